Context: an optimization exercise on an open-source flow, tuned for small area and a short achievable clock period. The choices shown serve that exercise and are no tape-out recipe. At most, simulation tests tie the RTL to the original design; equivalence was not proved. Runs are listed by start time; runs that overlapped did not see each other's results, and the first one shown may already differ from the original design. Some runs may be left out. An edit can pass the tests and still lose a function that they never use. For runs 2, 3, 5, 8 to 10, 12 and 13, only the layout was checked, not whether the RTL still works. Power figures rest on the tool's default switching activity, not on a simulated workload.

==> flow/design.v <==
module ALU (
    input [15:0] data1,
    input [15:0] data2,
    input [3:0] alu_op,  
    output reg [15:0] result
);
    always @(*) begin
        case (alu_op)
            4'b0000: result = data1 + data2;  
            4'b0001: result = data1 - data2;  
            4'b0010: result = data1 & data2;  
            4'b0011: result = data1 | data2;  
            4'b0100: result = data1 ^ data2;  
            4'b0101: result = ~data1;         
            4'b0110: result = data1 << data2[3:0];  
            4'b0111: result = data1 >> data2[3:0];  
            4'b1000: result = (data1 < data2) ? 16'b1 : 16'b0;  
            default: result = 16'b0;
        endcase
    end
endmodule
module Control_Unit (
    input [15:0] instr,
    output reg [3:0] alu_op,
    output reg mem_read,
    output reg mem_write,
    output reg reg_write,
    output reg [3:0] write_reg
);
    always @(*) begin
        case(instr[15:12])
            4'b0000: begin  
                alu_op = 4'b0000;
                mem_read = 1'b0;
                mem_write = 1'b0;
                reg_write = 1'b0;
                write_reg = 4'b0000;
            end
            4'b0001: begin  
                alu_op = 4'b0000;
                mem_read = 1'b0;
                mem_write = 1'b0;
                reg_write = 1'b1;
                write_reg = instr[11:8];
            end
            4'b0010: begin  
                alu_op = 4'b0001;
                mem_read = 1'b0;
                mem_write = 1'b0;
                reg_write = 1'b1;
                write_reg = instr[11:8];
            end
            4'b0011: begin  
                alu_op = 4'b0010;
                mem_read = 1'b0;
                mem_write = 1'b0;
                reg_write = 1'b1;
                write_reg = instr[11:8];
            end
            4'b0100: begin  
                alu_op = 4'b0011;
                mem_read = 1'b0;
                mem_write = 1'b0;
                reg_write = 1'b1;
                write_reg = instr[11:8];
            end
            4'b0101: begin  
                alu_op = 4'b0000;  
                mem_read = 1'b1;
                mem_write = 1'b0;
                reg_write = 1'b1;
                write_reg = instr[11:8];
            end
            4'b0110: begin  
                alu_op = 4'b0000;  
                mem_read = 1'b0;
                mem_write = 1'b1;
                reg_write = 1'b0;
                write_reg = 4'b0000;
            end
            default: begin
                alu_op = 4'b0000;
                mem_read = 1'b0;
                mem_write = 1'b0;
                reg_write = 1'b0;
                write_reg = 4'b0000;
            end
        endcase
    end
endmodule
module Register_File (
    input clk,
    input reset,
    input [3:0] read_reg1,
    input [3:0] read_reg2,
    input [3:0] write_reg,
    input [15:0] write_data,
    input reg_write,
    output [15:0] reg_data1,
    output [15:0] reg_data2
);
    reg [15:0] registers [0:15];
    integer i;
    always @(posedge clk or posedge reset) begin
        if(reset) begin
            for(i=0;i<16;i=i+1)
                registers[i]<=16'b0;
                end
        else if (reg_write) begin
            registers[write_reg] <= write_data;
        end
    end
    assign reg_data1 = registers[read_reg1];
    assign reg_data2 = registers[read_reg2];
endmodule
module Hazard_Detection_Unit (
    input [15:0] if_id_instr,
    input id_ex_mem_read,
    input [3:0] id_ex_write_reg,
    output reg hazard_detected
);
    always @(*) begin
        hazard_detected = (id_ex_mem_read &&
                           (id_ex_write_reg == if_id_instr[11:8] ||
                            id_ex_write_reg == if_id_instr[7:4]));
    end
endmodule
module CPU (
    input clk, 
    input reset, 
    output [15:0] pc, 
    input [15:0] instr, 
    output [15:0] alu_out, 
    output mem_read, 
    output mem_write, 
    input [15:0] mem_data
);
    reg [15:0] pc_reg;
    reg [15:0] if_id_instr;
    reg [15:0] id_ex_reg_data1, id_ex_reg_data2;
    reg [3:0] id_ex_alu_op;
    reg [15:0] id_ex_instr;
    reg id_ex_mem_read, id_ex_mem_write, id_ex_reg_write;
    reg [3:0] id_ex_write_reg;
    wire [15:0] alu_result;
    wire hazard_detected;
    wire [15:0] rf_reg_data1, rf_reg_data2;
    wire [3:0] alu_op;
    wire reg_write;
    wire [3:0] write_reg;
    wire [15:0] write_data;
    reg [15:0] ex_mem_alu_result;
    reg ex_mem_mem_read, ex_mem_mem_write, ex_mem_reg_write;
    reg [3:0] ex_mem_write_reg;
    always @(posedge clk or posedge reset) begin
        if (reset) begin
            pc_reg <= 0;
            if_id_instr <= 16'b0;
        end else if (!hazard_detected) begin
            pc_reg <= pc_reg + 1;
            if_id_instr <= instr;
        end
    end
    Control_Unit cu (
        .instr(if_id_instr), 
        .alu_op(alu_op), 
        .mem_read(mem_read), 
        .mem_write(mem_write), 
        .reg_write(reg_write), 
        .write_reg(write_reg)
    );
    Register_File rf (
        .clk(clk), 
        .reset(reset),
        .read_reg1(if_id_instr[11:8]), 
        .read_reg2(if_id_instr[7:4]), 
        .write_reg(ex_mem_write_reg), 
        .write_data(write_data), 
        .reg_write(ex_mem_reg_write), 
        .reg_data1(rf_reg_data1), 
        .reg_data2(rf_reg_data2)
    );
    ALU alu (
        .data1(id_ex_reg_data1), 
        .data2(id_ex_reg_data2), 
        .alu_op(id_ex_alu_op), 
        .result(alu_result)
    );
    Hazard_Detection_Unit hdu (
        .if_id_instr(if_id_instr),
        .id_ex_mem_read(id_ex_mem_read),
        .id_ex_write_reg(id_ex_write_reg),
        .hazard_detected(hazard_detected)
    );
    assign pc = pc_reg;
    assign alu_out = ex_mem_alu_result;
    always @(posedge clk or posedge reset) begin
        if (reset) begin
            id_ex_reg_data1 <= 16'b0;
            id_ex_reg_data2 <= 16'b0;
            id_ex_alu_op <= 4'b0;
            id_ex_instr <= 16'b0;
            id_ex_mem_read <= 1'b0;
            id_ex_mem_write <= 1'b0;
            id_ex_reg_write <= 1'b0;
            id_ex_write_reg <= 4'b0;
        end else if (!hazard_detected) begin
            id_ex_reg_data1 <= rf_reg_data1;
            id_ex_reg_data2 <= rf_reg_data2;
            id_ex_alu_op <= alu_op;
            id_ex_instr <= if_id_instr;
            id_ex_mem_read <= mem_read;
            id_ex_mem_write <= mem_write;
            id_ex_reg_write <= reg_write;
            id_ex_write_reg <= write_reg;
        end
    end
    always @(posedge clk or posedge reset) begin
        if (reset) begin
            ex_mem_alu_result <= 16'b0;
            ex_mem_mem_read <= 1'b0;
            ex_mem_mem_write <= 1'b0;
            ex_mem_reg_write <= 1'b0;
            ex_mem_write_reg <= 4'b0;
        end else begin
            ex_mem_alu_result <= alu_result;
            ex_mem_mem_read <= id_ex_mem_read;
            ex_mem_mem_write <= id_ex_mem_write;
            ex_mem_reg_write <= id_ex_reg_write;
            ex_mem_write_reg <= id_ex_write_reg;
        end
    end
    assign write_data = ex_mem_mem_read ? mem_data : ex_mem_alu_result;
endmodule
==> flow/run.sh <==
#!/bin/bash
# synth_recipe.tcl (not shown) runs the flow's synth.tcl, then flattens the netlist and writes it again
# the make line also repeats each setting of config.mk as NAME=value (left out here)
make -C /OpenROAD-flow-scripts/flow DESIGN_CONFIG=/design/flow/config.mk WORK_HOME=/design/flow/orfs CLKGATE_MAP_FILE= SYNTH_SCRIPT=/design/flow/synth_recipe.tcl finish
==> flow/config.mk <==
export PLATFORM = sky130hd
export DESIGN_NAME = CPU
export DESIGN_NICKNAME = CPU
export VERILOG_FILES = /design/flow/design.v
export SDC_FILE = /design/flow/constraint.sdc
export NUM_CORES = 4
export LEC_CHECK = 0
export CAP_MARGIN = 20
export CORE_MARGIN = 2
export CORE_UTILIZATION = 40
export SETUP_SLACK_MARGIN = 1.5
export SLEW_MARGIN = 20
==> flow/constraint.sdc <==
create_clock -name core_clock -period 3.5 [get_ports {clk}]
set_input_delay 0.7000 -clock core_clock [delete_from_list [all_inputs] [get_ports {clk}]]
set_output_delay 0.7000 -clock core_clock [all_outputs]
set_load 0.01 [all_outputs]
==> results of run 1 <==
cell usage after synthesis, drive strengths merged, types with 12 or more instances:
master	instances
a222oi	17
a21oi	228
mux2i	36
nand3	26
dfrtp	346
nand4	17
mux2	26
nor3	12
a32oi	15
inv	28
a22oi	77
clkbuf	142
a221oi	29
a22o	38
nand2b	23
o22ai	21
o21ai	165
nor2b	23
nor2	278
o221ai	12
xor2	30
nand2	183
ha	19
xnor2	20
worst paths after layout:
kind	depth (start not counted)	startpoint	end
max	12	id_ex_reg_data2[2]	ex_mem_alu_result[15]
min	0	id_ex_reg_write	ex_mem_reg_write
max reg2reg	12	id_ex_reg_data2[2]	ex_mem_alu_result[15]
min reg2reg	0	id_ex_reg_write	ex_mem_reg_write
max in group asynchronous	3	reset	id_ex_reg_data2[0]
min in group asynchronous	2	reset	rf.registers[13][13]
logic make-up (layout without fill, tap and decap cells):
family                   after synthesis  count (layout)  synth area share (%)
multiplexers                          63              63                  3.82
buffers and inverters                179             469                  3.80
adder cells (fa/ha/maj)               31              31                  2.08
other                                  0               1                     0
XOR/XNOR                              50              50                  2.48
AO/OA/AOI/OAI                        669             669                  24.1
flip-flops                           346             346                  49.0
AND/OR/NAND/NOR                      602             602                  14.7
metal layers:
layer / global-route usage, % / up-vias / routed length (um)
met5: 0 / - / 0
met4: 19.8 / 0 / 5430
met3: 8.23 / 351 / 8780
met2: 49.9 / 1227 / 33700
met1: 45.6 / 8628 / 31000
li1: - / 7552 / -
stage by stage:
stage / instances / TNS [ns] / util, % / area [um^2]
after global routing: 2822 / 0 / 55.5 / 24400
after CTS: 2797 / 0 / 54.0 / 23700
final: 2823 / 0 / 55.5 / 24400
after detailed placement: 2583 / 0 / 45.0 / 19800
after global placement: 2583 / 0 / 45.0 / 19800
after floorplan: 1940 / -633.34 / - / 17800
layout make-up:
type / count / share of cell area (%)
antenna: 1 / 0.0103
clock buffer: 51 / 4.40
clock inverter: 17 / 0.867
inverter: 28 / 0.472
multi-input combinational: 1415 / 39.7
sequential: 346 / 35.6
tap: 592 / 3.04
timing repair buffer: 373 / 15.9
power breakdown:
group	internal, W	switching (W)	total, W
Combinational	0.00218	0.00281	0.00499
Sequential	0.00505	0.00112	0.00616
Clock	0.00246	0.00175	0.00421
worst max-delay path, stage by stage, from the launching register on:
cell and delay, ns:
dfrtp_2 0.43, nor4_4 0.38, buf_4 0.18, nand2_2 0.10
o21ai_0 0.29, xor2_1 0.12, ha_1 0.35, nand2_1 0.15
o21ai_4 0.31, a2111oi_4 0.08, a211oi_2 0.23, or4b_4 0.47
nand4b_1 0.09
repair_timing:
| action | CTS | global route |
|---|---|---|
| setup buffers | 136 | 25 |
| endpoints found under the hold margin | 0 | 0 |
| pin swaps | 103 | 47 |
| endpoints found under the setup margin | 115 | 121 |
| gates resized for setup | 352 | 108 |
| cloned | 10 | 0 |
==> results_dict.tcl, run 1 <==
set metrics [dict create \
    overflow 0 \
    synth-edff-count 0 \
    clock-root-buffer "clkbuf_16" \
    grt_first_pass_wirelength_mm 116 \
    hold_path.class "flip-flop to flip-flop" \
    arrival_ns 3.77 \
    drc_errors 0 \
    status "finished clean" \
    setup_viol 0 \
    firstDrtPassIters 7 \
    grt_max_degree 91 \
    clk_pin_slew_ns 0.06 \
    drive_gt1_share_pct 28.6 \
    layout_commonest_cell "dfrtp_1" \
    syn_area_mm2 0.0177 \
    cp-start-kind "flip-flop" \
    ys.flop_type "dfrtp_1" \
    end_kind "flip-flop" \
    fin_crit_sh_pct 93.4 \
    grt_pass1_vias 17300 \
    htree_levels 2 \
    synth_seq_cells 346 \
    worst-r2r-setup-slack_ns 0.23 \
    syn_to_final_growth_pct 38.0 \
    power_w 0.0154 \
    path_class "flip-flop to flip-flop" \
    clock-sinks 346 \
    cap_violations 0 \
    grt_use_total_pct 33.9 \
    synth.area.top_cells "dfrtp_1 (49%), a21oi_1 (6.5%), nor2_1 (5.9%), o21ai_0 (4.6%), nand2_1 (3.9%)" \
    ys_warn_count 6 \
    fin_crit_ns 3.27 \
    syn_area_per_cell_um2 9.11 \
    ctsHoldBuffers 0 \
    place_hpwl_mm 48.7 \
    wl_per_cell_um 28.0 \
    drt_iter0_drc 2607 \
    die_h_um 214 \
    top_register "rf.registers" \
    drtAntennaViolNets 0 \
    antenna_found_initial 3 \
    finClkSkew_ns 0.0159 \
    seq_area_frac_synth_pct 49.0 \
    layout.area.seq_mm2 0.00868 \
    coreArea_mm2 0.0439 \
    multi_input_area_mm2 0.00967 \
    preCtsSetupSlack_ns 0.126 \
    viasPerCell 6.29 \
    clockBufferDepth 3 \
    yosysUniqueCellTypes 72 \
    power_density_mw_per_mm2 630 \
    start_util_pct 40.2 \
    holdWs_ns 0.384 \
    slew_headroom_pct 36.0 \
    clkLatencyLatePin_ns 0.57 \
    max_freq_ghz 0.306 \
    synth-async-reset-ratio_pct 100 \
    io_pins 68 \
    final_hold_viol_count 0 \
    routed_wl_mm 78.9 \
    crit_fanout 4 \
    die_w_um 214 \
    synth_top_area_share_pct 49.0 \
    drv_slew 0 \
    setup_ws_ns 0.230 \
    fillerInstances 3852 \
    num_vias 17800 \
    gp_congestion 0.997 \
    fin_nets 2257 \
    rsz0062_at_grt "yes" \
    tightest_slew_ns 0.959 \
    layout_common_cells "dfrtp_1 (335), nor2_1 (227), a21oi_1 (205), buf_4 (195), nand2_1 (169)" \
    io_buffers 63 \
    required_ns 4.00 \
    p_leak_nw 10.1 \
    largest_register_ffs 256 \
    cts_buffers 39 \
    yosys.area.top_type "dfrtp_1" \
    cts_tree "done" \
    synth_cells 1940 \
    row_count 77 \
    peakVddDrop_mv 0.423 \
    synth_nets 1994 \
    die_area_mm2 0.0459 \
]
==> run 2: changes to the inputs <==
==> flow/design.v (replaced) <==
module ALU (
    input  [15:0] data1,
    input  [15:0] data2,
    input  [1:0]  op,
    output [15:0] result
);
    wire [15:0] sum = data1 + (op[0] ? ~data2 : data2) + {15'b0, op[0]};
    assign result = op[1] ? (op[0] ? (data1 | data2) : (data1 & data2)) : sum;
endmodule
module Control_Unit (
    input  [3:0] opcode,
    output       mem_read,
    output       mem_write,
    output       reg_write,
    output [1:0] alu_op
);
    assign mem_read  = (opcode == 4'd5);
    assign mem_write = (opcode == 4'd6);
    assign reg_write = (opcode >= 4'd1) && (opcode <= 4'd5);
    assign alu_op    = (opcode == 4'd2) ? 2'd1 :
                       (opcode == 4'd3) ? 2'd2 :
                       (opcode == 4'd4) ? 2'd3 : 2'd0;
endmodule
module Register_File (
    input         clk,
    input         reset,
    input  [3:0]  read_reg1,
    input  [3:0]  read_reg2,
    input  [3:0]  write_reg,
    input  [15:0] write_data,
    input         reg_write,
    output reg [15:0] reg_data1,
    output reg [15:0] reg_data2
);
    reg [15:0] registers [0:15];
    reg [15:0] valid;
    integer i;
    always @(posedge clk) begin
        for (i = 0; i < 16; i = i + 1)
            if (reg_write && write_reg == i)
                registers[i] <= write_data;
    end
    always @(posedge clk or posedge reset) begin
        if (reset)
            valid <= 16'b0;
        else
            for (i = 0; i < 16; i = i + 1)
                if (reg_write && write_reg == i)
                    valid[i] <= 1'b1;
    end
    always @(*) begin
        reg_data1 = 16'b0;
        reg_data2 = 16'b0;
        for (i = 0; i < 16; i = i + 1) begin
            reg_data1 = reg_data1 | (registers[i] & {16{valid[i] && read_reg1 == i}});
            reg_data2 = reg_data2 | (registers[i] & {16{valid[i] && read_reg2 == i}});
        end
    end
endmodule
module Hazard_Detection_Unit (
    input        clk,
    input        reset,
    input        id_mem_read,
    input  [3:0] id_rd,
    input  [15:0] instr,
    output reg   stall
);
    always @(posedge clk or posedge reset) begin
        if (reset)
            stall <= 1'b0;
        else if (id_mem_read && (id_rd == instr[11:8] || id_rd == instr[7:4]))
            stall <= 1'b1;
    end
endmodule
module CPU (
    input clk,
    input reset,
    output [15:0] pc,
    input [15:0] instr,
    output [15:0] alu_out,
    output mem_read,
    output mem_write,
    input [15:0] mem_data
);
    wire stall;
    reg  stall_d;    
    reg [15:0] pc_reg;
    reg        id_mem_read, id_mem_write, id_reg_write;
    reg [1:0]  id_alu_op;
    reg [3:0]  id_ra, id_rb;
    reg [15:0] ex_data1, ex_data2;
    reg [1:0]  ex_alu_op;
    reg        ex_mem_read, ex_reg_write;
    reg [3:0]  ex_rd;
    reg [15:0] wb_result;
    reg        wb_mem_read, wb_reg_write;
    reg [3:0]  wb_rd;
    wire       dec_mem_read, dec_mem_write, dec_reg_write;
    wire [1:0] dec_alu_op;
    wire [15:0] rf_data1, rf_data2, alu_result;
    Control_Unit cu (
        .opcode(instr[15:12]),
        .mem_read(dec_mem_read),
        .mem_write(dec_mem_write),
        .reg_write(dec_reg_write),
        .alu_op(dec_alu_op)
    );
    Hazard_Detection_Unit hdu (
        .clk(clk),
        .reset(reset),
        .id_mem_read(id_mem_read),
        .id_rd(id_ra),
        .instr(instr),
        .stall(stall)
    );
    always @(posedge clk or posedge reset) begin
        if (reset) begin
            pc_reg       <= 16'b0;
            id_mem_read  <= 1'b0;
            id_mem_write <= 1'b0;
        end else begin
            pc_reg <= pc_reg + {15'b0, ~stall};
            if (!stall) begin
                id_mem_read  <= dec_mem_read;
                id_mem_write <= dec_mem_write;
            end
        end
    end
    always @(posedge clk or posedge reset) begin
        if (reset) begin
            id_reg_write <= 1'b0;
            id_alu_op    <= 2'b0;
            id_ra        <= 4'b0;
            id_rb        <= 4'b0;
        end else begin
            id_reg_write <= dec_reg_write;
            id_alu_op    <= dec_alu_op;
            id_ra        <= instr[11:8];
            id_rb        <= instr[7:4];
        end
    end
    Register_File rf (
        .clk(clk),
        .reset(reset),
        .read_reg1(id_ra),
        .read_reg2(id_rb),
        .write_reg(wb_rd),
        .write_data(wb_mem_read ? mem_data : wb_result),
        .reg_write(wb_reg_write),
        .reg_data1(rf_data1),
        .reg_data2(rf_data2)
    );
    always @(posedge clk or posedge reset) begin
        if (reset) begin
            ex_data1     <= 16'b0;
            ex_data2     <= 16'b0;
            ex_alu_op    <= 2'b0;
            ex_mem_read  <= 1'b0;
            ex_reg_write <= 1'b0;
            ex_rd        <= 4'b0;
        end else begin
            ex_data1     <= rf_data1;
            ex_data2     <= rf_data2;
            ex_alu_op    <= id_alu_op;
            ex_mem_read  <= id_mem_read;
            ex_reg_write <= id_reg_write;
            ex_rd        <= id_ra;
        end
    end
    ALU alu (
        .data1(ex_data1),
        .data2(ex_data2),
        .op(ex_alu_op),
        .result(alu_result)
    );
    always @(posedge clk or posedge reset) begin
        if (reset) begin
            stall_d      <= 1'b0;
            wb_result    <= 16'b0;
            wb_mem_read  <= 1'b0;
            wb_reg_write <= 1'b0;
            wb_rd        <= 4'b0;
        end else begin
            stall_d      <= stall;
            if (!stall_d)
                wb_result <= alu_result;
            wb_mem_read  <= ex_mem_read;
            wb_reg_write <= ex_reg_write;
            wb_rd        <= ex_rd;
        end
    end
    assign pc       = pc_reg;
    assign alu_out  = wb_result;
    assign mem_read = id_mem_read;
    assign mem_write = id_mem_write;
endmodule
==> run 2 against run 1 <==
Cell area decreased by 22%; highest routed layer unchanged; core utilization decreased by 6.1 points; clock skew increased by 0.0066 ns; hold slack got worse by 0.038 ns.
==> results_dict.tcl, run 2 <==
set metrics [dict create \
    max_freq_ghz 0.389 \
    busiest_layer "met2" \
    layout_commonest_cell "edfxtp_1" \
    yosysMostFrequentCell "edfxtp_1" \
    io_buffers 63 \
    largest_register_ffs 256 \
    clock-sinks 365 \
    syn_to_final_growth_pct 22.4 \
    synth_cells 1072 \
    synth_seq_cells 365 \
    drc_errors 0 \
    synth_nets 1125 \
    arrival_ns 2.99 \
    synth.area.top_cells "edfxtp_1 (49%), dfrtp_1 (18%), a221oi_1 (7.3%), a22o_1 (7.3%), xor2_1 (2.0%)" \
    die_area_mm2 0.0405 \
    cap_violations 0 \
    ys.flop_type "edfxtp_1" \
    end_kind "flip-flop" \
    yosys.area.top_type "edfxtp_1" \
    htree_levels 2 \
    rsz0062_at_grt "yes" \
    cp-start-kind "flip-flop" \
    syn_area_mm2 0.0156 \
    viasPerCell 6.47 \
    path_delay_family "compound AO/OA/AOI/OAI gates" \
    peakVddDrop_mv 0.302 \
    start_util_pct 40.4 \
    path_class "flip-flop to flip-flop" \
    overflow 0 \
    io_pins 68 \
    finClkSkew_ns 0.0225 \
    fin_crit_sh_pct 73.5 \
    top_register "rf.registers" \
    clk_pin_slew_ns 0.06 \
    tightest_slew_ns 0.824 \
    wl_per_cell_um 29.5 \
    synth-edff-count 256 \
    cts_buffers 38 \
    status "finished clean" \
    yosysUniqueCellTypes 55 \
    synth_top_area_share_pct 49.4 \
    hold_path.class "flip-flop to flip-flop" \
    drv_slew 0 \
    die_w_um 201 \
    setup_ws_ns 0.928 \
    finish.utilization_pct 49.4 \
    fin_crit_ns 2.57 \
    ys_warn_count 4 \
    row_count 72 \
    cp_slowest_cell "dfrtp_4" \
    syn_area_per_cell_um2 14.5 \
    met1_usage_pct 33.0 \
    grt_first_pass_wirelength_mm 73.9 \
    required_ns 3.92 \
    drive_gt1_share_pct 23.2 \
    coreArea_mm2 0.0386 \
    grt_max_degree 53 \
    firstDrtPassIters 6 \
    fillerInstances 3298 \
    crit_fanout 8 \
    place_hpwl_mm 30.6 \
    layout_common_cells "edfxtp_1 (256), a22o_1 (129), a221oi_1 (117), dfrtp_1 (101), buf_4 (86)" \
    path_buf_inv 2 \
    grt_pass1_vias 11000 \
    clkLatencyLatePin_ns 0.54 \
    setup_viol 0 \
    fin_nets 1255 \
    synth-async-reset-ratio_pct 29.9 \
    num_vias 11300 \
    crit_chain "buf_6 -> xor2_1 -> ha_1 -> a211o_1 -> o22a_1 -> o41ai_4 -> buf_4 -> nor3_2 -> o2111a_1 -> a211o_1" \
    drtAntennaViolNets 0 \
    grt_use_total_pct 25.0 \
    ctsHoldBuffers 0 \
    antenna_found_initial 1 \
    gp_congestion 0.934 \
    slowest_delay_ns 0.54 \
    cts_tree "done" \
    slew_headroom_pct 44.9 \
    grt_use_met2_pct 38.4 \
    die_h_um 201 \
    n_antenna_cell 0 \
    clockBufferDepth 3 \
    preCtsSetupSlack_ns 0.617 \
    seq_area_frac_synth_pct 66.9 \
    drt_iter0_drc 1802 \
    use_met3_pct 6.19 \
    fin_tns_setup_ns 0 \
    p_leak_nw 6.68 \
    netlist_top_cells_count "edfxtp_1 (256), a221oi_1 (129), a22o_1 (129)" \
    routed_wl_mm 51.5 \
    worst_path_most_repeated_cell "a211o_1" \
    final_hold_viol_count 0 \
    power_density_mw_per_mm2 560 \
    clock-root-buffer "clkbuf_16" \
]
[run 2: area by class of cell]
class,count,area (um^2),share of cell area (%)
inverters,9,37.5,0.197
clock inverters,18,138,0.722
clock buffers,51,1100,5.75
multi-input cells,622,5240,27.5
well taps,518,648,3.40
repair buffers,166,1470,7.71
flip-flops and latches,365,10400,54.7
[run 2: cell families (layout without fill, tap and decap cells)]
| family | Yosys count | in the layout | synth area share [%] |
|---|---|---|---|
| AOI/OAI and AO/OA | 329 | 329 | 17.6 |
| xor gates and xnor gates | 50 | 50 | 2.81 |
| adders and majority gates | 30 | 30 | 2.28 |
| buffers and inverters | 86 | 244 | 2.12 |
| DFF | 365 | 365 | 66.9 |
| muxes | 19 | 19 | 1.38 |
| and+or+nand+nor | 193 | 194 | 6.86 |
[run 2: path summary, 6_finish.rpt]
kind / start / endpoint / slack (ns) / depth (start not counted)
max: ex_alu_op[0] / wb_result[15] / 0.93 / 10
min: ex_rd[2] / wb_rd[2] / 0.35 / 0
max reg2reg: ex_alu_op[0] / wb_result[15] / 0.93 / 10
min reg2reg: ex_rd[2] / wb_rd[2] / 0.35 / 0
max in group asynchronous: reset / ex_alu_op[0] / 1.99 / 3
min in group asynchronous: reset / wb_result[5] / 0.63 / 2
[run 2: per-stage QoR]
stage / instances / hold slack, ns / cell area [um^2] / total power [W]
after floorplan: 1072 / 0.331 / 15700 / 0.00604
after global placement: 1630 / 0.333 / 17100 / 0.00645
after detailed placement: 1630 / 0.335 / 17100 / 0.00646
after CTS: 1730 / 0.347 / 18700 / 0.0106
after global routing: 1749 / 0.353 / 19100 / 0.0110
final: 1749 / 0.346 / 19100 / 0.0107
[run 2: power breakdown]
group          total, W  internal, W  leakage, nW  switching (W)
sequential      0.00499      0.00480         3.16       0.000187
combinational   0.00169     0.000779         2.91       0.000915
clock           0.00398      0.00229        0.608        0.00169
[run 2: routing by layer]
metal | vias to the layer above | routed length [um] | part of all wire [%]
met4 | 0 | 2840 | 5.5
met1 | 5575 | 19300 | 37
met2 | 881 | 22900 | 44
met5 | - | 0 | 0
met3 | 208 | 6480 | 13
li1 | 4658 | - | -
[run 2: timing repair]
item | CTS | global route
endpoints found under the setup margin | 131 | 44
cloned | 0 | 1
pin swaps | 19 | 22
resized for setup | 98 | 46
buffers inserted | 31 | 18
==> run 3: changes to the inputs <==
--- a/flow/config.mk
+++ b/flow/config.mk
@@ -9,4 +9,5 @@
 export CORE_MARGIN = 2
-export CORE_UTILIZATION = 40
-export SETUP_SLACK_MARGIN = 1.5
+export CORE_UTILIZATION = 60
+export PLACE_DENSITY = 0.7
+export SETUP_SLACK_MARGIN = 1.7
 export SLEW_MARGIN = 20
==> run 3 against run 2 <==
Still clean; combinational power rose by 21%; count of clock-buffer cells in the layout decreased by 3; global-route usage rose by 15 points; synthesized cell count did not move; final cell count is 2.9% lower; largest power group unchanged; die area fell by 33%; hold slack worse by 0.0056 ns; setup slack got worse by 0.0080 ns; critical path depth up 1; critical path type unchanged; register-to-register slack about the same.
==> results_dict.tcl, run 3 <==
set metrics [dict create \
    required_ns 3.91 \
    synth_seq_cells 365 \
    rsz0062_at_grt "yes" \
    end_kind "flip-flop" \
    fin_crit_sh_pct 73.7 \
    cts_tree "done" \
    num_vias 13000 \
    drtAntennaViolNets 0 \
    start_util_pct 61.5 \
    viasPerCell 7.66 \
    hold_depth 0 \
    multi_input_area_mm2 0.00608 \
    grt_pass1_vias 11900 \
    cts_buffers 37 \
    status "finished clean" \
    syn_area_mm2 0.0156 \
    coreArea_mm2 0.0253 \
    fin_tns_setup_ns 0 \
    clkLatencyLatePin_ns 0.54 \
    r2r_end "wb_result[15]" \
    synth_xor_area_share_pct 2.81 \
    place_hpwl_mm 29.7 \
    slew_headroom_pct 50.3 \
    layout_common_cells "edfxtp_1 (256), buf_4 (172), a22o_1 (129), a221oi_2 (107), dfrtp_1 (95)" \
    drt_iter0_drc 2533 \
    preCtsSetupSlack_ns 0.587 \
    synth-async-reset-ratio_pct 29.9 \
    hold_end "wb_rd[0]" \
    tightest_slew_ns 0.742 \
    yosysMostFrequentCell "edfxtp_1" \
    clk_pin_slew_ns 0.07 \
    seq_area_frac_synth_pct 66.9 \
    drv_slew 0 \
    io_buffers 63 \
    row_count 58 \
    fin_nets 1391 \
    setup_ws_ns 0.920 \
    synth-edff-count 256 \
    layout.area.seq_mm2 0.0104 \
    clockBufferDepth 3 \
    crit_fanout 14 \
    hold_path.class "flip-flop to flip-flop" \
    synth_simple_gate_area_share_pct 6.86 \
    max_freq_ghz 0.388 \
    fillerInstances 1202 \
    cap_violations 0 \
    synth_cells 1072 \
    power_density_mw_per_mm2 529 \
    gp_congestion 0.902 \
    peakVddDrop_mv 0.436 \
    arrival_ns 2.99 \
    clock-root-buffer "clkbuf_16" \
    die_h_um 165 \
    cp-start-kind "flip-flop" \
    synth_top_family_by_area "compound AO/OA/AOI/OAI gates" \
    clock-sinks 365 \
    path_class "flip-flop to flip-flop" \
    synth.area.mux_share_pct 1.38 \
    grt_max_degree 57 \
    fin_crit_ns 2.58 \
    rr_worst_depth 11 \
    synth_top_area_share_pct 49.4 \
    ys_warn_count 4 \
    drive_gt1_share_pct 42.8 \
    ys.flop_type "edfxtp_1" \
    layout_commonest_cell "edfxtp_1" \
    firstDrtPassIters 8 \
    synth_nets 1125 \
    io_pins 68 \
    final_hold_viol_count 0 \
    grt_use_total_pct 39.9 \
    setup_viol 0 \
    p_leak_nw 7.67 \
    largest_register_ffs 256 \
    regToRegStartpoint "ex_alu_op[0]" \
    yosysUniqueCellTypes 55 \
    syn_area_per_cell_um2 14.5 \
    wl_per_cell_um 35.1 \
    die_area_mm2 0.0273 \
    top_register "rf.registers" \
    drc_errors 0 \
    finClkSkew_ns 0.0284 \
    syn_to_final_growth_pct 35.1 \
    synth_fa_ha_area_share_pct 2.28 \
    synth_compound_area_share_pct 17.6 \
    grt_first_pass_wirelength_mm 76.2 \
    die_w_um 165 \
    worst-r2r-setup-slack_ns 0.92 \
    overflow 0 \
    routed_wl_mm 59.6 \
    netlist_top_cells_count "edfxtp_1 (256), a221oi_1 (129), a22o_1 (129)" \
    worstHoldStart "ex_rd[0]" \
    yosys.area.top_type "edfxtp_1" \
    synth.area.top_cells "edfxtp_1 (49%), dfrtp_1 (18%), a221oi_1 (7.3%), a22o_1 (7.3%), xor2_1 (2.0%)" \
    antenna_found_initial 2 \
    htree_levels 2 \
]
-- run 3: changes by cell type in the layout (fill, tap and decap cells not counted), moves of 7 or more --
cell           previous run  this run
dlygate4sd2_1            34         0
buf_6                    12        27
dfrtp_2                   7        14
buf_2                     0        31
nor2_1                   18        10
buf_4                    86       172
and3_4                   23        34
a221oi_2                 11       107
buf_12                    5        26
and3_1                   15         5
a221oi_1                117        20
buf_8                     0        10
-- run 3: logic make-up (layout without fill, tap and decap cells) --
| logic type | Yosys count | in the layout |
|---|---|---|
| buf+inv | 86 | 377 |
| simple gates | 193 | 197 |
| fa+ha+maj | 30 | 30 |
| mux | 19 | 19 |
| other cells | 0 | 1 |
| compound gates | 329 | 329 |
| xor+xnor | 50 | 50 |
| flops | 365 | 365 |
-- run 3: worst max-delay path: stages, from the launching register on --
cell and delay, ns:
dfrtp_2 0.42, buf_12 0.15, buf_6 0.15, xor2_1 0.18
ha_2 0.22, a211o_1 0.35, o22a_1 0.22, o41ai_4 0.06
buf_4 0.19, nor3_4 0.05, o2111a_1 0.24, a211o_1 0.23
-- run 3: stage by stage --
stage | area (um^2) | power (W) | utilization, % | hold WS, ns | cells
6_report | 21000 | 0.0111 | 83.0 | 0.340 | 1698
3_5_place_dp | 16800 | 0.00646 | 66.3 | 0.335 | 1436
2_1_floorplan | 15700 | 0.00604 | - | 0.331 | 1072
5_1_grt | 21000 | 0.0114 | 83.0 | 0.353 | 1697
3_3_place_gp | 16800 | 0.00643 | 66.3 | 0.333 | 1436
4_1_cts | 19900 | 0.0107 | 78.7 | 0.343 | 1636
-- run 3: where the power goes --
part	switching, W	total [W]	internal, W	leakage, nW
Combinational	0.00108	0.00205	0.000972	3.91
Clock	0.00171	0.00405	0.00233	0.612
Sequential	0.000215	0.00502	0.00480	3.16
Total	0.00301	0.0111	0.00811	7.67
-- run 3: how the worst max path moves through the flow --
| stage | from | end | slack, ns | depth (start not counted) |
|---|---|---|---|---|
| global route | ex_alu_op[0] | wb_result[14] | 0.84 | 10 |
| global placement | ex_alu_op[0] | wb_result[15] | 0.62 | 8 |
| CTS | ex_alu_op[0] | wb_result[14] | 0.92 | 9 |
| floorplan | ex_alu_op[0] | wb_result[15] | 0.87 | 11 |
| finish | ex_alu_op[0] | wb_result[15] | 0.92 | 11 |
| detailed placement | ex_alu_op[0] | wb_result[15] | 0.59 | 8 |
-- run 3: repair_timing --
| action | 4_1_cts | 5_1_grt |
|---|---|---|
| gates resized for setup | 352 | 117 |
| hold buffers | 0 | 0 |
| setup endpoints to repair | 190 | 125 |
| buffers inserted | 128 | 56 |
| pin swaps | 79 | 89 |
| gates cloned | 4 | 5 |
-- run 3: metal layers --
layer	vias to the layer above	global-route usage (%)	part of all wire [%]
met1	6189	50.6	32
met5	-	0	0.045
met4	4	23.6	8.5
met3	432	13.7	16
li1	4952	-	-
met2	1425	59.8	43
-- run 3: cell type report --
cell class / instances / area share (%)
Antenna cell: 1 / 0.0119
Clock buffer: 48 / 4.95
Clock inverter: 20 / 0.857
Inverter: 9 / 0.178
Multi-Input combinational cell: 625 / 28.9
Sequential cell: 365 / 49.6
Tap cell: 330 / 1.96
Timing Repair Buffer: 300 / 13.5
==> run 4: changes to the inputs <==
--- a/flow/design.v
+++ b/flow/design.v
@@ -1,4 +1,15 @@
-module ALU (
+module ALU_PG (
     input  [15:0] data1,
     input  [15:0] data2,
+    input         sub,
+    output [15:0] p,
+    output [15:0] g
+);
+    wire [15:0] b = data2 ^ {16{sub}};
+    assign p = data1 ^ b;
+    assign g = {data1[15:1] & b[15:1], (data1[0] & b[0]) | ((data1[0] ^ b[0]) & sub)};
+endmodule
+module ALU (
+    input  [15:0] p,
+    input  [15:0] g,
     input  [1:0]  op,
@@ -6,4 +17,41 @@
 );
-    wire [15:0] sum = data1 + (op[0] ? ~data2 : data2) + {15'b0, op[0]};
-    assign result = op[1] ? (op[0] ? (data1 | data2) : (data1 & data2)) : sum;
+    wire [15:0] g1, p1, g2, p2, g3, p3, c;
+    genvar i;
+    generate
+        for (i = 0; i < 16; i = i + 1) begin : l1
+            if (i >= 1) begin
+                assign g1[i] = g[i] | (p[i] & g[i-1]);
+                assign p1[i] = p[i] & p[i-1];
+            end else begin
+                assign g1[i] = g[i];
+                assign p1[i] = p[i];
+            end
+        end
+        for (i = 0; i < 16; i = i + 1) begin : l2
+            if (i >= 2) begin
+                assign g2[i] = g1[i] | (p1[i] & g1[i-2]);
+                assign p2[i] = p1[i] & p1[i-2];
+            end else begin
+                assign g2[i] = g1[i];
+                assign p2[i] = p1[i];
+            end
+        end
+        for (i = 0; i < 16; i = i + 1) begin : l3
+            if (i >= 4) begin
+                assign g3[i] = g2[i] | (p2[i] & g2[i-4]);
+                assign p3[i] = p2[i] & p2[i-4];
+            end else begin
+                assign g3[i] = g2[i];
+                assign p3[i] = p2[i];
+            end
+        end
+        for (i = 0; i < 16; i = i + 1) begin : l4
+            if (i >= 8)
+                assign c[i] = g3[i] | (p3[i] & g3[i-8]);
+            else
+                assign c[i] = g3[i];
+        end
+    endgenerate
+    wire [15:0] sum = p ^ {c[14:0], op[0]};
+    assign result = op[1] ? (op[0] ? (p | g) : g) : sum;
 endmodule
@@ -90,3 +138,3 @@
     reg [3:0]  id_ra, id_rb;
-    reg [15:0] ex_data1, ex_data2;
+    reg [15:0] ex_p, ex_g;
     reg [1:0]  ex_alu_op;
@@ -99,3 +147,3 @@
     wire [1:0] dec_alu_op;
-    wire [15:0] rf_data1, rf_data2, alu_result;
+    wire [15:0] rf_data1, rf_data2, alu_result, id_p, id_g;
     Control_Unit cu (
@@ -152,6 +200,13 @@
     );
-    always @(posedge clk or posedge reset) begin
-        if (reset) begin
-            ex_data1     <= 16'b0;
-            ex_data2     <= 16'b0;
+    ALU_PG alu_pg (
+        .data1(rf_data1),
+        .data2(rf_data2),
+        .sub(id_alu_op == 2'd1),
+        .p(id_p),
+        .g(id_g)
+    );
+    always @(posedge clk or posedge reset) begin
+        if (reset) begin
+            ex_p         <= 16'b0;
+            ex_g         <= 16'b0;
             ex_alu_op    <= 2'b0;
@@ -161,4 +216,4 @@
         end else begin
-            ex_data1     <= rf_data1;
-            ex_data2     <= rf_data2;
+            ex_p         <= id_p;
+            ex_g         <= id_g;
             ex_alu_op    <= id_alu_op;
@@ -170,4 +225,4 @@
     ALU alu (
-        .data1(ex_data1),
-        .data2(ex_data2),
+        .p(ex_p),
+        .g(ex_g),
         .op(ex_alu_op),
--- a/flow/config.mk
+++ b/flow/config.mk
@@ -9,5 +9,5 @@
 export CORE_MARGIN = 2
-export CORE_UTILIZATION = 60
-export PLACE_DENSITY = 0.7
-export SETUP_SLACK_MARGIN = 1.7
+export CORE_UTILIZATION = 55
+export CTS_BUF_LIST = sky130_fd_sc_hd__clkbuf_8
+export SETUP_SLACK_MARGIN = 1.2
 export SLEW_MARGIN = 20
==> run 4 against run 3 <==
Highest routed layer unchanged; hold slack gained 0.0016 ns; maximum frequency rose by 9.4%; sequential share of layout area rose by 4.7 points; die area grew 10%; first-iteration DRC count down 21%; combinational power down 49%; setup slack improved by 0.22 ns; via count decreased by 4.9%; global-route usage down 4.8 points; core utilization shrank 15 points; cell area decreased by 8.8%.
==> results_dict.tcl, run 4 <==
set metrics [dict create \
    routed_wl_mm 56.3 \
    max_freq_ghz 0.424 \
    cp_slowest_cell "or4_4" \
    crit_start "id_ra[1]" \
    slowest_delay_ns 0.57 \
    overflow 0 \
    synth_seq_cells 365 \
    synth_top_area_share_pct 48.7 \
    yosys.area.top_type "edfxtp_1" \
    fin_crit_sh_pct 67.3 \
    finClkSkew_ns 0.0379 \
    yosysMostFrequentCell "a22oi_1" \
    power_density_mw_per_mm2 498 \
    peakVddDrop_mv 0.395 \
    tightest_slew_ns 0.931 \
    fin_tns_setup_ns 0 \
    seq_area_frac_synth_pct 66.0 \
    synth-edff-count 256 \
    cts_tree "done" \
    required_ns 3.97 \
    wl_per_cell_um 31.3 \
    p_leak_nw 7.42 \
    viasPerCell 6.89 \
    seq_power_share_pct 52.6 \
    cp-endpoint "ex_p[1]" \
    htree_levels 2 \
    syn_area_per_cell_um2 13.0 \
    internal_power_w 0.00705 \
    holdWs_ns 0.342 \
    ctsHoldBuffers 0 \
    path_class "flip-flop to flip-flop" \
    cp.depth 7 \
    drc_errors 0 \
    switching_share_pct 26.3 \
    start_util_pct 56.3 \
    p_clk_share_pct 36.5 \
    slew_headroom_pct 37.8 \
    gp_congestion 0.906 \
    rsz0062_at_grt "yes" \
    layout_commonest_cell "edfxtp_1" \
    firstDrtPassIters 9 \
    ys.flop_type "edfxtp_1" \
    end_kind "flip-flop" \
    drtAntennaViolNets 0 \
    hold_path.class "flip-flop to flip-flop" \
    arrival_ns 2.82 \
    num_vias 12400 \
    grt_first_pass_wirelength_mm 76.5 \
    clock-root-buffer "clkbuf_8" \
    fillerInstances 2057 \
    coreArea_mm2 0.0280 \
    top_register "rf.registers" \
    layout_common_cells "edfxtp_1 (256), a22oi_1 (245), nand2_1 (155), dfrtp_1 (101), buf_4 (86)" \
    pwr-share-comb_pct 10.9 \
    regToRegStartpoint "id_ra[1]" \
    netlist_top_cells_count "a22oi_1 (260), edfxtp_1 (256), nand2_1 (156)" \
    die_h_um 173 \
    syn_area_mm2 0.0158 \
    drt_iter0_drc 2004 \
    yosysUniqueCellTypes 59 \
    setup_viol 0 \
    crit_chain "nor2b_4 -> and3_4 -> buf_4 -> a22oi_2 -> nand2_1 -> or4_4 -> ha_1" \
    place_hpwl_mm 30.9 \
    rr_worst_depth 7 \
    row_count 61 \
    grt_max_degree 67 \
    synth-async-reset-ratio_pct 29.9 \
    grt_pass1_vias 11700 \
    grt_use_total_pct 35.1 \
    fin_nets 1421 \
    cap_violations 0 \
    antenna_found_initial 2 \
    cts_buffers 58 \
    clkLatencyLatePin_ns 0.62 \
    drive_gt1_share_pct 24.1 \
    drv_slew 0 \
    r2r_end "ex_p[1]" \
    synth_cells 1216 \
    final_hold_viol_count 0 \
    largest_register_ffs 256 \
    worst-r2r-setup-slack_ns 1.14 \
    cp-start-kind "flip-flop" \
    clk_pin_slew_ns 0.06 \
    path_buf_inv 1 \
    ys_warn_count 4 \
    synth.area.top_cells "edfxtp_1 (49%), dfrtp_1 (17%), a22oi_1 (12%), nand2_1 (3.7%), xnor2_1 (1.7%)" \
    switchingPower_w 0.00251 \
    clock-sinks 365 \
    io_pins 68 \
    fin_crit_ns 2.36 \
    status "finished clean" \
    crit_fanout 6 \
    synth_nets 1268 \
    hold_depth 0 \
    io_buffers 63 \
    path_delay_family "simple AND/OR/NAND/NOR gates" \
    clockBufferDepth 3 \
    die_area_mm2 0.0301 \
    die_w_um 173 \
    worstHoldStart "ex_rd[1]" \
    syn_to_final_growth_pct 21.6 \
]
==> run 4: changes by cell type after synthesis, sizes merged, moves of 14 or more <==
cell / before / now
nand2: 23 / 156
nor4: 3 / 19
or4: 1 / 15
a22oi: 1 / 260
xnor2: 14 / 30
xor2: 36 / 14
a221oi: 129 / 3
nand4: 34 / 5
a22o: 129 / 4
==> run 4: layout make-up <==
type / instances / area, um^2 / share of cell area [%]
diodes: 5 / 12.5 / 0.0652
flip-flops and latches: 365 / 10400 / 54.3
multi-input cells: 763 / 5530 / 28.8
repair buffers: 168 / 1590 / 8.30
inverters: 13 / 52.6 / 0.274
well taps: 378 / 473 / 2.47
clock inverters: 37 / 179 / 0.933
clock buffers: 67 / 922 / 4.81
==> run 4: logic make-up after synthesis <==
logic type,synth area share [%]
DFF,66.0
muxes,1.05
and+or+nand+nor,10.4
adders and majority gates,1.43
xor gates and xnor gates,2.44
AOI/OAI and AO/OA,15.9
buffers and inverters,2.77
==> run 4: worst min-delay path by stage <==
stage / to / slack (ns)
after floorplan: ex_reg_write / 0.33
after global placement: wb_mem_read / 0.33
after detailed placement: wb_mem_read / 0.34
after CTS: wb_rd[1] / 0.34
after global routing: wb_rd[1] / 0.36
final: wb_rd[1] / 0.34
==> run 4: timing repair <==
action	in CTS	in global routing
pin swaps	13	33
cloned	0	6
endpoints found under the setup margin	34	34
buffers inserted	18	29
gates resized for setup	96	62
==> run 4: worst reg2reg max path: stages (launching register included) <==
cell,delay [ns]
dfrtp_2,0.45
nor2b_4,0.18
and3_4,0.28
buf_4,0.22
a22oi_2,0.14
nand2_1,0.08
or4_4,0.57
ha_1,0.30
==> run 4: routing by layer <==
metal	track usage (%)	routed length (um)
met1	46.4	19900
met5	0	84
met4	19.9	3750
met2	52.8	24400
met3	9.17	8050
==> run 4: through the flow <==
| stage | util, % | instance area, um^2 | instances | worst slack (ns) | power [W] |
|---|---|---|---|---|---|
| 3_5_place_dp | 60.7 | 17000 | 1634 | 0.675 | 0.00593 |
| 6_report | 68.5 | 19200 | 1796 | 1.14 | 0.00956 |
| 2_1_floorplan | - | 15800 | 1216 | 1.28 | 0.00559 |
| 3_3_place_gp | 60.7 | 17000 | 1634 | 0.688 | 0.00592 |
| 4_1_cts | 66.5 | 18600 | 1756 | 1.19 | 0.00944 |
| 5_1_grt | 68.4 | 19200 | 1791 | 1.13 | 0.00986 |
==> run 4: power groups by stage <==
stage	clock network [W]	logic [W]	registers, W
6_report	0.00349	0.00104	0.00503
2_1_floorplan	0	0.000610	0.00498
5_1_grt	0.00370	0.00112	0.00504
4_1_cts	0.00350	0.000955	0.00499
3_5_place_dp	0	0.000869	0.00506
3_3_place_gp	0	0.000856	0.00506
==> run 5: changes to the inputs <==
--- a/flow/design.v
+++ b/flow/design.v
@@ -74,7 +74,10 @@
     input         reset,
-    input  [3:0]  read_reg1,
-    input  [3:0]  read_reg2,
-    input  [3:0]  write_reg,
+    input  [3:0]  next_reg1,     
+    input  [3:0]  next_reg2,
+    input  [15:0] read_sel1,     
+    input  [15:0] read_sel2,
+    input  [15:0] write_en,      
     input  [15:0] write_data,
-    input         reg_write,
+    output reg [15:0] next_sel1,
+    output reg [15:0] next_sel2,
     output reg [15:0] reg_data1,
@@ -84,2 +87,3 @@
     reg [15:0] valid;
+    wire [15:0] we = write_en;
     integer i;
@@ -87,3 +91,3 @@
         for (i = 0; i < 16; i = i + 1)
-            if (reg_write && write_reg == i)
+            if (we[i])
                 registers[i] <= write_data;
@@ -94,5 +98,9 @@
         else
-            for (i = 0; i < 16; i = i + 1)
-                if (reg_write && write_reg == i)
-                    valid[i] <= 1'b1;
+            valid <= valid | we;
+    end
+    always @(*) begin
+        for (i = 0; i < 16; i = i + 1) begin
+            next_sel1[i] = (valid[i] || we[i]) && next_reg1 == i;
+            next_sel2[i] = (valid[i] || we[i]) && next_reg2 == i;
+        end
     end
@@ -102,4 +110,4 @@
         for (i = 0; i < 16; i = i + 1) begin
-            reg_data1 = reg_data1 | (registers[i] & {16{valid[i] && read_reg1 == i}});
-            reg_data2 = reg_data2 | (registers[i] & {16{valid[i] && read_reg2 == i}});
+            reg_data1 = reg_data1 | (registers[i] & {16{read_sel1[i]}});
+            reg_data2 = reg_data2 | (registers[i] & {16{read_sel2[i]}});
         end
@@ -137,3 +145,4 @@
     reg [1:0]  id_alu_op;
-    reg [3:0]  id_ra, id_rb;
+    reg [3:0]  id_ra;
+    reg [15:0] id_sel1, id_sel2;   
     reg [15:0] ex_p, ex_g;
@@ -143,6 +152,7 @@
     reg [15:0] wb_result;
-    reg        wb_mem_read, wb_reg_write;
-    reg [3:0]  wb_rd;
+    reg        wb_mem_read;
+    reg [15:0] wb_we;        
     wire       dec_mem_read, dec_mem_write, dec_reg_write;
     wire [1:0] dec_alu_op;
+    wire [15:0] next_sel1, next_sel2;
     wire [15:0] rf_data1, rf_data2, alu_result, id_p, id_g;
@@ -181,3 +191,4 @@
             id_ra        <= 4'b0;
-            id_rb        <= 4'b0;
+            id_sel1      <= 16'b0;
+            id_sel2      <= 16'b0;
         end else begin
@@ -186,3 +197,4 @@
             id_ra        <= instr[11:8];
-            id_rb        <= instr[7:4];
+            id_sel1      <= next_sel1;
+            id_sel2      <= next_sel2;
         end
@@ -192,7 +204,10 @@
         .reset(reset),
-        .read_reg1(id_ra),
-        .read_reg2(id_rb),
-        .write_reg(wb_rd),
+        .next_reg1(instr[11:8]),
+        .next_reg2(instr[7:4]),
+        .read_sel1(id_sel1),
+        .read_sel2(id_sel2),
+        .write_en(wb_we),
         .write_data(wb_mem_read ? mem_data : wb_result),
-        .reg_write(wb_reg_write),
+        .next_sel1(next_sel1),
+        .next_sel2(next_sel2),
         .reg_data1(rf_data1),
@@ -235,4 +250,3 @@
             wb_mem_read  <= 1'b0;
-            wb_reg_write <= 1'b0;
-            wb_rd        <= 4'b0;
+            wb_we        <= 16'b0;
         end else begin
@@ -242,4 +256,3 @@
             wb_mem_read  <= ex_mem_read;
-            wb_reg_write <= ex_reg_write;
-            wb_rd        <= ex_rd;
+            wb_we        <= {15'b0, ex_reg_write} << ex_rd;
         end
==> flow/flow/run.sh (new file) <==
#!/bin/bash
# Layout flow: the standard ORFS flow (standard.sh), with the standard
# synthesis unchanged. Only two layout settings differ from the standard
# flow: the resizer may swap a cell for one of another footprint, and the
# port buffers start as buf_2 instead of a delay cell. Each step's full
# output goes to a log file of its own here.
set -euo pipefail
bash standard.sh synth > synth.log 2>&1
bash standard.sh MATCH_CELL_FOOTPRINT=0 \
  "BUFFER_PORTS_ARGS=-buffer_cell sky130_fd_sc_hd__buf_2" finish > layout.log 2>&1
==> flow/standard.sh (new file) <==
#!/bin/bash
# synth_recipe.tcl (not shown) runs the flow's synth.tcl, then flattens the netlist and writes it again
# the make line also repeats each setting of config.mk as NAME=value (left out here)
make -C /OpenROAD-flow-scripts/flow DESIGN_CONFIG=/design/flow/config.mk WORK_HOME=/design/flow/orfs CLKGATE_MAP_FILE= SYNTH_SCRIPT=/design/flow/synth_recipe.tcl "${@:-finish}"
--- a/flow/config.mk
+++ b/flow/config.mk
@@ -10,4 +10,6 @@
 export CORE_UTILIZATION = 55
-export CTS_BUF_LIST = sky130_fd_sc_hd__clkbuf_8
-export SETUP_SLACK_MARGIN = 1.2
+export CTS_BUF_LIST = sky130_fd_sc_hd__clkbuf_16
+export CTS_CLUSTER_DIAMETER = 100
+export CTS_CLUSTER_SIZE = 30
+export SETUP_SLACK_MARGIN = 1.5
 export SLEW_MARGIN = 20
removed: flow/run.sh
==> run 5 against run 4 <==
First-iteration DRC count is 14% lower; hold slack worse by 0.0088 ns; sequential power is 9.7% higher; sequential cell count is 39 higher; count of clock-buffer cells in the layout is 50 lower; clock power is 32% lower; via count is 5.2% lower; final cell count is 8.5% lower; routed wire length is 6.6% lower.
==> results_dict.tcl, run 5 <==
set metrics [dict create \
    synth.area.top_cells "edfxtp_1 (46%), dfrtp_1 (22%), a22o_1 (6.7%), a221oi_1 (6.6%), xnor2_1 (1.8%)" \
    cts_buffers 17 \
    synth-async-reset-ratio_pct 36.6 \
    top_register "rf.registers" \
    htree_levels 1 \
    cap_violations 0 \
    r2r_end "ex_p[4]" \
    finClkSkew_ns 0.0222 \
    gp_congestion 0.893 \
    drt_iter0_drc 1714 \
    synth_top_area_share_pct 46.3 \
    yosysMostFrequentCell "edfxtp_1" \
    hold_depth 1 \
    grt_pass1_vias 11300 \
    synth-edff-count 256 \
    syn_to_final_growth_pct 13.6 \
    drive_gt1_share_pct 22.8 \
    cp-start-kind "flip-flop" \
    end_kind "flip-flop" \
    switching_share_pct 25.6 \
    pwr-share-comb_pct 11.0 \
    yosysUniqueCellTypes 60 \
    crit_start "id_sel2[1]" \
    fin_tns_setup_ns 0 \
    power_density_mw_per_mm2 471 \
    layout_commonest_cell "edfxtp_1" \
    max_freq_ghz 0.485 \
    coreArea_mm2 0.0297 \
    fillerInstances 2226 \
    place_hpwl_mm 29.3 \
    hold_path.class "input pin to flip-flop" \
    die_area_mm2 0.0316 \
    clockBufferDepth 3 \
    start_util_pct 55.9 \
    path_class "flip-flop to flip-flop" \
    row_count 63 \
    synth_seq_cells 404 \
    largest_register_ffs 256 \
    clkLatencyLatePin_ns 0.55 \
    finish.utilization_pct 63.5 \
    slew_headroom_pct 17.0 \
    final_hold_viol_count 0 \
    rsz0062_at_grt "yes" \
    ys_warn_count 4 \
    status "finished clean" \
    seq_area_frac_synth_pct 68.6 \
    multi_input_area_mm2 0.00509 \
    setup_viol 0 \
    wl_per_cell_um 32.0 \
    drv_slew 0 \
    layout.area.seq_mm2 0.0115 \
    synth_nets 1200 \
    firstDrtPassIters 9 \
    die_w_um 178 \
    p_clk_share_pct 26.8 \
    ctsHoldBuffers 0 \
    rr_worst_depth 6 \
    peakVddDrop_mv 0.323 \
    p_leak_nw 6.93 \
    crit_fanout 6 \
    cts_tree "done" \
    viasPerCell 7.14 \
    fin_crit_sh_pct 58.9 \
    tightest_slew_ns 1.25 \
    grt_max_degree 149 \
    grt_first_pass_wirelength_mm 73.9 \
    fin_nets 1294 \
    grt_use_total_pct 33.0 \
    clock-sinks 404 \
    clock-root-buffer "clkbuf_16" \
    drc_errors 0 \
    io_buffers 63 \
    io_pins 68 \
    overflow 0 \
    netlist_top_cells_count "edfxtp_1 (256), dfrtp_1 (148), a22o_1 (127)" \
    required_ns 3.95 \
    syn_area_per_cell_um2 14.5 \
    layout_common_cells "edfxtp_1 (256), a22o_1 (127), dfrtp_1 (114), a221oi_1 (85), buf_4 (67)" \
    arrival_ns 2.51 \
    cp-endpoint "ex_p[4]" \
    worst-r2r-setup-slack_ns 1.44 \
    num_vias 11700 \
    n_antenna_cell 0 \
    fin_crit_ns 2.06 \
    ys.flop_type "edfxtp_1" \
    switchingPower_w 0.00228 \
    internal_power_w 0.00661 \
    clk_pin_slew_ns 0.12 \
    die_h_um 178 \
    routed_wl_mm 52.6 \
    regToRegStartpoint "id_sel2[1]" \
    seq_power_share_pct 62.1 \
    syn_area_mm2 0.0166 \
    synth_cells 1148 \
    yosys.area.top_type "edfxtp_1" \
    holdWs_ns 0.333 \
    drtAntennaViolNets 0 \
    antenna_found_initial 0 \
]
-- run 5: cell type report --
type / count / share of cell area (%)
clock inverter: 13 / 0.371
sequential: 404 / 60.9
clock buffer: 17 / 2.25
timing repair buffer: 154 / 6.35
inverter: 28 / 0.577
tap: 390 / 2.59
multi-input combinational: 637 / 27.0
-- run 5: worst min path at each step --
| stage | endpoint | from |
|---|---|---|
| 2_1_floorplan | ex_reg_write | id_reg_write |
| 3_3_place_gp | wb_mem_read | ex_mem_read |
| 3_5_place_dp | wb_mem_read | ex_mem_read |
| 4_1_cts | id_ra[2] | instr[10] |
| 5_1_grt | id_ra[2] | instr[10] |
| 6_report | id_ra[2] | instr[10] |
-- run 5: power by group through the flow --
stage | clock (W) | sequential (W) | combinational [W]
floorplan | 0 | 0.00549 | 0.000662
global placement | 0 | 0.00563 | 0.000824
detailed placement | 0 | 0.00564 | 0.000839
CTS | 0.00242 | 0.00551 | 0.000928
global route | 0.00255 | 0.00555 | 0.00107
finish | 0.00239 | 0.00552 | 0.000980
-- run 5: critical path, stage by stage, from the launching register on --
cell and delay (ns):
dfrtp_4 0.58, buf_8 0.19, a22o_1 0.22, a221oi_2 0.18, nand4_1 0.30, xnor2_1 0.23, ha_1 0.28
-- run 5: metal layers --
| layer | global-route usage [%] | wire [um] | up-vias |
|---|---|---|---|
| met4 | 15.6 | 2610 | 0 |
| met3 | 6.88 | 5540 | 163 |
| li1 | - | - | 4805 |
| met5 | 0 | 0 | - |
| met2 | 48.9 | 23500 | 770 |
| met1 | 46.8 | 20900 | 5988 |
-- run 5: kinds of logic after synthesis --
logic type      share of synthesized area, %
compound gates                          17.3
xor+xnor                                2.48
fa+ha+maj                               1.36
flops                                   68.6
mux                                     1.07
buf+inv                                 2.45
simple gates                            6.70
-- run 5: timing repair --
item | 4_1_cts | 5_1_grt
setup endpoints to repair | 37 | 24
pin swaps | 16 | 43
endpoints found under the hold margin | 0 | 0
setup buffers | 52 | 13
gates resized for setup | 56 | 57
-- run 5: through the flow --
stage | worst slack [ns] | instances | power (W) | area (um^2)
final | 1.44 | 1643 | 0.00889 | 18900
after global routing | 1.44 | 1643 | 0.00917 | 18900
after detailed placement | 1.14 | 1548 | 0.00648 | 17300
after global placement | 1.11 | 1548 | 0.00646 | 17300
after floorplan | 0.939 | 1148 | 0.00615 | 16600
after CTS | 1.46 | 1630 | 0.00886 | 18400
==> run 6: changes to the inputs <==
--- a/flow/design.v
+++ b/flow/design.v
@@ -142,2 +142,3 @@
     reg  stall_d;    
+    reg  [1:0] started;
     reg [15:0] pc_reg;
@@ -158,2 +159,3 @@
     wire [15:0] rf_data1, rf_data2, alu_result, id_p, id_g;
+    reg  [15:0] ex_we;
     Control_Unit cu (
@@ -178,2 +180,3 @@
             id_mem_write <= 1'b0;
+            id_reg_write <= 1'b0;
         end else begin
@@ -184,18 +187,10 @@
             end
-        end
-    end
-    always @(posedge clk or posedge reset) begin
-        if (reset) begin
-            id_reg_write <= 1'b0;
-            id_alu_op    <= 2'b0;
-            id_ra        <= 4'b0;
-            id_sel1      <= 16'b0;
-            id_sel2      <= 16'b0;
-        end else begin
             id_reg_write <= dec_reg_write;
-            id_alu_op    <= dec_alu_op;
-            id_ra        <= instr[11:8];
-            id_sel1      <= next_sel1;
-            id_sel2      <= next_sel2;
-        end
+        end
+    end
+    always @(posedge clk) begin
+        id_alu_op <= dec_alu_op;
+        id_ra     <= instr[11:8];
+        id_sel1   <= next_sel1;
+        id_sel2   <= next_sel2;
     end
@@ -223,17 +218,13 @@
     always @(posedge clk or posedge reset) begin
-        if (reset) begin
-            ex_p         <= 16'b0;
-            ex_g         <= 16'b0;
-            ex_alu_op    <= 2'b0;
-            ex_mem_read  <= 1'b0;
+        if (reset)
             ex_reg_write <= 1'b0;
-            ex_rd        <= 4'b0;
-        end else begin
-            ex_p         <= id_p;
-            ex_g         <= id_g;
-            ex_alu_op    <= id_alu_op;
-            ex_mem_read  <= id_mem_read;
+        else
             ex_reg_write <= id_reg_write;
-            ex_rd        <= id_ra;
-        end
+    end
+    always @(posedge clk) begin
+        ex_p        <= id_p;
+        ex_g        <= id_g;
+        ex_alu_op   <= id_alu_op;
+        ex_mem_read <= id_mem_read;
+        ex_rd       <= id_ra;
     end
@@ -245,16 +236,24 @@
     );
+    integer i;
+    always @(*)
+        for (i = 0; i < 16; i = i + 1)
+            ex_we[i] = ex_reg_write && ex_rd == i;
     always @(posedge clk or posedge reset) begin
         if (reset) begin
+            started      <= 2'b0;
             stall_d      <= 1'b0;
             wb_result    <= 16'b0;
-            wb_mem_read  <= 1'b0;
             wb_we        <= 16'b0;
         end else begin
+            started      <= {started[0], 1'b1};
             stall_d      <= stall;
-            if (!stall_d)
+            if (!started[1])
+                wb_result <= 16'b0;
+            else if (!stall_d)
                 wb_result <= alu_result;
-            wb_mem_read  <= ex_mem_read;
-            wb_we        <= {15'b0, ex_reg_write} << ex_rd;
-        end
-    end
+            wb_we        <= ex_we;
+        end
+    end
+    always @(posedge clk)
+        wb_mem_read <= ex_mem_read;
     assign pc       = pc_reg;
--- a/flow/config.mk
+++ b/flow/config.mk
@@ -11,5 +11,5 @@
 export CTS_BUF_LIST = sky130_fd_sc_hd__clkbuf_16
-export CTS_CLUSTER_DIAMETER = 100
-export CTS_CLUSTER_SIZE = 30
-export SETUP_SLACK_MARGIN = 1.5
+export CTS_CLUSTER_DIAMETER = 80
+export CTS_CLUSTER_SIZE = 24
+export SETUP_SLACK_MARGIN = 1.6
 export SLEW_MARGIN = 20
==> run 6 against run 5 <==
Hold slack improved by 0.013 ns; sequential cell count rose by 2; synthesized cell count fell by 0.26%; non-clock buffer count fell by 28; via count fell by 4.1%; sequential share of layout area rose by 1.0 points; final cell count fell by 1.9%; cell area fell by 4.6%; register-to-register slack improved by 0.17 ns; critical path type unchanged; largest power group unchanged.
==> results_dict.tcl, run 6 <==
set metrics [dict create \
    wl_per_cell_um 31.7 \
    die_h_um 176 \
    io_pins 68 \
    fin_nets 1264 \
    grt_use_total_pct 33.2 \
    clock-root-buffer "clkbuf_16" \
    netlist_top_cells_count "edfxtp_1 (256), a221oi_1 (129), a22o_1 (127)" \
    drc_errors 0 \
    gp_congestion 0.912 \
    cp_slowest_cell "dfxtp_4" \
    antenna_found_initial 0 \
    max_freq_ghz 0.530 \
    finish.utilization_pct 62.4 \
    clkLatencyLatePin_ns 0.55 \
    final_hold_viol_count 0 \
    arrival_ns 2.32 \
    syn_to_final_growth_pct 11.2 \
    layout_common_cells "edfxtp_1 (256), a22o_1 (127), a221oi_1 (122), dfrtp_1 (69), buf_2 (63)" \
    coreArea_mm2 0.0289 \
    path_class "flip-flop to flip-flop" \
    drtAntennaViolNets 0 \
    synth_seq_cells 406 \
    syn_area_per_cell_um2 14.1 \
    cp-start-kind "flip-flop" \
    seq_area_frac_synth_pct 68.3 \
    drive_gt1_share_pct 18.7 \
    drv_slew 0 \
    crit_chain "a22o_1 -> a221oi_1 -> nand4_1 -> xnor2_1 -> ha_1" \
    fin_tns_setup_ns 0 \
    firstDrtPassIters 7 \
    required_ns 3.93 \
    io_buffers 63 \
    grt_first_pass_wirelength_mm 73.5 \
    die_area_mm2 0.0308 \
    slowest_delay_ns 0.47 \
    p_leak_nw 6.18 \
    synth_top_area_share_pct 47.5 \
    layout_commonest_cell "edfxtp_1" \
    row_count 62 \
    synth-async-reset-ratio_pct 17.7 \
    routed_wl_mm 51.0 \
    n_antenna_cell 0 \
    drt_iter0_drc 1717 \
    cts_tree "done" \
    path_buf_inv 0 \
    grt_pass1_vias 10900 \
    num_vias 11200 \
    overflow 0 \
    ys_warn_count 4 \
    clock-sinks 406 \
    crit_fanout 16 \
    largest_register_ffs 256 \
    cts_buffers 21 \
    peakVddDrop_mv 0.380 \
    status "finished clean" \
    synth_cells 1145 \
    clk_pin_slew_ns 0.10 \
    tightest_slew_ns 1.11 \
    ctsHoldBuffers 0 \
    cap_violations 0 \
    syn_area_mm2 0.0162 \
    setup_viol 0 \
    die_w_um 176 \
    place_hpwl_mm 30.3 \
    clockBufferDepth 3 \
    yosysMostFrequentCell "edfxtp_1" \
    htree_levels 1 \
    finClkSkew_ns 0.0248 \
    ys.flop_type "edfxtp_1" \
    fillerInstances 2275 \
    path_delay_family "flip-flops" \
    fin_crit_ns 1.89 \
    slew_headroom_pct 26.0 \
    synth-edff-count 256 \
    fin_crit_sh_pct 53.9 \
    yosys.area.top_type "edfxtp_1" \
    synth_nets 1197 \
    hold_path.class "flip-flop to flip-flop" \
    end_kind "flip-flop" \
    rsz0062_at_grt "yes" \
    top_register "rf.registers" \
    synth.area.top_cells "edfxtp_1 (47%), dfrtp_1 (11%), dfxtp_1 (9.6%), a221oi_1 (7.0%), a22o_1 (6.9%)" \
    yosysUniqueCellTypes 59 \
    power_density_mw_per_mm2 529 \
    grt_max_degree 73 \
    viasPerCell 6.98 \
    start_util_pct 56.1 \
]
## run 6: changes by cell type after synthesis, moves of 5 or more
cell,delta
inv_1,-5
dfxtp_1,+78
nor2_1,+6
o21ai_0,+9
dfrtp_1,-76
## run 6: layer usage
layer	up-vias	part of all wire (%)	wire [um]	track usage, %
met5	-	0	0	0
met4	0	4.6	2330	13.6
met3	145	12	5890	6.93
met2	775	45	23100	51.1
met1	5596	39	19700	46.6
li1	4726	-	-	-
## run 6: power breakdown
group / leakage (nW) / internal (W) / switching (W)
Clock: 0.346 / 0.00112 / 0.00151
Combinational: 2.42 / 0.000560 / 0.000687
Sequential: 3.41 / 0.00531 / 0.000341
## run 6: cell type report
class,instances,area [um^2],area share (%)
flip-flops and latches,406,11100,61.9
multi-input cells,634,4800,26.7
repair buffers,126,867,4.82
clock buffers,21,526,2.92
well taps,384,480,2.67
inverters,23,93.8,0.521
clock inverters,17,85.1,0.473
## run 6: kinds of logic after synthesis
family	Yosys count	share of synthesized area (%)
compound gates	347	17.7
other cells	1	0.0232
mux	17	1.17
xor+xnor	47	2.54
fa+ha+maj	18	1.39
simple gates	204	6.38
flops	406	68.3
buf+inv	105	2.50
## run 6: worst paths after layout
kind | start | end | slack, ns | depth (start not counted)
min in group asynchronous | reset | wb_result[3] | 0.46 | 3
setup reg to reg | id_sel2[13] | ex_p[13] | 1.61 | 5
hold / removal | ex_mem_read | wb_mem_read | 0.35 | 0
setup / recovery | id_sel2[13] | ex_p[13] | 1.61 | 5
hold reg to reg | ex_mem_read | wb_mem_read | 0.35 | 0
max in group asynchronous | reset | wb_we[14] | 2.37 | 3
## run 6: what timing repair did
item | CTS | global route
cloned | 0 | 0
endpoints found under the setup margin | 35 | 18
pin swaps | 9 | 19
gates resized for setup | 51 | 21
setup buffers | 7 | 30
## run 6: through the flow
stage / hold WS, ns / setup slack, ns / instances / total power, W / area (um^2)
floorplan: 0.310 / 1.76 / 1145 / 0.00649 / 16200
detailed placement: 0.324 / 1.19 / 1536 / 0.00692 / 16900
global route: 0.346 / 1.57 / 1611 / 0.00989 / 18000
global placement: 0.315 / 1.22 / 1536 / 0.00691 / 16900
finish: 0.345 / 1.61 / 1611 / 0.00952 / 18000
CTS: 0.339 / 1.56 / 1581 / 0.00949 / 17700
## run 6: worst reg2reg max path: cells and delay by family (launching register included)
kind	cells	cell delay (ns)
fa+ha+maj	1	0.30
simple gates	1	0.31
flops	1	0.47
compound gates	2	0.47
xor+xnor	1	0.23
==> run 7: changes to the inputs <==
==> flow/flow/run.sh (replaced) <==
#!/bin/bash
set -euo pipefail
bash standard.sh synth > synth.log 2>&1
bash standard.sh MATCH_CELL_FOOTPRINT=0 \
  "BUFFER_PORTS_ARGS=-buffer_cell sky130_fd_sc_hd__buf_2" \
  "CTS_ARGS=-sink_clustering_enable -repair_clock_nets -buf_list sky130_fd_sc_hd__clkbuf_16 -sink_clustering_size 24 -sink_clustering_max_diameter 80 -dont_use_dummy_load" \
  finish > layout.log 2>&1
--- a/flow/config.mk
+++ b/flow/config.mk
@@ -9,3 +9,3 @@
 export CORE_MARGIN = 2
-export CORE_UTILIZATION = 55
+export CORE_UTILIZATION = 65
 export CTS_BUF_LIST = sky130_fd_sc_hd__clkbuf_16
==> run 7 against run 6 <==
Critical path type unchanged; maximum frequency down 2.2%; via count grew 1.7%; highest routed layer unchanged; first-iteration DRC count is 24% higher; combinational power about the same; clock power down 6%; critical endpoint unchanged; count of clock-buffer cells in the layout unchanged; register-to-register slack worse by 0.04 ns; critical path depth stayed put; synthesized area is the same; die area decreased by 15%; non-clock buffer count shrank 20; synthesized cell count unchanged.
==> results_dict.tcl, run 7 <==
set metrics [dict create \
    cts_buffers 21 \
    num_vias 11400 \
    seq_area_frac_synth_pct 68.3 \
    syn_area_mm2 0.0162 \
    p_leak_nw 5.98 \
    drc_errors 0 \
    largest_register_ffs 256 \
    hold_path.class "input pin to flip-flop" \
    setup_viol 0 \
    die_area_mm2 0.0262 \
    io_buffers 63 \
    yosysUniqueCellTypes 59 \
    peakVddDrop_mv 0.467 \
    drv_slew 0 \
    clock-root-buffer "clkbuf_16" \
    syn_area_per_cell_um2 14.1 \
    synth_seq_cells 406 \
    path_class "flip-flop to flip-flop" \
    synth_nets 1197 \
    drive_gt1_share_pct 18.3 \
    n_antenna_cell 0 \
    top_register "rf.registers" \
    power_density_mw_per_mm2 528 \
    dp_cells 1462 \
    overflow 0 \
    start_util_pct 66.4 \
    htree_levels 1 \
    crit_fanout 7 \
    ys.flop_type "edfxtp_1" \
    instances_no_fill 1514 \
    holdWs_ns 0.323 \
    routed_wl_mm 48.5 \
    end_kind "flip-flop" \
    firstDrtPassIters 6 \
    fin_crit_ns 1.93 \
    synth_top_area_share_pct 47.5 \
    multi_input_area_mm2 0.00483 \
    synth-edff-count 256 \
    place_hpwl_mm 27.7 \
    gp_congestion 0.901 \
    tightest_slew_ns 1.20 \
    synth_cells 1145 \
    io_pins 68 \
    max_freq_ghz 0.518 \
    clock-sinks 406 \
    row_count 57 \
    yosys.area.top_type "edfxtp_1" \
    grt_use_total_pct 36.8 \
    cts_tree "done" \
    grt_max_degree 73 \
    clockBufferDepth 3 \
    ys_warn_count 4 \
    fin_crit_sh_pct 55.2 \
    synth-async-reset-ratio_pct 17.7 \
    coreArea_mm2 0.0244 \
    cap_violations 0 \
    drtAntennaViolNets 0 \
    layout.area.seq_mm2 0.0112 \
    fillerInstances 1613 \
    antenna_found_initial 0 \
    arrival_ns 2.32 \
    rsz0062_at_grt "yes" \
    die_w_um 162 \
    slew_headroom_pct 19.7 \
    fin_tns_setup_ns 0 \
    die_h_um 162 \
    final_hold_viol_count 0 \
    viasPerCell 7.55 \
    drt_iter0_drc 2134 \
    cp_slowest_cell "dfxtp_4" \
    crit_chain "buf_4 -> a221oi_1 -> nand4_1 -> xnor2_1 -> ha_1" \
    clk_pin_slew_ns 0.09 \
    fin_nets 1244 \
    hold_depth 1 \
    netlist_top_cells_count "edfxtp_1 (256), a221oi_1 (129), a22o_1 (127)" \
    status "finished clean" \
    finClkSkew_ns 0.0544 \
    cp-start-kind "flip-flop" \
    layout_commonest_cell "edfxtp_1" \
    grt_first_pass_wirelength_mm 69.5 \
    yosysMostFrequentCell "edfxtp_1" \
    syn_to_final_growth_pct 9.62 \
    wl_per_cell_um 32.1 \
    required_ns 3.89 \
    rr_worst_depth 5 \
    layout_common_cells "edfxtp_1 (256), a22o_1 (127), a221oi_1 (120), dfrtp_1 (65), buf_2 (63)" \
    slowest_delay_ns 0.42 \
    grt_pass1_vias 11000 \
    synth.area.top_cells "edfxtp_1 (47%), dfrtp_1 (11%), dfxtp_1 (9.6%), a221oi_1 (7.0%), a22o_1 (6.9%)" \
    clkLatencyLatePin_ns 0.55 \
]
==> run 7: stage by stage <==
step | area (um^2) | power, W | setup WS (ns) | util, %
final | 17700 | 0.00936 | 1.57 | 72.8
after global routing | 17700 | 0.00971 | 1.48 | 72.8
after floorplan | 16200 | 0.00649 | 1.76 | -
after detailed placement | 16700 | 0.00689 | 1.27 | 68.4
after CTS | 17400 | 0.00929 | 1.54 | 71.4
after global placement | 16700 | 0.00686 | 1.28 | 68.4
==> run 7: final cells by class <==
cell class | instances | area share, %
timing repair buffer | 106 | 4.18
multi-input combinational | 634 | 27.2
inverter | 23 | 0.529
tap | 324 | 2.28
sequential | 406 | 62.8
clock buffer | 21 | 2.96
==> run 7: cells by family (layout without fill, tap and decap cells) <==
logic type      count (synthesis)  after routing  share of synthesized area, %
compound gates                347            347                          17.7
xor+xnor                       47             47                          2.54
fa+ha+maj                      18             18                          1.39
buf+inv                       105            150                          2.50
flops                         406            406                          68.3
mux                            17             17                          1.17
other cells                     1              1                        0.0232
simple gates                  204            204                          6.38
==> run 7: what timing repair did <==
item                                    in CTS  in global routing
pin swaps                                   12                 17
gates cloned                                 0                  0
endpoints found under the setup margin      46                 22
hold buffers                                 0                  0
gates resized for setup                     55                 22
setup buffers                                8                 23
==> run 7: where the power goes <==
group,total [W],switching (W),internal (W)
combinational,0.00123,0.000662,0.000567
sequential,0.00567,0.000364,0.00531
clock,0.00246,0.00139,0.00107
==> run 7: worst paths after layout <==
kind	startpoint	slack (ns)	end
min in group asynchronous	reset	0.45	pc_reg[6]
worst max register to register	id_sel2[14]	1.57	ex_p[13]
max in group asynchronous	reset	2.39	wb_we[6]
worst min register to register	id_alu_op[0]	0.34	ex_alu_op[0]
worst max-delay path	id_sel2[14]	1.57	ex_p[13]
worst min-delay path	instr[11]	0.32	id_ra[3]
==> run 7: metal layers <==
metal	vias up	wire [um]	share of wire (%)	GRT usage, %
met5	-	0	0	0
met4	0	3000	6.2	19.8
met3	217	7010	14	9.55
met2	1005	21200	44	54.6
met1	5542	17300	36	50.4
li1	4664	-	-	-
==> run 7: worst max-delay path: cells and delay by family (launching register included) <==
| kind | cells | cell delay, ns |
|---|---|---|
| buffers and inverters | 1 | 0.21 |
| flip-flops | 1 | 0.42 |
| adder cells (fa/ha/maj) | 1 | 0.30 |
| AO/OA/AOI/OAI | 1 | 0.33 |
| AND/OR/NAND/NOR | 1 | 0.30 |
| XOR/XNOR | 1 | 0.21 |
==> run 8: changes to the inputs <==
--- a/flow/design.v
+++ b/flow/design.v
@@ -8,4 +8,4 @@
     wire [15:0] b = data2 ^ {16{sub}};
-    assign p = data1 ^ b;
-    assign g = {data1[15:1] & b[15:1], (data1[0] & b[0]) | ((data1[0] ^ b[0]) & sub)};
+    assign p = (data1 ^ data2) ^ {16{sub}};
+    assign g = {data1[15:1] & b[15:1], (data1[0] & b[0]) | (p[0] & sub)};
 endmodule
--- a/flow/config.mk
+++ b/flow/config.mk
@@ -9,3 +9,3 @@
 export CORE_MARGIN = 2
-export CORE_UTILIZATION = 65
+export CORE_UTILIZATION = 60
 export CTS_BUF_LIST = sky130_fd_sc_hd__clkbuf_16
==> run 8 against run 7 <==
First-iteration DRC count down 11%; register-to-register slack better by 0.02 ns; combinational power about the same; synthesized cell count grew 5.6%; count of clock-buffer cells in the layout stayed put; via count up 0.89%; routed wire length up 2.8%; critical endpoint is now ex_p[12].
==> results_dict.tcl, run 8 <==
set metrics [dict create \
    viasPerCell 7.26 \
    slowest_delay_ns 0.37 \
    required_ns 3.92 \
    rsz0062_at_grt "yes" \
    design_area_mm2 0.0178 \
    status "finished clean" \
    fin_nets 1286 \
    clkLatencyLatePin_ns 0.55 \
    cts_buffers 21 \
    drtAntennaViolNets 0 \
    die_h_um 170 \
    arrival_ns 2.34 \
    synth_cells 1209 \
    internal_power_w 0.00691 \
    top_register "rf.registers" \
    power_w 0.00937 \
    crit_chain "buf_4 -> a22o_1 -> a221oi_1 -> nand4_1 -> xnor2_2 -> xor2_1" \
    ctsHoldBuffers 0 \
    gp_congestion 0.906 \
    io_buffers 63 \
    regToRegStartpoint "id_sel2[4]" \
    drv_slew 0 \
    yosys.area.top_type "edfxtp_1" \
    cp-endpoint "ex_p[12]" \
    grt_max_degree 43 \
    switchingPower_w 0.00246 \
    power_density_mw_per_mm2 525 \
    grt_first_pass_wirelength_mm 70.9 \
    slew_headroom_pct 19.2 \
    syn_to_final_growth_pct 7.80 \
    row_count 60 \
    r2r_end "ex_p[12]" \
    cp-start-kind "flip-flop" \
    layout_commonest_cell "edfxtp_1" \
    seq_area_frac_synth_pct 66.8 \
    clock-root-buffer "clkbuf_16" \
    peakVddDrop_mv 0.451 \
    synth_seq_cells 406 \
    die_area_mm2 0.0289 \
    largest_register_ffs 256 \
    switching_share_pct 26.2 \
    synth_nets 1246 \
    num_vias 11500 \
    seq_power_share_pct 60.3 \
    drc_errors 0 \
    firstDrtPassIters 6 \
    io_pins 68 \
    max_freq_ghz 0.522 \
    antenna_found_initial 0 \
    path_class "flip-flop to flip-flop" \
    crit_fanout 16 \
    p_leak_nw 5.98 \
    path_buf_inv 1 \
    cap_violations 0 \
    crit_start "id_sel2[4]" \
    final_hold_viol_count 0 \
    fin_tns_setup_ns 0 \
    cts_tree "done" \
    layout_common_cells "edfxtp_1 (256), a22o_1 (94), a221oi_1 (78), nor2_1 (77), a22oi_1 (70)" \
    dpl_cell_area_mm2 0.0170 \
    path_delay_family "compound AO/OA/AOI/OAI gates" \
    ys_warn_count 4 \
    finish.utilization_pct 66.0 \
    grt_use_total_pct 34.5 \
    setup_viol 0 \
    worst-r2r-setup-slack_ns 1.58 \
    hold_path.class "input pin to async pin" \
    overflow 0 \
    syn_area_per_cell_um2 13.7 \
    yosysMostFrequentCell "edfxtp_1" \
    fin_crit_ns 1.92 \
    yosysUniqueCellTypes 54 \
    die_w_um 170 \
    wl_per_cell_um 31.4 \
    n_antenna_cell 0 \
    clock-sinks 406 \
    drt_iter0_drc 1906 \
    place_hpwl_mm 29.1 \
    htree_levels 1 \
    syn_area_mm2 0.0165 \
    pwr-share-comb_pct 13.0 \
    fin_crit_sh_pct 54.7 \
    coreArea_mm2 0.0270 \
    routed_wl_mm 49.9 \
    netlist_top_cells_count "edfxtp_1 (256), a22o_1 (94), a221oi_1 (82)" \
    rr_worst_depth 6 \
    synth.area.top_cells "edfxtp_1 (46%), dfrtp_1 (11%), dfxtp_1 (9.4%), a22o_1 (5.0%), a221oi_1 (4.3%)" \
    cp_slowest_cell "nand4_1" \
    synth-edff-count 256 \
    end_kind "flip-flop" \
    tightest_slew_ns 1.21 \
    synth_top_area_share_pct 46.5 \
    clockBufferDepth 3 \
    start_util_pct 61.2 \
    finClkSkew_ns 0.0471 \
    clk_pin_slew_ns 0.09 \
    cp.depth 6 \
    grt_pass1_vias 10900 \
    synth-async-reset-ratio_pct 17.7 \
    ys.flop_type "edfxtp_1" \
    p_clk_share_pct 26.7 \
    drive_gt1_share_pct 18.0 \
]
run 8: cell count changes after synthesis, moves of 18 or more:
cell,previous run,this run
a22oi_1,11,70
clkbuf_1,77,52
buf_6,1,19
a22o_1,127,94
nor2_1,47,80
nand3_1,15,44
a221oi_1,129,82
run 8: worst register-to-register path: stages (launching register included):
cell	delay (ns)
dfxtp_1	0.29
buf_4	0.24
a22o_1	0.26
a221oi_1	0.24
nand4_1	0.37
xnor2_2	0.26
xor2_1	0.17
run 8: power groups by stage:
| stage | logic, W | registers [W] | clock network (W) |
|---|---|---|---|
| after floorplan | 0.000942 | 0.00557 | 0 |
| after global placement | 0.00112 | 0.00574 | 0 |
| after detailed placement | 0.00114 | 0.00575 | 0 |
| after CTS | 0.00117 | 0.00563 | 0.00251 |
| after global routing | 0.00135 | 0.00568 | 0.00267 |
| final | 0.00122 | 0.00565 | 0.00250 |
run 8: how the worst min path moves through the flow:
| stage | start | end | slack (ns) | cells after the start |
|---|---|---|---|---|
| global route | instr[11] | id_ra[3] | 0.33 | 1 |
| CTS | instr[11] | id_ra[3] | 0.31 | 1 |
| global placement | ex_mem_read | wb_mem_read | 0.31 | 0 |
| finish | reset | pc_reg[11] | 0.30 | 2 |
| floorplan | ex_mem_read | wb_mem_read | 0.31 | 0 |
| detailed placement | ex_mem_read | wb_mem_read | 0.31 | 0 |
run 8: cells by family after synthesis:
logic type	Yosys count	share of synthesized area, %
AO/OA/AOI/OAI	350	17.4
flip-flops	406	66.8
XOR/XNOR	61	3.23
adder cells (fa/ha/maj)	3	0.227
buffers and inverters	110	3.58
other	1	0.0227
AND/OR/NAND/NOR	260	7.55
multiplexers	18	1.21
run 8: what timing repair did:
item | CTS | global route
buffers inserted | 2 | 7
hold endpoints to repair | 0 | 0
pin swaps | 5 | 11
resized for setup | 44 | 23
setup endpoints to repair | 34 | 23
run 8: layout make-up:
type | count | area, um^2
well taps | 341 | 427
repair buffers | 103 | 627
multi-input cells | 693 | 5030
flip-flops and latches | 406 | 11100
inverters | 24 | 97.6
clock buffers | 21 | 526
fillers | 1978 | 9200
run 8: stage by stage:
stage,cells,setup slack [ns],hold slack (ns)
after detailed placement,1558,1.31,0.312
after global routing,1588,1.52,0.327
after global placement,1558,1.31,0.312
after CTS,1581,1.58,0.310
after floorplan,1209,1.87,0.310
final,1588,1.58,0.303
run 8: metal layers:
metal	part of all wire (%)	up-vias	wire length, um	GRT usage, %
li1	-	4808	-	-
met1	37	5614	18700	48.4
met2	44	929	22100	52.7
met3	13	179	6560	8.07
met4	5.1	0	2570	14.0
met5	0	-	0	0
==> run 9: changes to the inputs <==
--- a/flow/design.v
+++ b/flow/design.v
@@ -141,4 +141,4 @@
     wire stall;
-    reg  stall_d;    
-    reg  [1:0] started;
+    reg        started;
+    reg        wb_load, wb_hold;
     reg [15:0] pc_reg;
@@ -146,2 +146,3 @@
     reg [1:0]  id_alu_op;
+    reg        id_sub;
     reg [3:0]  id_ra;
@@ -192,2 +193,3 @@
         id_alu_op <= dec_alu_op;
+        id_sub    <= dec_alu_op == 2'd1;
         id_ra     <= instr[11:8];
@@ -213,3 +215,3 @@
         .data2(rf_data2),
-        .sub(id_alu_op == 2'd1),
+        .sub(id_sub),
         .p(id_p),
@@ -242,4 +244,5 @@
         if (reset) begin
-            started      <= 2'b0;
-            stall_d      <= 1'b0;
+            started      <= 1'b0;
+            wb_load      <= 1'b0;
+            wb_hold      <= 1'b0;
             wb_result    <= 16'b0;
@@ -247,8 +250,6 @@
         end else begin
-            started      <= {started[0], 1'b1};
-            stall_d      <= stall;
-            if (!started[1])
-                wb_result <= 16'b0;
-            else if (!stall_d)
-                wb_result <= alu_result;
+            started      <= 1'b1;
+            wb_load      <= started & ~stall;
+            wb_hold      <= started & stall;
+            wb_result    <= (alu_result & {16{wb_load}}) | (wb_result & {16{wb_hold}});
             wb_we        <= ex_we;
==> run 9 against run 8 <==
Register-to-register slack worse by 0.08 ns; still clean; sequential share of layout area grew 0.96 points; setup slack got worse by 0.076 ns; count of clock-buffer cells in the layout stayed put; synthesized cell count fell by 3.1%; combinational power fell by about 30%; critical endpoint is now wb_result[6]; global-route usage decreased by 0.28 points.
==> results_dict.tcl, run 9 <==
set metrics [dict create \
    required_ns 3.92 \
    crit_fanout 3 \
    die_h_um 168 \
    die_area_mm2 0.0283 \
    power_density_mw_per_mm2 508 \
    yosys.area.top_type "edfxtp_1" \
    viasPerCell 7.24 \
    max_freq_ghz 0.502 \
    syn_area_per_cell_um2 13.8 \
    drt_iter0_drc 1744 \
    r2r_end "wb_result[6]" \
    row_count 60 \
    synth-edff-count 256 \
    fin_crit_sh_pct 56.9 \
    io_pins 68 \
    start_util_pct 60.6 \
    ys_warn_count 4 \
    syn_area_mm2 0.0162 \
    grt_pass1_vias 10700 \
    slowest_delay_ns 0.38 \
    clock-root-buffer "clkbuf_16" \
    cap_violations 0 \
    holdWs_ns 0.330 \
    n_antenna_cell 0 \
    clock-sinks 407 \
    p_leak_nw 6.28 \
    wl_per_cell_um 31.3 \
    cp.depth 8 \
    crit_start "ex_g[0]" \
    synth.area.top_cells "edfxtp_1 (47%), dfrtp_1 (11%), dfxtp_1 (9.8%), a22o_1 (5.5%), a221oi_1 (5.1%)" \
    path_class "flip-flop to flip-flop" \
    clk_pin_slew_ns 0.09 \
    finClkSkew_ns 0.0202 \
    clkLatencyLatePin_ns 0.54 \
    synth_seq_cells 407 \
    io_buffers 63 \
    path_buf_inv 1 \
    die_w_um 168 \
    cts_tree "done" \
    synth_cells 1172 \
    netlist_top_cells_count "edfxtp_1 (256), a22o_1 (101), a221oi_1 (94)" \
    fillerInstances 1977 \
    gp_congestion 0.912 \
    ys.flop_type "edfxtp_1" \
    final_hold_viol_count 0 \
    layout_common_cells "edfxtp_1 (256), a22o_1 (101), a221oi_1 (91), a22oi_1 (68), dfrtp_1 (68)" \
    grt_use_total_pct 34.3 \
    synth_nets 1209 \
    syn_to_final_growth_pct 8.78 \
    place_hpwl_mm 28.0 \
    finish.utilization_pct 65.9 \
    num_vias 11200 \
    internal_power_w 0.00677 \
    cp_slowest_cell "dfxtp_4" \
    switching_share_pct 24.4 \
    drive_gt1_share_pct 16.0 \
    coreArea_mm2 0.0267 \
    clockBufferDepth 3 \
    htree_levels 1 \
    fin_crit_ns 1.99 \
    cp-endpoint "wb_result[6]" \
    firstDrtPassIters 5 \
    dpl_cell_area_mm2 0.0168 \
    antenna_found_initial 0 \
    cp-start-kind "flip-flop" \
    path_delay_family "compound AO/OA/AOI/OAI gates" \
    synth_top_area_share_pct 47.5 \
    end_kind "flip-flop" \
    top_register "rf.registers" \
    hold_path.class "input pin to async pin" \
    status "finished clean" \
    drv_slew 0 \
    fin_tns_setup_ns 0 \
    crit_chain "ha_4 -> o211ai_1 -> a21oi_2 -> buf_4 -> or2_1 -> nor3b_1 -> a221o_1 -> a22o_1" \
    tightest_slew_ns 1.17 \
    p_clk_share_pct 27.8 \
    slew_headroom_pct 21.8 \
    seq_power_share_pct 62.7 \
    largest_register_ffs 256 \
    setup_viol 0 \
    peakVddDrop_mv 0.377 \
    switchingPower_w 0.00219 \
    ctsHoldBuffers 0 \
    rr_worst_depth 8 \
    pwr-share-comb_pct 9.6 \
    seq_area_frac_synth_pct 68.4 \
    fin_nets 1248 \
    cts_buffers 21 \
    yosysUniqueCellTypes 54 \
    regToRegStartpoint "ex_g[0]" \
    drc_errors 0 \
    grt_max_degree 44 \
    rsz0062_at_grt "yes" \
    grt_first_pass_wirelength_mm 69.5 \
    yosysMostFrequentCell "edfxtp_1" \
    layout_commonest_cell "edfxtp_1" \
    drtAntennaViolNets 0 \
    overflow 0 \
    arrival_ns 2.41 \
    synth-async-reset-ratio_pct 17.7 \
    worst-r2r-setup-slack_ns 1.51 \
    routed_wl_mm 48.5 \
    design_area_mm2 0.0176 \
]
run 9: cell types whose count changed in the layout (fill, tap and decap cells not counted), sizes merged, moves of 5 or more:
| cell | delta |
|---|---|
| nor2 | -21 |
| xnor2 | +15 |
| nor2b | +13 |
| xor2 | -12 |
| nand2 | -11 |
| o21ai | -10 |
| a221o | +7 |
| o221ai | +7 |
| a31oi | -6 |
| buf | -6 |
| a22o | +5 |
run 9: metrics by stage:
stage               total power, W  cells  setup slack (ns)
finish                     0.00895   1550              1.51
global route               0.00922   1550              1.44
CTS                        0.00891   1544              1.50
detailed placement         0.00650   1514              1.34
global placement           0.00648   1514              1.37
floorplan                  0.00618   1172              1.66
run 9: how the worst min path moves through the flow:
stage / from / endpoint / slack, ns / cells past startpoint
final: reset / id_reg_write / 0.33 / 2
after global routing: id_alu_op[0] / ex_alu_op[0] / 0.34 / 0
after CTS: instr[11] / id_ra[3] / 0.33 / 1
after detailed placement: id_alu_op[0] / ex_alu_op[0] / 0.31 / 0
after global placement: id_alu_op[1] / ex_alu_op[1] / 0.31 / 0
after floorplan: id_alu_op[0] / ex_alu_op[0] / 0.31 / 0
run 9: final cells by class:
class | count | area, um^2 | area share (%)
Clock buffer | 21 | 526 | 2.98
Inverter | 21 | 82.6 | 0.469
Multi-Input combinational cell | 663 | 4840 | 27.5
Sequential cell | 407 | 11100 | 63.3
Tap cell | 341 | 427 | 2.42
Timing Repair Buffer | 97 | 578 | 3.28
run 9: kinds of logic (layout without fill, tap and decap cells):
family          Yosys count  in the layout  synth area share (%)
mux                      17             17                  1.18
fa+ha+maj                 3              3                 0.232
other cells               1              1                0.0232
buf+inv                 102            139                  2.37
flops                   407            407                  68.4
xor+xnor                 64             64                  3.46
simple gates            243            243                  7.55
compound gates          335            335                  16.8
run 9: timing repair:
item,CTS,global route
buffers inserted,9,6
hold endpoints to repair,0,0
pin swaps,11,16
setup endpoints to repair,40,34
resized for setup,31,35
run 9: layer usage:
metal	vias up	global-route usage [%]	part of all wire, %
li1	4690	-	-
met1	5519	48.7	38
met2	860	52.8	45
met3	153	6.89	13
met4	0	13.3	4.3
met5	-	0	0
run 9: power by group through the flow:
stage / sequential, W / combinational (W) / clock (W)
3_5_place_dp: 0.00570 / 0.000802 / 0
5_1_grt: 0.00563 / 0.000938 / 0.00265
4_1_cts: 0.00560 / 0.000817 / 0.00249
6_report: 0.00561 / 0.000856 / 0.00248
2_1_floorplan: 0.00554 / 0.000644 / 0
3_3_place_gp: 0.00569 / 0.000787 / 0
==> run 10: changes to the inputs <==
--- a/flow/config.mk
+++ b/flow/config.mk
@@ -13,3 +13,3 @@
 export CTS_CLUSTER_SIZE = 24
-export SETUP_SLACK_MARGIN = 1.6
+export SETUP_SLACK_MARGIN = 1.8
 export SLEW_MARGIN = 20
==> run 10 against run 9 <==
First-iteration DRC count rose by 18%; register-to-register slack improved by 0.06 ns; global-route usage increased by 2.1 points; maximum frequency is 3.1% higher; count of clock-buffer cells in the layout unchanged; die area did not move; largest cell class unchanged; non-clock buffer count up 87; clock skew rose by 0.024 ns; setup slack better by 0.059 ns; power rose by 1.7%; sequential cell count did not move; critical path depth fell by 1.
==> results_dict.tcl, run 10 <==
set metrics [dict create \
    synth.area.mux_share_pct 1.18 \
    synth_simple_gate_area_share_pct 7.55 \
    synth_cells 1172 \
    ctsHoldBuffers 0 \
    power_density_mw_per_mm2 480 \
    io_pins 68 \
    gp_congestion 0.951 \
    required_ns 3.94 \
    grt_first_pass_wirelength_mm 73.7 \
    max_freq_ghz 0.517 \
    finish.utilization_pct 71.0 \
    io_buffers 63 \
    antenna_found_initial 0 \
    synth-async-reset-ratio_pct 17.7 \
    crit_fanout 6 \
    slew_headroom_pct 46.8 \
    clockBufferDepth 3 \
    synth_xor_area_share_pct 3.46 \
    p_clk_share_pct 27.7 \
    switching_share_pct 25.0 \
    peakVddDrop_mv 0.351 \
    num_vias 11800 \
    top_register "rf.registers" \
    cts_buffers 21 \
    start_util_pct 60.6 \
    yosysUniqueCellTypes 54 \
    die_w_um 168 \
    drc_errors 0 \
    largest_register_ffs 256 \
    final_hold_viol_count 0 \
    synth_seq_cells 407 \
    syn_area_mm2 0.0162 \
    fin_crit_ns 1.93 \
    synth.area.top_cells "edfxtp_1 (47%), dfrtp_1 (11%), dfxtp_1 (9.8%), a22o_1 (5.5%), a221oi_1 (5.1%)" \
    routed_wl_mm 52.2 \
    syn_to_final_growth_pct 17.2 \
    drt_iter0_drc 2062 \
    rr_worst_depth 7 \
    die_h_um 168 \
    path_class "flip-flop to flip-flop" \
    seq_area_frac_synth_pct 68.4 \
    row_count 60 \
    wl_per_cell_um 31.9 \
    syn_area_per_cell_um2 13.8 \
    switchingPower_w 0.00228 \
    fin_tns_setup_ns 0 \
    status "finished clean" \
    cp-start-kind "flip-flop" \
    yosys.area.top_type "edfxtp_1" \
    yosysMostFrequentCell "edfxtp_1" \
    rsz0062_at_grt "yes" \
    fillerInstances 1802 \
    seq_power_share_pct 61.5 \
    clk_pin_slew_ns 0.09 \
    synth_fa_ha_area_share_pct 0.232 \
    clock-sinks 407 \
    ys_warn_count 4 \
    firstDrtPassIters 6 \
    preCtsSetupSlack_ns 1.31 \
    fin_crit_sh_pct 55.2 \
    power_w 0.00910 \
    synth-edff-count 256 \
    fin_nets 1335 \
    cts_tree "done" \
    setup_viol 0 \
    ys.flop_type "edfxtp_1" \
    synth_compound_area_share_pct 16.8 \
    clkLatencyLatePin_ns 0.56 \
    cap_violations 0 \
    coreArea_mm2 0.0267 \
    end_kind "flip-flop" \
    overflow 0 \
    synth_top_area_share_pct 47.5 \
    grt_pass1_vias 11400 \
    setup_ws_ns 1.57 \
    grt_max_degree 73 \
    n_antenna_cell 0 \
    finClkSkew_ns 0.0443 \
    clock-root-buffer "clkbuf_16" \
    arrival_ns 2.37 \
    tightest_slew_ns 0.799 \
    grt_use_total_pct 36.4 \
    internal_power_w 0.00683 \
    viasPerCell 7.24 \
    htree_levels 1 \
    hold_path.class "input pin to async pin" \
    drtAntennaViolNets 0 \
    drive_gt1_share_pct 27.5 \
    layout_common_cells "edfxtp_1 (256), a22o_1 (101), buf_4 (89), a22oi_1 (68), dfrtp_1 (67)" \
    die_area_mm2 0.0283 \
    p_leak_nw 6.99 \
    synth_nets 1209 \
    place_hpwl_mm 28.1 \
    drv_slew 0 \
    layout_commonest_cell "edfxtp_1" \
    synth_top_family_by_area "compound AO/OA/AOI/OAI gates" \
    netlist_top_cells_count "edfxtp_1 (256), a22o_1 (101), a221oi_1 (94)" \
    pwr-share-comb_pct 10.9 \
]
run 10: stage by stage:
stage / hold WS (ns) / instance area (um^2) / instances
6_report: 0.246 / 19000 / 1637
4_1_cts: 0.261 / 18500 / 1614
5_1_grt: 0.279 / 19000 / 1637
3_5_place_dp: 0.313 / 16800 / 1509
2_1_floorplan: 0.310 / 16200 / 1172
3_3_place_gp: 0.311 / 16800 / 1509
run 10: final cells by class:
type / count / area, um^2 / share of cell area, %
clock buffer: 21 / 526 / 2.77
multi-input combinational: 663 / 5250 / 27.7
tap: 341 / 427 / 2.25
inverter: 21 / 82.6 / 0.435
timing repair buffer: 184 / 1500 / 7.89
sequential: 407 / 11200 / 59.0
run 10: logic make-up after synthesis:
kind of cell             count (synthesis)
AO/OA/AOI/OAI                          335
XOR/XNOR                                64
adder cells (fa/ha/maj)                  3
buffers and inverters                  102
flip-flops                             407
multiplexers                            17
other                                    1
AND/OR/NAND/NOR                        243
run 10: what timing repair did:
action                                  in CTS  in global routing
buffers inserted                            84                 23
gates resized for setup                    124                 52
pin swaps                                   41                 42
endpoints found under the setup margin     156                 83
run 10: power groups by stage:
| stage | clock network [W] | registers (W) | logic (W) |
|---|---|---|---|
| floorplan | 0 | 0.00554 | 0.000645 |
| global placement | 0 | 0.00571 | 0.000772 |
| detailed placement | 0 | 0.00571 | 0.000789 |
| CTS | 0.00254 | 0.00558 | 0.000909 |
| global route | 0.00268 | 0.00562 | 0.00106 |
| finish | 0.00252 | 0.00559 | 0.000988 |
run 10: worst max-delay path, cell delays in order, from the launching register on:
cell     delay, ns
dfxtp_1       0.51
nand2_1       0.07
o21ai_0       0.34
nor3_1        0.10
a21oi_2       0.17
nand2_1       0.08
or4_1         0.41
a31oi_1       0.17
run 10: per-layer routing:
| metal | global-route usage [%] | wire length, um | vias to the layer above | part of all wire, % |
|---|---|---|---|---|
| met4 | 16.3 | 2380 | 0 | 4.6 |
| met5 | 0 | 0 | - | 0 |
| met1 | 50.2 | 19400 | 5836 | 37 |
| met2 | 54.8 | 23300 | 973 | 45 |
| met3 | 9.76 | 7170 | 168 | 14 |
| li1 | - | - | 4869 | - |
run 10: path summary, 6_finish.rpt:
path                            slack (ns)            end          from
worst min-delay path                  0.25       wb_we[7]         reset
max in group asynchronous             2.91  wb_result[12]         reset
worst max register to register        1.57  wb_result[14]       ex_p[9]
worst min register to register        0.33   ex_alu_op[1]  id_alu_op[1]
worst max-delay path                  1.57  wb_result[14]       ex_p[9]
min in group core_clock               0.31       id_ra[3]     instr[11]
==> run 11: changes to the inputs <==
--- a/flow/design.v
+++ b/flow/design.v
@@ -14,4 +14,6 @@
     input  [15:0] g,
-    input  [1:0]  op,
-    output [15:0] result
+    input         sub,
+    output [15:0] sum,
+    output [15:0] and_result,
+    output [15:0] or_result
 );
@@ -54,4 +56,5 @@
     endgenerate
-    wire [15:0] sum = p ^ {c[14:0], op[0]};
-    assign result = op[1] ? (op[0] ? (p | g) : g) : sum;
+    assign sum = p ^ {c[14:0], sub};
+    assign and_result = g;
+    assign or_result  = p | g;
 endmodule
@@ -142,3 +145,3 @@
     reg        started;
-    reg        wb_load, wb_hold;
+    reg        ex_sel_sum, ex_sel_and, ex_sel_or, wb_hold;
     reg [15:0] pc_reg;
@@ -150,3 +153,3 @@
     reg [15:0] ex_p, ex_g;
-    reg [1:0]  ex_alu_op;
+    reg        ex_sub;
     reg        ex_mem_read, ex_reg_write;
@@ -159,3 +162,3 @@
     wire [15:0] next_sel1, next_sel2;
-    wire [15:0] rf_data1, rf_data2, alu_result, id_p, id_g;
+    wire [15:0] rf_data1, rf_data2, id_p, id_g, alu_sum, alu_and, alu_or;
     reg  [15:0] ex_we;
@@ -228,3 +231,3 @@
         ex_g        <= id_g;
-        ex_alu_op   <= id_alu_op;
+        ex_sub      <= id_sub;
         ex_mem_read <= id_mem_read;
@@ -235,4 +238,6 @@
         .g(ex_g),
-        .op(ex_alu_op),
-        .result(alu_result)
+        .sub(ex_sub),
+        .sum(alu_sum),
+        .and_result(alu_and),
+        .or_result(alu_or)
     );
@@ -245,3 +250,5 @@
             started      <= 1'b0;
-            wb_load      <= 1'b0;
+            ex_sel_sum   <= 1'b0;
+            ex_sel_and   <= 1'b0;
+            ex_sel_or    <= 1'b0;
             wb_hold      <= 1'b0;
@@ -251,5 +258,8 @@
             started      <= 1'b1;
-            wb_load      <= started & ~stall;
+            ex_sel_sum   <= started & ~stall & ~id_alu_op[1];
+            ex_sel_and   <= started & ~stall & (id_alu_op == 2'd2);
+            ex_sel_or    <= started & ~stall & (id_alu_op == 2'd3);
             wb_hold      <= started & stall;
-            wb_result    <= (alu_result & {16{wb_load}}) | (wb_result & {16{wb_hold}});
+            wb_result    <= (alu_sum & {16{ex_sel_sum}}) | (alu_and & {16{ex_sel_and}})
+                          | (alu_or & {16{ex_sel_or}}) | (wb_result & {16{wb_hold}});
             wb_we        <= ex_we;
--- a/flow/config.mk
+++ b/flow/config.mk
@@ -13,3 +13,3 @@
 export CTS_CLUSTER_SIZE = 24
-export SETUP_SLACK_MARGIN = 1.8
+export SETUP_SLACK_MARGIN = 1.6
 export SLEW_MARGIN = 20
==> run 11 against run 10 <==
Count of clock-buffer cells in the layout did not move; sequential cell count increased by 1; critical path type unchanged; first-iteration DRC count grew 1.8%; synthesized cell count up 1.9%; power shrank 1.9%; sequential power about the same; via count decreased by 4.4%; maximum frequency increased by 1.6%; sequential share of layout area up 4.3 points; final cell count shrank 4.9%; critical endpoint is now ex_g[5]; core utilization is 5.2 points lower; register-to-register slack improved by 0.03 ns.
==> results_dict.tcl, run 11 <==
set metrics [dict create \
    status "finished clean" \
    switchingPower_w 0.00219 \
    path_class "flip-flop to flip-flop" \
    yosysUniqueCellTypes 65 \
    htree_levels 1 \
    grt_first_pass_wirelength_mm 70.8 \
    pwr-share-comb_pct 9.0 \
    ctsHoldBuffers 0 \
    clockBufferDepth 3 \
    top_register "rf.registers" \
    syn_area_per_cell_um2 13.7 \
    hold_path.class "input pin to async pin" \
    synth_seq_cells 408 \
    cts_buffers 21 \
    r2r_end "ex_g[5]" \
    end_kind "flip-flop" \
    max_freq_ghz 0.526 \
    synth_nets 1231 \
    die_area_mm2 0.0286 \
    worst-r2r-setup-slack_ns 1.60 \
    switching_share_pct 24.6 \
    die_w_um 169 \
    cts_tree "done" \
    rsz0062_at_grt "yes" \
    setup_viol 0 \
    drv_slew 0 \
    slew_headroom_pct 19.3 \
    grt_max_degree 43 \
    dp_cells 1534 \
    ys.flop_type "edfxtp_1" \
    place_hpwl_mm 28.4 \
    yosysMostFrequentCell "edfxtp_1" \
    holdWs_ns 0.294 \
    overflow 0 \
    rr_worst_depth 5 \
    drtAntennaViolNets 0 \
    io_buffers 63 \
    layout_common_cells "edfxtp_1 (256), a221oi_1 (99), a22o_1 (98), dfrtp_1 (71)" \
    setup_ws_ns 1.60 \
    seq_area_frac_synth_pct 67.8 \
    coreArea_mm2 0.0269 \
    grt_use_total_pct 34.4 \
    syn_area_mm2 0.0164 \
    clock-sinks 408 \
    peakVddDrop_mv 0.353 \
    drt_iter0_drc 2099 \
    synth_cells 1194 \
    clkLatencyLatePin_ns 0.55 \
    internal_power_w 0.00673 \
    viasPerCell 7.27 \
    instances_no_fill 1557 \
    synth_top_area_share_pct 46.9 \
    row_count 60 \
    layout_commonest_cell "edfxtp_1" \
    clock-root-buffer "clkbuf_16" \
    preCtsSetupSlack_ns 1.34 \
    fin_nets 1255 \
    cp-start-kind "flip-flop" \
    power_density_mw_per_mm2 505 \
    n_antenna_cell 0 \
    drc_errors 0 \
    cap_violations 0 \
    largest_register_ffs 256 \
    wl_per_cell_um 31.8 \
    finClkSkew_ns 0.0462 \
    required_ns 3.91 \
    fin_tns_setup_ns 0 \
    final_hold_viol_count 0 \
    dpl_cell_area_mm2 0.0169 \
    crit_fanout 16 \
    gp_congestion 0.932 \
    die_h_um 169 \
    synth.area.top_cells "edfxtp_1 (47%), dfrtp_1 (11%), dfxtp_1 (9.5%), a221oi_1 (5.3%), a22o_1 (5.2%)" \
    start_util_pct 61.0 \
    synth-async-reset-ratio_pct 18.1 \
    ys_warn_count 4 \
    fin_crit_sh_pct 54.3 \
    routed_wl_mm 49.5 \
    io_pins 68 \
    arrival_ns 2.31 \
    grt_pass1_vias 11100 \
    regToRegStartpoint "id_sel2[0]" \
    syn_to_final_growth_pct 7.89 \
    fin_crit_ns 1.90 \
    tightest_slew_ns 1.21 \
    drive_gt1_share_pct 15.0 \
    p_leak_nw 6.28 \
    seq_power_share_pct 63.0 \
    synth-edff-count 256 \
    design_area_mm2 0.0177 \
    clk_pin_slew_ns 0.09 \
    yosys.area.top_type "edfxtp_1" \
    netlist_top_cells_count "edfxtp_1 (256), a221oi_1 (99), a22o_1 (98)" \
    fillerInstances 1980 \
    antenna_found_initial 0 \
    num_vias 11300 \
    p_clk_share_pct 28.0 \
    firstDrtPassIters 6 \
]
## run 11: logic make-up (layout without fill, tap and decap cells)
| logic type | count (synthesis) | count (layout) | synth area share [%] |
|---|---|---|---|
| compound gates | 347 | 347 | 17.2 |
| xor+xnor | 60 | 60 | 3.21 |
| fa+ha+maj | 3 | 3 | 0.229 |
| buf+inv | 106 | 128 | 2.63 |
| flops | 408 | 408 | 67.8 |
| mux | 19 | 19 | 1.29 |
| other cells | 1 | 1 | 0.0229 |
| simple gates | 250 | 250 | 7.71 |
## run 11: final cells by class
| class | instances | area (um^2) | share of cell area [%] |
|---|---|---|---|
| inverter | 21 | 82.6 | 0.467 |
| sequential | 408 | 11200 | 63.2 |
| timing repair buffer | 86 | 504 | 2.85 |
| multi-input combinational | 680 | 4960 | 28.1 |
| tap | 341 | 427 | 2.41 |
| clock buffer | 21 | 526 | 2.97 |
## run 11: worst max path at each step
stage                      startpoint            end  slack [ns]  depth (start not counted)
after global routing         ex_p[11]  wb_result[15]        1.57                          5
after floorplan               ex_g[0]  wb_result[10]        1.69                          6
final                      id_sel2[0]        ex_g[5]        1.60                          5
after global placement      ex_sel_or  wb_result[14]        1.35                          5
after CTS                    ex_p[11]  wb_result[15]        1.60                          5
after detailed placement  id_sel2[14]       ex_g[12]        1.34                          5
## run 11: stage by stage
| step | total power [W] | util, % |
|---|---|---|
| after global routing | 0.00920 | 65.8 |
| after floorplan | 0.00617 | - |
| final | 0.00893 | 65.8 |
| after detailed placement | 0.00648 | 63.1 |
| after CTS | 0.00890 | 65.4 |
| after global placement | 0.00646 | 63.1 |
## run 11: critical path: stages, from the launching register on
cell      delay, ns
dfxtp_4        0.47
a22o_1         0.26
a221oi_1       0.25
nand4_1        0.37
xnor2_2        0.25
nor2b_1        0.15
## run 11: repair_timing
item | in CTS | in global routing
setup buffers | 2 | 0
pin swaps | 2 | 9
setup endpoints to repair | 42 | 31
hold endpoints to repair | 0 | 0
resized for setup | 39 | 28
## run 11: power by group through the flow
stage	sequential [W]	clock (W)	combinational, W
after floorplan	0.00554	0	0.000634
after global placement	0.00571	0	0.000751
after detailed placement	0.00571	0	0.000765
after CTS	0.00561	0.00252	0.000778
after global routing	0.00565	0.00268	0.000874
final	0.00562	0.00250	0.000803
## run 11: metal layers
layer	global-route usage, %	share of wire (%)	vias up
met3	8.12	14	161
met1	48.0	37	5547
li1	-	-	4749
met4	15.4	4.8	0
met5	0	0	-
met2	52.2	44	864
==> run 12: changes to the inputs <==
--- a/flow/design.v
+++ b/flow/design.v
@@ -89,15 +89,14 @@
     reg [15:0] registers [0:15];
-    reg [15:0] valid;
-    wire [15:0] we = write_en;
+    reg        clear;
     integer i;
+    always @(posedge clk or posedge reset) begin
+        if (reset)
+            clear <= 1'b1;
+        else
+            clear <= 1'b0;
+    end
     always @(posedge clk) begin
         for (i = 0; i < 16; i = i + 1)
-            if (we[i])
-                registers[i] <= write_data;
-    end
-    always @(posedge clk or posedge reset) begin
-        if (reset)
-            valid <= 16'b0;
-        else
-            valid <= valid | we;
+            if (write_en[i] || clear)
+                registers[i] <= write_data & {16{~clear}};
     end
@@ -105,4 +104,4 @@
         for (i = 0; i < 16; i = i + 1) begin
-            next_sel1[i] = (valid[i] || we[i]) && next_reg1 == i;
-            next_sel2[i] = (valid[i] || we[i]) && next_reg2 == i;
+            next_sel1[i] = next_reg1 == i;
+            next_sel2[i] = next_reg2 == i;
         end
==> run 12 against run 11 <==
Register-to-register slack lost 0.23 ns; core utilization grew 1.0 points; cell area shrank 1.3%; die area shrank 2.3%; maximum frequency shrank 11%; count of clock-buffer cells in the layout shrank 1; still clean; largest power group unchanged; sequential share of layout area shrank 1.3 points; synthesized cell count is the same; clock skew shrank 0.00074 ns; highest routed layer unchanged; via count grew 0.40%; hold slack gained 0.028 ns; largest cell class unchanged; sequential cell count shrank 15.
==> results_dict.tcl, run 12 <==
set metrics [dict create \
    viasPerCell 7.35 \
    dp_cells 1513 \
    synth_seq_cells 393 \
    final_hold_viol_count 0 \
    switching_share_pct 26.4 \
    syn_area_mm2 0.0160 \
    fin_tns_setup_ns 0 \
    switchingPower_w 0.00247 \
    largest_register_ffs 256 \
    instances_no_fill 1546 \
    cap_violations 0 \
    drc_errors 0 \
    grt_first_pass_wirelength_mm 71.6 \
    rr_worst_depth 7 \
    cts_buffers 20 \
    coreArea_mm2 0.0261 \
    synth.area.top_cells "edfxtp_1 (48%), dfxtp_1 (9.8%), dfrtp_1 (9.1%), a221oi_1 (5.2%), a22o_1 (5.1%)" \
    fin_crit_ns 2.13 \
    syn_to_final_growth_pct 9.10 \
    num_vias 11400 \
    end_kind "flip-flop" \
    firstDrtPassIters 17 \
    drv_slew 0 \
    routed_wl_mm 49.5 \
    grt_use_total_pct 35.2 \
    io_pins 68 \
    synth_nets 1231 \
    drive_gt1_share_pct 17.6 \
    status "finished clean" \
    fin_crit_sh_pct 60.9 \
    synth-async-reset-ratio_pct 15.0 \
    setup_viol 0 \
    layout_commonest_cell "edfxtp_1" \
    yosysUniqueCellTypes 58 \
    max_freq_ghz 0.469 \
    die_area_mm2 0.0280 \
    clk_pin_slew_ns 0.09 \
    peakVddDrop_mv 0.370 \
    cts_tree "done" \
    grt_pass1_vias 11000 \
    multi_input_area_mm2 0.00515 \
    htree_levels 1 \
    required_ns 3.88 \
    synth_top_area_share_pct 48.1 \
    ys_warn_count 4 \
    p_clk_share_pct 25.6 \
    die_w_um 167 \
    crit_fanout 3 \
    io_buffers 63 \
    power_w 0.00935 \
    clkLatencyLatePin_ns 0.54 \
    grt_max_degree 45 \
    fin_nets 1250 \
    cp-start-kind "flip-flop" \
    arrival_ns 2.51 \
    tightest_slew_ns 0.888 \
    synth-edff-count 256 \
    slew_headroom_pct 40.7 \
    clock-root-buffer "clkbuf_16" \
    die_h_um 167 \
    ys.flop_type "edfxtp_1" \
    netlist_top_cells_count "edfxtp_1 (256), a221oi_1 (95), a22o_1 (94)" \
    start_util_pct 61.2 \
    finClkSkew_ns 0.0455 \
    path_class "flip-flop to flip-flop" \
    synth_cells 1194 \
    seq_area_frac_synth_pct 67.1 \
    p_leak_nw 6.43 \
    yosys.area.top_type "edfxtp_1" \
    seq_power_share_pct 62.0 \
    gp_congestion 0.901 \
    layout_common_cells "edfxtp_1 (256), a22o_1 (94), a221oi_1 (92), a22oi_1 (69), nor2_1 (68)" \
    row_count 59 \
    clock-sinks 393 \
    power_density_mw_per_mm2 536 \
    hold_path.class "input pin to async pin" \
    layout.area.seq_mm2 0.0108 \
    clockBufferDepth 3 \
    internal_power_w 0.00688 \
    antenna_found_initial 0 \
    syn_area_per_cell_um2 13.4 \
    yosysMostFrequentCell "edfxtp_1" \
    finish.utilization_pct 66.8 \
    drtAntennaViolNets 0 \
    wl_per_cell_um 32.0 \
    drt_iter0_drc 2002 \
    pwr-share-comb_pct 12.5 \
    top_register "rf.registers" \
    rsz0062_at_grt "yes" \
    place_hpwl_mm 28.1 \
    fillerInstances 1931 \
    overflow 0 \
    n_antenna_cell 0 \
    ctsHoldBuffers 0 \
]
## run 12: metal layers
| layer | wire length, um | track usage [%] |
|---|---|---|
| met5 | 0 | 0 |
| met2 | 21800 | 54.4 |
| met1 | 18100 | 48.2 |
| met4 | 2900 | 16.8 |
| met3 | 6650 | 7.75 |
## run 12: cells by family (layout without fill, tap and decap cells)
| kind of cell | after synthesis | in the layout | share of synthesized area (%) |
|---|---|---|---|
| DFF | 393 | 393 | 67.1 |
| AOI/OAI and AO/OA | 343 | 343 | 17.3 |
| and+or+nand+nor | 266 | 266 | 8.16 |
| buffers and inverters | 104 | 121 | 2.51 |
| xor gates and xnor gates | 65 | 65 | 3.56 |
| muxes | 18 | 18 | 1.13 |
| adders and majority gates | 3 | 3 | 0.235 |
| other | 2 | 2 | 0.0470 |
## run 12: cell type report
class                           count  area share [%]
Tap cell                          335            2.40
Clock buffer                       20            2.87
Multi-Input combinational cell    697            29.5
Sequential cell                   393            61.9
Timing Repair Buffer               90            3.05
Inverter                           11           0.258
## run 12: worst max-delay path, cell delays in order, from the launching register on
cell and delay [ns]:
dfxtp_2 0.34, ha_2 0.17, or2_1 0.22, a221o_2 0.41
a31oi_1 0.24, a21oi_1 0.12, xor2_1 0.17, a221o_1 0.30
## run 12: power by group through the flow
stage	clock network (W)	logic, W	registers (W)
after floorplan	0	0.000811	0.00564
after global placement	0	0.000982	0.00585
after detailed placement	0	0.000998	0.00585
after CTS	0.00240	0.00108	0.00576
after global routing	0.00256	0.00126	0.00583
final	0.00239	0.00117	0.00579
## run 12: final timing paths
| check | from | to | slack (ns) |
|---|---|---|---|
| min in group core_clock | ex_mem_read | wb_mem_read | 0.34 |
| worst max-delay path | ex_g[0] | wb_result[14] | 1.37 |
| worst min-delay path | reset | wb_hold | 0.32 |
| worst min register to register | ex_mem_read | wb_mem_read | 0.34 |
| max in group asynchronous | reset | wb_result[13] | 2.41 |
| worst max register to register | ex_g[0] | wb_result[14] | 1.37 |
## run 12: stage by stage
stage	hold WS, ns	area (um^2)	setup WS [ns]
after detailed placement	0.325	16500	1.22
after CTS	0.341	17300	1.37
after global routing	0.345	17500	1.33
after floorplan	0.310	16000	1.60
after global placement	0.315	16500	1.28
final	0.321	17500	1.37
## run 12: timing repair
| item | CTS | global route |
|---|---|---|
| hold endpoints to repair | 0 | 0 |
| setup buffers | 3 | 10 |
| pin swaps | 16 | 19 |
| setup endpoints to repair | 554 | 117 |
| gates cloned | 0 | 0 |
| gates resized for setup | 85 | 33 |
==> run 13: changes to the inputs <==
--- a/flow/config.mk
+++ b/flow/config.mk
@@ -15 +15,2 @@
 export SLEW_MARGIN = 20
+export SYNTH_HIERARCHICAL = 1
==> run 13 against run 12 <==
Maximum frequency grew 9.8%; clock skew is 0.013 ns lower; register-to-register slack better by 0.19 ns; first-iteration DRC count down 48%.
==> results_dict.tcl, run 13 <==
set metrics [dict create \
    hold_path.class "input pin to async pin" \
    synth.area.top_cells "edfxtp_1 (46%), dfxtp_1 (9.4%), dfrtp_1 (8.8%), a221oi_1 (6.7%), a22o_1 (6.3%)" \
    cp_slowest_cell "a221oi_1" \
    finClkSkew_ns 0.0321 \
    clockBufferDepth 3 \
    start_util_pct 61.2 \
    drc_errors 0 \
    yosys.area.top_type "edfxtp_1" \
    dp_cells 1482 \
    syn_area_mm2 0.0165 \
    crit_chain "a221oi_1 -> nand4_1 -> and2_2" \
    final_hold_viol_count 0 \
    routed_wl_mm 40.9 \
    fin_crit_sh_pct 55.5 \
    coreArea_mm2 0.0270 \
    drt_iter0_drc 1033 \
    netlist_top_cells_count "edfxtp_1 (256), a221oi_1 (126), a22o_1 (119)" \
    synth_seq_cells 393 \
    synth_cells 1161 \
    p_leak_nw 6.60 \
    rsz0062_at_grt "yes" \
    synth_top_area_share_pct 46.5 \
    setup_viol 0 \
    largest_register_ffs 256 \
    max_freq_ghz 0.515 \
    peakVddDrop_mv 0.501 \
    synth-async-reset-ratio_pct 15.0 \
    place_hpwl_mm 27.0 \
    htree_levels 1 \
    end_kind "flip-flop" \
    grt_use_total_pct 28.6 \
    gp_congestion 0.862 \
    grt_pass1_vias 9995 \
    num_vias 10300 \
    slowest_delay_ns 0.64 \
    synth-edff-count 256 \
    overflow 0 \
    grt_first_pass_wirelength_mm 60.9 \
    path_class "flip-flop to flip-flop" \
    drive_gt1_share_pct 23.7 \
    yosysUniqueCellTypes 62 \
    top_register "rf.registers" \
    n_antenna_cell 0 \
    io_pins 68 \
    clock-sinks 393 \
    layout_commonest_cell "edfxtp_1" \
    fillerInstances 2011 \
    status "finished clean" \
    antenna_found_initial 0 \
    rr_worst_depth 3 \
    finish.utilization_pct 64.9 \
    drv_slew 0 \
    clock-root-buffer "clkbuf_16" \
    cp-start-kind "flip-flop" \
    path_delay_family "compound AO/OA/AOI/OAI gates" \
    syn_to_final_growth_pct 6.09 \
    layout.area.seq_mm2 0.0108 \
    fin_tns_setup_ns 0 \
    holdWs_ns 0.0291 \
    ctsHoldBuffers 0 \
    die_h_um 170 \
    r2r_end "ex_g[11]" \
    crit_fanout 16 \
    cts_buffers 20 \
    instances_no_fill 1502 \
    grt_max_degree 42 \
    path_buf_inv 0 \
    ys_warn_count 10 \
    tightest_slew_ns 0.984 \
    dpl_cell_area_mm2 0.0167 \
    row_count 60 \
    syn_area_per_cell_um2 14.2 \
    fin_nets 1200 \
    drtAntennaViolNets 0 \
    slew_headroom_pct 34.3 \
    cap_violations 0 \
    io_buffers 63 \
    regToRegStartpoint "id_sel1[6]" \
    fin_crit_ns 1.94 \
    design_area_mm2 0.0175 \
    seq_area_frac_synth_pct 64.9 \
    layout_common_cells "edfxtp_1 (256), a22o_1 (119), a221oi_1 (96), buf_2 (63), dfrtp_1 (51)" \
    arrival_ns 2.34 \
    viasPerCell 6.87 \
    die_area_mm2 0.0289 \
    required_ns 3.90 \
    clk_pin_slew_ns 0.08 \
    synth_nets 1198 \
    power_density_mw_per_mm2 609 \
    multi_input_area_mm2 0.00535 \
    wl_per_cell_um 27.2 \
    ys.flop_type "edfxtp_1" \
    yosysMostFrequentCell "edfxtp_1" \
    worst-r2r-setup-slack_ns 1.56 \
    firstDrtPassIters 5 \
    clkLatencyLatePin_ns 0.53 \
    cts_tree "done" \
    die_w_um 170 \
]
==> run 13: cell count changes after synthesis, moves of 23 or more <==
cell	change
clkbuf_1	-61
nor2_1	-52
nand3_1	-39
a22oi_1	-37
a221oi_1	+31
xnor2_1	-30
xor2_1	+26
a22o_1	+25
buf_2	+25
buf_6	+23
==> run 13: how the worst max path moves through the flow <==
stage,slack [ns],to,cells past startpoint,from
2_1_floorplan,1.87,wb_result[6],8,ex_p[1]
3_3_place_gp,1.29,ex_g[9],5,id_sel2[4]
3_5_place_dp,1.27,ex_g[5],5,id_sel2[4]
4_1_cts,1.57,rf.registers[0][12],1,rf.clear
5_1_grt,1.49,pc_reg[14],6,hdu.stall
6_report,1.56,ex_g[11],3,id_sel1[6]
==> run 13: cells by family after synthesis <==
family	count (synthesis)	synth area share [%]
mux	19	1.29
flops	393	64.9
buf+inv	107	4.34
fa+ha+maj	3	0.227
xor+xnor	69	4.02
simple gates	238	8.20
other cells	2	0.0454
compound gates	330	17.0
==> run 13: area by class of cell <==
class,instances,area share [%]
Multi-Input combinational cell,661,30.5
Clock buffer,20,2.85
Timing Repair Buffer,78,2.44
Sequential cell,393,61.6
Inverter,9,0.214
Tap cell,341,2.43
==> run 13: what timing repair did <==
item,in CTS,in global routing
hold endpoints to repair,0,0
pin swaps,3,16
buffers inserted,0,0
endpoints found under the setup margin,213,288
gates resized for setup,55,41
==> run 13: where the power goes <==
group	internal, W	switching, W	leakage [nW]	total [W]
combinational	0.000763	0.000976	2.28	0.00174
sequential	0.00585	0.000710	4.07	0.00656
clock	0.00103	0.00135	0.246	0.00238
total	0.00764	0.00304	6.60	0.0107
==> run 13: layer usage <==
metal	global-route usage, %	share of wire (%)
met5	0	0
met4	10.6	3.9
met3	2.37	5.9
met2	48.9	50
met1	38.8	40
==> run 13: Yosys stat by module (local to each module, per instance) <==
module	cells inside	cell area [um^2]	flops+latches	copies in the design
ALU	115	776	0	1
ALU_PG	50	485	0	1
CPU	283	4030	135	1
Control_Unit	10	68.8	0	1
Hazard_Detection_Unit	13	121	1	1
Register_File	690	11100	257	1
==> run 13: stage by stage <==
step | power, W | worst slack, ns
CTS | 0.0106 | 1.57
detailed placement | 0.00830 | 1.27
finish | 0.0107 | 1.56
global route | 0.0111 | 1.49
floorplan | 0.00764 | 1.87
global placement | 0.00823 | 1.29
==> run 14: changes to the inputs <==
--- a/flow/design.v
+++ b/flow/design.v
@@ -76,3 +76,3 @@
     input         clk,
-    input         reset,
+    input         clear,
     input  [3:0]  next_reg1,     
@@ -89,10 +89,3 @@
     reg [15:0] registers [0:15];
-    reg        clear;
     integer i;
-    always @(posedge clk or posedge reset) begin
-        if (reset)
-            clear <= 1'b1;
-        else
-            clear <= 1'b0;
-    end
     always @(posedge clk) begin
@@ -143,3 +136,5 @@
     wire stall;
-    reg        started;
+    reg  [1:0] after_reset;
+    wire       rf_clear = after_reset != 2'd3;
+    wire       started  = after_reset != 2'd0;
     reg        ex_sel_sum, ex_sel_and, ex_sel_or, wb_hold;
@@ -180,2 +175,3 @@
         if (reset) begin
+            after_reset  <= 2'd0;
             pc_reg       <= 16'b0;
@@ -183,4 +179,5 @@
             id_mem_write <= 1'b0;
-            id_reg_write <= 1'b0;
         end else begin
+            if (rf_clear)
+                after_reset <= after_reset + 2'd1;
             pc_reg <= pc_reg + {15'b0, ~stall};
@@ -190,11 +187,11 @@
             end
-            id_reg_write <= dec_reg_write;
-        end
-    end
-    always @(posedge clk) begin
-        id_alu_op <= dec_alu_op;
-        id_sub    <= dec_alu_op == 2'd1;
-        id_ra     <= instr[11:8];
-        id_sel1   <= next_sel1;
-        id_sel2   <= next_sel2;
+        end
+    end
+    always @(posedge clk) begin
+        id_reg_write <= dec_reg_write;
+        id_alu_op    <= dec_alu_op;
+        id_sub       <= dec_alu_op == 2'd1;
+        id_ra        <= instr[11:8];
+        id_sel1      <= next_sel1;
+        id_sel2      <= next_sel2;
     end
@@ -202,3 +199,3 @@
         .clk(clk),
-        .reset(reset),
+        .clear(rf_clear),
         .next_reg1(instr[11:8]),
@@ -221,14 +218,9 @@
     );
-    always @(posedge clk or posedge reset) begin
-        if (reset)
-            ex_reg_write <= 1'b0;
-        else
-            ex_reg_write <= id_reg_write;
-    end
-    always @(posedge clk) begin
-        ex_p        <= id_p;
-        ex_g        <= id_g;
-        ex_sub      <= id_sub;
-        ex_mem_read <= id_mem_read;
-        ex_rd       <= id_ra;
+    always @(posedge clk) begin
+        ex_p         <= id_p;
+        ex_g         <= id_g;
+        ex_sub       <= id_sub;
+        ex_mem_read  <= id_mem_read;
+        ex_reg_write <= id_reg_write;
+        ex_rd        <= id_ra;
     end
@@ -248,3 +240,2 @@
         if (reset) begin
-            started      <= 1'b0;
             ex_sel_sum   <= 1'b0;
@@ -254,5 +245,3 @@
             wb_result    <= 16'b0;
-            wb_we        <= 16'b0;
         end else begin
-            started      <= 1'b1;
             ex_sel_sum   <= started & ~stall & ~id_alu_op[1];
@@ -263,7 +252,8 @@
                           | (alu_or & {16{ex_sel_or}}) | (wb_result & {16{wb_hold}});
-            wb_we        <= ex_we;
-        end
-    end
-    always @(posedge clk)
+        end
+    end
+    always @(posedge clk) begin
         wb_mem_read <= ex_mem_read;
+        wb_we       <= ex_we;
+    end
     assign pc       = pc_reg;
--- a/flow/config.mk
+++ b/flow/config.mk
@@ -15,2 +15 @@
 export SLEW_MARGIN = 20
-export SYNTH_HIERARCHICAL = 1
==> run 14 against run 13 <==
Still clean on timing, DRC and antenna; non-clock buffer count increased by 16; combinational power fell by 55%; sequential cell count unchanged; cell area down 0.98%; synthesized area fell by 3.5%; register-to-register slack improved by 0.04 ns; first-iteration DRC count increased by 52%; sequential share of layout area up 0.11 points; critical endpoint is now ex_p[6]; highest routed layer unchanged.
==> results_dict.tcl, run 14 <==
set metrics [dict create \
    synth-edff-count 256 \
    cap_violations 0 \
    grt_pass1_vias 10600 \
    syn_area_mm2 0.0160 \
    status "finished clean" \
    place_hpwl_mm 26.6 \
    fin_nets 1252 \
    fin_crit_ns 1.91 \
    synth-async-reset-ratio_pct 10.4 \
    clkLatencyLatePin_ns 0.53 \
    cts_tree "done" \
    clockBufferDepth 3 \
    overflow 0 \
    viasPerCell 7.15 \
    die_area_mm2 0.0279 \
    hold_path.class "input pin to async pin" \
    slew_headroom_pct 35.8 \
    antenna_found_initial 0 \
    peakVddDrop_mv 0.431 \
    end_kind "flip-flop" \
    synth.area.top_cells "edfxtp_1 (48%), dfxtp_1 (12%), dfrtp_1 (6.4%), a221oi_1 (5.3%), a22o_1 (5.2%)" \
    max_freq_ghz 0.525 \
    htree_levels 1 \
    yosys.area.top_type "edfxtp_1" \
    clk_pin_slew_ns 0.09 \
    syn_to_final_growth_pct 8.89 \
    top_register "rf.registers" \
    required_ns 3.88 \
    die_h_um 167 \
    io_buffers 63 \
    grt_max_degree 42 \
    crit_fanout 16 \
    holdWs_ns 0.277 \
    drv_slew 0 \
    seq_area_frac_synth_pct 66.7 \
    power_density_mw_per_mm2 489 \
    num_vias 11100 \
    drive_gt1_share_pct 16.8 \
    io_pins 68 \
    fin_tns_setup_ns 0 \
    instances_no_fill 1546 \
    synth_seq_cells 393 \
    largest_register_ffs 256 \
    clock-sinks 393 \
    syn_area_per_cell_um2 13.4 \
    row_count 59 \
    dpl_cell_area_mm2 0.0165 \
    design_area_mm2 0.0174 \
    ctsHoldBuffers 0 \
    firstDrtPassIters 5 \
    start_util_pct 61.2 \
    final_hold_viol_count 0 \
    yosysMostFrequentCell "edfxtp_1" \
    cts_buffers 20 \
    drt_iter0_drc 1565 \
    synth_cells 1187 \
    yosysUniqueCellTypes 56 \
    drc_errors 0 \
    finClkSkew_ns 0.0455 \
    gp_congestion 0.877 \
    netlist_top_cells_count "edfxtp_1 (256), a221oi_1 (97), dfxtp_1 (96)" \
    rsz0062_at_grt "yes" \
    drtAntennaViolNets 0 \
    arrival_ns 2.28 \
    multi_input_area_mm2 0.00514 \
    setup_viol 0 \
    layout_common_cells "edfxtp_1 (256), a22o_1 (94), a221oi_1 (93), nor2_1 (73), a22oi_1 (68)" \
    dp_cells 1516 \
    n_antenna_cell 0 \
    coreArea_mm2 0.0261 \
    die_w_um 167 \
    path_class "flip-flop to flip-flop" \
    fin_crit_sh_pct 54.4 \
    cp-start-kind "flip-flop" \
    ys_warn_count 4 \
    layout_commonest_cell "edfxtp_1" \
    clock-root-buffer "clkbuf_16" \
    synth_top_area_share_pct 48.2 \
    grt_first_pass_wirelength_mm 67.7 \
    tightest_slew_ns 0.954 \
    grt_use_total_pct 33.1 \
    routed_wl_mm 46.8 \
    layout.area.seq_mm2 0.0107 \
    wl_per_cell_um 30.3 \
    ys.flop_type "edfxtp_1" \
    fillerInstances 1924 \
    synth_nets 1226 \
    p_leak_nw 6.28 \
]
==> run 14: routing by layer <==
layer	global-route usage, %	vias up	share of wire [%]
li1	-	4690	-
met1	45.3	5326	37
met2	50.6	858	45
met3	8.37	184	13
met4	14.4	0	4.9
met5	0	-	0
==> run 14: area by class of cell <==
type,count,area share [%]
inverters,9,0.194
well taps,335,2.41
repair buffers,94,3.23
flip-flops and latches,393,61.7
clock buffers,20,2.88
multi-input cells,695,29.6
==> run 14: worst paths after layout <==
check	end	depth (start not counted)	slack (ns)	start
hold / removal	pc_reg[10]	3	0.28	reset
setup / recovery	ex_p[6]	5	1.59	id_sel2[1]
hold reg to reg	wb_mem_read	0	0.34	ex_mem_read
max in group asynchronous	wb_result[11]	3	2.82	reset
setup reg to reg	ex_p[6]	5	1.59	id_sel2[1]
min in group core_clock	wb_mem_read	0	0.34	ex_mem_read
==> run 14: what timing repair did <==
item,in CTS,in global routing
setup endpoints to repair,299,272
gates resized for setup,55,47
setup buffers,1,9
pin swaps,1,10
==> run 14: cell families after synthesis <==
family,Yosys count,synth area share [%]
AO/OA/AOI/OAI,329,16.7
AND/OR/NAND/NOR,274,8.86
adder cells (fa/ha/maj),5,0.392
buffers and inverters,99,2.42
multiplexers,22,1.40
flip-flops,393,66.7
XOR/XNOR,65,3.57
==> run 14: worst max-delay path, stage by stage, from the launching register on <==
cell and delay [ns]:
dfxtp_4 0.46, a22o_1 0.24, a221oi_1 0.32, nand4_1 0.22
xnor2_1 0.19, xnor2_1 0.30
==> run 14: per-stage QoR <==
step / total power [W] / utilization (%) / worst slack [ns]
floorplan: 0.00587 / - / 1.75
global placement: 0.00609 / 63.3 / 1.17
detailed placement: 0.00611 / 63.3 / 1.07
CTS: 0.00843 / 65.6 / 1.59
global route: 0.00877 / 66.7 / 1.51
finish: 0.00849 / 66.7 / 1.59
==> run 14: where the power goes <==
part	switching, W	total (W)	internal, W
Sequential	0.000245	0.00533	0.00509
Clock	0.00136	0.00238	0.00102
Combinational	0.000425	0.000778	0.000352
==> run 15: changes to the inputs <==
--- a/flow/config.mk
+++ b/flow/config.mk
@@ -9,3 +9,3 @@
 export CORE_MARGIN = 2
-export CORE_UTILIZATION = 60
+export CORE_UTILIZATION = 55
 export CTS_BUF_LIST = sky130_fd_sc_hd__clkbuf_16
==> run 15 against run 14 <==
Synthesized area did not move; critical path type unchanged; routed wire length rose by 5.5%; non-clock buffer count rose by 17; first-iteration DRC count rose by 6.6%; highest routed layer unchanged; maximum frequency fell by 2.4%; combinational power rose by 4.1%; critical endpoint is now ex_g[2]; power rose by 0.51%; sequential cell count did not move; global-route usage fell by 1.1 points.
==> results_dict.tcl, run 15 <==
set metrics [dict create \
    status "finished clean" \
    end_kind "flip-flop" \
    synth_seq_cells 393 \
    hold_path.class "input pin to async pin" \
    clockBufferDepth 3 \
    start_util_pct 55.7 \
    htree_levels 1 \
    yosys.area.top_type "edfxtp_1" \
    ys_warn_count 4 \
    synth.area.top_cells "edfxtp_1 (48%), dfxtp_1 (12%), dfrtp_1 (6.4%), a221oi_1 (5.3%), a22o_1 (5.2%)" \
    cts_buffers 20 \
    clkLatencyLatePin_ns 0.53 \
    gp_congestion 0.884 \
    clock-root-buffer "clkbuf_16" \
    fin_tns_setup_ns 0 \
    setup_viol 0 \
    path_class "flip-flop to flip-flop" \
    layout_commonest_cell "edfxtp_1" \
    place_hpwl_mm 29.1 \
    cap_violations 0 \
    clk_pin_slew_ns 0.10 \
    synth_top_family_by_area "compound AO/OA/AOI/OAI gates" \
    synth_nets 1226 \
    arrival_ns 2.40 \
    synth_fa_ha_area_share_pct 0.392 \
    required_ns 3.95 \
    dpl_cell_area_mm2 0.0167 \
    max_freq_ghz 0.512 \
    peakVddDrop_mv 0.451 \
    syn_to_final_growth_pct 9.84 \
    final_hold_viol_count 0 \
    p_leak_nw 6.33 \
    wl_per_cell_um 30.6 \
    crit_start "id_sel2[1]" \
    synth.area.mux_share_pct 1.40 \
    grt_first_pass_wirelength_mm 70.3 \
    die_h_um 174 \
    rsz0062_at_grt "yes" \
    grt_use_total_pct 32.0 \
    regToRegStartpoint "id_sel2[1]" \
    drtAntennaViolNets 0 \
    fillerInstances 2250 \
    synth_compound_area_share_pct 16.7 \
    die_w_um 174 \
    top_register "rf.registers" \
    syn_area_mm2 0.0160 \
    syn_area_per_cell_um2 13.4 \
    yosysUniqueCellTypes 56 \
    grt_pass1_vias 10500 \
    drc_errors 0 \
    fin_crit_ns 1.95 \
    fin_crit_sh_pct 55.8 \
    die_area_mm2 0.0304 \
    drt_iter0_drc 1668 \
    io_buffers 63 \
    power_density_mw_per_mm2 487 \
    netlist_top_cells_count "edfxtp_1 (256), a221oi_1 (97), dfxtp_1 (96)" \
    synth_xor_area_share_pct 3.57 \
    finClkSkew_ns 0.0304 \
    io_pins 68 \
    slew_headroom_pct 42.7 \
    fin_nets 1269 \
    seq_area_frac_synth_pct 66.7 \
    slowest_delay_ns 0.44 \
    largest_register_ffs 256 \
    ys.flop_type "edfxtp_1" \
    clock-sinks 393 \
    tightest_slew_ns 0.859 \
    num_vias 11100 \
    worst-r2r-setup-slack_ns 1.55 \
    drive_gt1_share_pct 17.3 \
    synth_simple_gate_area_share_pct 8.86 \
    synth-async-reset-ratio_pct 10.4 \
    antenna_found_initial 0 \
    row_count 62 \
    cp-start-kind "flip-flop" \
    viasPerCell 6.90 \
    crit_chain "buf_4 -> a22o_1 -> a221oi_1 -> nand4_1 -> xnor2_1 -> nor2b_1" \
    cts_tree "done" \
    cp_slowest_cell "dfxtp_2" \
    yosysMostFrequentCell "edfxtp_1" \
    drv_slew 0 \
    synth_cells 1187 \
    synth_top_area_share_pct 48.2 \
    design_area_mm2 0.0175 \
    synth-edff-count 256 \
    grt_max_degree 42 \
    overflow 0 \
    routed_wl_mm 49.4 \
    coreArea_mm2 0.0286 \
    layout_common_cells "edfxtp_1 (256), a221oi_1 (95), a22o_1 (94), nor2_1 (75), a22oi_1 (68)" \
    firstDrtPassIters 5 \
    crit_fanout 9 \
    ctsHoldBuffers 0 \
]
## run 15: cell types whose count changed in the layout (fill, tap and decap cells not counted), sizes merged
cell / previous run / this run
inv: 8 / 9
buf: 94 / 111
clkinv: 1 / 0
diode: 0 / 1
## run 15: layer usage
layer | vias to the layer above | global-route usage [%] | share of wire, %
met5 | - | 0 | 0
met3 | 174 | 5.71 | 10
met4 | 0 | 13.4 | 4.6
met1 | 5467 | 43.3 | 39
met2 | 762 | 51.4 | 46
li1 | 4723 | - | -
## run 15: critical path: cells and delay by family, from the launching register on
family                    cells  cell delay (ns)
and+or+nand+nor               2             0.43
buffers and inverters         1             0.25
DFF                           1             0.44
AOI/OAI and AO/OA             2             0.46
xor gates and xnor gates      1             0.28
## run 15: power by group
group          internal [W]  switching (W)
Clock               0.00103        0.00139
Combinational      0.000351       0.000459
Sequential          0.00509       0.000217
## run 15: repair_timing
item                                    in CTS  in global routing
pin swaps                                    6                 10
gates resized for setup                     51                 40
endpoints found under the setup margin     306                 53
setup buffers                                2                  4
## run 15: path summary, 6_finish.rpt
check / end / depth (start not counted)
setup / recovery: ex_g[2] / 6
min in group core_clock: ex_reg_write / 0
hold reg to reg: ex_reg_write / 0
max in group asynchronous: id_mem_read / 2
setup reg to reg: ex_g[2] / 6
hold / removal: pc_reg[8] / 2
## run 15: area by class of cell
cell class	count	area, um^2	share of cell area (%)
repair buffers	111	694	3.96
clock buffers	20	500	2.86
flip-flops and latches	393	10700	61.1
diodes	1	2.50	0.0143
well taps	384	480	2.74
inverters	9	33.8	0.193
multi-input cells	695	5110	29.2
## run 15: metrics by stage
| stage | total power [W] | setup WS, ns | std cells | utilization (%) | hold slack (ns) |
|---|---|---|---|---|---|
| floorplan | 0.00587 | 1.75 | 1187 | - | 0.310 |
| global placement | 0.00612 | 1.14 | 1586 | 58.4 | 0.313 |
| detailed placement | 0.00613 | 1.08 | 1586 | 58.4 | 0.317 |
| CTS | 0.00851 | 1.60 | 1608 | 60.6 | 0.340 |
| global route | 0.00881 | 1.54 | 1612 | 61.2 | 0.343 |
| finish | 0.00854 | 1.55 | 1613 | 61.2 | 0.337 |
## run 15: logic make-up after synthesis
family | count (synthesis)
compound gates | 329
xor+xnor | 65
fa+ha+maj | 5
buf+inv | 99
flops | 393
mux | 22
simple gates | 274
==> run 16: changes to the inputs <==
--- a/flow/config.mk
+++ b/flow/config.mk
@@ -9,3 +9,3 @@
 export CORE_MARGIN = 2
-export CORE_UTILIZATION = 55
+export CORE_UTILIZATION = 65
 export CTS_BUF_LIST = sky130_fd_sc_hd__clkbuf_16
==> run 16 against run 15 <==
Still clean on timing, DRC and antenna; non-clock buffer count is 17 lower; clock power down 2%; sequential power hardly changed; combinational power is 2% lower; maximum frequency is 2.1% higher; die area down 15%; routed wire length shrank 4.7%; first-iteration DRC count up 18%; sequential cell count stayed put; global-route usage increased by 3.8 points; count of clock-buffer cells in the layout unchanged; critical path depth did not move; critical endpoint is now ex_g[4]; largest cell class unchanged; largest power group unchanged.
==> results_dict.tcl, run 16 <==
set metrics [dict create \
    status "finished clean" \
    drv_slew 0 \
    synth_top_family_by_area "compound AO/OA/AOI/OAI gates" \
    p_leak_nw 6.29 \
    cap_violations 0 \
    yosysMostFrequentCell "edfxtp_1" \
    clkLatencyLatePin_ns 0.53 \
    syn_to_final_growth_pct 9.12 \
    synth_seq_cells 393 \
    fillerInstances 1635 \
    synth_nets 1226 \
    viasPerCell 7.32 \
    synth_top_area_share_pct 48.2 \
    layout_common_cells "edfxtp_1 (256), a22o_1 (94), a221oi_1 (94), nor2_1 (74), a22oi_1 (68)" \
    power_density_mw_per_mm2 487 \
    synth_simple_gate_area_share_pct 8.86 \
    start_util_pct 66.0 \
    finClkSkew_ns 0.0368 \
    required_ns 3.97 \
    die_h_um 161 \
    grt_use_total_pct 35.8 \
    fin_crit_sh_pct 54.6 \
    synth.area.top_cells "edfxtp_1 (48%), dfxtp_1 (12%), dfrtp_1 (6.4%), a221oi_1 (5.3%), a22o_1 (5.2%)" \
    io_pins 68 \
    fin_tns_setup_ns 0 \
    io_buffers 63 \
    synth-edff-count 256 \
    hold_path.class "input pin to async pin" \
    grt_pass1_vias 10500 \
    top_register "rf.registers" \
    clockBufferDepth 3 \
    syn_area_mm2 0.0160 \
    die_area_mm2 0.0258 \
    synth_xor_area_share_pct 3.57 \
    final_hold_viol_count 0 \
    htree_levels 1 \
    synth_fa_ha_area_share_pct 0.392 \
    crit_fanout 14 \
    ys.flop_type "edfxtp_1" \
    ctsHoldBuffers 0 \
    layout_commonest_cell "edfxtp_1" \
    gp_congestion 0.906 \
    routed_wl_mm 47.1 \
    yosysUniqueCellTypes 56 \
    yosys.area.top_type "edfxtp_1" \
    end_kind "flip-flop" \
    synth.area.mux_share_pct 1.40 \
    cts_buffers 20 \
    max_freq_ghz 0.523 \
    slew_headroom_pct 39.5 \
    setup_viol 0 \
    grt_max_degree 30 \
    synth-async-reset-ratio_pct 10.4 \
    drc_errors 0 \
    synth_cells 1187 \
    num_vias 11200 \
    fin_crit_ns 1.91 \
    antenna_found_initial 2 \
    syn_area_per_cell_um2 13.4 \
    grt_first_pass_wirelength_mm 67.1 \
    coreArea_mm2 0.0242 \
    clk_pin_slew_ns 0.09 \
    die_w_um 161 \
    seq_area_frac_synth_pct 66.7 \
    tightest_slew_ns 0.900 \
    synth_compound_area_share_pct 16.7 \
    netlist_top_cells_count "edfxtp_1 (256), a221oi_1 (97), dfxtp_1 (96)" \
    path_class "flip-flop to flip-flop" \
    firstDrtPassIters 6 \
    arrival_ns 2.38 \
    row_count 57 \
    largest_register_ffs 256 \
    cts_tree "done" \
    drive_gt1_share_pct 17.4 \
    place_hpwl_mm 26.7 \
    drt_iter0_drc 1972 \
    fin_nets 1252 \
    ys_warn_count 4 \
    wl_per_cell_um 30.6 \
    clock-root-buffer "clkbuf_16" \
    rsz0062_at_grt "yes" \
    overflow 0 \
    cp-start-kind "flip-flop" \
    finish.utilization_pct 72.0 \
    clock-sinks 393 \
    peakVddDrop_mv 0.427 \
    drtAntennaViolNets 0 \
]
## run 16: changes by cell type in the layout (fill, tap and decap cells not counted), moves of 2 or more
cell | previous run | this run
dfxtp_4 | 10 | 12
nor2b_2 | 14 | 17
dfxtp_1 | 65 | 62
buf_4 | 43 | 30
xnor2_1 | 44 | 36
nor2b_1 | 16 | 13
ha_1 | 4 | 2
xnor2_2 | 6 | 14
buf_6 | 5 | 1
## run 16: cell type report
type / instances / area [um^2] / share of cell area [%]
antenna: 2 / 5.00 / 0.0288
inverter: 9 / 33.8 / 0.194
tap: 324 / 405 / 2.33
multi-input combinational: 695 / 5200 / 29.9
sequential: 393 / 10700 / 61.5
timing repair buffer: 94 / 552 / 3.17
clock buffer: 20 / 500 / 2.88
## run 16: stage by stage
step	total power (W)	cell area (um^2)	hold slack (ns)	cells	worst slack, ns
after floorplan	0.00587	16000	0.310	1187	1.75
after global placement	0.00610	16500	0.314	1512	1.14
after detailed placement	0.00611	16500	0.317	1512	1.10
after CTS	0.00842	17200	0.107	1532	1.53
after global routing	0.00873	17400	0.128	1535	1.57
final	0.00848	17400	0.110	1537	1.59
## run 16: metal layers
layer	GRT usage (%)	routed length (um)	part of all wire (%)	vias to the layer above
met4	15.7	2550	5.4	2
met3	9.58	6910	15	242
met5	0	13	0.028	-
li1	-	-	-	4686
met1	48.1	16700	35	5349
met2	55.8	21000	45	967
## run 16: path summary, 6_finish.rpt
path	cells after the start	to	slack (ns)	startpoint
max in group asynchronous	3	wb_result[10]	2.69	reset
worst max-delay path	6	ex_g[4]	1.59	id_sel2[0]
worst min register to register	0	wb_mem_read	0.34	ex_mem_read
worst max register to register	6	ex_g[4]	1.59	id_sel2[0]
min in group core_clock	0	wb_mem_read	0.34	ex_mem_read
worst min-delay path	2	pc_reg[2]	0.11	reset
## run 16: timing repair
action / CTS / global route
gates resized for setup: 57 / 51
endpoints found under the setup margin: 558 / 111
gates cloned: 0 / 0
pin swaps: 0 / 11
buffers inserted: 0 / 3
## run 16: worst max-delay path, cell delays in order, from the launching register on
cell and delay, ns:
dfxtp_2 0.38, buf_6 0.20, a22o_1 0.22, a221oi_1 0.30, nand4_1 0.22, xnor2_2 0.33, nor2b_1 0.19
## run 16: kinds of logic after synthesis
group / count (synthesis)
AO/OA/AOI/OAI: 329
XOR/XNOR: 65
adder cells (fa/ha/maj): 5
buffers and inverters: 99
flip-flops: 393
multiplexers: 22
AND/OR/NAND/NOR: 274
## run 16: power by group
group	leakage, nW	internal [W]	total (W)	switching, W
clock network	0.246	0.00102	0.00237	0.00134
registers	3.66	0.00509	0.00532	0.000231
logic	2.39	0.000348	0.000795	0.000447
total	6.29	0.00646	0.00848	0.00202
==> run 17: changes to the inputs <==
==> flow/flow/run.sh (replaced) <==
#!/bin/bash
set -euo pipefail
bash standard.sh synth > synth.log 2>&1
bash standard.sh MATCH_CELL_FOOTPRINT=0 \
  "BUFFER_PORTS_ARGS=-buffer_cell sky130_fd_sc_hd__buf_1" \
  "CTS_ARGS=-sink_clustering_enable -repair_clock_nets -buf_list sky130_fd_sc_hd__clkbuf_16 -sink_clustering_size 24 -sink_clustering_max_diameter 80 -dont_use_dummy_load" \
  finish > layout.log 2>&1
--- a/flow/config.mk
+++ b/flow/config.mk
@@ -9,3 +9,3 @@
 export CORE_MARGIN = 2
-export CORE_UTILIZATION = 65
+export CORE_UTILIZATION = 60
 export CTS_BUF_LIST = sky130_fd_sc_hd__clkbuf_16
==> run 17 against run 16 <==
Count of clock-buffer cells in the layout is the same; synthesized cell count stayed put; cell area did not move; sequential power about the same; critical path depth down 1; non-clock buffer count up 15; sequential share of layout area barely moved; clock skew increased by 0.017 ns; combinational power is 2% higher; routed wire length up 1.5%; highest routed layer is now met4.
==> results_dict.tcl, run 17 <==
set metrics [dict create \
    largest_register_ffs 256 \
    clockBufferDepth 3 \
    wl_per_cell_um 30.6 \
    tightest_slew_ns 0.730 \
    arrival_ns 2.30 \
    path_buf_inv 0 \
    clock-sinks 393 \
    n_antenna_cell 0 \
    grt_max_degree 42 \
    finish.utilization_pct 66.8 \
    finClkSkew_ns 0.0536 \
    die_h_um 167 \
    cp-start-kind "flip-flop" \
    slew_headroom_pct 51.3 \
    synth_seq_cells 393 \
    drv_slew 0 \
    end_kind "flip-flop" \
    die_area_mm2 0.0279 \
    routed_wl_mm 47.8 \
    gp_congestion 0.895 \
    synth_nets 1226 \
    drc_errors 0 \
    holdWs_ns 0.268 \
    dp_cells 1528 \
    crit_chain "a22o_1 -> a221oi_1 -> nand4_1 -> xnor2_2 -> nor2b_1" \
    fin_crit_ns 1.93 \
    yosysUniqueCellTypes 56 \
    drt_iter0_drc 1785 \
    cp_slowest_cell "dfxtp_4" \
    start_util_pct 61.2 \
    syn_area_mm2 0.0160 \
    hold_path.class "input pin to async pin" \
    p_clk_share_pct 28.1 \
    io_pins 68 \
    ys.flop_type "edfxtp_1" \
    synth-async-reset-ratio_pct 10.4 \
    pwr-share-comb_pct 9.6 \
    synth_cells 1187 \
    layout_common_cells "edfxtp_1 (256), a22o_1 (94), a221oi_1 (93), nor2_1 (72), a22oi_1 (68)" \
    syn_area_per_cell_um2 13.4 \
    setup_viol 0 \
    peakVddDrop_mv 0.520 \
    drtAntennaViolNets 0 \
    viasPerCell 7.20 \
    syn_to_final_growth_pct 9.12 \
    p_leak_nw 6.11 \
    synth_top_area_share_pct 48.2 \
    switching_share_pct 24.1 \
    path_class "flip-flop to flip-flop" \
    internal_power_w 0.00647 \
    synth-edff-count 256 \
    cts_tree "done" \
    firstDrtPassIters 6 \
    switchingPower_w 0.00205 \
    coreArea_mm2 0.0261 \
    power_w 0.00852 \
    antenna_found_initial 0 \
    max_freq_ghz 0.519 \
    instances_no_fill 1561 \
    fin_tns_setup_ns 0 \
    overflow 0 \
    fin_crit_sh_pct 55.1 \
    netlist_top_cells_count "edfxtp_1 (256), a221oi_1 (97), dfxtp_1 (96)" \
    cap_violations 0 \
    yosysMostFrequentCell "edfxtp_1" \
    clkLatencyLatePin_ns 0.54 \
    die_w_um 167 \
    num_vias 11200 \
    htree_levels 1 \
    synth.area.top_cells "edfxtp_1 (48%), dfxtp_1 (12%), dfrtp_1 (6.4%), a221oi_1 (5.3%), a22o_1 (5.2%)" \
    clk_pin_slew_ns 0.09 \
    required_ns 3.87 \
    crit_fanout 16 \
    path_delay_family "compound AO/OA/AOI/OAI gates" \
    yosys.area.top_type "edfxtp_1" \
    ctsHoldBuffers 0 \
    fin_nets 1267 \
    seq_area_frac_synth_pct 66.7 \
    final_hold_viol_count 0 \
    grt_pass1_vias 10400 \
    top_register "rf.registers" \
    ys_warn_count 4 \
    rsz0062_at_grt "yes" \
    status "finished clean" \
    place_hpwl_mm 27.6 \
    seq_power_share_pct 62.3 \
    grt_first_pass_wirelength_mm 68.8 \
    row_count 59 \
    slowest_delay_ns 0.47 \
    cts_buffers 20 \
    power_density_mw_per_mm2 489 \
    clock-root-buffer "clkbuf_16" \
    layout_commonest_cell "edfxtp_1" \
    grt_use_total_pct 33.7 \
    io_buffers 63 \
    drive_gt1_share_pct 13.0 \
]
==> run 17: cell counts after synthesis <==
No cell type changed its count.
==> run 17: layout make-up <==
cell class | count | area [um^2]
clock buffers | 20 | 500
fillers | 1936 | 8650
inverters | 9 | 33.8
multi-input cells | 695 | 5140
flip-flops and latches | 393 | 10700
well taps | 335 | 419
repair buffers | 109 | 594
==> run 17: path summary, 6_finish.rpt <==
| check | end | slack, ns | start | cells after the start |
|---|---|---|---|---|
| worst min-delay path | wb_result[1] | 0.27 | reset | 3 |
| worst max register to register | ex_g[14] | 1.57 | id_sel2[1] | 5 |
| min in group core_clock | wb_mem_read | 0.33 | ex_mem_read | 0 |
| worst min register to register | wb_mem_read | 0.33 | ex_mem_read | 0 |
| max in group asynchronous | wb_result[8] | 2.85 | reset | 3 |
| worst max-delay path | ex_g[14] | 1.57 | id_sel2[1] | 5 |
==> run 17: kinds of logic after synthesis <==
kind of cell / synth area share (%)
xor gates and xnor gates: 3.57
and+or+nand+nor: 8.86
adders and majority gates: 0.392
muxes: 1.40
AOI/OAI and AO/OA: 16.7
DFF: 66.7
buffers and inverters: 2.42
==> run 17: metrics by stage <==
step                setup WS (ns)  area (um^2)
CTS                          1.56        17100
floorplan                    1.75        16000
detailed placement           1.07        16500
global route                 1.52        17400
global placement             1.16        16500
finish                       1.57        17400
==> run 17: metal layers <==
metal  vias up  GRT usage, %  wire [um]
li1       4716             -          -
met2       918          51.1      21100
met3       185          7.56       6330
met1      5427          47.5      18000
met4         0          14.2       2300
met5         -             0          0
==> run 17: power groups by stage <==
| stage | clock network, W | logic (W) | registers [W] |
|---|---|---|---|
| after global routing | 0.00256 | 0.000888 | 0.00532 |
| after global placement | 0 | 0.000704 | 0.00540 |
| final | 0.00240 | 0.000814 | 0.00531 |
| after CTS | 0.00241 | 0.000732 | 0.00529 |
| after floorplan | 0 | 0.000586 | 0.00528 |
| after detailed placement | 0 | 0.000716 | 0.00540 |
==> run 17: worst register-to-register path, cell delays in order, from the launching register on <==
cell and delay [ns]:
dfxtp_4 0.47, a22o_1 0.29, a221oi_1 0.28, nand4_1 0.32
xnor2_2 0.25, nor2b_1 0.15
==> run 17: repair_timing <==
item,CTS,global route
pin swaps,2,15
endpoints found under the hold margin,0,0
resized for setup,50,53
setup endpoints to repair,299,276
buffers inserted,1,12
==> run 18: changes to the inputs <==
==> flow/flow/run.sh (replaced) <==
#!/bin/bash
set -euo pipefail
bash standard.sh synth > synth.log 2>&1
bash standard.sh MATCH_CELL_FOOTPRINT=0 \
  "BUFFER_PORTS_ARGS=-buffer_cell sky130_fd_sc_hd__buf_2" \
  "CTS_ARGS=-sink_clustering_enable -repair_clock_nets -buf_list sky130_fd_sc_hd__clkbuf_16 -sink_clustering_size 24 -sink_clustering_max_diameter 80 -dont_use_dummy_load" \
  finish > layout.log 2>&1
--- a/flow/config.mk
+++ b/flow/config.mk
@@ -13,3 +13,3 @@
 export CTS_CLUSTER_SIZE = 24
-export SETUP_SLACK_MARGIN = 1.6
+export SETUP_SLACK_MARGIN = 1.5
 export SLEW_MARGIN = 20
==> run 18 against run 17 <==
Still clean; sequential power about the same; via count decreased by 1.8%; synthesized cell count unchanged; final cell count decreased by 1.5%; core utilization decreased by 0.88 points; non-clock buffer count decreased by 24; critical path type unchanged; largest cell class unchanged; highest routed layer unchanged.
==> results_dict.tcl, run 18 <==
set metrics [dict create \
    crit_fanout 16 \
    end_kind "flip-flop" \
    power_density_mw_per_mm2 491 \
    largest_register_ffs 256 \
    use_met3_pct 8.53 \
    path_buf_inv 0 \
    yosysUniqueCellTypes 56 \
    die_area_mm2 0.0279 \
    path_class "flip-flop to flip-flop" \
    start_util_pct 61.2 \
    clock-sinks 393 \
    coreArea_mm2 0.0261 \
    holdWs_ns 0.283 \
    fin_tns_setup_ns 0 \
    place_hpwl_mm 26.6 \
    synth_top_family_by_area "compound AO/OA/AOI/OAI gates" \
    synth_cells 1187 \
    hold_path.class "input pin to async pin" \
    synth_simple_gate_area_share_pct 8.86 \
    synth_top_area_share_pct 48.2 \
    ys_warn_count 4 \
    cap_violations 0 \
    synth_fa_ha_area_share_pct 0.392 \
    die_h_um 167 \
    ys.flop_type "edfxtp_1" \
    row_count 59 \
    internal_power_w 0.00643 \
    htree_levels 1 \
    clk_pin_slew_ns 0.09 \
    drc_errors 0 \
    layout_commonest_cell "edfxtp_1" \
    grt_use_met2_pct 50.8 \
    seq_area_frac_synth_pct 66.7 \
    seq_power_share_pct 63.2 \
    synth_compound_area_share_pct 16.7 \
    arrival_ns 2.41 \
    top_register "rf.registers" \
    cp-start-kind "flip-flop" \
    p_leak_nw 6.19 \
    syn_area_mm2 0.0160 \
    fin_crit_sh_pct 58.1 \
    cp_slowest_cell "dfxtp_1" \
    rsz0062_at_grt "no" \
    clock-root-buffer "clkbuf_16" \
    dpl_cell_area_mm2 0.0165 \
    grt_first_pass_wirelength_mm 67.6 \
    grt_pass1_vias 10500 \
    drtAntennaViolNets 0 \
    syn_area_per_cell_um2 13.4 \
    busiest_layer "met2" \
    design_area_mm2 0.0172 \
    fin_crit_ns 2.03 \
    clkLatencyLatePin_ns 0.53 \
    io_buffers 63 \
    drive_gt1_share_pct 14.4 \
    yosysMostFrequentCell "edfxtp_1" \
    firstDrtPassIters 8 \
    multi_input_area_mm2 0.00505 \
    synth-async-reset-ratio_pct 10.4 \
    synth.area.top_cells "edfxtp_1 (48%), dfxtp_1 (12%), dfrtp_1 (6.4%), a221oi_1 (5.3%), a22o_1 (5.2%)" \
    grt_use_total_pct 33.1 \
    n_antenna_cell 0 \
    fin_nets 1243 \
    slew_headroom_pct 20.8 \
    grt_max_degree 42 \
    tightest_slew_ns 1.19 \
    met1_usage_pct 45.0 \
    switching_share_pct 23.7 \
    synth_seq_cells 393 \
    layout_common_cells "edfxtp_1 (256), a221oi_1 (96), a22o_1 (94), nor2_1 (76), a22oi_1 (68)" \
    required_ns 3.88 \
    cts_buffers 20 \
    gp_congestion 0.877 \
    viasPerCell 7.19 \
    drt_iter0_drc 1765 \
    routed_wl_mm 46.7 \
    syn_to_final_growth_pct 7.68 \
    finClkSkew_ns 0.0411 \
    layout.area.seq_mm2 0.0107 \
    num_vias 11000 \
    synth_xor_area_share_pct 3.57 \
    die_w_um 167 \
    pwr-share-comb_pct 8.6 \
    fillerInstances 1961 \
    setup_viol 0 \
    antenna_found_initial 0 \
    peakVddDrop_mv 0.433 \
    status "finished clean" \
    wl_per_cell_um 30.4 \
    yosys.area.top_type "edfxtp_1" \
    final_hold_viol_count 0 \
    synth_nets 1226 \
    drv_slew 0 \
    slowest_delay_ns 0.67 \
    cp.depth 5 \
    rr_worst_depth 5 \
    overflow 0 \
    clockBufferDepth 3 \
    netlist_top_cells_count "edfxtp_1 (256), a221oi_1 (97), dfxtp_1 (96)" \
    switchingPower_w 0.00200 \
    crit_chain "a22o_1 -> a221oi_1 -> nand3_1 -> nor2_1 -> xnor2_1" \
    max_freq_ghz 0.492 \
    cts_tree "done" \
    path_delay_family "flip-flops" \
    p_clk_share_pct 28.3 \
    synth.area.mux_share_pct 1.40 \
    synth-edff-count 256 \
    io_pins 68 \
]
-- run 18: per-layer routing --
layer	vias to the layer above	share of wire, %
li1	4677	-
met1	5328	37
met2	864	45
met3	179	13
met4	0	4.8
met5	-	0
-- run 18: tightest hold or removal path, delay by kind of cell --
kind | cells | cell delay [ns]
buffers and inverters | 3 | 0.57
-- run 18: worst paths after layout --
path | slack, ns | endpoint | start
max | 1.47 | ex_p[6] | id_sel1[3]
min reg2reg | 0.34 | wb_mem_read | ex_mem_read
max in group asynchronous | 2.82 | wb_result[12] | reset
min | 0.28 | pc_reg[10] | reset
max reg2reg | 1.47 | ex_p[6] | id_sel1[3]
min in group core_clock | 0.34 | wb_mem_read | ex_mem_read
-- run 18: logic make-up (layout without fill, tap and decap cells) --
logic type | count (synthesis) | in the layout
fa+ha+maj | 5 | 5
simple gates | 274 | 274
compound gates | 329 | 329
buf+inv | 99 | 114
xor+xnor | 65 | 65
mux | 22 | 22
flops | 393 | 393
-- run 18: power by group through the flow --
stage               Clock [W]  Sequential, W  Combinational [W]
finish                0.00238        0.00532           0.000722
global route          0.00258        0.00534           0.000797
CTS                   0.00241        0.00531           0.000698
detailed placement          0        0.00542           0.000688
global placement            0        0.00541           0.000679
floorplan                   0        0.00528           0.000586
-- run 18: metrics by stage --
stage          utilization (%)  std cells  total power [W]  setup WS [ns]
2_1_floorplan                -       1187          0.00587           1.75
3_3_place_gp              63.3       1516          0.00609           1.17
3_5_place_dp              63.3       1516          0.00611           1.07
4_1_cts                   65.5       1536          0.00842           1.50
5_1_grt                   65.9       1537          0.00871           1.50
6_report                  65.9       1537          0.00843           1.47
-- run 18: area by class of cell --
| cell class | instances | area share (%) |
|---|---|---|
| Sequential cell | 393 | 62.2 |
| Tap cell | 335 | 2.44 |
| Clock buffer | 20 | 2.91 |
| Timing Repair Buffer | 85 | 2.80 |
| Multi-Input combinational cell | 695 | 29.4 |
| Inverter | 9 | 0.197 |
-- run 18: repair_timing --
| action | 4_1_cts | 5_1_grt |
|---|---|---|
| resized for setup | 38 | 32 |
| pin swaps | 0 | 3 |
| buffers inserted | 0 | 1 |
| hold buffers | 0 | 0 |
| endpoints found under the setup margin | 264 | 62 |
==> run 19: changes to the inputs <==
--- a/flow/config.mk
+++ b/flow/config.mk
@@ -13,3 +13,3 @@
 export CTS_CLUSTER_SIZE = 24
-export SETUP_SLACK_MARGIN = 1.5
+export SETUP_SLACK_MARGIN = 1.7
 export SLEW_MARGIN = 20
==> run 19 against run 18 <==
Final cell count rose by 3.9%; critical path depth is 3 lower; clock power barely moved; sequential cell count is the same; still clean on timing, DRC and antenna; critical endpoint is now rf.registers[12][11]; cell area increased by 5.7%; routed wire length grew 2.0%; via count increased by 2.3%; sequential share of layout area down 3.1 points; highest routed layer unchanged; power up 1.6%; hold slack got worse by 0.0067 ns; core utilization up 3.8 points.
==> results_dict.tcl, run 19 <==
set metrics [dict create \
    status "finished clean" \
    grt_first_pass_wirelength_mm 68.6 \
    seq_area_frac_synth_pct 66.7 \
    drt_iter0_drc 1713 \
    crit_start "wb_mem_read" \
    synth_top_area_share_pct 48.2 \
    routed_wl_mm 47.7 \
    p_clk_share_pct 27.8 \
    synth_compound_area_share_pct 16.7 \
    yosysMostFrequentCell "edfxtp_1" \
    ys_warn_count 4 \
    top_register "rf.registers" \
    drive_gt1_share_pct 22.9 \
    power_density_mw_per_mm2 471 \
    fin_tns_setup_ns 0 \
    clock-sinks 393 \
    firstDrtPassIters 5 \
    synth-edff-count 256 \
    syn_area_per_cell_um2 13.4 \
    syn_to_final_growth_pct 13.9 \
    layout.area.seq_mm2 0.0107 \
    seq_power_share_pct 62.2 \
    max_freq_ghz 0.539 \
    gp_congestion 0.877 \
    path_class "flip-flop to flip-flop" \
    synth_xor_area_share_pct 3.57 \
    synth_top_family_by_area "compound AO/OA/AOI/OAI gates" \
    clk_pin_slew_ns 0.09 \
    io_buffers 63 \
    syn_area_mm2 0.0160 \
    r2r_end "rf.registers[12][11]" \
    cap_violations 0 \
    htree_levels 1 \
    grt_max_degree 42 \
    cts_buffers 20 \
    drv_slew 0 \
    ys.flop_type "edfxtp_1" \
    grt_pass1_vias 10700 \
    cp-start-kind "flip-flop" \
    row_count 59 \
    die_area_mm2 0.0279 \
    num_vias 11300 \
    yosysUniqueCellTypes 56 \
    p_leak_nw 6.74 \
    place_hpwl_mm 26.6 \
    netlist_top_cells_count "edfxtp_1 (256), a221oi_1 (97), dfxtp_1 (96)" \
    viasPerCell 7.08 \
    rr_worst_depth 2 \
    finish.utilization_pct 69.7 \
    overflow 0 \
    io_pins 68 \
    drtAntennaViolNets 0 \
    pwr-share-comb_pct 9.9 \
    switchingPower_w 0.00206 \
    wl_per_cell_um 29.9 \
    worst-r2r-setup-slack_ns 1.65 \
    largest_register_ffs 256 \
    multi_input_area_mm2 0.00538 \
    synth.area.top_cells "edfxtp_1 (48%), dfxtp_1 (12%), dfrtp_1 (6.4%), a221oi_1 (5.3%), a22o_1 (5.2%)" \
    ctsHoldBuffers 0 \
    end_kind "flip-flop" \
    yosys.area.top_type "edfxtp_1" \
    coreArea_mm2 0.0261 \
    internal_power_w 0.00650 \
    switching_share_pct 24.0 \
    final_hold_viol_count 0 \
    hold_path.class "input pin to async pin" \
    regToRegStartpoint "wb_mem_read" \
    clockBufferDepth 3 \
    cts_tree "done" \
    antenna_found_initial 0 \
    fin_crit_ns 1.85 \
    clkLatencyLatePin_ns 0.53 \
    grt_use_total_pct 33.5 \
    crit_fanout 16 \
    fin_nets 1303 \
    fillerInstances 1845 \
    slew_headroom_pct 33.7 \
    synth-async-reset-ratio_pct 10.4 \
    drc_errors 0 \
    n_antenna_cell 0 \
    synth_fa_ha_area_share_pct 0.392 \
    required_ns 3.72 \
    setup_viol 0 \
    layout_common_cells "edfxtp_1 (256), a22o_1 (94), a221oi_1 (81), nor2_1 (68), a22oi_1 (68)" \
    start_util_pct 61.2 \
    synth_seq_cells 393 \
    die_w_um 167 \
    synth.area.mux_share_pct 1.40 \
    die_h_um 167 \
    rsz0062_at_grt "yes" \
    synth_simple_gate_area_share_pct 8.86 \
    arrival_ns 2.07 \
    finClkSkew_ns 0.0387 \
    tightest_slew_ns 0.986 \
    layout_commonest_cell "edfxtp_1" \
    synth_nets 1226 \
    fin_crit_sh_pct 53.0 \
    peakVddDrop_mv 0.436 \
    synth_cells 1187 \
    clock-root-buffer "clkbuf_16" \
]
-- run 19: how the worst max path moves through the flow --
stage	depth (start not counted)	to
floorplan	4	rf.registers[0][10]
global placement	2	rf.registers[11][14]
detailed placement	2	rf.registers[11][14]
CTS	7	wb_result[10]
global route	6	ex_p[14]
finish	2	rf.registers[12][11]
-- run 19: power groups by stage --
stage	Combinational [W]	Clock, W	Sequential (W)
finish	0.000851	0.00238	0.00533
global route	0.000928	0.00258	0.00534
CTS	0.000762	0.00241	0.00531
detailed placement	0.000688	0	0.00542
global placement	0.000679	0	0.00541
floorplan	0.000586	0	0.00528
-- run 19: per-layer routing --
metal / up-vias / track usage (%) / share of wire [%]
met5: - / 0 / 0
met2: 901 / 51.6 / 45
met4: 0 / 14.1 / 4.7
li1: 4790 / - / -
met1: 5439 / 45.8 / 36
met3: 175 / 8.20 / 14
-- run 19: worst max-delay path, stage by stage (launching register included) --
cell and delay, ns:
dfxtp_2 0.62, mux2i_1 0.71, nor2b_4 0.20
-- run 19: cell families (layout without fill, tap and decap cells) --
family,Yosys count,in the layout
buffers and inverters,99,174
xor gates and xnor gates,65,65
and+or+nand+nor,274,274
adders and majority gates,5,5
AOI/OAI and AO/OA,329,329
DFF,393,393
muxes,22,22
-- run 19: metrics by stage --
step,total power (W),hold slack [ns],instance area [um^2],instances,setup slack [ns]
after detailed placement,0.00611,0.329,16500,1516,1.07
after global placement,0.00609,0.313,16500,1516,1.17
after CTS,0.00848,0.286,17500,1563,1.68
after global routing,0.00885,0.311,18200,1597,1.60
after floorplan,0.00587,0.310,16000,1187,1.75
final,0.00856,0.276,18200,1597,1.65
-- run 19: final cells by class --
type / instances / share of cell area [%]
inverters: 9 / 0.186
repair buffers: 145 / 5.97
multi-input cells: 695 / 29.6
flip-flops and latches: 393 / 59.2
clock buffers: 20 / 2.76
well taps: 335 / 2.31
-- run 19: timing repair --
action | 4_1_cts | 5_1_grt
pin swaps | 11 | 28
resized for setup | 101 | 82
endpoints found under the setup margin | 323 | 331
setup buffers | 27 | 34
==> run 20: changes to the inputs <==
--- a/flow/config.mk
+++ b/flow/config.mk
@@ -13,3 +13,4 @@
 export CTS_CLUSTER_SIZE = 24
-export SETUP_SLACK_MARGIN = 1.7
+export PLACE_DENSITY = 0.68
+export SETUP_SLACK_MARGIN = 1.6
 export SLEW_MARGIN = 20
==> run 20 against run 19 <==
Still clean; non-clock buffer count is 35 lower; count of clock-buffer cells in the layout stayed put; register-to-register slack worse by 0.05 ns; core utilization is 2.5 points lower; final cell count is 2.2% lower; first-iteration DRC count is 5.0% higher.
==> results_dict.tcl, run 20 <==
set metrics [dict create \
    synth-async-reset-ratio_pct 10.4 \
    die_w_um 167 \
    p_clk_share_pct 28.1 \
    synth-edff-count 256 \
    fin_crit_sh_pct 54.4 \
    fin_crit_ns 1.90 \
    die_area_mm2 0.0279 \
    wl_met3_mm 6.25 \
    cp_slowest_cell "dfxtp_2" \
    grt_max_degree 25 \
    htree_levels 1 \
    start_util_pct 61.2 \
    yosysUniqueCellTypes 56 \
    routed_wl_mm 47.8 \
    gp_congestion 0.918 \
    wl_met2_mm 21.9 \
    num_vias 11200 \
    clock-sinks 393 \
    clock-root-buffer "clkbuf_16" \
    max_freq_ghz 0.525 \
    cp-start-kind "flip-flop" \
    ys_warn_count 4 \
    syn_area_mm2 0.0160 \
    synth_cells 1187 \
    fin_nets 1268 \
    yosys.area.top_type "edfxtp_1" \
    coreArea_mm2 0.0261 \
    fin_tns_setup_ns 0 \
    finClkSkew_ns 0.0266 \
    top_layer "met4" \
    largest_register_ffs 256 \
    crit_fanout 16 \
    final_hold_viol_count 0 \
    ys.flop_type "edfxtp_1" \
    power_density_mw_per_mm2 488 \
    io_pins 68 \
    overflow 0 \
    seq_power_share_pct 62.1 \
    layout_commonest_cell "edfxtp_1" \
    place_hpwl_mm 27.6 \
    viasPerCell 7.17 \
    syn_to_final_growth_pct 9.70 \
    preCtsSetupSlack_ns 1.07 \
    switchingPower_w 0.00205 \
    cap_violations 0 \
    seq_area_frac_synth_pct 66.7 \
    crit_chain "a22o_1 -> a221oi_1 -> nand3_1 -> nor2_1 -> xnor2_1" \
    n_antenna_cell 0 \
    clk_pin_slew_ns 0.10 \
    die_h_um 167 \
    crit_start "id_sel1[0]" \
    status "finished clean" \
    drt_iter0_drc 1799 \
    peakVddDrop_mv 0.434 \
    cts_tree "done" \
    synth_top_area_share_pct 48.2 \
    p_leak_nw 6.35 \
    ctsHoldBuffers 0 \
    cts_buffers 20 \
    drv_slew 0 \
    synth_seq_cells 393 \
    slowest_delay_ns 0.55 \
    rsz0062_at_grt "yes" \
    setup_ws_ns 1.60 \
    synth_nets 1226 \
    clockBufferDepth 3 \
    grt_pass1_vias 10500 \
    antenna_found_initial 2 \
    synth.area.top_cells "edfxtp_1 (48%), dfxtp_1 (12%), dfrtp_1 (6.4%), a221oi_1 (5.3%), a22o_1 (5.2%)" \
    slew_headroom_pct 40.7 \
    top_register "rf.registers" \
    drtAntennaViolNets 0 \
    grt_use_total_pct 33.6 \
    io_buffers 63 \
    switching_share_pct 24.1 \
    path_buf_inv 0 \
    path_class "flip-flop to flip-flop" \
    wl_per_cell_um 30.6 \
    regToRegStartpoint "id_sel1[0]" \
    drive_gt1_share_pct 17.6 \
    firstDrtPassIters 6 \
    pwr-share-comb_pct 9.8 \
    setup_viol 0 \
    grt_first_pass_wirelength_mm 68.4 \
    drc_errors 0 \
    fillerInstances 1903 \
    clkLatencyLatePin_ns 0.53 \
    end_kind "flip-flop" \
    tightest_slew_ns 0.882 \
    arrival_ns 2.30 \
    path_delay_family "compound AO/OA/AOI/OAI gates" \
    row_count 59 \
    syn_area_per_cell_um2 13.4 \
    internal_power_w 0.00648 \
    yosysMostFrequentCell "edfxtp_1" \
    required_ns 3.89 \
    drt-met1-wl_mm 17.3 \
    layout_common_cells "edfxtp_1 (256), a221oi_1 (95), a22o_1 (94), nor2_1 (75), a22oi_1 (68)" \
    netlist_top_cells_count "edfxtp_1 (256), a221oi_1 (97), dfxtp_1 (96)" \
    hold_path.class "input pin to async pin" \
]
==> run 20: cell types whose count changed in the layout (fill, tap and decap cells not counted), sizes merged <==
cell  delta
buf     -35
==> run 20: what timing repair did <==
action,CTS,global route
endpoints found under the setup margin,556,207
pin swaps,1,11
gates resized for setup,52,47
hold endpoints to repair,0,0
cloned,0,0
buffers inserted,1,7
==> run 20: power groups by stage <==
| stage | clock, W | sequential (W) | combinational [W] |
|---|---|---|---|
| 2_1_floorplan | 0 | 0.00528 | 0.000586 |
| 3_3_place_gp | 0 | 0.00539 | 0.000720 |
| 3_5_place_dp | 0 | 0.00540 | 0.000731 |
| 4_1_cts | 0.00240 | 0.00529 | 0.000758 |
| 5_1_grt | 0.00257 | 0.00532 | 0.000900 |
| 6_report | 0.00240 | 0.00530 | 0.000836 |
==> run 20: cell families after synthesis <==
family	Yosys count	synth area share (%)
XOR/XNOR	65	3.57
AND/OR/NAND/NOR	274	8.86
AO/OA/AOI/OAI	329	16.7
adder cells (fa/ha/maj)	5	0.392
flip-flops	393	66.7
buffers and inverters	99	2.42
multiplexers	22	1.40
==> run 20: area by class of cell <==
class                      instances  area [um^2]  area share, %
clock buffer                      20          500           2.86
inverter                           9         33.8          0.193
multi-input combinational        695         5170           29.5
sequential                       393        10700           61.2
tap                              335          419           2.40
timing repair buffer             110          672           3.84
==> run 20: path summary, 6_finish.rpt <==
path	endpoint	cells after the start	slack (ns)
worst max-delay path	ex_p[11]	5	1.60
worst min-delay path	id_mem_read	2	0.16
worst max register to register	ex_p[11]	5	1.60
worst min register to register	wb_mem_read	0	0.35
max in group asynchronous	wb_result[13]	3	2.67
min in group core_clock	wb_mem_read	0	0.35
==> run 20: stage by stage <==
stage               area, um^2  util (%)  hold WS, ns  std cells  power [W]
floorplan                16000         -        0.310       1187    0.00587
global placement         16600      63.8        0.315       1534    0.00611
detailed placement       16600      63.8        0.318       1534    0.00613
CTS                      17300      66.2        0.170       1555    0.00845
global route             17500      67.2        0.204       1562    0.00879
finish                   17500      67.2        0.159       1562    0.00853
==> run 20: layer usage <==
layer	track usage (%)	vias up
met4	14.2	0
met2	53.5	944
met5	0	-
li1	-	4714
met3	7.41	196
met1	44.9	5347
==> run 21: changes to the inputs <==
--- a/flow/config.mk
+++ b/flow/config.mk
@@ -13,3 +13,3 @@
 export CTS_CLUSTER_SIZE = 24
-export PLACE_DENSITY = 0.68
+export PLACE_DENSITY = 0.78
 export SETUP_SLACK_MARGIN = 1.6
==> run 21 against run 20 <==
Cell area decreased by 0.88%; final cell count down 1.0%; maximum frequency shrank 0.77%; clock skew increased by 0.015 ns; first-iteration DRC count increased by 26%; critical path type unchanged; largest power group unchanged.
==> results_dict.tcl, run 21 <==
set metrics [dict create \
    layout_common_cells "edfxtp_1 (256), a221oi_1 (96), a22o_1 (94), nor2_1 (74), a22oi_1 (68)" \
    fillerInstances 1833 \
    instances_no_fill 1546 \
    layout_commonest_cell "edfxtp_1" \
    routed_wl_mm 46.3 \
    ys.flop_type "edfxtp_1" \
    place_hpwl_mm 26.5 \
    clk_pin_slew_ns 0.10 \
    grt_max_degree 31 \
    clock-sinks 393 \
    dp_cells 1521 \
    top_register "rf.registers" \
    coreArea_mm2 0.0261 \
    ctsHoldBuffers 0 \
    seq_area_frac_synth_pct 66.7 \
    die_w_um 167 \
    drt_iter0_drc 2263 \
    wl_per_cell_um 29.9 \
    setup_viol 0 \
    crit_fanout 16 \
    synth_cells 1187 \
    grt_pass1_vias 10800 \
    synth_seq_cells 393 \
    clkLatencyLatePin_ns 0.54 \
    fin_tns_setup_ns 0 \
    synth-async-reset-ratio_pct 10.4 \
    cts_buffers 20 \
    rsz0062_at_grt "yes" \
    num_vias 11300 \
    drv_slew 0 \
    hold_path.class "input pin to async pin" \
    overflow 0 \
    die_area_mm2 0.0279 \
    yosysUniqueCellTypes 56 \
    antenna_found_initial 3 \
    firstDrtPassIters 10 \
    io_pins 68 \
    clock-root-buffer "clkbuf_16" \
    arrival_ns 2.35 \
    row_count 59 \
    path_class "flip-flop to flip-flop" \
    viasPerCell 7.31 \
    max_freq_ghz 0.521 \
    status "finished clean" \
    largest_register_ffs 256 \
    syn_to_final_growth_pct 8.74 \
    io_buffers 63 \
    syn_area_per_cell_um2 13.4 \
    syn_area_mm2 0.0160 \
    cap_violations 0 \
    fin_crit_sh_pct 54.8 \
    power_density_mw_per_mm2 490 \
    htree_levels 1 \
    holdWs_ns 0.0866 \
    synth.area.top_cells "edfxtp_1 (48%), dfxtp_1 (12%), dfrtp_1 (6.4%), a221oi_1 (5.3%), a22o_1 (5.2%)" \
    fin_crit_ns 1.92 \
    netlist_top_cells_count "edfxtp_1 (256), a221oi_1 (97), dfxtp_1 (96)" \
    final_hold_viol_count 0 \
    gp_congestion 0.912 \
    grt_first_pass_wirelength_mm 66.6 \
    finClkSkew_ns 0.0414 \
    p_leak_nw 6.26 \
    cts_tree "done" \
    yosysMostFrequentCell "edfxtp_1" \
    rr_worst_depth 5 \
    required_ns 3.93 \
    peakVddDrop_mv 0.387 \
    fin_nets 1251 \
    die_h_um 167 \
    drc_errors 0 \
    cp-start-kind "flip-flop" \
    drtAntennaViolNets 0 \
    drive_gt1_share_pct 17.2 \
    ys_warn_count 4 \
    slew_headroom_pct 45.5 \
    synth_nets 1226 \
    synth_top_area_share_pct 48.2 \
    clockBufferDepth 3 \
    end_kind "flip-flop" \
    yosys.area.top_type "edfxtp_1" \
    start_util_pct 61.2 \
    tightest_slew_ns 0.810 \
    grt_use_total_pct 32.4 \
    synth-edff-count 256 \
]
run 21: cell type report:
type                       count  area, um^2  share of cell area [%]
tap                          335         419                    2.42
sequential                   393       10700                    61.7
clock buffer                  20         500                    2.89
timing repair buffer          93         541                    3.12
multi-input combinational    695        5150                    29.7
inverter                       9        33.8                   0.195
antenna                        1        2.50                  0.0144
run 21: timing repair:
action	in CTS	in global routing
setup buffers	0	4
setup endpoints to repair	550	221
pin swaps	1	5
resized for setup	51	46
run 21: worst paths after layout:
path                                   from       endpoint  slack (ns)
worst max register to register  id_sel2[13]       ex_p[14]        1.58
min in group core_clock         ex_mem_read    wb_mem_read        0.35
worst min-delay path                  reset  wb_result[14]        0.09
worst min register to register  ex_mem_read    wb_mem_read        0.35
worst max-delay path            id_sel2[13]       ex_p[14]        1.58
max in group asynchronous             reset      hdu.stall        2.67
run 21: logic make-up (layout without fill, tap and decap cells):
| group | after synthesis | count (layout) | share of synthesized area, % |
|---|---|---|---|
| mux | 22 | 22 | 1.40 |
| other cells | 0 | 1 | 0 |
| simple gates | 274 | 274 | 8.86 |
| buf+inv | 99 | 122 | 2.42 |
| fa+ha+maj | 5 | 5 | 0.392 |
| flops | 393 | 393 | 66.7 |
| compound gates | 329 | 329 | 16.7 |
| xor+xnor | 65 | 65 | 3.57 |
run 21: through the flow:
stage	worst slack, ns	instance area, um^2	power [W]	util (%)
2_1_floorplan	1.75	16000	0.00587	-
3_3_place_gp	1.20	16500	0.00608	63.4
3_5_place_dp	1.09	16500	0.00611	63.4
4_1_cts	1.54	17100	0.00841	65.7
5_1_grt	1.52	17300	0.00873	66.6
6_report	1.58	17300	0.00850	66.6
run 21: power by group:
| part | switching [W] | internal, W | total, W |
|---|---|---|---|
| Sequential | 0.000238 | 0.00509 | 0.00533 |
| Clock | 0.00136 | 0.00102 | 0.00239 |
| Combinational | 0.000441 | 0.000343 | 0.000784 |
run 21: routing by layer:
layer	share of wire (%)	GRT usage [%]	routed length, um	up-vias
li1	-	-	-	4701
met1	34	41.7	15900	5279
met2	44	50.1	20400	1057
met3	15	9.55	7110	256
met4	6.1	16.8	2850	2
met5	0.11	0	49	-
run 21: worst max-delay path, cell delays in order, from the launching register on:
cell and delay [ns]:
dfxtp_2 0.53, a22o_1 0.27, a221oi_1 0.27, nand4_1 0.23, xnor2_2 0.23, xnor2_2 0.29
==> run 22: changes to the inputs <==
--- a/flow/config.mk
+++ b/flow/config.mk
@@ -13,4 +13,4 @@
 export CTS_CLUSTER_SIZE = 24
-export PLACE_DENSITY = 0.78
 export SETUP_SLACK_MARGIN = 1.6
 export SLEW_MARGIN = 20
+export TNS_END_PERCENT = 30
==> run 22 against run 21 <==
Via count shrank 2.9%; synthesized cell count is the same; largest power group unchanged; synthesized area is the same.
==> results_dict.tcl, run 22 <==
set metrics [dict create \
    syn_area_mm2 0.0160 \
    die_h_um 167 \
    crit_chain "a21o_1 -> a21o_1 -> a31o_1 -> a221oi_2 -> xnor2_1 -> a221o_1" \
    cp-start-kind "flip-flop" \
    clkLatencyLatePin_ns 0.53 \
    power_density_mw_per_mm2 488 \
    preCtsSetupSlack_ns 1.07 \
    firstDrtPassIters 5 \
    io_buffers 63 \
    grt_max_degree 42 \
    yosys.area.top_type "edfxtp_1" \
    cp_slowest_cell "dfxtp_1" \
    required_ns 3.92 \
    end_kind "flip-flop" \
    regToRegStartpoint "ex_p[11]" \
    die_w_um 167 \
    netlist_top_cells_count "edfxtp_1 (256), a221oi_1 (97), dfxtp_1 (96)" \
    start_util_pct 61.2 \
    hold_path.class "input pin to async pin" \
    fin_tns_setup_ns 0 \
    cts_tree "done" \
    clk_pin_slew_ns 0.10 \
    multi_input_area_mm2 0.00511 \
    seq_area_frac_synth_pct 66.7 \
    coreArea_mm2 0.0261 \
    setup_ws_ns 1.56 \
    wl_per_cell_um 30.2 \
    synth_seq_cells 393 \
    cap_violations 0 \
    routed_wl_mm 46.6 \
    slowest_delay_ns 0.42 \
    num_vias 11000 \
    tightest_slew_ns 0.882 \
    setup_viol 0 \
    clock-root-buffer "clkbuf_16" \
    path_delay_family "compound AO/OA/AOI/OAI gates" \
    grt_use_total_pct 33.1 \
    path_class "flip-flop to flip-flop" \
    yosysUniqueCellTypes 56 \
    drc_errors 0 \
    clock-sinks 393 \
    synth-async-reset-ratio_pct 10.4 \
    syn_to_final_growth_pct 8.52 \
    place_hpwl_mm 26.6 \
    ys.flop_type "edfxtp_1" \
    cts_buffers 20 \
    htree_levels 1 \
    final_hold_viol_count 0 \
    fin_crit_sh_pct 55.5 \
    layout_common_cells "edfxtp_1 (256), a22o_1 (94), a221oi_1 (93), nor2_1 (73), a22oi_1 (68)" \
    layout.area.seq_mm2 0.0107 \
    path_buf_inv 0 \
    synth.area.top_cells "edfxtp_1 (48%), dfxtp_1 (12%), dfrtp_1 (6.4%), a221oi_1 (5.3%), a22o_1 (5.2%)" \
    crit_fanout 10 \
    antenna_found_initial 0 \
    viasPerCell 7.11 \
    grt_pass1_vias 10500 \
    max_freq_ghz 0.514 \
    top_register "rf.registers" \
    overflow 0 \
    io_pins 68 \
    peakVddDrop_mv 0.434 \
    crit_start "ex_p[11]" \
    status "finished clean" \
    synth-edff-count 256 \
    power_w 0.00845 \
    largest_register_ffs 256 \
    yosysMostFrequentCell "edfxtp_1" \
    row_count 59 \
    arrival_ns 2.36 \
    syn_area_per_cell_um2 13.4 \
    n_antenna_cell 0 \
    layout_commonest_cell "edfxtp_1" \
    synth_top_area_share_pct 48.2 \
    slew_headroom_pct 40.7 \
    synth_cells 1187 \
    holdWs_ns 0.276 \
    finClkSkew_ns 0.0429 \
    synth_nets 1226 \
    fin_nets 1249 \
    instances_no_fill 1543 \
    grt_first_pass_wirelength_mm 67.6 \
    ctsHoldBuffers 0 \
    drt_iter0_drc 1691 \
    gp_congestion 0.877 \
    drv_slew 0 \
    ys_warn_count 4 \
    rsz0062_at_grt "yes" \
    drive_gt1_share_pct 16.1 \
    fillerInstances 1941 \
    clockBufferDepth 3 \
    dp_cells 1516 \
    die_area_mm2 0.0279 \
    fin_crit_ns 1.94 \
    worst_path_most_repeated_cell "a21o_1" \
    p_leak_nw 6.25 \
    drtAntennaViolNets 0 \
]
[run 22: stage by stage]
stage               instance area [um^2]  utilization [%]
floorplan                          16000                -
global placement                   16500             63.3
detailed placement                 16500             63.3
CTS                                17000             65.4
global route                       17300             66.4
finish                             17300             66.4
[run 22: worst reg2reg max path, stage by stage (launching register included)]
cell,delay (ns)
dfxtp_1,0.42
a21o_1,0.22
a21o_1,0.20
a31o_1,0.21
a221oi_2,0.40
xnor2_1,0.11
a221o_1,0.29
[run 22: final timing paths]
check	to	slack [ns]	depth (start not counted)
setup / recovery	wb_result[15]	1.56	6
hold / removal	pc_reg[11]	0.28	3
setup reg to reg	wb_result[15]	1.56	6
hold reg to reg	wb_mem_read	0.34	0
max in group asynchronous	wb_result[12]	2.83	3
min in group core_clock	wb_mem_read	0.34	0
[run 22: kinds of logic after synthesis]
kind of cell	count (synthesis)	share of synthesized area (%)
DFF	393	66.7
AOI/OAI and AO/OA	329	16.7
and+or+nand+nor	274	8.86
buffers and inverters	99	2.42
xor gates and xnor gates	65	3.57
muxes	22	1.40
adders and majority gates	5	0.392
[run 22: final cells by class]
cell class | instances | area share, %
multi-input combinational | 695 | 29.5
tap | 335 | 2.42
timing repair buffer | 91 | 3.11
inverter | 9 | 0.195
sequential | 393 | 61.9
clock buffer | 20 | 2.89
[run 22: timing repair]
item / 4_1_cts / 5_1_grt
setup buffers: 0 / 7
gates resized for setup: 16 / 76
pin swaps: 0 / 10
cloned: 0 / 0
setup endpoints to repair: 299 / 291
[run 22: layer usage]
layer  GRT usage [%]  part of all wire (%)  up-vias
met5               0                     0        -
met4            14.4                   4.5        0
met3            8.37                    13      173
met2            50.6                    45      857
met1            45.2                    37     5254
li1                -                     -     4688
[run 22: power by group]
part	switching (W)	internal, W
combinational	0.000413	0.000334
sequential	0.000239	0.00509
clock	0.00136	0.00102
==> run 23: changes to the inputs <==
--- a/flow/config.mk
+++ b/flow/config.mk
@@ -15,2 +15,2 @@
 export SLEW_MARGIN = 20
-export TNS_END_PERCENT = 30
+export TNS_END_PERCENT = 60
==> run 23 against run 22 <==
Still clean on timing, DRC and antenna; count of clock-buffer cells in the layout did not move; setup slack gained 0.033 ns; sequential power about the same; core utilization up 0.12 points; die area unchanged; sequential share of layout area decreased by 0.10 points; maximum frequency up 1.7%; global-route usage is the same; routed wire length grew 0.67%; critical endpoint is now ex_p[6].
==> results_dict.tcl, run 23 <==
set metrics [dict create \
    status "finished clean" \
    final_hold_viol_count 0 \
    top_register "rf.registers" \
    syn_to_final_growth_pct 8.72 \
    die_h_um 167 \
    n_antenna_cell 0 \
    synth-edff-count 256 \
    fin_crit_sh_pct 54.6 \
    coreArea_mm2 0.0261 \
    start_util_pct 61.2 \
    r2r_end "ex_p[6]" \
    ys_warn_count 4 \
    gp_congestion 0.877 \
    drc_errors 0 \
    firstDrtPassIters 5 \
    cts_buffers 20 \
    seq_area_frac_synth_pct 66.7 \
    largest_register_ffs 256 \
    drive_gt1_share_pct 16.6 \
    fin_tns_setup_ns 0 \
    drt-met1-wl_mm 17.6 \
    viasPerCell 7.23 \
    synth_seq_cells 393 \
    slew_headroom_pct 35.6 \
    num_vias 11200 \
    worst-r2r-setup-slack_ns 1.59 \
    clkLatencyLatePin_ns 0.53 \
    instances_no_fill 1543 \
    cts_tree "done" \
    tightest_slew_ns 0.958 \
    grt_pass1_vias 10500 \
    ctsHoldBuffers 0 \
    fin_nets 1249 \
    io_buffers 63 \
    routed_wl_mm 46.9 \
    setup_viol 0 \
    regToRegStartpoint "id_sel2[1]" \
    netlist_top_cells_count "edfxtp_1 (256), a221oi_1 (97), dfxtp_1 (96)" \
    overflow 0 \
    peakVddDrop_mv 0.433 \
    synth-async-reset-ratio_pct 10.4 \
    wl_per_cell_um 30.4 \
    hold_path.class "input pin to async pin" \
    grt_first_pass_wirelength_mm 67.6 \
    syn_area_per_cell_um2 13.4 \
    finish.utilization_pct 66.6 \
    grt_max_degree 42 \
    syn_area_mm2 0.0160 \
    preCtsSetupSlack_ns 1.07 \
    dp_cells 1516 \
    die_area_mm2 0.0279 \
    power_density_mw_per_mm2 488 \
    synth_top_area_share_pct 48.2 \
    design_area_mm2 0.0173 \
    crit_fanout 16 \
    cp-start-kind "flip-flop" \
    yosys.area.top_type "edfxtp_1" \
    grt_use_total_pct 33.1 \
    rsz0062_at_grt "yes" \
    place_hpwl_mm 26.6 \
    drt_iter0_drc 1743 \
    die_w_um 167 \
    yosysMostFrequentCell "edfxtp_1" \
    row_count 59 \
    finClkSkew_ns 0.0452 \
    clock-sinks 393 \
    max_freq_ghz 0.523 \
    ys.flop_type "edfxtp_1" \
    p_leak_nw 6.26 \
    synth.area.top_cells "edfxtp_1 (48%), dfxtp_1 (12%), dfrtp_1 (6.4%), a221oi_1 (5.3%), a22o_1 (5.2%)" \
    arrival_ns 2.29 \
    drv_slew 0 \
    layout_common_cells "edfxtp_1 (256), a22o_1 (94), a221oi_1 (93), nor2_1 (72), a22oi_1 (68)" \
    top_layer "met4" \
    clockBufferDepth 3 \
    synth_cells 1187 \
    dpl_cell_area_mm2 0.0165 \
    antenna_found_initial 0 \
    clk_pin_slew_ns 0.09 \
    wl_met2_mm 20.9 \
    clock-root-buffer "clkbuf_16" \
    path_class "flip-flop to flip-flop" \
    drtAntennaViolNets 0 \
    htree_levels 1 \
    end_kind "flip-flop" \
    layout_commonest_cell "edfxtp_1" \
    io_pins 68 \
    yosysUniqueCellTypes 56 \
    fin_crit_ns 1.91 \
    required_ns 3.88 \
    cap_violations 0 \
    rr_worst_depth 5 \
    wl_met3_mm 6.01 \
    synth_nets 1226 \
    setup_ws_ns 1.59 \
]
## run 23: cell counts after synthesis
No cell type changed its count.
## run 23: cells by family (layout without fill, tap and decap cells)
family / Yosys count / count (layout) / synth area share, %
compound gates: 329 / 329 / 16.7
xor+xnor: 65 / 65 / 3.57
fa+ha+maj: 5 / 5 / 0.392
buf+inv: 99 / 120 / 2.42
flops: 393 / 393 / 66.7
mux: 22 / 22 / 1.40
simple gates: 274 / 274 / 8.86
## run 23: layout make-up
type / instances / area, um^2
multi-input combinational: 695 / 5140
inverter: 9 / 33.8
timing repair buffer: 91 / 538
clock buffer: 20 / 500
fill: 1929 / 8720
sequential: 393 / 10700
tap: 335 / 419
## run 23: critical path, stage by stage, from the launching register on
cell      delay [ns]
dfxtp_4         0.47
a22o_1          0.25
a221oi_1        0.32
nand4_1         0.23
xnor2_1         0.19
xnor2_1         0.30
## run 23: metal layers
metal,track usage [%],up-vias
met5,0,-
met3,8.37,198
li1,-,4684
met2,50.6,885
met1,45.2,5387
met4,14.4,0
## run 23: worst max path at each step
| stage | startpoint | end | slack, ns | depth (start not counted) |
|---|---|---|---|---|
| global placement | wb_mem_read | rf.registers[11][14] | 1.17 | 2 |
| floorplan | wb_mem_read | rf.registers[0][10] | 1.75 | 4 |
| global route | after_reset[0] | rf.registers[10][3] | 1.51 | 3 |
| CTS | id_sel2[1] | ex_g[2] | 1.35 | 5 |
| finish | id_sel2[1] | ex_p[6] | 1.59 | 5 |
| detailed placement | wb_mem_read | rf.registers[11][14] | 1.07 | 2 |
## run 23: power breakdown
part / switching (W) / internal, W / leakage, nW / total (W)
clock network: 0.00135 / 0.00102 / 0.246 / 0.00238
registers: 0.000245 / 0.00509 / 3.66 / 0.00533
logic: 0.000421 / 0.000340 / 2.35 / 0.000761
## run 23: stage by stage
step	hold slack [ns]	total power [W]
after floorplan	0.310	0.00587
after global placement	0.313	0.00609
after detailed placement	0.329	0.00611
after CTS	0.286	0.00841
after global routing	0.314	0.00876
final	0.277	0.00847
## run 23: repair_timing
item,4_1_cts,5_1_grt
pin swaps,0,10
gates cloned,0,0
setup buffers,0,7
gates resized for setup,16,84
endpoints found under the setup margin,299,291
==> run 24: changes to the inputs <==
--- a/flow/config.mk
+++ b/flow/config.mk
@@ -13,4 +13,4 @@
 export CTS_CLUSTER_SIZE = 24
-export SETUP_SLACK_MARGIN = 1.6
+export SETUP_SLACK_MARGIN = 1.7
 export SLEW_MARGIN = 20
-export TNS_END_PERCENT = 60
+export TNS_END_PERCENT = 30
==> run 24 against run 23 <==
Power grew 0.89%; clock skew is essentially flat; non-clock buffer count up 31; sequential share of layout area fell by 1.7 points; sequential cell count unchanged; die area stayed put; cell area increased by 3.1%; critical endpoint is now rf.registers[9][15]; largest power group unchanged.
==> results_dict.tcl, run 24 <==
set metrics [dict create \
    synth_seq_cells 393 \
    synth-async-reset-ratio_pct 10.4 \
    netlist_top_cells_count "edfxtp_1 (256), a221oi_1 (97), dfxtp_1 (96)" \
    synth_nets 1226 \
    grt_use_total_pct 33.1 \
    crit_chain "ha_1 -> buf_4 -> nor2b_2" \
    synth_top_area_share_pct 48.2 \
    power_density_mw_per_mm2 478 \
    drc_errors 0 \
    seq_area_frac_synth_pct 66.7 \
    required_ns 3.75 \
    io_buffers 63 \
    yosys.area.top_type "edfxtp_1" \
    rsz0062_at_grt "yes" \
    slew_headroom_pct 40.0 \
    start_util_pct 61.2 \
    peakVddDrop_mv 0.436 \
    clockBufferDepth 3 \
    n_antenna_cell 0 \
    grt_first_pass_wirelength_mm 67.6 \
    viasPerCell 7.13 \
    p_leak_nw 6.54 \
    regToRegStartpoint "after_reset[0]" \
    syn_area_mm2 0.0160 \
    crit_fanout 34 \
    pwr-share-comb_pct 9.9 \
    fin_nets 1280 \
    top_register "rf.registers" \
    coreArea_mm2 0.0261 \
    dp_cells 1516 \
    layout_common_cells "edfxtp_1 (256), a22o_1 (94), a221oi_1 (80), nor2_1 (68), a22oi_1 (68)" \
    synth_cells 1187 \
    instances_no_fill 1574 \
    ys.flop_type "edfxtp_1" \
    synth.area.top_cells "edfxtp_1 (48%), dfxtp_1 (12%), dfrtp_1 (6.4%), a221oi_1 (5.3%), a22o_1 (5.2%)" \
    htree_levels 1 \
    drt_iter0_drc 1672 \
    path_class "flip-flop to flip-flop" \
    clk_pin_slew_ns 0.10 \
    hold_path.class "input pin to async pin" \
    seq_power_share_pct 62.2 \
    cp_slowest_cell "nor2b_2" \
    syn_to_final_growth_pct 12.1 \
    place_hpwl_mm 26.6 \
    ctsHoldBuffers 0 \
    grt_pass1_vias 10500 \
    overflow 0 \
    largest_register_ffs 256 \
    clkLatencyLatePin_ns 0.53 \
    fin_crit_sh_pct 53.6 \
    tightest_slew_ns 0.892 \
    p_clk_share_pct 27.9 \
    drtAntennaViolNets 0 \
    drive_gt1_share_pct 21.0 \
    crit_start "after_reset[0]" \
    num_vias 11200 \
    cap_violations 0 \
    die_h_um 167 \
    clock-sinks 393 \
    antenna_found_initial 0 \
    syn_area_per_cell_um2 13.4 \
    power_w 0.00855 \
    firstDrtPassIters 5 \
    ys_warn_count 4 \
    dpl_cell_area_mm2 0.0165 \
    internal_power_w 0.00650 \
    die_w_um 167 \
    fin_tns_setup_ns 0 \
    status "finished clean" \
    finClkSkew_ns 0.0452 \
    routed_wl_mm 47.2 \
    end_kind "flip-flop" \
    switchingPower_w 0.00205 \
    max_freq_ghz 0.533 \
    setup_viol 0 \
    design_area_mm2 0.0179 \
    gp_congestion 0.877 \
    row_count 59 \
    fin_crit_ns 1.88 \
    layout_commonest_cell "edfxtp_1" \
    die_area_mm2 0.0279 \
    cts_buffers 20 \
    grt_max_degree 42 \
    synth-edff-count 256 \
    switching_share_pct 23.9 \
    slowest_delay_ns 0.60 \
    clock-root-buffer "clkbuf_16" \
    io_pins 68 \
    holdWs_ns 0.277 \
    arrival_ns 2.13 \
    fillerInstances 1867 \
    cp-start-kind "flip-flop" \
    yosysUniqueCellTypes 56 \
    final_hold_viol_count 0 \
    cts_tree "done" \
    yosysMostFrequentCell "edfxtp_1" \
    drv_slew 0 \
    wl_per_cell_um 30.0 \
]
[run 24: cell count changes in the layout (fill, tap and decap cells not counted), sizes merged]
cell | previous run | this run
buf | 91 | 122
[run 24: power by group through the flow]
stage / clock network [W] / logic, W / registers (W)
detailed placement: 0 / 0.000688 / 0.00542
floorplan: 0 / 0.000586 / 0.00528
CTS: 0.00241 / 0.000701 / 0.00531
global route: 0.00258 / 0.000919 / 0.00534
global placement: 0 / 0.000679 / 0.00541
finish: 0.00238 / 0.000844 / 0.00532
[run 24: cell type report]
class / count / area (um^2) / share of cell area (%)
multi-input combinational: 695 / 5320 / 29.7
tap: 335 / 419 / 2.34
sequential: 393 / 10700 / 60.0
timing repair buffer: 122 / 878 / 4.91
clock buffer: 20 / 500 / 2.80
inverter: 9 / 33.8 / 0.189
[run 24: metrics by stage]
stage / utilization [%] / setup slack [ns]
global placement: 63.3 / 1.17
floorplan: - / 1.75
detailed placement: 63.3 / 1.07
finish: 68.6 / 1.62
global route: 68.6 / 1.50
CTS: 65.7 / 1.56
[run 24: routing by layer]
layer | track usage (%) | part of all wire [%] | vias up | routed length (um)
li1 | - | - | 4749 | -
met1 | 45.2 | 37 | 5418 | 17500
met2 | 50.8 | 45 | 882 | 21300
met5 | 0 | 0 | - | 0
met4 | 14.2 | 4.7 | 0 | 2210
met3 | 8.34 | 13 | 169 | 6180
[run 24: worst max-delay path: cells and delay by family (launching register included)]
kind	cells	cell delay, ns
adders and majority gates	1	0.17
buffers and inverters	1	0.42
and+or+nand+nor	1	0.60
DFF	1	0.40
[run 24: cells by family (layout without fill, tap and decap cells)]
| logic type | Yosys count | in the layout | synth area share (%) |
|---|---|---|---|
| simple gates | 274 | 274 | 8.86 |
| compound gates | 329 | 329 | 16.7 |
| xor+xnor | 65 | 65 | 3.57 |
| flops | 393 | 393 | 66.7 |
| buf+inv | 99 | 151 | 2.42 |
| mux | 22 | 22 | 1.40 |
| fa+ha+maj | 5 | 5 | 0.392 |
[run 24: worst paths after layout]
path,endpoint,slack [ns],cells past startpoint
worst min register to register,wb_mem_read,0.34,0
worst min-delay path,pc_reg[12],0.28,3
min in group core_clock,wb_mem_read,0.34,0
max in group asynchronous,wb_result[12],2.83,3
worst max-delay path,rf.registers[9][15],1.62,3
worst max register to register,rf.registers[9][15],1.62,3
[run 24: repair_timing]
item,CTS,global route
endpoints found under the hold margin,0,0
resized for setup,54,93
endpoints found under the setup margin,323,447
setup buffers,0,38
pin swaps,0,27
==> run 25: changes to the inputs <==
--- a/flow/config.mk
+++ b/flow/config.mk
@@ -13,4 +13,4 @@
 export CTS_CLUSTER_SIZE = 24
-export SETUP_SLACK_MARGIN = 1.7
+export SETUP_SLACK_MARGIN = 1.6
 export SLEW_MARGIN = 20
-export TNS_END_PERCENT = 30
+export TNS_END_PERCENT = 0
==> run 25 against run 24 <==
Clock skew rose by 0.0022 ns; highest routed layer unchanged; die area did not move; register-to-register slack got worse by 0.15 ns; maximum frequency fell by 7.2%.
==> results_dict.tcl, run 25 <==
set metrics [dict create \
    status "finished clean" \
    row_count 59 \
    power_density_mw_per_mm2 491 \
    fin_crit_ns 2.02 \
    ctsHoldBuffers 0 \
    yosysUniqueCellTypes 56 \
    path_buf_inv 0 \
    fin_nets 1243 \
    dp_cells 1516 \
    peakVddDrop_mv 0.432 \
    holdWs_ns 0.276 \
    hold_path.class "input pin to async pin" \
    final_hold_viol_count 0 \
    power_w 0.00842 \
    required_ns 3.88 \
    synth_top_area_share_pct 48.2 \
    ys.flop_type "edfxtp_1" \
    num_vias 11000 \
    path_class "flip-flop to flip-flop" \
    clkLatencyLatePin_ns 0.53 \
    finClkSkew_ns 0.0474 \
    rsz0062_at_grt "yes" \
    grt_pass1_vias 10500 \
    synth-async-reset-ratio_pct 10.4 \
    start_util_pct 61.2 \
    viasPerCell 7.15 \
    antenna_found_initial 0 \
    synth-edff-count 256 \
    cp_slowest_cell "dfxtp_1" \
    crit_chain "a221oi_1 -> nand3_1 -> nor2_1 -> xnor2_1" \
    drive_gt1_share_pct 14.1 \
    n_antenna_cell 0 \
    setup_viol 0 \
    clockBufferDepth 3 \
    grt_first_pass_wirelength_mm 67.6 \
    netlist_top_cells_count "edfxtp_1 (256), a221oi_1 (97), dfxtp_1 (96)" \
    overflow 0 \
    die_w_um 167 \
    largest_register_ffs 256 \
    top_register "rf.registers" \
    coreArea_mm2 0.0261 \
    p_leak_nw 6.16 \
    firstDrtPassIters 6 \
    cts_tree "done" \
    tightest_slew_ns 1.21 \
    cts_buffers 20 \
    fillerInstances 1969 \
    drtAntennaViolNets 0 \
    preCtsSetupSlack_ns 1.07 \
    syn_to_final_growth_pct 7.38 \
    drv_slew 0 \
    io_pins 68 \
    layout_commonest_cell "edfxtp_1" \
    place_hpwl_mm 26.6 \
    clock-sinks 393 \
    layout.area.seq_mm2 0.0107 \
    yosysMostFrequentCell "edfxtp_1" \
    fin_tns_setup_ns 0 \
    slowest_delay_ns 1.12 \
    gp_congestion 0.877 \
    cap_violations 0 \
    slew_headroom_pct 19.5 \
    max_freq_ghz 0.494 \
    fin_crit_sh_pct 57.8 \
    die_area_mm2 0.0279 \
    setup_ws_ns 1.48 \
    arrival_ns 2.41 \
    layout_common_cells "edfxtp_1 (256), a221oi_1 (97), a22o_1 (94), nor2_1 (76), a22oi_1 (68)" \
    syn_area_mm2 0.0160 \
    wl_per_cell_um 30.2 \
    routed_wl_mm 46.4 \
    grt_use_total_pct 33.1 \
    instances_no_fill 1537 \
    seq_area_frac_synth_pct 66.7 \
    clock-root-buffer "clkbuf_16" \
    synth.area.top_cells "edfxtp_1 (48%), dfxtp_1 (12%), dfrtp_1 (6.4%), a221oi_1 (5.3%), a22o_1 (5.2%)" \
    drt_iter0_drc 1647 \
    die_h_um 167 \
    synth_seq_cells 393 \
    multi_input_area_mm2 0.00501 \
    io_buffers 63 \
    drc_errors 0 \
    crit_fanout 16 \
    yosys.area.top_type "edfxtp_1" \
    syn_area_per_cell_um2 13.4 \
    grt_max_degree 42 \
    htree_levels 1 \
    clk_pin_slew_ns 0.09 \
    synth_cells 1187 \
    end_kind "flip-flop" \
    synth_nets 1226 \
    ys_warn_count 4 \
    cp-start-kind "flip-flop" \
    path_delay_family "flip-flops" \
]
-- run 25: what timing repair did --
item                       4_1_cts  5_1_grt
gates resized for setup         16       43
buffers inserted                 0        1
pin swaps                        0        2
setup endpoints to repair      299      291
-- run 25: through the flow --
stage / utilization, % / cell area [um^2]
floorplan: - / 16000
detailed placement: 63.3 / 16500
finish: 65.7 / 17100
CTS: 65.4 / 17000
global placement: 63.3 / 16500
global route: 65.7 / 17100
-- run 25: kinds of logic (layout without fill, tap and decap cells) --
group,count (synthesis),count (layout),synth area share [%]
xor+xnor,65,65,3.57
simple gates,274,274,8.86
mux,22,22,1.40
compound gates,329,329,16.7
flops,393,393,66.7
buf+inv,99,114,2.42
fa+ha+maj,5,5,0.392
-- run 25: tightest hold or removal path: cells and delay by family --
kind | cells | cell delay (ns)
buffers and inverters | 3 | 0.56
-- run 25: where the power goes --
group          switching [W]  total, W  internal [W]
clock                0.00136   0.00238       0.00102
combinational       0.000394  0.000709      0.000315
sequential          0.000239   0.00533       0.00509
-- run 25: final timing paths --
check / from / end / slack, ns / depth (start not counted)
max: id_sel1[2] / ex_p[6] / 1.48 / 4
min: reset / pc_reg[11] / 0.28 / 3
max reg2reg: id_sel1[2] / ex_p[6] / 1.48 / 4
min reg2reg: ex_mem_read / wb_mem_read / 0.34 / 0
max in group asynchronous: reset / wb_result[12] / 2.83 / 3
min in group core_clock: ex_mem_read / wb_mem_read / 0.34 / 0
-- run 25: final cells by class --
cell class | instances | area share (%)
Sequential cell | 393 | 62.4
Multi-Input combinational cell | 695 | 29.3
Clock buffer | 20 | 2.92
Timing Repair Buffer | 85 | 2.80
Tap cell | 335 | 2.45
Inverter | 9 | 0.197
-- run 25: per-layer routing --
metal	part of all wire, %	vias to the layer above	track usage, %
li1	-	4676	-
met1	37	5273	45.2
met2	45	847	50.6
met3	13	196	8.37
met4	5.1	0	14.4
met5	0	-	0
==> run 26: changes to the inputs <==
--- a/flow/config.mk
+++ b/flow/config.mk
@@ -15,2 +15,2 @@
 export SLEW_MARGIN = 20
-export TNS_END_PERCENT = 0
+export TNS_END_PERCENT = 5
==> run 26 against run 25 <==
Non-clock buffer count increased by 2; clock skew decreased by 0.0018 ns; hold slack improved by 0.0012 ns; synthesized cell count unchanged; largest cell class unchanged; still clean on timing, DRC and antenna; routed wire length increased by 0.13%; core utilization increased by 0.31 points.
==> results_dict.tcl, run 26 <==
set metrics [dict create \
    cts_tree "done" \
    cap_violations 0 \
    required_ns 3.92 \
    synth_nets 1226 \
    synth.area.top_cells "edfxtp_1 (48%), dfxtp_1 (12%), dfrtp_1 (6.4%), a221oi_1 (5.3%), a22o_1 (5.2%)" \
    firstDrtPassIters 5 \
    pwr-share-comb_pct 8.5 \
    rsz0062_at_grt "yes" \
    worst-r2r-setup-slack_ns 1.55 \
    drv_slew 0 \
    antenna_found_initial 0 \
    finClkSkew_ns 0.0457 \
    yosysUniqueCellTypes 56 \
    die_w_um 167 \
    switching_share_pct 23.6 \
    routed_wl_mm 46.5 \
    syn_area_per_cell_um2 13.4 \
    drtAntennaViolNets 0 \
    hold_path.class "input pin to async pin" \
    clkLatencyLatePin_ns 0.54 \
    syn_to_final_growth_pct 7.89 \
    clockBufferDepth 3 \
    grt_pass1_vias 10500 \
    htree_levels 1 \
    slew_headroom_pct 40.7 \
    switchingPower_w 0.00199 \
    end_kind "flip-flop" \
    synth_cells 1187 \
    coreArea_mm2 0.0261 \
    fin_nets 1245 \
    clk_pin_slew_ns 0.10 \
    num_vias 11100 \
    grt_use_total_pct 33.1 \
    status "finished clean" \
    top_register "rf.registers" \
    crit_fanout 10 \
    start_util_pct 61.2 \
    layout_commonest_cell "edfxtp_1" \
    ys_warn_count 4 \
    finish.utilization_pct 66.0 \
    seq_power_share_pct 63.2 \
    io_pins 68 \
    r2r_end "wb_result[15]" \
    clock-root-buffer "clkbuf_16" \
    place_hpwl_mm 26.6 \
    viasPerCell 7.18 \
    p_clk_share_pct 28.2 \
    holdWs_ns 0.277 \
    overflow 0 \
    tightest_slew_ns 0.881 \
    setup_viol 0 \
    ys.flop_type "edfxtp_1" \
    p_leak_nw 6.19 \
    grt_max_degree 42 \
    worst_path_most_repeated_cell "a21o_1" \
    arrival_ns 2.37 \
    seq_area_frac_synth_pct 66.7 \
    die_h_um 167 \
    grt_first_pass_wirelength_mm 67.6 \
    max_freq_ghz 0.513 \
    power_density_mw_per_mm2 489 \
    final_hold_viol_count 0 \
    io_buffers 63 \
    clock-sinks 393 \
    netlist_top_cells_count "edfxtp_1 (256), a221oi_1 (97), dfxtp_1 (96)" \
    path_class "flip-flop to flip-flop" \
    yosysMostFrequentCell "edfxtp_1" \
    n_antenna_cell 0 \
    cts_buffers 20 \
    crit_chain "a21o_1 -> a21o_1 -> a31o_1 -> a221oi_2 -> xnor2_1 -> a221o_1" \
    internal_power_w 0.00643 \
    instances_no_fill 1539 \
    row_count 59 \
    path_buf_inv 0 \
    path_delay_family "compound AO/OA/AOI/OAI gates" \
    peakVddDrop_mv 0.433 \
    layout_common_cells "edfxtp_1 (256), a221oi_1 (95), a22o_1 (94), nor2_1 (74), a22oi_1 (68)" \
    die_area_mm2 0.0279 \
    wl_per_cell_um 30.2 \
    fin_crit_ns 1.95 \
    drc_errors 0 \
    syn_area_mm2 0.0160 \
    drive_gt1_share_pct 15.1 \
    regToRegStartpoint "ex_p[11]" \
    synth-edff-count 256 \
    largest_register_ffs 256 \
    synth_top_area_share_pct 48.2 \
    fin_tns_setup_ns 0 \
    gp_congestion 0.877 \
    synth_seq_cells 393 \
    rr_worst_depth 6 \
    slowest_delay_ns 0.42 \
    dp_cells 1516 \
    fin_crit_sh_pct 55.7 \
    drt_iter0_drc 1534 \
    yosys.area.top_type "edfxtp_1" \
    cp_slowest_cell "dfxtp_1" \
    synth-async-reset-ratio_pct 10.4 \
    cp-start-kind "flip-flop" \
]
## run 26: cell type report
class,count,area (um^2)
multi-input combinational,695,5050
clock buffer,20,500
fill,1958,8850
sequential,393,10700
inverter,9,33.8
tap,335,419
timing repair buffer,87,508
## run 26: timing repair
action | 4_1_cts | 5_1_grt
endpoints found under the setup margin | 299 | 291
pin swaps | 0 | 4
hold buffers | 0 | 0
gates resized for setup | 16 | 60
buffers inserted | 0 | 3
cloned | 0 | 0
## run 26: logic make-up (layout without fill, tap and decap cells)
kind of cell    after synthesis  in the layout  synth area share, %
compound gates              329            329                 16.7
xor+xnor                     65             65                 3.57
fa+ha+maj                     5              5                0.392
buf+inv                      99            116                 2.42
flops                       393            393                 66.7
mux                          22             22                 1.40
simple gates                274            274                 8.86
## run 26: how the worst max path moves through the flow
| stage | from | to | cells past startpoint |
|---|---|---|---|
| CTS | id_sel2[1] | ex_g[2] | 5 |
| global route | after_reset[0] | rf.registers[2][14] | 3 |
| global placement | wb_mem_read | rf.registers[11][14] | 2 |
| detailed placement | wb_mem_read | rf.registers[11][14] | 2 |
| floorplan | wb_mem_read | rf.registers[0][10] | 4 |
| finish | ex_p[11] | wb_result[15] | 6 |
## run 26: worst register-to-register path: stages (launching register included)
cell      delay [ns]
dfxtp_1         0.42
a21o_1          0.22
a21o_1          0.20
a31o_1          0.21
a221oi_2        0.40
xnor2_1         0.11
a221o_1         0.29
## run 26: power groups by stage
| stage | combinational (W) | sequential (W) | clock (W) |
|---|---|---|---|
| after CTS | 0.000694 | 0.00531 | 0.00241 |
| after floorplan | 0.000586 | 0.00528 | 0 |
| after detailed placement | 0.000688 | 0.00542 | 0 |
| after global routing | 0.000793 | 0.00534 | 0.00258 |
| after global placement | 0.000679 | 0.00541 | 0 |
| final | 0.000719 | 0.00532 | 0.00238 |
## run 26: per-layer routing
metal	vias up	track usage [%]	part of all wire, %
met3	204	8.37	13
met5	-	0	0
met4	0	14.4	5.0
met2	867	50.6	45
li1	4681	-	-
met1	5298	45.2	37
## run 26: through the flow
| stage | power, W | cell area (um^2) | setup slack [ns] |
|---|---|---|---|
| detailed placement | 0.00611 | 16500 | 1.07 |
| floorplan | 0.00587 | 16000 | 1.75 |
| global placement | 0.00609 | 16500 | 1.17 |
| global route | 0.00871 | 17200 | 1.47 |
| CTS | 0.00841 | 17000 | 1.35 |
| finish | 0.00842 | 17200 | 1.55 |
==> run 27: changes to the inputs <==
--- a/flow/config.mk
+++ b/flow/config.mk
@@ -15,2 +15,2 @@
 export SLEW_MARGIN = 20
-export TNS_END_PERCENT = 5
+export TNS_END_PERCENT = 10
==> run 27 against run 26 <==
Cell area grew 0.39%; sequential power hardly changed; critical endpoint unchanged; non-clock buffer count is 2 higher; still clean on timing, DRC and antenna; routed wire length grew 0.34%; critical path type unchanged; largest cell class unchanged; highest routed layer unchanged; count of clock-buffer cells in the layout did not move; register-to-register slack is essentially flat; synthesized area is the same; critical path depth unchanged; global-route usage unchanged; core utilization up 0.25 points.
==> results_dict.tcl, run 27 <==
set metrics [dict create \
    status "finished clean" \
    setup_ws_ns 1.55 \
    hold_path.class "input pin to async pin" \
    finClkSkew_ns 0.0483 \
    cts_tree "done" \
    synth_seq_cells 393 \
    rr_worst_depth 6 \
    fin_crit_sh_pct 55.6 \
    use_met3_pct 8.37 \
    design_area_mm2 0.0173 \
    io_buffers 63 \
    synth-async-reset-ratio_pct 10.4 \
    grt_pass1_vias 10500 \
    synth_cells 1187 \
    required_ns 3.92 \
    finish.utilization_pct 66.3 \
    max_freq_ghz 0.514 \
    fin_crit_ns 1.95 \
    die_w_um 167 \
    drv_slew 0 \
    wl_per_cell_um 30.3 \
    firstDrtPassIters 5 \
    yosysUniqueCellTypes 56 \
    largest_register_ffs 256 \
    ys.flop_type "edfxtp_1" \
    synth.area.top_cells "edfxtp_1 (48%), dfxtp_1 (12%), dfrtp_1 (6.4%), a221oi_1 (5.3%), a22o_1 (5.2%)" \
    preCtsSetupSlack_ns 1.07 \
    end_kind "flip-flop" \
    num_vias 11100 \
    seq_area_frac_synth_pct 66.7 \
    antenna_found_initial 0 \
    yosys.area.top_type "edfxtp_1" \
    grt_use_met2_pct 50.6 \
    row_count 59 \
    syn_area_mm2 0.0160 \
    ys_warn_count 4 \
    synth-edff-count 256 \
    gp_congestion 0.877 \
    layout_common_cells "edfxtp_1 (256), a22o_1 (94), a221oi_1 (93), nor2_1 (73), a22oi_1 (68)" \
    slew_headroom_pct 35.6 \
    clock-root-buffer "clkbuf_16" \
    clockBufferDepth 3 \
    cp-start-kind "flip-flop" \
    die_area_mm2 0.0279 \
    path_class "flip-flop to flip-flop" \
    overflow 0 \
    start_util_pct 61.2 \
    peakVddDrop_mv 0.431 \
    layout_commonest_cell "edfxtp_1" \
    grt_first_pass_wirelength_mm 67.6 \
    r2r_end "wb_result[15]" \
    viasPerCell 7.18 \
    drc_errors 0 \
    tightest_slew_ns 0.957 \
    drive_gt1_share_pct 15.8 \
    synth_nets 1226 \
    rsz0062_at_grt "yes" \
    cts_buffers 20 \
    power_density_mw_per_mm2 488 \
    yosysMostFrequentCell "edfxtp_1" \
    dpl_cell_area_mm2 0.0165 \
    io_pins 68 \
    fin_tns_setup_ns 0 \
    coreArea_mm2 0.0261 \
    drt_iter0_drc 1663 \
    clock-sinks 393 \
    routed_wl_mm 46.7 \
    p_leak_nw 6.21 \
    crit_fanout 10 \
    regToRegStartpoint "ex_p[11]" \
    die_h_um 167 \
    grt_max_degree 42 \
    worst-r2r-setup-slack_ns 1.55 \
    top_register "rf.registers" \
    cap_violations 0 \
    clkLatencyLatePin_ns 0.54 \
    syn_to_final_growth_pct 8.31 \
    htree_levels 1 \
    synth_top_area_share_pct 48.2 \
    busiest_layer "met2" \
    syn_area_per_cell_um2 13.4 \
    n_antenna_cell 0 \
    clk_pin_slew_ns 0.10 \
    setup_viol 0 \
    final_hold_viol_count 0 \
    grt_use_total_pct 33.1 \
    netlist_top_cells_count "edfxtp_1 (256), a221oi_1 (97), dfxtp_1 (96)" \
    arrival_ns 2.37 \
    drtAntennaViolNets 0 \
    met1_usage_pct 45.2 \
    fin_nets 1247 \
    place_hpwl_mm 26.6 \
]
-- run 27: cell count changes in the layout (fill, tap and decap cells not counted), moves of 2 or more --
cell	before	now
a221oi_1	95	93
ha_1	5	3
a221oi_2	3	5
ha_2	0	2
buf_4	23	25
-- run 27: critical path: stages, from the launching register on --
cell,delay (ns)
dfxtp_1,0.42
a21o_1,0.22
a21o_1,0.20
a31o_1,0.21
a221oi_2,0.40
xnor2_1,0.12
a221o_1,0.29
-- run 27: worst max-delay path by stage --
stage | startpoint | endpoint | slack (ns) | depth (start not counted)
global route | after_reset[0] | rf.registers[2][14] | 1.47 | 3
CTS | id_sel2[1] | ex_g[2] | 1.35 | 5
detailed placement | wb_mem_read | rf.registers[11][14] | 1.07 | 2
global placement | wb_mem_read | rf.registers[11][14] | 1.17 | 2
floorplan | wb_mem_read | rf.registers[0][10] | 1.75 | 4
finish | ex_p[11] | wb_result[15] | 1.55 | 6
-- run 27: where the power goes --
group	internal [W]	switching, W	total [W]
Sequential	0.00508	0.000240	0.00532
Combinational	0.000325	0.000410	0.000736
Clock	0.00102	0.00136	0.00238
Total	0.00643	0.00201	0.00844
-- run 27: repair_timing --
action,in CTS,in global routing
pin swaps,0,8
endpoints found under the setup margin,299,291
hold buffers,0,0
setup buffers,0,5
gates resized for setup,16,70
-- run 27: cells by family (layout without fill, tap and decap cells) --
logic type,after synthesis,after routing,synth area share (%)
AO/OA/AOI/OAI,329,329,16.7
XOR/XNOR,65,65,3.57
adder cells (fa/ha/maj),5,5,0.392
buffers and inverters,99,118,2.42
flip-flops,393,393,66.7
multiplexers,22,22,1.40
AND/OR/NAND/NOR,274,274,8.86
-- run 27: metal layers --
| metal | vias up | wire (um) | share of wire [%] |
|---|---|---|---|
| li1 | 4679 | - | - |
| met1 | 5349 | 17400 | 37 |
| met2 | 837 | 20800 | 44 |
| met3 | 193 | 6070 | 13 |
| met4 | 0 | 2410 | 5.2 |
| met5 | - | 0 | 0 |
-- run 27: per-stage QoR --
step | hold WS [ns] | total power, W | std cells
after floorplan | 0.310 | 0.00587 | 1187
after global placement | 0.313 | 0.00609 | 1516
after detailed placement | 0.329 | 0.00611 | 1516
after CTS | 0.286 | 0.00841 | 1536
after global routing | 0.314 | 0.00872 | 1541
final | 0.272 | 0.00844 | 1541
-- run 27: final cells by class --
cell class | instances | area (um^2)
timing repair buffer | 89 | 523
multi-input combinational | 695 | 5090
sequential | 393 | 10700
clock buffer | 20 | 500
inverter | 9 | 33.8
tap | 335 | 419
fill | 1950 | 8780
==> run 28: changes to the inputs <==
--- a/flow/design.v
+++ b/flow/design.v
@@ -4,13 +4,16 @@
     input         sub,
-    output [15:0] p,
-    output [15:0] g
+    output [15:0] t,
+    output [15:0] g,
+    output        sum0
 );
     wire [15:0] b = data2 ^ {16{sub}};
-    assign p = (data1 ^ data2) ^ {16{sub}};
-    assign g = {data1[15:1] & b[15:1], (data1[0] & b[0]) | (p[0] & sub)};
+    wire [15:0] gen = data1 & b;
+    assign t    = data1 | b;
+    assign g    = {gen[15:1], sub ? t[0] : gen[0]};
+    assign sum0 = data1[0] ^ data2[0];
 endmodule
 module ALU (
-    input  [15:0] p,
+    input  [15:0] t,
     input  [15:0] g,
-    input         sub,
+    input         sum0,
     output [15:0] sum,
@@ -24,7 +27,7 @@
             if (i >= 1) begin
-                assign g1[i] = g[i] | (p[i] & g[i-1]);
-                assign p1[i] = p[i] & p[i-1];
+                assign g1[i] = g[i] | (t[i] & g[i-1]);
+                assign p1[i] = t[i] & t[i-1];
             end else begin
                 assign g1[i] = g[i];
-                assign p1[i] = p[i];
+                assign p1[i] = t[i];
             end
@@ -56,5 +59,6 @@
     endgenerate
-    assign sum = p ^ {c[14:0], sub};
+    wire [15:0] p = t & ~g;
+    assign sum = {p[15:1] ^ c[14:0], sum0};
     assign and_result = g;
-    assign or_result  = p | g;
+    assign or_result  = t;
 endmodule
@@ -146,4 +150,4 @@
     reg [15:0] id_sel1, id_sel2;   
-    reg [15:0] ex_p, ex_g;
-    reg        ex_sub;
+    reg [15:0] ex_t, ex_g;
+    reg        ex_sum0;
     reg        ex_mem_read, ex_reg_write;
@@ -156,3 +160,4 @@
     wire [15:0] next_sel1, next_sel2;
-    wire [15:0] rf_data1, rf_data2, id_p, id_g, alu_sum, alu_and, alu_or;
+    wire [15:0] rf_data1, rf_data2, id_t, id_g, alu_sum, alu_and, alu_or;
+    wire        id_sum0;
     reg  [15:0] ex_we;
@@ -215,9 +220,10 @@
         .sub(id_sub),
-        .p(id_p),
-        .g(id_g)
-    );
-    always @(posedge clk) begin
-        ex_p         <= id_p;
+        .t(id_t),
+        .g(id_g),
+        .sum0(id_sum0)
+    );
+    always @(posedge clk) begin
+        ex_t         <= id_t;
         ex_g         <= id_g;
-        ex_sub       <= id_sub;
+        ex_sum0      <= id_sum0;
         ex_mem_read  <= id_mem_read;
@@ -227,5 +233,5 @@
     ALU alu (
-        .p(ex_p),
+        .t(ex_t),
         .g(ex_g),
-        .sub(ex_sub),
+        .sum0(ex_sum0),
         .sum(alu_sum),
==> run 28 against run 27 <==
Global-route usage rose by 2.1 points; core utilization fell by 0.40 points; critical endpoint is now ex_sum0; first-iteration DRC count rose by 11%; still clean; critical path type unchanged; highest routed layer unchanged; final cell count rose by 0.78%; sequential share of layout area rose by 0.36 points; via count rose by 2.5%.
==> results_dict.tcl, run 28 <==
set metrics [dict create \
    status "finished clean" \
    seq_area_frac_synth_pct 67.1 \
    largest_register_ffs 256 \
    synth-edff-count 256 \
    r2r_end "ex_sum0" \
    drive_gt1_share_pct 14.2 \
    grt_first_pass_wirelength_mm 71.0 \
    instances_no_fill 1553 \
    switchingPower_w 0.00194 \
    die_area_mm2 0.0277 \
    max_freq_ghz 0.512 \
    tightest_slew_ns 1.20 \
    syn_area_per_cell_um2 13.4 \
    num_vias 11300 \
    worst-r2r-setup-slack_ns 1.55 \
    syn_to_final_growth_pct 8.07 \
    layout_commonest_cell "edfxtp_1" \
    wl_per_cell_um 31.8 \
    synth_top_area_share_pct 48.5 \
    crit_fanout 16 \
    yosysMostFrequentCell "edfxtp_1" \
    top_register "rf.registers" \
    pwr-share-comb_pct 7.3 \
    rr_worst_depth 4 \
    place_hpwl_mm 28.6 \
    drv_slew 0 \
    fillerInstances 1948 \
    clkLatencyLatePin_ns 0.55 \
    power_density_mw_per_mm2 483 \
    overflow 0 \
    grt_pass1_vias 10900 \
    drc_errors 0 \
    crit_chain "a221oi_1 -> nand3_1 -> nor2_1 -> xor2_1" \
    layout_common_cells "edfxtp_1 (256), a22o_1 (95), a221oi_1 (94), a22oi_1 (78)" \
    netlist_top_cells_count "edfxtp_1 (256), dfxtp_1 (96), a221oi_1 (95), a22o_1 (95), clkbuf_1 (84)" \
    antenna_found_initial 0 \
    syn_area_mm2 0.0158 \
    gp_congestion 0.919 \
    clock-root-buffer "clkbuf_16" \
    firstDrtPassIters 8 \
    cts_tree "done" \
    setup_viol 0 \
    hold_path.class "input pin to async pin" \
    cp_slowest_cell "dfxtp_1" \
    slew_headroom_pct 19.9 \
    regToRegStartpoint "id_sel1[2]" \
    synth_cells 1186 \
    end_kind "flip-flop" \
    cap_violations 0 \
    finClkSkew_ns 0.0410 \
    drt_iter0_drc 1838 \
    switching_share_pct 23.5 \
    fin_crit_sh_pct 55.8 \
    cts_buffers 20 \
    die_h_um 167 \
    synth.area.top_cells "edfxtp_1 (49%), dfxtp_1 (12%), dfrtp_1 (6.5%), a221oi_1 (5.3%), a22o_1 (5.3%)" \
    htree_levels 1 \
    path_class "flip-flop to flip-flop" \
    final_hold_viol_count 0 \
    dp_cells 1531 \
    ys.flop_type "edfxtp_1" \
    die_w_um 167 \
    viasPerCell 7.30 \
    p_clk_share_pct 28.9 \
    start_util_pct 61.0 \
    cp-start-kind "flip-flop" \
    clock-sinks 393 \
    io_pins 68 \
    io_buffers 63 \
    grt_max_degree 25 \
    drtAntennaViolNets 0 \
    synth_nets 1224 \
    routed_wl_mm 49.5 \
    clockBufferDepth 3 \
    seq_power_share_pct 63.7 \
    rsz0062_at_grt "yes" \
    ys_warn_count 4 \
    fin_nets 1258 \
    required_ns 3.90 \
    slowest_delay_ns 1.12 \
    yosysUniqueCellTypes 58 \
    coreArea_mm2 0.0260 \
    arrival_ns 2.35 \
    internal_power_w 0.00632 \
    clk_pin_slew_ns 0.09 \
    synth_seq_cells 393 \
    holdWs_ns 0.175 \
    fin_tns_setup_ns 0 \
    p_leak_nw 6.25 \
    row_count 59 \
    synth-async-reset-ratio_pct 10.4 \
    grt_use_total_pct 35.2 \
    peakVddDrop_mv 0.588 \
    fin_crit_ns 1.95 \
    n_antenna_cell 0 \
    yosys.area.top_type "edfxtp_1" \
]
[run 28: layout make-up]
cell class / count / area, um^2 / share of cell area [%]
Sequential cell: 393 / 10700 / 62.3
Multi-Input combinational cell: 685 / 4860 / 28.4
Timing Repair Buffer: 101 / 604 / 3.53
Clock buffer: 20 / 500 / 2.92
Tap cell: 335 / 419 / 2.45
Inverter: 19 / 71.3 / 0.416
[run 28: how the worst max path moves through the flow]
| stage | start | to |
|---|---|---|
| floorplan | wb_mem_read | rf.registers[0][10] |
| global placement | after_reset[0] | rf.registers[0][11] |
| detailed placement | after_reset[0] | rf.registers[11][11] |
| CTS | id_sel2[10] | ex_t[4] |
| global route | ex_g[2] | wb_result[10] |
| finish | id_sel1[2] | ex_sum0 |
[run 28: cells by family (layout without fill, tap and decap cells)]
logic type	Yosys count	count (layout)	share of synthesized area, %
AOI/OAI and AO/OA	333	333	17.3
xor gates and xnor gates	42	42	2.32
adders and majority gates	4	4	0.316
buffers and inverters	108	140	2.60
DFF	393	393	67.1
muxes	20	20	1.27
and+or+nand+nor	286	286	9.10
[run 28: worst max-delay path, delay by kind of cell (launching register included)]
kind	cells	cell delay, ns
DFF	1	1.12
and+or+nand+nor	2	0.24
xor gates and xnor gates	1	0.16
AOI/OAI and AO/OA	1	0.28
[run 28: routing by layer]
layer | wire, um | GRT usage, % | vias up
li1 | - | - | 4729
met1 | 18000 | 47.7 | 5487
met2 | 22100 | 53.5 | 907
met3 | 6470 | 8.72 | 210
met4 | 2910 | 17.6 | 0
met5 | 0 | 0 | -
[run 28: metrics by stage]
step | setup WS (ns) | total power, W | cell area, um^2 | util (%)
after floorplan | 1.75 | 0.00569 | 15800 | -
after global placement | 1.25 | 0.00594 | 16500 | 63.5
after detailed placement | 1.09 | 0.00595 | 16500 | 63.5
after CTS | 1.47 | 0.00826 | 17000 | 65.6
after global routing | 1.53 | 0.00850 | 17100 | 65.9
final | 1.55 | 0.00827 | 17100 | 65.9
[run 28: timing repair]
item,4_1_cts,5_1_grt
pin swaps,0,2
buffers inserted,0,2
endpoints found under the setup margin,500,192
hold buffers,0,0
resized for setup,15,27
endpoints found under the hold margin,0,0
[run 28: power by group through the flow]
stage	Sequential (W)	Combinational [W]	Clock, W
CTS	0.00526	0.000597	0.00241
floorplan	0.00524	0.000454	0
global route	0.00528	0.000666	0.00256
detailed placement	0.00536	0.000592	0
global placement	0.00536	0.000584	0
finish	0.00527	0.000607	0.00239
==> run 29: changes to the inputs <==
--- a/flow/config.mk
+++ b/flow/config.mk
@@ -15,2 +15,2 @@
 export SLEW_MARGIN = 20
-export TNS_END_PERCENT = 10
+export TNS_END_PERCENT = 100
==> run 29 against run 28 <==
Core utilization up 0.15 points; global-route usage about the same; highest routed layer unchanged; die area unchanged; final cell count up 0.19%; first-iteration DRC count up 8.6%; largest power group unchanged.
==> results_dict.tcl, run 29 <==
set metrics [dict create \
    status "finished clean" \
    fin_crit_ns 1.93 \
    synth-edff-count 256 \
    synth_nets 1224 \
    synth.area.top_cells "edfxtp_1 (49%), dfxtp_1 (12%), dfrtp_1 (6.5%), a221oi_1 (5.3%), a22o_1 (5.3%)" \
    num_vias 11400 \
    p_leak_nw 6.27 \
    die_area_mm2 0.0277 \
    grt_first_pass_wirelength_mm 71.0 \
    io_pins 68 \
    synth-async-reset-ratio_pct 10.4 \
    setup_viol 0 \
    routed_wl_mm 49.6 \
    end_kind "flip-flop" \
    cts_tree "done" \
    clk_pin_slew_ns 0.09 \
    row_count 59 \
    cap_violations 0 \
    place_hpwl_mm 28.6 \
    power_w 0.00828 \
    tightest_slew_ns 1.13 \
    ys_warn_count 4 \
    drtAntennaViolNets 0 \
    start_util_pct 61.0 \
    fin_crit_sh_pct 55.1 \
    fillerInstances 1940 \
    arrival_ns 2.36 \
    multi_input_area_mm2 0.00487 \
    die_w_um 167 \
    finClkSkew_ns 0.0420 \
    grt_use_total_pct 35.2 \
    cp_slowest_cell "dfxtp_1" \
    peakVddDrop_mv 0.590 \
    synth_cells 1186 \
    rsz0062_at_grt "no" \
    antenna_found_initial 0 \
    clock-root-buffer "clkbuf_16" \
    wl_per_cell_um 31.9 \
    cts_buffers 20 \
    dpl_cell_area_mm2 0.0165 \
    final_hold_viol_count 0 \
    fin_tns_setup_ns 0 \
    drc_errors 0 \
    syn_area_per_cell_um2 13.4 \
    die_h_um 167 \
    regToRegStartpoint "id_sel2[11]" \
    clockBufferDepth 3 \
    coreArea_mm2 0.0260 \
    instances_no_fill 1556 \
    preCtsSetupSlack_ns 1.09 \
    grt_max_degree 25 \
    layout_commonest_cell "edfxtp_1" \
    max_freq_ghz 0.518 \
    setup_ws_ns 1.57 \
    viasPerCell 7.35 \
    drt_iter0_drc 1996 \
    largest_register_ffs 256 \
    slowest_delay_ns 0.43 \
    ys.flop_type "edfxtp_1" \
    yosysUniqueCellTypes 58 \
    dp_cells 1531 \
    layout.area.seq_mm2 0.0107 \
    layout_common_cells "edfxtp_1 (256), a22o_1 (95), a221oi_1 (94), a22oi_1 (78), nor2_1 (72)" \
    crit_fanout 12 \
    synth_top_area_share_pct 48.5 \
    design_area_mm2 0.0172 \
    slew_headroom_pct 24.4 \
    gp_congestion 0.919 \
    fin_nets 1261 \
    crit_start "id_sel2[11]" \
    drv_slew 0 \
    yosysMostFrequentCell "edfxtp_1" \
    htree_levels 1 \
    hold_path.class "input pin to async pin" \
    firstDrtPassIters 7 \
    top_register "rf.registers" \
    syn_to_final_growth_pct 8.32 \
    required_ns 3.93 \
    n_antenna_cell 0 \
    grt_pass1_vias 10900 \
    overflow 0 \
    power_density_mw_per_mm2 483 \
    yosys.area.top_type "edfxtp_1" \
    netlist_top_cells_count "edfxtp_1 (256), dfxtp_1 (96), a221oi_1 (95), a22o_1 (95), clkbuf_1 (84)" \
    syn_area_mm2 0.0158 \
    crit_chain "buf_6 -> a22o_1 -> a221oi_1 -> nand4_1 -> xnor2_1 -> nor2_1" \
    cp-start-kind "flip-flop" \
    path_class "flip-flop to flip-flop" \
    clkLatencyLatePin_ns 0.55 \
    drive_gt1_share_pct 14.7 \
    synth_seq_cells 393 \
    clock-sinks 393 \
    seq_area_frac_synth_pct 67.1 \
    io_buffers 63 \
]
## run 29: cell counts after synthesis
Identical to the previous run, type by type.
## run 29: where the power goes
part	switching [W]	internal (W)	total, W	leakage, nW
clock	0.00137	0.00102	0.00240	0.246
combinational	0.000377	0.000239	0.000616	2.37
sequential	0.000203	0.00507	0.00527	3.65
## run 29: final timing paths
| check | endpoint | slack [ns] | depth (start not counted) |
|---|---|---|---|
| max | ex_g[1] | 1.57 | 6 |
| min | pc_reg[7] | 0.17 | 2 |
| max reg2reg | ex_g[1] | 1.57 | 6 |
| min reg2reg | ex_reg_write | 0.34 | 0 |
| max in group asynchronous | wb_result[3] | 2.64 | 3 |
| min in group core_clock | ex_reg_write | 0.34 | 0 |
## run 29: routing by layer
metal	routed length (um)	up-vias	part of all wire, %	global-route usage, %
met2	22300	863	45	53.6
met4	2810	0	5.7	17.4
met3	6020	207	12	8.67
met1	18500	5628	37	47.8
li1	-	4733	-	-
met5	0	-	0	0
## run 29: kinds of logic after synthesis
family	synth area share, %
simple gates	9.10
flops	67.1
fa+ha+maj	0.316
xor+xnor	2.32
mux	1.27
buf+inv	2.60
compound gates	17.3
## run 29: cell type report
cell class / count / area share (%)
clock buffers: 20 / 2.92
repair buffers: 104 / 3.65
inverters: 19 / 0.416
multi-input cells: 685 / 28.4
well taps: 335 / 2.44
flip-flops and latches: 393 / 62.2
## run 29: stage by stage
stage | utilization, % | hold WS (ns)
after global placement | 63.5 | 0.310
after CTS | 65.7 | 0.188
after floorplan | - | 0.310
after global routing | 66.1 | 0.218
after detailed placement | 63.5 | 0.312
final | 66.1 | 0.169
## run 29: what timing repair did
action | CTS | global route
buffers inserted | 1 | 4
gates resized for setup | 33 | 18
pin swaps | 0 | 2
setup endpoints to repair | 500 | 26
hold buffers | 0 | 0
## run 29: worst max-delay path, delay by kind of cell, from the launching register on
family                 cells  cell delay [ns]
AO/OA/AOI/OAI              2             0.47
flip-flops                 1             0.43
XOR/XNOR                   1             0.38
AND/OR/NAND/NOR            2             0.29
buffers and inverters      1             0.24
==> run 30: changes to the inputs <==
--- a/flow/config.mk
+++ b/flow/config.mk
@@ -13,3 +13,3 @@
 export CTS_CLUSTER_SIZE = 24
-export SETUP_SLACK_MARGIN = 1.6
+export SETUP_SLACK_MARGIN = 1.8
 export SLEW_MARGIN = 20
==> run 30 against run 29 <==
Core utilization increased by 4.3 points; routed wire length shrank 0.85%; hold slack improved by 0.039 ns; final cell count grew 4.6%; combinational power is 14% higher; synthesized area did not move; register-to-register slack improved by 0.13 ns; largest power group unchanged.
==> results_dict.tcl, run 30 <==
set metrics [dict create \
    fillerInstances 1817 \
    pwr-share-comb_pct 8.4 \
    die_w_um 167 \
    layout_commonest_cell "edfxtp_1" \
    p_clk_share_pct 28.8 \
    cp-start-kind "flip-flop" \
    syn_area_mm2 0.0158 \
    start_util_pct 61.0 \
    path_class "flip-flop to flip-flop" \
    netlist_top_cells_count "edfxtp_1 (256), dfxtp_1 (96), a221oi_1 (95), a22o_1 (95), clkbuf_1 (84)" \
    tightest_slew_ns 1.00 \
    top_register "rf.registers" \
    fin_crit_sh_pct 51.4 \
    power_density_mw_per_mm2 457 \
    ys.flop_type "edfxtp_1" \
    io_pins 68 \
    r2r_end "ex_g[5]" \
    synth_nets 1224 \
    clkLatencyLatePin_ns 0.55 \
    htree_levels 1 \
    fin_tns_setup_ns 0 \
    cts_buffers 20 \
    io_buffers 63 \
    overflow 0 \
    slew_headroom_pct 33.0 \
    gp_congestion 0.861 \
    ctsHoldBuffers 0 \
    clock-sinks 393 \
    worst-r2r-setup-slack_ns 1.70 \
    grt_max_degree 25 \
    holdWs_ns 0.208 \
    fin_crit_ns 1.80 \
    seq_area_frac_synth_pct 67.1 \
    crit_chain "a221oi_1 -> nand4_1 -> xnor2_1 -> nor2_1" \
    path_buf_inv 0 \
    drc_errors 0 \
    ys_warn_count 4 \
    routed_wl_mm 49.2 \
    regToRegStartpoint "id_sel2[8]" \
    yosysMostFrequentCell "edfxtp_1" \
    cts_tree "done" \
    largest_register_ffs 256 \
    synth-edff-count 256 \
    row_count 59 \
    p_leak_nw 6.85 \
    antenna_found_initial 1 \
    synth-async-reset-ratio_pct 10.4 \
    crit_fanout 16 \
    arrival_ns 2.18 \
    clock-root-buffer "clkbuf_16" \
    wl_per_cell_um 30.2 \
    die_h_um 167 \
    clk_pin_slew_ns 0.09 \
    syn_area_per_cell_um2 13.4 \
    rr_worst_depth 4 \
    switchingPower_w 0.00199 \
    crit_start "id_sel2[8]" \
    finClkSkew_ns 0.0832 \
    synth_top_area_share_pct 48.5 \
    multi_input_area_mm2 0.00515 \
    layout.area.seq_mm2 0.0107 \
    cp_slowest_cell "dfxtp_2" \
    max_freq_ghz 0.556 \
    place_hpwl_mm 27.2 \
    drt_iter0_drc 1829 \
    drv_slew 0 \
    drtAntennaViolNets 0 \
    rsz0062_at_grt "yes" \
    status "finished clean" \
    die_area_mm2 0.0277 \
    grt_pass1_vias 10900 \
    grt_use_total_pct 34.4 \
    viasPerCell 7.10 \
    grt_first_pass_wirelength_mm 70.2 \
    layout_common_cells "edfxtp_1 (256), a22o_1 (95), buf_4 (80), a22oi_1 (78), a221oi_1 (74)" \
    synth.area.top_cells "edfxtp_1 (49%), dfxtp_1 (12%), dfrtp_1 (6.5%), a221oi_1 (5.3%), a22o_1 (5.3%)" \
    yosysUniqueCellTypes 58 \
    path_delay_family "flip-flops" \
    syn_to_final_growth_pct 15.4 \
    switching_share_pct 23.8 \
    setup_viol 0 \
    firstDrtPassIters 6 \
    hold_path.class "input pin to async pin" \
    peakVddDrop_mv 0.438 \
    cap_violations 0 \
    clockBufferDepth 3 \
    num_vias 11600 \
    end_kind "flip-flop" \
    internal_power_w 0.00638 \
    n_antenna_cell 0 \
    slowest_delay_ns 0.56 \
    synth_seq_cells 393 \
    synth_cells 1186 \
    coreArea_mm2 0.0260 \
    final_hold_viol_count 0 \
    yosys.area.top_type "edfxtp_1" \
    seq_power_share_pct 62.7 \
    fin_nets 1332 \
    drive_gt1_share_pct 24.0 \
    required_ns 3.88 \
]
[run 30: cell families (layout without fill, tap and decap cells)]
group | count (synthesis) | after routing | synth area share [%]
xor gates and xnor gates | 42 | 42 | 2.32
buffers and inverters | 108 | 214 | 2.60
AOI/OAI and AO/OA | 333 | 333 | 17.3
adders and majority gates | 4 | 4 | 0.316
DFF | 393 | 393 | 67.1
and+or+nand+nor | 286 | 286 | 9.10
muxes | 20 | 20 | 1.27
[run 30: worst reg2reg max path, delay by kind of cell (launching register included)]
kind            cells  cell delay, ns
flops               1            0.56
simple gates        2            0.41
compound gates      1            0.39
xor+xnor            1            0.28
[run 30: worst max path at each step]
stage	end	slack [ns]	cells after the start
floorplan	rf.registers[10][0]	1.84	3
global placement	rf.registers[11][3]	1.39	2
detailed placement	rf.registers[4][3]	1.33	2
CTS	wb_result[9]	1.75	7
global route	ex_t[5]	1.61	6
finish	ex_g[5]	1.70	4
[run 30: routing by layer]
| metal | vias to the layer above | part of all wire (%) | GRT usage (%) |
|---|---|---|---|
| met4 | 2 | 5.5 | 16.4 |
| met5 | - | 0.087 | 0 |
| met1 | 5552 | 36 | 45.0 |
| met3 | 200 | 13 | 9.46 |
| li1 | 4884 | - | - |
| met2 | 916 | 45 | 53.8 |
[run 30: power groups by stage]
| stage | Sequential [W] | Combinational [W] | Clock, W |
|---|---|---|---|
| after floorplan | 0.00524 | 0.000456 | 0 |
| after global placement | 0.00535 | 0.000571 | 0 |
| after detailed placement | 0.00535 | 0.000580 | 0 |
| after CTS | 0.00524 | 0.000659 | 0.00242 |
| after global routing | 0.00526 | 0.000761 | 0.00256 |
| final | 0.00525 | 0.000704 | 0.00241 |
[run 30: cell type report]
type / count / share of cell area, %
sequential: 393 / 58.8
inverter: 19 / 0.404
multi-input combinational: 685 / 28.2
tap: 335 / 2.29
timing repair buffer: 175 / 7.63
clock buffer: 20 / 2.74
[run 30: what timing repair did]
item / in CTS / in global routing
setup buffers: 73 / 12
pin swaps: 34 / 28
gates cloned: 1 / 0
gates resized for setup: 121 / 40
endpoints found under the setup margin: 590 / 490
[run 30: per-stage QoR]
| step | instances | total power [W] | setup slack (ns) | cell area [um^2] | util [%] |
|---|---|---|---|---|---|
| finish | 1627 | 0.00837 | 1.70 | 18300 | 70.4 |
| global route | 1627 | 0.00858 | 1.61 | 18300 | 70.4 |
| CTS | 1615 | 0.00832 | 1.75 | 18000 | 69.3 |
| floorplan | 1186 | 0.00569 | 1.84 | 15900 | - |
| detailed placement | 1521 | 0.00593 | 1.33 | 16500 | 63.3 |
| global placement | 1521 | 0.00592 | 1.39 | 16500 | 63.3 |
==> run 31: changes to the inputs <==
--- a/flow/config.mk
+++ b/flow/config.mk
@@ -13,3 +13,3 @@
 export CTS_CLUSTER_SIZE = 24
-export SETUP_SLACK_MARGIN = 1.8
+export SETUP_SLACK_MARGIN = 1.9
 export SLEW_MARGIN = 20
==> run 31 against run 30 <==
Still clean; maximum frequency grew 0.43%; sequential share of layout area is 2.8 points lower; count of clock-buffer cells in the layout is the same; final cell count increased by 2.8%; die area did not move; setup slack improved by 0.0076 ns; highest routed layer is now met4.
==> results_dict.tcl, run 31 <==
set metrics [dict create \
    max_freq_ghz 0.558 \
    top_register "rf.registers" \
    syn_to_final_growth_pct 21.1 \
    crit_chain "buf_12 -> a22o_1 -> a221oi_2 -> nand4_1 -> xnor2_2 -> nor2_1" \
    clock-sinks 393 \
    num_vias 12000 \
    slew_headroom_pct 27.8 \
    required_ns 3.95 \
    arrival_ns 2.24 \
    seq_area_frac_synth_pct 67.1 \
    cts_tree "done" \
    clkLatencyLatePin_ns 0.54 \
    rr_worst_depth 6 \
    dpl_cell_area_mm2 0.0165 \
    final_hold_viol_count 0 \
    yosysMostFrequentCell "edfxtp_1" \
    drtAntennaViolNets 0 \
    yosys.area.top_type "edfxtp_1" \
    routed_wl_mm 50.5 \
    viasPerCell 7.15 \
    cp-start-kind "flip-flop" \
    clockBufferDepth 3 \
    finClkSkew_ns 0.0655 \
    grt_max_degree 42 \
    row_count 59 \
    clk_pin_slew_ns 0.10 \
    synth_nets 1224 \
    power_density_mw_per_mm2 441 \
    antenna_found_initial 0 \
    die_w_um 167 \
    seq_power_share_pct 61.8 \
    setup_viol 0 \
    path_class "flip-flop to flip-flop" \
    design_area_mm2 0.0192 \
    io_pins 68 \
    drt_iter0_drc 2034 \
    ys_warn_count 4 \
    synth_top_area_share_pct 48.5 \
    synth_seq_cells 393 \
    hold_path.class "flip-flop to flip-flop" \
    grt_pass1_vias 11600 \
    place_hpwl_mm 27.2 \
    yosysUniqueCellTypes 58 \
    wl_per_cell_um 30.2 \
    die_area_mm2 0.0277 \
    cp_slowest_cell "nand4_1" \
    layout_common_cells "edfxtp_1 (256), buf_4 (108), a22o_1 (95), a22oi_1 (78), nor2_1 (66)" \
    firstDrtPassIters 6 \
    crit_fanout 3 \
    internal_power_w 0.00645 \
    p_leak_nw 7.34 \
    grt_first_pass_wirelength_mm 73.2 \
    hold_depth 0 \
    start_util_pct 61.0 \
    coreArea_mm2 0.0260 \
    synth-async-reset-ratio_pct 10.4 \
    layout_commonest_cell "edfxtp_1" \
    p_clk_share_pct 28.3 \
    tightest_slew_ns 1.08 \
    netlist_top_cells_count "edfxtp_1 (256), dfxtp_1 (96), a221oi_1 (95), a22o_1 (95), clkbuf_1 (84)" \
    ys.flop_type "edfxtp_1" \
    overflow 0 \
    switching_share_pct 23.9 \
    syn_area_mm2 0.0158 \
    htree_levels 1 \
    fin_crit_ns 1.79 \
    fin_crit_sh_pct 51.2 \
    fin_tns_setup_ns 0 \
    grt_use_total_pct 35.7 \
    drc_errors 0 \
    ctsHoldBuffers 0 \
    cap_violations 0 \
    synth_cells 1186 \
    synth-edff-count 256 \
    peakVddDrop_mv 0.636 \
    pwr-share-comb_pct 9.8 \
    gp_congestion 0.889 \
    drv_slew 0 \
    largest_register_ffs 256 \
    clock-root-buffer "clkbuf_16" \
    rsz0062_at_grt "yes" \
    syn_area_per_cell_um2 13.4 \
    fin_nets 1376 \
    slowest_delay_ns 0.39 \
    end_kind "flip-flop" \
    drive_gt1_share_pct 29.3 \
    io_buffers 63 \
    die_h_um 167 \
    synth.area.top_cells "edfxtp_1 (49%), dfxtp_1 (12%), dfrtp_1 (6.5%), a221oi_1 (5.3%), a22o_1 (5.3%)" \
    cts_buffers 20 \
    switchingPower_w 0.00202 \
    status "finished clean" \
]
-- run 31: cell counts after synthesis --
Identical to the previous run, type by type.
-- run 31: logic make-up (layout without fill, tap and decap cells) --
family | count (synthesis) | after routing | synth area share (%)
AO/OA/AOI/OAI | 333 | 333 | 17.3
XOR/XNOR | 42 | 42 | 2.32
adder cells (fa/ha/maj) | 4 | 4 | 0.316
buffers and inverters | 108 | 258 | 2.60
flip-flops | 393 | 393 | 67.1
multiplexers | 20 | 20 | 1.27
other | 0 | 1 | 0
AND/OR/NAND/NOR | 286 | 286 | 9.10
-- run 31: final timing paths --
check,start,to,slack (ns)
max,id_sel2[14],ex_g[15],1.71
min,ex_mem_read,wb_mem_read,0.35
max reg2reg,id_sel2[14],ex_g[15],1.71
min reg2reg,ex_mem_read,wb_mem_read,0.35
max in group asynchronous,reset,hdu.stall,2.57
min in group asynchronous,reset,wb_result[2],0.38
-- run 31: timing repair --
action	4_1_cts	5_1_grt
endpoints found under the setup margin	593	316
resized for setup	162	41
hold endpoints to repair	0	0
pin swaps	68	45
buffers inserted	111	20
-- run 31: per-stage QoR --
step	hold slack [ns]	total power (W)	worst slack (ns)	utilization (%)	instances
floorplan	0.310	0.00570	1.84	-	1186
global placement	0.313	0.00593	1.24	63.5	1520
detailed placement	0.320	0.00594	1.22	63.5	1520
CTS	0.356	0.00842	1.73	72.5	1651
global route	0.354	0.00872	1.66	73.9	1671
finish	0.349	0.00847	1.71	73.9	1672
-- run 31: cell type report --
class                   count  area (um^2)
well taps                 335          419
diodes                      1         2.50
multi-input cells         685         5490
inverters                  19         81.3
fillers                  1664         6790
flip-flops and latches    393        10700
clock buffers              20          500
repair buffers            219         1960
-- run 31: critical path: cells and delay by family, from the launching register on --
kind                      cells  cell delay (ns)
AOI/OAI and AO/OA             2             0.41
xor gates and xnor gates      1             0.25
and+or+nand+nor               2             0.53
DFF                           1             0.38
buffers and inverters         1             0.14
-- run 31: layer usage --
| layer | vias up | share of wire, % | track usage (%) |
|---|---|---|---|
| li1 | 4972 | - | - |
| met1 | 5794 | 37 | 47.9 |
| met2 | 995 | 45 | 55.9 |
| met3 | 198 | 13 | 9.67 |
| met4 | 0 | 4.9 | 14.2 |
| met5 | - | 0 | 0 |
-- run 31: power groups by stage --
| stage | combinational [W] | sequential, W | clock, W |
|---|---|---|---|
| 5_1_grt | 0.000887 | 0.00525 | 0.00258 |
| 3_3_place_gp | 0.000584 | 0.00534 | 0 |
| 4_1_cts | 0.000776 | 0.00522 | 0.00242 |
| 3_5_place_dp | 0.000595 | 0.00535 | 0 |
| 6_report | 0.000834 | 0.00524 | 0.00240 |
| 2_1_floorplan | 0.000458 | 0.00524 | 0 |
==> run 32: changes to the inputs <==
--- a/flow/config.mk
+++ b/flow/config.mk
@@ -13,3 +13,3 @@
 export CTS_CLUSTER_SIZE = 24
-export SETUP_SLACK_MARGIN = 1.9
+export SETUP_SLACK_MARGIN = 1.7
 export SLEW_MARGIN = 20
==> run 32 against run 31 <==
Still clean; power down 2.0%; routed wire length down 1.2%; register-to-register slack about the same; synthesized area unchanged; die area unchanged; clock skew down 0.021 ns.
==> results_dict.tcl, run 32 <==
set metrics [dict create \
    status "finished clean" \
    grt_max_degree 25 \
    die_w_um 167 \
    fin_nets 1292 \
    fin_tns_setup_ns 0 \
    drive_gt1_share_pct 18.6 \
    clockBufferDepth 3 \
    io_buffers 63 \
    path_buf_inv 1 \
    die_area_mm2 0.0277 \
    drt_iter0_drc 1811 \
    grt_use_total_pct 35.4 \
    place_hpwl_mm 28.6 \
    arrival_ns 1.11 \
    fin_crit_sh_pct 51.8 \
    grt_first_pass_wirelength_mm 71.5 \
    wl_per_cell_um 31.5 \
    netlist_top_cells_count "edfxtp_1 (256), dfxtp_1 (96), a221oi_1 (95), a22o_1 (95), clkbuf_1 (84)" \
    htree_levels 1 \
    holdWs_ns 0.172 \
    peakVddDrop_mv 0.594 \
    viasPerCell 7.26 \
    p_leak_nw 6.50 \
    num_vias 11500 \
    max_freq_ghz 0.552 \
    cts_tree "done" \
    routed_wl_mm 49.9 \
    setup_ws_ns 1.69 \
    cap_violations 0 \
    syn_area_per_cell_um2 13.4 \
    crit_fanout 2 \
    die_h_um 167 \
    largest_register_ffs 256 \
    synth_nets 1224 \
    syn_to_final_growth_pct 10.9 \
    ys_warn_count 4 \
    synth.area.top_cells "edfxtp_1 (49%), dfxtp_1 (12%), dfrtp_1 (6.5%), a221oi_1 (5.3%), a22o_1 (5.3%)" \
    drc_errors 0 \
    layout_common_cells "edfxtp_1 (256), a22o_1 (95), a221oi_1 (91), a22oi_1 (78), nor2_1 (72)" \
    cts_buffers 20 \
    drtAntennaViolNets 0 \
    hold_path.class "input pin to async pin" \
    layout_commonest_cell "edfxtp_1" \
    io_pins 68 \
    yosysMostFrequentCell "edfxtp_1" \
    ctsHoldBuffers 0 \
    tightest_slew_ns 0.745 \
    required_ns 2.80 \
    fin_crit_ns 1.81 \
    cp_slowest_cell "dfrtp_1" \
    synth-edff-count 256 \
    synth-async-reset-ratio_pct 10.4 \
    n_antenna_cell 0 \
    synth_cells 1186 \
    slowest_delay_ns 0.41 \
    clock-root-buffer "clkbuf_16" \
    path_class "flip-flop to output port" \
    slew_headroom_pct 50.3 \
    grt_pass1_vias 11000 \
    seq_area_frac_synth_pct 67.1 \
    antenna_found_initial 0 \
    yosysUniqueCellTypes 58 \
    path_delay_family "flip-flops" \
    clkLatencyLatePin_ns 0.55 \
    crit_chain "buf_2" \
    gp_congestion 0.919 \
    syn_area_mm2 0.0158 \
    overflow 0 \
    power_density_mw_per_mm2 472 \
    drv_slew 0 \
    top_register "rf.registers" \
    cp-start-kind "flip-flop" \
    synth_seq_cells 393 \
    yosys.area.top_type "edfxtp_1" \
    rsz0062_at_grt "yes" \
    ys.flop_type "edfxtp_1" \
    coreArea_mm2 0.0260 \
    finClkSkew_ns 0.0445 \
    clock-sinks 393 \
    firstDrtPassIters 8 \
    setup_viol 0 \
    final_hold_viol_count 0 \
    synth_top_area_share_pct 48.5 \
    preCtsSetupSlack_ns 1.09 \
    end_kind "output port" \
    row_count 59 \
    clk_pin_slew_ns 0.10 \
    worst-r2r-setup-slack_ns 1.72 \
    start_util_pct 61.0 \
]
[run 32: cell counts after synthesis]
Identical to the previous run, type by type.
[run 32: logic make-up (layout without fill, tap and decap cells)]
| logic type | Yosys count | after routing | share of synthesized area (%) |
|---|---|---|---|
| AO/OA/AOI/OAI | 333 | 333 | 17.3 |
| XOR/XNOR | 42 | 42 | 2.32 |
| adder cells (fa/ha/maj) | 4 | 4 | 0.316 |
| buffers and inverters | 108 | 174 | 2.60 |
| flip-flops | 393 | 393 | 67.1 |
| multiplexers | 20 | 20 | 1.27 |
| AND/OR/NAND/NOR | 286 | 286 | 9.10 |
[run 32: routing by layer]
metal	global-route usage, %	part of all wire [%]	up-vias
met5	0	0	-
met4	18.0	5.9	0
met3	8.67	13	231
met2	54.0	44	914
met1	48.0	37	5590
li1	-	-	4792
[run 32: worst reg2reg max path: cells and delay by family (launching register included)]
kind | cells | cell delay [ns]
DFF | 1 | 0.47
AOI/OAI and AO/OA | 2 | 0.60
xor gates and xnor gates | 1 | 0.17
and+or+nand+nor | 2 | 0.43
[run 32: what timing repair did]
action,4_1_cts,5_1_grt
cloned,0,0
resized for setup,49,49
endpoints found under the setup margin,551,193
setup buffers,18,18
pin swaps,3,12
[run 32: metrics by stage]
| stage | utilization [%] | std cells | cell area [um^2] | power, W |
|---|---|---|---|---|
| final | 67.6 | 1587 | 17600 | 0.00830 |
| after global routing | 67.6 | 1587 | 17600 | 0.00853 |
| after CTS | 66.4 | 1569 | 17200 | 0.00827 |
| after detailed placement | 63.5 | 1531 | 16500 | 0.00595 |
| after global placement | 63.5 | 1531 | 16500 | 0.00594 |
| after floorplan | - | 1186 | 15800 | 0.00569 |
[run 32: power by group]
part | switching (W) | internal (W) | total (W)
Clock | 0.00137 | 0.00103 | 0.00240
Sequential | 0.000204 | 0.00506 | 0.00527
Combinational | 0.000384 | 0.000253 | 0.000637
[run 32: area by class of cell]
cell class | count | area (um^2)
Inverter | 19 | 75.1
Clock buffer | 20 | 500
Tap cell | 335 | 419
Fill cell | 1911 | 8410
Multi-Input combinational cell | 685 | 4960
Sequential cell | 393 | 10700
Timing Repair Buffer | 135 | 897
[run 32: path summary, 6_finish.rpt]
path                         startpoint      endpoint  depth (start not counted)
setup / recovery           wb_result[5]    alu_out[5]                          1
hold / removal                    reset     pc_reg[7]                          2
setup reg to reg             id_sel2[0]       ex_g[2]                          5
hold reg to reg            id_reg_write  ex_reg_write                          0
max in group asynchronous         reset  wb_result[6]                          3
min in group core_clock    id_reg_write  ex_reg_write                          0
==> run 33: changes to the inputs <==
--- a/flow/config.mk
+++ b/flow/config.mk
@@ -15,2 +15,2 @@
 export SLEW_MARGIN = 20
-export TNS_END_PERCENT = 100
+export TNS_END_PERCENT = 30
==> run 33 against run 32 <==
Still clean on timing, DRC and antenna; via count down 0.83%; cell area is 1.2% lower; count of clock-buffer cells in the layout unchanged; synthesized cell count did not move; core utilization is 0.81 points lower; synthesized area is the same; setup slack worse by 0.019 ns; clock power is essentially flat; sequential cell count stayed put; register-to-register slack lost 0.02 ns; largest cell class unchanged.
==> results_dict.tcl, run 33 <==
set metrics [dict create \
    status "finished clean" \
    grt_max_degree 25 \
    synth_xor_area_share_pct 2.32 \
    syn_area_per_cell_um2 13.4 \
    fillerInstances 1923 \
    cts_tree "done" \
    cap_violations 0 \
    netlist_top_cells_count "edfxtp_1 (256), dfxtp_1 (96), a221oi_1 (95), a22o_1 (95), clkbuf_1 (84)" \
    p_clk_share_pct 28.9 \
    overflow 0 \
    grt_first_pass_wirelength_mm 71.1 \
    setup_viol 0 \
    fin_tns_setup_ns 0 \
    yosysUniqueCellTypes 58 \
    drt_iter0_drc 1873 \
    num_vias 11400 \
    slowest_delay_ns 0.43 \
    n_antenna_cell 0 \
    cts_buffers 20 \
    synth_seq_cells 393 \
    synth_nets 1224 \
    crit_fanout 3 \
    synth-async-reset-ratio_pct 10.4 \
    routed_wl_mm 49.7 \
    path_delay_family "flip-flops" \
    place_hpwl_mm 28.6 \
    preCtsSetupSlack_ns 1.09 \
    path_class "flip-flop to output port" \
    arrival_ns 1.13 \
    peakVddDrop_mv 0.590 \
    crit_chain "buf_2" \
    clock-sinks 393 \
    required_ns 2.80 \
    setup_ws_ns 1.67 \
    seq_area_frac_synth_pct 67.1 \
    row_count 59 \
    slew_headroom_pct 49.4 \
    finClkSkew_ns 0.0475 \
    die_area_mm2 0.0277 \
    fin_crit_ns 1.83 \
    layout_common_cells "edfxtp_1 (256), a22o_1 (95), a221oi_1 (91), a22oi_1 (78), nor2_1 (72)" \
    p_leak_nw 6.36 \
    clk_pin_slew_ns 0.09 \
    io_buffers 63 \
    drv_slew 0 \
    gp_congestion 0.919 \
    drc_errors 0 \
    synth.area.top_cells "edfxtp_1 (49%), dfxtp_1 (12%), dfrtp_1 (6.5%), a221oi_1 (5.3%), a22o_1 (5.3%)" \
    firstDrtPassIters 10 \
    ctsHoldBuffers 0 \
    wl_per_cell_um 31.8 \
    max_freq_ghz 0.546 \
    die_h_um 167 \
    dpl_cell_area_mm2 0.0165 \
    drive_gt1_share_pct 17.0 \
    antenna_found_initial 0 \
    synth_top_area_share_pct 48.5 \
    internal_power_w 0.00634 \
    layout_commonest_cell "edfxtp_1" \
    synth_top_family_by_area "compound AO/OA/AOI/OAI gates" \
    final_hold_viol_count 0 \
    switching_share_pct 23.6 \
    path_buf_inv 1 \
    synth_simple_gate_area_share_pct 9.10 \
    synth_cells 1186 \
    start_util_pct 61.0 \
    end_kind "output port" \
    htree_levels 1 \
    ys.flop_type "edfxtp_1" \
    synth_compound_area_share_pct 17.3 \
    coreArea_mm2 0.0260 \
    cp-start-kind "flip-flop" \
    syn_area_mm2 0.0158 \
    synth_fa_ha_area_share_pct 0.316 \
    syn_to_final_growth_pct 9.60 \
    fin_nets 1267 \
    power_density_mw_per_mm2 478 \
    design_area_mm2 0.0174 \
    fin_crit_sh_pct 52.3 \
    hold_path.class "input pin to async pin" \
    rsz0062_at_grt "yes" \
    switchingPower_w 0.00196 \
    largest_register_ffs 256 \
    clockBufferDepth 3 \
    synth-edff-count 256 \
    clock-root-buffer "clkbuf_16" \
    ys_warn_count 4 \
    tightest_slew_ns 0.759 \
    seq_power_share_pct 63.4 \
    synth.area.mux_share_pct 1.27 \
    grt_use_total_pct 35.2 \
    io_pins 68 \
    die_w_um 167 \
    drtAntennaViolNets 0 \
    yosysMostFrequentCell "edfxtp_1" \
    top_register "rf.registers" \
    grt_pass1_vias 10900 \
    cp_slowest_cell "dfrtp_1" \
    yosys.area.top_type "edfxtp_1" \
    pwr-share-comb_pct 7.7 \
    viasPerCell 7.32 \
    clkLatencyLatePin_ns 0.55 \
]
run 33: cell counts after synthesis:
Identical to the previous run, type by type.
run 33: routing by layer:
layer  GRT usage (%)  wire [um]
met1            47.7      17900
met2            53.3      22200
met3            8.67       6680
met4            18.2       2920
met5               0          0
run 33: kinds of logic (layout without fill, tap and decap cells):
logic type                 after synthesis  in the layout
and+or+nand+nor                        286            286
AOI/OAI and AO/OA                      333            333
buffers and inverters                  108            149
xor gates and xnor gates                42             42
adders and majority gates                4              4
DFF                                    393            393
muxes                                   20             20
run 33: timing repair:
action	in CTS	in global routing
endpoints found under the hold margin	0	0
buffers inserted	0	11
pin swaps	1	12
gates resized for setup	35	60
setup endpoints to repair	551	212
run 33: worst paths after layout:
| path | from | end | slack [ns] | cells past startpoint |
|---|---|---|---|---|
| worst max-delay path | wb_result[5] | alu_out[5] | 1.67 | 1 |
| worst min-delay path | reset | pc_reg[7] | 0.17 | 2 |
| worst max register to register | after_reset[0] | rf.registers[13][12] | 1.70 | 4 |
| worst min register to register | id_reg_write | ex_reg_write | 0.34 | 0 |
| max in group asynchronous | reset | wb_result[0] | 2.63 | 3 |
| min in group core_clock | id_reg_write | ex_reg_write | 0.34 | 0 |
run 33: power by group through the flow:
stage | combinational (W) | sequential (W) | clock (W)
2_1_floorplan | 0.000454 | 0.00524 | 0
6_report | 0.000638 | 0.00527 | 0.00240
5_1_grt | 0.000698 | 0.00527 | 0.00256
3_3_place_gp | 0.000584 | 0.00536 | 0
4_1_cts | 0.000599 | 0.00526 | 0.00241
3_5_place_dp | 0.000592 | 0.00536 | 0
run 33: through the flow:
| stage | cells | power [W] | util (%) | hold WS, ns |
|---|---|---|---|---|
| finish | 1562 | 0.00831 | 66.8 | 0.173 |
| global route | 1562 | 0.00854 | 66.8 | 0.219 |
| CTS | 1551 | 0.00826 | 65.8 | 0.188 |
| detailed placement | 1531 | 0.00595 | 63.5 | 0.312 |
| global placement | 1531 | 0.00594 | 63.5 | 0.310 |
| floorplan | 1186 | 0.00569 | - | 0.310 |
run 33: area by class of cell:
class	instances	area [um^2]	share of cell area, %
well taps	335	419	2.41
repair buffers	110	686	3.95
multi-input cells	685	4960	28.6
inverters	19	77.6	0.447
clock buffers	20	500	2.88
flip-flops and latches	393	10700	61.7
==> run 34: changes to the inputs <==
--- a/flow/config.mk
+++ b/flow/config.mk
@@ -13,4 +13,4 @@
 export CTS_CLUSTER_SIZE = 24
-export SETUP_SLACK_MARGIN = 1.7
+export SETUP_SLACK_MARGIN = 1.65
 export SLEW_MARGIN = 20
-export TNS_END_PERCENT = 30
+export TNS_END_PERCENT = 100
==> run 34 against run 33 <==
Sequential power is essentially flat; first-iteration DRC count up 2.2%; synthesized area is the same; maximum frequency shrank 1.8%; clock skew down 0.0060 ns.
==> results_dict.tcl, run 34 <==
set metrics [dict create \
    ctsHoldBuffers 0 \
    rr_worst_depth 4 \
    layout_commonest_cell "edfxtp_1" \
    htree_levels 1 \
    max_freq_ghz 0.536 \
    grt_pass1_vias 10900 \
    arrival_ns 2.27 \
    routed_wl_mm 49.6 \
    synth-edff-count 256 \
    ys_warn_count 4 \
    die_w_um 167 \
    die_h_um 167 \
    drv_slew 0 \
    slowest_delay_ns 1.06 \
    peakVddDrop_mv 0.586 \
    fin_nets 1264 \
    clockBufferDepth 3 \
    clock-root-buffer "clkbuf_16" \
    viasPerCell 7.30 \
    syn_to_final_growth_pct 8.71 \
    gp_congestion 0.919 \
    layout_common_cells "edfxtp_1 (256), a22o_1 (95), a221oi_1 (94), a22oi_1 (78), nor2_1 (73)" \
    drive_gt1_share_pct 15.4 \
    grt_max_degree 25 \
    synth-async-reset-ratio_pct 10.4 \
    crit_chain "a22oi_1 -> nand3_1 -> nor2_1 -> xor2_1" \
    io_buffers 63 \
    num_vias 11400 \
    drtAntennaViolNets 0 \
    row_count 59 \
    status "finished clean" \
    syn_area_per_cell_um2 13.4 \
    internal_power_w 0.00633 \
    overflow 0 \
    setup_ws_ns 1.64 \
    end_kind "flip-flop" \
    final_hold_viol_count 0 \
    cp-endpoint "ex_sum0" \
    cts_tree "done" \
    p_leak_nw 6.29 \
    grt_first_pass_wirelength_mm 71.0 \
    seq_area_frac_synth_pct 67.1 \
    clock-sinks 393 \
    r2r_end "ex_sum0" \
    n_antenna_cell 0 \
    drc_errors 0 \
    tightest_slew_ns 1.11 \
    syn_area_mm2 0.0158 \
    hold_path.class "input pin to async pin" \
    clk_pin_slew_ns 0.10 \
    pwr-share-comb_pct 7.5 \
    antenna_found_initial 0 \
    worst-r2r-setup-slack_ns 1.64 \
    drt_iter0_drc 1915 \
    synth_top_area_share_pct 48.5 \
    setup_viol 0 \
    yosysMostFrequentCell "edfxtp_1" \
    io_pins 68 \
    p_clk_share_pct 28.9 \
    finClkSkew_ns 0.0415 \
    coreArea_mm2 0.0260 \
    fin_crit_sh_pct 53.3 \
    synth_seq_cells 393 \
    cap_violations 0 \
    cp-start-kind "flip-flop" \
    fin_crit_ns 1.86 \
    wl_per_cell_um 31.8 \
    clkLatencyLatePin_ns 0.55 \
    ys.flop_type "edfxtp_1" \
    top_register "rf.registers" \
    crit_start "id_sel1[8]" \
    fin_tns_setup_ns 0 \
    path_class "flip-flop to flip-flop" \
    synth_nets 1224 \
    cts_buffers 20 \
    slew_headroom_pct 26.1 \
    power_density_mw_per_mm2 481 \
    start_util_pct 61.0 \
    rsz0062_at_grt "yes" \
    switching_share_pct 23.5 \
    largest_register_ffs 256 \
    cp_slowest_cell "dfxtp_1" \
    yosysUniqueCellTypes 58 \
    synth.area.top_cells "edfxtp_1 (49%), dfxtp_1 (12%), dfrtp_1 (6.5%), a221oi_1 (5.3%), a22o_1 (5.3%)" \
    place_hpwl_mm 28.6 \
    regToRegStartpoint "id_sel1[8]" \
    grt_use_total_pct 35.2 \
    die_area_mm2 0.0277 \
    firstDrtPassIters 5 \
    preCtsSetupSlack_ns 1.09 \
    netlist_top_cells_count "edfxtp_1 (256), dfxtp_1 (96), a221oi_1 (95), a22o_1 (95), clkbuf_1 (84)" \
    switchingPower_w 0.00195 \
    synth_cells 1186 \
    yosys.area.top_type "edfxtp_1" \
    seq_power_share_pct 63.6 \
    required_ns 3.90 \
    crit_fanout 16 \
]
run 34: layout make-up:
cell class                      count  area (um^2)
Fill cell                        1939         8760
Multi-Input combinational cell    685         4870
Sequential cell                   393        10700
Inverter                           19         75.1
Timing Repair Buffer              107          657
Clock buffer                       20          500
Tap cell                          335          419
run 34: cells by family (layout without fill, tap and decap cells):
| family | Yosys count | count (layout) | share of synthesized area (%) |
|---|---|---|---|
| and+or+nand+nor | 286 | 286 | 9.10 |
| adders and majority gates | 4 | 4 | 0.316 |
| AOI/OAI and AO/OA | 333 | 333 | 17.3 |
| buffers and inverters | 108 | 146 | 2.60 |
| muxes | 20 | 20 | 1.27 |
| xor gates and xnor gates | 42 | 42 | 2.32 |
| DFF | 393 | 393 | 67.1 |
run 34: per-stage QoR:
step	hold slack [ns]	power [W]	util [%]	instance area, um^2	std cells
after floorplan	0.310	0.00569	-	15800	1186
after global placement	0.310	0.00594	63.5	16500	1531
after detailed placement	0.312	0.00595	63.5	16500	1531
after CTS	0.188	0.00826	65.8	17100	1554
after global routing	0.219	0.00851	66.3	17200	1559
final	0.172	0.00828	66.3	17200	1559
run 34: layer usage:
| layer | up-vias | GRT usage, % | share of wire, % |
|---|---|---|---|
| met4 | 0 | 17.5 | 5.7 |
| met1 | 5551 | 47.6 | 37 |
| met5 | - | 0.870 | 0 |
| met3 | 193 | 8.58 | 13 |
| met2 | 893 | 53.7 | 45 |
| li1 | 4740 | - | - |
run 34: power by group through the flow:
stage               Sequential (W)  Combinational (W)  Clock, W
finish                     0.00527           0.000617   0.00239
global route               0.00528           0.000675   0.00256
CTS                        0.00526           0.000597   0.00241
detailed placement         0.00536           0.000592         0
global placement           0.00536           0.000584         0
floorplan                  0.00524           0.000454         0
run 34: timing repair:
| action | CTS | global route |
|---|---|---|
| buffers inserted | 3 | 5 |
| gates resized for setup | 38 | 28 |
| pin swaps | 1 | 4 |
| setup endpoints to repair | 529 | 44 |
run 34: worst max-delay path, delay by kind of cell, from the launching register on:
| kind | cells | cell delay [ns] |
|---|---|---|
| and+or+nand+nor | 2 | 0.25 |
| AOI/OAI and AO/OA | 1 | 0.24 |
| xor gates and xnor gates | 1 | 0.16 |
| DFF | 1 | 1.06 |
run 34: how the worst min path moves through the flow:
| stage | startpoint | end | slack [ns] | depth (start not counted) |
|---|---|---|---|---|
| after detailed placement | ex_mem_read | wb_mem_read | 0.31 | 0 |
| after global placement | ex_mem_read | wb_mem_read | 0.31 | 0 |
| after floorplan | id_reg_write | ex_reg_write | 0.31 | 0 |
| after CTS | reset | pc_reg[5] | 0.19 | 2 |
| after global routing | reset | pc_reg[7] | 0.22 | 2 |
| final | reset | pc_reg[7] | 0.17 | 2 |
==> run 35: changes to the inputs <==
--- a/flow/config.mk
+++ b/flow/config.mk
@@ -13,4 +13,3 @@
 export CTS_CLUSTER_SIZE = 24
-export SETUP_SLACK_MARGIN = 1.65
+export SETUP_SLACK_MARGIN = 1.75
 export SLEW_MARGIN = 20
-export TNS_END_PERCENT = 100
==> run 35 against run 34 <==
Still clean; global-route usage is 1.2 points lower; count of clock-buffer cells in the layout unchanged; power up 0.87%; combinational power is 12% higher; clock skew rose by 0.043 ns; sequential cell count unchanged; maximum frequency up 1.9%; via count grew 0.69%; register-to-register slack improved by 0.03 ns; final cell count rose by 3.3%; largest power group unchanged.
==> results_dict.tcl, run 35 <==
set metrics [dict create \
    arrival_ns 2.21 \
    netlist_top_cells_count "edfxtp_1 (256), dfxtp_1 (96), a221oi_1 (95), a22o_1 (95), clkbuf_1 (84)" \
    die_h_um 167 \
    rsz0062_at_grt "yes" \
    ctsHoldBuffers 0 \
    firstDrtPassIters 6 \
    start_util_pct 61.0 \
    htree_levels 1 \
    yosysUniqueCellTypes 58 \
    required_ns 3.88 \
    ys.flop_type "edfxtp_1" \
    use_met3_pct 9.36 \
    row_count 59 \
    end_kind "flip-flop" \
    n_antenna_cell 0 \
    synth.area.top_cells "edfxtp_1 (49%), dfxtp_1 (12%), dfrtp_1 (6.5%), a221oi_1 (5.3%), a22o_1 (5.3%)" \
    drtAntennaViolNets 0 \
    fin_crit_sh_pct 52.3 \
    overflow 0 \
    p_clk_share_pct 28.8 \
    met1_usage_pct 44.5 \
    grt_max_degree 25 \
    peakVddDrop_mv 0.437 \
    layout_commonest_cell "edfxtp_1" \
    syn_to_final_growth_pct 13.9 \
    gp_congestion 0.861 \
    holdWs_ns 0.208 \
    status "finished clean" \
    finClkSkew_ns 0.0843 \
    io_buffers 63 \
    grt_first_pass_wirelength_mm 69.3 \
    setup_viol 0 \
    place_hpwl_mm 27.2 \
    cts_buffers 20 \
    switching_share_pct 23.7 \
    tightest_slew_ns 1.03 \
    die_w_um 167 \
    fin_tns_setup_ns 0 \
    drt_iter0_drc 1798 \
    seq_power_share_pct 62.9 \
    pwr-share-comb_pct 8.3 \
    viasPerCell 7.12 \
    drv_slew 0 \
    clockBufferDepth 3 \
    yosys.area.top_type "edfxtp_1" \
    cap_violations 0 \
    path_class "flip-flop to flip-flop" \
    routed_wl_mm 48.8 \
    clock-root-buffer "clkbuf_16" \
    largest_register_ffs 256 \
    synth_cells 1186 \
    yosysMostFrequentCell "edfxtp_1" \
    wl_per_cell_um 30.3 \
    synth-async-reset-ratio_pct 10.4 \
    internal_power_w 0.00637 \
    synth_top_area_share_pct 48.5 \
    io_pins 68 \
    clock-sinks 393 \
    top_register "rf.registers" \
    grt_pass1_vias 10800 \
    slew_headroom_pct 31.5 \
    fin_nets 1315 \
    final_hold_viol_count 0 \
    clkLatencyLatePin_ns 0.55 \
    drive_gt1_share_pct 22.3 \
    crit_fanout 6 \
    worst-r2r-setup-slack_ns 1.67 \
    clk_pin_slew_ns 0.09 \
    p_leak_nw 6.71 \
    power_density_mw_per_mm2 463 \
    hold_path.class "input pin to async pin" \
    cts_tree "done" \
    max_freq_ghz 0.547 \
    antenna_found_initial 1 \
    num_vias 11500 \
    layout_common_cells "edfxtp_1 (256), a22o_1 (95), a221oi_1 (79), a22oi_1 (78), buf_4 (66)" \
    seq_area_frac_synth_pct 67.1 \
    ys_warn_count 4 \
    synth-edff-count 256 \
    syn_area_mm2 0.0158 \
    synth_nets 1224 \
    drc_errors 0 \
    grt_use_total_pct 34.0 \
    die_area_mm2 0.0277 \
    syn_area_per_cell_um2 13.4 \
    switchingPower_w 0.00198 \
    coreArea_mm2 0.0260 \
    busiest_layer "met2" \
    cp-start-kind "flip-flop" \
    fin_crit_ns 1.83 \
    synth_seq_cells 393 \
    grt_use_met2_pct 53.2 \
]
## run 35: cell type report
cell class / instances / area [um^2]
repair buffers: 158 / 1220
well taps: 335 / 419
flip-flops and latches: 393 / 10700
inverters: 19 / 71.3
multi-input cells: 685 / 5100
fillers: 1844 / 7940
clock buffers: 20 / 500
## run 35: kinds of logic (layout without fill, tap and decap cells)
kind of cell / Yosys count / after routing / synth area share [%]
AOI/OAI and AO/OA: 333 / 333 / 17.3
xor gates and xnor gates: 42 / 42 / 2.32
adders and majority gates: 4 / 4 / 0.316
buffers and inverters: 108 / 197 / 2.60
DFF: 393 / 393 / 67.1
muxes: 20 / 20 / 1.27
and+or+nand+nor: 286 / 286 / 9.10
## run 35: path summary, 6_finish.rpt
path                               from            end  depth (start not counted)
setup / recovery             id_sel2[0]        ex_t[5]                          6
hold / removal                    reset   id_mem_write                          2
setup reg to reg             id_sel2[0]        ex_t[5]                          6
hold reg to reg            id_reg_write   ex_reg_write                          0
max in group asynchronous         reset  wb_result[11]                          3
min in group core_clock    id_reg_write   ex_reg_write                          0
## run 35: critical path: stages (launching register included)
cell and delay (ns):
dfxtp_4 0.39, buf_6 0.15, a22o_1 0.22, a221oi_2 0.18, nand4_1 0.33, xnor2_1 0.30
nand2_1 0.08
## run 35: metrics by stage
step	instance area [um^2]	cells	power [W]	setup WS, ns	utilization, %
after detailed placement	16500	1521	0.00593	1.33	63.3
final	18000	1610	0.00835	1.67	69.5
after floorplan	15900	1186	0.00569	1.84	-
after CTS	17700	1594	0.00829	1.69	68.0
after global placement	16500	1521	0.00592	1.39	63.3
after global routing	18000	1610	0.00857	1.63	69.5
## run 35: per-layer routing
metal / part of all wire [%] / wire length [um]
met5: 0.17 / 82
met2: 45 / 22100
met1: 37 / 18100
met4: 5.2 / 2520
met3: 12 / 5920
## run 35: power by group through the flow
| stage | registers (W) | clock network (W) | logic (W) |
|---|---|---|---|
| floorplan | 0.00524 | 0 | 0.000456 |
| global placement | 0.00535 | 0 | 0.000571 |
| detailed placement | 0.00535 | 0 | 0.000580 |
| CTS | 0.00524 | 0.00242 | 0.000632 |
| global route | 0.00526 | 0.00256 | 0.000748 |
| finish | 0.00525 | 0.00241 | 0.000691 |
## run 35: timing repair
item | in CTS | in global routing
buffers inserted | 53 | 16
resized for setup | 93 | 50
endpoints found under the hold margin | 0 | 0
endpoints found under the setup margin | 575 | 198
pin swaps | 19 | 39
==> run 36: changes to the inputs <==
--- a/flow/config.mk
+++ b/flow/config.mk
@@ -9,3 +9,3 @@
 export CORE_MARGIN = 2
-export CORE_UTILIZATION = 60
+export CORE_UTILIZATION = 65
 export CTS_BUF_LIST = sky130_fd_sc_hd__clkbuf_16
@@ -13,3 +13,3 @@
 export CTS_CLUSTER_SIZE = 24
-export SETUP_SLACK_MARGIN = 1.75
+export SETUP_SLACK_MARGIN = 1.7
 export SLEW_MARGIN = 20
==> run 36 against run 35 <==
Largest cell class unchanged; highest routed layer is now met4; final cell count fell by 1.9%; cell area is 1.6% lower; setup slack got worse by 0.0097 ns; clock power about the same; hold slack better by 0.071 ns; first-iteration DRC count grew 15%; still clean.
==> results_dict.tcl, run 36 <==
set metrics [dict create \
    status "finished clean" \
    synth.area.top_cells "edfxtp_1 (49%), dfxtp_1 (12%), dfrtp_1 (6.5%), a221oi_1 (5.3%), a22o_1 (5.3%)" \
    arrival_ns 2.26 \
    final_hold_viol_count 0 \
    layout.area.seq_mm2 0.0107 \
    die_area_mm2 0.0256 \
    max_freq_ghz 0.544 \
    synth_top_area_share_pct 48.5 \
    viasPerCell 7.30 \
    path_class "flip-flop to flip-flop" \
    yosys.area.top_type "edfxtp_1" \
    rsz0062_at_grt "yes" \
    routed_wl_mm 47.5 \
    r2r_end "ex_t[2]" \
    fin_tns_setup_ns 0 \
    drt_iter0_drc 2069 \
    regToRegStartpoint "id_sel1[4]" \
    coreArea_mm2 0.0241 \
    grt_first_pass_wirelength_mm 67.7 \
    grt_use_met2_pct 55.8 \
    p_leak_nw 6.66 \
    row_count 57 \
    num_vias 11500 \
    ys.flop_type "edfxtp_1" \
    synth-async-reset-ratio_pct 10.4 \
    drc_errors 0 \
    htree_levels 1 \
    drtAntennaViolNets 0 \
    met1_usage_pct 48.9 \
    layout_commonest_cell "edfxtp_1" \
    cts_buffers 20 \
    die_h_um 160 \
    multi_input_area_mm2 0.00507 \
    start_util_pct 65.7 \
    ys_warn_count 4 \
    syn_area_mm2 0.0158 \
    yosysUniqueCellTypes 58 \
    fin_crit_sh_pct 52.6 \
    preCtsSetupSlack_ns 1.09 \
    setup_ws_ns 1.66 \
    dpl_cell_area_mm2 0.0164 \
    design_area_mm2 0.0178 \
    top_register "rf.registers" \
    yosysMostFrequentCell "edfxtp_1" \
    overflow 0 \
    clockBufferDepth 3 \
    antenna_found_initial 0 \
    synth-edff-count 256 \
    busiest_layer "met2" \
    syn_area_per_cell_um2 13.4 \
    grt_use_total_pct 36.2 \
    syn_to_final_growth_pct 12.1 \
    crit_fanout 16 \
    synth_seq_cells 393 \
    clock-sinks 393 \
    peakVddDrop_mv 0.492 \
    clkLatencyLatePin_ns 0.53 \
    cap_violations 0 \
    use_met3_pct 9.22 \
    netlist_top_cells_count "edfxtp_1 (256), dfxtp_1 (96), a221oi_1 (95), a22o_1 (95), clkbuf_1 (84)" \
    layout_common_cells "edfxtp_1 (256), a22o_1 (95), a221oi_1 (89), a22oi_1 (78), nor2_1 (69)" \
    drive_gt1_share_pct 20.1 \
    rr_worst_depth 5 \
    end_kind "flip-flop" \
    power_density_mw_per_mm2 468 \
    grt_pass1_vias 10700 \
    cts_tree "done" \
    gp_congestion 0.890 \
    cp-start-kind "flip-flop" \
    grt_max_degree 42 \
    clk_pin_slew_ns 0.09 \
    place_hpwl_mm 26.4 \
    synth_nets 1224 \
    setup_viol 0 \
    clock-root-buffer "clkbuf_16" \
    io_pins 68 \
    finClkSkew_ns 0.0372 \
    required_ns 3.92 \
    fin_crit_ns 1.84 \
    io_buffers 63 \
    power_w 0.00831 \
    hold_path.class "input pin to async pin" \
    n_antenna_cell 0 \
    worst-r2r-setup-slack_ns 1.66 \
    wl_per_cell_um 30.0 \
    tightest_slew_ns 1.08 \
    fin_nets 1296 \
    firstDrtPassIters 8 \
    slew_headroom_pct 28.0 \
    die_w_um 160 \
    drv_slew 0 \
    largest_register_ffs 256 \
    fillerInstances 1612 \
    seq_area_frac_synth_pct 67.1 \
    holdWs_ns 0.278 \
    synth_cells 1186 \
]
-- run 36: cells by family after synthesis --
kind of cell               count (synthesis)  synth area share (%)
and+or+nand+nor                          286                  9.10
xor gates and xnor gates                  42                  2.32
AOI/OAI and AO/OA                        333                  17.3
DFF                                      393                  67.1
adders and majority gates                  4                 0.316
buffers and inverters                    108                  2.60
muxes                                     20                  1.27
-- run 36: per-stage QoR --
stage                     utilization (%)  std cells
after global placement               68.2       1511
after CTS                            71.4       1544
final                                73.7       1580
after detailed placement             68.2       1511
after floorplan                         -       1186
after global routing                 73.7       1580
-- run 36: how the worst max path moves through the flow --
| stage | from | endpoint | depth (start not counted) |
|---|---|---|---|
| floorplan | wb_mem_read | rf.registers[0][10] | 4 |
| global placement | wb_mem_read | rf.registers[15][5] | 2 |
| detailed placement | wb_mem_read | rf.registers[1][9] | 2 |
| CTS | pc_reg[1] | pc[1] | 1 |
| global route | id_sel1[1] | ex_t[5] | 5 |
| finish | id_sel1[4] | ex_t[2] | 5 |
-- run 36: what timing repair did --
action	in CTS	in global routing
pin swaps	3	14
buffers inserted	13	36
setup endpoints to repair	303	98
hold endpoints to repair	0	0
gates resized for setup	66	58
hold buffers	0	0
-- run 36: worst max-delay path, stage by stage, from the launching register on --
cell and delay, ns:
dfxtp_2 0.57, a22o_1 0.31, a221oi_1 0.34, nand3_1 0.16, nor2_2 0.27, nand2_1 0.08
-- run 36: final cells by class --
cell class,count,share of cell area [%]
inverter,19,0.402
multi-input combinational,685,28.6
timing repair buffer,139,5.56
clock buffer,20,2.82
tap,324,2.28
sequential,393,60.4
-- run 36: routing by layer --
metal	vias up	wire length, um
met2	979	21300
met1	5515	16900
met3	227	6600
li1	4808	-
met4	0	2720
met5	-	0
-- run 36: power breakdown --
group          internal, W  switching [W]
combinational     0.000274       0.000405
sequential         0.00506       0.000179
clock              0.00103        0.00136

## re-timing with driven ports
The results above use ideal ports. As a check the final layouts listed here were re-extracted and re-timed, cells and wires unchanged.
Step 1, drivers: a clkbuf_16 drives clk and a buf_2 each remaining input, both assumed.
Step 2 moves the port delays by t, midway between the first and last clock arrival at a register: inputs arrive t later, outputs are due t later. That takes back most of the time a late clock gives input paths.
Three values: ideal ports, drivers, drivers and shift; two values: the first two.
run	t, ns	setup WS [ns]	worst hold slack (ns)	worst setup path at the end	slew at the worst register clock pin (ns)
run 1	0.621	0.230 / 0.230 / 0.230	0.384 / 0.384 / 0.384	register to register	0.06 / 0.06
run 2	0.578	0.928 / 0.928 / 0.928	0.346 / 0.346 / 0.346	register to register	0.07 / 0.07
run 3	0.583	0.920 / 0.920 / 0.920	0.340 / 0.340 / 0.340	register to register	0.07 / 0.07
run 4	0.651	1.143 / 1.143 / 1.143	0.342 / 0.342 / 0.342	register to register	0.07 / 0.07
run 5	0.587	1.437 / 1.437 / 1.437	0.333 / 0.300 / 0.354	register to register	0.12 / 0.12
run 6	0.586	1.612 / 1.612 / 1.612	0.345 / 0.321 / 0.345	register to register	0.10 / 0.10
run 7	0.574	1.568 / 1.568 / 1.568	0.323 / 0.294 / 0.342	register to register	0.10 / 0.10
run 8	0.575	1.584 / 1.584 / 1.584	0.303 / 0.275 / 0.333	register to register	0.09 / 0.09
run 9	0.579	1.508 / 1.508 / 1.508	0.330 / 0.295 / 0.334	register to register	0.09 / 0.09
run 10	0.587	1.567 / 1.567 / 1.567	0.246 / 0.218 / 0.331	register to register	0.10 / 0.10
run 11	0.582	1.599 / 1.599 / 1.582	0.294 / 0.261 / 0.328	input to register	0.10 / 0.10
run 12	0.569	1.368 / 1.368 / 1.368	0.321 / 0.289 / 0.340	register to register	0.10 / 0.10
run 13	0.564	1.558 / 1.558 / 1.533	0.029 / -0.003 / 0.333	input to register	0.09 / 0.09
run 14	0.563	1.594 / 1.594 / 1.272	0.277 / 0.245 / 0.340	input to register	0.10 / 0.10
run 15	0.573	1.548 / 1.548 / 1.486	0.337 / 0.311 / 0.337	input to register	0.10 / 0.10
run 16	0.560	1.588 / 1.588 / 1.331	0.110 / 0.082 / 0.339	input to register	0.10 / 0.10
run 17	0.568	1.571 / 1.571 / 1.448	0.268 / 0.239 / 0.334	input to register	0.10 / 0.10
run 18	0.562	1.468 / 1.468 / 1.338	0.283 / 0.251 / 0.343	input to register	0.10 / 0.10
run 19	0.559	1.646 / 1.646 / 1.251	0.276 / 0.249 / 0.341	input to register	0.10 / 0.10
run 20	0.572	1.596 / 1.596 / 1.341	0.159 / 0.131 / 0.345	input to register	0.10 / 0.10
run 21	0.573	1.582 / 1.582 / 1.332	0.087 / 0.052 / 0.353	input to register	0.10 / 0.10
run 22	0.564	1.556 / 1.556 / 1.329	0.276 / 0.244 / 0.340	input to register	0.10 / 0.10
run 23	0.565	1.589 / 1.589 / 1.274	0.277 / 0.245 / 0.340	input to register	0.10 / 0.10
run 24	0.564	1.622 / 1.597 / 1.332	0.277 / 0.245 / 0.341	input to register	0.10 / 0.10
run 25	0.562	1.476 / 1.476 / 1.344	0.276 / 0.245 / 0.343	input to register	0.10 / 0.10
run 26	0.565	1.549 / 1.549 / 1.342	0.277 / 0.246 / 0.343	input to register	0.10 / 0.10
run 27	0.564	1.554 / 1.554 / 1.279	0.272 / 0.240 / 0.340	input to register	0.10 / 0.10
run 28	0.584	1.547 / 1.547 / 1.547	0.175 / 0.138 / 0.340	register to register	0.10 / 0.10
run 29	0.587	1.571 / 1.571 / 1.571	0.169 / 0.132 / 0.341	register to register	0.10 / 0.10
run 30	0.564	1.702 / 1.702 / 1.596	0.208 / 0.183 / 0.346	input to register	0.10 / 0.10
run 31	0.562	1.709 / 1.691 / 1.589	0.349 / 0.343 / 0.349	input to register	0.10 / 0.10
run 32	0.583	1.688 / 1.632 / 1.725	0.172 / 0.135 / 0.340	register to register	0.10 / 0.10
run 33	0.584	1.669 / 1.613 / 1.696	0.173 / 0.136 / 0.340	register to register	0.10 / 0.10
run 34	0.581	1.636 / 1.615 / 1.636	0.172 / 0.139 / 0.341	register to register	0.10 / 0.10
run 35	0.563	1.670 / 1.670 / 1.388	0.208 / 0.182 / 0.347	input to register	0.10 / 0.10
run 36	0.562	1.661 / 1.661 / 1.631	0.278 / 0.248 / 0.346	input to register	0.10 / 0.10
After both steps setup and hold are still met in every run listed. For run 19, which loses most, drivers alone change the setup slack by 0.000 ns; drivers and shift together by -0.395 ns.
